From an optimization exercise on the open Yosys and OpenROAD flow, aimed at small area and a short achievable clock period; shortcuts taken in it are not production practice. At most, simulation tests tie the RTL to the original design; equivalence was not proved. Runs are listed by start time; runs that overlapped did not see each other's results, and the first one shown may already differ from the original design. Some runs may be left out. An edit can pass the tests and still lose a function that they never use. For runs 2 to 4, 9, 11, 13 to 16, 18, 23 and 28, only the layout was checked, not whether the RTL still works. Power figures rest on the tool's default switching activity, not on a simulated workload.

### flow/design.v
module Aux_Segmentado #(
    parameter integer tamanyo = 32
) (
    input logic CLK, RSTa, Start,                    
    input logic SignNum, SignDen,                    
    input logic [tamanyo-1:0] Q, M, ACCU,            
    output logic [tamanyo-1:0] Q_out, M_out, ACCU_out,   
    output logic SignNum_out, SignDen_out,               
    output logic Done                                    
);
logic [tamanyo-1:0] ACCU_int, Q_int;         
assign {ACCU_int, Q_int} = {ACCU[tamanyo-2:0],Q,1'b0};
always_ff @(posedge CLK, negedge RSTa) begin
    if (!RSTa)
        {Q_out, M_out, ACCU_out, SignNum_out, SignDen_out, Done} <= '0;     
    else begin       
        M_out <= M;                  
        SignNum_out <= SignNum;      
        SignDen_out <= SignDen;     
        Q_out <= (ACCU_int >= M) ? Q_int + 1 : Q_int;    
        ACCU_out <= (ACCU_int >= M) ? ACCU_int-M : ACCU_int;     
        Done <= Start;       
    end
end
endmodule
module Dividor_Segmentado #(
    parameter integer tamanyo = 32
) (
    input CLK , RSTa , Start ,   
    input logic [tamanyo-1:0] Num , Den ,  
    output logic Done ,   
    output logic [tamanyo-1:0] Coc , Res     
);
localparam etapas=tamanyo;  
logic [etapas-1:0][tamanyo-1:0] ACCU, Q, M;   
logic [etapas-1:0] SignNum, SignDen, Done_mem;   
genvar i ;
generate
   for(i = 0; i<(etapas+1) ; i = i+1)   
      begin :generador
         case(i)   
            0:     
               Aux_Segmentado #(
                  .tamanyo(tamanyo)
               ) Comienzo_Division (      
                  .CLK(CLK),                              
                  .RSTa(RSTa),                            
                  .Start(Start),                          
                  .SignNum(Num[tamanyo-1]),               
                  .SignDen(Den[tamanyo-1]),               
                  .ACCU('0),                              
                  .Q(Num[tamanyo-1] ? (~Num+1) : Num),   
                  .M(Den[tamanyo-1] ? (~Den+1) : Den),   
                  .ACCU_out(ACCU[i]),                     
                  .Q_out(Q[i]),                           
                  .M_out(M[i]),                           
                  .SignNum_out(SignNum[i]),               
                  .SignDen_out(SignDen[i]),
                  .Done(Done_mem[i])                      
               );
            etapas:     
               always_ff @(posedge CLK,negedge RSTa)  
               begin                                  
                  if(!RSTa)             
                     begin
                        Coc <= '0;      
                        Res <= '0;      
                        Done <= 1'b0;   
                     end
                  else                  
                     begin 
                        Coc <= (SignNum[i-1]^SignDen[i-1]) ? (~Q[i-1]+1) : Q[i-1];   
                        Res <= (SignNum[i-1]) ? (~ACCU[i-1]+1) : ACCU[i-1];          
                        Done <= Done_mem[i-1];         
                     end
               end
            default:     
               Aux_Segmentado #(
                  .tamanyo(tamanyo)
               ) Siguiendo_Division (      
                  .CLK(CLK),                     
                  .RSTa(RSTa),                   
                  .Start(Done_mem[i-1]),         
                  .SignNum(SignNum[i-1]),        
                  .SignDen(SignDen[i-1]),        
                  .ACCU(ACCU[i-1]),              
                  .Q(Q[i-1]),                    
                  .M(M[i-1]),                    
                  .ACCU_out(ACCU[i]),            
                  .Q_out(Q[i]),                  
                  .M_out(M[i]),                  
                  .SignNum_out(SignNum[i]),      
                  .SignDen_out(SignDen[i]),      
                  .Done(Done_mem[i])             
               );
         endcase      
      end
endgenerate           
endmodule 
### flow/run.sh
#!/bin/bash
# synth_recipe.tcl (not shown) runs the flow's synth.tcl, then flattens the netlist and writes it again
# the make line also repeats each setting of config.mk as NAME=value (left out here)
make -C /OpenROAD-flow-scripts/flow DESIGN_CONFIG=/design/flow/config.mk WORK_HOME=/design/flow/orfs CLKGATE_MAP_FILE= SYNTH_SCRIPT=/design/flow/synth_recipe.tcl finish
### flow/config.mk
export PLATFORM = sky130hd
export DESIGN_NAME = Dividor_Segmentado
export DESIGN_NICKNAME = Dividor_Segmentado
export VERILOG_FILES = /design/flow/design.v
export SDC_FILE = /design/flow/constraint.sdc
export NUM_CORES = 4
export LEC_CHECK = 0
export CAP_MARGIN = 20
export CORE_MARGIN = 2
export CORE_UTILIZATION = 40
export SLEW_MARGIN = 20
### flow/constraint.sdc
create_clock -name core_clock -period 6.0 [get_ports {CLK}]
set_input_delay 1.2000 -clock core_clock [delete_from_list [all_inputs] [get_ports {CLK}]]
set_output_delay 1.2000 -clock core_clock [all_outputs]
set_load 0.01 [all_outputs]
==> results of run 1 <==
-- cells in the mapped netlist, types with 31 or more instances --
library cell,n
sky130_fd_sc_hd__a211oi_1,72
sky130_fd_sc_hd__a21o_1,458
sky130_fd_sc_hd__a21oi_1,1108
sky130_fd_sc_hd__a31oi_1,87
sky130_fd_sc_hd__and2_1,44
sky130_fd_sc_hd__and3_1,92
sky130_fd_sc_hd__buf_2,36
sky130_fd_sc_hd__clkbuf_1,200
sky130_fd_sc_hd__dfrtp_1,3170
sky130_fd_sc_hd__fa_1,31
sky130_fd_sc_hd__ha_1,998
sky130_fd_sc_hd__inv_1,1281
sky130_fd_sc_hd__mux2_2,360
sky130_fd_sc_hd__nand2_1,784
sky130_fd_sc_hd__nand2b_1,118
sky130_fd_sc_hd__nand3_1,181
sky130_fd_sc_hd__nand4_1,139
sky130_fd_sc_hd__nor2_1,722
sky130_fd_sc_hd__nor2b_1,109
sky130_fd_sc_hd__nor3_1,121
sky130_fd_sc_hd__nor4_1,46
sky130_fd_sc_hd__o211ai_1,53
sky130_fd_sc_hd__o21a_1,137
sky130_fd_sc_hd__o21ai_0,795
sky130_fd_sc_hd__o21bai_1,147
sky130_fd_sc_hd__o31ai_1,100
sky130_fd_sc_hd__or2_2,44
sky130_fd_sc_hd__or3_1,61
sky130_fd_sc_hd__xnor2_1,607
sky130_fd_sc_hd__xor2_1,335
-- per-stage QoR --
step           utilization, %  TNS, ns  instances  total power, mW
3_3_place_gp             42.3   -14.15      17700             41.3
2_1_floorplan               -        0      12900             37.0
6_report                 45.5        0      18300             62.2
4_1_cts                  45.5        0      18200             62.9
3_5_place_dp             42.3   -14.33      17700             41.5
5_1_grt                  45.5        0      18300             66.0
-- final cells by class --
class / count / share of cell area [%]
inverter: 1281 / 2.96
antenna: 34 / 0.0524
tap: 4751 / 3.66
multi-input combinational: 8219 / 36.0
timing repair buffer: 240 / 1.50
sequential: 3170 / 48.9
clock inverter: 132 / 1.11
clock buffer: 451 / 5.86
-- critical path: stages --
cell and delay (ns):
sky130_fd_sc_hd__clkdlybuf4s50_1 0.43, sky130_fd_sc_hd__nor4_1 0.40, sky130_fd_sc_hd__nand2_1 0.14, sky130_fd_sc_hd__or3_1 0.37, sky130_fd_sc_hd__nand2b_1 0.16, sky130_fd_sc_hd__or4_1 0.53, sky130_fd_sc_hd__or3_1 0.45, sky130_fd_sc_hd__nand4bb_1 0.29
sky130_fd_sc_hd__buf_4 0.24, sky130_fd_sc_hd__ha_1 0.18, sky130_fd_sc_hd__inv_1 0.07, sky130_fd_sc_hd__ha_1 0.16, sky130_fd_sc_hd__a21oi_1 0.05, sky130_fd_sc_hd__or4_1 0.46, sky130_fd_sc_hd__nor4_1 0.22, sky130_fd_sc_hd__nand3b_1 0.21
sky130_fd_sc_hd__a2111oi_4 0.29, sky130_fd_sc_hd__nand4_4 0.15, sky130_fd_sc_hd__buf_12 0.20, sky130_fd_sc_hd__mux2i_1 0.12
-- registers in the layout, summed over array words and instances (netlist names), 31 cells and up --
name                                              count
generador.genblk1.Comienzo_Division.ACCU_out         31
generador.genblk1.Siguiendo_Division.Done            31
generador.genblk1.Comienzo_Division.Q_out            32
Coc                                                  32
generador.genblk1.Siguiendo_Division.M_out          960
generador.genblk1.Siguiendo_Division.Q_out          992
generador.genblk1.Siguiendo_Division.ACCU_out       962
Res                                                  32
generador.genblk1.Siguiendo_Division.SignNum_out     31
generador.genblk1.Siguiendo_Division.SignDen_out     31
generador.genblk1.Comienzo_Division.M_out            32
-- logic make-up (layout without fill, tap and decap cells) --
group                      count (synthesis)  in the layout  synth area share [%]
DFF                                     3170           3170                  55.3
buffers and inverters                   1544           2104                  4.11
muxes                                    379            379                  2.96
AOI/OAI and AO/OA                       3306           3306                  14.3
other                                      0             34                     0
xor gates and xnor gates                 942            942                  5.75
and+or+nand+nor                         2563           2563                  8.44
adders and majority gates               1029           1029                  9.14
-- layer usage --
metal  GRT usage, %  share of wire (%)  vias to the layer above
met2           26.1                 45                     1690
met1           23.6                 47                    44800
li1               -                  -                    45300
met3           2.23                4.4                      511
met4           6.38                3.7                        0
met5              0                  0                        -
-- worst max-delay path by stage --
| stage | start | endpoint |
|---|---|---|
| 4_1_cts | Num[5] | generador[0].genblk1.Comienzo_Division.ACCU_out[0] |
| 3_3_place_gp | Num[5] | generador[0].genblk1.Comienzo_Division.ACCU_out[0] |
| 6_report | Num[5] | generador[0].genblk1.Comienzo_Division.ACCU_out[0] |
| 3_5_place_dp | Num[5] | generador[0].genblk1.Comienzo_Division.ACCU_out[0] |
| 5_1_grt | Num[5] | flip-flop |
| 2_1_floorplan | Num[9] | flip-flop |
-- power by group through the flow --
stage	combinational (mW)	sequential, mW	clock [mW]
floorplan	11.8	25.1	0
global placement	15.5	25.9	0
detailed placement	15.6	25.9	0
CTS	15.7	25.5	21.6
global route	17.7	25.7	22.6
finish	15.8	25.4	21.0
==> metrics.csv, run 1 <==
metric;value;unit
postCtsSetupBuffers;0;
placement_rows;219;
cts_max_level;5;
area_growth;13.2;%
io_buffers;131;
slew_viol_final;0;
syn_area_per_cell;11.1;um2
rr_startpoint;generador[27].genblk1.Siguiendo_Division.Q_out[31];
fp.coreArea;356000;um2
timing.setup.critical_path_class;in2reg;
synth_cell_types;93;
ctsHoldBuffers;0;
unrepaired_setup_endpoints_after_global_routing;false;
antenna_found_initial;18;
cts_resized;0;
clock_tree.root_cell;sky130_fd_sc_hd__clkbuf_16;
timing.final.setup_violations;0;
first_global_vias;90000;
timing.critical_path.required;6.73;ns
synth_largest_area_cell;sky130_fd_sc_hd__dfrtp_1;
wl_per_cell;16.7;um
timing.slew.headroom;15.1;%
multi_input_area;58500;um2
die_h;603;um
first_pass_iters;6;
drc_errors;0;
power.clock.fraction;33.8;%
max_cap_viol_count;0;
initial_core_util;40.2;%
netSwitchingFraction;30.5;%
worstPathMaxFanout;21;
tritoncts;built;
fp.dieArea;363000;um2
post-synth-top-area-fraction;55.3;%
preCtsSetupSlack;-0.522;ns
p_int;43.2;mW
period_share;93.3;%
clk_pin_slew;0.06;ns
nNetsFinal;14300;
postSynthRegisterBits;3170;
route.detailed.vias_per_inst;5.04;
synth.cell_area;143000;um2
synth-edff-count;0;
dpl-instance-area;151000;um2
worst_slew_pin_slew;1.26;ns
timing_hold_violations_final;0;
share_seq_of_total_power;40.8;%
hold_ws;0.303;ns
reg2reg_setup_slack;1.31;ns
most_common_cell_after_layout_fill_and_taps_aside;sky130_fd_sc_hd__dfrtp_1;
detail-route-antenna-nets;0;
drt-initial-drc-count;6646;
post_detailed_routing_wire_length;305000;um
p_leak;80.2;nW
horizontal_die_dimension;603;um
globalRouteTotalUtil;16.7;%
max_clock_buf_depth;4;
run_status;finished clean;
p_sw;19.0;mW
post-route-min-period;5.60;ns
cts-buffers-inserted;330;
synthTopCellsByArea;sky130_fd_sc_hd__dfrtp_1 (55%), sky130_fd_sc_hd__ha_1 (8.7%), sky130_fd_sc_hd__a21oi_1 (3.9%);
post-route-worst-setup-slack;0.401;ns
detailroute.via_count;92200;
max_freq;179;MHz
layout-drive-gt1-share;8.46;%
cp_data_arrival_time;6.33;ns
ff_latch_area;79300;um2
crit_path_end_kind;flip-flop;
asyncSetResetFlopFracSynth;100;%
yosysWarningCount;2;
pwr_cell_area;383;nW/um2
place.detailed.hpwl;228000;um
insertion_delay;0.87;ns
final.fill_count;32900;
timing.clock.skew;0.0564;ns
synth_ff_type;sky130_fd_sc_hd__dfrtp_1;
timing.critical_path.from_type;input port;
grt_pass1_wl;491000;um
ff2ff_path_depth;14;
place_congestion;0.882;
global_route.overflow_total;0;
vdd_ir_drop_max;0.247;mV
synth.net_count;14000;
combinationalPowerShare;25.4;%
commonest_cells_after_routing_fill_and_taps_aside;sky130_fd_sc_hd__dfrtp_1 (3170), sky130_fd_sc_hd__inv_1 (1281), sky130_fd_sc_hd__a21oi_1 (1103);
top_level_ports;132;
ys_seq_area_share;55.3;%
hp-class;in2async;
layout.cell_area.non_filler;162000;um2
largest_net_degree_at_the_start_of_global_routing;178;
count_of_clock_tree_sinks;3170;
syn-instance-count;12900;
==> run 2: changes to the inputs <==
==> flow/design.v (replaced) <==
module Aux_Segmentado #(
    parameter integer W = 1
) (
    input  logic [W-1:0]  R,
    input  logic          b,
    input  logic [31:0]   Dx,
    input  logic          sd,
    output logic [W:0]    R_out,
    output logic          qbit
);
    logic [W:0] T;
    logic [W+2:0] s;
    logic hz;
    assign T = {R, b};
    assign s = {1'b0, T, 1'b1} + {1'b0, ~Dx[W:0], ~sd};
    generate
        if (W + 1 < 32) begin : g_hi
            assign hz = ~|Dx[31:W+1];
        end else begin : g_nohi
            assign hz = 1'b1;
        end
    endgenerate
    assign qbit = s[W+2] & hz;
    assign R_out = qbit ? s[W+1:1] : T;
endmodule
module Dividor_Segmentado #(
    parameter integer tamanyo = 32
) (
    input CLK, RSTa, Start,
    input logic [tamanyo-1:0] Num, Den,
    output logic Done,
    output logic [tamanyo-1:0] Coc, Res
);
    logic v0, sn0, sq0, sd0;
    logic [31:0] dx0, qr0;
    logic [0:0] r0;
    logic v1, sn1, sq1, sd1;
    logic [31:0] dx1, qr1;
    logic [1:0] r1;
    logic v2, sn2, sq2, sd2;
    logic [31:0] dx2, qr2;
    logic [2:0] r2;
    logic v3, sn3, sq3, sd3;
    logic [31:0] dx3, qr3;
    logic [3:0] r3;
    logic v4, sn4, sq4, sd4;
    logic [31:0] dx4, qr4;
    logic [4:0] r4;
    logic v5, sn5, sq5, sd5;
    logic [31:0] dx5, qr5;
    logic [5:0] r5;
    logic v6, sn6, sq6, sd6;
    logic [31:0] dx6, qr6;
    logic [6:0] r6;
    logic v7, sn7, sq7, sd7;
    logic [31:0] dx7, qr7;
    logic [7:0] r7;
    logic v8, sn8, sq8, sd8;
    logic [31:0] dx8, qr8;
    logic [8:0] r8;
    logic v9, sn9, sq9, sd9;
    logic [31:0] dx9, qr9;
    logic [9:0] r9;
    logic v10, sn10, sq10, sd10;
    logic [31:0] dx10, qr10;
    logic [10:0] r10;
    logic v11, sn11, sq11, sd11;
    logic [31:0] dx11, qr11;
    logic [11:0] r11;
    logic v12, sn12, sq12, sd12;
    logic [31:0] dx12, qr12;
    logic [12:0] r12;
    logic v13, sn13, sq13, sd13;
    logic [31:0] dx13, qr13;
    logic [13:0] r13;
    logic v14, sn14, sq14, sd14;
    logic [31:0] dx14, qr14;
    logic [14:0] r14;
    logic v15, sn15, sq15, sd15;
    logic [31:0] dx15, qr15;
    logic [15:0] r15;
    logic v16, sn16, sq16, sd16;
    logic [31:0] dx16, qr16;
    logic [16:0] r16;
    logic v17, sn17, sq17, sd17;
    logic [31:0] dx17, qr17;
    logic [17:0] r17;
    logic v18, sn18, sq18, sd18;
    logic [31:0] dx18, qr18;
    logic [18:0] r18;
    logic v19, sn19, sq19, sd19;
    logic [31:0] dx19, qr19;
    logic [19:0] r19;
    logic v20, sn20, sq20, sd20;
    logic [31:0] dx20, qr20;
    logic [20:0] r20;
    logic v21, sn21, sq21, sd21;
    logic [31:0] dx21, qr21;
    logic [21:0] r21;
    logic v22, sn22, sq22, sd22;
    logic [31:0] dx22, qr22;
    logic [22:0] r22;
    logic v23, sn23, sq23, sd23;
    logic [31:0] dx23, qr23;
    logic [23:0] r23;
    logic v24, sn24, sq24, sd24;
    logic [31:0] dx24, qr24;
    logic [24:0] r24;
    logic v25, sn25, sq25, sd25;
    logic [31:0] dx25, qr25;
    logic [25:0] r25;
    logic v26, sn26, sq26, sd26;
    logic [31:0] dx26, qr26;
    logic [26:0] r26;
    logic v27, sn27, sq27, sd27;
    logic [31:0] dx27, qr27;
    logic [27:0] r27;
    logic v28, sn28, sq28, sd28;
    logic [31:0] dx28, qr28;
    logic [28:0] r28;
    logic v29, sn29, sq29, sd29;
    logic [31:0] dx29, qr29;
    logic [29:0] r29;
    logic v30, sn30, sq30, sd30;
    logic [31:0] dx30, qr30;
    logic [30:0] r30;
    logic v31, sn31, sq31, sd31;
    logic [31:0] dx31, qr31;
    logic [31:0] r31;
    logic [31:0] nabs, dxin;
    assign nabs = Num[31] ? (~Num + 32'd1) : Num;
    assign dxin = Den ^ {32{Den[31]}};
    logic [0:0] rr0_0; logic qb0_0;
    logic m0_0_0, m1_0_0;
    assign m0_0_0 = (dxin == 32'd0) & ~Den[31];
    assign m1_0_0 = (dxin == 32'd0) ? Den[31] : ((dxin == 32'd1) & ~Den[31]);
    assign qb0_0 = m0_0_0 | (m1_0_0 & nabs[31]);
    assign rr0_0 = nabs[31] & ~m1_0_0;
    logic [31:0] qq0_0;
    assign qq0_0 = {nabs[30:0], qb0_0};
    always_ff @(posedge CLK, negedge RSTa)
        if (!RSTa) v0 <= 1'b0;
        else v0 <= Start;
    always_ff @(posedge CLK) begin
        sn0 <= Num[31];
        sq0 <= Num[31] ^ Den[31];
        sd0 <= Den[31];
        dx0 <= dxin;
        qr0 <= qq0_0;
        r0 <= rr0_0;
    end
    logic [1:0] rr1_0; logic qb1_0;
    Aux_Segmentado #(.W(1)) u_step1_0 (.R(r0), .b(qr0[31]), .Dx(dx0), .sd(sd0), .R_out(rr1_0), .qbit(qb1_0));
    logic [31:0] qq1_0;
    assign qq1_0 = {qr0[30:0], qb1_0};
    always_ff @(posedge CLK, negedge RSTa)
        if (!RSTa) v1 <= 1'b0;
        else v1 <= v0;
    always_ff @(posedge CLK) begin
        sn1 <= sn0;
        sq1 <= sq0;
        sd1 <= sd0;
        dx1 <= dx0;
        qr1 <= qq1_0;
        r1 <= rr1_0;
    end
    logic [2:0] rr2_0; logic qb2_0;
    Aux_Segmentado #(.W(2)) u_step2_0 (.R(r1), .b(qr1[31]), .Dx(dx1), .sd(sd1), .R_out(rr2_0), .qbit(qb2_0));
    logic [31:0] qq2_0;
    assign qq2_0 = {qr1[30:0], qb2_0};
    always_ff @(posedge CLK, negedge RSTa)
        if (!RSTa) v2 <= 1'b0;
        else v2 <= v1;
    always_ff @(posedge CLK) begin
        sn2 <= sn1;
        sq2 <= sq1;
        sd2 <= sd1;
        dx2 <= dx1;
        qr2 <= qq2_0;
        r2 <= rr2_0;
    end
    logic [3:0] rr3_0; logic qb3_0;
    Aux_Segmentado #(.W(3)) u_step3_0 (.R(r2), .b(qr2[31]), .Dx(dx2), .sd(sd2), .R_out(rr3_0), .qbit(qb3_0));
    logic [31:0] qq3_0;
    assign qq3_0 = {qr2[30:0], qb3_0};
    always_ff @(posedge CLK, negedge RSTa)
        if (!RSTa) v3 <= 1'b0;
        else v3 <= v2;
    always_ff @(posedge CLK) begin
        sn3 <= sn2;
        sq3 <= sq2;
        sd3 <= sd2;
        dx3 <= dx2;
        qr3 <= qq3_0;
        r3 <= rr3_0;
    end
    logic [4:0] rr4_0; logic qb4_0;
    Aux_Segmentado #(.W(4)) u_step4_0 (.R(r3), .b(qr3[31]), .Dx(dx3), .sd(sd3), .R_out(rr4_0), .qbit(qb4_0));
    logic [31:0] qq4_0;
    assign qq4_0 = {qr3[30:0], qb4_0};
    always_ff @(posedge CLK, negedge RSTa)
        if (!RSTa) v4 <= 1'b0;
        else v4 <= v3;
    always_ff @(posedge CLK) begin
        sn4 <= sn3;
        sq4 <= sq3;
        sd4 <= sd3;
        dx4 <= dx3;
        qr4 <= qq4_0;
        r4 <= rr4_0;
    end
    logic [5:0] rr5_0; logic qb5_0;
    Aux_Segmentado #(.W(5)) u_step5_0 (.R(r4), .b(qr4[31]), .Dx(dx4), .sd(sd4), .R_out(rr5_0), .qbit(qb5_0));
    logic [31:0] qq5_0;
    assign qq5_0 = {qr4[30:0], qb5_0};
    always_ff @(posedge CLK, negedge RSTa)
        if (!RSTa) v5 <= 1'b0;
        else v5 <= v4;
    always_ff @(posedge CLK) begin
        sn5 <= sn4;
        sq5 <= sq4;
        sd5 <= sd4;
        dx5 <= dx4;
        qr5 <= qq5_0;
        r5 <= rr5_0;
    end
    logic [6:0] rr6_0; logic qb6_0;
    Aux_Segmentado #(.W(6)) u_step6_0 (.R(r5), .b(qr5[31]), .Dx(dx5), .sd(sd5), .R_out(rr6_0), .qbit(qb6_0));
    logic [31:0] qq6_0;
    assign qq6_0 = {qr5[30:0], qb6_0};
    always_ff @(posedge CLK, negedge RSTa)
        if (!RSTa) v6 <= 1'b0;
        else v6 <= v5;
    always_ff @(posedge CLK) begin
        sn6 <= sn5;
        sq6 <= sq5;
        sd6 <= sd5;
        dx6 <= dx5;
        qr6 <= qq6_0;
        r6 <= rr6_0;
    end
    logic [7:0] rr7_0; logic qb7_0;
    Aux_Segmentado #(.W(7)) u_step7_0 (.R(r6), .b(qr6[31]), .Dx(dx6), .sd(sd6), .R_out(rr7_0), .qbit(qb7_0));
    logic [31:0] qq7_0;
    assign qq7_0 = {qr6[30:0], qb7_0};
    always_ff @(posedge CLK, negedge RSTa)
        if (!RSTa) v7 <= 1'b0;
        else v7 <= v6;
    always_ff @(posedge CLK) begin
        sn7 <= sn6;
        sq7 <= sq6;
        sd7 <= sd6;
        dx7 <= dx6;
        qr7 <= qq7_0;
        r7 <= rr7_0;
    end
    logic [8:0] rr8_0; logic qb8_0;
    Aux_Segmentado #(.W(8)) u_step8_0 (.R(r7), .b(qr7[31]), .Dx(dx7), .sd(sd7), .R_out(rr8_0), .qbit(qb8_0));
    logic [31:0] qq8_0;
    assign qq8_0 = {qr7[30:0], qb8_0};
    always_ff @(posedge CLK, negedge RSTa)
        if (!RSTa) v8 <= 1'b0;
        else v8 <= v7;
    always_ff @(posedge CLK) begin
        sn8 <= sn7;
        sq8 <= sq7;
        sd8 <= sd7;
        dx8 <= dx7;
        qr8 <= qq8_0;
        r8 <= rr8_0;
    end
    logic [9:0] rr9_0; logic qb9_0;
    Aux_Segmentado #(.W(9)) u_step9_0 (.R(r8), .b(qr8[31]), .Dx(dx8), .sd(sd8), .R_out(rr9_0), .qbit(qb9_0));
    logic [31:0] qq9_0;
    assign qq9_0 = {qr8[30:0], qb9_0};
    always_ff @(posedge CLK, negedge RSTa)
        if (!RSTa) v9 <= 1'b0;
        else v9 <= v8;
    always_ff @(posedge CLK) begin
        sn9 <= sn8;
        sq9 <= sq8;
        sd9 <= sd8;
        dx9 <= dx8;
        qr9 <= qq9_0;
        r9 <= rr9_0;
    end
    logic [10:0] rr10_0; logic qb10_0;
    Aux_Segmentado #(.W(10)) u_step10_0 (.R(r9), .b(qr9[31]), .Dx(dx9), .sd(sd9), .R_out(rr10_0), .qbit(qb10_0));
    logic [31:0] qq10_0;
    assign qq10_0 = {qr9[30:0], qb10_0};
    always_ff @(posedge CLK, negedge RSTa)
        if (!RSTa) v10 <= 1'b0;
        else v10 <= v9;
    always_ff @(posedge CLK) begin
        sn10 <= sn9;
        sq10 <= sq9;
        sd10 <= sd9;
        dx10 <= dx9;
        qr10 <= qq10_0;
        r10 <= rr10_0;
    end
    logic [11:0] rr11_0; logic qb11_0;
    Aux_Segmentado #(.W(11)) u_step11_0 (.R(r10), .b(qr10[31]), .Dx(dx10), .sd(sd10), .R_out(rr11_0), .qbit(qb11_0));
    logic [31:0] qq11_0;
    assign qq11_0 = {qr10[30:0], qb11_0};
    always_ff @(posedge CLK, negedge RSTa)
        if (!RSTa) v11 <= 1'b0;
        else v11 <= v10;
    always_ff @(posedge CLK) begin
        sn11 <= sn10;
        sq11 <= sq10;
        sd11 <= sd10;
        dx11 <= dx10;
        qr11 <= qq11_0;
        r11 <= rr11_0;
    end
    logic [12:0] rr12_0; logic qb12_0;
    Aux_Segmentado #(.W(12)) u_step12_0 (.R(r11), .b(qr11[31]), .Dx(dx11), .sd(sd11), .R_out(rr12_0), .qbit(qb12_0));
    logic [31:0] qq12_0;
    assign qq12_0 = {qr11[30:0], qb12_0};
    always_ff @(posedge CLK, negedge RSTa)
        if (!RSTa) v12 <= 1'b0;
        else v12 <= v11;
    always_ff @(posedge CLK) begin
        sn12 <= sn11;
        sq12 <= sq11;
        sd12 <= sd11;
        dx12 <= dx11;
        qr12 <= qq12_0;
        r12 <= rr12_0;
    end
    logic [13:0] rr13_0; logic qb13_0;
    Aux_Segmentado #(.W(13)) u_step13_0 (.R(r12), .b(qr12[31]), .Dx(dx12), .sd(sd12), .R_out(rr13_0), .qbit(qb13_0));
    logic [31:0] qq13_0;
    assign qq13_0 = {qr12[30:0], qb13_0};
    always_ff @(posedge CLK, negedge RSTa)
        if (!RSTa) v13 <= 1'b0;
        else v13 <= v12;
    always_ff @(posedge CLK) begin
        sn13 <= sn12;
        sq13 <= sq12;
        sd13 <= sd12;
        dx13 <= dx12;
        qr13 <= qq13_0;
        r13 <= rr13_0;
    end
    logic [14:0] rr14_0; logic qb14_0;
    Aux_Segmentado #(.W(14)) u_step14_0 (.R(r13), .b(qr13[31]), .Dx(dx13), .sd(sd13), .R_out(rr14_0), .qbit(qb14_0));
    logic [31:0] qq14_0;
    assign qq14_0 = {qr13[30:0], qb14_0};
    always_ff @(posedge CLK, negedge RSTa)
        if (!RSTa) v14 <= 1'b0;
        else v14 <= v13;
    always_ff @(posedge CLK) begin
        sn14 <= sn13;
        sq14 <= sq13;
        sd14 <= sd13;
        dx14 <= dx13;
        qr14 <= qq14_0;
        r14 <= rr14_0;
    end
    logic [15:0] rr15_0; logic qb15_0;
    Aux_Segmentado #(.W(15)) u_step15_0 (.R(r14), .b(qr14[31]), .Dx(dx14), .sd(sd14), .R_out(rr15_0), .qbit(qb15_0));
    logic [31:0] qq15_0;
    assign qq15_0 = {qr14[30:0], qb15_0};
    always_ff @(posedge CLK, negedge RSTa)
        if (!RSTa) v15 <= 1'b0;
        else v15 <= v14;
    always_ff @(posedge CLK) begin
        sn15 <= sn14;
        sq15 <= sq14;
        sd15 <= sd14;
        dx15 <= dx14;
        qr15 <= qq15_0;
        r15 <= rr15_0;
    end
    logic [16:0] rr16_0; logic qb16_0;
    Aux_Segmentado #(.W(16)) u_step16_0 (.R(r15), .b(qr15[31]), .Dx(dx15), .sd(sd15), .R_out(rr16_0), .qbit(qb16_0));
    logic [31:0] qq16_0;
    assign qq16_0 = {qr15[30:0], qb16_0};
    always_ff @(posedge CLK, negedge RSTa)
        if (!RSTa) v16 <= 1'b0;
        else v16 <= v15;
    always_ff @(posedge CLK) begin
        sn16 <= sn15;
        sq16 <= sq15;
        sd16 <= sd15;
        dx16 <= dx15;
        qr16 <= qq16_0;
        r16 <= rr16_0;
    end
    logic [17:0] rr17_0; logic qb17_0;
    Aux_Segmentado #(.W(17)) u_step17_0 (.R(r16), .b(qr16[31]), .Dx(dx16), .sd(sd16), .R_out(rr17_0), .qbit(qb17_0));
    logic [31:0] qq17_0;
    assign qq17_0 = {qr16[30:0], qb17_0};
    always_ff @(posedge CLK, negedge RSTa)
        if (!RSTa) v17 <= 1'b0;
        else v17 <= v16;
    always_ff @(posedge CLK) begin
        sn17 <= sn16;
        sq17 <= sq16;
        sd17 <= sd16;
        dx17 <= dx16;
        qr17 <= qq17_0;
        r17 <= rr17_0;
    end
    logic [18:0] rr18_0; logic qb18_0;
    Aux_Segmentado #(.W(18)) u_step18_0 (.R(r17), .b(qr17[31]), .Dx(dx17), .sd(sd17), .R_out(rr18_0), .qbit(qb18_0));
    logic [31:0] qq18_0;
    assign qq18_0 = {qr17[30:0], qb18_0};
    always_ff @(posedge CLK, negedge RSTa)
        if (!RSTa) v18 <= 1'b0;
        else v18 <= v17;
    always_ff @(posedge CLK) begin
        sn18 <= sn17;
        sq18 <= sq17;
        sd18 <= sd17;
        dx18 <= dx17;
        qr18 <= qq18_0;
        r18 <= rr18_0;
    end
    logic [19:0] rr19_0; logic qb19_0;
    Aux_Segmentado #(.W(19)) u_step19_0 (.R(r18), .b(qr18[31]), .Dx(dx18), .sd(sd18), .R_out(rr19_0), .qbit(qb19_0));
    logic [31:0] qq19_0;
    assign qq19_0 = {qr18[30:0], qb19_0};
    always_ff @(posedge CLK, negedge RSTa)
        if (!RSTa) v19 <= 1'b0;
        else v19 <= v18;
    always_ff @(posedge CLK) begin
        sn19 <= sn18;
        sq19 <= sq18;
        sd19 <= sd18;
        dx19 <= dx18;
        qr19 <= qq19_0;
        r19 <= rr19_0;
    end
    logic [20:0] rr20_0; logic qb20_0;
    Aux_Segmentado #(.W(20)) u_step20_0 (.R(r19), .b(qr19[31]), .Dx(dx19), .sd(sd19), .R_out(rr20_0), .qbit(qb20_0));
    logic [31:0] qq20_0;
    assign qq20_0 = {qr19[30:0], qb20_0};
    always_ff @(posedge CLK, negedge RSTa)
        if (!RSTa) v20 <= 1'b0;
        else v20 <= v19;
    always_ff @(posedge CLK) begin
        sn20 <= sn19;
        sq20 <= sq19;
        sd20 <= sd19;
        dx20 <= dx19;
        qr20 <= qq20_0;
        r20 <= rr20_0;
    end
    logic [21:0] rr21_0; logic qb21_0;
    Aux_Segmentado #(.W(21)) u_step21_0 (.R(r20), .b(qr20[31]), .Dx(dx20), .sd(sd20), .R_out(rr21_0), .qbit(qb21_0));
    logic [31:0] qq21_0;
    assign qq21_0 = {qr20[30:0], qb21_0};
    always_ff @(posedge CLK, negedge RSTa)
        if (!RSTa) v21 <= 1'b0;
        else v21 <= v20;
    always_ff @(posedge CLK) begin
        sn21 <= sn20;
        sq21 <= sq20;
        sd21 <= sd20;
        dx21 <= dx20;
        qr21 <= qq21_0;
        r21 <= rr21_0;
    end
    logic [22:0] rr22_0; logic qb22_0;
    Aux_Segmentado #(.W(22)) u_step22_0 (.R(r21), .b(qr21[31]), .Dx(dx21), .sd(sd21), .R_out(rr22_0), .qbit(qb22_0));
    logic [31:0] qq22_0;
    assign qq22_0 = {qr21[30:0], qb22_0};
    always_ff @(posedge CLK, negedge RSTa)
        if (!RSTa) v22 <= 1'b0;
        else v22 <= v21;
    always_ff @(posedge CLK) begin
        sn22 <= sn21;
        sq22 <= sq21;
        sd22 <= sd21;
        dx22 <= dx21;
        qr22 <= qq22_0;
        r22 <= rr22_0;
    end
    logic [23:0] rr23_0; logic qb23_0;
    Aux_Segmentado #(.W(23)) u_step23_0 (.R(r22), .b(qr22[31]), .Dx(dx22), .sd(sd22), .R_out(rr23_0), .qbit(qb23_0));
    logic [31:0] qq23_0;
    assign qq23_0 = {qr22[30:0], qb23_0};
    always_ff @(posedge CLK, negedge RSTa)
        if (!RSTa) v23 <= 1'b0;
        else v23 <= v22;
    always_ff @(posedge CLK) begin
        sn23 <= sn22;
        sq23 <= sq22;
        sd23 <= sd22;
        dx23 <= dx22;
        qr23 <= qq23_0;
        r23 <= rr23_0;
    end
    logic [24:0] rr24_0; logic qb24_0;
    Aux_Segmentado #(.W(24)) u_step24_0 (.R(r23), .b(qr23[31]), .Dx(dx23), .sd(sd23), .R_out(rr24_0), .qbit(qb24_0));
    logic [31:0] qq24_0;
    assign qq24_0 = {qr23[30:0], qb24_0};
    always_ff @(posedge CLK, negedge RSTa)
        if (!RSTa) v24 <= 1'b0;
        else v24 <= v23;
    always_ff @(posedge CLK) begin
        sn24 <= sn23;
        sq24 <= sq23;
        sd24 <= sd23;
        dx24 <= dx23;
        qr24 <= qq24_0;
        r24 <= rr24_0;
    end
    logic [25:0] rr25_0; logic qb25_0;
    Aux_Segmentado #(.W(25)) u_step25_0 (.R(r24), .b(qr24[31]), .Dx(dx24), .sd(sd24), .R_out(rr25_0), .qbit(qb25_0));
    logic [31:0] qq25_0;
    assign qq25_0 = {qr24[30:0], qb25_0};
    always_ff @(posedge CLK, negedge RSTa)
        if (!RSTa) v25 <= 1'b0;
        else v25 <= v24;
    always_ff @(posedge CLK) begin
        sn25 <= sn24;
        sq25 <= sq24;
        sd25 <= sd24;
        dx25 <= dx24;
        qr25 <= qq25_0;
        r25 <= rr25_0;
    end
    logic [26:0] rr26_0; logic qb26_0;
    Aux_Segmentado #(.W(26)) u_step26_0 (.R(r25), .b(qr25[31]), .Dx(dx25), .sd(sd25), .R_out(rr26_0), .qbit(qb26_0));
    logic [31:0] qq26_0;
    assign qq26_0 = {qr25[30:0], qb26_0};
    always_ff @(posedge CLK, negedge RSTa)
        if (!RSTa) v26 <= 1'b0;
        else v26 <= v25;
    always_ff @(posedge CLK) begin
        sn26 <= sn25;
        sq26 <= sq25;
        sd26 <= sd25;
        dx26 <= dx25;
        qr26 <= qq26_0;
        r26 <= rr26_0;
    end
    logic [27:0] rr27_0; logic qb27_0;
    Aux_Segmentado #(.W(27)) u_step27_0 (.R(r26), .b(qr26[31]), .Dx(dx26), .sd(sd26), .R_out(rr27_0), .qbit(qb27_0));
    logic [31:0] qq27_0;
    assign qq27_0 = {qr26[30:0], qb27_0};
    always_ff @(posedge CLK, negedge RSTa)
        if (!RSTa) v27 <= 1'b0;
        else v27 <= v26;
    always_ff @(posedge CLK) begin
        sn27 <= sn26;
        sq27 <= sq26;
        sd27 <= sd26;
        dx27 <= dx26;
        qr27 <= qq27_0;
        r27 <= rr27_0;
    end
    logic [28:0] rr28_0; logic qb28_0;
    Aux_Segmentado #(.W(28)) u_step28_0 (.R(r27), .b(qr27[31]), .Dx(dx27), .sd(sd27), .R_out(rr28_0), .qbit(qb28_0));
    logic [31:0] qq28_0;
    assign qq28_0 = {qr27[30:0], qb28_0};
    always_ff @(posedge CLK, negedge RSTa)
        if (!RSTa) v28 <= 1'b0;
        else v28 <= v27;
    always_ff @(posedge CLK) begin
        sn28 <= sn27;
        sq28 <= sq27;
        sd28 <= sd27;
        dx28 <= dx27;
        qr28 <= qq28_0;
        r28 <= rr28_0;
    end
    logic [29:0] rr29_0; logic qb29_0;
    Aux_Segmentado #(.W(29)) u_step29_0 (.R(r28), .b(qr28[31]), .Dx(dx28), .sd(sd28), .R_out(rr29_0), .qbit(qb29_0));
    logic [31:0] qq29_0;
    assign qq29_0 = {qr28[30:0], qb29_0};
    always_ff @(posedge CLK, negedge RSTa)
        if (!RSTa) v29 <= 1'b0;
        else v29 <= v28;
    always_ff @(posedge CLK) begin
        sn29 <= sn28;
        sq29 <= sq28;
        sd29 <= sd28;
        dx29 <= dx28;
        qr29 <= qq29_0;
        r29 <= rr29_0;
    end
    logic [30:0] rr30_0; logic qb30_0;
    Aux_Segmentado #(.W(30)) u_step30_0 (.R(r29), .b(qr29[31]), .Dx(dx29), .sd(sd29), .R_out(rr30_0), .qbit(qb30_0));
    logic [31:0] qq30_0;
    assign qq30_0 = {qr29[30:0], qb30_0};
    always_ff @(posedge CLK, negedge RSTa)
        if (!RSTa) v30 <= 1'b0;
        else v30 <= v29;
    always_ff @(posedge CLK) begin
        sn30 <= sn29;
        sq30 <= sq29;
        sd30 <= sd29;
        dx30 <= dx29;
        qr30 <= qq30_0;
        r30 <= rr30_0;
    end
    logic [31:0] rr31_0; logic qb31_0;
    Aux_Segmentado #(.W(31)) u_step31_0 (.R(r30), .b(qr30[31]), .Dx(dx30), .sd(sd30), .R_out(rr31_0), .qbit(qb31_0));
    logic [31:0] qq31_0;
    assign qq31_0 = {qr30[30:0], qb31_0};
    always_ff @(posedge CLK, negedge RSTa)
        if (!RSTa) v31 <= 1'b0;
        else v31 <= v30;
    always_ff @(posedge CLK) begin
        sn31 <= sn30;
        sq31 <= sq30;
        sd31 <= sd30;
        dx31 <= dx30;
        qr31 <= qq31_0;
        r31 <= rr31_0;
    end
    always_ff @(posedge CLK, negedge RSTa)
        if (!RSTa) Done <= 1'b0;
        else Done <= v31;
    always_ff @(posedge CLK) begin
        Coc <= sq31 ? (~qr31 + 32'd1) : qr31;
        Res <= sn31 ? (~r31 + 32'd1) : r31;
    end
endmodule
--- a/flow/config.mk
+++ b/flow/config.mk
@@ -10,2 +10,3 @@
 export CORE_UTILIZATION = 40
+export SETUP_SLACK_MARGIN = 2.5
 export SLEW_MARGIN = 20
==> run 2 against run 1 <==
  * Cell area shrank 35%
  * Via count decreased by 41%
  * Final cell count decreased by 37%
  * Core utilization grew 2.1 points
  * Die area decreased by 37%
  * Highest routed layer unchanged
  * Synthesized cell count is 39% lower
  * Critical path depth fell by 3
  * Register-to-register slack improved by 1.1 ns
  * Wire length shrank 45%
  * Clock-buffer cell count decreased by 58
  * Sequential power is 17% lower
==> metrics.csv, run 2 <==
metric;value;unit;change
fp.dieArea;227000;um2;-37%
cp_data_arrival_time;4.35;ns;-1.98 ns
post-route-min-period;3.59;ns;-2.01 ns
worstPathMaxFanout;5;;-76%
multi_input_area;33200;um2;-43%
most_common_cell_after_layout_fill_and_taps_aside;sky130_fd_sc_hd__dfxtp_1;;
globalRouteTotalUtil;14.4;%;-2.3 points
path_cells;inv_1, ha_4, o211ai_1, a21oi_2, o21ai_2, a21oi_2, o2111ai_2, a311oi_2, buf_4, a2111oi_4, buf_4, o41ai_4, a21oi_4, buf_6, buf_12, buf_16, mux2_4;;
top_level_ports;132;;unchanged
area_growth;18.4;%;
place.detailed.hpwl;120000;um;-48%
die_h;477;um;-21%
cts_max_level;5;;unchanged
first_global_vias;53300;;-41%
synth_largest_area_cell;sky130_fd_sc_hd__dfxtp_1;;
finalSetupTns;0;ns;unchanged
ctsHoldBuffers;0;;unchanged
drc_errors;0;;unchanged
route.detailed.vias_per_inst;4.73;;-6.3%
max_clock_buf_depth;4;;unchanged
max_cap_viol_count;0;;unchanged
timing.final.setup_violations;0;;unchanged
max_freq;278;MHz;+56%
ff_latch_area;54300;um2;-32%
layout-drive-gt1-share;12.1;%;+3.6 points
postSynthRegisterBits;2705;;-15%
critical_path.max_stage_delay;0.42;ns;-0.11 ns
grt_pass1_wl;272000;um;-45%
worst-path-buf-inv;6;;+2
clk_pin_slew;0.06;ns;about the same
syn-instance-count;7886;;-39%
ys_seq_area_share;60.7;%;+5.4 points
first_pass_iters;6;;unchanged
critical-path-slowest-cell;sky130_fd_sc_hd__o41ai_4;;
dpl.cell_count;10900;;-38%
commonest_cells_after_routing_fill_and_taps_aside;sky130_fd_sc_hd__dfxtp_1 (2661), sky130_fd_sc_hd__inv_1 (722), sky130_fd_sc_hd__ha_1 (513);;
drt-initial-drc-count;2913;;-56%
final.fill_count;19900;;-39%
asyncSetResetFlopFracSynth;1.22;%;-99 points
unrepaired_setup_endpoints_after_global_routing;true;;
wl_per_cell;14.7;um;-12%
timing.critical_path.required;6.76;ns;+0.03 ns
detail-route-antenna-nets;0;;unchanged
timing.critical_path.from_type;flip-flop;;
cts-buffers-inserted;288;;-13%
timing.slew.headroom;12.9;%;-2.2 points
crit_path_end_kind;flip-flop;;
timing.clock.skew;0.0401;ns;-0.0163 ns
worst_path_dominant_cell_family;compound AO/OA/AOI/OAI gates;;
vdd_ir_drop_max;0.300;mV;+22%
nNetsFinal;8923;;-38%
worst_slew_pin_slew;1.29;ns;+0.0361 ns
preCtsSetupSlack;1.51;ns;+2.04 ns
largest_net_degree_at_the_start_of_global_routing;47;;-74%
fp.coreArea;222000;um2;-38%
place_congestion;0.835;;-5.4%
clock_tree.root_cell;sky130_fd_sc_hd__clkbuf_16;;
synth_cell_types;82;;-12%
count_of_clock_tree_sinks;2705;;-15%
detailroute.via_count;54200;;-41%
post-synth-top-area-fraction;59.8;%;+4.5 points
pwr_cell_area;461;nW/um2;+20%
global_route.overflow_total;0;;unchanged
synth_ff_type;sky130_fd_sc_hd__dfxtp_1;;
timing.setup.critical_path_class;reg2reg;;
synthTopCellsByArea;sky130_fd_sc_hd__dfxtp_1 (60%), sky130_fd_sc_hd__ha_1 (7.4%), sky130_fd_sc_hd__xnor2_1 (3.4%);;
post-synth-top-count-cell;sky130_fd_sc_hd__dfxtp_1;;
timing_hold_violations_final;0;;unchanged
yosysWarningCount;1;;-1
run_status;finished clean;;
period_share;59.8;%;-33 points
horizontal_die_dimension;477;um;-21%
post_detailed_routing_wire_length;169000;um;-45%
hp-class;reg2reg;;
num_antenna_cells;0;;-100%
post-route-worst-setup-slack;2.41;ns;+2.01 ns
p_leak;46.8;nW;-42%
placement_rows;173;;-21%
finalNonFillerCells;11500;;-37%
reg2reg_setup_slack;2.41;ns;+1.10 ns
synth-edff-count;0;;unchanged
hold_ws;0.303;ns;-0.000565 ns
io_buffers;131;;unchanged
initial_core_util;40.2;%;about the same
synth.cell_area;89400;um2;-38%
tritoncts;built;;
antenna_found_initial;1;;-17
synth.top_cells.by_count;sky130_fd_sc_hd__dfxtp_1 (2672), sky130_fd_sc_hd__inv_1 (730), sky130_fd_sc_hd__ha_1 (529), sky130_fd_sc_hd__nand2_1 (422), sky130_fd_sc_hd__a21oi_1 (388);;
slew_viol_final;0;;unchanged
syn_area_per_cell;11.3;um2;+2.2%
synth.net_count;8513;;-39%
insertion_delay;0.90;ns;+0.03 ns
run 2: cell types whose count changed in the layout (fill, tap and decap cells not counted), moves of 119 or more:
cell / previous run / this run
sky130_fd_sc_hd__inv_1: 1281 / 722
sky130_fd_sc_hd__a21o_1: 458 / 189
sky130_fd_sc_hd__ha_1: 998 / 513
sky130_fd_sc_hd__dfxtp_1: 0 / 2661
sky130_fd_sc_hd__dfrtp_1: 3170 / 33
sky130_fd_sc_hd__mux2_2: 360 / 241
sky130_fd_sc_hd__xnor2_1: 607 / 349
sky130_fd_sc_hd__o21ai_0: 794 / 361
sky130_fd_sc_hd__a21oi_1: 1103 / 372
sky130_fd_sc_hd__nand2_1: 783 / 418
sky130_fd_sc_hd__xor2_1: 335 / 193
sky130_fd_sc_hd__nor2_1: 721 / 348
run 2: through the flow:
| stage | utilization [%] | area [um2] | total power [mW] |
|---|---|---|---|
| CTS | 47.2 | 105000 | 48.9 |
| global placement | 42.4 | 94200 | 30.3 |
| detailed placement | 42.4 | 94300 | 30.5 |
| global route | 47.6 | 106000 | 51.5 |
| floorplan | - | 89400 | 28.1 |
| finish | 47.6 | 106000 | 48.8 |
run 2: final timing paths:
path                          start        to  cells after the start
max                         dx28[2]   r29[11]                     17
min                        qr11[20]  qr12[21]                      0
max reg2reg                 dx28[2]   r29[11]                     17
min reg2reg                qr11[20]  qr12[21]                      0
max in group asynchronous      RSTa       v23                      1
min in group asynchronous      RSTa        v0                      1
run 2: cell families after synthesis:
family	synth area share, %
XOR/XNOR	5.31
AND/OR/NAND/NOR	7.83
flip-flops	60.7
AO/OA/AOI/OAI	10.5
adder cells (fa/ha/maj)	8.10
buffers and inverters	3.54
multiplexers	4.01
run 2: cell type report:
class	count	share of cell area, %
multi-input cells	4348	31.4
clock inverters	94	1.10
flip-flops and latches	2705	51.3
inverters	731	2.60
well taps	2975	3.52
clock buffers	393	7.86
repair buffers	222	2.23
run 2: routing by layer:
layer / wire length (um) / share of wire, % / global-route usage (%)
met1: 80500 / 48 / 19.4
met2: 75000 / 45 / 23.1
met3: 8380 / 5.0 / 2.67
met4: 4600 / 2.7 / 4.81
met5: 0 / 0 / 0
run 2: power breakdown:
part | switching (mW) | total (mW) | internal (mW)
Clock | 6.77 | 17.5 | 10.7
Combinational | 5.28 | 10.2 | 4.97
Sequential | 1.09 | 21.1 | 20.0
run 2: timing repair:
item,4_1_cts,5_1_grt
setup buffers,31,33
gates resized for setup,129,148
pin swaps,32,41
gates cloned,7,8
setup endpoints to repair,380,354
run 2: worst reg2reg max path, delay by kind of cell (launching register included):
kind	cells	cell delay, ns
compound gates	9	1.71
buf+inv	6	0.86
flops	1	0.33
mux	1	0.29
fa+ha+maj	1	0.27
==> run 3: changes to the inputs <==
==> flow/design.v (replaced) <==
module Aux_Segmentado #(
    parameter integer W = 1
) (
    input  logic [W-1:0]  R,
    input  logic          b,
    input  logic [31:0]   Dn,
    input  logic          ci,
    output logic [W:0]    R_out,
    output logic          qbit
);
    logic [W:0] T;
    logic [W+2:0] s;
    logic hz;
    assign T = {R, b};
    assign s = {1'b0, T, 1'b1} + {1'b0, Dn[W:0], ci};
    generate
        if (W + 1 < 32) begin : g_hi
            assign hz = &Dn[31:W+1];
        end else begin : g_nohi
            assign hz = 1'b1;
        end
    endgenerate
    assign qbit = s[W+2] & hz;
    assign R_out = qbit ? s[W+1:1] : T;
endmodule
module Dividor_Segmentado #(
    parameter integer tamanyo = 32
) (
    input CLK, RSTa, Start,
    input logic [tamanyo-1:0] Num, Den,
    output logic Done,
    output logic [tamanyo-1:0] Coc, Res
);
    logic s0_v, s0_sn, s0_sq, s0_ci;
    logic [31:0] s0_dn, s0_qr;
    logic [0:0] s0_r;
    logic s1_v, s1_sn, s1_sq, s1_ci;
    logic [31:0] s1_dn, s1_qr;
    logic [1:0] s1_r;
    logic s2_v, s2_sn, s2_sq, s2_ci;
    logic [31:0] s2_dn, s2_qr;
    logic [2:0] s2_r;
    logic s3_v, s3_sn, s3_sq, s3_ci;
    logic [31:0] s3_dn, s3_qr;
    logic [3:0] s3_r;
    logic s4_v, s4_sn, s4_sq, s4_ci;
    logic [31:0] s4_dn, s4_qr;
    logic [4:0] s4_r;
    logic s5_v, s5_sn, s5_sq, s5_ci;
    logic [31:0] s5_dn, s5_qr;
    logic [5:0] s5_r;
    logic s6_v, s6_sn, s6_sq, s6_ci;
    logic [31:0] s6_dn, s6_qr;
    logic [6:0] s6_r;
    logic s7_v, s7_sn, s7_sq, s7_ci;
    logic [31:0] s7_dn, s7_qr;
    logic [7:0] s7_r;
    logic s8_v, s8_sn, s8_sq, s8_ci;
    logic [31:0] s8_dn, s8_qr;
    logic [8:0] s8_r;
    logic s9_v, s9_sn, s9_sq, s9_ci;
    logic [31:0] s9_dn, s9_qr;
    logic [9:0] s9_r;
    logic s10_v, s10_sn, s10_sq, s10_ci;
    logic [31:0] s10_dn, s10_qr;
    logic [10:0] s10_r;
    logic s11_v, s11_sn, s11_sq, s11_ci;
    logic [31:0] s11_dn, s11_qr;
    logic [11:0] s11_r;
    logic s12_v, s12_sn, s12_sq, s12_ci;
    logic [31:0] s12_dn, s12_qr;
    logic [12:0] s12_r;
    logic s13_v, s13_sn, s13_sq, s13_ci;
    logic [31:0] s13_dn, s13_qr;
    logic [13:0] s13_r;
    logic s14_v, s14_sn, s14_sq, s14_ci;
    logic [31:0] s14_dn, s14_qr;
    logic [14:0] s14_r;
    logic s15_v, s15_sn, s15_sq, s15_ci;
    logic [31:0] s15_dn, s15_qr;
    logic [15:0] s15_r;
    logic s16_v, s16_sn, s16_sq, s16_ci;
    logic [31:0] s16_dn, s16_qr;
    logic [16:0] s16_r;
    logic s17_v, s17_sn, s17_sq, s17_ci;
    logic [31:0] s17_dn, s17_qr;
    logic [17:0] s17_r;
    logic s18_v, s18_sn, s18_sq, s18_ci;
    logic [31:0] s18_dn, s18_qr;
    logic [18:0] s18_r;
    logic s19_v, s19_sn, s19_sq, s19_ci;
    logic [31:0] s19_dn, s19_qr;
    logic [19:0] s19_r;
    logic s20_v, s20_sn, s20_sq, s20_ci;
    logic [31:0] s20_dn, s20_qr;
    logic [20:0] s20_r;
    logic s21_v, s21_sn, s21_sq, s21_ci;
    logic [31:0] s21_dn, s21_qr;
    logic [21:0] s21_r;
    logic s22_v, s22_sn, s22_sq, s22_ci;
    logic [31:0] s22_dn, s22_qr;
    logic [22:0] s22_r;
    logic s23_v, s23_sn, s23_sq, s23_ci;
    logic [31:0] s23_dn, s23_qr;
    logic [23:0] s23_r;
    logic s24_v, s24_sn, s24_sq, s24_ci;
    logic [31:0] s24_dn, s24_qr;
    logic [24:0] s24_r;
    logic s25_v, s25_sn, s25_sq, s25_ci;
    logic [31:0] s25_dn, s25_qr;
    logic [25:0] s25_r;
    logic s26_v, s26_sn, s26_sq, s26_ci;
    logic [31:0] s26_dn, s26_qr;
    logic [26:0] s26_r;
    logic s27_v, s27_sn, s27_sq, s27_ci;
    logic [31:0] s27_dn, s27_qr;
    logic [27:0] s27_r;
    logic s28_v, s28_sn, s28_sq, s28_ci;
    logic [31:0] s28_dn, s28_qr;
    logic [28:0] s28_r;
    logic s29_v, s29_sn, s29_sq, s29_ci;
    logic [31:0] s29_dn, s29_qr;
    logic [29:0] s29_r;
    logic s30_v, s30_sn, s30_sq, s30_ci;
    logic [31:0] s30_dn, s30_qr;
    logic [30:0] s30_r;
    logic s31_v, s31_sn, s31_sq, s31_ci;
    logic [31:0] s31_dn, s31_qr;
    logic [31:0] s31_r;
    logic [31:0] nabs, dnin;
    assign nabs = Num ^ {32{Num[31]}};
    assign dnin = ~(Den ^ {32{Den[31]}});
    logic [0:0] rr0_0; logic qb0_0;
    logic m0_0_0, m1_0_0;
    assign m0_0_0 = (&dnin) & ~Den[31];
    assign m1_0_0 = (&dnin) ? ~~Den[31] : ((dnin == 32'hFFFFFFFE) & ~Den[31]);
    assign qb0_0 = m0_0_0 | (m1_0_0 & nabs[31]);
    assign rr0_0 = nabs[31] & ~m1_0_0;
    logic [31:0] qq0_0;
    assign qq0_0 = {nabs[30:0], qb0_0};
    always_ff @(posedge CLK, negedge RSTa)
        if (!RSTa) s0_v <= 1'b0;
        else s0_v <= Start;
    always_ff @(posedge CLK) begin
        s0_sn <= Num[31];
        s0_sq <= Num[31] ^ Den[31];
        s0_ci <= ~Den[31];
        s0_dn <= dnin;
        s0_qr <= qq0_0;
        s0_r <= rr0_0;
    end
    logic [1:0] rr1_0; logic qb1_0;
    Aux_Segmentado #(.W(1)) u_step1_0 (.R(s0_r), .b(s0_qr[31]), .Dn(s0_dn), .ci(s0_ci), .R_out(rr1_0), .qbit(qb1_0));
    logic [31:0] qq1_0;
    assign qq1_0 = {s0_qr[30:0], qb1_0};
    always_ff @(posedge CLK, negedge RSTa)
        if (!RSTa) s1_v <= 1'b0;
        else s1_v <= s0_v;
    always_ff @(posedge CLK) begin
        s1_sn <= s0_sn;
        s1_sq <= s0_sq;
        s1_ci <= s0_ci;
        s1_dn <= s0_dn;
        s1_qr <= qq1_0;
        s1_r <= rr1_0;
    end
    logic [2:0] rr2_0; logic qb2_0;
    Aux_Segmentado #(.W(2)) u_step2_0 (.R(s1_r), .b(s1_qr[31]), .Dn(s1_dn), .ci(s1_ci), .R_out(rr2_0), .qbit(qb2_0));
    logic [31:0] qq2_0;
    assign qq2_0 = {s1_qr[30:0], qb2_0};
    always_ff @(posedge CLK, negedge RSTa)
        if (!RSTa) s2_v <= 1'b0;
        else s2_v <= s1_v;
    always_ff @(posedge CLK) begin
        s2_sn <= s1_sn;
        s2_sq <= s1_sq;
        s2_ci <= s1_ci;
        s2_dn <= s1_dn;
        s2_qr <= qq2_0;
        s2_r <= rr2_0;
    end
    logic [3:0] rr3_0; logic qb3_0;
    Aux_Segmentado #(.W(3)) u_step3_0 (.R(s2_r), .b(s2_qr[31]), .Dn(s2_dn), .ci(s2_ci), .R_out(rr3_0), .qbit(qb3_0));
    logic [31:0] qq3_0;
    assign qq3_0 = {s2_qr[30:0], qb3_0};
    always_ff @(posedge CLK, negedge RSTa)
        if (!RSTa) s3_v <= 1'b0;
        else s3_v <= s2_v;
    always_ff @(posedge CLK) begin
        s3_sn <= s2_sn;
        s3_sq <= s2_sq;
        s3_ci <= s2_ci;
        s3_dn <= s2_dn;
        s3_qr <= qq3_0;
        s3_r <= rr3_0;
    end
    logic [4:0] rr4_0; logic qb4_0;
    Aux_Segmentado #(.W(4)) u_step4_0 (.R(s3_r), .b(s3_qr[31]), .Dn(s3_dn), .ci(s3_ci), .R_out(rr4_0), .qbit(qb4_0));
    logic [31:0] qq4_0;
    assign qq4_0 = {s3_qr[30:0], qb4_0};
    always_ff @(posedge CLK, negedge RSTa)
        if (!RSTa) s4_v <= 1'b0;
        else s4_v <= s3_v;
    always_ff @(posedge CLK) begin
        s4_sn <= s3_sn;
        s4_sq <= s3_sq;
        s4_ci <= s3_ci;
        s4_dn <= s3_dn;
        s4_qr <= qq4_0;
        s4_r <= rr4_0;
    end
    logic [5:0] rr5_0; logic qb5_0;
    Aux_Segmentado #(.W(5)) u_step5_0 (.R(s4_r), .b(s4_qr[31]), .Dn(s4_dn), .ci(s4_ci), .R_out(rr5_0), .qbit(qb5_0));
    logic [31:0] qq5_0;
    assign qq5_0 = {s4_qr[30:0], qb5_0};
    always_ff @(posedge CLK, negedge RSTa)
        if (!RSTa) s5_v <= 1'b0;
        else s5_v <= s4_v;
    always_ff @(posedge CLK) begin
        s5_sn <= s4_sn;
        s5_sq <= s4_sq;
        s5_ci <= s4_ci;
        s5_dn <= s4_dn;
        s5_qr <= qq5_0;
        s5_r <= rr5_0;
    end
    logic [6:0] rr6_0; logic qb6_0;
    Aux_Segmentado #(.W(6)) u_step6_0 (.R(s5_r), .b(s5_qr[31]), .Dn(s5_dn), .ci(s5_ci), .R_out(rr6_0), .qbit(qb6_0));
    logic [31:0] qq6_0;
    assign qq6_0 = {s5_qr[30:0], qb6_0};
    always_ff @(posedge CLK, negedge RSTa)
        if (!RSTa) s6_v <= 1'b0;
        else s6_v <= s5_v;
    always_ff @(posedge CLK) begin
        s6_sn <= s5_sn;
        s6_sq <= s5_sq;
        s6_ci <= s5_ci;
        s6_dn <= s5_dn;
        s6_qr <= qq6_0;
        s6_r <= rr6_0;
    end
    logic [7:0] rr7_0; logic qb7_0;
    Aux_Segmentado #(.W(7)) u_step7_0 (.R(s6_r), .b(s6_qr[31]), .Dn(s6_dn), .ci(s6_ci), .R_out(rr7_0), .qbit(qb7_0));
    logic [31:0] qq7_0;
    assign qq7_0 = {s6_qr[30:0], qb7_0};
    always_ff @(posedge CLK, negedge RSTa)
        if (!RSTa) s7_v <= 1'b0;
        else s7_v <= s6_v;
    always_ff @(posedge CLK) begin
        s7_sn <= s6_sn;
        s7_sq <= s6_sq;
        s7_ci <= s6_ci;
        s7_dn <= s6_dn;
        s7_qr <= qq7_0;
        s7_r <= rr7_0;
    end
    logic [8:0] rr8_0; logic qb8_0;
    Aux_Segmentado #(.W(8)) u_step8_0 (.R(s7_r), .b(s7_qr[31]), .Dn(s7_dn), .ci(s7_ci), .R_out(rr8_0), .qbit(qb8_0));
    logic [31:0] qq8_0;
    assign qq8_0 = {s7_qr[30:0], qb8_0};
    always_ff @(posedge CLK, negedge RSTa)
        if (!RSTa) s8_v <= 1'b0;
        else s8_v <= s7_v;
    always_ff @(posedge CLK) begin
        s8_sn <= s7_sn;
        s8_sq <= s7_sq;
        s8_ci <= s7_ci;
        s8_dn <= s7_dn;
        s8_qr <= qq8_0;
        s8_r <= rr8_0;
    end
    logic [9:0] rr9_0; logic qb9_0;
    Aux_Segmentado #(.W(9)) u_step9_0 (.R(s8_r), .b(s8_qr[31]), .Dn(s8_dn), .ci(s8_ci), .R_out(rr9_0), .qbit(qb9_0));
    logic [31:0] qq9_0;
    assign qq9_0 = {s8_qr[30:0], qb9_0};
    always_ff @(posedge CLK, negedge RSTa)
        if (!RSTa) s9_v <= 1'b0;
        else s9_v <= s8_v;
    always_ff @(posedge CLK) begin
        s9_sn <= s8_sn;
        s9_sq <= s8_sq;
        s9_ci <= s8_ci;
        s9_dn <= s8_dn;
        s9_qr <= qq9_0;
        s9_r <= rr9_0;
    end
    logic [10:0] rr10_0; logic qb10_0;
    Aux_Segmentado #(.W(10)) u_step10_0 (.R(s9_r), .b(s9_qr[31]), .Dn(s9_dn), .ci(s9_ci), .R_out(rr10_0), .qbit(qb10_0));
    logic [31:0] qq10_0;
    assign qq10_0 = {s9_qr[30:0], qb10_0};
    always_ff @(posedge CLK, negedge RSTa)
        if (!RSTa) s10_v <= 1'b0;
        else s10_v <= s9_v;
    always_ff @(posedge CLK) begin
        s10_sn <= s9_sn;
        s10_sq <= s9_sq;
        s10_ci <= s9_ci;
        s10_dn <= s9_dn;
        s10_qr <= qq10_0;
        s10_r <= rr10_0;
    end
    logic [11:0] rr11_0; logic qb11_0;
    Aux_Segmentado #(.W(11)) u_step11_0 (.R(s10_r), .b(s10_qr[31]), .Dn(s10_dn), .ci(s10_ci), .R_out(rr11_0), .qbit(qb11_0));
    logic [31:0] qq11_0;
    assign qq11_0 = {s10_qr[30:0], qb11_0};
    always_ff @(posedge CLK, negedge RSTa)
        if (!RSTa) s11_v <= 1'b0;
        else s11_v <= s10_v;
    always_ff @(posedge CLK) begin
        s11_sn <= s10_sn;
        s11_sq <= s10_sq;
        s11_ci <= s10_ci;
        s11_dn <= s10_dn;
        s11_qr <= qq11_0;
        s11_r <= rr11_0;
    end
    logic [12:0] rr12_0; logic qb12_0;
    Aux_Segmentado #(.W(12)) u_step12_0 (.R(s11_r), .b(s11_qr[31]), .Dn(s11_dn), .ci(s11_ci), .R_out(rr12_0), .qbit(qb12_0));
    logic [31:0] qq12_0;
    assign qq12_0 = {s11_qr[30:0], qb12_0};
    always_ff @(posedge CLK, negedge RSTa)
        if (!RSTa) s12_v <= 1'b0;
        else s12_v <= s11_v;
    always_ff @(posedge CLK) begin
        s12_sn <= s11_sn;
        s12_sq <= s11_sq;
        s12_ci <= s11_ci;
        s12_dn <= s11_dn;
        s12_qr <= qq12_0;
        s12_r <= rr12_0;
    end
    logic [13:0] rr13_0; logic qb13_0;
    Aux_Segmentado #(.W(13)) u_step13_0 (.R(s12_r), .b(s12_qr[31]), .Dn(s12_dn), .ci(s12_ci), .R_out(rr13_0), .qbit(qb13_0));
    logic [31:0] qq13_0;
    assign qq13_0 = {s12_qr[30:0], qb13_0};
    always_ff @(posedge CLK, negedge RSTa)
        if (!RSTa) s13_v <= 1'b0;
        else s13_v <= s12_v;
    always_ff @(posedge CLK) begin
        s13_sn <= s12_sn;
        s13_sq <= s12_sq;
        s13_ci <= s12_ci;
        s13_dn <= s12_dn;
        s13_qr <= qq13_0;
        s13_r <= rr13_0;
    end
    logic [14:0] rr14_0; logic qb14_0;
    Aux_Segmentado #(.W(14)) u_step14_0 (.R(s13_r), .b(s13_qr[31]), .Dn(s13_dn), .ci(s13_ci), .R_out(rr14_0), .qbit(qb14_0));
    logic [31:0] qq14_0;
    assign qq14_0 = {s13_qr[30:0], qb14_0};
    always_ff @(posedge CLK, negedge RSTa)
        if (!RSTa) s14_v <= 1'b0;
        else s14_v <= s13_v;
    always_ff @(posedge CLK) begin
        s14_sn <= s13_sn;
        s14_sq <= s13_sq;
        s14_ci <= s13_ci;
        s14_dn <= s13_dn;
        s14_qr <= qq14_0;
        s14_r <= rr14_0;
    end
    logic [15:0] rr15_0; logic qb15_0;
    Aux_Segmentado #(.W(15)) u_step15_0 (.R(s14_r), .b(s14_qr[31]), .Dn(s14_dn), .ci(s14_ci), .R_out(rr15_0), .qbit(qb15_0));
    logic [31:0] qq15_0;
    assign qq15_0 = {s14_qr[30:0], qb15_0};
    always_ff @(posedge CLK, negedge RSTa)
        if (!RSTa) s15_v <= 1'b0;
        else s15_v <= s14_v;
    always_ff @(posedge CLK) begin
        s15_sn <= s14_sn;
        s15_sq <= s14_sq;
        s15_ci <= s14_ci;
        s15_dn <= s14_dn;
        s15_qr <= qq15_0;
        s15_r <= rr15_0;
    end
    logic [16:0] rr16_0; logic qb16_0;
    Aux_Segmentado #(.W(16)) u_step16_0 (.R(s15_r), .b(s15_qr[31]), .Dn(s15_dn), .ci(s15_ci), .R_out(rr16_0), .qbit(qb16_0));
    logic [31:0] qq16_0;
    assign qq16_0 = {s15_qr[30:0], qb16_0};
    always_ff @(posedge CLK, negedge RSTa)
        if (!RSTa) s16_v <= 1'b0;
        else s16_v <= s15_v;
    always_ff @(posedge CLK) begin
        s16_sn <= s15_sn;
        s16_sq <= s15_sq;
        s16_ci <= s15_ci;
        s16_dn <= s15_dn;
        s16_qr <= qq16_0;
        s16_r <= rr16_0;
    end
    logic [17:0] rr17_0; logic qb17_0;
    Aux_Segmentado #(.W(17)) u_step17_0 (.R(s16_r), .b(s16_qr[31]), .Dn(s16_dn), .ci(s16_ci), .R_out(rr17_0), .qbit(qb17_0));
    logic [31:0] qq17_0;
    assign qq17_0 = {s16_qr[30:0], qb17_0};
    always_ff @(posedge CLK, negedge RSTa)
        if (!RSTa) s17_v <= 1'b0;
        else s17_v <= s16_v;
    always_ff @(posedge CLK) begin
        s17_sn <= s16_sn;
        s17_sq <= s16_sq;
        s17_ci <= s16_ci;
        s17_dn <= s16_dn;
        s17_qr <= qq17_0;
        s17_r <= rr17_0;
    end
    logic [18:0] rr18_0; logic qb18_0;
    Aux_Segmentado #(.W(18)) u_step18_0 (.R(s17_r), .b(s17_qr[31]), .Dn(s17_dn), .ci(s17_ci), .R_out(rr18_0), .qbit(qb18_0));
    logic [31:0] qq18_0;
    assign qq18_0 = {s17_qr[30:0], qb18_0};
    always_ff @(posedge CLK, negedge RSTa)
        if (!RSTa) s18_v <= 1'b0;
        else s18_v <= s17_v;
    always_ff @(posedge CLK) begin
        s18_sn <= s17_sn;
        s18_sq <= s17_sq;
        s18_ci <= s17_ci;
        s18_dn <= s17_dn;
        s18_qr <= qq18_0;
        s18_r <= rr18_0;
    end
    logic [19:0] rr19_0; logic qb19_0;
    Aux_Segmentado #(.W(19)) u_step19_0 (.R(s18_r), .b(s18_qr[31]), .Dn(s18_dn), .ci(s18_ci), .R_out(rr19_0), .qbit(qb19_0));
    logic [31:0] qq19_0;
    assign qq19_0 = {s18_qr[30:0], qb19_0};
    always_ff @(posedge CLK, negedge RSTa)
        if (!RSTa) s19_v <= 1'b0;
        else s19_v <= s18_v;
    always_ff @(posedge CLK) begin
        s19_sn <= s18_sn;
        s19_sq <= s18_sq;
        s19_ci <= s18_ci;
        s19_dn <= s18_dn;
        s19_qr <= qq19_0;
        s19_r <= rr19_0;
    end
    logic [20:0] rr20_0; logic qb20_0;
    Aux_Segmentado #(.W(20)) u_step20_0 (.R(s19_r), .b(s19_qr[31]), .Dn(s19_dn), .ci(s19_ci), .R_out(rr20_0), .qbit(qb20_0));
    logic [31:0] qq20_0;
    assign qq20_0 = {s19_qr[30:0], qb20_0};
    always_ff @(posedge CLK, negedge RSTa)
        if (!RSTa) s20_v <= 1'b0;
        else s20_v <= s19_v;
    always_ff @(posedge CLK) begin
        s20_sn <= s19_sn;
        s20_sq <= s19_sq;
        s20_ci <= s19_ci;
        s20_dn <= s19_dn;
        s20_qr <= qq20_0;
        s20_r <= rr20_0;
    end
    logic [21:0] rr21_0; logic qb21_0;
    Aux_Segmentado #(.W(21)) u_step21_0 (.R(s20_r), .b(s20_qr[31]), .Dn(s20_dn), .ci(s20_ci), .R_out(rr21_0), .qbit(qb21_0));
    logic [31:0] qq21_0;
    assign qq21_0 = {s20_qr[30:0], qb21_0};
    always_ff @(posedge CLK, negedge RSTa)
        if (!RSTa) s21_v <= 1'b0;
        else s21_v <= s20_v;
    always_ff @(posedge CLK) begin
        s21_sn <= s20_sn;
        s21_sq <= s20_sq;
        s21_ci <= s20_ci;
        s21_dn <= s20_dn;
        s21_qr <= qq21_0;
        s21_r <= rr21_0;
    end
    logic [22:0] rr22_0; logic qb22_0;
    Aux_Segmentado #(.W(22)) u_step22_0 (.R(s21_r), .b(s21_qr[31]), .Dn(s21_dn), .ci(s21_ci), .R_out(rr22_0), .qbit(qb22_0));
    logic [31:0] qq22_0;
    assign qq22_0 = {s21_qr[30:0], qb22_0};
    always_ff @(posedge CLK, negedge RSTa)
        if (!RSTa) s22_v <= 1'b0;
        else s22_v <= s21_v;
    always_ff @(posedge CLK) begin
        s22_sn <= s21_sn;
        s22_sq <= s21_sq;
        s22_ci <= s21_ci;
        s22_dn <= s21_dn;
        s22_qr <= qq22_0;
        s22_r <= rr22_0;
    end
    logic [23:0] rr23_0; logic qb23_0;
    Aux_Segmentado #(.W(23)) u_step23_0 (.R(s22_r), .b(s22_qr[31]), .Dn(s22_dn), .ci(s22_ci), .R_out(rr23_0), .qbit(qb23_0));
    logic [31:0] qq23_0;
    assign qq23_0 = {s22_qr[30:0], qb23_0};
    always_ff @(posedge CLK, negedge RSTa)
        if (!RSTa) s23_v <= 1'b0;
        else s23_v <= s22_v;
    always_ff @(posedge CLK) begin
        s23_sn <= s22_sn;
        s23_sq <= s22_sq;
        s23_ci <= s22_ci;
        s23_dn <= s22_dn;
        s23_qr <= qq23_0;
        s23_r <= rr23_0;
    end
    logic [24:0] rr24_0; logic qb24_0;
    Aux_Segmentado #(.W(24)) u_step24_0 (.R(s23_r), .b(s23_qr[31]), .Dn(s23_dn), .ci(s23_ci), .R_out(rr24_0), .qbit(qb24_0));
    logic [31:0] qq24_0;
    assign qq24_0 = {s23_qr[30:0], qb24_0};
    always_ff @(posedge CLK, negedge RSTa)
        if (!RSTa) s24_v <= 1'b0;
        else s24_v <= s23_v;
    always_ff @(posedge CLK) begin
        s24_sn <= s23_sn;
        s24_sq <= s23_sq;
        s24_ci <= s23_ci;
        s24_dn <= s23_dn;
        s24_qr <= qq24_0;
        s24_r <= rr24_0;
    end
    logic [25:0] rr25_0; logic qb25_0;
    Aux_Segmentado #(.W(25)) u_step25_0 (.R(s24_r), .b(s24_qr[31]), .Dn(s24_dn), .ci(s24_ci), .R_out(rr25_0), .qbit(qb25_0));
    logic [31:0] qq25_0;
    assign qq25_0 = {s24_qr[30:0], qb25_0};
    always_ff @(posedge CLK, negedge RSTa)
        if (!RSTa) s25_v <= 1'b0;
        else s25_v <= s24_v;
    always_ff @(posedge CLK) begin
        s25_sn <= s24_sn;
        s25_sq <= s24_sq;
        s25_ci <= s24_ci;
        s25_dn <= s24_dn;
        s25_qr <= qq25_0;
        s25_r <= rr25_0;
    end
    logic [26:0] rr26_0; logic qb26_0;
    Aux_Segmentado #(.W(26)) u_step26_0 (.R(s25_r), .b(s25_qr[31]), .Dn(s25_dn), .ci(s25_ci), .R_out(rr26_0), .qbit(qb26_0));
    logic [31:0] qq26_0;
    assign qq26_0 = {s25_qr[30:0], qb26_0};
    always_ff @(posedge CLK, negedge RSTa)
        if (!RSTa) s26_v <= 1'b0;
        else s26_v <= s25_v;
    always_ff @(posedge CLK) begin
        s26_sn <= s25_sn;
        s26_sq <= s25_sq;
        s26_ci <= s25_ci;
        s26_dn <= s25_dn;
        s26_qr <= qq26_0;
        s26_r <= rr26_0;
    end
    logic [27:0] rr27_0; logic qb27_0;
    Aux_Segmentado #(.W(27)) u_step27_0 (.R(s26_r), .b(s26_qr[31]), .Dn(s26_dn), .ci(s26_ci), .R_out(rr27_0), .qbit(qb27_0));
    logic [31:0] qq27_0;
    assign qq27_0 = {s26_qr[30:0], qb27_0};
    always_ff @(posedge CLK, negedge RSTa)
        if (!RSTa) s27_v <= 1'b0;
        else s27_v <= s26_v;
    always_ff @(posedge CLK) begin
        s27_sn <= s26_sn;
        s27_sq <= s26_sq;
        s27_ci <= s26_ci;
        s27_dn <= s26_dn;
        s27_qr <= qq27_0;
        s27_r <= rr27_0;
    end
    logic [28:0] rr28_0; logic qb28_0;
    Aux_Segmentado #(.W(28)) u_step28_0 (.R(s27_r), .b(s27_qr[31]), .Dn(s27_dn), .ci(s27_ci), .R_out(rr28_0), .qbit(qb28_0));
    logic [31:0] qq28_0;
    assign qq28_0 = {s27_qr[30:0], qb28_0};
    always_ff @(posedge CLK, negedge RSTa)
        if (!RSTa) s28_v <= 1'b0;
        else s28_v <= s27_v;
    always_ff @(posedge CLK) begin
        s28_sn <= s27_sn;
        s28_sq <= s27_sq;
        s28_ci <= s27_ci;
        s28_dn <= s27_dn;
        s28_qr <= qq28_0;
        s28_r <= rr28_0;
    end
    logic [29:0] rr29_0; logic qb29_0;
    Aux_Segmentado #(.W(29)) u_step29_0 (.R(s28_r), .b(s28_qr[31]), .Dn(s28_dn), .ci(s28_ci), .R_out(rr29_0), .qbit(qb29_0));
    logic [31:0] qq29_0;
    assign qq29_0 = {s28_qr[30:0], qb29_0};
    always_ff @(posedge CLK, negedge RSTa)
        if (!RSTa) s29_v <= 1'b0;
        else s29_v <= s28_v;
    always_ff @(posedge CLK) begin
        s29_sn <= s28_sn;
        s29_sq <= s28_sq;
        s29_ci <= s28_ci;
        s29_dn <= s28_dn;
        s29_qr <= qq29_0;
        s29_r <= rr29_0;
    end
    logic [30:0] rr30_0; logic qb30_0;
    Aux_Segmentado #(.W(30)) u_step30_0 (.R(s29_r), .b(s29_qr[31]), .Dn(s29_dn), .ci(s29_ci), .R_out(rr30_0), .qbit(qb30_0));
    logic [31:0] qq30_0;
    assign qq30_0 = {s29_qr[30:0], qb30_0};
    always_ff @(posedge CLK, negedge RSTa)
        if (!RSTa) s30_v <= 1'b0;
        else s30_v <= s29_v;
    always_ff @(posedge CLK) begin
        s30_sn <= s29_sn;
        s30_sq <= s29_sq;
        s30_ci <= s29_ci;
        s30_dn <= s29_dn;
        s30_qr <= qq30_0;
        s30_r <= rr30_0;
    end
    logic [31:0] rr31_0; logic qb31_0;
    Aux_Segmentado #(.W(31)) u_step31_0 (.R(s30_r), .b(s30_qr[31]), .Dn(s30_dn), .ci(s30_ci), .R_out(rr31_0), .qbit(qb31_0));
    logic [31:0] qq31_0;
    assign qq31_0 = {s30_qr[30:0], qb31_0};
    always_ff @(posedge CLK, negedge RSTa)
        if (!RSTa) s31_v <= 1'b0;
        else s31_v <= s30_v;
    always_ff @(posedge CLK) begin
        s31_sn <= s30_sn;
        s31_sq <= s30_sq;
        s31_ci <= s30_ci;
        s31_dn <= s30_dn;
        s31_qr <= qq31_0;
        s31_r <= rr31_0;
    end
    logic [31:0] fa, fb, fx;
    logic eq, wrap;
    assign fa = s31_r;
    assign fb = s31_dn;
    assign fx = ~(fa ^ fb);
    assign eq = (fx == {fa[30:0] & fb[30:0], s31_ci});
    assign wrap = s31_sn & eq;
    always_ff @(posedge CLK, negedge RSTa)
        if (!RSTa) Done <= 1'b0;
        else Done <= s31_v;
    always_ff @(posedge CLK) begin
        Coc <= (s31_qr ^ {32{s31_sq}}) + {31'd0, s31_sq ^ wrap};
        Res <= s31_sn ? (wrap ? 32'd0 : ~s31_r) : s31_r;
    end
endmodule
--- a/flow/config.mk
+++ b/flow/config.mk
@@ -10,2 +10,3 @@
 export CORE_UTILIZATION = 40
+export CTS_BUF_LIST = sky130_fd_sc_hd__clkbuf_4 sky130_fd_sc_hd__clkbuf_8
 export SETUP_SLACK_MARGIN = 2.5
==> run 3 against run 2 <==
  * Still clean
  * Final cell count fell by 0.68%
  * Total power fell by 2.3%
  * Synthesized area fell by 0.40%
  * Non-clock buffer count rose by 21
  * First-iteration DRC count fell by 29%
  * Global-route usage rose by 0.89 points
  * Combinational power barely moved
  * Sequential share of layout area rose by 0.69 points
  * Maximum frequency fell by 1.7%
  * Clock skew rose by 0.089 ns
  * Critical path depth fell by 3
  * Clock-buffer cell count rose by 285
==> metrics.csv, run 3 <==
metric;value;unit;change
clock_tree.root_cell;sky130_fd_sc_hd__clkbuf_8;;
timing.setup.critical_path_class;reg2reg;;
vdd_ir_drop_max;0.248;mV;-17%
place.detailed.hpwl;128000;um;+6.9%
unrepaired_setup_endpoints_after_global_routing;true;;
path_cells;ha_4, a211o_1, a2111oi_4, buf_4, o32ai_4, a32oi_2, a31oi_4, a221o_1, a21o_1, a21oi_4, o21ai_4, buf_12, buf_16, mux2_4;;
commonest_cells_after_routing_fill_and_taps_aside;sky130_fd_sc_hd__dfxtp_1 (2669), sky130_fd_sc_hd__clkbuf_8 (567), sky130_fd_sc_hd__ha_1 (531);;
ff2ff_path_depth;14;;-3
hold_ws;0.168;ns;-0.135 ns
crit_path_end_kind;flip-flop;;
timing.slew.headroom;33.8;%;+21 points
cts_max_level;5;;unchanged
syn_area_per_cell;11.8;um2;+4.3%
syn-instance-count;7532;;-4.5%
detail-route-antenna-nets;0;;unchanged
synth.cell_area;89100;um2;-0.40%
synth_largest_area_cell;sky130_fd_sc_hd__dfxtp_1;;
fp.dieArea;226000;um2;-0.40%
globalRouteTotalUtil;15.3;%;+0.89 points
ys_seq_area_share;61.7;%;+0.94 points
cp_data_arrival_time;4.56;ns;+0.21 ns
initial_core_util;40.1;%;-0.083 points
horizontal_die_dimension;476;um;-0.20%
max_cap_viol_count;0;;unchanged
max_freq;274;MHz;-1.7%
placement_rows;173;;unchanged
drc_errors;0;;unchanged
crit_path_start;s24_qr[31];;
run_status;finished clean;;
p_int;34.6;mW;-3.1%
clk_pin_slew;0.06;ns;about the same
synth-edff-count;0;;unchanged
yosysWarningCount;1;;unchanged
largest_net_degree_at_the_start_of_global_routing;65;;+38%
place_congestion;0.840;;+0.64%
fp.coreArea;222000;um2;-0.19%
synth_cell_types;92;;+12%
period_share;60.9;%;+1.0 points
post-synth-top-count-cell;sky130_fd_sc_hd__dfxtp_1;;
worstPathMaxFanout;7;;+2
reg2reg_setup_slack;2.35;ns;-0.06 ns
detailroute.via_count;54700;;+0.95%
p_sw;13.1;mW;-0.11%
pwr_cell_area;451;nW/um2;-2.2%
timing.final.setup_violations;0;;unchanged
first_pass_iters;5;;-1
finalSetupTns;0;ns;unchanged
timing_hold_violations_final;0;;unchanged
nNetsFinal;8749;;-2.0%
p_leak;45.5;nW;-2.8%
layout-drive-gt1-share;16.2;%;+4.1 points
drt-initial-drc-count;2067;;-29%
synth.net_count;8189;;-3.8%
timing.critical_path.from_type;flip-flop;;
tritoncts;built;;
wl_per_cell;15.5;um;+5.7%
top_level_ports;132;;unchanged
max_clock_buf_depth;4;;unchanged
rr_startpoint;s24_qr[31];;
power.clock.fraction;34.5;%;-1.3 points
post-route-min-period;3.65;ns;+0.0606 ns
count_of_clock_tree_sinks;2736;;+1.1%
timing.critical_path.required;6.91;ns;+0.15 ns
worst_slew_pin_slew;0.993;ns;-0.300 ns
antenna_found_initial;9;;+8
grt_pass1_wl;282000;um;+3.7%
post_detailed_routing_wire_length;177000;um;+5.0%
post-synth-top-area-fraction;60.8;%;+0.94 points
cts-buffers-inserted;436;;+51%
share_seq_of_total_power;44.6;%;+1.4 points
timing.clock.skew;0.129;ns;+0.0890 ns
slew_viol_final;0;;unchanged
first_global_vias;57100;;+7.2%
asyncSetResetFlopFracSynth;1.21;%;-0.014 points
synth.top_cells.by_count;sky130_fd_sc_hd__dfxtp_1 (2703), sky130_fd_sc_hd__ha_1 (559), sky130_fd_sc_hd__o21ai_0 (472), sky130_fd_sc_hd__nand2_1 (453), sky130_fd_sc_hd__a21oi_1 (362);;
insertion_delay;1.07;ns;+0.17 ns
area_growth;18.7;%;
most_common_cell_after_layout_fill_and_taps_aside;sky130_fd_sc_hd__dfxtp_1;;
worstReg2RegEnd;s25_r[10];;
synthTopCellsByArea;sky130_fd_sc_hd__dfxtp_1 (61%), sky130_fd_sc_hd__ha_1 (7.9%), sky130_fd_sc_hd__xnor2_1 (3.4%);;
hp-class;in2async;;
critical-path-slowest-cell;sky130_fd_sc_hd__a211o_1;;
combinationalPowerShare;20.9;%;about the same
route.detailed.vias_per_inst;4.80;;+1.6%
netSwitchingFraction;27.5;%;+0.61 points
synth_ff_type;sky130_fd_sc_hd__dfxtp_1;;
io_buffers;131;;unchanged
critical_path.max_stage_delay;0.34;ns;-0.08 ns
postSynthRegisterBits;2736;;+1.1%
die_h;476;um;-0.20%
global_route.overflow_total;0;;unchanged
[run 3: cell types whose count changed after synthesis, sizes merged, moves of 34 or more]
| cell | change |
|---|---|
| inv | -466 |
| nand4 | +101 |
| nor2 | -88 |
| o21ai | +84 |
| nor4 | -73 |
| mux2 | -46 |
| o31ai | -34 |
[run 3: repair_timing]
item	in CTS	in global routing
pin swaps	57	69
gates cloned	10	5
hold buffers	0	0
buffers inserted	43	30
endpoints found under the setup margin	358	359
gates resized for setup	171	119
endpoints found under the hold margin	0	0
[run 3: through the flow]
step / total power, mW / util [%] / std cells / setup slack [ns] / instance area (um2)
final: 47.7 / 47.6 / 11400 / 2.35 / 106000
after global routing: 50.4 / 47.6 / 11400 / 2.21 / 106000
after CTS: 48.0 / 47.2 / 11300 / 2.23 / 105000
after detailed placement: 30.9 / 42.3 / 10500 / 1.57 / 93900
after global placement: 30.7 / 42.3 / 10500 / 1.53 / 93900
after floorplan: 28.2 / - / 7532 / 2.41 / 89100
[run 3: kinds of logic (layout without fill, tap and decap cells)]
group,after synthesis,after routing,share of synthesized area [%]
and+or+nand+nor,1406,1408,7.78
buffers and inverters,389,1262,1.68
muxes,278,278,3.55
other,0,8,0
DFF,2736,2736,61.7
xor gates and xnor gates,565,565,5.56
AOI/OAI and AO/OA,1568,1568,11.2
adders and majority gates,590,590,8.55
[run 3: area by class of cell]
| class | instances | area (um2) |
|---|---|---|
| Sequential cell | 2736 | 55000 |
| Clock buffer | 678 | 8630 |
| Fill cell | 19900 | 116000 |
| Tap cell | 2975 | 3720 |
| Timing Repair Buffer | 243 | 2620 |
| Clock inverter | 75 | 749 |
| Antenna cell | 8 | 20.0 |
| Inverter | 266 | 998 |
| Multi-Input combinational cell | 4409 | 34000 |
[run 3: worst max path at each step]
stage | depth (start not counted) | endpoint
floorplan | 18 | Coc[30]
global placement | 17 | Coc[30]
detailed placement | 17 | Coc[30]
CTS | 19 | Coc[30]
global route | 17 | Coc[31]
finish | 14 | s25_r[10]
[run 3: layer usage]
layer	track usage [%]	routed length [um]
met5	0	0
met4	6.29	5870
met3	2.81	6260
met2	30.2	96900
met1	15.4	67900
[run 3: critical path: cells and delay by family, from the launching register on]
kind / cells / cell delay, ns
adder cells (fa/ha/maj): 1 / 0.23
multiplexers: 1 / 0.29
flip-flops: 1 / 0.33
AO/OA/AOI/OAI: 9 / 2.09
buffers and inverters: 3 / 0.51
[run 3: power by group through the flow]
stage               Combinational, mW  Sequential [mW]  Clock (mW)
detailed placement               9.21             21.6           0
global placement                 9.08             21.6           0
floorplan                        7.03             21.2           0
CTS                              9.69             21.3        17.0
global route                     11.1             21.5        17.9
finish                           9.97             21.3        16.5
==> run 4: changes to the inputs <==
--- a/flow/config.mk
+++ b/flow/config.mk
@@ -10,3 +10,3 @@
 export CORE_UTILIZATION = 40
-export CTS_BUF_LIST = sky130_fd_sc_hd__clkbuf_4 sky130_fd_sc_hd__clkbuf_8
+export CTS_BUF_LIST = sky130_fd_sc_hd__clkbuf_8
 export SETUP_SLACK_MARGIN = 2.5
==> run 4 against run 3 <==
  * Highest routed layer unchanged
  * Still clean on timing, DRC and antenna
  * Cell area fell by 0.34%
  * Synthesized area is the same
  * Sequential power about the same
  * Critical endpoint unchanged
  * Wire length hardly changed
  * Global-route usage is essentially flat
  * Critical path depth unchanged
  * Clock skew is 0.0071 ns higher
  * Combinational power is essentially flat
  * First-iteration DRC count is 4.5% lower
  * Sequential cell count unchanged
  * Via count decreased by 0.18%
  * Clock-buffer cell count decreased by 112
==> metrics.csv, run 4 <==
metric;value;unit;change
layout.cell_area.non_filler;105000;um2;-0.34%
period_share;60.9;%;about the same
run_status;finished clean;;
commonest_cells_after_routing_fill_and_taps_aside;sky130_fd_sc_hd__dfxtp_1 (2672), sky130_fd_sc_hd__clkbuf_8 (567), sky130_fd_sc_hd__ha_1 (530);;
cts-buffers-inserted;436;;unchanged
clock_tree.root_cell;sky130_fd_sc_hd__clkbuf_8;;
die_h;476;um;unchanged
hp-class;in2async;;
post-synth-top-area-fraction;60.8;%;unchanged
count_of_clock_tree_sinks;2736;;unchanged
wl_per_cell;15.5;um;about the same
drt-initial-drc-count;1974;;-4.5%
synth.net_count;8189;;unchanged
timing.critical_path.from_type;flip-flop;;
timing.clock.skew;0.136;ns;+0.00708 ns
global_route.overflow_total;0;;unchanged
preCtsSetupSlack;1.57;ns;unchanged
fp.dieArea;226000;um2;unchanged
pwr_cell_area;447;nW/um2;-1.1%
timing.setup.critical_path_class;reg2reg;;
horizontal_die_dimension;476;um;unchanged
detail-route-antenna-nets;0;;unchanged
p_leak;45.6;nW;+0.20%
first_global_vias;57100;;-0.042%
cts_max_level;5;;unchanged
post-synth-top-count-cell;sky130_fd_sc_hd__dfxtp_1;;
insertion_delay;1.07;ns;about the same
vdd_ir_drop_max;0.248;mV;about the same
timing.critical_path.required;6.90;ns;about the same
max_clock_buf_depth;4;;unchanged
syn_area_per_cell;11.8;um2;unchanged
asyncSetResetFlopFracSynth;1.21;%;unchanged
yosysWarningCount;1;;unchanged
initial_core_util;40.1;%;unchanged
place_congestion;0.840;;unchanged
cp_data_arrival_time;4.55;ns;about the same
layout-drive-gt1-share;14.9;%;-1.3 points
area_growth;18.2;%;
synthTopCellsByArea;sky130_fd_sc_hd__dfxtp_1 (61%), sky130_fd_sc_hd__ha_1 (7.9%), sky130_fd_sc_hd__xnor2_1 (3.4%);;
largest_net_degree_at_the_start_of_global_routing;65;;unchanged
synth.top_cells.by_count;sky130_fd_sc_hd__dfxtp_1 (2703), sky130_fd_sc_hd__ha_1 (559), sky130_fd_sc_hd__o21ai_0 (472), sky130_fd_sc_hd__nand2_1 (453), sky130_fd_sc_hd__a21oi_1 (362);;
postSynthRegisterBits;2736;;unchanged
timing.final.setup_violations;0;;unchanged
tritoncts;built;;
timing.slew.headroom;34.3;%;+0.55 points
io_buffers;131;;unchanged
nNetsFinal;8749;;unchanged
synth_ff_type;sky130_fd_sc_hd__dfxtp_1;;
slew_viol_final;0;;unchanged
multi_input_area;34000;um2;+0.15%
synth-edff-count;0;;unchanged
finalSetupTns;0;ns;unchanged
route.detailed.vias_per_inst;4.80;;-0.17%
clk_pin_slew;0.06;ns;about the same
crit_path_end_kind;flip-flop;;
first_pass_iters;5;;unchanged
ff_latch_area;55000;um2;about the same
globalRouteTotalUtil;15.2;%;about the same
top_level_ports;132;;unchanged
antenna_found_initial;9;;unchanged
synth_cell_types;92;;unchanged
max_cap_viol_count;0;;unchanged
most_common_cell_after_layout_fill_and_taps_aside;sky130_fd_sc_hd__dfxtp_1;;
final.fill_count;20000;;+0.36%
post-route-worst-setup-slack;2.35;ns;-0.000370 ns
placement_rows;173;;unchanged
synth.cell_area;89100;um2;unchanged
post_detailed_routing_wire_length;177000;um;about the same
synth_largest_area_cell;sky130_fd_sc_hd__dfxtp_1;;
max_freq;274;MHz;about the same
post-route-min-period;3.65;ns;+0.000370 ns
timing_hold_violations_final;0;;unchanged
grt_pass1_wl;282000;um;about the same
worst_slew_pin_slew;0.985;ns;-0.00823 ns
ys_seq_area_share;61.7;%;unchanged
syn-instance-count;7532;;unchanged
place.detailed.hpwl;128000;um;unchanged
layout.core_utilization;47.5;%;-0.16 points
fp.coreArea;222000;um2;unchanged
detailroute.via_count;54600;;-0.18%
dpl-instance-area;93900;um2;unchanged
unrepaired_setup_endpoints_after_global_routing;true;;
drc_errors;0;;unchanged
worstPathMaxFanout;7;;unchanged
## run 4: changes by cell type in the layout (fill, tap and decap cells not counted), moves of 3 or more
cell | before | now
sky130_fd_sc_hd__buf_6 | 12 | 16
sky130_fd_sc_hd__dfxtp_2 | 34 | 31
sky130_fd_sc_hd__inv_1 | 261 | 374
sky130_fd_sc_hd__dfxtp_1 | 2669 | 2672
sky130_fd_sc_hd__buf_4 | 70 | 66
sky130_fd_sc_hd__clkbuf_4 | 112 | 0
## run 4: final timing paths
kind,startpoint,endpoint,slack [ns],cells after the start
setup / recovery,s24_qr[31],s25_r[10],2.35,14
hold / removal,RSTa,s6_v,0.18,1
setup reg to reg,s24_qr[31],s25_r[10],2.35,14
hold reg to reg,s24_qr[3],s25_qr[4],0.25,0
max in group asynchronous,RSTa,s27_v,5.31,1
min in group core_clock,s24_qr[3],s25_qr[4],0.25,0
## run 4: through the flow
stage	power (mW)	cells	hold slack, ns
after floorplan	28.2	7532	0.310
after global placement	30.7	10500	0.310
after detailed placement	30.9	10500	0.312
after CTS	47.3	11300	0.0717
after global routing	49.7	11400	0.166
final	47.0	11400	0.177
## run 4: area by class of cell
class	count	share of cell area [%]
Sequential cell	2736	52.2
Clock buffer	566	7.40
Antenna cell	7	0.0166
Clock inverter	187	1.11
Multi-Input combinational cell	4409	32.3
Timing Repair Buffer	243	2.50
Tap cell	2975	3.53
Inverter	266	0.948
## run 4: critical path: stages (launching register included)
cell and delay, ns:
sky130_fd_sc_hd__dfxtp_2 0.33, sky130_fd_sc_hd__ha_4 0.24, sky130_fd_sc_hd__a211o_4 0.34, sky130_fd_sc_hd__a2111oi_4 0.28, sky130_fd_sc_hd__buf_4 0.19, sky130_fd_sc_hd__o32ai_4 0.14, sky130_fd_sc_hd__a32oi_2 0.29, sky130_fd_sc_hd__a31oi_4 0.13
sky130_fd_sc_hd__a221o_1 0.33, sky130_fd_sc_hd__a21o_1 0.22, sky130_fd_sc_hd__a21oi_4 0.20, sky130_fd_sc_hd__o21ai_4 0.15, sky130_fd_sc_hd__buf_12 0.18, sky130_fd_sc_hd__buf_16 0.14, sky130_fd_sc_hd__mux2_4 0.29
## run 4: cell families after synthesis
logic type | share of synthesized area, %
and+or+nand+nor | 7.78
xor gates and xnor gates | 5.56
AOI/OAI and AO/OA | 11.2
DFF | 61.7
buffers and inverters | 1.68
muxes | 3.55
adders and majority gates | 8.55
## run 4: repair_timing
item | CTS | global route
pin swaps | 59 | 79
gates cloned | 10 | 5
resized for setup | 163 | 140
setup endpoints to repair | 358 | 359
setup buffers | 41 | 32
hold buffers | 0 | 0
## run 4: power breakdown
| group | total, mW | internal (mW) | switching, mW | leakage (nW) |
|---|---|---|---|---|
| Clock | 15.8 | 8.95 | 6.81 | 5.07 |
| Combinational | 9.99 | 4.76 | 5.23 | 17.5 |
| Sequential | 21.3 | 20.2 | 1.09 | 23.0 |
| Total | 47.0 | 33.9 | 13.1 | 45.6 |
## run 4: metal layers
layer	share of wire (%)	GRT usage (%)	routed length, um
met5	0	0	0
met4	3.2	6.19	5730
met3	3.6	2.83	6380
met2	55	30.3	97100
met1	38	15.4	67700
==> run 5: changes to the inputs <==
--- a/flow/design.v
+++ b/flow/design.v
@@ -35,96 +35,90 @@
     logic [31:0] s0_dn, s0_qr;
-    logic [0:0] s0_r;
+    logic [1:0] s0_r;
     logic s1_v, s1_sn, s1_sq, s1_ci;
     logic [31:0] s1_dn, s1_qr;
-    logic [1:0] s1_r;
+    logic [3:0] s1_r;
     logic s2_v, s2_sn, s2_sq, s2_ci;
     logic [31:0] s2_dn, s2_qr;
-    logic [2:0] s2_r;
+    logic [4:0] s2_r;
     logic s3_v, s3_sn, s3_sq, s3_ci;
     logic [31:0] s3_dn, s3_qr;
-    logic [3:0] s3_r;
+    logic [5:0] s3_r;
     logic s4_v, s4_sn, s4_sq, s4_ci;
     logic [31:0] s4_dn, s4_qr;
-    logic [4:0] s4_r;
+    logic [6:0] s4_r;
     logic s5_v, s5_sn, s5_sq, s5_ci;
     logic [31:0] s5_dn, s5_qr;
-    logic [5:0] s5_r;
+    logic [7:0] s5_r;
     logic s6_v, s6_sn, s6_sq, s6_ci;
     logic [31:0] s6_dn, s6_qr;
-    logic [6:0] s6_r;
+    logic [8:0] s6_r;
     logic s7_v, s7_sn, s7_sq, s7_ci;
     logic [31:0] s7_dn, s7_qr;
-    logic [7:0] s7_r;
+    logic [9:0] s7_r;
     logic s8_v, s8_sn, s8_sq, s8_ci;
     logic [31:0] s8_dn, s8_qr;
-    logic [8:0] s8_r;
+    logic [10:0] s8_r;
     logic s9_v, s9_sn, s9_sq, s9_ci;
     logic [31:0] s9_dn, s9_qr;
-    logic [9:0] s9_r;
+    logic [11:0] s9_r;
     logic s10_v, s10_sn, s10_sq, s10_ci;
     logic [31:0] s10_dn, s10_qr;
-    logic [10:0] s10_r;
+    logic [12:0] s10_r;
     logic s11_v, s11_sn, s11_sq, s11_ci;
     logic [31:0] s11_dn, s11_qr;
-    logic [11:0] s11_r;
+    logic [13:0] s11_r;
     logic s12_v, s12_sn, s12_sq, s12_ci;
     logic [31:0] s12_dn, s12_qr;
-    logic [12:0] s12_r;
+    logic [14:0] s12_r;
     logic s13_v, s13_sn, s13_sq, s13_ci;
     logic [31:0] s13_dn, s13_qr;
-    logic [13:0] s13_r;
+    logic [15:0] s13_r;
     logic s14_v, s14_sn, s14_sq, s14_ci;
     logic [31:0] s14_dn, s14_qr;
-    logic [14:0] s14_r;
+    logic [16:0] s14_r;
     logic s15_v, s15_sn, s15_sq, s15_ci;
     logic [31:0] s15_dn, s15_qr;
-    logic [15:0] s15_r;
+    logic [17:0] s15_r;
     logic s16_v, s16_sn, s16_sq, s16_ci;
     logic [31:0] s16_dn, s16_qr;
-    logic [16:0] s16_r;
+    logic [18:0] s16_r;
     logic s17_v, s17_sn, s17_sq, s17_ci;
     logic [31:0] s17_dn, s17_qr;
-    logic [17:0] s17_r;
+    logic [19:0] s17_r;
     logic s18_v, s18_sn, s18_sq, s18_ci;
     logic [31:0] s18_dn, s18_qr;
-    logic [18:0] s18_r;
+    logic [20:0] s18_r;
     logic s19_v, s19_sn, s19_sq, s19_ci;
     logic [31:0] s19_dn, s19_qr;
-    logic [19:0] s19_r;
+    logic [21:0] s19_r;
     logic s20_v, s20_sn, s20_sq, s20_ci;
     logic [31:0] s20_dn, s20_qr;
-    logic [20:0] s20_r;
+    logic [22:0] s20_r;
     logic s21_v, s21_sn, s21_sq, s21_ci;
     logic [31:0] s21_dn, s21_qr;
-    logic [21:0] s21_r;
+    logic [23:0] s21_r;
     logic s22_v, s22_sn, s22_sq, s22_ci;
     logic [31:0] s22_dn, s22_qr;
-    logic [22:0] s22_r;
+    logic [24:0] s22_r;
     logic s23_v, s23_sn, s23_sq, s23_ci;
     logic [31:0] s23_dn, s23_qr;
-    logic [23:0] s23_r;
+    logic [25:0] s23_r;
     logic s24_v, s24_sn, s24_sq, s24_ci;
     logic [31:0] s24_dn, s24_qr;
-    logic [24:0] s24_r;
+    logic [26:0] s24_r;
     logic s25_v, s25_sn, s25_sq, s25_ci;
     logic [31:0] s25_dn, s25_qr;
-    logic [25:0] s25_r;
+    logic [27:0] s25_r;
     logic s26_v, s26_sn, s26_sq, s26_ci;
     logic [31:0] s26_dn, s26_qr;
-    logic [26:0] s26_r;
+    logic [28:0] s26_r;
     logic s27_v, s27_sn, s27_sq, s27_ci;
     logic [31:0] s27_dn, s27_qr;
-    logic [27:0] s27_r;
+    logic [29:0] s27_r;
     logic s28_v, s28_sn, s28_sq, s28_ci;
     logic [31:0] s28_dn, s28_qr;
-    logic [28:0] s28_r;
+    logic [30:0] s28_r;
     logic s29_v, s29_sn, s29_sq, s29_ci;
     logic [31:0] s29_dn, s29_qr;
-    logic [29:0] s29_r;
-    logic s30_v, s30_sn, s30_sq, s30_ci;
-    logic [31:0] s30_dn, s30_qr;
-    logic [30:0] s30_r;
-    logic s31_v, s31_sn, s31_sq, s31_ci;
-    logic [31:0] s31_dn, s31_qr;
-    logic [31:0] s31_r;
+    logic [31:0] s29_r;
     logic [31:0] nabs, dnin;
@@ -140,2 +134,6 @@
     assign qq0_0 = {nabs[30:0], qb0_0};
+    logic [1:0] rr0_1; logic qb0_1;
+    Aux_Segmentado #(.W(1)) u_step0_1 (.R(rr0_0), .b(qq0_0[31]), .Dn(dnin), .ci(~Den[31]), .R_out(rr0_1), .qbit(qb0_1));
+    logic [31:0] qq0_1;
+    assign qq0_1 = {qq0_0[30:0], qb0_1};
     always_ff @(posedge CLK, negedge RSTa)
@@ -148,9 +146,13 @@
         s0_dn <= dnin;
-        s0_qr <= qq0_0;
-        s0_r <= rr0_0;
+        s0_qr <= qq0_1;
+        s0_r <= rr0_1;
     end
-    logic [1:0] rr1_0; logic qb1_0;
-    Aux_Segmentado #(.W(1)) u_step1_0 (.R(s0_r), .b(s0_qr[31]), .Dn(s0_dn), .ci(s0_ci), .R_out(rr1_0), .qbit(qb1_0));
+    logic [2:0] rr1_0; logic qb1_0;
+    Aux_Segmentado #(.W(2)) u_step1_0 (.R(s0_r), .b(s0_qr[31]), .Dn(s0_dn), .ci(s0_ci), .R_out(rr1_0), .qbit(qb1_0));
     logic [31:0] qq1_0;
     assign qq1_0 = {s0_qr[30:0], qb1_0};
+    logic [3:0] rr1_1; logic qb1_1;
+    Aux_Segmentado #(.W(3)) u_step1_1 (.R(rr1_0), .b(qq1_0[31]), .Dn(s0_dn), .ci(s0_ci), .R_out(rr1_1), .qbit(qb1_1));
+    logic [31:0] qq1_1;
+    assign qq1_1 = {qq1_0[30:0], qb1_1};
     always_ff @(posedge CLK, negedge RSTa)
@@ -163,7 +165,7 @@
         s1_dn <= s0_dn;
-        s1_qr <= qq1_0;
-        s1_r <= rr1_0;
+        s1_qr <= qq1_1;
+        s1_r <= rr1_1;
     end
-    logic [2:0] rr2_0; logic qb2_0;
-    Aux_Segmentado #(.W(2)) u_step2_0 (.R(s1_r), .b(s1_qr[31]), .Dn(s1_dn), .ci(s1_ci), .R_out(rr2_0), .qbit(qb2_0));
+    logic [4:0] rr2_0; logic qb2_0;
+    Aux_Segmentado #(.W(4)) u_step2_0 (.R(s1_r), .b(s1_qr[31]), .Dn(s1_dn), .ci(s1_ci), .R_out(rr2_0), .qbit(qb2_0));
     logic [31:0] qq2_0;
@@ -181,4 +183,4 @@
     end
-    logic [3:0] rr3_0; logic qb3_0;
-    Aux_Segmentado #(.W(3)) u_step3_0 (.R(s2_r), .b(s2_qr[31]), .Dn(s2_dn), .ci(s2_ci), .R_out(rr3_0), .qbit(qb3_0));
+    logic [5:0] rr3_0; logic qb3_0;
+    Aux_Segmentado #(.W(5)) u_step3_0 (.R(s2_r), .b(s2_qr[31]), .Dn(s2_dn), .ci(s2_ci), .R_out(rr3_0), .qbit(qb3_0));
     logic [31:0] qq3_0;
@@ -196,4 +198,4 @@
     end
-    logic [4:0] rr4_0; logic qb4_0;
-    Aux_Segmentado #(.W(4)) u_step4_0 (.R(s3_r), .b(s3_qr[31]), .Dn(s3_dn), .ci(s3_ci), .R_out(rr4_0), .qbit(qb4_0));
+    logic [6:0] rr4_0; logic qb4_0;
+    Aux_Segmentado #(.W(6)) u_step4_0 (.R(s3_r), .b(s3_qr[31]), .Dn(s3_dn), .ci(s3_ci), .R_out(rr4_0), .qbit(qb4_0));
     logic [31:0] qq4_0;
@@ -211,4 +213,4 @@
     end
-    logic [5:0] rr5_0; logic qb5_0;
-    Aux_Segmentado #(.W(5)) u_step5_0 (.R(s4_r), .b(s4_qr[31]), .Dn(s4_dn), .ci(s4_ci), .R_out(rr5_0), .qbit(qb5_0));
+    logic [7:0] rr5_0; logic qb5_0;
+    Aux_Segmentado #(.W(7)) u_step5_0 (.R(s4_r), .b(s4_qr[31]), .Dn(s4_dn), .ci(s4_ci), .R_out(rr5_0), .qbit(qb5_0));
     logic [31:0] qq5_0;
@@ -226,4 +228,4 @@
     end
-    logic [6:0] rr6_0; logic qb6_0;
-    Aux_Segmentado #(.W(6)) u_step6_0 (.R(s5_r), .b(s5_qr[31]), .Dn(s5_dn), .ci(s5_ci), .R_out(rr6_0), .qbit(qb6_0));
+    logic [8:0] rr6_0; logic qb6_0;
+    Aux_Segmentado #(.W(8)) u_step6_0 (.R(s5_r), .b(s5_qr[31]), .Dn(s5_dn), .ci(s5_ci), .R_out(rr6_0), .qbit(qb6_0));
     logic [31:0] qq6_0;
@@ -241,4 +243,4 @@
     end
-    logic [7:0] rr7_0; logic qb7_0;
-    Aux_Segmentado #(.W(7)) u_step7_0 (.R(s6_r), .b(s6_qr[31]), .Dn(s6_dn), .ci(s6_ci), .R_out(rr7_0), .qbit(qb7_0));
+    logic [9:0] rr7_0; logic qb7_0;
+    Aux_Segmentado #(.W(9)) u_step7_0 (.R(s6_r), .b(s6_qr[31]), .Dn(s6_dn), .ci(s6_ci), .R_out(rr7_0), .qbit(qb7_0));
     logic [31:0] qq7_0;
@@ -256,4 +258,4 @@
     end
-    logic [8:0] rr8_0; logic qb8_0;
-    Aux_Segmentado #(.W(8)) u_step8_0 (.R(s7_r), .b(s7_qr[31]), .Dn(s7_dn), .ci(s7_ci), .R_out(rr8_0), .qbit(qb8_0));
+    logic [10:0] rr8_0; logic qb8_0;
+    Aux_Segmentado #(.W(10)) u_step8_0 (.R(s7_r), .b(s7_qr[31]), .Dn(s7_dn), .ci(s7_ci), .R_out(rr8_0), .qbit(qb8_0));
     logic [31:0] qq8_0;
@@ -271,4 +273,4 @@
     end
-    logic [9:0] rr9_0; logic qb9_0;
-    Aux_Segmentado #(.W(9)) u_step9_0 (.R(s8_r), .b(s8_qr[31]), .Dn(s8_dn), .ci(s8_ci), .R_out(rr9_0), .qbit(qb9_0));
+    logic [11:0] rr9_0; logic qb9_0;
+    Aux_Segmentado #(.W(11)) u_step9_0 (.R(s8_r), .b(s8_qr[31]), .Dn(s8_dn), .ci(s8_ci), .R_out(rr9_0), .qbit(qb9_0));
     logic [31:0] qq9_0;
@@ -286,4 +288,4 @@
     end
-    logic [10:0] rr10_0; logic qb10_0;
-    Aux_Segmentado #(.W(10)) u_step10_0 (.R(s9_r), .b(s9_qr[31]), .Dn(s9_dn), .ci(s9_ci), .R_out(rr10_0), .qbit(qb10_0));
+    logic [12:0] rr10_0; logic qb10_0;
+    Aux_Segmentado #(.W(12)) u_step10_0 (.R(s9_r), .b(s9_qr[31]), .Dn(s9_dn), .ci(s9_ci), .R_out(rr10_0), .qbit(qb10_0));
     logic [31:0] qq10_0;
@@ -301,4 +303,4 @@
     end
-    logic [11:0] rr11_0; logic qb11_0;
-    Aux_Segmentado #(.W(11)) u_step11_0 (.R(s10_r), .b(s10_qr[31]), .Dn(s10_dn), .ci(s10_ci), .R_out(rr11_0), .qbit(qb11_0));
+    logic [13:0] rr11_0; logic qb11_0;
+    Aux_Segmentado #(.W(13)) u_step11_0 (.R(s10_r), .b(s10_qr[31]), .Dn(s10_dn), .ci(s10_ci), .R_out(rr11_0), .qbit(qb11_0));
     logic [31:0] qq11_0;
@@ -316,4 +318,4 @@
     end
-    logic [12:0] rr12_0; logic qb12_0;
-    Aux_Segmentado #(.W(12)) u_step12_0 (.R(s11_r), .b(s11_qr[31]), .Dn(s11_dn), .ci(s11_ci), .R_out(rr12_0), .qbit(qb12_0));
+    logic [14:0] rr12_0; logic qb12_0;
+    Aux_Segmentado #(.W(14)) u_step12_0 (.R(s11_r), .b(s11_qr[31]), .Dn(s11_dn), .ci(s11_ci), .R_out(rr12_0), .qbit(qb12_0));
     logic [31:0] qq12_0;
@@ -331,4 +333,4 @@
     end
-    logic [13:0] rr13_0; logic qb13_0;
-    Aux_Segmentado #(.W(13)) u_step13_0 (.R(s12_r), .b(s12_qr[31]), .Dn(s12_dn), .ci(s12_ci), .R_out(rr13_0), .qbit(qb13_0));
+    logic [15:0] rr13_0; logic qb13_0;
+    Aux_Segmentado #(.W(15)) u_step13_0 (.R(s12_r), .b(s12_qr[31]), .Dn(s12_dn), .ci(s12_ci), .R_out(rr13_0), .qbit(qb13_0));
     logic [31:0] qq13_0;
@@ -346,4 +348,4 @@
     end
-    logic [14:0] rr14_0; logic qb14_0;
-    Aux_Segmentado #(.W(14)) u_step14_0 (.R(s13_r), .b(s13_qr[31]), .Dn(s13_dn), .ci(s13_ci), .R_out(rr14_0), .qbit(qb14_0));
+    logic [16:0] rr14_0; logic qb14_0;
+    Aux_Segmentado #(.W(16)) u_step14_0 (.R(s13_r), .b(s13_qr[31]), .Dn(s13_dn), .ci(s13_ci), .R_out(rr14_0), .qbit(qb14_0));
     logic [31:0] qq14_0;
@@ -361,4 +363,4 @@
     end
-    logic [15:0] rr15_0; logic qb15_0;
-    Aux_Segmentado #(.W(15)) u_step15_0 (.R(s14_r), .b(s14_qr[31]), .Dn(s14_dn), .ci(s14_ci), .R_out(rr15_0), .qbit(qb15_0));
+    logic [17:0] rr15_0; logic qb15_0;
+    Aux_Segmentado #(.W(17)) u_step15_0 (.R(s14_r), .b(s14_qr[31]), .Dn(s14_dn), .ci(s14_ci), .R_out(rr15_0), .qbit(qb15_0));
     logic [31:0] qq15_0;
@@ -376,4 +378,4 @@
     end
-    logic [16:0] rr16_0; logic qb16_0;
-    Aux_Segmentado #(.W(16)) u_step16_0 (.R(s15_r), .b(s15_qr[31]), .Dn(s15_dn), .ci(s15_ci), .R_out(rr16_0), .qbit(qb16_0));
+    logic [18:0] rr16_0; logic qb16_0;
+    Aux_Segmentado #(.W(18)) u_step16_0 (.R(s15_r), .b(s15_qr[31]), .Dn(s15_dn), .ci(s15_ci), .R_out(rr16_0), .qbit(qb16_0));
     logic [31:0] qq16_0;
@@ -391,4 +393,4 @@
     end
-    logic [17:0] rr17_0; logic qb17_0;
-    Aux_Segmentado #(.W(17)) u_step17_0 (.R(s16_r), .b(s16_qr[31]), .Dn(s16_dn), .ci(s16_ci), .R_out(rr17_0), .qbit(qb17_0));
+    logic [19:0] rr17_0; logic qb17_0;
+    Aux_Segmentado #(.W(19)) u_step17_0 (.R(s16_r), .b(s16_qr[31]), .Dn(s16_dn), .ci(s16_ci), .R_out(rr17_0), .qbit(qb17_0));
     logic [31:0] qq17_0;
@@ -406,4 +408,4 @@
     end
-    logic [18:0] rr18_0; logic qb18_0;
-    Aux_Segmentado #(.W(18)) u_step18_0 (.R(s17_r), .b(s17_qr[31]), .Dn(s17_dn), .ci(s17_ci), .R_out(rr18_0), .qbit(qb18_0));
+    logic [20:0] rr18_0; logic qb18_0;
+    Aux_Segmentado #(.W(20)) u_step18_0 (.R(s17_r), .b(s17_qr[31]), .Dn(s17_dn), .ci(s17_ci), .R_out(rr18_0), .qbit(qb18_0));
     logic [31:0] qq18_0;
@@ -421,4 +423,4 @@
     end
-    logic [19:0] rr19_0; logic qb19_0;
-    Aux_Segmentado #(.W(19)) u_step19_0 (.R(s18_r), .b(s18_qr[31]), .Dn(s18_dn), .ci(s18_ci), .R_out(rr19_0), .qbit(qb19_0));
+    logic [21:0] rr19_0; logic qb19_0;
+    Aux_Segmentado #(.W(21)) u_step19_0 (.R(s18_r), .b(s18_qr[31]), .Dn(s18_dn), .ci(s18_ci), .R_out(rr19_0), .qbit(qb19_0));
     logic [31:0] qq19_0;
@@ -436,4 +438,4 @@
     end
-    logic [20:0] rr20_0; logic qb20_0;
-    Aux_Segmentado #(.W(20)) u_step20_0 (.R(s19_r), .b(s19_qr[31]), .Dn(s19_dn), .ci(s19_ci), .R_out(rr20_0), .qbit(qb20_0));
+    logic [22:0] rr20_0; logic qb20_0;
+    Aux_Segmentado #(.W(22)) u_step20_0 (.R(s19_r), .b(s19_qr[31]), .Dn(s19_dn), .ci(s19_ci), .R_out(rr20_0), .qbit(qb20_0));
     logic [31:0] qq20_0;
@@ -451,4 +453,4 @@
     end
-    logic [21:0] rr21_0; logic qb21_0;
-    Aux_Segmentado #(.W(21)) u_step21_0 (.R(s20_r), .b(s20_qr[31]), .Dn(s20_dn), .ci(s20_ci), .R_out(rr21_0), .qbit(qb21_0));
+    logic [23:0] rr21_0; logic qb21_0;
+    Aux_Segmentado #(.W(23)) u_step21_0 (.R(s20_r), .b(s20_qr[31]), .Dn(s20_dn), .ci(s20_ci), .R_out(rr21_0), .qbit(qb21_0));
     logic [31:0] qq21_0;
@@ -466,4 +468,4 @@
     end
-    logic [22:0] rr22_0; logic qb22_0;
-    Aux_Segmentado #(.W(22)) u_step22_0 (.R(s21_r), .b(s21_qr[31]), .Dn(s21_dn), .ci(s21_ci), .R_out(rr22_0), .qbit(qb22_0));
+    logic [24:0] rr22_0; logic qb22_0;
+    Aux_Segmentado #(.W(24)) u_step22_0 (.R(s21_r), .b(s21_qr[31]), .Dn(s21_dn), .ci(s21_ci), .R_out(rr22_0), .qbit(qb22_0));
     logic [31:0] qq22_0;
@@ -481,4 +483,4 @@
     end
-    logic [23:0] rr23_0; logic qb23_0;
-    Aux_Segmentado #(.W(23)) u_step23_0 (.R(s22_r), .b(s22_qr[31]), .Dn(s22_dn), .ci(s22_ci), .R_out(rr23_0), .qbit(qb23_0));
+    logic [25:0] rr23_0; logic qb23_0;
+    Aux_Segmentado #(.W(25)) u_step23_0 (.R(s22_r), .b(s22_qr[31]), .Dn(s22_dn), .ci(s22_ci), .R_out(rr23_0), .qbit(qb23_0));
     logic [31:0] qq23_0;
@@ -496,4 +498,4 @@
     end
-    logic [24:0] rr24_0; logic qb24_0;
-    Aux_Segmentado #(.W(24)) u_step24_0 (.R(s23_r), .b(s23_qr[31]), .Dn(s23_dn), .ci(s23_ci), .R_out(rr24_0), .qbit(qb24_0));
+    logic [26:0] rr24_0; logic qb24_0;
+    Aux_Segmentado #(.W(26)) u_step24_0 (.R(s23_r), .b(s23_qr[31]), .Dn(s23_dn), .ci(s23_ci), .R_out(rr24_0), .qbit(qb24_0));
     logic [31:0] qq24_0;
@@ -511,4 +513,4 @@
     end
-    logic [25:0] rr25_0; logic qb25_0;
-    Aux_Segmentado #(.W(25)) u_step25_0 (.R(s24_r), .b(s24_qr[31]), .Dn(s24_dn), .ci(s24_ci), .R_out(rr25_0), .qbit(qb25_0));
+    logic [27:0] rr25_0; logic qb25_0;
+    Aux_Segmentado #(.W(27)) u_step25_0 (.R(s24_r), .b(s24_qr[31]), .Dn(s24_dn), .ci(s24_ci), .R_out(rr25_0), .qbit(qb25_0));
     logic [31:0] qq25_0;
@@ -526,4 +528,4 @@
     end
-    logic [26:0] rr26_0; logic qb26_0;
-    Aux_Segmentado #(.W(26)) u_step26_0 (.R(s25_r), .b(s25_qr[31]), .Dn(s25_dn), .ci(s25_ci), .R_out(rr26_0), .qbit(qb26_0));
+    logic [28:0] rr26_0; logic qb26_0;
+    Aux_Segmentado #(.W(28)) u_step26_0 (.R(s25_r), .b(s25_qr[31]), .Dn(s25_dn), .ci(s25_ci), .R_out(rr26_0), .qbit(qb26_0));
     logic [31:0] qq26_0;
@@ -541,4 +543,4 @@
     end
-    logic [27:0] rr27_0; logic qb27_0;
-    Aux_Segmentado #(.W(27)) u_step27_0 (.R(s26_r), .b(s26_qr[31]), .Dn(s26_dn), .ci(s26_ci), .R_out(rr27_0), .qbit(qb27_0));
+    logic [29:0] rr27_0; logic qb27_0;
+    Aux_Segmentado #(.W(29)) u_step27_0 (.R(s26_r), .b(s26_qr[31]), .Dn(s26_dn), .ci(s26_ci), .R_out(rr27_0), .qbit(qb27_0));
     logic [31:0] qq27_0;
@@ -556,4 +558,4 @@
     end
-    logic [28:0] rr28_0; logic qb28_0;
-    Aux_Segmentado #(.W(28)) u_step28_0 (.R(s27_r), .b(s27_qr[31]), .Dn(s27_dn), .ci(s27_ci), .R_out(rr28_0), .qbit(qb28_0));
+    logic [30:0] rr28_0; logic qb28_0;
+    Aux_Segmentado #(.W(30)) u_step28_0 (.R(s27_r), .b(s27_qr[31]), .Dn(s27_dn), .ci(s27_ci), .R_out(rr28_0), .qbit(qb28_0));
     logic [31:0] qq28_0;
@@ -571,4 +573,4 @@
     end
-    logic [29:0] rr29_0; logic qb29_0;
-    Aux_Segmentado #(.W(29)) u_step29_0 (.R(s28_r), .b(s28_qr[31]), .Dn(s28_dn), .ci(s28_ci), .R_out(rr29_0), .qbit(qb29_0));
+    logic [31:0] rr29_0; logic qb29_0;
+    Aux_Segmentado #(.W(31)) u_step29_0 (.R(s28_r), .b(s28_qr[31]), .Dn(s28_dn), .ci(s28_ci), .R_out(rr29_0), .qbit(qb29_0));
     logic [31:0] qq29_0;
@@ -586,45 +588,24 @@
     end
-    logic [30:0] rr30_0; logic qb30_0;
-    Aux_Segmentado #(.W(30)) u_step30_0 (.R(s29_r), .b(s29_qr[31]), .Dn(s29_dn), .ci(s29_ci), .R_out(rr30_0), .qbit(qb30_0));
-    logic [31:0] qq30_0;
-    assign qq30_0 = {s29_qr[30:0], qb30_0};
-    always_ff @(posedge CLK, negedge RSTa)
-        if (!RSTa) s30_v <= 1'b0;
-        else s30_v <= s29_v;
-    always_ff @(posedge CLK) begin
-        s30_sn <= s29_sn;
-        s30_sq <= s29_sq;
-        s30_ci <= s29_ci;
-        s30_dn <= s29_dn;
-        s30_qr <= qq30_0;
-        s30_r <= rr30_0;
-    end
-    logic [31:0] rr31_0; logic qb31_0;
-    Aux_Segmentado #(.W(31)) u_step31_0 (.R(s30_r), .b(s30_qr[31]), .Dn(s30_dn), .ci(s30_ci), .R_out(rr31_0), .qbit(qb31_0));
-    logic [31:0] qq31_0;
-    assign qq31_0 = {s30_qr[30:0], qb31_0};
-    always_ff @(posedge CLK, negedge RSTa)
-        if (!RSTa) s31_v <= 1'b0;
-        else s31_v <= s30_v;
-    always_ff @(posedge CLK) begin
-        s31_sn <= s30_sn;
-        s31_sq <= s30_sq;
-        s31_ci <= s30_ci;
-        s31_dn <= s30_dn;
-        s31_qr <= qq31_0;
-        s31_r <= rr31_0;
-    end
     logic [31:0] fa, fb, fx;
     logic eq, wrap;
-    assign fa = s31_r;
-    assign fb = s31_dn;
+    assign fa = s29_r;
+    assign fb = s29_dn;
     assign fx = ~(fa ^ fb);
-    assign eq = (fx == {fa[30:0] & fb[30:0], s31_ci});
-    assign wrap = s31_sn & eq;
+    assign eq = (fx == {fa[30:0] & fb[30:0], s29_ci});
+    assign wrap = s29_sn & eq;
+    logic [31:0] cy, cpre;
+    assign cy = s29_qr ^ {32{s29_sq}};
+    assign cpre[0] = 1'b1;
+    genvar ci_;
+    generate
+        for (ci_ = 1; ci_ < 32; ci_ = ci_ + 1) begin : g_cpre
+            assign cpre[ci_] = &cy[ci_-1:0];
+        end
+    endgenerate
     always_ff @(posedge CLK, negedge RSTa)
         if (!RSTa) Done <= 1'b0;
-        else Done <= s31_v;
+        else Done <= s29_v;
     always_ff @(posedge CLK) begin
-        Coc <= (s31_qr ^ {32{s31_sq}}) + {31'd0, s31_sq ^ wrap};
-        Res <= s31_sn ? (wrap ? 32'd0 : ~s31_r) : s31_r;
+        Coc <= cy ^ (cpre & {32{s29_sq ^ wrap}});
+        Res <= s29_sn ? (wrap ? 32'd0 : ~s29_r) : s29_r;
     end
--- a/flow/config.mk
+++ b/flow/config.mk
@@ -10,3 +10,4 @@
 export CORE_UTILIZATION = 40
-export CTS_BUF_LIST = sky130_fd_sc_hd__clkbuf_8
+export CTS_CLUSTER_DIAMETER = 100
+export CTS_CLUSTER_SIZE = 30
 export SETUP_SLACK_MARGIN = 2.5
==> run 5 against run 4 <==
  * Maximum frequency up 3.4%
  * Global-route usage down 0.85 points
  * Via count down 8.6%
  * Core utilization down 2.7 points
  * Non-clock buffer count up 3
  * First-iteration DRC count up 15%
  * Sequential power down 5%
==> metrics.csv, run 5 <==
metric;value;unit;change
io_buffers;131;;unchanged
critical_path.max_stage_delay;0.44;ns;+0.10 ns
crit_path_frequent_cell;sky130_fd_sc_hd__o21ai_2;;
die_h;466;um;-2.1%
post-synth-top-count-cell;sky130_fd_sc_hd__dfxtp_1;;
largest_net_degree_at_the_start_of_global_routing;58;;-11%
tritoncts;built;;
fp.coreArea;212000;um2;-4.4%
max_clock_buf_depth;3;;-1
synth_cell_types;101;;+9.8%
worst-path-buf-inv;2;;-1
fp.dieArea;217000;um2;-4.1%
count_of_clock_tree_sinks;2599;;-5.0%
pwr_cell_area;404;nW/um2;-9.5%
detailroute.via_count;49900;;-8.6%
ys_seq_area_share;61.1;%;-0.54 points
worstReg2RegEnd;s25_r[3];;
dpl.cell_count;10100;;-4.0%
crit_path_start;s24_dn[0];;
finalSetupTns;0;ns;unchanged
globalRouteTotalUtil;14.4;%;-0.85 points
path_cells;ha_1, a21o_1, a21oi_4, o21ai_4, a2111oi_4, a21oi_2, o41ai_4, o21ai_2, a311oi_2, o21ai_2, o211ai_4, buf_6, buf_12, mux2_2;;
ctsHoldBuffers;0;;unchanged
synth_ff_type;sky130_fd_sc_hd__dfxtp_1;;
detail-route-antenna-nets;0;;unchanged
top_level_ports;132;;unchanged
wl_per_cell;15.8;um;+2.0%
crit_path_end_kind;flip-flop;;
drt-initial-drc-count;2276;;+15%
grt_pass1_wl;253000;um;-10%
insertion_delay;0.81;ns;-0.26 ns
cts_max_level;3;;-2
unrepaired_setup_endpoints_after_global_routing;true;;
timing.final.setup_violations;0;;unchanged
first_global_vias;49400;;-13%
worst_path_dominant_cell_family;compound AO/OA/AOI/OAI gates;;
syn-instance-count;7259;;-3.6%
synth_largest_area_cell;sky130_fd_sc_hd__dfxtp_1;;
postSynthRegisterBits;2599;;-5.0%
vdd_ir_drop_max;0.304;mV;+23%
clk_pin_slew;0.11;ns;+0.05 ns
layout-drive-gt1-share;8.76;%;-6.1 points
area_growth;11.4;%;
worst_slew_pin_slew;0.952;ns;-0.0329 ns
post_detailed_routing_wire_length;164000;um;-7.4%
cts-buffers-inserted;102;;-77%
slew_viol_final;0;;unchanged
post-synth-top-area-fraction;60.2;%;-0.52 points
worstPathMaxFanout;8;;+1
timing.slew.headroom;36.5;%;+2.2 points
rr_startpoint;s24_dn[0];;
placement_rows;169;;-2.3%
finalNonFillerCells;10300;;-9.2%
first_pass_iters;7;;+2
timing_hold_violations_final;0;;unchanged
timing.setup.critical_path_class;reg2reg;;
asyncSetResetFlopFracSynth;1.19;%;-0.013 points
clock_tree.root_cell;sky130_fd_sc_hd__clkbuf_16;;
post-route-min-period;3.53;ns;-0.121 ns
cp_data_arrival_time;4.21;ns;-0.34 ns
yosysWarningCount;1;;unchanged
ff2ff_path_depth;14;;unchanged
horizontal_die_dimension;466;um;-2.1%
timing.critical_path.from_type;flip-flop;;
initial_core_util;40.2;%;+0.097 points
drc_errors;0;;unchanged
crit_cells;14;;unchanged
synth-edff-count;0;;unchanged
timing.clock.skew;0.0851;ns;-0.0511 ns
synthTopCellsByArea;sky130_fd_sc_hd__dfxtp_1 (60%), sky130_fd_sc_hd__ha_1 (8.2%), sky130_fd_sc_hd__xnor2_1 (3.5%);;
final.fill_count;19400;;-3.0%
reg2reg_setup_slack;2.47;ns;+0.12 ns
syn_area_per_cell;11.8;um2;-0.57%
synth.cell_area;85300;um2;-4.2%
place_congestion;0.850;;+1.2%
synth.top_cells.by_count;sky130_fd_sc_hd__dfxtp_1 (2568), sky130_fd_sc_hd__ha_1 (557), sky130_fd_sc_hd__nand2_1 (451), sky130_fd_sc_hd__a21oi_1 (429), sky130_fd_sc_hd__o21ai_0 (412);;
most_common_cell_after_layout_fill_and_taps_aside;sky130_fd_sc_hd__dfxtp_1;;
max_freq;283;MHz;+3.4%
synth.net_count;7913;;-3.4%
commonest_cells_after_routing_fill_and_taps_aside;sky130_fd_sc_hd__dfxtp_1 (2551), sky130_fd_sc_hd__ha_1 (548), sky130_fd_sc_hd__nand2_1 (451);;
place.detailed.hpwl;121000;um;-5.3%
run_status;finished clean;;
global_route.overflow_total;0;;unchanged
hold_ws;0.286;ns;+0.109 ns
p_leak;40.5;nW;-11%
hp-class;reg2reg;;
timing.critical_path.required;6.68;ns;-0.22 ns
route.detailed.vias_per_inst;4.83;;+0.67%
critPathCapture;s25_r[3];;
critical-path-slowest-cell;sky130_fd_sc_hd__a2111oi_4;;
antenna_found_initial;8;;-1
max_cap_viol_count;0;;unchanged
nNetsFinal;8147;;-6.9%
period_share;58.8;%;-2.0 points
==> run 5: cell count changes in the layout (fill, tap and decap cells not counted), sizes merged, moves of 20 or more <==
| cell | previous run | this run |
|---|---|---|
| inv | 380 | 221 |
| nor2 | 264 | 323 |
| nor3 | 92 | 61 |
| dfxtp | 2703 | 2568 |
| a21o | 217 | 248 |
| clkinv | 53 | 10 |
| a21oi | 363 | 431 |
| clkbuf | 572 | 122 |
| o21ai | 476 | 449 |
| nand3b | 38 | 4 |
| nand4 | 136 | 116 |
==> run 5: area by class of cell <==
| class | instances | area, um2 | area share [%] |
|---|---|---|---|
| Clock inverter | 26 | 489 | 0.515 |
| Clock buffer | 108 | 2590 | 2.73 |
| Multi-Input combinational cell | 4334 | 32700 | 34.4 |
| Inverter | 210 | 792 | 0.833 |
| Antenna cell | 1 | 2.50 | 0.00263 |
| Tap cell | 2821 | 3530 | 3.71 |
| Sequential cell | 2599 | 52200 | 54.9 |
| Timing Repair Buffer | 246 | 2730 | 2.87 |
==> run 5: worst min-delay path by stage <==
stage                    start         end  cells past startpoint
finish              s10_qr[23]  s11_qr[24]                      0
global route         s7_qr[19]   s8_qr[20]                      0
CTS                 s10_qr[23]  s11_qr[24]                      0
detailed placement   s10_qr[7]   s11_qr[8]                      0
global placement         s8_sn       s9_sn                      0
floorplan             s9_qr[9]  s10_qr[10]                      0
==> run 5: logic make-up after synthesis <==
group / synth area share, %
flip-flops: 61.1
AO/OA/AOI/OAI: 11.4
AND/OR/NAND/NOR: 7.60
adder cells (fa/ha/maj): 8.87
XOR/XNOR: 5.91
buffers and inverters: 1.55
multiplexers: 3.54
==> run 5: per-layer routing <==
| metal | wire length (um) | global-route usage [%] | share of wire, % | up-vias |
|---|---|---|---|---|
| li1 | - | - | - | 25600 |
| met3 | 4980 | 1.77 | 3.0 | 245 |
| met5 | 0 | 0 | 0 | - |
| met1 | 67300 | 16.0 | 41 | 23500 |
| met4 | 6400 | 6.03 | 3.9 | 0 |
| met2 | 85100 | 27.3 | 52 | 683 |
==> run 5: timing repair <==
action / CTS / global route
cloned: 7 / 16
pin swaps: 28 / 57
setup endpoints to repair: 331 / 353
gates resized for setup: 74 / 165
buffers inserted: 28 / 41
==> run 5: where the power goes <==
part | switching [mW] | internal [mW] | total (mW)
clock | 5.15 | 3.40 | 8.55
sequential | 1.20 | 19.1 | 20.3
combinational | 4.96 | 4.56 | 9.52
==> run 5: through the flow <==
stage          utilization, %  cell area, um2  power (mW)  worst slack (ns)
2_1_floorplan               -           85300        27.0              2.72
3_3_place_gp             42.4           89900        29.4              1.91
3_5_place_dp             42.4           89900        29.5              1.87
4_1_cts                  44.2           93700        38.3              2.46
5_1_grt                  44.8           95000        40.7              2.30
6_report                 44.8           95000        38.4              2.47
==> run 6: changes to the inputs <==
--- a/flow/config.mk
+++ b/flow/config.mk
@@ -12,3 +12,3 @@
 export CTS_CLUSTER_SIZE = 30
-export SETUP_SLACK_MARGIN = 2.5
+export SETUP_SLACK_MARGIN = 3.0
 export SLEW_MARGIN = 20
==> run 6 against run 5 <==
  * Global-route usage up 1.6 points
  * Sequential share of layout area shrank 3.7 points
  * Cell area up 7.6%
  * Final cell count increased by 3.0%
  * Critical path depth increased by 1
  * Highest routed layer is now met5
  * Non-clock buffer count up 292
  * Core utilization increased by 3.4 points
  * Sequential power about the same
  * Worst setup slack improved by 0.13 ns
  * Synthesized area unchanged
==> metrics.csv, run 6 <==
metric;value;unit;change
unrepaired_setup_endpoints_after_global_routing;true;;
globalRouteTotalUtil;16.0;%;+1.6 points
die_h;466;um;unchanged
placement_rows;169;;unchanged
timing.critical_path.required;6.65;ns;-0.03 ns
critical_path.max_stage_delay;0.38;ns;-0.06 ns
synth-xor-area-share;5.91;%;unchanged
hp-class;reg2reg;;
most_common_cell_after_layout_fill_and_taps_aside;sky130_fd_sc_hd__dfxtp_1;;
timing.clock.skew;0.0639;ns;-0.0213 ns
first_pass_iters;6;;-1
nNetsFinal;8442;;+3.6%
postSynthRegisterBits;2599;;unchanged
syn-instance-count;7259;;unchanged
period_share;56.7;%;-2.2 points
compound_gate_portion_of_the_synthesized_area;11.4;%;unchanged
synth-edff-count;0;;unchanged
layout-drive-gt1-share;20.0;%;+11 points
top_level_ports;132;;unchanged
synth.cell_area;85300;um2;unchanged
p_leak;43.2;nW;+6.6%
yosysWarningCount;1;;unchanged
detail-route-antenna-nets;0;;unchanged
path_cells;inv_2, fa_2, nor2b_1, o21a_1, o211ai_1, a211o_1, a41oi_4, a22oi_2, a21oi_2, a21oi_2, nand2b_4, a211oi_4, buf_6, buf_12, mux2_4;;
post-synth-top-count-cell;sky130_fd_sc_hd__dfxtp_1;;
post_detailed_routing_wire_length;184000;um;+12%
insertion_delay;0.79;ns;-0.02 ns
commonest_cells_after_routing_fill_and_taps_aside;sky130_fd_sc_hd__dfxtp_1 (2439), sky130_fd_sc_hd__ha_1 (493), sky130_fd_sc_hd__a21oi_1 (355);;
place_congestion;0.874;;+2.9%
final.fill_count;18800;;-3.2%
max_cap_viol_count;0;;unchanged
synth_cell_types;101;;unchanged
first_global_vias;52000;;+5.2%
timing.critical_path.from_type;flip-flop;;
post_synth_fa_ha_maj_area_fraction;8.87;%;unchanged
post-route-min-period;3.40;ns;-0.132 ns
dpl.cell_count;10100;;unchanged
worst_slew_pin_slew;0.895;ns;-0.0568 ns
run_status;finished clean;;
synth_largest_area_cell;sky130_fd_sc_hd__dfxtp_1;;
cp_data_arrival_time;4.05;ns;-0.16 ns
fp.dieArea;217000;um2;unchanged
pwr_cell_area;399;nW/um2;-1.3%
layout.cell_area.non_filler;102000;um2;+7.6%
grt_pass1_wl;280000;um;+11%
io_buffers;131;;unchanged
worstPathMaxFanout;7;;-1
timing_hold_violations_final;0;;unchanged
tritoncts;built;;
ff2ff_path_depth;15;;+1
ctsHoldBuffers;0;;unchanged
synthTopCellsByArea;sky130_fd_sc_hd__dfxtp_1 (60%), sky130_fd_sc_hd__ha_1 (8.2%), sky130_fd_sc_hd__xnor2_1 (3.5%);;
post-synth-top-area-fraction;60.2;%;unchanged
slew_viol_final;0;;unchanged
clk_pin_slew;0.10;ns;about the same
horizontal_die_dimension;466;um;unchanged
synth.net_count;7913;;unchanged
timing.setup.critical_path_class;reg2reg;;
largest_family_of_logic_cells_by_synthesized_area;compound AO/OA/AOI/OAI gates;;
timing.slew.headroom;39.8;%;+3.2 points
synth.top_cells.by_count;sky130_fd_sc_hd__dfxtp_1 (2568), sky130_fd_sc_hd__ha_1 (557), sky130_fd_sc_hd__nand2_1 (451), sky130_fd_sc_hd__a21oi_1 (429), sky130_fd_sc_hd__o21ai_0 (412);;
clock_tree.root_cell;sky130_fd_sc_hd__clkbuf_16;;
global_route.overflow_total;0;;unchanged
max_clock_buf_depth;3;;unchanged
synth_ff_type;sky130_fd_sc_hd__dfxtp_1;;
min_delay_path_depth;0;;unchanged
layout.core_utilization;48.2;%;+3.4 points
largest_net_degree_at_the_start_of_global_routing;46;;-21%
antenna_found_initial;11;;+3
crit_path_end_kind;flip-flop;;
area_growth;19.8;%;
drt-initial-drc-count;2574;;+13%
cts-buffers-inserted;103;;+0.98%
fp.coreArea;212000;um2;unchanged
synth-simple-area-share;7.60;%;unchanged
detailroute.via_count;52300;;+4.8%
finalSetupTns;0;ns;unchanged
count_of_clock_tree_sinks;2599;;unchanged
wl_per_cell;17.3;um;+9.2%
fin_total_pwr;40.8;mW;+6.1%
ys_seq_area_share;61.1;%;unchanged
drc_errors;0;;unchanged
asyncSetResetFlopFracSynth;1.19;%;unchanged
route.detailed.vias_per_inst;4.91;;+1.8%
crit_path_frequent_cell;sky130_fd_sc_hd__a21oi_2;;
initial_core_util;40.2;%;unchanged
max_freq;294;MHz;+3.9%
synthMuxAreaShare;3.54;%;unchanged
cts_max_level;3;;unchanged
dpl-instance-area;90200;um2;+0.35%
critical-path-slowest-cell;sky130_fd_sc_hd__fa_2;;
finalNonFillerCells;10700;;+3.0%
syn_area_per_cell;11.8;um2;unchanged
vdd_ir_drop_max;0.252;mV;-17%
place.detailed.hpwl;126000;um;+3.7%
timing.final.setup_violations;0;;unchanged
[run 6: cell types whose count changed in the layout (fill, tap and decap cells not counted), sizes merged, moves of 7 or more]
cell           delta
buf             +288
clkbuf           +12
diode            +11
clkdlybuf4s50    -10
dlygate4sd2       +7
[run 6: where the power goes]
group          switching (mW)  internal [mW]
Combinational            5.87           5.83
Clock                    5.18           3.41
Sequential               1.31           19.2
[run 6: repair_timing]
item                                    CTS  global route
buffers inserted                        195           114
endpoints found under the setup margin  533           529
gates cloned                             46            31
hold endpoints to repair                  0             0
gates resized for setup                 618           736
pin swaps                               191           306
[run 6: worst max-delay path: cells and delay by family (launching register included)]
kind | cells | cell delay, ns
simple gates | 2 | 0.26
buf+inv | 3 | 0.42
flops | 1 | 0.36
fa+ha+maj | 1 | 0.38
mux | 1 | 0.30
compound gates | 8 | 1.54
[run 6: final cells by class]
class	count	area (um2)	area share, %
diodes	12	30.0	0.0294
well taps	2821	3530	3.45
flip-flops and latches	2599	52400	51.3
clock inverters	25	374	0.366
multi-input cells	4336	36100	35.4
clock buffers	113	2670	2.61
repair buffers	538	6270	6.13
inverters	210	808	0.791
[run 6: cell families after synthesis]
group | Yosys count
mux | 271
flops | 2599
buf+inv | 330
simple gates | 1357
fa+ha+maj | 587
compound gates | 1539
xor+xnor | 576
[run 6: path summary, 6_finish.rpt]
kind	slack, ns	to	startpoint
worst max-delay path	2.60	s22_r[3]	s21_dn[0]
min in group asynchronous	0.79	s24_v	RSTa
max in group asynchronous	4.93	s6_v	RSTa
worst min-delay path	0.31	s14_qr[20]	s13_qr[19]
worst min register to register	0.31	s14_qr[20]	s13_qr[19]
worst max register to register	2.60	s22_r[3]	s21_dn[0]
[run 6: per-layer routing]
metal  vias to the layer above  part of all wire [%]  global-route usage, %
met5                         -                0.0071                      0
met4                         2                   3.6                   5.62
met3                       305                   3.1                   1.85
met2                       869                    51                   29.8
met1                     24900                    42                   18.8
li1                      26200                     -                      -
[run 6: stage by stage]
step | hold WS (ns) | setup slack (ns)
after floorplan | 0.310 | 2.82
after global placement | 0.310 | 1.92
after detailed placement | 0.312 | 2.12
after CTS | 0.308 | 2.61
after global routing | 0.327 | 2.47
final | 0.307 | 2.60
==> run 7: changes to the inputs <==
--- a/flow/config.mk
+++ b/flow/config.mk
@@ -7,2 +7,3 @@
 export LEC_CHECK = 0
+export ABC_AREA = 1
 export CAP_MARGIN = 20
@@ -12,3 +13,3 @@
 export CTS_CLUSTER_SIZE = 30
-export SETUP_SLACK_MARGIN = 3.0
+export SETUP_SLACK_MARGIN = 3.3
 export SLEW_MARGIN = 20
==> run 7 against run 6 <==
  * Critical path depth down 1
  * Critical endpoint is now s1_r[2]
  * Sequential power hardly changed
  * Core utilization decreased by 4.0 points
  * Still clean
  * Highest routed layer is now met4
  * Combinational power fell by 5%
==> metrics.csv, run 7 <==
metric;value;unit;change
run_status;finished clean;;
clock_tree.root_cell;sky130_fd_sc_hd__clkbuf_16;;
grt_pass1_wl;395000;um;+41%
reg2reg_setup_slack;3.32;ns;+0.72 ns
rr_startpoint;s0_dn[3];;
cp_data_arrival_time;3.45;ns;-0.60 ns
most_common_cell_after_layout_fill_and_taps_aside;sky130_fd_sc_hd__nand2_1;;
post-synth-top-count-cell;sky130_fd_sc_hd__nand2_1;;
period_share;44.7;%;-12 points
tritoncts;built;;
max_freq;373;MHz;+27%
critical-path-slowest-cell;sky130_fd_sc_hd__dfxtp_1;;
timing.critical_path.required;6.77;ns;+0.12 ns
hold_ws;0.312;ns;+0.00476 ns
worst_slew_pin_slew;1.02;ns;+0.127 ns
place_congestion;0.966;;+11%
nNetsFinal;11400;;+35%
multi_input_area;37700;um2;+4.3%
globalRouteTotalUtil;21.7;%;+5.7 points
horizontal_die_dimension;487;um;+4.5%
clk_pin_slew;0.11;ns;about the same
max_cap_viol_count;0;;unchanged
crit_path_end_kind;flip-flop;;
min_delay_path_depth;0;;unchanged
area_growth;10.1;%;
placement_rows;177;;+4.7%
unrepaired_setup_endpoints_after_global_routing;true;;
detail-route-antenna-nets;0;;unchanged
timing.critical_path.from_type;flip-flop;;
die_h;487;um;+4.5%
pwr_cell_area;400;nW/um2;+0.29%
place.detailed.hpwl;215000;um;+71%
timing_hold_violations_final;0;;unchanged
p_leak;47.8;nW;+11%
fp.coreArea;232000;um2;+9.5%
timing.final.setup_violations;0;;unchanged
holdCritStartpoint;s2_qr[16];;
post_detailed_routing_wire_length;265000;um;+44%
first_pass_iters;6;;unchanged
worstPathMaxFanout;6;;-1
drc_errors;0;;unchanged
synth.net_count;11200;;+42%
worst_path_dominant_cell_family;simple AND/OR/NAND/NOR gates;;
detailroute.via_count;67700;;+29%
wl_per_cell;19.1;um;+10%
syn_area_per_cell;8.83;um2;-25%
io_buffers;131;;unchanged
vdd_ir_drop_max;0.259;mV;+3.0%
ys_seq_area_share;55.9;%;-5.2 points
timing.slew.headroom;31.2;%;-8.6 points
fp.dieArea;237000;um2;+9.3%
insertion_delay;0.82;ns;+0.03 ns
worst-path-buf-inv;2;;-1
ff_latch_area;52300;um2;-0.17%
antenna_found_initial;20;;+9
timing.clock.skew;0.0847;ns;+0.0208 ns
largest_net_degree_at_the_start_of_global_routing;66;;+43%
synth_ff_type;sky130_fd_sc_hd__dfxtp_1;;
global_route.overflow_total;0;;unchanged
yosysWarningCount;1;;unchanged
asyncSetResetFlopFracSynth;1.19;%;unchanged
critical_path.max_stage_delay;0.45;ns;+0.07 ns
worstReg2RegEnd;s1_r[2];;
ff2ff_path_depth;14;;-1
syn-instance-count;10600;;+46%
cts_max_level;3;;unchanged
synth_largest_area_cell;sky130_fd_sc_hd__dfxtp_1;;
synth-edff-count;0;;unchanged
hp-class;reg2reg;;
drt-initial-drc-count;4218;;+64%
synth.cell_area;93400;um2;+9.4%
first_global_vias;65500;;+26%
crit_path_frequent_cell;sky130_fd_sc_hd__a21oi_2;;
timing.setup.critical_path_class;reg2reg;;
final.fill_count;22500;;+20%
cts-buffers-inserted;106;;+2.9%
layout-drive-gt1-share;3.96;%;-16 points
finalSetupTns;0;ns;unchanged
path_cells;nand4_1, nor4_4, nand4_1, and2_4, ha_4, a21oi_2, nand2_1, a21oi_2, inv_1, a21oi_2, nor2_4, inv_4, nand3_2, nand2_1;;
route.detailed.vias_per_inst;4.87;;-0.81%
postSynthRegisterBits;2599;;unchanged
commonest_cells_after_routing_fill_and_taps_aside;sky130_fd_sc_hd__nand2_1 (3009), sky130_fd_sc_hd__dfxtp_1 (2507), sky130_fd_sc_hd__inv_1 (897);;
count_of_clock_tree_sinks;2599;;unchanged
post-route-min-period;2.68;ns;-0.717 ns
initial_core_util;40.2;%;-0.057 points
max_clock_buf_depth;3;;unchanged
top_level_ports;132;;unchanged
synth_cell_types;48;;-52%
slew_viol_final;0;;unchanged
synthTopCellsByArea;sky130_fd_sc_hd__dfxtp_1 (55%), sky130_fd_sc_hd__nand2_1 (12%), sky130_fd_sc_hd__ha_1 (7.5%);;
synth.top_cells.by_count;sky130_fd_sc_hd__nand2_1 (3037), sky130_fd_sc_hd__dfxtp_1 (2568), sky130_fd_sc_hd__inv_1 (901), sky130_fd_sc_hd__nor2_1 (677), sky130_fd_sc_hd__a21oi_1 (565);;
post-synth-top-area-fraction;55.1;%;-5.2 points
whs_endpoint;s3_qr[17];;
run 7: cell types whose count changed after synthesis, sizes merged, moves of 119 or more:
cell	change
a21o	-209
a21oi	+134
inv	+695
mux2	-244
nand2	+2590
nand3	+428
nor2	+357
o21ai	+121
xnor2	-119
run 7: cell type report:
cell class	count	share of cell area, %
Clock buffer	120	2.66
Inverter	907	3.34
Clock inverter	35	0.648
Antenna cell	39	0.0950
Sequential cell	2599	50.9
Tap cell	3043	3.71
Multi-Input combinational cell	6950	36.7
Timing Repair Buffer	192	1.93
run 7: worst max path at each step:
stage          slack [ns]         to  cells after the start       from
2_1_floorplan        3.31    s1_r[1]                     16      s0_ci
3_3_place_gp         2.70  s19_r[14]                     11  s18_dn[1]
3_5_place_dp         2.72    s0_r[0]                     12    Den[31]
4_1_cts              3.10    Coc[27]                      1    Coc[27]
5_1_grt              3.15    s1_r[1]                     14   s0_dn[3]
6_report             3.32    s1_r[2]                     14   s0_dn[3]
run 7: kinds of logic (layout without fill, tap and decap cells):
kind of cell	count (synthesis)	in the layout	synth area share [%]
adder cells (fa/ha/maj)	587	587	8.11
flip-flops	2599	2599	55.9
other	0	39	0
AO/OA/AOI/OAI	1293	1293	7.35
XOR/XNOR	428	428	4.02
AND/OR/NAND/NOR	4641	4642	20.4
buffers and inverters	1023	1254	4.22
run 7: stage by stage:
step                      area (um2)  std cells  power, mW  setup WS, ns  util [%]
after floorplan                93400      10600       27.9          3.31         -
after global placement         98100      13700       32.0          2.70      42.2
after detailed placement       98100      13700       32.0          2.72      42.2
after CTS                     102000      13800       41.2          3.10      43.9
after global routing          103000      13900       43.5          3.15      44.2
final                         103000      13900       41.1          3.32      44.2
run 7: where the power goes:
part	switching (mW)	internal (mW)
Sequential	1.65	19.1
Combinational	7.18	3.97
Clock	5.47	3.68
run 7: routing by layer:
| layer | GRT usage [%] | vias up | routed length [um] |
|---|---|---|---|
| met4 | 8.85 | 0 | 11200 |
| met2 | 36.0 | 1408 | 121000 |
| li1 | - | 34500 | - |
| met5 | 0 | - | 0 |
| met1 | 29.1 | 31500 | 123000 |
| met3 | 1.91 | 317 | 9770 |
run 7: timing repair:
item / CTS / global route
endpoints found under the setup margin: 329 / 342
gates resized for setup: 305 / 141
pin swaps: 5 / 21
setup buffers: 9 / 23
gates cloned: 1 / 4
hold buffers: 0 / 0
==> run 8: changes to the inputs <==
--- a/flow/config.mk
+++ b/flow/config.mk
@@ -13,3 +13,3 @@
 export CTS_CLUSTER_SIZE = 30
-export SETUP_SLACK_MARGIN = 3.3
+export SETUP_SLACK_MARGIN = 3.0
 export SLEW_MARGIN = 20
==> run 8 against run 7 <==
  * Still clean
  * Total power grew 0.22%
  * Sequential cell count stayed put
  * Cell area shrank 0.57%
  * Sequential power about the same
  * Die area unchanged
  * Worst hold slack lost 0.018 ns
  * Critical endpoint is now Res[13]
  * Largest cell class unchanged
  * Highest routed layer is now met5
==> metrics.csv, run 8 <==
metric;value;unit;change
ys_seq_area_share;55.9;%;unchanged
final.fill_count;22600;;+0.83%
detailroute.via_count;67300;;-0.53%
synthTopCellsByArea;sky130_fd_sc_hd__dfxtp_1 (55%), sky130_fd_sc_hd__nand2_1 (12%), sky130_fd_sc_hd__ha_1 (7.5%);;
syn-instance-count;10600;;unchanged
placement_rows;177;;unchanged
share_seq_of_total_power;50.3;%;-0.3 points
finalNonFillerCells;13900;;+0.022%
tritoncts;built;;
globalRouteTotalUtil;21.8;%;+0.084 points
clock_tree.root_cell;sky130_fd_sc_hd__clkbuf_16;;
first_pass_iters;6;;unchanged
post-route-min-period;2.96;ns;+0.277 ns
crit_path_end_kind;primary output;;
io_buffers;131;;unchanged
vdd_ir_drop_max;0.268;mV;+3.4%
worstPathMaxFanout;1;;-5
met3WireLength;7880;um;-19%
timing.setup.critical_path_class;reg2out;;
routed_length_on_met1;125000;um;+2.2%
worst-path-buf-inv;1;;-1
slew_viol_final;0;;unchanged
cp_data_arrival_time;1.76;ns;-1.69 ns
count_of_clock_tree_sinks;2599;;unchanged
timing.final.setup_violations;0;;unchanged
p_leak;47.5;nW;-0.58%
finalSetupTns;0;ns;unchanged
synth-simple-area-share;20.4;%;unchanged
hp-class;reg2reg;;
fp.coreArea;232000;um2;unchanged
initial_core_util;40.2;%;unchanged
die_h;487;um;unchanged
synth-edff-count;0;;unchanged
yosysWarningCount;1;;unchanged
horizontal_die_dimension;487;um;unchanged
timing.critical_path.required;4.80;ns;-1.97 ns
area_growth;9.43;%;
power.clock.fraction;22.7;%;+0.4 points
clk_pin_slew;0.12;ns;about the same
worst_slew_pin_slew;1.15;ns;+0.128 ns
synth.net_count;11200;;unchanged
largest_family_of_logic_cells_by_synthesized_area;simple AND/OR/NAND/NOR gates;;
place_congestion;0.931;;-3.7%
wl_per_cell;19.1;um;-0.15%
cts_max_level;3;;unchanged
top_level_ports;132;;unchanged
layout-drive-gt1-share;2.61;%;-1.4 points
topRoutingLayerUsed;met5;;
max_freq;338;MHz;-9.4%
place.detailed.hpwl;216000;um;+0.30%
drt-initial-drc-count;4306;;+2.1%
synthMuxAreaShare;0;%;unchanged
synth_largest_area_cell;sky130_fd_sc_hd__dfxtp_1;;
global_route.overflow_total;0;;unchanged
compound_gate_portion_of_the_synthesized_area;7.35;%;unchanged
pwr_cell_area;403;nW/um2;+0.79%
drc_errors;0;;unchanged
max_clock_buf_depth;3;;unchanged
insertion_delay;0.82;ns;about the same
post_detailed_routing_wire_length;265000;um;-0.13%
timing.clock.skew;0.0643;ns;-0.0203 ns
asyncSetResetFlopFracSynth;1.19;%;unchanged
fp.dieArea;237000;um2;unchanged
p_sw;14.4;mW;+0.67%
synth.top_cells.by_count;sky130_fd_sc_hd__nand2_1 (3037), sky130_fd_sc_hd__dfxtp_1 (2568), sky130_fd_sc_hd__inv_1 (901), sky130_fd_sc_hd__nor2_1 (677), sky130_fd_sc_hd__a21oi_1 (565);;
ctsHoldBuffers;0;;unchanged
route.detailed.vias_per_inst;4.85;;-0.55%
largest_net_degree_at_the_start_of_global_routing;66;;unchanged
synth-xor-area-share;4.02;%;unchanged
first_global_vias;65800;;+0.50%
netSwitchingFraction;35.0;%;+0.16 points
worst_path_dominant_cell_family;buffers and inverters;;
most_common_cell_after_layout_fill_and_taps_aside;sky130_fd_sc_hd__nand2_1;;
path_cells;clkdlybuf4s50_1;;
commonest_cells_after_routing_fill_and_taps_aside;sky130_fd_sc_hd__nand2_1 (3028), sky130_fd_sc_hd__dfxtp_1 (2531), sky130_fd_sc_hd__inv_1 (899);;
timing.critical_path.from_type;flip-flop;;
run_status;finished clean;;
post-synth-top-area-fraction;55.1;%;unchanged
timing.slew.headroom;22.6;%;-8.6 points
dpl.cell_count;13700;;-0.022%
syn_area_per_cell;8.83;um2;unchanged
grt_pass1_wl;397000;um;+0.32%
period_share;49.3;%;+4.6 points
timing_hold_violations_final;0;;unchanged
combinationalPowerShare;27.0;%;about the same
routed-wl-met2;122000;um;+0.51%
cts-buffers-inserted;110;;+3.8%
synth_ff_type;sky130_fd_sc_hd__dfxtp_1;;
antenna_found_initial;26;;+30%
max_cap_viol_count;0;;unchanged
critical-path-slowest-cell;sky130_fd_sc_hd__clkdlybuf4s50_1;;
synth.cell_area;93400;um2;unchanged
postSynthRegisterBits;2599;;unchanged
detail-route-antenna-nets;0;;unchanged
post-synth-top-count-cell;sky130_fd_sc_hd__nand2_1;;
unrepaired_setup_endpoints_after_global_routing;true;;
critical_path.max_stage_delay;0.57;ns;+0.12 ns
p_int;26.8;mW;about the same
post_synth_fa_ha_maj_area_fraction;8.11;%;unchanged
nNetsFinal;11400;;-0.26%
synth_cell_types;48;;unchanged
[run 8: cell types whose count changed in the layout (fill, tap and decap cells not counted), sizes merged]
| cell | delta |
|---|---|
| clkdlybuf4s50 | +39 |
| diode | +26 |
| clkdlybuf4s15 | -23 |
| dlygate4sd2 | +5 |
| buf | -51 |
| clkbuf | +2 |
| clkinv | +3 |
| clkinvlp | -1 |
| bufinv | -3 |
| inv | +6 |
[run 8: cell type report]
class	instances	area (um2)	share of cell area, %
Multi-Input combinational cell	6950	37300	36.6
Timing Repair Buffer	158	1540	1.51
Clock inverter	40	741	0.725
Tap cell	3043	3810	3.73
Inverter	907	3410	3.34
Clock buffer	126	2860	2.80
Antenna cell	65	163	0.159
Sequential cell	2599	52300	51.2
[run 8: logic make-up after synthesis]
kind of cell | after synthesis
adders and majority gates | 587
buffers and inverters | 1023
xor gates and xnor gates | 428
DFF | 2599
and+or+nand+nor | 4641
AOI/OAI and AO/OA | 1293
[run 8: metal layers]
| layer | up-vias | GRT usage, % |
|---|---|---|
| met5 | - | 0 |
| met4 | 2 | 7.72 |
| met3 | 306 | 1.71 |
| met2 | 1257 | 36.4 |
| met1 | 31300 | 29.5 |
| li1 | 34400 | - |
[run 8: timing repair]
action / CTS / global route
pin swaps: 0 / 4
gates cloned: 0 / 1
setup buffers: 1 / 4
setup endpoints to repair: 83 / 189
gates resized for setup: 88 / 38
[run 8: power groups by stage]
| stage | Combinational [mW] | Sequential [mW] | Clock (mW) |
|---|---|---|---|
| global placement | 11.0 | 21.1 | 0 |
| CTS | 11.0 | 20.7 | 9.68 |
| finish | 11.1 | 20.7 | 9.34 |
| detailed placement | 11.0 | 21.1 | 0 |
| floorplan | 7.76 | 20.1 | 0 |
| global route | 12.5 | 20.9 | 10.3 |
[run 8: worst paths after layout]
| kind | slack (ns) | depth (start not counted) | to | startpoint |
|---|---|---|---|---|
| setup / recovery | 3.04 | 1 | Res[13] | Res[13] |
| hold / removal | 0.29 | 0 | s27_qr[30] | s26_qr[29] |
| setup reg to reg | 3.15 | 14 | s18_r[7] | s17_ci |
| hold reg to reg | 0.29 | 0 | s27_qr[30] | s26_qr[29] |
| max in group asynchronous | 4.83 | 1 | s8_v | RSTa |
| min in group asynchronous | 0.54 | 1 | Done | RSTa |
[run 8: through the flow]
step	power [mW]	instance area (um2)	worst slack, ns	hold slack [ns]	utilization [%]
6_report	41.2	102000	3.04	0.294	44.0
3_5_place_dp	32.0	98100	2.74	0.312	42.2
3_3_place_gp	32.1	98100	2.49	0.309	42.2
5_1_grt	43.6	102000	2.99	0.279	44.0
4_1_cts	41.4	102000	2.93	0.271	43.8
2_1_floorplan	27.9	93400	3.24	0.310	-
==> run 9: changes to the inputs <==
--- a/flow/design.v
+++ b/flow/design.v
@@ -5,4 +5,5 @@
     input  logic          b,
-    input  logic [31:0]   Dn,
+    input  logic [W:0]    Dn,
     input  logic          ci,
+    input  logic          hz,
     output logic [W:0]    R_out,
@@ -12,12 +13,4 @@
     logic [W+2:0] s;
-    logic hz;
     assign T = {R, b};
-    assign s = {1'b0, T, 1'b1} + {1'b0, Dn[W:0], ci};
-    generate
-        if (W + 1 < 32) begin : g_hi
-            assign hz = &Dn[31:W+1];
-        end else begin : g_nohi
-            assign hz = 1'b1;
-        end
-    endgenerate
+    assign s = {1'b0, T, 1'b1} + {1'b0, Dn, ci};
     assign qbit = s[W+2] & hz;
@@ -34,104 +27,106 @@
     logic s0_v, s0_sn, s0_sq, s0_ci;
-    logic [31:0] s0_dn, s0_qr;
+    logic [31:0] s0_dn, s0_qr;    
     logic [1:0] s0_r;
     logic s1_v, s1_sn, s1_sq, s1_ci;
-    logic [31:0] s1_dn, s1_qr;
-    logic [3:0] s1_r;
+    logic [31:0] s1_dn, s1_qr;    
+    logic [2:0] s1_r;
     logic s2_v, s2_sn, s2_sq, s2_ci;
-    logic [31:0] s2_dn, s2_qr;
-    logic [4:0] s2_r;
+    logic [31:0] s2_dn, s2_qr;    
+    logic [3:0] s2_r;
     logic s3_v, s3_sn, s3_sq, s3_ci;
-    logic [31:0] s3_dn, s3_qr;
-    logic [5:0] s3_r;
+    logic [31:0] s3_dn, s3_qr;    
+    logic [4:0] s3_r;
     logic s4_v, s4_sn, s4_sq, s4_ci;
-    logic [31:0] s4_dn, s4_qr;
-    logic [6:0] s4_r;
+    logic [31:0] s4_dn, s4_qr;    
+    logic [5:0] s4_r;
     logic s5_v, s5_sn, s5_sq, s5_ci;
-    logic [31:0] s5_dn, s5_qr;
-    logic [7:0] s5_r;
+    logic [31:0] s5_dn, s5_qr;    
+    logic [6:0] s5_r;
     logic s6_v, s6_sn, s6_sq, s6_ci;
-    logic [31:0] s6_dn, s6_qr;
-    logic [8:0] s6_r;
+    logic [31:0] s6_dn, s6_qr;    
+    logic [7:0] s6_r;
     logic s7_v, s7_sn, s7_sq, s7_ci;
-    logic [31:0] s7_dn, s7_qr;
-    logic [9:0] s7_r;
+    logic [31:0] s7_dn, s7_qr;    
+    logic [8:0] s7_r;
     logic s8_v, s8_sn, s8_sq, s8_ci;
-    logic [31:0] s8_dn, s8_qr;
-    logic [10:0] s8_r;
+    logic [31:0] s8_dn, s8_qr;    
+    logic [9:0] s8_r;
     logic s9_v, s9_sn, s9_sq, s9_ci;
-    logic [31:0] s9_dn, s9_qr;
-    logic [11:0] s9_r;
+    logic [31:0] s9_dn, s9_qr;    
+    logic [10:0] s9_r;
     logic s10_v, s10_sn, s10_sq, s10_ci;
-    logic [31:0] s10_dn, s10_qr;
-    logic [12:0] s10_r;
+    logic [31:0] s10_dn, s10_qr;    
+    logic [11:0] s10_r;
     logic s11_v, s11_sn, s11_sq, s11_ci;
-    logic [31:0] s11_dn, s11_qr;
-    logic [13:0] s11_r;
+    logic [31:0] s11_dn, s11_qr;    
+    logic [12:0] s11_r;
     logic s12_v, s12_sn, s12_sq, s12_ci;
-    logic [31:0] s12_dn, s12_qr;
-    logic [14:0] s12_r;
+    logic [31:0] s12_dn, s12_qr;    
+    logic [13:0] s12_r;
     logic s13_v, s13_sn, s13_sq, s13_ci;
-    logic [31:0] s13_dn, s13_qr;
-    logic [15:0] s13_r;
+    logic [31:0] s13_dn, s13_qr;    
+    logic [14:0] s13_r;
     logic s14_v, s14_sn, s14_sq, s14_ci;
-    logic [31:0] s14_dn, s14_qr;
-    logic [16:0] s14_r;
+    logic [31:0] s14_dn, s14_qr;    
+    logic [15:0] s14_r;
     logic s15_v, s15_sn, s15_sq, s15_ci;
-    logic [31:0] s15_dn, s15_qr;
-    logic [17:0] s15_r;
+    logic [31:0] s15_dn, s15_qr;    
+    logic [16:0] s15_r;
     logic s16_v, s16_sn, s16_sq, s16_ci;
-    logic [31:0] s16_dn, s16_qr;
-    logic [18:0] s16_r;
+    logic [31:0] s16_dn, s16_qr;    
+    logic [17:0] s16_r;
     logic s17_v, s17_sn, s17_sq, s17_ci;
-    logic [31:0] s17_dn, s17_qr;
-    logic [19:0] s17_r;
+    logic [31:0] s17_dn, s17_qr;    
+    logic [18:0] s17_r;
     logic s18_v, s18_sn, s18_sq, s18_ci;
-    logic [31:0] s18_dn, s18_qr;
-    logic [20:0] s18_r;
+    logic [31:0] s18_dn, s18_qr;    
+    logic [19:0] s18_r;
     logic s19_v, s19_sn, s19_sq, s19_ci;
-    logic [31:0] s19_dn, s19_qr;
-    logic [21:0] s19_r;
+    logic [31:0] s19_dn, s19_qr;    
+    logic [20:0] s19_r;
     logic s20_v, s20_sn, s20_sq, s20_ci;
-    logic [31:0] s20_dn, s20_qr;
-    logic [22:0] s20_r;
+    logic [31:0] s20_dn, s20_qr;    
+    logic [21:0] s20_r;
     logic s21_v, s21_sn, s21_sq, s21_ci;
-    logic [31:0] s21_dn, s21_qr;
-    logic [23:0] s21_r;
+    logic [31:0] s21_dn, s21_qr;    
+    logic [22:0] s21_r;
     logic s22_v, s22_sn, s22_sq, s22_ci;
-    logic [31:0] s22_dn, s22_qr;
-    logic [24:0] s22_r;
+    logic [31:0] s22_dn, s22_qr;    
+    logic [23:0] s22_r;
     logic s23_v, s23_sn, s23_sq, s23_ci;
-    logic [31:0] s23_dn, s23_qr;
-    logic [25:0] s23_r;
+    logic [31:0] s23_dn, s23_qr;    
+    logic [24:0] s23_r;
     logic s24_v, s24_sn, s24_sq, s24_ci;
-    logic [31:0] s24_dn, s24_qr;
-    logic [26:0] s24_r;
+    logic [31:0] s24_dn, s24_qr;    
+    logic [25:0] s24_r;
     logic s25_v, s25_sn, s25_sq, s25_ci;
-    logic [31:0] s25_dn, s25_qr;
-    logic [27:0] s25_r;
+    logic [31:0] s25_dn, s25_qr;    
+    logic [26:0] s25_r;
     logic s26_v, s26_sn, s26_sq, s26_ci;
-    logic [31:0] s26_dn, s26_qr;
-    logic [28:0] s26_r;
+    logic [31:0] s26_dn, s26_qr;    
+    logic [27:0] s26_r;
     logic s27_v, s27_sn, s27_sq, s27_ci;
-    logic [31:0] s27_dn, s27_qr;
-    logic [29:0] s27_r;
+    logic [31:0] s27_dn, s27_qr;    
+    logic [28:0] s27_r;
     logic s28_v, s28_sn, s28_sq, s28_ci;
-    logic [31:0] s28_dn, s28_qr;
-    logic [30:0] s28_r;
+    logic [31:0] s28_dn, s28_qr;    
+    logic [29:0] s28_r;
     logic s29_v, s29_sn, s29_sq, s29_ci;
-    logic [31:0] s29_dn, s29_qr;
-    logic [31:0] s29_r;
-    logic [31:0] nabs, dnin;
-    assign nabs = Num ^ {32{Num[31]}};
+    logic [31:0] s29_dn, s29_qr;    
+    logic [30:0] s29_r;
+    logic s30_v, s30_sn, s30_sq, s30_ci;
+    logic [31:0] s30_dn, s30_qr;    
+    logic [31:0] s30_r;
+    logic [31:0] xin, dnin;
+    assign xin = Num ^ {32{Num[31]}};
     assign dnin = ~(Den ^ {32{Den[31]}});
-    logic [0:0] rr0_0; logic qb0_0;
-    logic m0_0_0, m1_0_0;
+    logic rr0_0, qb0_0, m0_0_0, m1_0_0;
     assign m0_0_0 = (&dnin) & ~Den[31];
     assign m1_0_0 = (&dnin) ? ~~Den[31] : ((dnin == 32'hFFFFFFFE) & ~Den[31]);
-    assign qb0_0 = m0_0_0 | (m1_0_0 & nabs[31]);
-    assign rr0_0 = nabs[31] & ~m1_0_0;
+    assign qb0_0 = m0_0_0 | (m1_0_0 & xin[31]);
+    assign rr0_0 = xin[31] & ~m1_0_0;
     logic [31:0] qq0_0;
-    assign qq0_0 = {nabs[30:0], qb0_0};
+    assign qq0_0 = {xin[30:0], qb0_0};
     logic [1:0] rr0_1; logic qb0_1;
-    Aux_Segmentado #(.W(1)) u_step0_1 (.R(rr0_0), .b(qq0_0[31]), .Dn(dnin), .ci(~Den[31]), .R_out(rr0_1), .qbit(qb0_1));
+    Aux_Segmentado #(.W(1)) u_step0_1 (.R(rr0_0), .b(qq0_0[31]), .Dn(dnin[1:0]), .ci(~Den[31]), .hz(&dnin[31:2]), .R_out(rr0_1), .qbit(qb0_1));
     logic [31:0] qq0_1;
@@ -150,9 +145,5 @@
     logic [2:0] rr1_0; logic qb1_0;
-    Aux_Segmentado #(.W(2)) u_step1_0 (.R(s0_r), .b(s0_qr[31]), .Dn(s0_dn), .ci(s0_ci), .R_out(rr1_0), .qbit(qb1_0));
+    Aux_Segmentado #(.W(2)) u_step1_0 (.R(s0_r), .b(s0_qr[31]), .Dn(s0_dn[2:0]), .ci(s0_ci), .hz(&s0_dn[31:3]), .R_out(rr1_0), .qbit(qb1_0));
     logic [31:0] qq1_0;
     assign qq1_0 = {s0_qr[30:0], qb1_0};
-    logic [3:0] rr1_1; logic qb1_1;
-    Aux_Segmentado #(.W(3)) u_step1_1 (.R(rr1_0), .b(qq1_0[31]), .Dn(s0_dn), .ci(s0_ci), .R_out(rr1_1), .qbit(qb1_1));
-    logic [31:0] qq1_1;
-    assign qq1_1 = {qq1_0[30:0], qb1_1};
     always_ff @(posedge CLK, negedge RSTa)
@@ -165,7 +156,7 @@
         s1_dn <= s0_dn;
-        s1_qr <= qq1_1;
-        s1_r <= rr1_1;
+        s1_qr <= qq1_0;
+        s1_r <= rr1_0;
     end
-    logic [4:0] rr2_0; logic qb2_0;
-    Aux_Segmentado #(.W(4)) u_step2_0 (.R(s1_r), .b(s1_qr[31]), .Dn(s1_dn), .ci(s1_ci), .R_out(rr2_0), .qbit(qb2_0));
+    logic [3:0] rr2_0; logic qb2_0;
+    Aux_Segmentado #(.W(3)) u_step2_0 (.R(s1_r), .b(s1_qr[31]), .Dn(s1_dn[3:0]), .ci(s1_ci), .hz(&s1_dn[31:4]), .R_out(rr2_0), .qbit(qb2_0));
     logic [31:0] qq2_0;
@@ -183,4 +174,4 @@
     end
-    logic [5:0] rr3_0; logic qb3_0;
-    Aux_Segmentado #(.W(5)) u_step3_0 (.R(s2_r), .b(s2_qr[31]), .Dn(s2_dn), .ci(s2_ci), .R_out(rr3_0), .qbit(qb3_0));
+    logic [4:0] rr3_0; logic qb3_0;
+    Aux_Segmentado #(.W(4)) u_step3_0 (.R(s2_r), .b(s2_qr[31]), .Dn(s2_dn[4:0]), .ci(s2_ci), .hz(&s2_dn[31:5]), .R_out(rr3_0), .qbit(qb3_0));
     logic [31:0] qq3_0;
@@ -198,4 +189,4 @@
     end
-    logic [6:0] rr4_0; logic qb4_0;
-    Aux_Segmentado #(.W(6)) u_step4_0 (.R(s3_r), .b(s3_qr[31]), .Dn(s3_dn), .ci(s3_ci), .R_out(rr4_0), .qbit(qb4_0));
+    logic [5:0] rr4_0; logic qb4_0;
+    Aux_Segmentado #(.W(5)) u_step4_0 (.R(s3_r), .b(s3_qr[31]), .Dn(s3_dn[5:0]), .ci(s3_ci), .hz(&s3_dn[31:6]), .R_out(rr4_0), .qbit(qb4_0));
     logic [31:0] qq4_0;
@@ -213,4 +204,4 @@
     end
-    logic [7:0] rr5_0; logic qb5_0;
-    Aux_Segmentado #(.W(7)) u_step5_0 (.R(s4_r), .b(s4_qr[31]), .Dn(s4_dn), .ci(s4_ci), .R_out(rr5_0), .qbit(qb5_0));
+    logic [6:0] rr5_0; logic qb5_0;
+    Aux_Segmentado #(.W(6)) u_step5_0 (.R(s4_r), .b(s4_qr[31]), .Dn(s4_dn[6:0]), .ci(s4_ci), .hz(&s4_dn[31:7]), .R_out(rr5_0), .qbit(qb5_0));
     logic [31:0] qq5_0;
@@ -228,4 +219,4 @@
     end
-    logic [8:0] rr6_0; logic qb6_0;
-    Aux_Segmentado #(.W(8)) u_step6_0 (.R(s5_r), .b(s5_qr[31]), .Dn(s5_dn), .ci(s5_ci), .R_out(rr6_0), .qbit(qb6_0));
+    logic [7:0] rr6_0; logic qb6_0;
+    Aux_Segmentado #(.W(7)) u_step6_0 (.R(s5_r), .b(s5_qr[31]), .Dn(s5_dn[7:0]), .ci(s5_ci), .hz(&s5_dn[31:8]), .R_out(rr6_0), .qbit(qb6_0));
     logic [31:0] qq6_0;
@@ -243,4 +234,4 @@
     end
-    logic [9:0] rr7_0; logic qb7_0;
-    Aux_Segmentado #(.W(9)) u_step7_0 (.R(s6_r), .b(s6_qr[31]), .Dn(s6_dn), .ci(s6_ci), .R_out(rr7_0), .qbit(qb7_0));
+    logic [8:0] rr7_0; logic qb7_0;
+    Aux_Segmentado #(.W(8)) u_step7_0 (.R(s6_r), .b(s6_qr[31]), .Dn(s6_dn[8:0]), .ci(s6_ci), .hz(&s6_dn[31:9]), .R_out(rr7_0), .qbit(qb7_0));
     logic [31:0] qq7_0;
@@ -258,4 +249,4 @@
     end
-    logic [10:0] rr8_0; logic qb8_0;
-    Aux_Segmentado #(.W(10)) u_step8_0 (.R(s7_r), .b(s7_qr[31]), .Dn(s7_dn), .ci(s7_ci), .R_out(rr8_0), .qbit(qb8_0));
+    logic [9:0] rr8_0; logic qb8_0;
+    Aux_Segmentado #(.W(9)) u_step8_0 (.R(s7_r), .b(s7_qr[31]), .Dn(s7_dn[9:0]), .ci(s7_ci), .hz(&s7_dn[31:10]), .R_out(rr8_0), .qbit(qb8_0));
     logic [31:0] qq8_0;
@@ -273,4 +264,4 @@
     end
-    logic [11:0] rr9_0; logic qb9_0;
-    Aux_Segmentado #(.W(11)) u_step9_0 (.R(s8_r), .b(s8_qr[31]), .Dn(s8_dn), .ci(s8_ci), .R_out(rr9_0), .qbit(qb9_0));
+    logic [10:0] rr9_0; logic qb9_0;
+    Aux_Segmentado #(.W(10)) u_step9_0 (.R(s8_r), .b(s8_qr[31]), .Dn(s8_dn[10:0]), .ci(s8_ci), .hz(&s8_dn[31:11]), .R_out(rr9_0), .qbit(qb9_0));
     logic [31:0] qq9_0;
@@ -288,4 +279,4 @@
     end
-    logic [12:0] rr10_0; logic qb10_0;
-    Aux_Segmentado #(.W(12)) u_step10_0 (.R(s9_r), .b(s9_qr[31]), .Dn(s9_dn), .ci(s9_ci), .R_out(rr10_0), .qbit(qb10_0));
+    logic [11:0] rr10_0; logic qb10_0;
+    Aux_Segmentado #(.W(11)) u_step10_0 (.R(s9_r), .b(s9_qr[31]), .Dn(s9_dn[11:0]), .ci(s9_ci), .hz(&s9_dn[31:12]), .R_out(rr10_0), .qbit(qb10_0));
     logic [31:0] qq10_0;
@@ -303,4 +294,4 @@
     end
-    logic [13:0] rr11_0; logic qb11_0;
-    Aux_Segmentado #(.W(13)) u_step11_0 (.R(s10_r), .b(s10_qr[31]), .Dn(s10_dn), .ci(s10_ci), .R_out(rr11_0), .qbit(qb11_0));
+    logic [12:0] rr11_0; logic qb11_0;
+    Aux_Segmentado #(.W(12)) u_step11_0 (.R(s10_r), .b(s10_qr[31]), .Dn(s10_dn[12:0]), .ci(s10_ci), .hz(&s10_dn[31:13]), .R_out(rr11_0), .qbit(qb11_0));
     logic [31:0] qq11_0;
@@ -318,4 +309,4 @@
     end
-    logic [14:0] rr12_0; logic qb12_0;
-    Aux_Segmentado #(.W(14)) u_step12_0 (.R(s11_r), .b(s11_qr[31]), .Dn(s11_dn), .ci(s11_ci), .R_out(rr12_0), .qbit(qb12_0));
+    logic [13:0] rr12_0; logic qb12_0;
+    Aux_Segmentado #(.W(13)) u_step12_0 (.R(s11_r), .b(s11_qr[31]), .Dn(s11_dn[13:0]), .ci(s11_ci), .hz(&s11_dn[31:14]), .R_out(rr12_0), .qbit(qb12_0));
     logic [31:0] qq12_0;
@@ -333,4 +324,4 @@
     end
-    logic [15:0] rr13_0; logic qb13_0;
-    Aux_Segmentado #(.W(15)) u_step13_0 (.R(s12_r), .b(s12_qr[31]), .Dn(s12_dn), .ci(s12_ci), .R_out(rr13_0), .qbit(qb13_0));
+    logic [14:0] rr13_0; logic qb13_0;
+    Aux_Segmentado #(.W(14)) u_step13_0 (.R(s12_r), .b(s12_qr[31]), .Dn(s12_dn[14:0]), .ci(s12_ci), .hz(&s12_dn[31:15]), .R_out(rr13_0), .qbit(qb13_0));
     logic [31:0] qq13_0;
@@ -348,4 +339,4 @@
     end
-    logic [16:0] rr14_0; logic qb14_0;
-    Aux_Segmentado #(.W(16)) u_step14_0 (.R(s13_r), .b(s13_qr[31]), .Dn(s13_dn), .ci(s13_ci), .R_out(rr14_0), .qbit(qb14_0));
+    logic [15:0] rr14_0; logic qb14_0;
+    Aux_Segmentado #(.W(15)) u_step14_0 (.R(s13_r), .b(s13_qr[31]), .Dn(s13_dn[15:0]), .ci(s13_ci), .hz(&s13_dn[31:16]), .R_out(rr14_0), .qbit(qb14_0));
     logic [31:0] qq14_0;
@@ -363,4 +354,4 @@
     end
-    logic [17:0] rr15_0; logic qb15_0;
-    Aux_Segmentado #(.W(17)) u_step15_0 (.R(s14_r), .b(s14_qr[31]), .Dn(s14_dn), .ci(s14_ci), .R_out(rr15_0), .qbit(qb15_0));
+    logic [16:0] rr15_0; logic qb15_0;
+    Aux_Segmentado #(.W(16)) u_step15_0 (.R(s14_r), .b(s14_qr[31]), .Dn(s14_dn[16:0]), .ci(s14_ci), .hz(&s14_dn[31:17]), .R_out(rr15_0), .qbit(qb15_0));
     logic [31:0] qq15_0;
@@ -378,4 +369,4 @@
     end
-    logic [18:0] rr16_0; logic qb16_0;
-    Aux_Segmentado #(.W(18)) u_step16_0 (.R(s15_r), .b(s15_qr[31]), .Dn(s15_dn), .ci(s15_ci), .R_out(rr16_0), .qbit(qb16_0));
+    logic [17:0] rr16_0; logic qb16_0;
+    Aux_Segmentado #(.W(17)) u_step16_0 (.R(s15_r), .b(s15_qr[31]), .Dn(s15_dn[17:0]), .ci(s15_ci), .hz(&s15_dn[31:18]), .R_out(rr16_0), .qbit(qb16_0));
     logic [31:0] qq16_0;
@@ -393,4 +384,4 @@
     end
-    logic [19:0] rr17_0; logic qb17_0;
-    Aux_Segmentado #(.W(19)) u_step17_0 (.R(s16_r), .b(s16_qr[31]), .Dn(s16_dn), .ci(s16_ci), .R_out(rr17_0), .qbit(qb17_0));
+    logic [18:0] rr17_0; logic qb17_0;
+    Aux_Segmentado #(.W(18)) u_step17_0 (.R(s16_r), .b(s16_qr[31]), .Dn(s16_dn[18:0]), .ci(s16_ci), .hz(&s16_dn[31:19]), .R_out(rr17_0), .qbit(qb17_0));
     logic [31:0] qq17_0;
@@ -408,4 +399,4 @@
     end
-    logic [20:0] rr18_0; logic qb18_0;
-    Aux_Segmentado #(.W(20)) u_step18_0 (.R(s17_r), .b(s17_qr[31]), .Dn(s17_dn), .ci(s17_ci), .R_out(rr18_0), .qbit(qb18_0));
+    logic [19:0] rr18_0; logic qb18_0;
+    Aux_Segmentado #(.W(19)) u_step18_0 (.R(s17_r), .b(s17_qr[31]), .Dn(s17_dn[19:0]), .ci(s17_ci), .hz(&s17_dn[31:20]), .R_out(rr18_0), .qbit(qb18_0));
     logic [31:0] qq18_0;
@@ -423,4 +414,4 @@
     end
-    logic [21:0] rr19_0; logic qb19_0;
-    Aux_Segmentado #(.W(21)) u_step19_0 (.R(s18_r), .b(s18_qr[31]), .Dn(s18_dn), .ci(s18_ci), .R_out(rr19_0), .qbit(qb19_0));
+    logic [20:0] rr19_0; logic qb19_0;
+    Aux_Segmentado #(.W(20)) u_step19_0 (.R(s18_r), .b(s18_qr[31]), .Dn(s18_dn[20:0]), .ci(s18_ci), .hz(&s18_dn[31:21]), .R_out(rr19_0), .qbit(qb19_0));
     logic [31:0] qq19_0;
@@ -438,4 +429,4 @@
     end
-    logic [22:0] rr20_0; logic qb20_0;
-    Aux_Segmentado #(.W(22)) u_step20_0 (.R(s19_r), .b(s19_qr[31]), .Dn(s19_dn), .ci(s19_ci), .R_out(rr20_0), .qbit(qb20_0));
+    logic [21:0] rr20_0; logic qb20_0;
+    Aux_Segmentado #(.W(21)) u_step20_0 (.R(s19_r), .b(s19_qr[31]), .Dn(s19_dn[21:0]), .ci(s19_ci), .hz(&s19_dn[31:22]), .R_out(rr20_0), .qbit(qb20_0));
     logic [31:0] qq20_0;
@@ -453,4 +444,4 @@
     end
-    logic [23:0] rr21_0; logic qb21_0;
-    Aux_Segmentado #(.W(23)) u_step21_0 (.R(s20_r), .b(s20_qr[31]), .Dn(s20_dn), .ci(s20_ci), .R_out(rr21_0), .qbit(qb21_0));
+    logic [22:0] rr21_0; logic qb21_0;
+    Aux_Segmentado #(.W(22)) u_step21_0 (.R(s20_r), .b(s20_qr[31]), .Dn(s20_dn[22:0]), .ci(s20_ci), .hz(&s20_dn[31:23]), .R_out(rr21_0), .qbit(qb21_0));
     logic [31:0] qq21_0;
@@ -468,4 +459,4 @@
     end
-    logic [24:0] rr22_0; logic qb22_0;
-    Aux_Segmentado #(.W(24)) u_step22_0 (.R(s21_r), .b(s21_qr[31]), .Dn(s21_dn), .ci(s21_ci), .R_out(rr22_0), .qbit(qb22_0));
+    logic [23:0] rr22_0; logic qb22_0;
+    Aux_Segmentado #(.W(23)) u_step22_0 (.R(s21_r), .b(s21_qr[31]), .Dn(s21_dn[23:0]), .ci(s21_ci), .hz(&s21_dn[31:24]), .R_out(rr22_0), .qbit(qb22_0));
     logic [31:0] qq22_0;
@@ -483,4 +474,4 @@
     end
-    logic [25:0] rr23_0; logic qb23_0;
-    Aux_Segmentado #(.W(25)) u_step23_0 (.R(s22_r), .b(s22_qr[31]), .Dn(s22_dn), .ci(s22_ci), .R_out(rr23_0), .qbit(qb23_0));
+    logic [24:0] rr23_0; logic qb23_0;
+    Aux_Segmentado #(.W(24)) u_step23_0 (.R(s22_r), .b(s22_qr[31]), .Dn(s22_dn[24:0]), .ci(s22_ci), .hz(&s22_dn[31:25]), .R_out(rr23_0), .qbit(qb23_0));
     logic [31:0] qq23_0;
@@ -498,4 +489,4 @@
     end
-    logic [26:0] rr24_0; logic qb24_0;
-    Aux_Segmentado #(.W(26)) u_step24_0 (.R(s23_r), .b(s23_qr[31]), .Dn(s23_dn), .ci(s23_ci), .R_out(rr24_0), .qbit(qb24_0));
+    logic [25:0] rr24_0; logic qb24_0;
+    Aux_Segmentado #(.W(25)) u_step24_0 (.R(s23_r), .b(s23_qr[31]), .Dn(s23_dn[25:0]), .ci(s23_ci), .hz(&s23_dn[31:26]), .R_out(rr24_0), .qbit(qb24_0));
     logic [31:0] qq24_0;
@@ -513,4 +504,4 @@
     end
-    logic [27:0] rr25_0; logic qb25_0;
-    Aux_Segmentado #(.W(27)) u_step25_0 (.R(s24_r), .b(s24_qr[31]), .Dn(s24_dn), .ci(s24_ci), .R_out(rr25_0), .qbit(qb25_0));
+    logic [26:0] rr25_0; logic qb25_0;
+    Aux_Segmentado #(.W(26)) u_step25_0 (.R(s24_r), .b(s24_qr[31]), .Dn(s24_dn[26:0]), .ci(s24_ci), .hz(&s24_dn[31:27]), .R_out(rr25_0), .qbit(qb25_0));
     logic [31:0] qq25_0;
@@ -528,4 +519,4 @@
     end
-    logic [28:0] rr26_0; logic qb26_0;
-    Aux_Segmentado #(.W(28)) u_step26_0 (.R(s25_r), .b(s25_qr[31]), .Dn(s25_dn), .ci(s25_ci), .R_out(rr26_0), .qbit(qb26_0));
+    logic [27:0] rr26_0; logic qb26_0;
+    Aux_Segmentado #(.W(27)) u_step26_0 (.R(s25_r), .b(s25_qr[31]), .Dn(s25_dn[27:0]), .ci(s25_ci), .hz(&s25_dn[31:28]), .R_out(rr26_0), .qbit(qb26_0));
     logic [31:0] qq26_0;
@@ -543,4 +534,4 @@
     end
-    logic [29:0] rr27_0; logic qb27_0;
-    Aux_Segmentado #(.W(29)) u_step27_0 (.R(s26_r), .b(s26_qr[31]), .Dn(s26_dn), .ci(s26_ci), .R_out(rr27_0), .qbit(qb27_0));
+    logic [28:0] rr27_0; logic qb27_0;
+    Aux_Segmentado #(.W(28)) u_step27_0 (.R(s26_r), .b(s26_qr[31]), .Dn(s26_dn[28:0]), .ci(s26_ci), .hz(&s26_dn[31:29]), .R_out(rr27_0), .qbit(qb27_0));
     logic [31:0] qq27_0;
@@ -558,4 +549,4 @@
     end
-    logic [30:0] rr28_0; logic qb28_0;
-    Aux_Segmentado #(.W(30)) u_step28_0 (.R(s27_r), .b(s27_qr[31]), .Dn(s27_dn), .ci(s27_ci), .R_out(rr28_0), .qbit(qb28_0));
+    logic [29:0] rr28_0; logic qb28_0;
+    Aux_Segmentado #(.W(29)) u_step28_0 (.R(s27_r), .b(s27_qr[31]), .Dn(s27_dn[29:0]), .ci(s27_ci), .hz(&s27_dn[31:30]), .R_out(rr28_0), .qbit(qb28_0));
     logic [31:0] qq28_0;
@@ -573,4 +564,4 @@
     end
-    logic [31:0] rr29_0; logic qb29_0;
-    Aux_Segmentado #(.W(31)) u_step29_0 (.R(s28_r), .b(s28_qr[31]), .Dn(s28_dn), .ci(s28_ci), .R_out(rr29_0), .qbit(qb29_0));
+    logic [30:0] rr29_0; logic qb29_0;
+    Aux_Segmentado #(.W(30)) u_step29_0 (.R(s28_r), .b(s28_qr[31]), .Dn(s28_dn[30:0]), .ci(s28_ci), .hz(&s28_dn[31:31]), .R_out(rr29_0), .qbit(qb29_0));
     logic [31:0] qq29_0;
@@ -588,16 +579,29 @@
     end
-    logic [31:0] fa, fb, fx;
+    logic [31:0] rr30_0; logic qb30_0;
+    Aux_Segmentado #(.W(31)) u_step30_0 (.R(s29_r), .b(s29_qr[31]), .Dn(s29_dn[31:0]), .ci(s29_ci), .hz(1'b1), .R_out(rr30_0), .qbit(qb30_0));
+    logic [31:0] qq30_0;
+    assign qq30_0 = {s29_qr[30:0], qb30_0};
+    always_ff @(posedge CLK, negedge RSTa)
+        if (!RSTa) s30_v <= 1'b0;
+        else s30_v <= s29_v;
+    always_ff @(posedge CLK) begin
+        s30_sn <= s29_sn;
+        s30_sq <= s29_sq;
+        s30_ci <= s29_ci;
+        s30_dn <= s29_dn;
+        s30_qr <= qq30_0;
+        s30_r <= rr30_0;
+    end
+    logic [31:0] fx;
     logic eq, wrap;
-    assign fa = s29_r;
-    assign fb = s29_dn;
-    assign fx = ~(fa ^ fb);
-    assign eq = (fx == {fa[30:0] & fb[30:0], s29_ci});
-    assign wrap = s29_sn & eq;
+    assign fx = ~(s30_r ^ s30_dn);
+    assign eq = (fx == {s30_r[30:0] & s30_dn[30:0], s30_ci});
+    assign wrap = s30_sn & eq;
     logic [31:0] cy, cpre;
-    assign cy = s29_qr ^ {32{s29_sq}};
+    assign cy = s30_qr ^ {32{s30_sq}};
     assign cpre[0] = 1'b1;
-    genvar ci_;
+    genvar gi;
     generate
-        for (ci_ = 1; ci_ < 32; ci_ = ci_ + 1) begin : g_cpre
-            assign cpre[ci_] = &cy[ci_-1:0];
+        for (gi = 1; gi < 32; gi = gi + 1) begin : g_cpre
+            assign cpre[gi] = &cy[gi-1:0];
         end
@@ -606,6 +610,6 @@
         if (!RSTa) Done <= 1'b0;
-        else Done <= s29_v;
+        else Done <= s30_v;
     always_ff @(posedge CLK) begin
-        Coc <= cy ^ (cpre & {32{s29_sq ^ wrap}});
-        Res <= s29_sn ? (wrap ? 32'd0 : ~s29_r) : s29_r;
+        Coc <= cy ^ (cpre & {32{s30_sq ^ wrap}});
+        Res <= s30_sn ? (wrap ? 32'd0 : ~s30_r) : s30_r;
     end
--- a/flow/config.mk
+++ b/flow/config.mk
@@ -13,3 +13,3 @@
 export CTS_CLUSTER_SIZE = 30
-export SETUP_SLACK_MARGIN = 3.0
+export SETUP_SLACK_MARGIN = 3.3
 export SLEW_MARGIN = 20
==> run 9 against run 8 <==
  * Clock skew increased by 0.022 ns
  * Cell area rose by 2.4%
  * Now fails the layout checks on capacitance limit, slew limit
  * Wire length rose by 3.0%
  * Die area up 1.4%
  * Non-clock buffer count rose by 38
  * Total power rose by 3.0%
  * Synthesized area is 1.4% higher
==> metrics.csv, run 9 <==
metric;value;unit;change
run_status;finished with violations;;
check-failures;capacitance limit, slew limit;;
p_leak;48.3;nW;+1.7%
vdd_ir_drop_max;0.332;mV;+24%
synth_cell_types;54;;+13%
io_buffers;131;;unchanged
worst-path-buf-inv;1;;unchanged
layout.core_utilization;44.5;%;+0.51 points
area_growth;10.5;%;
post-synth-top-count-cell;sky130_fd_sc_hd__nand2_1;;
post-synth-top-area-fraction;55.8;%;+0.70 points
globalRouteTotalUtil;21.9;%;+0.15 points
drt-initial-drc-count;4431;;+2.9%
first_global_vias;66700;;+1.3%
timing.setup.critical_path_class;reg2reg;;
detail-route-antenna-nets;0;;unchanged
worst_path_dominant_cell_family;compound AO/OA/AOI/OAI gates;;
max_cap_viol_count;1;;+1
timing.slew.headroom;-19.4;%;-42 points
hp-class;reg2reg;;
cts_max_level;3;;unchanged
ctsHoldBuffers;0;;unchanged
postSynthRegisterBits;2669;;+2.7%
insertion_delay;0.85;ns;+0.03 ns
fp.dieArea;241000;um2;+1.4%
critical_path.max_stage_delay;0.56;ns;about the same
pwr_cell_area;406;nW/um2;+0.59%
yosysWarningCount;1;;unchanged
finalNonFillerCells;14000;;+0.72%
clock_tree.root_cell;sky130_fd_sc_hd__clkbuf_16;;
synth-edff-count;0;;unchanged
grt_pass1_wl;406000;um;+2.5%
post_detailed_routing_wire_length;273000;um;+3.0%
max_freq;375;MHz;+11%
compound_gate_portion_of_the_synthesized_area;7.48;%;+0.13 points
global_route.overflow_total;0;;unchanged
synthTopCellsByArea;sky130_fd_sc_hd__dfxtp_1 (56%), sky130_fd_sc_hd__nand2_1 (12%), sky130_fd_sc_hd__ha_1 (7.4%);;
top_level_ports;132;;unchanged
largest_net_degree_at_the_start_of_global_routing;62;;-6.1%
commonest_cells_after_routing_fill_and_taps_aside;sky130_fd_sc_hd__nand2_1 (2912), sky130_fd_sc_hd__dfxtp_1 (2602), sky130_fd_sc_hd__inv_1 (870);;
worst_slew_pin_slew;1.78;ns;+0.626 ns
largest_family_of_logic_cells_by_synthesized_area;simple AND/OR/NAND/NOR gates;;
crit_path_frequent_cell;sky130_fd_sc_hd__nand2_1;;
horizontal_die_dimension;490;um;+0.69%
cp_data_arrival_time;3.29;ns;+1.53 ns
detailroute.via_count;67800;;+0.76%
placement_rows;178;;+0.56%
fp.coreArea;235000;um2;+1.2%
timing.clock.skew;0.0862;ns;+0.0219 ns
path_cells;ha_2, a21oi_1, o21ai_0, a21oi_2, nand3_1, nand2_1, nand2_2, buf_8, nand2_1, nand2_1;;
timing_hold_violations_final;0;;unchanged
synth_largest_area_cell;sky130_fd_sc_hd__dfxtp_1;;
synth-xor-area-share;3.94;%;-0.082 points
synth_ff_type;sky130_fd_sc_hd__dfxtp_1;;
cts-buffers-inserted;117;;+6.4%
synth.top_cells.by_count;sky130_fd_sc_hd__nand2_1 (2931), sky130_fd_sc_hd__dfxtp_1 (2637), sky130_fd_sc_hd__inv_1 (880), sky130_fd_sc_hd__nor2_1 (655), sky130_fd_sc_hd__o21ai_0 (606);;
count_of_clock_tree_sinks;2669;;+2.7%
wl_per_cell;19.5;um;+2.2%
post-route-min-period;2.67;ns;-0.289 ns
asyncSetResetFlopFracSynth;1.20;%;+0.0062 points
layout-drive-gt1-share;4.21;%;+1.6 points
dpl.cell_count;13700;;+0.69%
crit_path_end_kind;flip-flop;;
post_synth_fa_ha_maj_area_fraction;8.00;%;-0.11 points
most_common_cell_after_layout_fill_and_taps_aside;sky130_fd_sc_hd__nand2_1;;
synth.cell_area;94700;um2;+1.4%
die_h;490;um;+0.69%
max_clock_buf_depth;3;;unchanged
antenna_found_initial;19;;-27%
holdCritStartpoint;s28_dn[7];;
ys_seq_area_share;56.6;%;+0.71 points
syn-instance-count;10600;;-0.14%
place.detailed.hpwl;221000;um;+2.4%
first_pass_iters;8;;+2
initial_core_util;40.2;%;+0.066 points
crit_path_start;s27_dn[21];;
syn_area_per_cell;8.97;um2;+1.5%
worstPathMaxFanout;31;;+30
timing.critical_path.required;6.62;ns;+1.82 ns
unrepaired_setup_endpoints_after_global_routing;true;;
place_congestion;0.964;;+3.5%
tritoncts;built;;
synthMuxAreaShare;0;%;unchanged
slew_viol_final;3;;+3
timing.critical_path.from_type;flip-flop;;
critical-path-slowest-cell;sky130_fd_sc_hd__dfxtp_1;;
rr_startpoint;s27_dn[21];;
drc_errors;0;;unchanged
period_share;44.5;%;-4.8 points
synth-simple-area-share;19.9;%;-0.54 points
timing.final.setup_violations;0;;unchanged
nNetsFinal;11400;;+0.32%
route.detailed.vias_per_inst;4.85;;about the same
synth.net_count;11200;;-0.13%
finalSetupTns;0;ns;unchanged
clk_pin_slew;0.11;ns;about the same
[run 9: cell types whose count changed after synthesis, sizes merged, moves of 18 or more]
cell / before / now
clkbuf: 69 / 51
dfxtp: 2568 / 2637
inv: 904 / 883
nand2: 3041 / 2939
nor3: 125 / 107
o21ai: 570 / 611
xnor2: 219 / 237
xor2: 209 / 183
[run 9: path summary, 6_finish.rpt]
kind | slack [ns] | end | cells after the start
max reg2reg | 3.33 | s28_r[6] | 10
max in group asynchronous | 4.83 | s29_v | 2
min in group asynchronous | 0.79 | s1_v | 2
max | 3.33 | s28_r[6] | 10
min reg2reg | 0.31 | s29_dn[7] | 0
min | 0.31 | s29_dn[7] | 0
[run 9: worst reg2reg max path, cell delays in order, from the launching register on]
cell and delay, ns:
sky130_fd_sc_hd__dfxtp_1 0.56, sky130_fd_sc_hd__ha_2 0.40, sky130_fd_sc_hd__a21oi_1 0.22, sky130_fd_sc_hd__o21ai_0 0.19, sky130_fd_sc_hd__a21oi_2 0.22, sky130_fd_sc_hd__nand3_1 0.14, sky130_fd_sc_hd__nand2_1 0.09, sky130_fd_sc_hd__nand2_2 0.13
sky130_fd_sc_hd__buf_8 0.23, sky130_fd_sc_hd__nand2_1 0.11, sky130_fd_sc_hd__nand2_1 0.16
[run 9: repair_timing]
action / in CTS / in global routing
setup buffers: 22 / 17
setup endpoints to repair: 429 / 367
pin swaps: 4 / 8
gates resized for setup: 303 / 112
gates cloned: 4 / 5
[run 9: logic make-up (layout without fill, tap and decap cells)]
kind of cell / count (synthesis) / count (layout)
buffers and inverters: 998 / 1254
flip-flops: 2669 / 2669
adder cells (fa/ha/maj): 587 / 587
AND/OR/NAND/NOR: 4542 / 4545
AO/OA/AOI/OAI: 1340 / 1340
other: 0 / 23
XOR/XNOR: 420 / 420
[run 9: cell type report]
class                      instances  area, um2
timing repair buffer             196       2080
fill                           23100     131000
clock inverter                    45        872
sequential                      2669      53700
timing repair inverter             2       15.0
inverter                         884       3360
clock buffer                     127       3010
antenna                           23       57.6
multi-input combinational       6892      37600
tap                             3150       3940
[run 9: metrics by stage]
stage	setup WS, ns	total power [mW]	hold WS, ns	instance area, um2
after floorplan	3.36	28.5	0.310	94700
after global placement	2.39	32.7	0.309	99500
after detailed placement	2.35	32.6	0.312	99500
after CTS	3.22	42.6	0.313	104000
after global routing	3.27	44.9	0.313	105000
final	3.33	42.4	0.309	105000
[run 9: report_power, final]
group          internal (mW)  switching (mW)  leakage [nW]
Combinational           4.02            7.46          24.1
Sequential              19.6            1.49          22.4
Clock                   3.95            5.88          1.85
Total                   27.6            14.8          48.3
[run 9: metal layers]
layer | GRT usage, % | vias up | wire length [um]
met5 | 0 | - | 10
met2 | 37.9 | 1371 | 129000
met4 | 6.94 | 2 | 9230
met1 | 28.7 | 31600 | 124000
met3 | 2.30 | 341 | 9940
li1 | - | 34500 | -
==> run 10: changes to the inputs <==
--- a/flow/design.v
+++ b/flow/design.v
@@ -29,92 +29,90 @@
     logic [1:0] s0_r;
+    logic [1:0] s0_hz;    
     logic s1_v, s1_sn, s1_sq, s1_ci;
     logic [31:0] s1_dn, s1_qr;    
-    logic [2:0] s1_r;
+    logic [3:0] s1_r;
     logic s2_v, s2_sn, s2_sq, s2_ci;
     logic [31:0] s2_dn, s2_qr;    
-    logic [3:0] s2_r;
+    logic [4:0] s2_r;
     logic s3_v, s3_sn, s3_sq, s3_ci;
     logic [31:0] s3_dn, s3_qr;    
-    logic [4:0] s3_r;
+    logic [5:0] s3_r;
     logic s4_v, s4_sn, s4_sq, s4_ci;
     logic [31:0] s4_dn, s4_qr;    
-    logic [5:0] s4_r;
+    logic [6:0] s4_r;
     logic s5_v, s5_sn, s5_sq, s5_ci;
     logic [31:0] s5_dn, s5_qr;    
-    logic [6:0] s5_r;
+    logic [7:0] s5_r;
     logic s6_v, s6_sn, s6_sq, s6_ci;
     logic [31:0] s6_dn, s6_qr;    
-    logic [7:0] s6_r;
+    logic [8:0] s6_r;
     logic s7_v, s7_sn, s7_sq, s7_ci;
     logic [31:0] s7_dn, s7_qr;    
-    logic [8:0] s7_r;
+    logic [9:0] s7_r;
     logic s8_v, s8_sn, s8_sq, s8_ci;
     logic [31:0] s8_dn, s8_qr;    
-    logic [9:0] s8_r;
+    logic [10:0] s8_r;
     logic s9_v, s9_sn, s9_sq, s9_ci;
     logic [31:0] s9_dn, s9_qr;    
-    logic [10:0] s9_r;
+    logic [11:0] s9_r;
     logic s10_v, s10_sn, s10_sq, s10_ci;
     logic [31:0] s10_dn, s10_qr;    
-    logic [11:0] s10_r;
+    logic [12:0] s10_r;
     logic s11_v, s11_sn, s11_sq, s11_ci;
     logic [31:0] s11_dn, s11_qr;    
-    logic [12:0] s11_r;
+    logic [13:0] s11_r;
     logic s12_v, s12_sn, s12_sq, s12_ci;
     logic [31:0] s12_dn, s12_qr;    
-    logic [13:0] s12_r;
+    logic [14:0] s12_r;
     logic s13_v, s13_sn, s13_sq, s13_ci;
     logic [31:0] s13_dn, s13_qr;    
-    logic [14:0] s13_r;
+    logic [15:0] s13_r;
     logic s14_v, s14_sn, s14_sq, s14_ci;
     logic [31:0] s14_dn, s14_qr;    
-    logic [15:0] s14_r;
+    logic [16:0] s14_r;
     logic s15_v, s15_sn, s15_sq, s15_ci;
     logic [31:0] s15_dn, s15_qr;    
-    logic [16:0] s15_r;
+    logic [17:0] s15_r;
     logic s16_v, s16_sn, s16_sq, s16_ci;
     logic [31:0] s16_dn, s16_qr;    
-    logic [17:0] s16_r;
+    logic [18:0] s16_r;
     logic s17_v, s17_sn, s17_sq, s17_ci;
     logic [31:0] s17_dn, s17_qr;    
-    logic [18:0] s17_r;
+    logic [19:0] s17_r;
     logic s18_v, s18_sn, s18_sq, s18_ci;
     logic [31:0] s18_dn, s18_qr;    
-    logic [19:0] s18_r;
+    logic [20:0] s18_r;
     logic s19_v, s19_sn, s19_sq, s19_ci;
     logic [31:0] s19_dn, s19_qr;    
-    logic [20:0] s19_r;
+    logic [21:0] s19_r;
     logic s20_v, s20_sn, s20_sq, s20_ci;
     logic [31:0] s20_dn, s20_qr;    
-    logic [21:0] s20_r;
+    logic [22:0] s20_r;
     logic s21_v, s21_sn, s21_sq, s21_ci;
     logic [31:0] s21_dn, s21_qr;    
-    logic [22:0] s21_r;
+    logic [23:0] s21_r;
     logic s22_v, s22_sn, s22_sq, s22_ci;
     logic [31:0] s22_dn, s22_qr;    
-    logic [23:0] s22_r;
+    logic [24:0] s22_r;
     logic s23_v, s23_sn, s23_sq, s23_ci;
     logic [31:0] s23_dn, s23_qr;    
-    logic [24:0] s23_r;
+    logic [25:0] s23_r;
     logic s24_v, s24_sn, s24_sq, s24_ci;
     logic [31:0] s24_dn, s24_qr;    
-    logic [25:0] s24_r;
+    logic [26:0] s24_r;
     logic s25_v, s25_sn, s25_sq, s25_ci;
     logic [31:0] s25_dn, s25_qr;    
-    logic [26:0] s25_r;
+    logic [27:0] s25_r;
     logic s26_v, s26_sn, s26_sq, s26_ci;
     logic [31:0] s26_dn, s26_qr;    
-    logic [27:0] s26_r;
+    logic [28:0] s26_r;
     logic s27_v, s27_sn, s27_sq, s27_ci;
     logic [31:0] s27_dn, s27_qr;    
-    logic [28:0] s27_r;
+    logic [29:0] s27_r;
     logic s28_v, s28_sn, s28_sq, s28_ci;
     logic [31:0] s28_dn, s28_qr;    
-    logic [29:0] s28_r;
+    logic [30:0] s28_r;
     logic s29_v, s29_sn, s29_sq, s29_ci;
     logic [31:0] s29_dn, s29_qr;    
-    logic [30:0] s29_r;
-    logic s30_v, s30_sn, s30_sq, s30_ci;
-    logic [31:0] s30_dn, s30_qr;    
-    logic [31:0] s30_r;
+    logic [31:0] s29_r;
     logic [31:0] xin, dnin;
@@ -143,7 +141,13 @@
         s0_r <= rr0_1;
+        s0_hz[0] <= &dnin[31:3];
+        s0_hz[1] <= &dnin[31:4];
     end
     logic [2:0] rr1_0; logic qb1_0;
-    Aux_Segmentado #(.W(2)) u_step1_0 (.R(s0_r), .b(s0_qr[31]), .Dn(s0_dn[2:0]), .ci(s0_ci), .hz(&s0_dn[31:3]), .R_out(rr1_0), .qbit(qb1_0));
+    Aux_Segmentado #(.W(2)) u_step1_0 (.R(s0_r), .b(s0_qr[31]), .Dn(s0_dn[2:0]), .ci(s0_ci), .hz(s0_hz[0]), .R_out(rr1_0), .qbit(qb1_0));
     logic [31:0] qq1_0;
     assign qq1_0 = {s0_qr[30:0], qb1_0};
+    logic [3:0] rr1_1; logic qb1_1;
+    Aux_Segmentado #(.W(3)) u_step1_1 (.R(rr1_0), .b(qq1_0[31]), .Dn(s0_dn[3:0]), .ci(s0_ci), .hz(s0_hz[1]), .R_out(rr1_1), .qbit(qb1_1));
+    logic [31:0] qq1_1;
+    assign qq1_1 = {qq1_0[30:0], qb1_1};
     always_ff @(posedge CLK, negedge RSTa)
@@ -156,7 +160,7 @@
         s1_dn <= s0_dn;
-        s1_qr <= qq1_0;
-        s1_r <= rr1_0;
+        s1_qr <= qq1_1;
+        s1_r <= rr1_1;
     end
-    logic [3:0] rr2_0; logic qb2_0;
-    Aux_Segmentado #(.W(3)) u_step2_0 (.R(s1_r), .b(s1_qr[31]), .Dn(s1_dn[3:0]), .ci(s1_ci), .hz(&s1_dn[31:4]), .R_out(rr2_0), .qbit(qb2_0));
+    logic [4:0] rr2_0; logic qb2_0;
+    Aux_Segmentado #(.W(4)) u_step2_0 (.R(s1_r), .b(s1_qr[31]), .Dn(s1_dn[4:0]), .ci(s1_ci), .hz(&s1_dn[31:5]), .R_out(rr2_0), .qbit(qb2_0));
     logic [31:0] qq2_0;
@@ -174,4 +178,4 @@
     end
-    logic [4:0] rr3_0; logic qb3_0;
-    Aux_Segmentado #(.W(4)) u_step3_0 (.R(s2_r), .b(s2_qr[31]), .Dn(s2_dn[4:0]), .ci(s2_ci), .hz(&s2_dn[31:5]), .R_out(rr3_0), .qbit(qb3_0));
+    logic [5:0] rr3_0; logic qb3_0;
+    Aux_Segmentado #(.W(5)) u_step3_0 (.R(s2_r), .b(s2_qr[31]), .Dn(s2_dn[5:0]), .ci(s2_ci), .hz(&s2_dn[31:6]), .R_out(rr3_0), .qbit(qb3_0));
     logic [31:0] qq3_0;
@@ -189,4 +193,4 @@
     end
-    logic [5:0] rr4_0; logic qb4_0;
-    Aux_Segmentado #(.W(5)) u_step4_0 (.R(s3_r), .b(s3_qr[31]), .Dn(s3_dn[5:0]), .ci(s3_ci), .hz(&s3_dn[31:6]), .R_out(rr4_0), .qbit(qb4_0));
+    logic [6:0] rr4_0; logic qb4_0;
+    Aux_Segmentado #(.W(6)) u_step4_0 (.R(s3_r), .b(s3_qr[31]), .Dn(s3_dn[6:0]), .ci(s3_ci), .hz(&s3_dn[31:7]), .R_out(rr4_0), .qbit(qb4_0));
     logic [31:0] qq4_0;
@@ -204,4 +208,4 @@
     end
-    logic [6:0] rr5_0; logic qb5_0;
-    Aux_Segmentado #(.W(6)) u_step5_0 (.R(s4_r), .b(s4_qr[31]), .Dn(s4_dn[6:0]), .ci(s4_ci), .hz(&s4_dn[31:7]), .R_out(rr5_0), .qbit(qb5_0));
+    logic [7:0] rr5_0; logic qb5_0;
+    Aux_Segmentado #(.W(7)) u_step5_0 (.R(s4_r), .b(s4_qr[31]), .Dn(s4_dn[7:0]), .ci(s4_ci), .hz(&s4_dn[31:8]), .R_out(rr5_0), .qbit(qb5_0));
     logic [31:0] qq5_0;
@@ -219,4 +223,4 @@
     end
-    logic [7:0] rr6_0; logic qb6_0;
-    Aux_Segmentado #(.W(7)) u_step6_0 (.R(s5_r), .b(s5_qr[31]), .Dn(s5_dn[7:0]), .ci(s5_ci), .hz(&s5_dn[31:8]), .R_out(rr6_0), .qbit(qb6_0));
+    logic [8:0] rr6_0; logic qb6_0;
+    Aux_Segmentado #(.W(8)) u_step6_0 (.R(s5_r), .b(s5_qr[31]), .Dn(s5_dn[8:0]), .ci(s5_ci), .hz(&s5_dn[31:9]), .R_out(rr6_0), .qbit(qb6_0));
     logic [31:0] qq6_0;
@@ -234,4 +238,4 @@
     end
-    logic [8:0] rr7_0; logic qb7_0;
-    Aux_Segmentado #(.W(8)) u_step7_0 (.R(s6_r), .b(s6_qr[31]), .Dn(s6_dn[8:0]), .ci(s6_ci), .hz(&s6_dn[31:9]), .R_out(rr7_0), .qbit(qb7_0));
+    logic [9:0] rr7_0; logic qb7_0;
+    Aux_Segmentado #(.W(9)) u_step7_0 (.R(s6_r), .b(s6_qr[31]), .Dn(s6_dn[9:0]), .ci(s6_ci), .hz(&s6_dn[31:10]), .R_out(rr7_0), .qbit(qb7_0));
     logic [31:0] qq7_0;
@@ -249,4 +253,4 @@
     end
-    logic [9:0] rr8_0; logic qb8_0;
-    Aux_Segmentado #(.W(9)) u_step8_0 (.R(s7_r), .b(s7_qr[31]), .Dn(s7_dn[9:0]), .ci(s7_ci), .hz(&s7_dn[31:10]), .R_out(rr8_0), .qbit(qb8_0));
+    logic [10:0] rr8_0; logic qb8_0;
+    Aux_Segmentado #(.W(10)) u_step8_0 (.R(s7_r), .b(s7_qr[31]), .Dn(s7_dn[10:0]), .ci(s7_ci), .hz(&s7_dn[31:11]), .R_out(rr8_0), .qbit(qb8_0));
     logic [31:0] qq8_0;
@@ -264,4 +268,4 @@
     end
-    logic [10:0] rr9_0; logic qb9_0;
-    Aux_Segmentado #(.W(10)) u_step9_0 (.R(s8_r), .b(s8_qr[31]), .Dn(s8_dn[10:0]), .ci(s8_ci), .hz(&s8_dn[31:11]), .R_out(rr9_0), .qbit(qb9_0));
+    logic [11:0] rr9_0; logic qb9_0;
+    Aux_Segmentado #(.W(11)) u_step9_0 (.R(s8_r), .b(s8_qr[31]), .Dn(s8_dn[11:0]), .ci(s8_ci), .hz(&s8_dn[31:12]), .R_out(rr9_0), .qbit(qb9_0));
     logic [31:0] qq9_0;
@@ -279,4 +283,4 @@
     end
-    logic [11:0] rr10_0; logic qb10_0;
-    Aux_Segmentado #(.W(11)) u_step10_0 (.R(s9_r), .b(s9_qr[31]), .Dn(s9_dn[11:0]), .ci(s9_ci), .hz(&s9_dn[31:12]), .R_out(rr10_0), .qbit(qb10_0));
+    logic [12:0] rr10_0; logic qb10_0;
+    Aux_Segmentado #(.W(12)) u_step10_0 (.R(s9_r), .b(s9_qr[31]), .Dn(s9_dn[12:0]), .ci(s9_ci), .hz(&s9_dn[31:13]), .R_out(rr10_0), .qbit(qb10_0));
     logic [31:0] qq10_0;
@@ -294,4 +298,4 @@
     end
-    logic [12:0] rr11_0; logic qb11_0;
-    Aux_Segmentado #(.W(12)) u_step11_0 (.R(s10_r), .b(s10_qr[31]), .Dn(s10_dn[12:0]), .ci(s10_ci), .hz(&s10_dn[31:13]), .R_out(rr11_0), .qbit(qb11_0));
+    logic [13:0] rr11_0; logic qb11_0;
+    Aux_Segmentado #(.W(13)) u_step11_0 (.R(s10_r), .b(s10_qr[31]), .Dn(s10_dn[13:0]), .ci(s10_ci), .hz(&s10_dn[31:14]), .R_out(rr11_0), .qbit(qb11_0));
     logic [31:0] qq11_0;
@@ -309,4 +313,4 @@
     end
-    logic [13:0] rr12_0; logic qb12_0;
-    Aux_Segmentado #(.W(13)) u_step12_0 (.R(s11_r), .b(s11_qr[31]), .Dn(s11_dn[13:0]), .ci(s11_ci), .hz(&s11_dn[31:14]), .R_out(rr12_0), .qbit(qb12_0));
+    logic [14:0] rr12_0; logic qb12_0;
+    Aux_Segmentado #(.W(14)) u_step12_0 (.R(s11_r), .b(s11_qr[31]), .Dn(s11_dn[14:0]), .ci(s11_ci), .hz(&s11_dn[31:15]), .R_out(rr12_0), .qbit(qb12_0));
     logic [31:0] qq12_0;
@@ -324,4 +328,4 @@
     end
-    logic [14:0] rr13_0; logic qb13_0;
-    Aux_Segmentado #(.W(14)) u_step13_0 (.R(s12_r), .b(s12_qr[31]), .Dn(s12_dn[14:0]), .ci(s12_ci), .hz(&s12_dn[31:15]), .R_out(rr13_0), .qbit(qb13_0));
+    logic [15:0] rr13_0; logic qb13_0;
+    Aux_Segmentado #(.W(15)) u_step13_0 (.R(s12_r), .b(s12_qr[31]), .Dn(s12_dn[15:0]), .ci(s12_ci), .hz(&s12_dn[31:16]), .R_out(rr13_0), .qbit(qb13_0));
     logic [31:0] qq13_0;
@@ -339,4 +343,4 @@
     end
-    logic [15:0] rr14_0; logic qb14_0;
-    Aux_Segmentado #(.W(15)) u_step14_0 (.R(s13_r), .b(s13_qr[31]), .Dn(s13_dn[15:0]), .ci(s13_ci), .hz(&s13_dn[31:16]), .R_out(rr14_0), .qbit(qb14_0));
+    logic [16:0] rr14_0; logic qb14_0;
+    Aux_Segmentado #(.W(16)) u_step14_0 (.R(s13_r), .b(s13_qr[31]), .Dn(s13_dn[16:0]), .ci(s13_ci), .hz(&s13_dn[31:17]), .R_out(rr14_0), .qbit(qb14_0));
     logic [31:0] qq14_0;
@@ -354,4 +358,4 @@
     end
-    logic [16:0] rr15_0; logic qb15_0;
-    Aux_Segmentado #(.W(16)) u_step15_0 (.R(s14_r), .b(s14_qr[31]), .Dn(s14_dn[16:0]), .ci(s14_ci), .hz(&s14_dn[31:17]), .R_out(rr15_0), .qbit(qb15_0));
+    logic [17:0] rr15_0; logic qb15_0;
+    Aux_Segmentado #(.W(17)) u_step15_0 (.R(s14_r), .b(s14_qr[31]), .Dn(s14_dn[17:0]), .ci(s14_ci), .hz(&s14_dn[31:18]), .R_out(rr15_0), .qbit(qb15_0));
     logic [31:0] qq15_0;
@@ -369,4 +373,4 @@
     end
-    logic [17:0] rr16_0; logic qb16_0;
-    Aux_Segmentado #(.W(17)) u_step16_0 (.R(s15_r), .b(s15_qr[31]), .Dn(s15_dn[17:0]), .ci(s15_ci), .hz(&s15_dn[31:18]), .R_out(rr16_0), .qbit(qb16_0));
+    logic [18:0] rr16_0; logic qb16_0;
+    Aux_Segmentado #(.W(18)) u_step16_0 (.R(s15_r), .b(s15_qr[31]), .Dn(s15_dn[18:0]), .ci(s15_ci), .hz(&s15_dn[31:19]), .R_out(rr16_0), .qbit(qb16_0));
     logic [31:0] qq16_0;
@@ -384,4 +388,4 @@
     end
-    logic [18:0] rr17_0; logic qb17_0;
-    Aux_Segmentado #(.W(18)) u_step17_0 (.R(s16_r), .b(s16_qr[31]), .Dn(s16_dn[18:0]), .ci(s16_ci), .hz(&s16_dn[31:19]), .R_out(rr17_0), .qbit(qb17_0));
+    logic [19:0] rr17_0; logic qb17_0;
+    Aux_Segmentado #(.W(19)) u_step17_0 (.R(s16_r), .b(s16_qr[31]), .Dn(s16_dn[19:0]), .ci(s16_ci), .hz(&s16_dn[31:20]), .R_out(rr17_0), .qbit(qb17_0));
     logic [31:0] qq17_0;
@@ -399,4 +403,4 @@
     end
-    logic [19:0] rr18_0; logic qb18_0;
-    Aux_Segmentado #(.W(19)) u_step18_0 (.R(s17_r), .b(s17_qr[31]), .Dn(s17_dn[19:0]), .ci(s17_ci), .hz(&s17_dn[31:20]), .R_out(rr18_0), .qbit(qb18_0));
+    logic [20:0] rr18_0; logic qb18_0;
+    Aux_Segmentado #(.W(20)) u_step18_0 (.R(s17_r), .b(s17_qr[31]), .Dn(s17_dn[20:0]), .ci(s17_ci), .hz(&s17_dn[31:21]), .R_out(rr18_0), .qbit(qb18_0));
     logic [31:0] qq18_0;
@@ -414,4 +418,4 @@
     end
-    logic [20:0] rr19_0; logic qb19_0;
-    Aux_Segmentado #(.W(20)) u_step19_0 (.R(s18_r), .b(s18_qr[31]), .Dn(s18_dn[20:0]), .ci(s18_ci), .hz(&s18_dn[31:21]), .R_out(rr19_0), .qbit(qb19_0));
+    logic [21:0] rr19_0; logic qb19_0;
+    Aux_Segmentado #(.W(21)) u_step19_0 (.R(s18_r), .b(s18_qr[31]), .Dn(s18_dn[21:0]), .ci(s18_ci), .hz(&s18_dn[31:22]), .R_out(rr19_0), .qbit(qb19_0));
     logic [31:0] qq19_0;
@@ -429,4 +433,4 @@
     end
-    logic [21:0] rr20_0; logic qb20_0;
-    Aux_Segmentado #(.W(21)) u_step20_0 (.R(s19_r), .b(s19_qr[31]), .Dn(s19_dn[21:0]), .ci(s19_ci), .hz(&s19_dn[31:22]), .R_out(rr20_0), .qbit(qb20_0));
+    logic [22:0] rr20_0; logic qb20_0;
+    Aux_Segmentado #(.W(22)) u_step20_0 (.R(s19_r), .b(s19_qr[31]), .Dn(s19_dn[22:0]), .ci(s19_ci), .hz(&s19_dn[31:23]), .R_out(rr20_0), .qbit(qb20_0));
     logic [31:0] qq20_0;
@@ -444,4 +448,4 @@
     end
-    logic [22:0] rr21_0; logic qb21_0;
-    Aux_Segmentado #(.W(22)) u_step21_0 (.R(s20_r), .b(s20_qr[31]), .Dn(s20_dn[22:0]), .ci(s20_ci), .hz(&s20_dn[31:23]), .R_out(rr21_0), .qbit(qb21_0));
+    logic [23:0] rr21_0; logic qb21_0;
+    Aux_Segmentado #(.W(23)) u_step21_0 (.R(s20_r), .b(s20_qr[31]), .Dn(s20_dn[23:0]), .ci(s20_ci), .hz(&s20_dn[31:24]), .R_out(rr21_0), .qbit(qb21_0));
     logic [31:0] qq21_0;
@@ -459,4 +463,4 @@
     end
-    logic [23:0] rr22_0; logic qb22_0;
-    Aux_Segmentado #(.W(23)) u_step22_0 (.R(s21_r), .b(s21_qr[31]), .Dn(s21_dn[23:0]), .ci(s21_ci), .hz(&s21_dn[31:24]), .R_out(rr22_0), .qbit(qb22_0));
+    logic [24:0] rr22_0; logic qb22_0;
+    Aux_Segmentado #(.W(24)) u_step22_0 (.R(s21_r), .b(s21_qr[31]), .Dn(s21_dn[24:0]), .ci(s21_ci), .hz(&s21_dn[31:25]), .R_out(rr22_0), .qbit(qb22_0));
     logic [31:0] qq22_0;
@@ -474,4 +478,4 @@
     end
-    logic [24:0] rr23_0; logic qb23_0;
-    Aux_Segmentado #(.W(24)) u_step23_0 (.R(s22_r), .b(s22_qr[31]), .Dn(s22_dn[24:0]), .ci(s22_ci), .hz(&s22_dn[31:25]), .R_out(rr23_0), .qbit(qb23_0));
+    logic [25:0] rr23_0; logic qb23_0;
+    Aux_Segmentado #(.W(25)) u_step23_0 (.R(s22_r), .b(s22_qr[31]), .Dn(s22_dn[25:0]), .ci(s22_ci), .hz(&s22_dn[31:26]), .R_out(rr23_0), .qbit(qb23_0));
     logic [31:0] qq23_0;
@@ -489,4 +493,4 @@
     end
-    logic [25:0] rr24_0; logic qb24_0;
-    Aux_Segmentado #(.W(25)) u_step24_0 (.R(s23_r), .b(s23_qr[31]), .Dn(s23_dn[25:0]), .ci(s23_ci), .hz(&s23_dn[31:26]), .R_out(rr24_0), .qbit(qb24_0));
+    logic [26:0] rr24_0; logic qb24_0;
+    Aux_Segmentado #(.W(26)) u_step24_0 (.R(s23_r), .b(s23_qr[31]), .Dn(s23_dn[26:0]), .ci(s23_ci), .hz(&s23_dn[31:27]), .R_out(rr24_0), .qbit(qb24_0));
     logic [31:0] qq24_0;
@@ -504,4 +508,4 @@
     end
-    logic [26:0] rr25_0; logic qb25_0;
-    Aux_Segmentado #(.W(26)) u_step25_0 (.R(s24_r), .b(s24_qr[31]), .Dn(s24_dn[26:0]), .ci(s24_ci), .hz(&s24_dn[31:27]), .R_out(rr25_0), .qbit(qb25_0));
+    logic [27:0] rr25_0; logic qb25_0;
+    Aux_Segmentado #(.W(27)) u_step25_0 (.R(s24_r), .b(s24_qr[31]), .Dn(s24_dn[27:0]), .ci(s24_ci), .hz(&s24_dn[31:28]), .R_out(rr25_0), .qbit(qb25_0));
     logic [31:0] qq25_0;
@@ -519,4 +523,4 @@
     end
-    logic [27:0] rr26_0; logic qb26_0;
-    Aux_Segmentado #(.W(27)) u_step26_0 (.R(s25_r), .b(s25_qr[31]), .Dn(s25_dn[27:0]), .ci(s25_ci), .hz(&s25_dn[31:28]), .R_out(rr26_0), .qbit(qb26_0));
+    logic [28:0] rr26_0; logic qb26_0;
+    Aux_Segmentado #(.W(28)) u_step26_0 (.R(s25_r), .b(s25_qr[31]), .Dn(s25_dn[28:0]), .ci(s25_ci), .hz(&s25_dn[31:29]), .R_out(rr26_0), .qbit(qb26_0));
     logic [31:0] qq26_0;
@@ -534,4 +538,4 @@
     end
-    logic [28:0] rr27_0; logic qb27_0;
-    Aux_Segmentado #(.W(28)) u_step27_0 (.R(s26_r), .b(s26_qr[31]), .Dn(s26_dn[28:0]), .ci(s26_ci), .hz(&s26_dn[31:29]), .R_out(rr27_0), .qbit(qb27_0));
+    logic [29:0] rr27_0; logic qb27_0;
+    Aux_Segmentado #(.W(29)) u_step27_0 (.R(s26_r), .b(s26_qr[31]), .Dn(s26_dn[29:0]), .ci(s26_ci), .hz(&s26_dn[31:30]), .R_out(rr27_0), .qbit(qb27_0));
     logic [31:0] qq27_0;
@@ -549,4 +553,4 @@
     end
-    logic [29:0] rr28_0; logic qb28_0;
-    Aux_Segmentado #(.W(29)) u_step28_0 (.R(s27_r), .b(s27_qr[31]), .Dn(s27_dn[29:0]), .ci(s27_ci), .hz(&s27_dn[31:30]), .R_out(rr28_0), .qbit(qb28_0));
+    logic [30:0] rr28_0; logic qb28_0;
+    Aux_Segmentado #(.W(30)) u_step28_0 (.R(s27_r), .b(s27_qr[31]), .Dn(s27_dn[30:0]), .ci(s27_ci), .hz(&s27_dn[31:31]), .R_out(rr28_0), .qbit(qb28_0));
     logic [31:0] qq28_0;
@@ -564,4 +568,4 @@
     end
-    logic [30:0] rr29_0; logic qb29_0;
-    Aux_Segmentado #(.W(30)) u_step29_0 (.R(s28_r), .b(s28_qr[31]), .Dn(s28_dn[30:0]), .ci(s28_ci), .hz(&s28_dn[31:31]), .R_out(rr29_0), .qbit(qb29_0));
+    logic [31:0] rr29_0; logic qb29_0;
+    Aux_Segmentado #(.W(31)) u_step29_0 (.R(s28_r), .b(s28_qr[31]), .Dn(s28_dn[31:0]), .ci(s28_ci), .hz(1'b1), .R_out(rr29_0), .qbit(qb29_0));
     logic [31:0] qq29_0;
@@ -579,24 +583,9 @@
     end
-    logic [31:0] rr30_0; logic qb30_0;
-    Aux_Segmentado #(.W(31)) u_step30_0 (.R(s29_r), .b(s29_qr[31]), .Dn(s29_dn[31:0]), .ci(s29_ci), .hz(1'b1), .R_out(rr30_0), .qbit(qb30_0));
-    logic [31:0] qq30_0;
-    assign qq30_0 = {s29_qr[30:0], qb30_0};
-    always_ff @(posedge CLK, negedge RSTa)
-        if (!RSTa) s30_v <= 1'b0;
-        else s30_v <= s29_v;
-    always_ff @(posedge CLK) begin
-        s30_sn <= s29_sn;
-        s30_sq <= s29_sq;
-        s30_ci <= s29_ci;
-        s30_dn <= s29_dn;
-        s30_qr <= qq30_0;
-        s30_r <= rr30_0;
-    end
     logic [31:0] fx;
     logic eq, wrap;
-    assign fx = ~(s30_r ^ s30_dn);
-    assign eq = (fx == {s30_r[30:0] & s30_dn[30:0], s30_ci});
-    assign wrap = s30_sn & eq;
+    assign fx = ~(s29_r ^ s29_dn);
+    assign eq = (fx == {s29_r[30:0] & s29_dn[30:0], s29_ci});
+    assign wrap = s29_sn & eq;
     logic [31:0] cy, cpre;
-    assign cy = s30_qr ^ {32{s30_sq}};
+    assign cy = s29_qr ^ {32{s29_sq}};
     assign cpre[0] = 1'b1;
@@ -610,6 +599,6 @@
         if (!RSTa) Done <= 1'b0;
-        else Done <= s30_v;
+        else Done <= s29_v;
     always_ff @(posedge CLK) begin
-        Coc <= cy ^ (cpre & {32{s30_sq ^ wrap}});
-        Res <= s30_sn ? (wrap ? 32'd0 : ~s30_r) : s30_r;
+        Coc <= cy ^ (cpre & {32{s29_sq ^ wrap}});
+        Res <= s29_sn ? (wrap ? 32'd0 : ~s29_r) : s29_r;
     end
==> run 10 against run 9 <==
  * Still fails the layout checks on capacitance limit, slew limit
  * Core utilization down 0.17 points
  * Worst hold slack worse by 0.010 ns
  * Sequential cell count down 68
  * Non-clock buffer count down 31
  * Synthesized area down 1.3%
  * Total power down 0.94%
  * Critical endpoint is now Coc[22]
==> metrics.csv, run 10 <==
metric;value;unit;change
post-route-worst-setup-slack;3.34;ns;+0.00638 ns
timing.final.setup_violations;0;;unchanged
clock_tree.root_cell;sky130_fd_sc_hd__clkbuf_16;;
unrepaired_setup_endpoints_after_global_routing;true;;
commonest_cells_after_routing_fill_and_taps_aside;sky130_fd_sc_hd__nand2_1 (3020), sky130_fd_sc_hd__dfxtp_1 (2525), sky130_fd_sc_hd__inv_1 (904);;
timing.critical_path.required;4.80;ns;-1.82 ns
top_level_ports;132;;unchanged
max_clock_buf_depth;3;;unchanged
cts-buffers-inserted;118;;+0.85%
postSynthRegisterBits;2601;;-2.5%
worst_path_dominant_cell_family;flip-flops;;
synth.cell_area;93400;um2;-1.3%
timing.critical_path.from_type;flip-flop;;
hold_ws;0.299;ns;-0.0101 ns
insertion_delay;0.88;ns;+0.03 ns
place.detailed.hpwl;215000;um;-2.9%
placement_rows;177;;-0.56%
max_freq;375;MHz;+0.24%
worst_slew_pin_slew;1.53;ns;-0.243 ns
post-synth-top-count-cell;sky130_fd_sc_hd__nand2_1;;
nNetsFinal;11400;;-0.026%
largest_net_degree_at_the_start_of_global_routing;62;;unchanged
crit_path_start;Coc[22];;
most_common_cell_after_layout_fill_and_taps_aside;sky130_fd_sc_hd__nand2_1;;
critical_path.max_stage_delay;0.49;ns;-0.07 ns
layout-drive-gt1-share;3.73;%;-0.48 points
ctsHoldBuffers;0;;unchanged
hp-class;reg2reg;;
synth_ff_type;sky130_fd_sc_hd__dfxtp_1;;
synth_largest_area_cell;sky130_fd_sc_hd__dfxtp_1;;
clk_pin_slew;0.10;ns;about the same
first_pass_iters;6;;-2
crit_path_end_kind;primary output;;
globalRouteTotalUtil;21.9;%;-0.029 points
detailroute.via_count;67700;;-0.24%
synthTopCellsByArea;sky130_fd_sc_hd__dfxtp_1 (55%), sky130_fd_sc_hd__nand2_1 (12%), sky130_fd_sc_hd__ha_1 (7.5%);;
die_h;487;um;-0.66%
count_of_clock_tree_sinks;2601;;-2.5%
initial_core_util;40.2;%;-0.041 points
period_share;44.4;%;-0.11 points
synth-edff-count;0;;unchanged
post-route-min-period;2.66;ns;-0.00638 ns
global_route.overflow_total;0;;unchanged
post-synth-top-area-fraction;55.1;%;-0.69 points
post_detailed_routing_wire_length;265000;um;-2.6%
rr_startpoint;s28_r[6];;
worstPathMaxFanout;1;;-97%
timing_hold_violations_final;0;;unchanged
cp_data_arrival_time;1.46;ns;-1.83 ns
pwr_cell_area;408;nW/um2;+0.68%
max_cap_viol_count;1;;unchanged
run_status;finished with violations;;
ys_seq_area_share;55.9;%;-0.70 points
vdd_ir_drop_max;0.286;mV;-14%
place_congestion;0.952;;-1.2%
preCtsSetupSlack;2.77;ns;+0.418 ns
synth.top_cells.by_count;sky130_fd_sc_hd__nand2_1 (3044), sky130_fd_sc_hd__dfxtp_1 (2570), sky130_fd_sc_hd__inv_1 (908), sky130_fd_sc_hd__nor2_1 (683), sky130_fd_sc_hd__o21ai_0 (574);;
drc_errors;0;;unchanged
tritoncts;built;;
drt-initial-drc-count;4280;;-3.4%
io_buffers;131;;unchanged
timing.clock.skew;0.0669;ns;-0.0193 ns
holdCritStartpoint;s3_qr[13];;
timing.slew.headroom;-3.05;%;+16 points
timing.setup.critical_path_class;reg2out;;
cts_max_level;3;;unchanged
p_leak;48.0;nW;-0.74%
syn_area_per_cell;8.83;um2;-1.5%
horizontal_die_dimension;487;um;-0.66%
detail-route-antenna-nets;0;;unchanged
final.fill_count;22700;;-2.0%
synth_cell_types;51;;-5.6%
syn-instance-count;10600;;+0.23%
route.detailed.vias_per_inst;4.87;;+0.45%
yosysWarningCount;1;;unchanged
slew_viol_final;3;;unchanged
worst-path-buf-inv;1;;unchanged
asyncSetResetFlopFracSynth;1.19;%;-0.0071 points
synth.net_count;11200;;+0.21%
check-failures;capacitance limit, slew limit;;
fin_total_pwr;42.0;mW;-0.94%
grt_pass1_wl;398000;um;-2.1%
area_growth;10.2;%;
fp.coreArea;232000;um2;-1.2%
antenna_found_initial;16;;-3
critical-path-slowest-cell;sky130_fd_sc_hd__dfxtp_4;;
finalSetupTns;0;ns;unchanged
wl_per_cell;19.1;um;-2.0%
first_global_vias;66300;;-0.66%
path_cells;buf_6;;
fp.dieArea;237000;um2;-1.3%
run 10: changes by cell type after synthesis, sizes merged, moves of 8 or more:
| cell | change |
|---|---|
| inv | +33 |
| a21oi | -11 |
| o21ai | -26 |
| nand2 | +108 |
| buf | -8 |
| or2 | -10 |
| dfxtp | -67 |
| nor2 | +26 |
| nand4 | -16 |
| nand3 | -12 |
| xor2 | +10 |
run 10: stage by stage:
step | util (%) | instances | area (um2)
6_report | 44.3 | 13900 | 103000
5_1_grt | 44.3 | 13900 | 103000
4_1_cts | 44.1 | 13900 | 102000
3_5_place_dp | 42.2 | 13700 | 98100
3_3_place_gp | 42.2 | 13700 | 98100
2_1_floorplan | - | 10600 | 93400
run 10: worst paths after layout:
kind	end	slack, ns	cells past startpoint
min in group asynchronous	s5_v	0.43	1
worst max register to register	s29_r[11]	3.34	12
worst min register to register	s4_qr[14]	0.30	0
worst max-delay path	Coc[22]	3.34	1
max in group asynchronous	Done	4.88	1
worst min-delay path	s4_qr[14]	0.30	0
run 10: kinds of logic after synthesis:
kind of cell             count (synthesis)  share of synthesized area, %
AO/OA/AOI/OAI                         1304                          7.39
adder cells (fa/ha/maj)                587                          8.10
AND/OR/NAND/NOR                       4626                          20.3
XOR/XNOR                               431                          4.07
flip-flops                            2601                          55.9
buffers and inverters                 1031                          4.27
run 10: power by group:
group	switching (mW)	total [mW]	internal, mW
sequential	1.54	20.7	19.2
clock	6.01	9.97	3.96
combinational	7.40	11.4	3.95
run 10: layout make-up:
| cell class | instances | area, um2 | share of cell area, % |
|---|---|---|---|
| Clock inverter | 54 | 1000 | 0.975 |
| Timing Repair inverter | 2 | 15.0 | 0.0146 |
| Tap cell | 3043 | 3810 | 3.70 |
| Inverter | 919 | 3490 | 3.39 |
| Timing Repair Buffer | 165 | 1650 | 1.60 |
| Sequential cell | 2601 | 52300 | 50.8 |
| Clock buffer | 134 | 3040 | 2.96 |
| Multi-Input combinational cell | 6952 | 37500 | 36.5 |
| Antenna cell | 22 | 55.1 | 0.0535 |
run 10: timing repair:
| action | in CTS | in global routing |
|---|---|---|
| cloned | 2 | 4 |
| pin swaps | 5 | 10 |
| gates resized for setup | 313 | 114 |
| setup buffers | 4 | 12 |
| endpoints found under the setup margin | 412 | 351 |
run 10: layer usage:
| metal | share of wire, % | global-route usage [%] | vias to the layer above |
|---|---|---|---|
| li1 | - | - | 34500 |
| met1 | 45 | 28.5 | 31300 |
| met2 | 46 | 37.0 | 1424 |
| met3 | 3.4 | 2.14 | 436 |
| met4 | 4.9 | 9.53 | 0 |
| met5 | 0 | 0 | - |
## Run 11: large edit since run 10, in outline
flow/design.v: 605 -> 651 lines; modules unchanged: 1
  Aux_Segmentado_P: new, 44 lines, not shown
  Dividor_Segmentado: edited, 587 -> 589 lines, not shown
--- a/flow/config.mk
+++ b/flow/config.mk
@@ -8,3 +8,3 @@
 export ABC_AREA = 1
-export CAP_MARGIN = 20
+export CAP_MARGIN = 30
 export CORE_MARGIN = 2
@@ -13,3 +13,3 @@
 export CTS_CLUSTER_SIZE = 30
-export SETUP_SLACK_MARGIN = 3.3
-export SLEW_MARGIN = 20
+export SETUP_SLACK_MARGIN = 3.4
+export SLEW_MARGIN = 30
==> run 11 against run 10 <==
  * Now clean on timing, DRC and antenna
  * First-iteration DRC count up 27%
  * Clock power down 5.3%
  * Maximum frequency up 4.1%
  * Synthesized cell count up 30%
  * Total power up 27%
  * Largest cell class unchanged
  * Largest power group unchanged
==> metrics.csv, run 11 <==
metric;value;unit;change
synth_cell_types;58;;+14%
timing.slew.headroom;32.3;%;+35 points
timing_hold_violations_final;0;;unchanged
io_buffers;131;;unchanged
placement_rows;186;;+5.1%
max_clock_buf_depth;3;;unchanged
dpl.cell_count;17100;;+25%
cts-buffers-inserted;111;;-5.9%
p_leak;56.1;nW;+17%
timing.final.setup_violations;0;;unchanged
top_level_ports;132;;unchanged
detailroute.via_count;80700;;+19%
slew_viol_final;0;;-3
timing.critical_path.from_type;flip-flop;;
area_growth;8.99;%;
routed_length_on_met1;123000;um;+2.6%
finalNonFillerCells;17300;;+25%
final.fill_count;26100;;+15%
worst_path_dominant_cell_family;flip-flops;;
clk_pin_slew;0.11;ns;about the same
first_global_vias;75600;;+14%
largest_net_degree_at_the_start_of_global_routing;66;;+6.5%
unrepaired_setup_endpoints_after_global_routing;true;;
path_cells;buf_6;;
synth-edff-count;0;;unchanged
max_cap_viol_count;0;;-1
first_pass_iters;6;;unchanged
run_status;finished clean;;
detail-route-antenna-nets;0;;unchanged
timing.critical_path.required;4.80;ns;about the same
pwr_cell_area;476;nW/um2;+17%
critical_path.max_stage_delay;0.42;ns;-0.07 ns
hp-class;reg2reg;;
worst_slew_pin_slew;1.01;ns;-0.527 ns
insertion_delay;0.84;ns;-0.04 ns
synth.net_count;13800;;+23%
nNetsFinal;13900;;+22%
post-route-min-period;2.56;ns;-0.106 ns
tritoncts;built;;
synth_ff_type;sky130_fd_sc_hd__dfxtp_1;;
crit_path_end_kind;primary output;;
post_detailed_routing_wire_length;257000;um;-3.3%
cp_data_arrival_time;1.36;ns;-0.10 ns
syn-instance-count;13700;;+30%
grt_pass1_wl;409000;um;+2.8%
die_h;511;um;+4.9%
commonest_cells_after_routing_fill_and_taps_aside;sky130_fd_sc_hd__nand2_1 (4416), sky130_fd_sc_hd__dfxtp_1 (2525), sky130_fd_sc_hd__inv_1 (2139);;
post-synth-top-area-fraction;50.0;%;-5.0 points
drt-initial-drc-count;5446;;+27%
worstPathMaxFanout;1;;unchanged
ys_seq_area_share;50.8;%;-5.1 points
asyncSetResetFlopFracSynth;1.19;%;about the same
max_freq;391;MHz;+4.1%
critical-path-slowest-cell;sky130_fd_sc_hd__dfxtp_4;;
topRoutingLayerUsed;met4;;
timing.clock.skew;0.0886;ns;+0.0217 ns
routed-wl-met2;114000;um;-7.3%
antenna_found_initial;8;;-8
met3WireLength;11000;um;+23%
cts_max_level;3;;unchanged
global_route.overflow_total;0;;unchanged
post-route-worst-setup-slack;3.44;ns;+0.106 ns
globalRouteTotalUtil;19.2;%;-2.7 points
fp.dieArea;261000;um2;+10%
synth_largest_area_cell;sky130_fd_sc_hd__dfxtp_1;;
drc_errors;0;;unchanged
initial_core_util;40.1;%;-0.089 points
synth.top_cells.by_count;sky130_fd_sc_hd__nand2_1 (4441), sky130_fd_sc_hd__dfxtp_1 (2569), sky130_fd_sc_hd__inv_1 (2142), sky130_fd_sc_hd__nand3_1 (1198), sky130_fd_sc_hd__nor2_1 (737);;
period_share;42.6;%;-1.8 points
preCtsSetupSlack;2.87;ns;+0.0937 ns
route.detailed.vias_per_inst;4.66;;-4.3%
post-synth-top-count-cell;sky130_fd_sc_hd__nand2_1;;
layout-drive-gt1-share;3.57;%;-0.16 points
wl_per_cell;14.8;um;-22%
syn_area_per_cell;7.49;um2;-15%
clock_tree.root_cell;sky130_fd_sc_hd__clkbuf_16;;
place_congestion;0.928;;-2.6%
most_common_cell_after_layout_fill_and_taps_aside;sky130_fd_sc_hd__nand2_1;;
postSynthRegisterBits;2600;;-0.038%
fin_total_pwr;53.4;mW;+27%
yosysWarningCount;94;;+93
count_of_clock_tree_sinks;2600;;-0.038%
horizontal_die_dimension;511;um;+4.9%
fp.coreArea;256000;um2;+10%
finalSetupTns;0;ns;unchanged
vdd_ir_drop_max;0.287;mV;+0.27%
worst-path-buf-inv;1;;unchanged
synthTopCellsByArea;sky130_fd_sc_hd__dfxtp_1 (50%), sky130_fd_sc_hd__nand2_1 (16%), sky130_fd_sc_hd__inv_1 (7.8%);;
timing.setup.critical_path_class;reg2out;;
synth.cell_area;103000;um2;+10%
place.detailed.hpwl;204000;um;-5.0%
run 11: cell types whose count changed in the layout (fill, tap and decap cells not counted), moves of 64 or more:
cell                       before   now
sky130_fd_sc_hd__nand2_1     3020  4416
sky130_fd_sc_hd__xnor2_1      237   518
sky130_fd_sc_hd__o21ai_0      532   468
sky130_fd_sc_hd__a21oi_1      559   300
sky130_fd_sc_hd__nand3b_1      42   211
sky130_fd_sc_hd__inv_1        904  2139
sky130_fd_sc_hd__nand3_1      517  1190
sky130_fd_sc_hd__ha_1         555    34
run 11: repair_timing:
| item | in CTS | in global routing |
|---|---|---|
| hold buffers | 0 | 0 |
| gates resized for setup | 341 | 106 |
| pin swaps | 1 | 11 |
| buffers inserted | 1 | 11 |
| endpoints found under the setup margin | 345 | 410 |
| gates cloned | 2 | 2 |
run 11: area by class of cell:
class / count / area [um2] / area share (%)
Inverter: 2195 / 8260 / 7.37
Clock buffer: 120 / 2850 / 2.55
Antenna cell: 36 / 90.1 / 0.0804
Timing Repair Buffer: 185 / 1590 / 1.42
Sequential cell: 2600 / 52300 / 46.7
Multi-Input combinational cell: 8748 / 41900 / 37.4
Clock inverter: 48 / 820 / 0.731
Timing Repair inverter: 1 / 7.51 / 0.00670
Tap cell: 3384 / 4230 / 3.78
run 11: path summary, 6_finish.rpt:
kind / from / to / slack, ns / cells after the start
setup / recovery: Coc[27] / Coc[27] / 3.44 / 1
min in group asynchronous: RSTa / s13_v / 0.74 / 2
max in group asynchronous: RSTa / s14_v / 4.97 / 2
hold / removal: s16_qr[0] / s17_qr[1] / 0.30 / 0
hold reg to reg: s16_qr[0] / s17_qr[1] / 0.30 / 0
setup reg to reg: s7_dn[0] / s8_p[7] / 3.45 / 10
run 11: metrics by stage:
| step | utilization, % | instance area, um2 | hold slack [ns] |
|---|---|---|---|
| 2_1_floorplan | - | 103000 | 0.310 |
| 3_3_place_gp | 42.1 | 108000 | 0.310 |
| 3_5_place_dp | 42.1 | 108000 | 0.312 |
| 4_1_cts | 43.5 | 111000 | 0.292 |
| 5_1_grt | 43.7 | 112000 | 0.300 |
| 6_report | 43.7 | 112000 | 0.296 |
run 11: kinds of logic after synthesis:
kind of cell    after synthesis  share of synthesized area, %
compound gates             1056                          5.61
xor+xnor                    650                          5.58
fa+ha+maj                    34                         0.414
buf+inv                    2380                          8.84
flops                      2600                          50.8
simple gates               7006                          28.8
run 11: report_power, final:
group / internal [mW] / total, mW / switching (mW)
Sequential: 20.3 / 24.2 / 3.84
Combinational: 7.06 / 19.8 / 12.7
Clock: 3.84 / 9.44 / 5.60
Total: 31.3 / 53.4 / 22.1
run 11: metal layers:
| layer | vias to the layer above | GRT usage, % |
|---|---|---|
| li1 | 42700 | - |
| met1 | 36200 | 26.3 |
| met2 | 1431 | 31.7 |
| met3 | 289 | 2.30 |
| met4 | 0 | 5.70 |
| met5 | - | 0 |
==> run 12: changes to the inputs <==
==> flow/design.v: back to that of run 10 <==
==> run 12 against run 11 <==
  * Synthesized cell count shrank 23%
  * Synthesized area shrank 9.1%
  * Register-to-register slack better by 0.03 ns
  * Worst hold slack gained 0.015 ns
  * Clock power down 0.8%
==> metrics.csv, run 12 <==
metric;value;unit;change
run_status;finished clean;;
detailroute.via_count;67400;;-16%
post_detailed_routing_wire_length;269000;um;+4.7%
timing_hold_violations_final;0;;unchanged
clk_pin_slew;0.11;ns;about the same
wl_per_cell;19.4;um;+31%
grt_pass1_wl;399000;um;-2.3%
worst_path_dominant_cell_family;flip-flops;;
combinationalPowerShare;27.9;%;-9.1 points
post-synth-top-area-fraction;55.1;%;+5.0 points
globalRouteTotalUtil;22.0;%;+2.8 points
p_int;27.0;mW;-14%
place_congestion;0.920;;-0.89%
max_clock_buf_depth;3;;unchanged
synthTopCellsByArea;sky130_fd_sc_hd__dfxtp_1 (55%), sky130_fd_sc_hd__nand2_1 (12%), sky130_fd_sc_hd__ha_1 (7.5%);;
timing.setup.critical_path_class;reg2out;;
timing.critical_path.from_type;flip-flop;;
finalSetupTns;0;ns;unchanged
post-route-min-period;2.65;ns;+0.0892 ns
first_global_vias;65700;;-13%
timing.critical_path.required;4.80;ns;about the same
ff2ff_path_depth;12;;+2
count_of_clock_tree_sinks;2601;;+0.038%
synth-edff-count;0;;unchanged
pwr_cell_area;405;nW/um2;-15%
critical-path-slowest-cell;sky130_fd_sc_hd__dfxtp_4;;
hold_ws;0.310;ns;+0.0146 ns
netSwitchingFraction;35.3;%;-6.1 points
crit_path_end_kind;primary output;;
initial_core_util;40.2;%;+0.089 points
die_h;487;um;-4.6%
crit_cells;1;;unchanged
synth.top_cells.by_count;sky130_fd_sc_hd__nand2_1 (3044), sky130_fd_sc_hd__dfxtp_1 (2570), sky130_fd_sc_hd__inv_1 (908), sky130_fd_sc_hd__nor2_1 (683), sky130_fd_sc_hd__o21ai_0 (574);;
cts_max_level;3;;unchanged
max_cap_viol_count;0;;unchanged
top_level_ports;132;;unchanged
path_cells;buf_6;;
commonest_cells_after_routing_fill_and_taps_aside;sky130_fd_sc_hd__nand2_1 (3011), sky130_fd_sc_hd__dfxtp_1 (2495), sky130_fd_sc_hd__inv_1 (904);;
route.detailed.vias_per_inst;4.86;;+4.3%
most_common_cell_after_layout_fill_and_taps_aside;sky130_fd_sc_hd__nand2_1;;
p_leak;48.0;nW;-14%
synth_largest_area_cell;sky130_fd_sc_hd__dfxtp_1;;
worst_slew_pin_slew;1.08;ns;+0.0761 ns
asyncSetResetFlopFracSynth;1.19;%;about the same
power.clock.fraction;22.4;%;+4.7 points
postSynthRegisterBits;2601;;+0.038%
cp_data_arrival_time;1.45;ns;+0.09 ns
critical_path.max_stage_delay;0.50;ns;+0.08 ns
ys_seq_area_share;55.9;%;+5.1 points
drc_errors;0;;unchanged
cts-buffers-inserted;110;;-0.90%
synth.net_count;11200;;-19%
layout.cell_area.non_filler;103000;um2;-8.0%
drt-initial-drc-count;4146;;-24%
preCtsSetupSlack;2.73;ns;-0.132 ns
unrepaired_setup_endpoints_after_global_routing;true;;
synth_ff_type;sky130_fd_sc_hd__dfxtp_1;;
synth.cell_area;93400;um2;-9.1%
period_share;44.1;%;+1.5 points
place.detailed.hpwl;216000;um;+6.1%
timing.slew.headroom;27.3;%;-5.1 points
max_freq;378;MHz;-3.4%
tritoncts;built;;
post-route-worst-setup-slack;3.35;ns;-0.0892 ns
area_growth;10.3;%;
insertion_delay;0.84;ns;about the same
syn-instance-count;10600;;-23%
hp-class;in2async;;
syn_area_per_cell;8.83;um2;+18%
layout-drive-gt1-share;4.87;%;+1.3 points
largest_net_degree_at_the_start_of_global_routing;66;;unchanged
slew_viol_final;0;;unchanged
placement_rows;177;;-4.8%
synth_cell_types;51;;-12%
timing.clock.skew;0.0692;ns;-0.0195 ns
fp.dieArea;237000;um2;-9.1%
worstPathMaxFanout;1;;unchanged
finalNonFillerCells;13900;;-20%
global_route.overflow_total;0;;unchanged
p_sw;14.7;mW;-33%
vdd_ir_drop_max;0.318;mV;+11%
io_buffers;131;;unchanged
fp.coreArea;232000;um2;-9.3%
dpl-instance-area;98200;um2;-9.0%
clock_tree.root_cell;sky130_fd_sc_hd__clkbuf_16;;
first_pass_iters;8;;+2
share_seq_of_total_power;49.7;%;+4.4 points
dpl.cell_count;13700;;-20%
detail-route-antenna-nets;0;;unchanged
antenna_found_initial;17;;+9
post-synth-top-count-cell;sky130_fd_sc_hd__nand2_1;;
timing.final.setup_violations;0;;unchanged
horizontal_die_dimension;487;um;-4.6%
nNetsFinal;11400;;-18%
yosysWarningCount;1;;-99%
worst-path-buf-inv;1;;unchanged
ctsHoldBuffers;0;;unchanged
run 12: cell count changes in the layout (fill, tap and decap cells not counted), moves of 29 or more:
| cell | change |
|---|---|
| sky130_fd_sc_hd__nand4_1 | -49 |
| sky130_fd_sc_hd__nand3_1 | -676 |
| sky130_fd_sc_hd__xnor2_1 | -281 |
| sky130_fd_sc_hd__ha_1 | +503 |
| sky130_fd_sc_hd__nand2_1 | -1405 |
| sky130_fd_sc_hd__inv_1 | -1235 |
| sky130_fd_sc_hd__nand3b_1 | -169 |
| sky130_fd_sc_hd__o21ai_0 | +32 |
| sky130_fd_sc_hd__a21oi_1 | +247 |
| sky130_fd_sc_hd__dfxtp_1 | -30 |
| sky130_fd_sc_hd__inv_2 | -41 |
| sky130_fd_sc_hd__xor2_1 | +58 |
| sky130_fd_sc_hd__fa_1 | +29 |
| sky130_fd_sc_hd__nor2_1 | -61 |
run 12: layout make-up:
class                      instances  area (um2)
clock inverter                    41         739
fill                           22600      129000
sequential                      2601       52400
tap                             3043        3810
clock buffer                     127        2870
timing repair buffer             179        1840
antenna                           18        45.0
multi-input combinational       6952       37900
inverter                         919        3500
run 12: cell families (layout without fill, tap and decap cells):
family          after synthesis  after routing  share of synthesized area (%)
buf+inv                    1031           1266                           4.27
fa+ha+maj                   587            587                           8.10
simple gates               4626           4630                           20.3
xor+xnor                    431            431                           4.07
other cells                   0             18                              0
flops                      2601           2601                           55.9
compound gates             1304           1304                           7.39
run 12: path summary, 6_finish.rpt:
| kind | start | end | slack (ns) |
|---|---|---|---|
| max | Coc[23] | Coc[23] | 3.35 |
| min | RSTa | s0_v | 0.31 |
| max reg2reg | s26_dn[3] | s27_r[8] | 3.48 |
| min reg2reg | s13_qr[1] | s14_qr[2] | 0.31 |
| max in group asynchronous | RSTa | Done | 5.22 |
| min in group core_clock | s13_qr[1] | s14_qr[2] | 0.31 |
run 12: timing repair:
action / 4_1_cts / 5_1_grt
cloned: 2 / 9
setup buffers: 7 / 14
pin swaps: 4 / 18
resized for setup: 483 / 196
endpoints found under the setup margin: 492 / 444
run 12: layer usage:
metal	vias to the layer above	part of all wire, %	GRT usage (%)	wire length, um
met2	1344	47	37.5	127000
met5	-	0	0	0
met3	330	3.3	1.95	8800
li1	34400	-	-	-
met4	0	3.5	7.70	9520
met1	31300	46	29.1	123000
run 12: power groups by stage:
stage	Clock, mW	Combinational, mW	Sequential (mW)
6_report	9.36	11.6	20.7
5_1_grt	10.3	13.0	20.9
4_1_cts	9.71	11.3	20.7
3_5_place_dp	0	11.2	21.1
3_3_place_gp	0	11.2	21.1
2_1_floorplan	0	7.90	20.2
run 12: metrics by stage:
stage | power (mW) | utilization [%]
3_3_place_gp | 32.3 | 42.2
6_report | 41.7 | 44.4
2_1_floorplan | 28.1 | -
3_5_place_dp | 32.2 | 42.3
5_1_grt | 44.2 | 44.4
4_1_cts | 41.7 | 44.0
==> run 13: changes to the inputs <==
--- a/flow/design.v
+++ b/flow/design.v
@@ -18,2 +18,46 @@
 endmodule
+module Aux_Segmentado_P #(
+    parameter integer W = 1
+) (
+    input  logic [W:0]    P,
+    input  logic [W:0]    Dn,
+    input  logic          ci,
+    input  logic          hz,
+    input  logic          bn,
+    input  logic [W+1:0]  Dnn,
+    output logic [W:0]    R_out,
+    output logic [W+1:0]  P_out,
+    output logic          qbit
+);
+    localparam integer N = W + 1;
+    localparam integer LV = $clog2(N);
+    logic [W:0] T, g, sum;
+    logic [N:0] c;
+    assign T = P ^ Dn;
+    assign g = Dn & ~P;
+    logic [N-1:0] G [0:LV];
+    logic [N-1:0] Q [0:LV];
+    assign G[0] = {g[N-1:1], g[0] | (P[0] & ci)};
+    assign Q[0] = {P[N-1:1], 1'b0};
+    genvar l, i;
+    generate
+        for (l = 0; l < LV; l = l + 1) begin : g_l
+            for (i = 0; i < N; i = i + 1) begin : g_i
+                if (((i >> l) & 1) == 1) begin : g_c
+                    assign G[l+1][i] = G[l][i] | (Q[l][i] & G[l][((i >> l) << l) - 1]);
+                    assign Q[l+1][i] = Q[l][i] & Q[l][((i >> l) << l) - 1];
+                end else begin : g_p
+                    assign G[l+1][i] = G[l][i];
+                    assign Q[l+1][i] = Q[l][i];
+                end
+            end
+        end
+    endgenerate
+    assign c[0] = ci;
+    assign c[N:1] = G[LV];
+    assign sum = P ^ c[W:0];
+    assign qbit = c[N] & hz;
+    assign R_out = qbit ? sum : T;
+    assign P_out = {R_out, bn} ^ Dnn;
+endmodule
 module Dividor_Segmentado #(
@@ -28,3 +72,3 @@
     logic [31:0] s0_dn, s0_qr;    
-    logic [1:0] s0_r;
+    logic [2:0] s0_p;    
     logic [1:0] s0_hz;    
@@ -32,84 +76,84 @@
     logic [31:0] s1_dn, s1_qr;    
-    logic [3:0] s1_r;
+    logic [4:0] s1_p;    
     logic s2_v, s2_sn, s2_sq, s2_ci;
     logic [31:0] s2_dn, s2_qr;    
-    logic [4:0] s2_r;
+    logic [5:0] s2_p;    
     logic s3_v, s3_sn, s3_sq, s3_ci;
     logic [31:0] s3_dn, s3_qr;    
-    logic [5:0] s3_r;
+    logic [6:0] s3_p;    
     logic s4_v, s4_sn, s4_sq, s4_ci;
     logic [31:0] s4_dn, s4_qr;    
-    logic [6:0] s4_r;
+    logic [7:0] s4_p;    
     logic s5_v, s5_sn, s5_sq, s5_ci;
     logic [31:0] s5_dn, s5_qr;    
-    logic [7:0] s5_r;
+    logic [8:0] s5_p;    
     logic s6_v, s6_sn, s6_sq, s6_ci;
     logic [31:0] s6_dn, s6_qr;    
-    logic [8:0] s6_r;
+    logic [9:0] s6_p;    
     logic s7_v, s7_sn, s7_sq, s7_ci;
     logic [31:0] s7_dn, s7_qr;    
-    logic [9:0] s7_r;
+    logic [10:0] s7_p;    
     logic s8_v, s8_sn, s8_sq, s8_ci;
     logic [31:0] s8_dn, s8_qr;    
-    logic [10:0] s8_r;
+    logic [11:0] s8_p;    
     logic s9_v, s9_sn, s9_sq, s9_ci;
     logic [31:0] s9_dn, s9_qr;    
-    logic [11:0] s9_r;
+    logic [12:0] s9_p;    
     logic s10_v, s10_sn, s10_sq, s10_ci;
     logic [31:0] s10_dn, s10_qr;    
-    logic [12:0] s10_r;
+    logic [13:0] s10_p;    
     logic s11_v, s11_sn, s11_sq, s11_ci;
     logic [31:0] s11_dn, s11_qr;    
-    logic [13:0] s11_r;
+    logic [14:0] s11_p;    
     logic s12_v, s12_sn, s12_sq, s12_ci;
     logic [31:0] s12_dn, s12_qr;    
-    logic [14:0] s12_r;
+    logic [15:0] s12_p;    
     logic s13_v, s13_sn, s13_sq, s13_ci;
     logic [31:0] s13_dn, s13_qr;    
-    logic [15:0] s13_r;
+    logic [16:0] s13_p;    
     logic s14_v, s14_sn, s14_sq, s14_ci;
     logic [31:0] s14_dn, s14_qr;    
-    logic [16:0] s14_r;
+    logic [17:0] s14_p;    
     logic s15_v, s15_sn, s15_sq, s15_ci;
     logic [31:0] s15_dn, s15_qr;    
-    logic [17:0] s15_r;
+    logic [18:0] s15_p;    
     logic s16_v, s16_sn, s16_sq, s16_ci;
     logic [31:0] s16_dn, s16_qr;    
-    logic [18:0] s16_r;
+    logic [19:0] s16_p;    
     logic s17_v, s17_sn, s17_sq, s17_ci;
     logic [31:0] s17_dn, s17_qr;    
-    logic [19:0] s17_r;
+    logic [20:0] s17_p;    
     logic s18_v, s18_sn, s18_sq, s18_ci;
     logic [31:0] s18_dn, s18_qr;    
-    logic [20:0] s18_r;
+    logic [21:0] s18_p;    
     logic s19_v, s19_sn, s19_sq, s19_ci;
     logic [31:0] s19_dn, s19_qr;    
-    logic [21:0] s19_r;
+    logic [22:0] s19_p;    
     logic s20_v, s20_sn, s20_sq, s20_ci;
     logic [31:0] s20_dn, s20_qr;    
-    logic [22:0] s20_r;
+    logic [23:0] s20_p;    
     logic s21_v, s21_sn, s21_sq, s21_ci;
     logic [31:0] s21_dn, s21_qr;    
-    logic [23:0] s21_r;
+    logic [24:0] s21_p;    
     logic s22_v, s22_sn, s22_sq, s22_ci;
     logic [31:0] s22_dn, s22_qr;    
-    logic [24:0] s22_r;
+    logic [25:0] s22_p;    
     logic s23_v, s23_sn, s23_sq, s23_ci;
     logic [31:0] s23_dn, s23_qr;    
-    logic [25:0] s23_r;
+    logic [26:0] s23_p;    
     logic s24_v, s24_sn, s24_sq, s24_ci;
     logic [31:0] s24_dn, s24_qr;    
-    logic [26:0] s24_r;
+    logic [27:0] s24_p;    
     logic s25_v, s25_sn, s25_sq, s25_ci;
     logic [31:0] s25_dn, s25_qr;    
-    logic [27:0] s25_r;
+    logic [28:0] s25_p;    
     logic s26_v, s26_sn, s26_sq, s26_ci;
     logic [31:0] s26_dn, s26_qr;    
-    logic [28:0] s26_r;
+    logic [29:0] s26_p;    
     logic s27_v, s27_sn, s27_sq, s27_ci;
     logic [31:0] s27_dn, s27_qr;    
-    logic [29:0] s27_r;
+    logic [30:0] s27_p;    
     logic s28_v, s28_sn, s28_sq, s28_ci;
     logic [31:0] s28_dn, s28_qr;    
-    logic [30:0] s28_r;
+    logic [31:0] s28_p;    
     logic s29_v, s29_sn, s29_sq, s29_ci;
@@ -121,2 +165,3 @@
     logic rr0_0, qb0_0, m0_0_0, m1_0_0;
+    logic [1:0] pp0_0;
     assign m0_0_0 = (&dnin) & ~Den[31];
@@ -125,6 +170,7 @@
     assign rr0_0 = xin[31] & ~m1_0_0;
+    assign pp0_0 = {rr0_0, xin[30]} ^ dnin[1:0];
     logic [31:0] qq0_0;
     assign qq0_0 = {xin[30:0], qb0_0};
-    logic [1:0] rr0_1; logic qb0_1;
-    Aux_Segmentado #(.W(1)) u_step0_1 (.R(rr0_0), .b(qq0_0[31]), .Dn(dnin[1:0]), .ci(~Den[31]), .hz(&dnin[31:2]), .R_out(rr0_1), .qbit(qb0_1));
+    logic [1:0] rr0_1; logic [2:0] pp0_1; logic qb0_1;
+    Aux_Segmentado_P #(.W(1)) u_step0_1 (.P(pp0_0), .Dn(dnin[1:0]), .ci(~Den[31]), .hz(&dnin[31:2]), .bn(qq0_0[30]), .Dnn(dnin[2:0]), .R_out(rr0_1), .P_out(pp0_1), .qbit(qb0_1));
     logic [31:0] qq0_1;
@@ -140,3 +186,3 @@
         s0_qr <= qq0_1;
-        s0_r <= rr0_1;
+        s0_p <= pp0_1;
         s0_hz[0] <= &dnin[31:3];
@@ -144,8 +190,8 @@
     end
-    logic [2:0] rr1_0; logic qb1_0;
-    Aux_Segmentado #(.W(2)) u_step1_0 (.R(s0_r), .b(s0_qr[31]), .Dn(s0_dn[2:0]), .ci(s0_ci), .hz(s0_hz[0]), .R_out(rr1_0), .qbit(qb1_0));
+    logic [2:0] rr1_0; logic [3:0] pp1_0; logic qb1_0;
+    Aux_Segmentado_P #(.W(2)) u_step1_0 (.P(s0_p), .Dn(s0_dn[2:0]), .ci(s0_ci), .hz(s0_hz[0]), .bn(s0_qr[30]), .Dnn(s0_dn[3:0]), .R_out(rr1_0), .P_out(pp1_0), .qbit(qb1_0));
     logic [31:0] qq1_0;
     assign qq1_0 = {s0_qr[30:0], qb1_0};
-    logic [3:0] rr1_1; logic qb1_1;
-    Aux_Segmentado #(.W(3)) u_step1_1 (.R(rr1_0), .b(qq1_0[31]), .Dn(s0_dn[3:0]), .ci(s0_ci), .hz(s0_hz[1]), .R_out(rr1_1), .qbit(qb1_1));
+    logic [3:0] rr1_1; logic [4:0] pp1_1; logic qb1_1;
+    Aux_Segmentado_P #(.W(3)) u_step1_1 (.P(pp1_0), .Dn(s0_dn[3:0]), .ci(s0_ci), .hz(s0_hz[1]), .bn(qq1_0[30]), .Dnn(s0_dn[4:0]), .R_out(rr1_1), .P_out(pp1_1), .qbit(qb1_1));
     logic [31:0] qq1_1;
@@ -161,6 +207,6 @@
         s1_qr <= qq1_1;
-        s1_r <= rr1_1;
+        s1_p <= pp1_1;
     end
-    logic [4:0] rr2_0; logic qb2_0;
-    Aux_Segmentado #(.W(4)) u_step2_0 (.R(s1_r), .b(s1_qr[31]), .Dn(s1_dn[4:0]), .ci(s1_ci), .hz(&s1_dn[31:5]), .R_out(rr2_0), .qbit(qb2_0));
+    logic [4:0] rr2_0; logic [5:0] pp2_0; logic qb2_0;
+    Aux_Segmentado_P #(.W(4)) u_step2_0 (.P(s1_p), .Dn(s1_dn[4:0]), .ci(s1_ci), .hz(&s1_dn[31:5]), .bn(s1_qr[30]), .Dnn(s1_dn[5:0]), .R_out(rr2_0), .P_out(pp2_0), .qbit(qb2_0));
     logic [31:0] qq2_0;
@@ -176,6 +222,6 @@
         s2_qr <= qq2_0;
-        s2_r <= rr2_0;
+        s2_p <= pp2_0;
     end
-    logic [5:0] rr3_0; logic qb3_0;
-    Aux_Segmentado #(.W(5)) u_step3_0 (.R(s2_r), .b(s2_qr[31]), .Dn(s2_dn[5:0]), .ci(s2_ci), .hz(&s2_dn[31:6]), .R_out(rr3_0), .qbit(qb3_0));
+    logic [5:0] rr3_0; logic [6:0] pp3_0; logic qb3_0;
+    Aux_Segmentado_P #(.W(5)) u_step3_0 (.P(s2_p), .Dn(s2_dn[5:0]), .ci(s2_ci), .hz(&s2_dn[31:6]), .bn(s2_qr[30]), .Dnn(s2_dn[6:0]), .R_out(rr3_0), .P_out(pp3_0), .qbit(qb3_0));
     logic [31:0] qq3_0;
@@ -191,6 +237,6 @@
         s3_qr <= qq3_0;
-        s3_r <= rr3_0;
+        s3_p <= pp3_0;
     end
-    logic [6:0] rr4_0; logic qb4_0;
-    Aux_Segmentado #(.W(6)) u_step4_0 (.R(s3_r), .b(s3_qr[31]), .Dn(s3_dn[6:0]), .ci(s3_ci), .hz(&s3_dn[31:7]), .R_out(rr4_0), .qbit(qb4_0));
+    logic [6:0] rr4_0; logic [7:0] pp4_0; logic qb4_0;
+    Aux_Segmentado_P #(.W(6)) u_step4_0 (.P(s3_p), .Dn(s3_dn[6:0]), .ci(s3_ci), .hz(&s3_dn[31:7]), .bn(s3_qr[30]), .Dnn(s3_dn[7:0]), .R_out(rr4_0), .P_out(pp4_0), .qbit(qb4_0));
     logic [31:0] qq4_0;
@@ -206,6 +252,6 @@
         s4_qr <= qq4_0;
-        s4_r <= rr4_0;
+        s4_p <= pp4_0;
     end
-    logic [7:0] rr5_0; logic qb5_0;
-    Aux_Segmentado #(.W(7)) u_step5_0 (.R(s4_r), .b(s4_qr[31]), .Dn(s4_dn[7:0]), .ci(s4_ci), .hz(&s4_dn[31:8]), .R_out(rr5_0), .qbit(qb5_0));
+    logic [7:0] rr5_0; logic [8:0] pp5_0; logic qb5_0;
+    Aux_Segmentado_P #(.W(7)) u_step5_0 (.P(s4_p), .Dn(s4_dn[7:0]), .ci(s4_ci), .hz(&s4_dn[31:8]), .bn(s4_qr[30]), .Dnn(s4_dn[8:0]), .R_out(rr5_0), .P_out(pp5_0), .qbit(qb5_0));
     logic [31:0] qq5_0;
@@ -221,6 +267,6 @@
         s5_qr <= qq5_0;
-        s5_r <= rr5_0;
+        s5_p <= pp5_0;
     end
-    logic [8:0] rr6_0; logic qb6_0;
-    Aux_Segmentado #(.W(8)) u_step6_0 (.R(s5_r), .b(s5_qr[31]), .Dn(s5_dn[8:0]), .ci(s5_ci), .hz(&s5_dn[31:9]), .R_out(rr6_0), .qbit(qb6_0));
+    logic [8:0] rr6_0; logic [9:0] pp6_0; logic qb6_0;
+    Aux_Segmentado_P #(.W(8)) u_step6_0 (.P(s5_p), .Dn(s5_dn[8:0]), .ci(s5_ci), .hz(&s5_dn[31:9]), .bn(s5_qr[30]), .Dnn(s5_dn[9:0]), .R_out(rr6_0), .P_out(pp6_0), .qbit(qb6_0));
     logic [31:0] qq6_0;
@@ -236,6 +282,6 @@
         s6_qr <= qq6_0;
-        s6_r <= rr6_0;
+        s6_p <= pp6_0;
     end
-    logic [9:0] rr7_0; logic qb7_0;
-    Aux_Segmentado #(.W(9)) u_step7_0 (.R(s6_r), .b(s6_qr[31]), .Dn(s6_dn[9:0]), .ci(s6_ci), .hz(&s6_dn[31:10]), .R_out(rr7_0), .qbit(qb7_0));
+    logic [9:0] rr7_0; logic [10:0] pp7_0; logic qb7_0;
+    Aux_Segmentado_P #(.W(9)) u_step7_0 (.P(s6_p), .Dn(s6_dn[9:0]), .ci(s6_ci), .hz(&s6_dn[31:10]), .bn(s6_qr[30]), .Dnn(s6_dn[10:0]), .R_out(rr7_0), .P_out(pp7_0), .qbit(qb7_0));
     logic [31:0] qq7_0;
@@ -251,6 +297,6 @@
         s7_qr <= qq7_0;
-        s7_r <= rr7_0;
+        s7_p <= pp7_0;
     end
-    logic [10:0] rr8_0; logic qb8_0;
-    Aux_Segmentado #(.W(10)) u_step8_0 (.R(s7_r), .b(s7_qr[31]), .Dn(s7_dn[10:0]), .ci(s7_ci), .hz(&s7_dn[31:11]), .R_out(rr8_0), .qbit(qb8_0));
+    logic [10:0] rr8_0; logic [11:0] pp8_0; logic qb8_0;
+    Aux_Segmentado_P #(.W(10)) u_step8_0 (.P(s7_p), .Dn(s7_dn[10:0]), .ci(s7_ci), .hz(&s7_dn[31:11]), .bn(s7_qr[30]), .Dnn(s7_dn[11:0]), .R_out(rr8_0), .P_out(pp8_0), .qbit(qb8_0));
     logic [31:0] qq8_0;
@@ -266,6 +312,6 @@
         s8_qr <= qq8_0;
-        s8_r <= rr8_0;
+        s8_p <= pp8_0;
     end
-    logic [11:0] rr9_0; logic qb9_0;
-    Aux_Segmentado #(.W(11)) u_step9_0 (.R(s8_r), .b(s8_qr[31]), .Dn(s8_dn[11:0]), .ci(s8_ci), .hz(&s8_dn[31:12]), .R_out(rr9_0), .qbit(qb9_0));
+    logic [11:0] rr9_0; logic [12:0] pp9_0; logic qb9_0;
+    Aux_Segmentado_P #(.W(11)) u_step9_0 (.P(s8_p), .Dn(s8_dn[11:0]), .ci(s8_ci), .hz(&s8_dn[31:12]), .bn(s8_qr[30]), .Dnn(s8_dn[12:0]), .R_out(rr9_0), .P_out(pp9_0), .qbit(qb9_0));
     logic [31:0] qq9_0;
@@ -281,6 +327,6 @@
         s9_qr <= qq9_0;
-        s9_r <= rr9_0;
+        s9_p <= pp9_0;
     end
-    logic [12:0] rr10_0; logic qb10_0;
-    Aux_Segmentado #(.W(12)) u_step10_0 (.R(s9_r), .b(s9_qr[31]), .Dn(s9_dn[12:0]), .ci(s9_ci), .hz(&s9_dn[31:13]), .R_out(rr10_0), .qbit(qb10_0));
+    logic [12:0] rr10_0; logic [13:0] pp10_0; logic qb10_0;
+    Aux_Segmentado_P #(.W(12)) u_step10_0 (.P(s9_p), .Dn(s9_dn[12:0]), .ci(s9_ci), .hz(&s9_dn[31:13]), .bn(s9_qr[30]), .Dnn(s9_dn[13:0]), .R_out(rr10_0), .P_out(pp10_0), .qbit(qb10_0));
     logic [31:0] qq10_0;
@@ -296,6 +342,6 @@
         s10_qr <= qq10_0;
-        s10_r <= rr10_0;
+        s10_p <= pp10_0;
     end
-    logic [13:0] rr11_0; logic qb11_0;
-    Aux_Segmentado #(.W(13)) u_step11_0 (.R(s10_r), .b(s10_qr[31]), .Dn(s10_dn[13:0]), .ci(s10_ci), .hz(&s10_dn[31:14]), .R_out(rr11_0), .qbit(qb11_0));
+    logic [13:0] rr11_0; logic [14:0] pp11_0; logic qb11_0;
+    Aux_Segmentado_P #(.W(13)) u_step11_0 (.P(s10_p), .Dn(s10_dn[13:0]), .ci(s10_ci), .hz(&s10_dn[31:14]), .bn(s10_qr[30]), .Dnn(s10_dn[14:0]), .R_out(rr11_0), .P_out(pp11_0), .qbit(qb11_0));
     logic [31:0] qq11_0;
@@ -311,6 +357,6 @@
         s11_qr <= qq11_0;
-        s11_r <= rr11_0;
+        s11_p <= pp11_0;
     end
-    logic [14:0] rr12_0; logic qb12_0;
-    Aux_Segmentado #(.W(14)) u_step12_0 (.R(s11_r), .b(s11_qr[31]), .Dn(s11_dn[14:0]), .ci(s11_ci), .hz(&s11_dn[31:15]), .R_out(rr12_0), .qbit(qb12_0));
+    logic [14:0] rr12_0; logic [15:0] pp12_0; logic qb12_0;
+    Aux_Segmentado_P #(.W(14)) u_step12_0 (.P(s11_p), .Dn(s11_dn[14:0]), .ci(s11_ci), .hz(&s11_dn[31:15]), .bn(s11_qr[30]), .Dnn(s11_dn[15:0]), .R_out(rr12_0), .P_out(pp12_0), .qbit(qb12_0));
     logic [31:0] qq12_0;
@@ -326,6 +372,6 @@
         s12_qr <= qq12_0;
-        s12_r <= rr12_0;
+        s12_p <= pp12_0;
     end
-    logic [15:0] rr13_0; logic qb13_0;
-    Aux_Segmentado #(.W(15)) u_step13_0 (.R(s12_r), .b(s12_qr[31]), .Dn(s12_dn[15:0]), .ci(s12_ci), .hz(&s12_dn[31:16]), .R_out(rr13_0), .qbit(qb13_0));
+    logic [15:0] rr13_0; logic [16:0] pp13_0; logic qb13_0;
+    Aux_Segmentado_P #(.W(15)) u_step13_0 (.P(s12_p), .Dn(s12_dn[15:0]), .ci(s12_ci), .hz(&s12_dn[31:16]), .bn(s12_qr[30]), .Dnn(s12_dn[16:0]), .R_out(rr13_0), .P_out(pp13_0), .qbit(qb13_0));
     logic [31:0] qq13_0;
@@ -341,6 +387,6 @@
         s13_qr <= qq13_0;
-        s13_r <= rr13_0;
+        s13_p <= pp13_0;
     end
-    logic [16:0] rr14_0; logic qb14_0;
-    Aux_Segmentado #(.W(16)) u_step14_0 (.R(s13_r), .b(s13_qr[31]), .Dn(s13_dn[16:0]), .ci(s13_ci), .hz(&s13_dn[31:17]), .R_out(rr14_0), .qbit(qb14_0));
+    logic [16:0] rr14_0; logic [17:0] pp14_0; logic qb14_0;
+    Aux_Segmentado_P #(.W(16)) u_step14_0 (.P(s13_p), .Dn(s13_dn[16:0]), .ci(s13_ci), .hz(&s13_dn[31:17]), .bn(s13_qr[30]), .Dnn(s13_dn[17:0]), .R_out(rr14_0), .P_out(pp14_0), .qbit(qb14_0));
     logic [31:0] qq14_0;
@@ -356,6 +402,6 @@
         s14_qr <= qq14_0;
-        s14_r <= rr14_0;
+        s14_p <= pp14_0;
     end
-    logic [17:0] rr15_0; logic qb15_0;
-    Aux_Segmentado #(.W(17)) u_step15_0 (.R(s14_r), .b(s14_qr[31]), .Dn(s14_dn[17:0]), .ci(s14_ci), .hz(&s14_dn[31:18]), .R_out(rr15_0), .qbit(qb15_0));
+    logic [17:0] rr15_0; logic [18:0] pp15_0; logic qb15_0;
+    Aux_Segmentado_P #(.W(17)) u_step15_0 (.P(s14_p), .Dn(s14_dn[17:0]), .ci(s14_ci), .hz(&s14_dn[31:18]), .bn(s14_qr[30]), .Dnn(s14_dn[18:0]), .R_out(rr15_0), .P_out(pp15_0), .qbit(qb15_0));
     logic [31:0] qq15_0;
@@ -371,6 +417,6 @@
         s15_qr <= qq15_0;
-        s15_r <= rr15_0;
+        s15_p <= pp15_0;
     end
-    logic [18:0] rr16_0; logic qb16_0;
-    Aux_Segmentado #(.W(18)) u_step16_0 (.R(s15_r), .b(s15_qr[31]), .Dn(s15_dn[18:0]), .ci(s15_ci), .hz(&s15_dn[31:19]), .R_out(rr16_0), .qbit(qb16_0));
+    logic [18:0] rr16_0; logic [19:0] pp16_0; logic qb16_0;
+    Aux_Segmentado_P #(.W(18)) u_step16_0 (.P(s15_p), .Dn(s15_dn[18:0]), .ci(s15_ci), .hz(&s15_dn[31:19]), .bn(s15_qr[30]), .Dnn(s15_dn[19:0]), .R_out(rr16_0), .P_out(pp16_0), .qbit(qb16_0));
     logic [31:0] qq16_0;
@@ -386,6 +432,6 @@
         s16_qr <= qq16_0;
-        s16_r <= rr16_0;
+        s16_p <= pp16_0;
     end
-    logic [19:0] rr17_0; logic qb17_0;
-    Aux_Segmentado #(.W(19)) u_step17_0 (.R(s16_r), .b(s16_qr[31]), .Dn(s16_dn[19:0]), .ci(s16_ci), .hz(&s16_dn[31:20]), .R_out(rr17_0), .qbit(qb17_0));
+    logic [19:0] rr17_0; logic [20:0] pp17_0; logic qb17_0;
+    Aux_Segmentado_P #(.W(19)) u_step17_0 (.P(s16_p), .Dn(s16_dn[19:0]), .ci(s16_ci), .hz(&s16_dn[31:20]), .bn(s16_qr[30]), .Dnn(s16_dn[20:0]), .R_out(rr17_0), .P_out(pp17_0), .qbit(qb17_0));
     logic [31:0] qq17_0;
@@ -401,6 +447,6 @@
         s17_qr <= qq17_0;
-        s17_r <= rr17_0;
+        s17_p <= pp17_0;
     end
-    logic [20:0] rr18_0; logic qb18_0;
-    Aux_Segmentado #(.W(20)) u_step18_0 (.R(s17_r), .b(s17_qr[31]), .Dn(s17_dn[20:0]), .ci(s17_ci), .hz(&s17_dn[31:21]), .R_out(rr18_0), .qbit(qb18_0));
+    logic [20:0] rr18_0; logic [21:0] pp18_0; logic qb18_0;
+    Aux_Segmentado_P #(.W(20)) u_step18_0 (.P(s17_p), .Dn(s17_dn[20:0]), .ci(s17_ci), .hz(&s17_dn[31:21]), .bn(s17_qr[30]), .Dnn(s17_dn[21:0]), .R_out(rr18_0), .P_out(pp18_0), .qbit(qb18_0));
     logic [31:0] qq18_0;
@@ -416,6 +462,6 @@
         s18_qr <= qq18_0;
-        s18_r <= rr18_0;
+        s18_p <= pp18_0;
     end
-    logic [21:0] rr19_0; logic qb19_0;
-    Aux_Segmentado #(.W(21)) u_step19_0 (.R(s18_r), .b(s18_qr[31]), .Dn(s18_dn[21:0]), .ci(s18_ci), .hz(&s18_dn[31:22]), .R_out(rr19_0), .qbit(qb19_0));
+    logic [21:0] rr19_0; logic [22:0] pp19_0; logic qb19_0;
+    Aux_Segmentado_P #(.W(21)) u_step19_0 (.P(s18_p), .Dn(s18_dn[21:0]), .ci(s18_ci), .hz(&s18_dn[31:22]), .bn(s18_qr[30]), .Dnn(s18_dn[22:0]), .R_out(rr19_0), .P_out(pp19_0), .qbit(qb19_0));
     logic [31:0] qq19_0;
@@ -431,6 +477,6 @@
         s19_qr <= qq19_0;
-        s19_r <= rr19_0;
+        s19_p <= pp19_0;
     end
-    logic [22:0] rr20_0; logic qb20_0;
-    Aux_Segmentado #(.W(22)) u_step20_0 (.R(s19_r), .b(s19_qr[31]), .Dn(s19_dn[22:0]), .ci(s19_ci), .hz(&s19_dn[31:23]), .R_out(rr20_0), .qbit(qb20_0));
+    logic [22:0] rr20_0; logic [23:0] pp20_0; logic qb20_0;
+    Aux_Segmentado_P #(.W(22)) u_step20_0 (.P(s19_p), .Dn(s19_dn[22:0]), .ci(s19_ci), .hz(&s19_dn[31:23]), .bn(s19_qr[30]), .Dnn(s19_dn[23:0]), .R_out(rr20_0), .P_out(pp20_0), .qbit(qb20_0));
     logic [31:0] qq20_0;
@@ -446,6 +492,6 @@
         s20_qr <= qq20_0;
-        s20_r <= rr20_0;
+        s20_p <= pp20_0;
     end
-    logic [23:0] rr21_0; logic qb21_0;
-    Aux_Segmentado #(.W(23)) u_step21_0 (.R(s20_r), .b(s20_qr[31]), .Dn(s20_dn[23:0]), .ci(s20_ci), .hz(&s20_dn[31:24]), .R_out(rr21_0), .qbit(qb21_0));
+    logic [23:0] rr21_0; logic [24:0] pp21_0; logic qb21_0;
+    Aux_Segmentado_P #(.W(23)) u_step21_0 (.P(s20_p), .Dn(s20_dn[23:0]), .ci(s20_ci), .hz(&s20_dn[31:24]), .bn(s20_qr[30]), .Dnn(s20_dn[24:0]), .R_out(rr21_0), .P_out(pp21_0), .qbit(qb21_0));
     logic [31:0] qq21_0;
@@ -461,6 +507,6 @@
         s21_qr <= qq21_0;
-        s21_r <= rr21_0;
+        s21_p <= pp21_0;
     end
-    logic [24:0] rr22_0; logic qb22_0;
-    Aux_Segmentado #(.W(24)) u_step22_0 (.R(s21_r), .b(s21_qr[31]), .Dn(s21_dn[24:0]), .ci(s21_ci), .hz(&s21_dn[31:25]), .R_out(rr22_0), .qbit(qb22_0));
+    logic [24:0] rr22_0; logic [25:0] pp22_0; logic qb22_0;
+    Aux_Segmentado_P #(.W(24)) u_step22_0 (.P(s21_p), .Dn(s21_dn[24:0]), .ci(s21_ci), .hz(&s21_dn[31:25]), .bn(s21_qr[30]), .Dnn(s21_dn[25:0]), .R_out(rr22_0), .P_out(pp22_0), .qbit(qb22_0));
     logic [31:0] qq22_0;
@@ -476,6 +522,6 @@
         s22_qr <= qq22_0;
-        s22_r <= rr22_0;
+        s22_p <= pp22_0;
     end
-    logic [25:0] rr23_0; logic qb23_0;
-    Aux_Segmentado #(.W(25)) u_step23_0 (.R(s22_r), .b(s22_qr[31]), .Dn(s22_dn[25:0]), .ci(s22_ci), .hz(&s22_dn[31:26]), .R_out(rr23_0), .qbit(qb23_0));
+    logic [25:0] rr23_0; logic [26:0] pp23_0; logic qb23_0;
+    Aux_Segmentado_P #(.W(25)) u_step23_0 (.P(s22_p), .Dn(s22_dn[25:0]), .ci(s22_ci), .hz(&s22_dn[31:26]), .bn(s22_qr[30]), .Dnn(s22_dn[26:0]), .R_out(rr23_0), .P_out(pp23_0), .qbit(qb23_0));
     logic [31:0] qq23_0;
@@ -491,6 +537,6 @@
         s23_qr <= qq23_0;
-        s23_r <= rr23_0;
+        s23_p <= pp23_0;
     end
-    logic [26:0] rr24_0; logic qb24_0;
-    Aux_Segmentado #(.W(26)) u_step24_0 (.R(s23_r), .b(s23_qr[31]), .Dn(s23_dn[26:0]), .ci(s23_ci), .hz(&s23_dn[31:27]), .R_out(rr24_0), .qbit(qb24_0));
+    logic [26:0] rr24_0; logic [27:0] pp24_0; logic qb24_0;
+    Aux_Segmentado_P #(.W(26)) u_step24_0 (.P(s23_p), .Dn(s23_dn[26:0]), .ci(s23_ci), .hz(&s23_dn[31:27]), .bn(s23_qr[30]), .Dnn(s23_dn[27:0]), .R_out(rr24_0), .P_out(pp24_0), .qbit(qb24_0));
     logic [31:0] qq24_0;
@@ -506,6 +552,6 @@
         s24_qr <= qq24_0;
-        s24_r <= rr24_0;
+        s24_p <= pp24_0;
     end
-    logic [27:0] rr25_0; logic qb25_0;
-    Aux_Segmentado #(.W(27)) u_step25_0 (.R(s24_r), .b(s24_qr[31]), .Dn(s24_dn[27:0]), .ci(s24_ci), .hz(&s24_dn[31:28]), .R_out(rr25_0), .qbit(qb25_0));
+    logic [27:0] rr25_0; logic [28:0] pp25_0; logic qb25_0;
+    Aux_Segmentado_P #(.W(27)) u_step25_0 (.P(s24_p), .Dn(s24_dn[27:0]), .ci(s24_ci), .hz(&s24_dn[31:28]), .bn(s24_qr[30]), .Dnn(s24_dn[28:0]), .R_out(rr25_0), .P_out(pp25_0), .qbit(qb25_0));
     logic [31:0] qq25_0;
@@ -521,6 +567,6 @@
         s25_qr <= qq25_0;
-        s25_r <= rr25_0;
+        s25_p <= pp25_0;
     end
-    logic [28:0] rr26_0; logic qb26_0;
-    Aux_Segmentado #(.W(28)) u_step26_0 (.R(s25_r), .b(s25_qr[31]), .Dn(s25_dn[28:0]), .ci(s25_ci), .hz(&s25_dn[31:29]), .R_out(rr26_0), .qbit(qb26_0));
+    logic [28:0] rr26_0; logic [29:0] pp26_0; logic qb26_0;
+    Aux_Segmentado_P #(.W(28)) u_step26_0 (.P(s25_p), .Dn(s25_dn[28:0]), .ci(s25_ci), .hz(&s25_dn[31:29]), .bn(s25_qr[30]), .Dnn(s25_dn[29:0]), .R_out(rr26_0), .P_out(pp26_0), .qbit(qb26_0));
     logic [31:0] qq26_0;
@@ -536,6 +582,6 @@
         s26_qr <= qq26_0;
-        s26_r <= rr26_0;
+        s26_p <= pp26_0;
     end
-    logic [29:0] rr27_0; logic qb27_0;
-    Aux_Segmentado #(.W(29)) u_step27_0 (.R(s26_r), .b(s26_qr[31]), .Dn(s26_dn[29:0]), .ci(s26_ci), .hz(&s26_dn[31:30]), .R_out(rr27_0), .qbit(qb27_0));
+    logic [29:0] rr27_0; logic [30:0] pp27_0; logic qb27_0;
+    Aux_Segmentado_P #(.W(29)) u_step27_0 (.P(s26_p), .Dn(s26_dn[29:0]), .ci(s26_ci), .hz(&s26_dn[31:30]), .bn(s26_qr[30]), .Dnn(s26_dn[30:0]), .R_out(rr27_0), .P_out(pp27_0), .qbit(qb27_0));
     logic [31:0] qq27_0;
@@ -551,6 +597,6 @@
         s27_qr <= qq27_0;
-        s27_r <= rr27_0;
+        s27_p <= pp27_0;
     end
-    logic [30:0] rr28_0; logic qb28_0;
-    Aux_Segmentado #(.W(30)) u_step28_0 (.R(s27_r), .b(s27_qr[31]), .Dn(s27_dn[30:0]), .ci(s27_ci), .hz(&s27_dn[31:31]), .R_out(rr28_0), .qbit(qb28_0));
+    logic [30:0] rr28_0; logic [31:0] pp28_0; logic qb28_0;
+    Aux_Segmentado_P #(.W(30)) u_step28_0 (.P(s27_p), .Dn(s27_dn[30:0]), .ci(s27_ci), .hz(&s27_dn[31:31]), .bn(s27_qr[30]), .Dnn(s27_dn[31:0]), .R_out(rr28_0), .P_out(pp28_0), .qbit(qb28_0));
     logic [31:0] qq28_0;
@@ -566,6 +612,6 @@
         s28_qr <= qq28_0;
-        s28_r <= rr28_0;
+        s28_p <= pp28_0;
     end
-    logic [31:0] rr29_0; logic qb29_0;
-    Aux_Segmentado #(.W(31)) u_step29_0 (.R(s28_r), .b(s28_qr[31]), .Dn(s28_dn[31:0]), .ci(s28_ci), .hz(1'b1), .R_out(rr29_0), .qbit(qb29_0));
+    logic [31:0] rr29_0; logic [32:0] pp29_0; logic qb29_0;
+    Aux_Segmentado_P #(.W(31)) u_step29_0 (.P(s28_p), .Dn(s28_dn[31:0]), .ci(s28_ci), .hz(1'b1), .bn(1'b0), .Dnn({1'b0, s28_dn}), .R_out(rr29_0), .P_out(pp29_0), .qbit(qb29_0));
     logic [31:0] qq29_0;
--- a/flow/config.mk
+++ b/flow/config.mk
@@ -13,3 +13,3 @@
 export CTS_CLUSTER_SIZE = 30
-export SETUP_SLACK_MARGIN = 3.4
+export SETUP_SLACK_MARGIN = 3.6
 export SLEW_MARGIN = 30
==> run 13 against run 12 <==
  * Worst setup slack improved by 0.14 ns
  * Clock power down 7.4%
  * Core utilization up 0.56 points
  * Clock-buffer cell count decreased by 15
  * Combinational power rose by 46%
  * Wire length decreased by 26%
  * Global-route usage fell by 6.2 points
  * Cell area is 1.4% higher
  * Register-to-register slack improved by 0.18 ns
  * First-iteration DRC count is 11% higher
  * Largest power group unchanged
==> metrics.csv, run 13 <==
metric;value;unit;change
hp-class;reg2reg;;
period_share;41.7;%;-2.4 points
drt-initial-drc-count;4613;;+11%
holdCritStartpoint;s17_qr[1];;
p_int;30.5;mW;+13%
synth.net_count;11400;;+1.6%
worst_slew_pin_slew;1.01;ns;-0.0710 ns
reg2reg_setup_slack;3.66;ns;+0.18 ns
post_synth_fa_ha_maj_area_fraction;0.441;%;-7.7 points
timing.critical_path.from_type;flip-flop;;
synthTopCellsByArea;sky130_fd_sc_hd__dfxtp_1 (55%), sky130_fd_sc_hd__nand2_1 (13%), sky130_fd_sc_hd__inv_1 (6.6%);;
p_leak;50.4;nW;+5.0%
insertion_delay;0.80;ns;-0.04 ns
timing.critical_path.required;4.80;ns;about the same
globalRouteTotalUtil;15.8;%;-6.2 points
post_detailed_routing_wire_length;199000;um;-26%
critical-path-slowest-cell;sky130_fd_sc_hd__dfrtp_1;;
fp.dieArea;238000;um2;+0.20%
max_freq;400;MHz;+5.8%
clock_tree.root_cell;sky130_fd_sc_hd__clkbuf_16;;
postSynthRegisterBits;2600;;-0.038%
die_h;488;um;about the same
critical_path.max_stage_delay;0.37;ns;-0.13 ns
worstPathMaxFanout;1;;unchanged
place_congestion;0.843;;-8.4%
timing.setup.critical_path_class;reg2out;;
route.detailed.vias_per_inst;4.70;;-3.3%
whs_endpoint;s18_qr[2];;
synthMuxAreaShare;0.139;%;+0.14 points
tritoncts;built;;
placement_rows;177;;unchanged
timing.final.setup_violations;0;;unchanged
worstReg2RegEnd;Coc[30];;
preCtsSetupSlack;2.67;ns;-0.0674 ns
run_status;finished clean;;
synth.cell_area;93600;um2;+0.20%
max_cap_viol_count;0;;unchanged
min_delay_path_depth;0;;
cts-buffers-inserted;104;;-5.5%
syn_area_per_cell;8.27;um2;-6.3%
layout-drive-gt1-share;7.05;%;+2.2 points
timing_hold_violations_final;0;;unchanged
synth_cell_types;65;;+27%
synth-edff-count;0;;unchanged
timing.slew.headroom;31.9;%;+4.7 points
horizontal_die_dimension;488;um;about the same
dpl.cell_count;14400;;+5.1%
yosysWarningCount;94;;+93
count_of_clock_tree_sinks;2600;;-0.038%
slew_viol_final;0;;unchanged
crit_path_end_kind;primary output;;
global_route.overflow_total;0;;unchanged
asyncSetResetFlopFracSynth;1.19;%;about the same
place.detailed.hpwl;139000;um;-36%
synth-simple-area-share;25.5;%;+5.2 points
combinationalPowerShare;34.4;%;+6.5 points
first_global_vias;64600;;-1.6%
area_growth;11.6;%;
rr_startpoint;s29_dn[23];;
max_clock_buf_depth;3;;unchanged
top_level_ports;132;;unchanged
post-synth-top-count-cell;sky130_fd_sc_hd__nand2_1;;
commonest_cells_after_routing_fill_and_taps_aside;sky130_fd_sc_hd__nand2_1 (3246), sky130_fd_sc_hd__dfxtp_1 (2464), sky130_fd_sc_hd__inv_1 (1625);;
synth-xor-area-share;6.00;%;+1.9 points
clk_pin_slew;0.11;ns;about the same
synth_ff_type;sky130_fd_sc_hd__dfxtp_1;;
synth.top_cells.by_count;sky130_fd_sc_hd__nand2_1 (3317), sky130_fd_sc_hd__dfxtp_1 (2569), sky130_fd_sc_hd__inv_1 (1634), sky130_fd_sc_hd__nand3_1 (1122), sky130_fd_sc_hd__xnor2_1 (544);;
detail-route-antenna-nets;0;;unchanged
path_cells;buf_2;;
largest_net_degree_at_the_start_of_global_routing;66;;unchanged
first_pass_iters;6;;-2
post-synth-top-area-fraction;55.0;%;-0.13 points
share_seq_of_total_power;47.9;%;-1.8 points
unrepaired_setup_endpoints_after_global_routing;true;;
power.clock.fraction;17.7;%;-4.7 points
cts_max_level;3;;unchanged
synth_largest_area_cell;sky130_fd_sc_hd__dfxtp_1;;
fp.coreArea;233000;um2;about the same
antenna_found_initial;14;;-3
ff2ff_path_depth;14;;+2
finalNonFillerCells;14600;;+5.5%
post-route-worst-setup-slack;3.50;ns;+0.145 ns
most_common_cell_after_layout_fill_and_taps_aside;sky130_fd_sc_hd__nand2_1;;
finalSetupTns;0;ns;unchanged
timing.clock.skew;0.0560;ns;-0.0131 ns
pwr_cell_area;469;nW/um2;+16%
wl_per_cell;13.6;um;-30%
ctsHoldBuffers;0;;unchanged
worst-path-buf-inv;1;;unchanged
vdd_ir_drop_max;0.296;mV;-6.9%
post-route-min-period;2.50;ns;-0.145 ns
worst_path_dominant_cell_family;flip-flops;;
detailroute.via_count;68800;;+2.0%
ys_seq_area_share;55.8;%;-0.13 points
io_buffers;131;;unchanged
initial_core_util;40.2;%;+0.041 points
syn-instance-count;11300;;+7.0%
nNetsFinal;11700;;+2.1%
compound_gate_portion_of_the_synthesized_area;4.53;%;-2.9 points
hold_ws;0.302;ns;-0.00851 ns
grt_pass1_wl;318000;um;-20%
drc_errors;0;;unchanged
largest_family_of_logic_cells_by_synthesized_area;simple AND/OR/NAND/NOR gates;;
p_sw;18.5;mW;+26%
netSwitchingFraction;37.8;%;+2.5 points
cp_data_arrival_time;1.30;ns;-0.15 ns
==> run 13: kinds of logic (layout without fill, tap and decap cells) <==
| group | Yosys count | in the layout |
|---|---|---|
| xor+xnor | 636 | 636 |
| flops | 2600 | 2600 |
| compound gates | 780 | 780 |
| other cells | 0 | 6 |
| fa+ha+maj | 33 | 33 |
| buf+inv | 1810 | 2053 |
| simple gates | 5446 | 5480 |
| mux | 13 | 13 |
==> run 13: how the worst max path moves through the flow <==
stage                     cells after the start  slack, ns  endpoint       from
after floorplan                              11       3.60   s0_p[1]    Den[31]
after global placement                       11       2.66    Coc[1]     s29_sn
after detailed placement                     15       2.67  s19_p[8]  s18_dn[2]
after CTS                                     1       3.40      Done       Done
after global routing                          1       3.39      Done       Done
final                                         1       3.50      Done       Done
==> run 13: layer usage <==
metal,global-route usage (%),wire length (um)
met1,20.9,93100
met2,27.3,92100
met3,1.93,8550
met4,4.14,4960
met5,0,0
==> run 13: timing repair <==
| action | in CTS | in global routing |
|---|---|---|
| pin swaps | 23 | 56 |
| endpoints found under the setup margin | 548 | 589 |
| gates cloned | 15 | 31 |
| resized for setup | 460 | 294 |
| buffers inserted | 28 | 68 |
==> run 13: power groups by stage <==
stage / clock, mW / sequential (mW) / combinational (mW)
final: 8.67 / 23.5 / 16.9
after global routing: 9.66 / 23.9 / 19.3
after CTS: 9.08 / 23.4 / 15.5
after detailed placement: 0 / 23.8 / 14.8
after global placement: 0 / 23.8 / 14.4
after floorplan: 0 / 22.9 / 12.1
==> run 13: stage by stage <==
step                util, %  total power [mW]  area [um2]
CTS                    44.0              48.0      102000
detailed placement     42.2              38.6       98200
floorplan                 -              35.0       93800
global route           44.9              52.9      104000
global placement       42.2              38.1       98100
finish                 44.9              49.0      104000
==> run 13: final cells by class <==
cell class | instances | area, um2
clock inverter | 28 | 410
clock buffer | 112 | 2710
multi-input combinational | 6942 | 36300
tap | 3043 | 3810
sequential | 2600 | 52300
antenna | 6 | 15.0
timing repair buffer | 277 | 2770
fill | 22200 | 128000
inverter | 1636 | 6160
==> run 14: changes to the inputs <==
--- a/flow/config.mk
+++ b/flow/config.mk
@@ -10,5 +10,6 @@
 export CORE_MARGIN = 2
-export CORE_UTILIZATION = 40
+export CORE_UTILIZATION = 55
 export CTS_CLUSTER_DIAMETER = 100
 export CTS_CLUSTER_SIZE = 30
+export PLACE_DENSITY = 0.65
 export SETUP_SLACK_MARGIN = 3.6
==> run 14 against run 13 <==
  * Core utilization rose by 16 points
  * Sequential share of layout area rose by 0.87 points
  * Final cell count fell by 5.9%
  * Largest power group unchanged
  * Clock skew fell by 0.013 ns
  * Non-clock buffer count fell by 4
  * Synthesized area did not move
  * Clock-buffer cell count fell by 12
  * Worst setup slack got worse by 0.0030 ns
==> metrics.csv, run 14 <==
metric;value;unit;change
run_status;finished clean;;
reg2reg_setup_slack;3.49;ns;-0.17 ns
cp_data_arrival_time;3.17;ns;+1.87 ns
final.fill_count;14800;;-33%
routed-wl-met2;92700;um;+0.64%
most_common_cell_after_layout_fill_and_taps_aside;sky130_fd_sc_hd__nand2_1;;
syn-instance-count;11300;;unchanged
asyncSetResetFlopFracSynth;1.19;%;unchanged
timing_hold_violations_final;0;;unchanged
timing.critical_path.from_type;flip-flop;;
dpl-instance-area;97100;um2;-1.1%
clk_pin_slew;0.11;ns;about the same
io_buffers;131;;unchanged
first_pass_iters;6;;unchanged
slew_viol_final;0;;unchanged
synth-edff-count;0;;unchanged
critPathCapture;Coc[13];;
synth_cell_types;65;;unchanged
worst_path_dominant_cell_family;simple AND/OR/NAND/NOR gates;;
global_route.overflow_total;0;;unchanged
path_cells;ha_4, or2_2, nand4_1, nor3_4, nand2_2, nor2_4, buf_6, nand4_1, buf_12, nand2_8, buf_12, nand2_4, nand2_2, nand2_1;;
max_clock_buf_depth;3;;unchanged
timing.setup.critical_path_class;reg2reg;;
unrepaired_setup_endpoints_after_global_routing;true;;
crit_path_end_kind;flip-flop;;
layout-drive-gt1-share;6.69;%;-0.37 points
worst_slew_pin_slew;1.33;ns;+0.313 ns
synth.cell_area;93600;um2;unchanged
cts-buffers-inserted;97;;-6.7%
timing.slew.headroom;10.7;%;-21 points
synth_ff_type;sky130_fd_sc_hd__dfxtp_1;;
crit_path_start;s29_dn[17];;
period_share;41.8;%;+0.050 points
dpl.cell_count;13500;;-5.7%
drt-initial-drc-count;3966;;-14%
timing.final.setup_violations;0;;unchanged
post-synth-top-count-cell;sky130_fd_sc_hd__nand2_1;;
timing.critical_path.required;6.66;ns;+1.86 ns
place.detailed.hpwl;138000;um;-0.76%
layout.core_utilization;60.7;%;+16 points
vdd_ir_drop_max;0.329;mV;+11%
worstReg2RegEnd;Coc[13];;
detailroute.via_count;68500;;-0.48%
post-route-worst-setup-slack;3.49;ns;-0.00302 ns
pwr_cell_area;467;nW/um2;-0.49%
wl_per_cell;14.0;um;+3.2%
synth_largest_area_cell;sky130_fd_sc_hd__dfxtp_1;;
syn_area_per_cell;8.27;um2;unchanged
initial_core_util;55.3;%;+15 points
worst-path-buf-inv;3;;+2
detail-route-antenna-nets;0;;unchanged
grt_pass1_wl;310000;um;-2.4%
crit_cells;14;;+13
worstPathMaxFanout;8;;+7
fp.coreArea;169000;um2;-27%
route.detailed.vias_per_inst;4.97;;+5.7%
hp-class;reg2reg;;
timing.clock.skew;0.0435;ns;-0.0126 ns
finalSetupTns;0;ns;unchanged
horizontal_die_dimension;417;um;-15%
post-synth-top-area-fraction;55.0;%;unchanged
top_level_ports;132;;unchanged
synth.top_cells.by_count;sky130_fd_sc_hd__nand2_1 (3317), sky130_fd_sc_hd__dfxtp_1 (2569), sky130_fd_sc_hd__inv_1 (1634), sky130_fd_sc_hd__nand3_1 (1122), sky130_fd_sc_hd__xnor2_1 (544);;
die_h;417;um;-15%
clock_tree.root_cell;sky130_fd_sc_hd__clkbuf_16;;
ys_seq_area_share;55.8;%;unchanged
ff_latch_area;52400;um2;about the same
max_cap_viol_count;0;;unchanged
ctsHoldBuffers;0;;unchanged
first_global_vias;63600;;-1.6%
cts_max_level;3;;unchanged
tritoncts;built;;
met3WireLength;7040;um;-18%
max_freq;399;MHz;-0.12%
holdCritStartpoint;s13_qr[5];;
largest_net_degree_at_the_start_of_global_routing;66;;unchanged
finalNonFillerCells;13800;;-5.9%
fin_total_pwr;47.9;mW;-2.2%
preCtsSetupSlack;2.62;ns;-0.0507 ns
drc_errors;0;;unchanged
hold_ws;0.323;ns;+0.0208 ns
critical_path.max_stage_delay;0.35;ns;-0.02 ns
antenna_found_initial;9;;-5
critical-path-slowest-cell;sky130_fd_sc_hd__dfxtp_1;;
count_of_clock_tree_sinks;2600;;unchanged
placement_rows;151;;-15%
rr_startpoint;s29_dn[17];;
yosysWarningCount;94;;unchanged
nNetsFinal;11600;;-0.13%
routed_length_on_met1;88100;um;-5.4%
place_congestion;0.876;;+3.9%
post_detailed_routing_wire_length;193000;um;-2.9%
topRoutingLayerUsed;met4;;
p_leak;50.1;nW;-0.69%
layout.cell_area.non_filler;103000;um2;-1.7%
insertion_delay;0.80;ns;about the same
globalRouteTotalUtil;21.4;%;+5.5 points
commonest_cells_after_routing_fill_and_taps_aside;sky130_fd_sc_hd__nand2_1 (3222), sky130_fd_sc_hd__dfxtp_1 (2481), sky130_fd_sc_hd__inv_1 (1622);;
synth.net_count;11400;;unchanged
fp.dieArea;173000;um2;-27%
post-route-min-period;2.51;ns;+0.00302 ns
synthTopCellsByArea;sky130_fd_sc_hd__dfxtp_1 (55%), sky130_fd_sc_hd__nand2_1 (13%), sky130_fd_sc_hd__inv_1 (6.6%);;
multi_input_area;36100;um2;-0.53%
area_growth;9.73;%;
ff2ff_path_depth;14;;unchanged
postSynthRegisterBits;2600;;unchanged
[run 14: changes by cell type in the layout (fill, tap and decap cells not counted), moves of 7 or more]
cell	change
sky130_fd_sc_hd__dfxtp_1	+17
sky130_fd_sc_hd__clkbuf_16	-15
sky130_fd_sc_hd__o21ai_0	+8
sky130_fd_sc_hd__nand2_1	-24
sky130_fd_sc_hd__dfxtp_2	-27
sky130_fd_sc_hd__nand2_2	+24
sky130_fd_sc_hd__dfxtp_4	+10
sky130_fd_sc_hd__o21ai_1	-7
[run 14: routing by layer]
metal / vias to the layer above / GRT usage (%)
met5: - / 0
met4: 0 / 6.86
met3: 267 / 2.20
met2: 1083 / 37.6
met1: 31400 / 27.5
li1: 35700 / -
[run 14: worst reg2reg max path: cells and delay by family, from the launching register on]
kind                       cells  cell delay (ns)
adders and majority gates      1             0.27
buffers and inverters          3             0.52
DFF                            1             0.35
and+or+nand+nor               10             1.24
[run 14: worst min path at each step]
stage | endpoint | cells after the start
after floorplan | s10_qr[10] | 0
after global placement | s18_sn | 0
after detailed placement | s24_qr[27] | 0
after CTS | s8_qr[11] | 0
after global routing | s14_qr[6] | 0
final | s14_qr[6] | 0
[run 14: cell families after synthesis]
logic type / synth area share, %
compound gates: 4.53
xor+xnor: 6.00
fa+ha+maj: 0.441
buf+inv: 7.66
flops: 55.8
mux: 0.139
simple gates: 25.5
[run 14: report_power, final]
part	total (mW)	internal, mW	leakage [nW]	switching, mW
combinational	16.5	6.59	26.9	9.90
clock	8.02	3.03	1.29	4.99
sequential	23.4	20.4	21.8	3.07
total	47.9	30.0	50.1	18.0
[run 14: cell type report]
class / count / area share, %
timing repair buffer: 273 / 2.63
sequential: 2600 / 51.0
clock inverter: 13 / 0.192
tap: 2218 / 2.70
inverter: 1636 / 6.00
multi-input combinational: 6938 / 35.1
clock buffer: 100 / 2.37
antenna: 5 / 0.0122
[run 14: timing repair]
item                       CTS  global route
pin swaps                   27            57
resized for setup          474           259
setup endpoints to repair  540           601
gates cloned                18            20
buffers inserted            30            66
==> run 15: changes to the inputs <==
--- a/flow/config.mk
+++ b/flow/config.mk
@@ -14,3 +14,3 @@
 export PLACE_DENSITY = 0.65
-export SETUP_SLACK_MARGIN = 3.6
+export SETUP_SLACK_MARGIN = 3.75
 export SLEW_MARGIN = 30
==> run 15 against run 14 <==
  * Synthesized area is the same
  * Clock-buffer cell count up 3
  * Global-route usage increased by 0.25 points
  * Via count is 0.96% higher
  * Register-to-register slack improved by 0.20 ns
  * Non-clock buffer count up 82
  * First-iteration DRC count increased by 11%
  * Core utilization up 1.2 points
  * Worst hold slack got worse by 0.018 ns
  * Worst setup slack gained 0.030 ns
  * Clock power is essentially flat
  * Wire length is 2.3% higher
==> metrics.csv, run 15 <==
metric;value;unit;change
max_clock_buf_depth;3;;unchanged
synth-edff-count;0;;unchanged
post-synth-top-area-fraction;55.0;%;unchanged
route.detailed.vias_per_inst;4.98;;+0.31%
most_common_cell_after_layout_fill_and_taps_aside;sky130_fd_sc_hd__nand2_1;;
pwr_cell_area;469;nW/um2;+0.51%
largest_net_degree_at_the_start_of_global_routing;66;;unchanged
initial_core_util;55.3;%;unchanged
drt-initial-drc-count;4401;;+11%
cp_data_arrival_time;1.28;ns;-1.89 ns
global_route.overflow_total;0;;unchanged
post-synth-top-count-cell;sky130_fd_sc_hd__nand2_1;;
cts-buffers-inserted;97;;unchanged
detailroute.via_count;69100;;+0.96%
first_pass_iters;8;;+2
timing.critical_path.required;4.80;ns;-1.86 ns
yosysWarningCount;94;;unchanged
detail-route-antenna-nets;0;;unchanged
nNetsFinal;11700;;+0.76%
syn-instance-count;11300;;unchanged
post-route-worst-setup-slack;3.52;ns;+0.0304 ns
fp.dieArea;173000;um2;unchanged
drc_errors;0;;unchanged
critical-path-slowest-cell;sky130_fd_sc_hd__dfrtp_1;;
period_share;41.3;%;-0.51 points
timing.clock.skew;0.0311;ns;-0.0124 ns
timing.final.setup_violations;0;;unchanged
synthTopCellsByArea;sky130_fd_sc_hd__dfxtp_1 (55%), sky130_fd_sc_hd__nand2_1 (13%), sky130_fd_sc_hd__inv_1 (6.6%);;
fp.coreArea;169000;um2;unchanged
antenna_found_initial;8;;-1
worst_slew_pin_slew;0.985;ns;-0.340 ns
layout.core_utilization;61.9;%;+1.2 points
critical_path.max_stage_delay;0.37;ns;+0.02 ns
hold_ws;0.305;ns;-0.0175 ns
synth_largest_area_cell;sky130_fd_sc_hd__dfxtp_1;;
timing.slew.headroom;34.3;%;+24 points
post_detailed_routing_wire_length;198000;um;+2.3%
io_buffers;131;;unchanged
p_leak;50.9;nW;+1.6%
post-route-min-period;2.48;ns;-0.0304 ns
slew_viol_final;0;;unchanged
preCtsSetupSlack;2.30;ns;-0.313 ns
clk_pin_slew;0.11;ns;about the same
max_freq;404;MHz;+1.2%
insertion_delay;0.78;ns;-0.02 ns
unrepaired_setup_endpoints_after_global_routing;true;;
run_status;finished clean;;
vdd_ir_drop_max;0.366;mV;+11%
place_congestion;0.880;;+0.51%
synth_cell_types;65;;unchanged
synth.net_count;11400;;unchanged
ctsHoldBuffers;0;;unchanged
worst-path-buf-inv;1;;-2
top_level_ports;132;;unchanged
die_h;417;um;unchanged
clock_tree.root_cell;sky130_fd_sc_hd__clkbuf_16;;
worst_path_dominant_cell_family;flip-flops;;
placement_rows;151;;unchanged
commonest_cells_after_routing_fill_and_taps_aside;sky130_fd_sc_hd__nand2_1 (3204), sky130_fd_sc_hd__dfxtp_1 (2398), sky130_fd_sc_hd__inv_1 (1618);;
hp-class;reg2reg;;
place.detailed.hpwl;137000;um;-0.94%
wl_per_cell;14.2;um;+1.6%
max_cap_viol_count;0;;unchanged
synth.top_cells.by_count;sky130_fd_sc_hd__nand2_1 (3317), sky130_fd_sc_hd__dfxtp_1 (2569), sky130_fd_sc_hd__inv_1 (1634), sky130_fd_sc_hd__nand3_1 (1122), sky130_fd_sc_hd__xnor2_1 (544);;
finalSetupTns;0;ns;unchanged
ys_seq_area_share;55.8;%;unchanged
synth_ff_type;sky130_fd_sc_hd__dfxtp_1;;
worstPathMaxFanout;1;;-7
asyncSetResetFlopFracSynth;1.19;%;unchanged
syn_area_per_cell;8.27;um2;unchanged
area_growth;11.9;%;
count_of_clock_tree_sinks;2600;;unchanged
synth.cell_area;93600;um2;unchanged
globalRouteTotalUtil;21.6;%;+0.25 points
layout-drive-gt1-share;9.00;%;+2.3 points
timing.setup.critical_path_class;reg2out;;
timing.critical_path.from_type;flip-flop;;
crit_path_end_kind;primary output;;
postSynthRegisterBits;2600;;unchanged
timing_hold_violations_final;0;;unchanged
tritoncts;built;;
horizontal_die_dimension;417;um;unchanged
path_cells;buf_2;;
grt_pass1_wl;313000;um;+0.83%
first_global_vias;63300;;-0.52%
cts_max_level;3;;unchanged
[run 15: cell counts after synthesis]
Identical to the previous run, type by type.
[run 15: worst register-to-register path, cell delays in order (launching register included)]
cell and delay, ns:
sky130_fd_sc_hd__dfxtp_2 0.35, sky130_fd_sc_hd__ha_4 0.26, sky130_fd_sc_hd__or2_4 0.10, sky130_fd_sc_hd__nand4_1 0.11, sky130_fd_sc_hd__nor3_2 0.18, sky130_fd_sc_hd__nand2_1 0.12
sky130_fd_sc_hd__nor2_4 0.17, sky130_fd_sc_hd__nand3_4 0.11, sky130_fd_sc_hd__buf_12 0.15, sky130_fd_sc_hd__nand2_8 0.07, sky130_fd_sc_hd__buf_12 0.17, sky130_fd_sc_hd__buf_8 0.15
sky130_fd_sc_hd__nand2_8 0.10, sky130_fd_sc_hd__nand2_4 0.09, sky130_fd_sc_hd__nand2_2 0.04, sky130_fd_sc_hd__nand2_1 0.07
[run 15: logic make-up (layout without fill, tap and decap cells)]
| kind of cell | after synthesis | after routing | synth area share, % |
|---|---|---|---|
| multiplexers | 13 | 13 | 0.139 |
| AND/OR/NAND/NOR | 5446 | 5483 | 25.5 |
| AO/OA/AOI/OAI | 780 | 780 | 4.53 |
| other | 0 | 1 | 0 |
| flip-flops | 2600 | 2600 | 55.8 |
| XOR/XNOR | 636 | 636 | 6.00 |
| buffers and inverters | 1810 | 2107 | 7.66 |
| adder cells (fa/ha/maj) | 33 | 33 | 0.441 |
[run 15: layout make-up]
class	instances	area (um2)
diodes	1	2.50
clock buffers	103	2470
clock inverters	13	153
fillers	14300	64600
inverters	1636	6170
multi-input cells	6945	37000
flip-flops and latches	2600	52500
well taps	2218	2780
repair buffers	355	3680
[run 15: through the flow]
step                power (mW)  cell area, um2  instances
finish                    49.1          105000      13900
global route              52.9          105000      13900
CTS                       47.7          102000      13700
detailed placement        38.5           97100      13500
global placement          38.1           97100      13500
floorplan                 35.0           93800      11300
[run 15: worst paths after layout]
kind	start	end	slack [ns]	cells past startpoint
min in group asynchronous	RSTa	s28_v	0.80	2
worst min-delay path	s11_qr[3]	s12_qr[4]	0.31	0
worst max-delay path	Done	Done	3.52	1
worst max register to register	s29_r[17]	Coc[21]	3.69	15
max in group asynchronous	RSTa	s8_v	4.92	2
worst min register to register	s11_qr[3]	s12_qr[4]	0.31	0
[run 15: layer usage]
metal	vias up	track usage (%)	part of all wire, %
met1	31700	27.5	45
met5	-	0	0.0066
met3	308	2.27	4.0
li1	35900	-	-
met2	1238	38.3	48
met4	2	6.97	3.1
[run 15: report_power, final]
| part | internal, mW | total [mW] | switching, mW |
|---|---|---|---|
| registers | 20.4 | 23.6 | 3.17 |
| clock network | 3.04 | 8.01 | 4.97 |
| logic | 7.20 | 17.5 | 10.3 |
| total | 30.7 | 49.1 | 18.5 |
[run 15: what timing repair did]
item                                    4_1_cts  5_1_grt
gates cloned                                 30       25
resized for setup                           572      448
buffers inserted                             68      101
pin swaps                                    48      104
endpoints found under the setup margin      582      637
==> run 16: changes to the inputs <==
--- a/flow/design.v
+++ b/flow/design.v
@@ -70,3 +70,3 @@
 );
-    logic s0_v, s0_sn, s0_sq, s0_ci;
+    logic s0_v, s0_sn, s0_ci;
     logic [31:0] s0_dn, s0_qr;    
@@ -74,87 +74,87 @@
     logic [1:0] s0_hz;    
-    logic s1_v, s1_sn, s1_sq, s1_ci;
+    logic s1_v, s1_sn, s1_ci;
     logic [31:0] s1_dn, s1_qr;    
     logic [4:0] s1_p;    
-    logic s2_v, s2_sn, s2_sq, s2_ci;
+    logic s2_v, s2_sn, s2_ci;
     logic [31:0] s2_dn, s2_qr;    
     logic [5:0] s2_p;    
-    logic s3_v, s3_sn, s3_sq, s3_ci;
+    logic s3_v, s3_sn, s3_ci;
     logic [31:0] s3_dn, s3_qr;    
     logic [6:0] s3_p;    
-    logic s4_v, s4_sn, s4_sq, s4_ci;
+    logic s4_v, s4_sn, s4_ci;
     logic [31:0] s4_dn, s4_qr;    
     logic [7:0] s4_p;    
-    logic s5_v, s5_sn, s5_sq, s5_ci;
+    logic s5_v, s5_sn, s5_ci;
     logic [31:0] s5_dn, s5_qr;    
     logic [8:0] s5_p;    
-    logic s6_v, s6_sn, s6_sq, s6_ci;
+    logic s6_v, s6_sn, s6_ci;
     logic [31:0] s6_dn, s6_qr;    
     logic [9:0] s6_p;    
-    logic s7_v, s7_sn, s7_sq, s7_ci;
+    logic s7_v, s7_sn, s7_ci;
     logic [31:0] s7_dn, s7_qr;    
     logic [10:0] s7_p;    
-    logic s8_v, s8_sn, s8_sq, s8_ci;
+    logic s8_v, s8_sn, s8_ci;
     logic [31:0] s8_dn, s8_qr;    
     logic [11:0] s8_p;    
-    logic s9_v, s9_sn, s9_sq, s9_ci;
+    logic s9_v, s9_sn, s9_ci;
     logic [31:0] s9_dn, s9_qr;    
     logic [12:0] s9_p;    
-    logic s10_v, s10_sn, s10_sq, s10_ci;
+    logic s10_v, s10_sn, s10_ci;
     logic [31:0] s10_dn, s10_qr;    
     logic [13:0] s10_p;    
-    logic s11_v, s11_sn, s11_sq, s11_ci;
+    logic s11_v, s11_sn, s11_ci;
     logic [31:0] s11_dn, s11_qr;    
     logic [14:0] s11_p;    
-    logic s12_v, s12_sn, s12_sq, s12_ci;
+    logic s12_v, s12_sn, s12_ci;
     logic [31:0] s12_dn, s12_qr;    
     logic [15:0] s12_p;    
-    logic s13_v, s13_sn, s13_sq, s13_ci;
+    logic s13_v, s13_sn, s13_ci;
     logic [31:0] s13_dn, s13_qr;    
     logic [16:0] s13_p;    
-    logic s14_v, s14_sn, s14_sq, s14_ci;
+    logic s14_v, s14_sn, s14_ci;
     logic [31:0] s14_dn, s14_qr;    
     logic [17:0] s14_p;    
-    logic s15_v, s15_sn, s15_sq, s15_ci;
+    logic s15_v, s15_sn, s15_ci;
     logic [31:0] s15_dn, s15_qr;    
     logic [18:0] s15_p;    
-    logic s16_v, s16_sn, s16_sq, s16_ci;
+    logic s16_v, s16_sn, s16_ci;
     logic [31:0] s16_dn, s16_qr;    
     logic [19:0] s16_p;    
-    logic s17_v, s17_sn, s17_sq, s17_ci;
+    logic s17_v, s17_sn, s17_ci;
     logic [31:0] s17_dn, s17_qr;    
     logic [20:0] s17_p;    
-    logic s18_v, s18_sn, s18_sq, s18_ci;
+    logic s18_v, s18_sn, s18_ci;
     logic [31:0] s18_dn, s18_qr;    
     logic [21:0] s18_p;    
-    logic s19_v, s19_sn, s19_sq, s19_ci;
+    logic s19_v, s19_sn, s19_ci;
     logic [31:0] s19_dn, s19_qr;    
     logic [22:0] s19_p;    
-    logic s20_v, s20_sn, s20_sq, s20_ci;
+    logic s20_v, s20_sn, s20_ci;
     logic [31:0] s20_dn, s20_qr;    
     logic [23:0] s20_p;    
-    logic s21_v, s21_sn, s21_sq, s21_ci;
+    logic s21_v, s21_sn, s21_ci;
     logic [31:0] s21_dn, s21_qr;    
     logic [24:0] s21_p;    
-    logic s22_v, s22_sn, s22_sq, s22_ci;
+    logic s22_v, s22_sn, s22_ci;
     logic [31:0] s22_dn, s22_qr;    
     logic [25:0] s22_p;    
-    logic s23_v, s23_sn, s23_sq, s23_ci;
+    logic s23_v, s23_sn, s23_ci;
     logic [31:0] s23_dn, s23_qr;    
     logic [26:0] s23_p;    
-    logic s24_v, s24_sn, s24_sq, s24_ci;
+    logic s24_v, s24_sn, s24_ci;
     logic [31:0] s24_dn, s24_qr;    
     logic [27:0] s24_p;    
-    logic s25_v, s25_sn, s25_sq, s25_ci;
+    logic s25_v, s25_sn, s25_ci;
     logic [31:0] s25_dn, s25_qr;    
     logic [28:0] s25_p;    
-    logic s26_v, s26_sn, s26_sq, s26_ci;
+    logic s26_v, s26_sn, s26_ci;
     logic [31:0] s26_dn, s26_qr;    
     logic [29:0] s26_p;    
-    logic s27_v, s27_sn, s27_sq, s27_ci;
+    logic s27_v, s27_sn, s27_ci;
     logic [31:0] s27_dn, s27_qr;    
     logic [30:0] s27_p;    
-    logic s28_v, s28_sn, s28_sq, s28_ci;
+    logic s28_v, s28_sn, s28_ci;
     logic [31:0] s28_dn, s28_qr;    
     logic [31:0] s28_p;    
-    logic s29_v, s29_sn, s29_sq, s29_ci;
+    logic s29_v, s29_sn, s29_ci;
     logic [31:0] s29_dn, s29_qr;    
@@ -182,3 +182,2 @@
         s0_sn <= Num[31];
-        s0_sq <= Num[31] ^ Den[31];
         s0_ci <= ~Den[31];
@@ -203,3 +202,2 @@
         s1_sn <= s0_sn;
-        s1_sq <= s0_sq;
         s1_ci <= s0_ci;
@@ -218,3 +216,2 @@
         s2_sn <= s1_sn;
-        s2_sq <= s1_sq;
         s2_ci <= s1_ci;
@@ -233,3 +230,2 @@
         s3_sn <= s2_sn;
-        s3_sq <= s2_sq;
         s3_ci <= s2_ci;
@@ -248,3 +244,2 @@
         s4_sn <= s3_sn;
-        s4_sq <= s3_sq;
         s4_ci <= s3_ci;
@@ -263,3 +258,2 @@
         s5_sn <= s4_sn;
-        s5_sq <= s4_sq;
         s5_ci <= s4_ci;
@@ -278,3 +272,2 @@
         s6_sn <= s5_sn;
-        s6_sq <= s5_sq;
         s6_ci <= s5_ci;
@@ -293,3 +286,2 @@
         s7_sn <= s6_sn;
-        s7_sq <= s6_sq;
         s7_ci <= s6_ci;
@@ -308,3 +300,2 @@
         s8_sn <= s7_sn;
-        s8_sq <= s7_sq;
         s8_ci <= s7_ci;
@@ -323,3 +314,2 @@
         s9_sn <= s8_sn;
-        s9_sq <= s8_sq;
         s9_ci <= s8_ci;
@@ -338,3 +328,2 @@
         s10_sn <= s9_sn;
-        s10_sq <= s9_sq;
         s10_ci <= s9_ci;
@@ -353,3 +342,2 @@
         s11_sn <= s10_sn;
-        s11_sq <= s10_sq;
         s11_ci <= s10_ci;
@@ -368,3 +356,2 @@
         s12_sn <= s11_sn;
-        s12_sq <= s11_sq;
         s12_ci <= s11_ci;
@@ -383,3 +370,2 @@
         s13_sn <= s12_sn;
-        s13_sq <= s12_sq;
         s13_ci <= s12_ci;
@@ -398,3 +384,2 @@
         s14_sn <= s13_sn;
-        s14_sq <= s13_sq;
         s14_ci <= s13_ci;
@@ -413,3 +398,2 @@
         s15_sn <= s14_sn;
-        s15_sq <= s14_sq;
         s15_ci <= s14_ci;
@@ -428,3 +412,2 @@
         s16_sn <= s15_sn;
-        s16_sq <= s15_sq;
         s16_ci <= s15_ci;
@@ -443,3 +426,2 @@
         s17_sn <= s16_sn;
-        s17_sq <= s16_sq;
         s17_ci <= s16_ci;
@@ -458,3 +440,2 @@
         s18_sn <= s17_sn;
-        s18_sq <= s17_sq;
         s18_ci <= s17_ci;
@@ -473,3 +454,2 @@
         s19_sn <= s18_sn;
-        s19_sq <= s18_sq;
         s19_ci <= s18_ci;
@@ -488,3 +468,2 @@
         s20_sn <= s19_sn;
-        s20_sq <= s19_sq;
         s20_ci <= s19_ci;
@@ -503,3 +482,2 @@
         s21_sn <= s20_sn;
-        s21_sq <= s20_sq;
         s21_ci <= s20_ci;
@@ -518,3 +496,2 @@
         s22_sn <= s21_sn;
-        s22_sq <= s21_sq;
         s22_ci <= s21_ci;
@@ -533,3 +510,2 @@
         s23_sn <= s22_sn;
-        s23_sq <= s22_sq;
         s23_ci <= s22_ci;
@@ -548,3 +524,2 @@
         s24_sn <= s23_sn;
-        s24_sq <= s23_sq;
         s24_ci <= s23_ci;
@@ -563,3 +538,2 @@
         s25_sn <= s24_sn;
-        s25_sq <= s24_sq;
         s25_ci <= s24_ci;
@@ -578,3 +552,2 @@
         s26_sn <= s25_sn;
-        s26_sq <= s25_sq;
         s26_ci <= s25_ci;
@@ -593,3 +566,2 @@
         s27_sn <= s26_sn;
-        s27_sq <= s26_sq;
         s27_ci <= s26_ci;
@@ -608,3 +580,2 @@
         s28_sn <= s27_sn;
-        s28_sq <= s27_sq;
         s28_ci <= s27_ci;
@@ -623,3 +594,2 @@
         s29_sn <= s28_sn;
-        s29_sq <= s28_sq;
         s29_ci <= s28_ci;
@@ -630,3 +600,4 @@
     logic [31:0] fx;
-    logic eq, wrap;
+    logic eq, wrap, sq;
+    assign sq = s29_sn ^ ~s29_ci;    
     assign fx = ~(s29_r ^ s29_dn);
@@ -635,3 +606,3 @@
     logic [31:0] cy, cpre;
-    assign cy = s29_qr ^ {32{s29_sq}};
+    assign cy = s29_qr ^ {32{sq}};
     assign cpre[0] = 1'b1;
@@ -647,3 +618,3 @@
     always_ff @(posedge CLK) begin
-        Coc <= cy ^ (cpre & {32{s29_sq ^ wrap}});
+        Coc <= cy ^ (cpre & {32{sq ^ wrap}});
         Res <= s29_sn ? (wrap ? 32'd0 : ~s29_r) : s29_r;
--- a/flow/config.mk
+++ b/flow/config.mk
@@ -10,7 +10,6 @@
 export CORE_MARGIN = 2
-export CORE_UTILIZATION = 55
+export CORE_UTILIZATION = 40
 export CTS_CLUSTER_DIAMETER = 100
-export CTS_CLUSTER_SIZE = 30
-export PLACE_DENSITY = 0.65
-export SETUP_SLACK_MARGIN = 3.75
+export CTS_CLUSTER_SIZE = 25
+export SETUP_SLACK_MARGIN = 3.7
 export SLEW_MARGIN = 30
==> run 16 against run 15 <==
  * Combinational power down 3%
  * Synthesized area is 0.91% lower
  * Via count is 0.30% lower
  * Clock skew grew 0.011 ns
  * Highest routed layer is now met4
  * Clock-buffer cell count is 26 higher
  * Still clean on timing, DRC and antenna
  * Register-to-register slack worse by 0.09 ns
  * Worst hold slack worse by 0.00066 ns
  * Critical path depth stayed put
  * Cell area increased by 0.68%
  * Largest power group unchanged
  * First-iteration DRC count fell by 1.2%
  * Sequential power hardly changed
==> metrics.csv, run 16 <==
metric;value;unit;change
syn-instance-count;11300;;+0.13%
worst_slew_pin_slew;0.925;ns;-0.0599 ns
timing.critical_path.from_type;flip-flop;;
syn_area_per_cell;8.18;um2;-1.0%
finalSetupTns;0;ns;unchanged
first_global_vias;63600;;+0.48%
hp-class;reg2reg;;
drc_errors;0;;unchanged
pwr_cell_area;470;nW/um2;about the same
crit_path_end_kind;primary output;;
worst-path-buf-inv;1;;unchanged
largest_net_degree_at_the_start_of_global_routing;42;;-36%
timing.clock.skew;0.0420;ns;+0.0110 ns
asyncSetResetFlopFracSynth;1.21;%;+0.014 points
nNetsFinal;11800;;+0.20%
synth.cell_area;92700;um2;-0.91%
place_congestion;0.896;;+1.9%
timing_hold_violations_final;0;;unchanged
insertion_delay;0.80;ns;+0.02 ns
fin_total_pwr;49.5;mW;+0.75%
fp.dieArea;236000;um2;+36%
timing.setup.critical_path_class;reg2out;;
die_h;486;um;+17%
clk_pin_slew;0.09;ns;-0.02 ns
cts-buffers-inserted;121;;+25%
timing.final.setup_violations;0;;unchanged
slew_viol_final;0;;unchanged
top_level_ports;132;;unchanged
fp.coreArea;230000;um2;+36%
timing.critical_path.required;4.80;ns;about the same
crit_path_start;Done;;
drt-initial-drc-count;4346;;-1.2%
finalNonFillerCells;14700;;+6.1%
max_cap_viol_count;0;;unchanged
timing.slew.headroom;38.3;%;+4.0 points
worst_path_dominant_cell_family;flip-flops;;
cp_data_arrival_time;1.31;ns;+0.03 ns
most_common_cell_after_layout_fill_and_taps_aside;sky130_fd_sc_hd__nand2_1;;
min_delay_path_depth;0;;unchanged
layout-drive-gt1-share;8.23;%;-0.78 points
initial_core_util;40.3;%;-15 points
commonest_cells_after_routing_fill_and_taps_aside;sky130_fd_sc_hd__nand2_1 (3256), sky130_fd_sc_hd__dfxtp_1 (2418), sky130_fd_sc_hd__inv_1 (1643);;
max_freq;398;MHz;-1.5%
detailroute.via_count;68900;;-0.30%
post-route-min-period;2.51;ns;+0.0366 ns
io_buffers;131;;unchanged
synth.top_cells.by_count;sky130_fd_sc_hd__nand2_1 (3386), sky130_fd_sc_hd__dfxtp_1 (2539), sky130_fd_sc_hd__inv_1 (1655), sky130_fd_sc_hd__nand3_1 (1094), sky130_fd_sc_hd__xnor2_1 (541);;
yosysWarningCount;94;;unchanged
final.fill_count;21800;;+52%
unrepaired_setup_endpoints_after_global_routing;true;;
globalRouteTotalUtil;16.1;%;-5.5 points
ff2ff_path_depth;15;;unchanged
post_detailed_routing_wire_length;201000;um;+1.8%
multi_input_area;36700;um2;-0.84%
global_route.overflow_total;0;;unchanged
rr_startpoint;s29_sn;;
max_clock_buf_depth;3;;unchanged
synth-edff-count;0;;unchanged
critPathCapture;Done;;
place.detailed.hpwl;141000;um;+2.9%
count_of_clock_tree_sinks;2570;;-1.2%
tritoncts;built;;
ys_seq_area_share;55.6;%;-0.13 points
critical_path.max_stage_delay;0.39;ns;+0.02 ns
antenna_found_initial;9;;+1
crit_cells;1;;unchanged
wl_per_cell;13.7;um;-4.0%
route.detailed.vias_per_inst;4.68;;-6.1%
ff_latch_area;51800;um2;-1.3%
worstPathMaxFanout;1;;unchanged
cts_max_level;3;;unchanged
horizontal_die_dimension;486;um;+17%
run_status;finished clean;;
layout.cell_area.non_filler;105000;um2;+0.68%
reg2reg_setup_slack;3.60;ns;-0.09 ns
synth_largest_area_cell;sky130_fd_sc_hd__dfxtp_1;;
worstReg2RegEnd;Coc[23];;
synth_ff_type;sky130_fd_sc_hd__dfxtp_1;;
synth.net_count;11400;;+0.12%
placement_rows;176;;+17%
vdd_ir_drop_max;0.287;mV;-22%
detail-route-antenna-nets;0;;unchanged
grt_pass1_wl;318000;um;+1.7%
clock_tree.root_cell;sky130_fd_sc_hd__clkbuf_16;;
p_leak;51.0;nW;+0.21%
path_cells;buf_2;;
period_share;41.9;%;+0.61 points
first_pass_iters;6;;-2
area_growth;13.7;%;
dpl-instance-area;97500;um2;+0.36%
synth_cell_types;55;;-15%
synthTopCellsByArea;sky130_fd_sc_hd__dfxtp_1 (55%), sky130_fd_sc_hd__nand2_1 (14%), sky130_fd_sc_hd__inv_1 (6.7%);;
critical-path-slowest-cell;sky130_fd_sc_hd__dfrtp_1;;
dpl.cell_count;14400;;+6.1%
post-synth-top-count-cell;sky130_fd_sc_hd__nand2_1;;
postSynthRegisterBits;2570;;-1.2%
post-synth-top-area-fraction;54.8;%;-0.14 points
==> run 16: worst min path at each step <==
stage / start / end / slack, ns
2_1_floorplan: s9_qr[9] / s10_qr[10] / 0.31
3_3_place_gp: s15_qr[18] / s16_qr[19] / 0.31
3_5_place_dp: s9_qr[26] / s10_qr[27] / 0.31
4_1_cts: s9_sn / s10_sn / 0.30
5_1_grt: s20_qr[27] / s21_qr[28] / 0.31
6_report: s9_sn / s10_sn / 0.30
==> run 16: what timing repair did <==
item / CTS / global route
gates resized for setup: 550 / 395
hold endpoints to repair: 0 / 0
hold buffers: 0 / 0
pin swaps: 39 / 107
setup buffers: 62 / 101
gates cloned: 23 / 21
endpoints found under the setup margin: 620 / 631
==> run 16: power by group <==
group	total [mW]	leakage, nW	switching [mW]	internal [mW]
Sequential	23.3	21.6	3.19	20.1
Clock	9.23	1.72	5.34	3.88
Combinational	16.9	27.7	9.99	6.94
==> run 16: cell families after synthesis <==
kind of cell | synth area share, %
and+or+nand+nor | 25.5
DFF | 55.6
buffers and inverters | 7.64
AOI/OAI and AO/OA | 4.58
xor gates and xnor gates | 6.11
adders and majority gates | 0.432
muxes | 0.140
==> run 16: per-layer routing <==
| layer | GRT usage (%) | vias up | part of all wire (%) |
|---|---|---|---|
| met5 | 0 | - | 0 |
| met4 | 4.88 | 0 | 2.4 |
| met3 | 1.81 | 322 | 4.1 |
| met2 | 28.7 | 1367 | 49 |
| met1 | 20.3 | 31300 | 45 |
| li1 | - | 35900 | - |
==> run 16: through the flow <==
step	util (%)	setup WS, ns	hold slack, ns
after detailed placement	42.3	2.36	0.312
final	45.8	3.49	0.304
after global routing	45.8	3.41	0.312
after floorplan	-	3.63	0.310
after CTS	44.6	3.39	0.299
after global placement	42.3	2.41	0.309
==> run 16: final cells by class <==
cell class	count	area share (%)
clock inverters	28	0.388
well taps	3026	3.59
diodes	2	0.00475
flip-flops and latches	2570	49.1
repair buffers	345	3.20
multi-input cells	6958	34.8
inverters	1663	5.95
clock buffers	129	2.95
==> run 17: changes to the inputs <==
--- a/flow/design.v
+++ b/flow/design.v
@@ -32,3 +32,3 @@
     localparam integer N = W + 1;
-    localparam integer LV = $clog2(N);
+    localparam integer LV = (N > 16) ? 5 : (N > 8) ? 4 : (N > 4) ? 3 : (N > 2) ? 2 : 1;
     logic [W:0] T, g, sum;
--- a/flow/config.mk
+++ b/flow/config.mk
@@ -12,4 +12,4 @@
 export CTS_CLUSTER_DIAMETER = 100
-export CTS_CLUSTER_SIZE = 25
-export SETUP_SLACK_MARGIN = 3.7
+export CTS_CLUSTER_SIZE = 30
+export SETUP_SLACK_MARGIN = 3.6
 export SLEW_MARGIN = 30
==> run 17 against run 16 <==
  * Core utilization decreased by 0.62 points
  * Clock power increased by 0.4%
  * Wire length decreased by 1.8%
  * Sequential cell count unchanged
  * First-iteration DRC count decreased by 3.8%
  * Final cell count decreased by 0.40%
  * Non-clock buffer count decreased by 64
  * Global-route usage decreased by 0.090 points
  * Critical path depth unchanged
  * Worst setup slack got worse by 0.038 ns
  * Combinational power decreased by 4%
  * Die area unchanged
  * Critical endpoint unchanged
  * Largest cell class unchanged
  * Highest routed layer is now met5
==> metrics.csv, run 17 <==
metric;value;unit;change
path_cells;buf_2;;
synth_largest_area_cell;sky130_fd_sc_hd__dfxtp_1;;
fp.dieArea;236000;um2;unchanged
clock_tree.root_cell;sky130_fd_sc_hd__clkbuf_16;;
timing.critical_path.required;4.80;ns;about the same
post-synth-top-count-cell;sky130_fd_sc_hd__nand2_1;;
max_clock_buf_depth;3;;unchanged
antenna_found_initial;15;;+6
grt_pass1_wl;317000;um;-0.34%
ff2ff_path_depth;13;;-2
global_route.overflow_total;0;;unchanged
count_of_clock_tree_sinks;2570;;unchanged
initial_core_util;40.3;%;unchanged
crit_path_start;Done;;
most_common_cell_after_layout_fill_and_taps_aside;sky130_fd_sc_hd__nand2_1;;
first_pass_iters;7;;+1
vdd_ir_drop_max;0.259;mV;-9.9%
globalRouteTotalUtil;16.0;%;-0.090 points
multi_input_area;35800;um2;-2.4%
yosysWarningCount;94;;unchanged
worst-path-buf-inv;1;;unchanged
cts-buffers-inserted;110;;-9.1%
ys_seq_area_share;55.6;%;unchanged
holdCritStartpoint;s14_qr[23];;
p_leak;50.4;nW;-1.1%
synthTopCellsByArea;sky130_fd_sc_hd__dfxtp_1 (55%), sky130_fd_sc_hd__nand2_1 (14%), sky130_fd_sc_hd__inv_1 (6.7%);;
post_detailed_routing_wire_length;198000;um;-1.8%
tritoncts;built;;
run_status;finished clean;;
worst_path_dominant_cell_family;flip-flops;;
drc_errors;0;;unchanged
critical_path.max_stage_delay;0.39;ns;about the same
wl_per_cell;13.5;um;-1.4%
drt-initial-drc-count;4180;;-3.8%
rr_startpoint;s20_dn[3];;
period_share;42.5;%;+0.63 points
timing.clock.skew;0.0564;ns;+0.0144 ns
synth.top_cells.by_count;sky130_fd_sc_hd__nand2_1 (3386), sky130_fd_sc_hd__dfxtp_1 (2539), sky130_fd_sc_hd__inv_1 (1655), sky130_fd_sc_hd__nand3_1 (1094), sky130_fd_sc_hd__xnor2_1 (541);;
timing.critical_path.from_type;flip-flop;;
clk_pin_slew;0.10;ns;about the same
worstReg2RegEnd;s21_p[6];;
place.detailed.hpwl;141000;um;+0.14%
asyncSetResetFlopFracSynth;1.21;%;unchanged
hp-class;reg2reg;;
worst_slew_pin_slew;1.00;ns;+0.0779 ns
dpl.cell_count;14400;;-0.0070%
synth_ff_type;sky130_fd_sc_hd__dfxtp_1;;
cts_max_level;3;;unchanged
postSynthRegisterBits;2570;;unchanged
largest_net_degree_at_the_start_of_global_routing;54;;+29%
finalNonFillerCells;14700;;-0.40%
critical-path-slowest-cell;sky130_fd_sc_hd__dfrtp_1;;
insertion_delay;0.82;ns;+0.02 ns
synth-edff-count;0;;unchanged
timing.final.setup_violations;0;;unchanged
area_growth;12.1;%;
nNetsFinal;11700;;-0.70%
cp_data_arrival_time;1.35;ns;+0.04 ns
finalSetupTns;0;ns;unchanged
ctsHoldBuffers;0;;unchanged
place_congestion;0.860;;-4.0%
synth_cell_types;55;;unchanged
crit_cells;1;;unchanged
max_freq;392;MHz;-1.5%
synth.net_count;11400;;unchanged
top_level_ports;132;;unchanged
ff_latch_area;51800;um2;about the same
syn_area_per_cell;8.18;um2;unchanged
unrepaired_setup_endpoints_after_global_routing;true;;
horizontal_die_dimension;486;um;unchanged
first_global_vias;63100;;-0.77%
reg2reg_setup_slack;3.70;ns;+0.10 ns
post-synth-top-area-fraction;54.8;%;unchanged
timing.setup.critical_path_class;reg2out;;
synth.cell_area;92700;um2;unchanged
crit_path_end_kind;primary output;;
worstPathMaxFanout;1;;unchanged
timing.slew.headroom;32.8;%;-5.5 points
post-route-min-period;2.55;ns;+0.0378 ns
detailroute.via_count;68200;;-0.99%
slew_viol_final;0;;unchanged
detail-route-antenna-nets;0;;unchanged
route.detailed.vias_per_inst;4.65;;-0.59%
commonest_cells_after_routing_fill_and_taps_aside;sky130_fd_sc_hd__nand2_1 (3298), sky130_fd_sc_hd__dfxtp_1 (2442), sky130_fd_sc_hd__inv_1 (1648);;
timing_hold_violations_final;0;;unchanged
io_buffers;131;;unchanged
max_cap_viol_count;0;;unchanged
placement_rows;176;;unchanged
hold_ws;0.284;ns;-0.0203 ns
die_h;486;um;unchanged
syn-instance-count;11300;;unchanged
pwr_cell_area;470;nW/um2;+0.11%
fp.coreArea;230000;um2;unchanged
critPathCapture;Done;;
layout-drive-gt1-share;6.77;%;-1.5 points
final.fill_count;22000;;+0.88%
run 17: cell count changes in the layout (fill, tap and decap cells not counted), moves of 8 or more:
cell,change
sky130_fd_sc_hd__ha_4,-9
sky130_fd_sc_hd__ha_1,+9
sky130_fd_sc_hd__nand2_1,+42
sky130_fd_sc_hd__clkinv_8,+8
sky130_fd_sc_hd__nand2_2,-27
sky130_fd_sc_hd__nand2_4,-9
sky130_fd_sc_hd__nand2_8,-13
sky130_fd_sc_hd__clkbuf_16,-12
sky130_fd_sc_hd__dfxtp_1,+24
sky130_fd_sc_hd__dfxtp_2,-21
sky130_fd_sc_hd__buf_4,-49
sky130_fd_sc_hd__nor2_4,-21
sky130_fd_sc_hd__nor2_2,+15
run 17: power by group:
group          switching (mW)  internal [mW]
Combinational            9.73           6.60
Clock                    5.53           3.73
Sequential               3.15           20.1
Total                    18.4           30.5
run 17: how the worst min path moves through the flow:
stage | cells after the start | end
after CTS | 0 | s15_qr[24]
after global placement | 0 | s26_qr[11]
final | 0 | s15_qr[24]
after floorplan | 0 | s10_qr[10]
after global routing | 0 | s17_qr[3]
after detailed placement | 0 | s2_qr[9]
run 17: cell type report:
class                      instances  area share [%]
sequential                      2570            49.8
multi-input combinational       6951            34.4
inverter                        1663            6.02
tap                             3026            3.64
clock buffer                     117            2.71
timing repair buffer             281            2.70
clock inverter                    52           0.742
antenna                            2         0.00481
run 17: cells by family (layout without fill, tap and decap cells):
| group | Yosys count | after routing | share of synthesized area [%] |
|---|---|---|---|
| simple gates | 5461 | 5483 | 25.5 |
| flops | 2570 | 2570 | 55.6 |
| buf+inv | 1834 | 2113 | 7.64 |
| compound gates | 786 | 786 | 4.58 |
| xor+xnor | 637 | 637 | 6.11 |
| fa+ha+maj | 32 | 32 | 0.432 |
| mux | 13 | 13 | 0.140 |
| other cells | 0 | 2 | 0 |
run 17: what timing repair did:
action | CTS | global route
resized for setup | 489 | 241
cloned | 14 | 22
setup buffers | 27 | 73
setup endpoints to repair | 568 | 584
pin swaps | 14 | 49
run 17: per-stage QoR:
stage	util (%)	setup slack, ns	power, mW	area, um2
floorplan	-	3.61	34.6	92900
global placement	42.3	2.56	37.9	97400
finish	45.2	3.45	48.9	104000
global route	45.1	3.39	52.7	104000
detailed placement	42.3	2.50	38.3	97500
CTS	44.4	3.35	48.3	102000
run 17: metal layers:
metal	GRT usage [%]	part of all wire (%)	wire length [um]	vias up
met1	20.8	46	91600	30900
met5	0	0.0066	13	-
li1	-	-	-	35700
met3	1.96	4.4	8710	290
met2	27.7	47	92400	1310
met4	4.86	2.4	4770	2
==> run 18: changes to the inputs <==
==> flow/design.v (replaced) <==
module Aux_Segmentado #(
    parameter integer W = 1
) (
    input  logic [W:0]    Pn,
    input  logic [W:0]    Dn,
    input  logic          ci,
    input  logic          hz,
    input  logic          bn,
    input  logic [W+1:0]  Dnn,
    output logic [W:0]    R_out,
    output logic [W+1:0]  Pn_out,
    output logic          qbit
);
    localparam integer N = W + 1;
    localparam integer LV = (N > 16) ? 5 : (N > 8) ? 4 : (N > 4) ? 3 : (N > 2) ? 2 : 1;
    logic [W:0] P, T, g, sum;
    logic [N:0] c;
    assign P = ~Pn;
    assign T = P ^ Dn;
    assign g = Dn & ~P;
    logic [N-1:0] G [0:LV];
    logic [N-1:0] Q [0:LV];
    assign G[0] = {g[N-1:1], g[0] | (P[0] & ci)};
    assign Q[0] = {P[N-1:1], 1'b0};
    genvar l, i;
    generate
        for (l = 0; l < LV; l = l + 1) begin : g_l
            for (i = 0; i < N; i = i + 1) begin : g_i
                if (((i >> l) & 1) == 1) begin : g_c
                    assign G[l+1][i] = G[l][i] | (Q[l][i] & G[l][((i >> l) << l) - 1]);
                    assign Q[l+1][i] = Q[l][i] & Q[l][((i >> l) << l) - 1];
                end else begin : g_p
                    assign G[l+1][i] = G[l][i];
                    assign Q[l+1][i] = Q[l][i];
                end
            end
        end
    endgenerate
    assign c[0] = ci;
    assign c[N:1] = G[LV];
    assign sum = P ^ c[W:0];
    assign qbit = c[N] & hz;
    assign R_out = qbit ? sum : T;
    assign Pn_out = ~({R_out, bn} ^ Dnn);
endmodule
module Dividor_Segmentado #(
    parameter integer tamanyo = 32
) (
    input CLK, RSTa, Start,
    input logic [tamanyo-1:0] Num, Den,
    output logic Done,
    output logic [tamanyo-1:0] Coc, Res
);
    logic s0_v, s0_sn, s0_ci;
    logic [31:0] s0_dn, s0_qr;    
    logic [2:0] s0_p;    
    logic [1:0] s0_hz;    
    logic s1_v, s1_sn, s1_ci;
    logic [31:0] s1_dn, s1_qr;    
    logic [4:0] s1_p;    
    logic s2_v, s2_sn, s2_ci;
    logic [31:0] s2_dn, s2_qr;    
    logic [6:0] s2_p;    
    logic s3_v, s3_sn, s3_ci;
    logic [31:0] s3_dn, s3_qr;    
    logic [8:0] s3_p;    
    logic s4_v, s4_sn, s4_ci;
    logic [31:0] s4_dn, s4_qr;    
    logic [10:0] s4_p;    
    logic s5_v, s5_sn, s5_ci;
    logic [31:0] s5_dn, s5_qr;    
    logic [12:0] s5_p;    
    logic s6_v, s6_sn, s6_ci;
    logic [31:0] s6_dn, s6_qr;    
    logic [14:0] s6_p;    
    logic s7_v, s7_sn, s7_ci;
    logic [31:0] s7_dn, s7_qr;    
    logic [16:0] s7_p;    
    logic s8_v, s8_sn, s8_ci;
    logic [31:0] s8_dn, s8_qr;    
    logic [18:0] s8_p;    
    logic s9_v, s9_sn, s9_ci;
    logic [31:0] s9_dn, s9_qr;    
    logic [20:0] s9_p;    
    logic s10_v, s10_sn, s10_ci;
    logic [31:0] s10_dn, s10_qr;    
    logic [22:0] s10_p;    
    logic s11_v, s11_sn, s11_ci;
    logic [31:0] s11_dn, s11_qr;    
    logic [24:0] s11_p;    
    logic s12_v, s12_sn, s12_ci;
    logic [31:0] s12_dn, s12_qr;    
    logic [26:0] s12_p;    
    logic s13_v, s13_sn, s13_ci;
    logic [31:0] s13_dn, s13_qr;    
    logic [28:0] s13_p;    
    logic s14_v, s14_sn, s14_ci;
    logic [31:0] s14_dn, s14_qr;    
    logic [30:0] s14_p;    
    logic s15_v, s15_sn, s15_ci;
    logic [31:0] s15_dn, s15_qr;    
    logic [31:0] s15_r;
    logic [31:0] xin, dnin;
    assign xin = Num ^ {32{Num[31]}};
    assign dnin = ~(Den ^ {32{Den[31]}});
    logic rr0_0, qb0_0, m0_0_0, m1_0_0;
    logic [1:0] pp0_0;
    assign m0_0_0 = (&dnin) & ~Den[31];
    assign m1_0_0 = (&dnin) ? ~~Den[31] : ((dnin == 32'hFFFFFFFE) & ~Den[31]);
    assign qb0_0 = m0_0_0 | (m1_0_0 & xin[31]);
    assign rr0_0 = xin[31] & ~m1_0_0;
    assign pp0_0 = ~({rr0_0, xin[30]} ^ dnin[1:0]);
    logic [31:0] qq0_0;
    assign qq0_0 = {xin[30:0], qb0_0};
    logic [1:0] rr0_1; logic [2:0] pp0_1; logic qb0_1;
    Aux_Segmentado #(.W(1)) u_step0_1 (.Pn(pp0_0), .Dn(dnin[1:0]), .ci(~Den[31]), .hz(&dnin[31:2]), .bn(qq0_0[30]), .Dnn(dnin[2:0]), .R_out(rr0_1), .Pn_out(pp0_1), .qbit(qb0_1));
    logic [31:0] qq0_1;
    assign qq0_1 = {qq0_0[30:0], qb0_1};
    always_ff @(posedge CLK, negedge RSTa)
        if (!RSTa) s0_v <= 1'b0;
        else s0_v <= Start;
    always_ff @(posedge CLK) begin
        s0_sn <= Num[31];
        s0_ci <= ~Den[31];
        s0_dn <= dnin;
        s0_qr <= qq0_1;
        s0_p <= pp0_1;
        s0_hz[0] <= &dnin[31:3];
        s0_hz[1] <= &dnin[31:4];
    end
    logic [2:0] rr1_0; logic [3:0] pp1_0; logic qb1_0;
    Aux_Segmentado #(.W(2)) u_step1_0 (.Pn(s0_p), .Dn(s0_dn[2:0]), .ci(s0_ci), .hz(s0_hz[0]), .bn(s0_qr[30]), .Dnn(s0_dn[3:0]), .R_out(rr1_0), .Pn_out(pp1_0), .qbit(qb1_0));
    logic [31:0] qq1_0;
    assign qq1_0 = {s0_qr[30:0], qb1_0};
    logic [3:0] rr1_1; logic [4:0] pp1_1; logic qb1_1;
    Aux_Segmentado #(.W(3)) u_step1_1 (.Pn(pp1_0), .Dn(s0_dn[3:0]), .ci(s0_ci), .hz(s0_hz[1]), .bn(qq1_0[30]), .Dnn(s0_dn[4:0]), .R_out(rr1_1), .Pn_out(pp1_1), .qbit(qb1_1));
    logic [31:0] qq1_1;
    assign qq1_1 = {qq1_0[30:0], qb1_1};
    always_ff @(posedge CLK, negedge RSTa)
        if (!RSTa) s1_v <= 1'b0;
        else s1_v <= s0_v;
    always_ff @(posedge CLK) begin
        s1_sn <= s0_sn;
        s1_ci <= s0_ci;
        s1_dn <= s0_dn;
        s1_qr <= qq1_1;
        s1_p <= pp1_1;
    end
    logic [4:0] rr2_0; logic [5:0] pp2_0; logic qb2_0;
    Aux_Segmentado #(.W(4)) u_step2_0 (.Pn(s1_p), .Dn(s1_dn[4:0]), .ci(s1_ci), .hz(&s1_dn[31:5]), .bn(s1_qr[30]), .Dnn(s1_dn[5:0]), .R_out(rr2_0), .Pn_out(pp2_0), .qbit(qb2_0));
    logic [31:0] qq2_0;
    assign qq2_0 = {s1_qr[30:0], qb2_0};
    logic [5:0] rr2_1; logic [6:0] pp2_1; logic qb2_1;
    Aux_Segmentado #(.W(5)) u_step2_1 (.Pn(pp2_0), .Dn(s1_dn[5:0]), .ci(s1_ci), .hz(&s1_dn[31:6]), .bn(qq2_0[30]), .Dnn(s1_dn[6:0]), .R_out(rr2_1), .Pn_out(pp2_1), .qbit(qb2_1));
    logic [31:0] qq2_1;
    assign qq2_1 = {qq2_0[30:0], qb2_1};
    always_ff @(posedge CLK, negedge RSTa)
        if (!RSTa) s2_v <= 1'b0;
        else s2_v <= s1_v;
    always_ff @(posedge CLK) begin
        s2_sn <= s1_sn;
        s2_ci <= s1_ci;
        s2_dn <= s1_dn;
        s2_qr <= qq2_1;
        s2_p <= pp2_1;
    end
    logic [6:0] rr3_0; logic [7:0] pp3_0; logic qb3_0;
    Aux_Segmentado #(.W(6)) u_step3_0 (.Pn(s2_p), .Dn(s2_dn[6:0]), .ci(s2_ci), .hz(&s2_dn[31:7]), .bn(s2_qr[30]), .Dnn(s2_dn[7:0]), .R_out(rr3_0), .Pn_out(pp3_0), .qbit(qb3_0));
    logic [31:0] qq3_0;
    assign qq3_0 = {s2_qr[30:0], qb3_0};
    logic [7:0] rr3_1; logic [8:0] pp3_1; logic qb3_1;
    Aux_Segmentado #(.W(7)) u_step3_1 (.Pn(pp3_0), .Dn(s2_dn[7:0]), .ci(s2_ci), .hz(&s2_dn[31:8]), .bn(qq3_0[30]), .Dnn(s2_dn[8:0]), .R_out(rr3_1), .Pn_out(pp3_1), .qbit(qb3_1));
    logic [31:0] qq3_1;
    assign qq3_1 = {qq3_0[30:0], qb3_1};
    always_ff @(posedge CLK, negedge RSTa)
        if (!RSTa) s3_v <= 1'b0;
        else s3_v <= s2_v;
    always_ff @(posedge CLK) begin
        s3_sn <= s2_sn;
        s3_ci <= s2_ci;
        s3_dn <= s2_dn;
        s3_qr <= qq3_1;
        s3_p <= pp3_1;
    end
    logic [8:0] rr4_0; logic [9:0] pp4_0; logic qb4_0;
    Aux_Segmentado #(.W(8)) u_step4_0 (.Pn(s3_p), .Dn(s3_dn[8:0]), .ci(s3_ci), .hz(&s3_dn[31:9]), .bn(s3_qr[30]), .Dnn(s3_dn[9:0]), .R_out(rr4_0), .Pn_out(pp4_0), .qbit(qb4_0));
    logic [31:0] qq4_0;
    assign qq4_0 = {s3_qr[30:0], qb4_0};
    logic [9:0] rr4_1; logic [10:0] pp4_1; logic qb4_1;
    Aux_Segmentado #(.W(9)) u_step4_1 (.Pn(pp4_0), .Dn(s3_dn[9:0]), .ci(s3_ci), .hz(&s3_dn[31:10]), .bn(qq4_0[30]), .Dnn(s3_dn[10:0]), .R_out(rr4_1), .Pn_out(pp4_1), .qbit(qb4_1));
    logic [31:0] qq4_1;
    assign qq4_1 = {qq4_0[30:0], qb4_1};
    always_ff @(posedge CLK, negedge RSTa)
        if (!RSTa) s4_v <= 1'b0;
        else s4_v <= s3_v;
    always_ff @(posedge CLK) begin
        s4_sn <= s3_sn;
        s4_ci <= s3_ci;
        s4_dn <= s3_dn;
        s4_qr <= qq4_1;
        s4_p <= pp4_1;
    end
    logic [10:0] rr5_0; logic [11:0] pp5_0; logic qb5_0;
    Aux_Segmentado #(.W(10)) u_step5_0 (.Pn(s4_p), .Dn(s4_dn[10:0]), .ci(s4_ci), .hz(&s4_dn[31:11]), .bn(s4_qr[30]), .Dnn(s4_dn[11:0]), .R_out(rr5_0), .Pn_out(pp5_0), .qbit(qb5_0));
    logic [31:0] qq5_0;
    assign qq5_0 = {s4_qr[30:0], qb5_0};
    logic [11:0] rr5_1; logic [12:0] pp5_1; logic qb5_1;
    Aux_Segmentado #(.W(11)) u_step5_1 (.Pn(pp5_0), .Dn(s4_dn[11:0]), .ci(s4_ci), .hz(&s4_dn[31:12]), .bn(qq5_0[30]), .Dnn(s4_dn[12:0]), .R_out(rr5_1), .Pn_out(pp5_1), .qbit(qb5_1));
    logic [31:0] qq5_1;
    assign qq5_1 = {qq5_0[30:0], qb5_1};
    always_ff @(posedge CLK, negedge RSTa)
        if (!RSTa) s5_v <= 1'b0;
        else s5_v <= s4_v;
    always_ff @(posedge CLK) begin
        s5_sn <= s4_sn;
        s5_ci <= s4_ci;
        s5_dn <= s4_dn;
        s5_qr <= qq5_1;
        s5_p <= pp5_1;
    end
    logic [12:0] rr6_0; logic [13:0] pp6_0; logic qb6_0;
    Aux_Segmentado #(.W(12)) u_step6_0 (.Pn(s5_p), .Dn(s5_dn[12:0]), .ci(s5_ci), .hz(&s5_dn[31:13]), .bn(s5_qr[30]), .Dnn(s5_dn[13:0]), .R_out(rr6_0), .Pn_out(pp6_0), .qbit(qb6_0));
    logic [31:0] qq6_0;
    assign qq6_0 = {s5_qr[30:0], qb6_0};
    logic [13:0] rr6_1; logic [14:0] pp6_1; logic qb6_1;
    Aux_Segmentado #(.W(13)) u_step6_1 (.Pn(pp6_0), .Dn(s5_dn[13:0]), .ci(s5_ci), .hz(&s5_dn[31:14]), .bn(qq6_0[30]), .Dnn(s5_dn[14:0]), .R_out(rr6_1), .Pn_out(pp6_1), .qbit(qb6_1));
    logic [31:0] qq6_1;
    assign qq6_1 = {qq6_0[30:0], qb6_1};
    always_ff @(posedge CLK, negedge RSTa)
        if (!RSTa) s6_v <= 1'b0;
        else s6_v <= s5_v;
    always_ff @(posedge CLK) begin
        s6_sn <= s5_sn;
        s6_ci <= s5_ci;
        s6_dn <= s5_dn;
        s6_qr <= qq6_1;
        s6_p <= pp6_1;
    end
    logic [14:0] rr7_0; logic [15:0] pp7_0; logic qb7_0;
    Aux_Segmentado #(.W(14)) u_step7_0 (.Pn(s6_p), .Dn(s6_dn[14:0]), .ci(s6_ci), .hz(&s6_dn[31:15]), .bn(s6_qr[30]), .Dnn(s6_dn[15:0]), .R_out(rr7_0), .Pn_out(pp7_0), .qbit(qb7_0));
    logic [31:0] qq7_0;
    assign qq7_0 = {s6_qr[30:0], qb7_0};
    logic [15:0] rr7_1; logic [16:0] pp7_1; logic qb7_1;
    Aux_Segmentado #(.W(15)) u_step7_1 (.Pn(pp7_0), .Dn(s6_dn[15:0]), .ci(s6_ci), .hz(&s6_dn[31:16]), .bn(qq7_0[30]), .Dnn(s6_dn[16:0]), .R_out(rr7_1), .Pn_out(pp7_1), .qbit(qb7_1));
    logic [31:0] qq7_1;
    assign qq7_1 = {qq7_0[30:0], qb7_1};
    always_ff @(posedge CLK, negedge RSTa)
        if (!RSTa) s7_v <= 1'b0;
        else s7_v <= s6_v;
    always_ff @(posedge CLK) begin
        s7_sn <= s6_sn;
        s7_ci <= s6_ci;
        s7_dn <= s6_dn;
        s7_qr <= qq7_1;
        s7_p <= pp7_1;
    end
    logic [16:0] rr8_0; logic [17:0] pp8_0; logic qb8_0;
    Aux_Segmentado #(.W(16)) u_step8_0 (.Pn(s7_p), .Dn(s7_dn[16:0]), .ci(s7_ci), .hz(&s7_dn[31:17]), .bn(s7_qr[30]), .Dnn(s7_dn[17:0]), .R_out(rr8_0), .Pn_out(pp8_0), .qbit(qb8_0));
    logic [31:0] qq8_0;
    assign qq8_0 = {s7_qr[30:0], qb8_0};
    logic [17:0] rr8_1; logic [18:0] pp8_1; logic qb8_1;
    Aux_Segmentado #(.W(17)) u_step8_1 (.Pn(pp8_0), .Dn(s7_dn[17:0]), .ci(s7_ci), .hz(&s7_dn[31:18]), .bn(qq8_0[30]), .Dnn(s7_dn[18:0]), .R_out(rr8_1), .Pn_out(pp8_1), .qbit(qb8_1));
    logic [31:0] qq8_1;
    assign qq8_1 = {qq8_0[30:0], qb8_1};
    always_ff @(posedge CLK, negedge RSTa)
        if (!RSTa) s8_v <= 1'b0;
        else s8_v <= s7_v;
    always_ff @(posedge CLK) begin
        s8_sn <= s7_sn;
        s8_ci <= s7_ci;
        s8_dn <= s7_dn;
        s8_qr <= qq8_1;
        s8_p <= pp8_1;
    end
    logic [18:0] rr9_0; logic [19:0] pp9_0; logic qb9_0;
    Aux_Segmentado #(.W(18)) u_step9_0 (.Pn(s8_p), .Dn(s8_dn[18:0]), .ci(s8_ci), .hz(&s8_dn[31:19]), .bn(s8_qr[30]), .Dnn(s8_dn[19:0]), .R_out(rr9_0), .Pn_out(pp9_0), .qbit(qb9_0));
    logic [31:0] qq9_0;
    assign qq9_0 = {s8_qr[30:0], qb9_0};
    logic [19:0] rr9_1; logic [20:0] pp9_1; logic qb9_1;
    Aux_Segmentado #(.W(19)) u_step9_1 (.Pn(pp9_0), .Dn(s8_dn[19:0]), .ci(s8_ci), .hz(&s8_dn[31:20]), .bn(qq9_0[30]), .Dnn(s8_dn[20:0]), .R_out(rr9_1), .Pn_out(pp9_1), .qbit(qb9_1));
    logic [31:0] qq9_1;
    assign qq9_1 = {qq9_0[30:0], qb9_1};
    always_ff @(posedge CLK, negedge RSTa)
        if (!RSTa) s9_v <= 1'b0;
        else s9_v <= s8_v;
    always_ff @(posedge CLK) begin
        s9_sn <= s8_sn;
        s9_ci <= s8_ci;
        s9_dn <= s8_dn;
        s9_qr <= qq9_1;
        s9_p <= pp9_1;
    end
    logic [20:0] rr10_0; logic [21:0] pp10_0; logic qb10_0;
    Aux_Segmentado #(.W(20)) u_step10_0 (.Pn(s9_p), .Dn(s9_dn[20:0]), .ci(s9_ci), .hz(&s9_dn[31:21]), .bn(s9_qr[30]), .Dnn(s9_dn[21:0]), .R_out(rr10_0), .Pn_out(pp10_0), .qbit(qb10_0));
    logic [31:0] qq10_0;
    assign qq10_0 = {s9_qr[30:0], qb10_0};
    logic [21:0] rr10_1; logic [22:0] pp10_1; logic qb10_1;
    Aux_Segmentado #(.W(21)) u_step10_1 (.Pn(pp10_0), .Dn(s9_dn[21:0]), .ci(s9_ci), .hz(&s9_dn[31:22]), .bn(qq10_0[30]), .Dnn(s9_dn[22:0]), .R_out(rr10_1), .Pn_out(pp10_1), .qbit(qb10_1));
    logic [31:0] qq10_1;
    assign qq10_1 = {qq10_0[30:0], qb10_1};
    always_ff @(posedge CLK, negedge RSTa)
        if (!RSTa) s10_v <= 1'b0;
        else s10_v <= s9_v;
    always_ff @(posedge CLK) begin
        s10_sn <= s9_sn;
        s10_ci <= s9_ci;
        s10_dn <= s9_dn;
        s10_qr <= qq10_1;
        s10_p <= pp10_1;
    end
    logic [22:0] rr11_0; logic [23:0] pp11_0; logic qb11_0;
    Aux_Segmentado #(.W(22)) u_step11_0 (.Pn(s10_p), .Dn(s10_dn[22:0]), .ci(s10_ci), .hz(&s10_dn[31:23]), .bn(s10_qr[30]), .Dnn(s10_dn[23:0]), .R_out(rr11_0), .Pn_out(pp11_0), .qbit(qb11_0));
    logic [31:0] qq11_0;
    assign qq11_0 = {s10_qr[30:0], qb11_0};
    logic [23:0] rr11_1; logic [24:0] pp11_1; logic qb11_1;
    Aux_Segmentado #(.W(23)) u_step11_1 (.Pn(pp11_0), .Dn(s10_dn[23:0]), .ci(s10_ci), .hz(&s10_dn[31:24]), .bn(qq11_0[30]), .Dnn(s10_dn[24:0]), .R_out(rr11_1), .Pn_out(pp11_1), .qbit(qb11_1));
    logic [31:0] qq11_1;
    assign qq11_1 = {qq11_0[30:0], qb11_1};
    always_ff @(posedge CLK, negedge RSTa)
        if (!RSTa) s11_v <= 1'b0;
        else s11_v <= s10_v;
    always_ff @(posedge CLK) begin
        s11_sn <= s10_sn;
        s11_ci <= s10_ci;
        s11_dn <= s10_dn;
        s11_qr <= qq11_1;
        s11_p <= pp11_1;
    end
    logic [24:0] rr12_0; logic [25:0] pp12_0; logic qb12_0;
    Aux_Segmentado #(.W(24)) u_step12_0 (.Pn(s11_p), .Dn(s11_dn[24:0]), .ci(s11_ci), .hz(&s11_dn[31:25]), .bn(s11_qr[30]), .Dnn(s11_dn[25:0]), .R_out(rr12_0), .Pn_out(pp12_0), .qbit(qb12_0));
    logic [31:0] qq12_0;
    assign qq12_0 = {s11_qr[30:0], qb12_0};
    logic [25:0] rr12_1; logic [26:0] pp12_1; logic qb12_1;
    Aux_Segmentado #(.W(25)) u_step12_1 (.Pn(pp12_0), .Dn(s11_dn[25:0]), .ci(s11_ci), .hz(&s11_dn[31:26]), .bn(qq12_0[30]), .Dnn(s11_dn[26:0]), .R_out(rr12_1), .Pn_out(pp12_1), .qbit(qb12_1));
    logic [31:0] qq12_1;
    assign qq12_1 = {qq12_0[30:0], qb12_1};
    always_ff @(posedge CLK, negedge RSTa)
        if (!RSTa) s12_v <= 1'b0;
        else s12_v <= s11_v;
    always_ff @(posedge CLK) begin
        s12_sn <= s11_sn;
        s12_ci <= s11_ci;
        s12_dn <= s11_dn;
        s12_qr <= qq12_1;
        s12_p <= pp12_1;
    end
    logic [26:0] rr13_0; logic [27:0] pp13_0; logic qb13_0;
    Aux_Segmentado #(.W(26)) u_step13_0 (.Pn(s12_p), .Dn(s12_dn[26:0]), .ci(s12_ci), .hz(&s12_dn[31:27]), .bn(s12_qr[30]), .Dnn(s12_dn[27:0]), .R_out(rr13_0), .Pn_out(pp13_0), .qbit(qb13_0));
    logic [31:0] qq13_0;
    assign qq13_0 = {s12_qr[30:0], qb13_0};
    logic [27:0] rr13_1; logic [28:0] pp13_1; logic qb13_1;
    Aux_Segmentado #(.W(27)) u_step13_1 (.Pn(pp13_0), .Dn(s12_dn[27:0]), .ci(s12_ci), .hz(&s12_dn[31:28]), .bn(qq13_0[30]), .Dnn(s12_dn[28:0]), .R_out(rr13_1), .Pn_out(pp13_1), .qbit(qb13_1));
    logic [31:0] qq13_1;
    assign qq13_1 = {qq13_0[30:0], qb13_1};
    always_ff @(posedge CLK, negedge RSTa)
        if (!RSTa) s13_v <= 1'b0;
        else s13_v <= s12_v;
    always_ff @(posedge CLK) begin
        s13_sn <= s12_sn;
        s13_ci <= s12_ci;
        s13_dn <= s12_dn;
        s13_qr <= qq13_1;
        s13_p <= pp13_1;
    end
    logic [28:0] rr14_0; logic [29:0] pp14_0; logic qb14_0;
    Aux_Segmentado #(.W(28)) u_step14_0 (.Pn(s13_p), .Dn(s13_dn[28:0]), .ci(s13_ci), .hz(&s13_dn[31:29]), .bn(s13_qr[30]), .Dnn(s13_dn[29:0]), .R_out(rr14_0), .Pn_out(pp14_0), .qbit(qb14_0));
    logic [31:0] qq14_0;
    assign qq14_0 = {s13_qr[30:0], qb14_0};
    logic [29:0] rr14_1; logic [30:0] pp14_1; logic qb14_1;
    Aux_Segmentado #(.W(29)) u_step14_1 (.Pn(pp14_0), .Dn(s13_dn[29:0]), .ci(s13_ci), .hz(&s13_dn[31:30]), .bn(qq14_0[30]), .Dnn(s13_dn[30:0]), .R_out(rr14_1), .Pn_out(pp14_1), .qbit(qb14_1));
    logic [31:0] qq14_1;
    assign qq14_1 = {qq14_0[30:0], qb14_1};
    always_ff @(posedge CLK, negedge RSTa)
        if (!RSTa) s14_v <= 1'b0;
        else s14_v <= s13_v;
    always_ff @(posedge CLK) begin
        s14_sn <= s13_sn;
        s14_ci <= s13_ci;
        s14_dn <= s13_dn;
        s14_qr <= qq14_1;
        s14_p <= pp14_1;
    end
    logic [30:0] rr15_0; logic [31:0] pp15_0; logic qb15_0;
    Aux_Segmentado #(.W(30)) u_step15_0 (.Pn(s14_p), .Dn(s14_dn[30:0]), .ci(s14_ci), .hz(&s14_dn[31:31]), .bn(s14_qr[30]), .Dnn(s14_dn[31:0]), .R_out(rr15_0), .Pn_out(pp15_0), .qbit(qb15_0));
    logic [31:0] qq15_0;
    assign qq15_0 = {s14_qr[30:0], qb15_0};
    logic [31:0] rr15_1; logic [32:0] pp15_1; logic qb15_1;
    Aux_Segmentado #(.W(31)) u_step15_1 (.Pn(pp15_0), .Dn(s14_dn[31:0]), .ci(s14_ci), .hz(1'b1), .bn(1'b0), .Dnn({1'b0, s14_dn}), .R_out(rr15_1), .Pn_out(pp15_1), .qbit(qb15_1));
    logic [31:0] qq15_1;
    assign qq15_1 = {qq15_0[30:0], qb15_1};
    always_ff @(posedge CLK, negedge RSTa)
        if (!RSTa) s15_v <= 1'b0;
        else s15_v <= s14_v;
    always_ff @(posedge CLK) begin
        s15_sn <= s14_sn;
        s15_ci <= s14_ci;
        s15_dn <= s14_dn;
        s15_qr <= qq15_1;
        s15_r <= rr15_1;
    end
    logic [31:0] fx;
    logic eq, wrap, sq;
    assign sq = s15_sn ^ ~s15_ci;    
    assign fx = ~(s15_r ^ s15_dn);
    assign eq = (fx == {s15_r[30:0] & s15_dn[30:0], s15_ci});
    assign wrap = s15_sn & eq;
    logic [31:0] cy, cpre;
    assign cy = s15_qr ^ {32{sq}};
    assign cpre[0] = 1'b1;
    genvar gi;
    generate
        for (gi = 1; gi < 32; gi = gi + 1) begin : g_cpre
            assign cpre[gi] = &cy[gi-1:0];
        end
    endgenerate
    always_ff @(posedge CLK, negedge RSTa)
        if (!RSTa) Done <= 1'b0;
        else Done <= s15_v;
    always_ff @(posedge CLK) begin
        Coc <= cy ^ (cpre & {32{sq ^ wrap}});
        Res <= s15_sn ? (wrap ? 32'd0 : ~s15_r) : s15_r;
    end
endmodule
--- a/flow/config.mk
+++ b/flow/config.mk
@@ -13,3 +13,3 @@
 export CTS_CLUSTER_SIZE = 30
-export SETUP_SLACK_MARGIN = 3.6
+export SETUP_SLACK_MARGIN = 2.7
 export SLEW_MARGIN = 30
==> run 18 against run 17 <==
  * Register-to-register slack worse by 1.6 ns
  * Synthesized cell count down 21%
  * Total power down 8.5%
  * Worst hold slack better by 0.0012 ns
  * Core utilization up 7.6 points
  * Final cell count down 18%
  * Combinational power up 66%
  * Clock power down 46%
  * First-iteration DRC count down 28%
  * Largest cell class is now multi-input combinational cells
  * Largest power group is now combinational logic
  * Highest routed layer is now met4
==> metrics.csv, run 18 <==
metric;value;unit;change
timing.final.setup_violations;0;;unchanged
most_common_cell_after_layout_fill_and_taps_aside;sky130_fd_sc_hd__nand2_1;;
place_congestion;0.876;;+1.9%
vdd_ir_drop_max;0.353;mV;+36%
timing.critical_path.from_type;flip-flop;;
cts-buffers-inserted;59;;-46%
timing.slew.headroom;17.5;%;-15 points
wl_per_cell;15.1;um;+12%
placement_rows;148;;-16%
layout.core_utilization;52.8;%;+7.6 points
synthTopCellsByArea;sky130_fd_sc_hd__dfxtp_1 (42%), sky130_fd_sc_hd__nand2_1 (16%), sky130_fd_sc_hd__inv_1 (7.0%);;
global_route.overflow_total;0;;unchanged
clock_tree.root_cell;sky130_fd_sc_hd__clkbuf_16;;
antenna_found_initial;4;;-11
synth-xor-area-share;7.40;%;+1.3 points
worstPathMaxFanout;7;;+6
horizontal_die_dimension;410;um;-16%
syn-instance-count;8966;;-21%
route.detailed.vias_per_inst;4.91;;+5.4%
nNetsFinal;10000;;-14%
postSynthRegisterBits;1395;;-46%
crit_path_start;s13_dn[11];;
globalRouteTotalUtil;20.6;%;+4.6 points
tritoncts;built;;
pwr_cell_area;520;nW/um2;+11%
max_clock_buf_depth;3;;unchanged
commonest_cells_after_routing_fill_and_taps_aside;sky130_fd_sc_hd__nand2_1 (2340), sky130_fd_sc_hd__inv_1 (1147), sky130_fd_sc_hd__dfxtp_1 (1094);;
synth_cell_types;74;;+35%
top_level_ports;132;;unchanged
detailroute.via_count;59000;;-14%
grt_pass1_wl;284000;um;-10%
drc_errors;0;;unchanged
yosysWarningCount;94;;unchanged
first_global_vias;56800;;-9.9%
insertion_delay;0.78;ns;-0.04 ns
count_of_clock_tree_sinks;1395;;-46%
fp.dieArea;168000;um2;-29%
ff2ff_path_depth;26;;+13
timing.critical_path.required;6.63;ns;+1.83 ns
reg2reg_setup_slack;2.10;ns;-1.60 ns
final.fill_count;14800;;-33%
largest_family_of_logic_cells_by_synthesized_area;simple AND/OR/NAND/NOR gates;;
place.detailed.hpwl;120000;um;-15%
crit_path_end_kind;flip-flop;;
dpl.cell_count;11200;;-22%
finalSetupTns;0;ns;unchanged
timing.setup.critical_path_class;reg2reg;;
post-synth-top-count-cell;sky130_fd_sc_hd__nand2_1;;
fp.coreArea;163000;um2;-29%
max_cap_viol_count;0;;unchanged
synth.top_cells.by_count;sky130_fd_sc_hd__nand2_1 (2849), sky130_fd_sc_hd__dfxtp_1 (1378), sky130_fd_sc_hd__inv_1 (1235), sky130_fd_sc_hd__nand3_1 (919), sky130_fd_sc_hd__nor2_1 (383);;
worstReg2RegEnd;s14_p[23];;
asyncSetResetFlopFracSynth;1.22;%;+0.012 points
rr_startpoint;s13_dn[11];;
finalNonFillerCells;12000;;-18%
slew_viol_final;0;;unchanged
synth-simple-area-share;32.0;%;+6.6 points
initial_core_util;40.4;%;+0.11 points
period_share;65.1;%;+23 points
timing.clock.skew;0.0717;ns;+0.0153 ns
synth.net_count;9184;;-20%
timing_hold_violations_final;0;;unchanged
synth-edff-count;0;;unchanged
ys_seq_area_share;42.6;%;-13 points
hp-class;reg2reg;;
unrepaired_setup_endpoints_after_global_routing;true;;
p_leak;41.6;nW;-17%
largest_net_degree_at_the_start_of_global_routing;66;;+22%
clk_pin_slew;0.12;ns;+0.02 ns
detail-route-antenna-nets;0;;unchanged
area_growth;30.7;%;
post-route-min-period;3.90;ns;+1.36 ns
worst_slew_pin_slew;1.23;ns;+0.224 ns
synth_largest_area_cell;sky130_fd_sc_hd__dfxtp_1;;
io_buffers;131;;unchanged
synth_ff_type;sky130_fd_sc_hd__dfxtp_1;;
post_synth_fa_ha_maj_area_fraction;2.87;%;+2.4 points
max_freq;256;MHz;-35%
run_status;finished clean;;
cp_data_arrival_time;4.54;ns;+3.19 ns
post_detailed_routing_wire_length;182000;um;-7.8%
synth.cell_area;65800;um2;-29%
drt-initial-drc-count;3022;;-28%
compound_gate_portion_of_the_synthesized_area;6.50;%;+1.9 points
first_pass_iters;8;;+1
layout-drive-gt1-share;25.7;%;+19 points
synthMuxAreaShare;0.108;%;-0.032 points
syn_area_per_cell;7.34;um2;-10%
die_h;410;um;-16%
post-synth-top-area-fraction;41.9;%;-13 points
critPathCapture;s14_p[23];;
cts_max_level;2;;-1
## run 18: cell count changes in the layout (fill, tap and decap cells not counted), sizes merged, moves of 119 or more
cell,previous run,this run
nand2,3440,3006
buf,205,740
ha,32,151
xnor2,548,231
inv,1682,1265
nand3,1095,953
xor2,89,323
dfxtp,2539,1378
## run 18: cells by family (layout without fill, tap and decap cells)
kind of cell / count (synthesis) / in the layout
AOI/OAI and AO/OA: 721 / 722
adders and majority gates: 151 / 151
buffers and inverters: 1388 / 2224
muxes: 7 / 7
DFF: 1395 / 1395
other: 0 / 2
and+or+nand+nor: 4750 / 4798
xor gates and xnor gates: 554 / 554
## run 18: per-stage QoR
stage	area (um2)	hold WS, ns	setup WS (ns)	power [mW]
after floorplan	66500	0.310	2.56	26.6
after global placement	69800	0.309	1.28	30.0
after detailed placement	69800	0.312	1.28	30.3
after CTS	81500	0.286	2.21	42.2
after global routing	86000	0.287	1.86	48.2
final	86000	0.285	2.10	44.7
## run 18: worst min-delay path by stage
| stage | start | end | slack (ns) | cells past startpoint |
|---|---|---|---|---|
| detailed placement | s4_qr[22] | s5_qr[24] | 0.31 | 0 |
| global route | s6_qr[21] | s7_qr[23] | 0.29 | 0 |
| global placement | s7_qr[15] | s8_qr[17] | 0.31 | 0 |
| floorplan | s9_qr[8] | s10_qr[10] | 0.31 | 0 |
| finish | s6_qr[20] | s7_qr[22] | 0.29 | 0 |
| CTS | s6_qr[20] | s7_qr[22] | 0.29 | 0 |
## run 18: worst max-delay path: stages (launching register included)
cell and delay, ns:
sky130_fd_sc_hd__dfxtp_1 0.40, sky130_fd_sc_hd__o21ai_0 0.27, sky130_fd_sc_hd__nand2_2 0.13, sky130_fd_sc_hd__a21oi_4 0.20
sky130_fd_sc_hd__nand2_8 0.09, sky130_fd_sc_hd__nand2_4 0.09, sky130_fd_sc_hd__nand2_8 0.09, sky130_fd_sc_hd__nand2_8 0.17
sky130_fd_sc_hd__buf_6 0.16, sky130_fd_sc_hd__nand2_1 0.06, sky130_fd_sc_hd__o221ai_2 0.07, sky130_fd_sc_hd__xor2_1 0.18
sky130_fd_sc_hd__inv_1 0.09, sky130_fd_sc_hd__ha_4 0.29, sky130_fd_sc_hd__inv_1 0.06, sky130_fd_sc_hd__nor2_4 0.11
sky130_fd_sc_hd__nand2_4 0.08, sky130_fd_sc_hd__inv_4 0.06, sky130_fd_sc_hd__nand2_4 0.07, sky130_fd_sc_hd__nor3_4 0.25
sky130_fd_sc_hd__nand2_8 0.15, sky130_fd_sc_hd__nand2_8 0.22, sky130_fd_sc_hd__nand2_8 0.13, sky130_fd_sc_hd__nand2_4 0.14
sky130_fd_sc_hd__nand3_2 0.06, sky130_fd_sc_hd__nand2_1 0.06, sky130_fd_sc_hd__inv_1 0.03
## run 18: timing repair
item	in CTS	in global routing
hold buffers	0	0
resized for setup	1276	803
pin swaps	548	512
gates cloned	64	10
endpoints found under the setup margin	292	292
endpoints found under the hold margin	0	0
buffers inserted	494	184
## run 18: routing by layer
| layer | GRT usage [%] | wire length, um |
|---|---|---|
| met3 | 2.25 | 5990 |
| met4 | 13.0 | 13600 |
| met5 | 0 | 0 |
| met1 | 21.6 | 68800 |
| met2 | 38.7 | 93800 |
## run 18: layout make-up
class                   count  area (um2)  area share (%)
clock inverters            26         375           0.437
multi-input cells        6232       39300            45.7
diodes                      2        5.00         0.00582
repair inverters            6        63.8          0.0742
flip-flops and latches   1395       28600            33.3
inverters                1258        4900            5.70
repair buffers            873        8480            9.86
well taps                2175        2720            3.16
clock buffers              61        1480            1.73
## run 18: power by group
| part | switching, mW | leakage (nW) | internal, mW |
|---|---|---|---|
| sequential | 1.57 | 11.8 | 11.1 |
| clock | 3.07 | 0.896 | 1.97 |
| combinational | 15.5 | 29.0 | 11.6 |
==> run 19: changes to the inputs <==
==> flow/design.v (replaced) <==
module Aux_Segmentado #(
    parameter integer W = 1
) (
    input  logic [W:0]    Pn,
    input  logic [W:0]    Dn,
    input  logic          ci,
    input  logic          hz,
    input  logic          bn,
    input  logic [W+1:0]  Dnn,
    output logic [W:0]    R_out,
    output logic [W+1:0]  Pn_out,
    output logic          qbit
);
    localparam integer N = W + 1;
    localparam integer LV = (N > 16) ? 5 : (N > 8) ? 4 : (N > 4) ? 3 : (N > 2) ? 2 : 1;
    logic [W:0] P, T, g, sum;
    logic [N:0] c;
    assign P = ~Pn;
    assign T = P ^ Dn;
    assign g = Dn & ~P;
    logic [N-1:0] G [0:LV];
    logic [N-1:0] Q [0:LV];
    assign G[0] = {g[N-1:1], g[0] | (P[0] & ci)};
    assign Q[0] = {P[N-1:1], 1'b0};
    genvar l, i;
    generate
        for (l = 0; l < LV; l = l + 1) begin : g_l
            for (i = 0; i < N; i = i + 1) begin : g_i
                if (((i >> l) & 1) == 1) begin : g_c
                    assign G[l+1][i] = G[l][i] | (Q[l][i] & G[l][((i >> l) << l) - 1]);
                    assign Q[l+1][i] = Q[l][i] & Q[l][((i >> l) << l) - 1];
                end else begin : g_p
                    assign G[l+1][i] = G[l][i];
                    assign Q[l+1][i] = Q[l][i];
                end
            end
        end
    endgenerate
    assign c[0] = ci;
    assign c[N:1] = G[LV];
    assign sum = P ^ c[W:0];
    assign qbit = c[N] & hz;
    assign R_out = qbit ? sum : T;
    assign Pn_out = ~({R_out, bn} ^ Dnn);
endmodule
module Dividor_Segmentado #(
    parameter integer tamanyo = 32
) (
    input CLK, RSTa, Start,
    input logic [tamanyo-1:0] Num, Den,
    output logic Done,
    output logic [tamanyo-1:0] Coc, Res
);
    logic s0_v, s0_sn, s0_ci;
    logic [31:0] s0_dn, s0_qr;    
    logic [2:0] s0_p;    
    logic [1:0] s0_hz;    
    logic s1_v, s1_sn, s1_ci;
    logic [31:0] s1_dn, s1_qr;    
    logic [4:0] s1_p;    
    logic s2_v, s2_sn, s2_ci;
    logic [31:0] s2_dn, s2_qr;    
    logic [5:0] s2_p;    
    logic s3_v, s3_sn, s3_ci;
    logic [31:0] s3_dn, s3_qr;    
    logic [6:0] s3_p;    
    logic s4_v, s4_sn, s4_ci;
    logic [31:0] s4_dn, s4_qr;    
    logic [7:0] s4_p;    
    logic s5_v, s5_sn, s5_ci;
    logic [31:0] s5_dn, s5_qr;    
    logic [8:0] s5_p;    
    logic s6_v, s6_sn, s6_ci;
    logic [31:0] s6_dn, s6_qr;    
    logic [9:0] s6_p;    
    logic s7_v, s7_sn, s7_ci;
    logic [31:0] s7_dn, s7_qr;    
    logic [10:0] s7_p;    
    logic s8_v, s8_sn, s8_ci;
    logic [31:0] s8_dn, s8_qr;    
    logic [11:0] s8_p;    
    logic s9_v, s9_sn, s9_ci;
    logic [31:0] s9_dn, s9_qr;    
    logic [12:0] s9_p;    
    logic s10_v, s10_sn, s10_ci;
    logic [31:0] s10_dn, s10_qr;    
    logic [13:0] s10_p;    
    logic s11_v, s11_sn, s11_ci;
    logic [31:0] s11_dn, s11_qr;    
    logic [14:0] s11_p;    
    logic s12_v, s12_sn, s12_ci;
    logic [31:0] s12_dn, s12_qr;    
    logic [15:0] s12_p;    
    logic s13_v, s13_sn, s13_ci;
    logic [31:0] s13_dn, s13_qr;    
    logic [16:0] s13_p;    
    logic s14_v, s14_sn, s14_ci;
    logic [31:0] s14_dn, s14_qr;    
    logic [17:0] s14_p;    
    logic s15_v, s15_sn, s15_ci;
    logic [31:0] s15_dn, s15_qr;    
    logic [18:0] s15_p;    
    logic s16_v, s16_sn, s16_ci;
    logic [31:0] s16_dn, s16_qr;    
    logic [19:0] s16_p;    
    logic s17_v, s17_sn, s17_ci;
    logic [31:0] s17_dn, s17_qr;    
    logic [20:0] s17_p;    
    logic s18_v, s18_sn, s18_ci;
    logic [31:0] s18_dn, s18_qr;    
    logic [21:0] s18_p;    
    logic s19_v, s19_sn, s19_ci;
    logic [31:0] s19_dn, s19_qr;    
    logic [22:0] s19_p;    
    logic s20_v, s20_sn, s20_ci;
    logic [31:0] s20_dn, s20_qr;    
    logic [23:0] s20_p;    
    logic s21_v, s21_sn, s21_ci;
    logic [31:0] s21_dn, s21_qr;    
    logic [24:0] s21_p;    
    logic s22_v, s22_sn, s22_ci;
    logic [31:0] s22_dn, s22_qr;    
    logic [25:0] s22_p;    
    logic s23_v, s23_sn, s23_ci;
    logic [31:0] s23_dn, s23_qr;    
    logic [26:0] s23_p;    
    logic s24_v, s24_sn, s24_ci;
    logic [31:0] s24_dn, s24_qr;    
    logic [27:0] s24_p;    
    logic s25_v, s25_sn, s25_ci;
    logic [31:0] s25_dn, s25_qr;    
    logic [28:0] s25_p;    
    logic s26_v, s26_sn, s26_ci;
    logic [31:0] s26_dn, s26_qr;    
    logic [29:0] s26_p;    
    logic s27_v, s27_sn, s27_ci;
    logic [31:0] s27_dn, s27_qr;    
    logic [30:0] s27_p;    
    logic s28_v, s28_sn, s28_ci;
    logic [31:0] s28_dn, s28_qr;    
    logic [31:0] s28_p;    
    logic s29_v, s29_sn, s29_ci;
    logic [31:0] s29_dn, s29_qr;    
    logic [31:0] s29_r;
    logic [31:0] xin, dnin;
    assign xin = Num ^ {32{Num[31]}};
    assign dnin = ~(Den ^ {32{Den[31]}});
    logic rr0_0, qb0_0, m0_0_0, m1_0_0;
    logic [1:0] pp0_0;
    assign m0_0_0 = (&dnin) & ~Den[31];
    assign m1_0_0 = (&dnin) ? ~~Den[31] : ((dnin == 32'hFFFFFFFE) & ~Den[31]);
    assign qb0_0 = m0_0_0 | (m1_0_0 & xin[31]);
    assign rr0_0 = xin[31] & ~m1_0_0;
    assign pp0_0 = ~({rr0_0, xin[30]} ^ dnin[1:0]);
    logic [31:0] qq0_0;
    assign qq0_0 = {xin[30:0], qb0_0};
    logic [1:0] rr0_1; logic [2:0] pp0_1; logic qb0_1;
    Aux_Segmentado #(.W(1)) u_step0_1 (.Pn(pp0_0), .Dn(dnin[1:0]), .ci(~Den[31]), .hz(&dnin[31:2]), .bn(qq0_0[30]), .Dnn(dnin[2:0]), .R_out(rr0_1), .Pn_out(pp0_1), .qbit(qb0_1));
    logic [31:0] qq0_1;
    assign qq0_1 = {qq0_0[30:0], qb0_1};
    always_ff @(posedge CLK, negedge RSTa)
        if (!RSTa) s0_v <= 1'b0;
        else s0_v <= Start;
    always_ff @(posedge CLK) begin
        s0_sn <= Num[31];
        s0_ci <= ~Den[31];
        s0_dn <= dnin;
        s0_qr <= qq0_1;
        s0_p <= pp0_1;
        s0_hz[0] <= &dnin[31:3];
        s0_hz[1] <= &dnin[31:4];
    end
    logic [2:0] rr1_0; logic [3:0] pp1_0; logic qb1_0;
    Aux_Segmentado #(.W(2)) u_step1_0 (.Pn(s0_p), .Dn(s0_dn[2:0]), .ci(s0_ci), .hz(s0_hz[0]), .bn(s0_qr[30]), .Dnn(s0_dn[3:0]), .R_out(rr1_0), .Pn_out(pp1_0), .qbit(qb1_0));
    logic [31:0] qq1_0;
    assign qq1_0 = {s0_qr[30:0], qb1_0};
    logic [3:0] rr1_1; logic [4:0] pp1_1; logic qb1_1;
    Aux_Segmentado #(.W(3)) u_step1_1 (.Pn(pp1_0), .Dn(s0_dn[3:0]), .ci(s0_ci), .hz(s0_hz[1]), .bn(qq1_0[30]), .Dnn(s0_dn[4:0]), .R_out(rr1_1), .Pn_out(pp1_1), .qbit(qb1_1));
    logic [31:0] qq1_1;
    assign qq1_1 = {qq1_0[30:0], qb1_1};
    always_ff @(posedge CLK, negedge RSTa)
        if (!RSTa) s1_v <= 1'b0;
        else s1_v <= s0_v;
    always_ff @(posedge CLK) begin
        s1_sn <= s0_sn;
        s1_ci <= s0_ci;
        s1_dn <= s0_dn;
        s1_qr <= qq1_1;
        s1_p <= pp1_1;
    end
    logic [4:0] rr2_0; logic [5:0] pp2_0; logic qb2_0;
    Aux_Segmentado #(.W(4)) u_step2_0 (.Pn(s1_p), .Dn(s1_dn[4:0]), .ci(s1_ci), .hz(&s1_dn[31:5]), .bn(s1_qr[30]), .Dnn(s1_dn[5:0]), .R_out(rr2_0), .Pn_out(pp2_0), .qbit(qb2_0));
    logic [31:0] qq2_0;
    assign qq2_0 = {s1_qr[30:0], qb2_0};
    always_ff @(posedge CLK, negedge RSTa)
        if (!RSTa) s2_v <= 1'b0;
        else s2_v <= s1_v;
    always_ff @(posedge CLK) begin
        s2_sn <= s1_sn;
        s2_ci <= s1_ci;
        s2_dn <= s1_dn;
        s2_qr <= qq2_0;
        s2_p <= pp2_0;
    end
    logic [5:0] rr3_0; logic [6:0] pp3_0; logic qb3_0;
    Aux_Segmentado #(.W(5)) u_step3_0 (.Pn(s2_p), .Dn(s2_dn[5:0]), .ci(s2_ci), .hz(&s2_dn[31:6]), .bn(s2_qr[30]), .Dnn(s2_dn[6:0]), .R_out(rr3_0), .Pn_out(pp3_0), .qbit(qb3_0));
    logic [31:0] qq3_0;
    assign qq3_0 = {s2_qr[30:0], qb3_0};
    always_ff @(posedge CLK, negedge RSTa)
        if (!RSTa) s3_v <= 1'b0;
        else s3_v <= s2_v;
    always_ff @(posedge CLK) begin
        s3_sn <= s2_sn;
        s3_ci <= s2_ci;
        s3_dn <= s2_dn;
        s3_qr <= qq3_0;
        s3_p <= pp3_0;
    end
    logic [6:0] rr4_0; logic [7:0] pp4_0; logic qb4_0;
    Aux_Segmentado #(.W(6)) u_step4_0 (.Pn(s3_p), .Dn(s3_dn[6:0]), .ci(s3_ci), .hz(&s3_dn[31:7]), .bn(s3_qr[30]), .Dnn(s3_dn[7:0]), .R_out(rr4_0), .Pn_out(pp4_0), .qbit(qb4_0));
    logic [31:0] qq4_0;
    assign qq4_0 = {s3_qr[30:0], qb4_0};
    always_ff @(posedge CLK, negedge RSTa)
        if (!RSTa) s4_v <= 1'b0;
        else s4_v <= s3_v;
    always_ff @(posedge CLK) begin
        s4_sn <= s3_sn;
        s4_ci <= s3_ci;
        s4_dn <= s3_dn;
        s4_qr <= qq4_0;
        s4_p <= pp4_0;
    end
    logic [7:0] rr5_0; logic [8:0] pp5_0; logic qb5_0;
    Aux_Segmentado #(.W(7)) u_step5_0 (.Pn(s4_p), .Dn(s4_dn[7:0]), .ci(s4_ci), .hz(&s4_dn[31:8]), .bn(s4_qr[30]), .Dnn(s4_dn[8:0]), .R_out(rr5_0), .Pn_out(pp5_0), .qbit(qb5_0));
    logic [31:0] qq5_0;
    assign qq5_0 = {s4_qr[30:0], qb5_0};
    always_ff @(posedge CLK, negedge RSTa)
        if (!RSTa) s5_v <= 1'b0;
        else s5_v <= s4_v;
    always_ff @(posedge CLK) begin
        s5_sn <= s4_sn;
        s5_ci <= s4_ci;
        s5_dn <= s4_dn;
        s5_qr <= qq5_0;
        s5_p <= pp5_0;
    end
    logic [8:0] rr6_0; logic [9:0] pp6_0; logic qb6_0;
    Aux_Segmentado #(.W(8)) u_step6_0 (.Pn(s5_p), .Dn(s5_dn[8:0]), .ci(s5_ci), .hz(&s5_dn[31:9]), .bn(s5_qr[30]), .Dnn(s5_dn[9:0]), .R_out(rr6_0), .Pn_out(pp6_0), .qbit(qb6_0));
    logic [31:0] qq6_0;
    assign qq6_0 = {s5_qr[30:0], qb6_0};
    always_ff @(posedge CLK, negedge RSTa)
        if (!RSTa) s6_v <= 1'b0;
        else s6_v <= s5_v;
    always_ff @(posedge CLK) begin
        s6_sn <= s5_sn;
        s6_ci <= s5_ci;
        s6_dn <= s5_dn;
        s6_qr <= qq6_0;
        s6_p <= pp6_0;
    end
    logic [9:0] rr7_0; logic [10:0] pp7_0; logic qb7_0;
    Aux_Segmentado #(.W(9)) u_step7_0 (.Pn(s6_p), .Dn(s6_dn[9:0]), .ci(s6_ci), .hz(&s6_dn[31:10]), .bn(s6_qr[30]), .Dnn(s6_dn[10:0]), .R_out(rr7_0), .Pn_out(pp7_0), .qbit(qb7_0));
    logic [31:0] qq7_0;
    assign qq7_0 = {s6_qr[30:0], qb7_0};
    always_ff @(posedge CLK, negedge RSTa)
        if (!RSTa) s7_v <= 1'b0;
        else s7_v <= s6_v;
    always_ff @(posedge CLK) begin
        s7_sn <= s6_sn;
        s7_ci <= s6_ci;
        s7_dn <= s6_dn;
        s7_qr <= qq7_0;
        s7_p <= pp7_0;
    end
    logic [10:0] rr8_0; logic [11:0] pp8_0; logic qb8_0;
    Aux_Segmentado #(.W(10)) u_step8_0 (.Pn(s7_p), .Dn(s7_dn[10:0]), .ci(s7_ci), .hz(&s7_dn[31:11]), .bn(s7_qr[30]), .Dnn(s7_dn[11:0]), .R_out(rr8_0), .Pn_out(pp8_0), .qbit(qb8_0));
    logic [31:0] qq8_0;
    assign qq8_0 = {s7_qr[30:0], qb8_0};
    always_ff @(posedge CLK, negedge RSTa)
        if (!RSTa) s8_v <= 1'b0;
        else s8_v <= s7_v;
    always_ff @(posedge CLK) begin
        s8_sn <= s7_sn;
        s8_ci <= s7_ci;
        s8_dn <= s7_dn;
        s8_qr <= qq8_0;
        s8_p <= pp8_0;
    end
    logic [11:0] rr9_0; logic [12:0] pp9_0; logic qb9_0;
    Aux_Segmentado #(.W(11)) u_step9_0 (.Pn(s8_p), .Dn(s8_dn[11:0]), .ci(s8_ci), .hz(&s8_dn[31:12]), .bn(s8_qr[30]), .Dnn(s8_dn[12:0]), .R_out(rr9_0), .Pn_out(pp9_0), .qbit(qb9_0));
    logic [31:0] qq9_0;
    assign qq9_0 = {s8_qr[30:0], qb9_0};
    always_ff @(posedge CLK, negedge RSTa)
        if (!RSTa) s9_v <= 1'b0;
        else s9_v <= s8_v;
    always_ff @(posedge CLK) begin
        s9_sn <= s8_sn;
        s9_ci <= s8_ci;
        s9_dn <= s8_dn;
        s9_qr <= qq9_0;
        s9_p <= pp9_0;
    end
    logic [12:0] rr10_0; logic [13:0] pp10_0; logic qb10_0;
    Aux_Segmentado #(.W(12)) u_step10_0 (.Pn(s9_p), .Dn(s9_dn[12:0]), .ci(s9_ci), .hz(&s9_dn[31:13]), .bn(s9_qr[30]), .Dnn(s9_dn[13:0]), .R_out(rr10_0), .Pn_out(pp10_0), .qbit(qb10_0));
    logic [31:0] qq10_0;
    assign qq10_0 = {s9_qr[30:0], qb10_0};
    always_ff @(posedge CLK, negedge RSTa)
        if (!RSTa) s10_v <= 1'b0;
        else s10_v <= s9_v;
    always_ff @(posedge CLK) begin
        s10_sn <= s9_sn;
        s10_ci <= s9_ci;
        s10_dn <= s9_dn;
        s10_qr <= qq10_0;
        s10_p <= pp10_0;
    end
    logic [13:0] rr11_0; logic [14:0] pp11_0; logic qb11_0;
    Aux_Segmentado #(.W(13)) u_step11_0 (.Pn(s10_p), .Dn(s10_dn[13:0]), .ci(s10_ci), .hz(&s10_dn[31:14]), .bn(s10_qr[30]), .Dnn(s10_dn[14:0]), .R_out(rr11_0), .Pn_out(pp11_0), .qbit(qb11_0));
    logic [31:0] qq11_0;
    assign qq11_0 = {s10_qr[30:0], qb11_0};
    always_ff @(posedge CLK, negedge RSTa)
        if (!RSTa) s11_v <= 1'b0;
        else s11_v <= s10_v;
    always_ff @(posedge CLK) begin
        s11_sn <= s10_sn;
        s11_ci <= s10_ci;
        s11_dn <= s10_dn;
        s11_qr <= qq11_0;
        s11_p <= pp11_0;
    end
    logic [14:0] rr12_0; logic [15:0] pp12_0; logic qb12_0;
    Aux_Segmentado #(.W(14)) u_step12_0 (.Pn(s11_p), .Dn(s11_dn[14:0]), .ci(s11_ci), .hz(&s11_dn[31:15]), .bn(s11_qr[30]), .Dnn(s11_dn[15:0]), .R_out(rr12_0), .Pn_out(pp12_0), .qbit(qb12_0));
    logic [31:0] qq12_0;
    assign qq12_0 = {s11_qr[30:0], qb12_0};
    always_ff @(posedge CLK, negedge RSTa)
        if (!RSTa) s12_v <= 1'b0;
        else s12_v <= s11_v;
    always_ff @(posedge CLK) begin
        s12_sn <= s11_sn;
        s12_ci <= s11_ci;
        s12_dn <= s11_dn;
        s12_qr <= qq12_0;
        s12_p <= pp12_0;
    end
    logic [15:0] rr13_0; logic [16:0] pp13_0; logic qb13_0;
    Aux_Segmentado #(.W(15)) u_step13_0 (.Pn(s12_p), .Dn(s12_dn[15:0]), .ci(s12_ci), .hz(&s12_dn[31:16]), .bn(s12_qr[30]), .Dnn(s12_dn[16:0]), .R_out(rr13_0), .Pn_out(pp13_0), .qbit(qb13_0));
    logic [31:0] qq13_0;
    assign qq13_0 = {s12_qr[30:0], qb13_0};
    always_ff @(posedge CLK, negedge RSTa)
        if (!RSTa) s13_v <= 1'b0;
        else s13_v <= s12_v;
    always_ff @(posedge CLK) begin
        s13_sn <= s12_sn;
        s13_ci <= s12_ci;
        s13_dn <= s12_dn;
        s13_qr <= qq13_0;
        s13_p <= pp13_0;
    end
    logic [16:0] rr14_0; logic [17:0] pp14_0; logic qb14_0;
    Aux_Segmentado #(.W(16)) u_step14_0 (.Pn(s13_p), .Dn(s13_dn[16:0]), .ci(s13_ci), .hz(&s13_dn[31:17]), .bn(s13_qr[30]), .Dnn(s13_dn[17:0]), .R_out(rr14_0), .Pn_out(pp14_0), .qbit(qb14_0));
    logic [31:0] qq14_0;
    assign qq14_0 = {s13_qr[30:0], qb14_0};
    always_ff @(posedge CLK, negedge RSTa)
        if (!RSTa) s14_v <= 1'b0;
        else s14_v <= s13_v;
    always_ff @(posedge CLK) begin
        s14_sn <= s13_sn;
        s14_ci <= s13_ci;
        s14_dn <= s13_dn;
        s14_qr <= qq14_0;
        s14_p <= pp14_0;
    end
    logic [17:0] rr15_0; logic [18:0] pp15_0; logic qb15_0;
    Aux_Segmentado #(.W(17)) u_step15_0 (.Pn(s14_p), .Dn(s14_dn[17:0]), .ci(s14_ci), .hz(&s14_dn[31:18]), .bn(s14_qr[30]), .Dnn(s14_dn[18:0]), .R_out(rr15_0), .Pn_out(pp15_0), .qbit(qb15_0));
    logic [31:0] qq15_0;
    assign qq15_0 = {s14_qr[30:0], qb15_0};
    always_ff @(posedge CLK, negedge RSTa)
        if (!RSTa) s15_v <= 1'b0;
        else s15_v <= s14_v;
    always_ff @(posedge CLK) begin
        s15_sn <= s14_sn;
        s15_ci <= s14_ci;
        s15_dn <= s14_dn;
        s15_qr <= qq15_0;
        s15_p <= pp15_0;
    end
    logic [18:0] rr16_0; logic [19:0] pp16_0; logic qb16_0;
    Aux_Segmentado #(.W(18)) u_step16_0 (.Pn(s15_p), .Dn(s15_dn[18:0]), .ci(s15_ci), .hz(&s15_dn[31:19]), .bn(s15_qr[30]), .Dnn(s15_dn[19:0]), .R_out(rr16_0), .Pn_out(pp16_0), .qbit(qb16_0));
    logic [31:0] qq16_0;
    assign qq16_0 = {s15_qr[30:0], qb16_0};
    always_ff @(posedge CLK, negedge RSTa)
        if (!RSTa) s16_v <= 1'b0;
        else s16_v <= s15_v;
    always_ff @(posedge CLK) begin
        s16_sn <= s15_sn;
        s16_ci <= s15_ci;
        s16_dn <= s15_dn;
        s16_qr <= qq16_0;
        s16_p <= pp16_0;
    end
    logic [19:0] rr17_0; logic [20:0] pp17_0; logic qb17_0;
    Aux_Segmentado #(.W(19)) u_step17_0 (.Pn(s16_p), .Dn(s16_dn[19:0]), .ci(s16_ci), .hz(&s16_dn[31:20]), .bn(s16_qr[30]), .Dnn(s16_dn[20:0]), .R_out(rr17_0), .Pn_out(pp17_0), .qbit(qb17_0));
    logic [31:0] qq17_0;
    assign qq17_0 = {s16_qr[30:0], qb17_0};
    always_ff @(posedge CLK, negedge RSTa)
        if (!RSTa) s17_v <= 1'b0;
        else s17_v <= s16_v;
    always_ff @(posedge CLK) begin
        s17_sn <= s16_sn;
        s17_ci <= s16_ci;
        s17_dn <= s16_dn;
        s17_qr <= qq17_0;
        s17_p <= pp17_0;
    end
    logic [20:0] rr18_0; logic [21:0] pp18_0; logic qb18_0;
    Aux_Segmentado #(.W(20)) u_step18_0 (.Pn(s17_p), .Dn(s17_dn[20:0]), .ci(s17_ci), .hz(&s17_dn[31:21]), .bn(s17_qr[30]), .Dnn(s17_dn[21:0]), .R_out(rr18_0), .Pn_out(pp18_0), .qbit(qb18_0));
    logic [31:0] qq18_0;
    assign qq18_0 = {s17_qr[30:0], qb18_0};
    always_ff @(posedge CLK, negedge RSTa)
        if (!RSTa) s18_v <= 1'b0;
        else s18_v <= s17_v;
    always_ff @(posedge CLK) begin
        s18_sn <= s17_sn;
        s18_ci <= s17_ci;
        s18_dn <= s17_dn;
        s18_qr <= qq18_0;
        s18_p <= pp18_0;
    end
    logic [21:0] rr19_0; logic [22:0] pp19_0; logic qb19_0;
    Aux_Segmentado #(.W(21)) u_step19_0 (.Pn(s18_p), .Dn(s18_dn[21:0]), .ci(s18_ci), .hz(&s18_dn[31:22]), .bn(s18_qr[30]), .Dnn(s18_dn[22:0]), .R_out(rr19_0), .Pn_out(pp19_0), .qbit(qb19_0));
    logic [31:0] qq19_0;
    assign qq19_0 = {s18_qr[30:0], qb19_0};
    always_ff @(posedge CLK, negedge RSTa)
        if (!RSTa) s19_v <= 1'b0;
        else s19_v <= s18_v;
    always_ff @(posedge CLK) begin
        s19_sn <= s18_sn;
        s19_ci <= s18_ci;
        s19_dn <= s18_dn;
        s19_qr <= qq19_0;
        s19_p <= pp19_0;
    end
    logic [22:0] rr20_0; logic [23:0] pp20_0; logic qb20_0;
    Aux_Segmentado #(.W(22)) u_step20_0 (.Pn(s19_p), .Dn(s19_dn[22:0]), .ci(s19_ci), .hz(&s19_dn[31:23]), .bn(s19_qr[30]), .Dnn(s19_dn[23:0]), .R_out(rr20_0), .Pn_out(pp20_0), .qbit(qb20_0));
    logic [31:0] qq20_0;
    assign qq20_0 = {s19_qr[30:0], qb20_0};
    always_ff @(posedge CLK, negedge RSTa)
        if (!RSTa) s20_v <= 1'b0;
        else s20_v <= s19_v;
    always_ff @(posedge CLK) begin
        s20_sn <= s19_sn;
        s20_ci <= s19_ci;
        s20_dn <= s19_dn;
        s20_qr <= qq20_0;
        s20_p <= pp20_0;
    end
    logic [23:0] rr21_0; logic [24:0] pp21_0; logic qb21_0;
    Aux_Segmentado #(.W(23)) u_step21_0 (.Pn(s20_p), .Dn(s20_dn[23:0]), .ci(s20_ci), .hz(&s20_dn[31:24]), .bn(s20_qr[30]), .Dnn(s20_dn[24:0]), .R_out(rr21_0), .Pn_out(pp21_0), .qbit(qb21_0));
    logic [31:0] qq21_0;
    assign qq21_0 = {s20_qr[30:0], qb21_0};
    always_ff @(posedge CLK, negedge RSTa)
        if (!RSTa) s21_v <= 1'b0;
        else s21_v <= s20_v;
    always_ff @(posedge CLK) begin
        s21_sn <= s20_sn;
        s21_ci <= s20_ci;
        s21_dn <= s20_dn;
        s21_qr <= qq21_0;
        s21_p <= pp21_0;
    end
    logic [24:0] rr22_0; logic [25:0] pp22_0; logic qb22_0;
    Aux_Segmentado #(.W(24)) u_step22_0 (.Pn(s21_p), .Dn(s21_dn[24:0]), .ci(s21_ci), .hz(&s21_dn[31:25]), .bn(s21_qr[30]), .Dnn(s21_dn[25:0]), .R_out(rr22_0), .Pn_out(pp22_0), .qbit(qb22_0));
    logic [31:0] qq22_0;
    assign qq22_0 = {s21_qr[30:0], qb22_0};
    always_ff @(posedge CLK, negedge RSTa)
        if (!RSTa) s22_v <= 1'b0;
        else s22_v <= s21_v;
    always_ff @(posedge CLK) begin
        s22_sn <= s21_sn;
        s22_ci <= s21_ci;
        s22_dn <= s21_dn;
        s22_qr <= qq22_0;
        s22_p <= pp22_0;
    end
    logic [25:0] rr23_0; logic [26:0] pp23_0; logic qb23_0;
    Aux_Segmentado #(.W(25)) u_step23_0 (.Pn(s22_p), .Dn(s22_dn[25:0]), .ci(s22_ci), .hz(&s22_dn[31:26]), .bn(s22_qr[30]), .Dnn(s22_dn[26:0]), .R_out(rr23_0), .Pn_out(pp23_0), .qbit(qb23_0));
    logic [31:0] qq23_0;
    assign qq23_0 = {s22_qr[30:0], qb23_0};
    always_ff @(posedge CLK, negedge RSTa)
        if (!RSTa) s23_v <= 1'b0;
        else s23_v <= s22_v;
    always_ff @(posedge CLK) begin
        s23_sn <= s22_sn;
        s23_ci <= s22_ci;
        s23_dn <= s22_dn;
        s23_qr <= qq23_0;
        s23_p <= pp23_0;
    end
    logic [26:0] rr24_0; logic [27:0] pp24_0; logic qb24_0;
    Aux_Segmentado #(.W(26)) u_step24_0 (.Pn(s23_p), .Dn(s23_dn[26:0]), .ci(s23_ci), .hz(&s23_dn[31:27]), .bn(s23_qr[30]), .Dnn(s23_dn[27:0]), .R_out(rr24_0), .Pn_out(pp24_0), .qbit(qb24_0));
    logic [31:0] qq24_0;
    assign qq24_0 = {s23_qr[30:0], qb24_0};
    always_ff @(posedge CLK, negedge RSTa)
        if (!RSTa) s24_v <= 1'b0;
        else s24_v <= s23_v;
    always_ff @(posedge CLK) begin
        s24_sn <= s23_sn;
        s24_ci <= s23_ci;
        s24_dn <= s23_dn;
        s24_qr <= qq24_0;
        s24_p <= pp24_0;
    end
    logic [27:0] rr25_0; logic [28:0] pp25_0; logic qb25_0;
    Aux_Segmentado #(.W(27)) u_step25_0 (.Pn(s24_p), .Dn(s24_dn[27:0]), .ci(s24_ci), .hz(&s24_dn[31:28]), .bn(s24_qr[30]), .Dnn(s24_dn[28:0]), .R_out(rr25_0), .Pn_out(pp25_0), .qbit(qb25_0));
    logic [31:0] qq25_0;
    assign qq25_0 = {s24_qr[30:0], qb25_0};
    always_ff @(posedge CLK, negedge RSTa)
        if (!RSTa) s25_v <= 1'b0;
        else s25_v <= s24_v;
    always_ff @(posedge CLK) begin
        s25_sn <= s24_sn;
        s25_ci <= s24_ci;
        s25_dn <= s24_dn;
        s25_qr <= qq25_0;
        s25_p <= pp25_0;
    end
    logic [28:0] rr26_0; logic [29:0] pp26_0; logic qb26_0;
    Aux_Segmentado #(.W(28)) u_step26_0 (.Pn(s25_p), .Dn(s25_dn[28:0]), .ci(s25_ci), .hz(&s25_dn[31:29]), .bn(s25_qr[30]), .Dnn(s25_dn[29:0]), .R_out(rr26_0), .Pn_out(pp26_0), .qbit(qb26_0));
    logic [31:0] qq26_0;
    assign qq26_0 = {s25_qr[30:0], qb26_0};
    always_ff @(posedge CLK, negedge RSTa)
        if (!RSTa) s26_v <= 1'b0;
        else s26_v <= s25_v;
    always_ff @(posedge CLK) begin
        s26_sn <= s25_sn;
        s26_ci <= s25_ci;
        s26_dn <= s25_dn;
        s26_qr <= qq26_0;
        s26_p <= pp26_0;
    end
    logic [29:0] rr27_0; logic [30:0] pp27_0; logic qb27_0;
    Aux_Segmentado #(.W(29)) u_step27_0 (.Pn(s26_p), .Dn(s26_dn[29:0]), .ci(s26_ci), .hz(&s26_dn[31:30]), .bn(s26_qr[30]), .Dnn(s26_dn[30:0]), .R_out(rr27_0), .Pn_out(pp27_0), .qbit(qb27_0));
    logic [31:0] qq27_0;
    assign qq27_0 = {s26_qr[30:0], qb27_0};
    always_ff @(posedge CLK, negedge RSTa)
        if (!RSTa) s27_v <= 1'b0;
        else s27_v <= s26_v;
    always_ff @(posedge CLK) begin
        s27_sn <= s26_sn;
        s27_ci <= s26_ci;
        s27_dn <= s26_dn;
        s27_qr <= qq27_0;
        s27_p <= pp27_0;
    end
    logic [30:0] rr28_0; logic [31:0] pp28_0; logic qb28_0;
    Aux_Segmentado #(.W(30)) u_step28_0 (.Pn(s27_p), .Dn(s27_dn[30:0]), .ci(s27_ci), .hz(&s27_dn[31:31]), .bn(s27_qr[30]), .Dnn(s27_dn[31:0]), .R_out(rr28_0), .Pn_out(pp28_0), .qbit(qb28_0));
    logic [31:0] qq28_0;
    assign qq28_0 = {s27_qr[30:0], qb28_0};
    always_ff @(posedge CLK, negedge RSTa)
        if (!RSTa) s28_v <= 1'b0;
        else s28_v <= s27_v;
    always_ff @(posedge CLK) begin
        s28_sn <= s27_sn;
        s28_ci <= s27_ci;
        s28_dn <= s27_dn;
        s28_qr <= qq28_0;
        s28_p <= pp28_0;
    end
    logic [31:0] rr29_0; logic [32:0] pp29_0; logic qb29_0;
    Aux_Segmentado #(.W(31)) u_step29_0 (.Pn(s28_p), .Dn(s28_dn[31:0]), .ci(s28_ci), .hz(1'b1), .bn(1'b0), .Dnn({1'b0, s28_dn}), .R_out(rr29_0), .Pn_out(pp29_0), .qbit(qb29_0));
    logic [31:0] qq29_0;
    assign qq29_0 = {s28_qr[30:0], qb29_0};
    always_ff @(posedge CLK, negedge RSTa)
        if (!RSTa) s29_v <= 1'b0;
        else s29_v <= s28_v;
    always_ff @(posedge CLK) begin
        s29_sn <= s28_sn;
        s29_ci <= s28_ci;
        s29_dn <= s28_dn;
        s29_qr <= qq29_0;
        s29_r <= rr29_0;
    end
    logic [31:0] fx;
    logic eq, wrap, sq;
    assign sq = s29_sn ^ ~s29_ci;    
    assign fx = ~(s29_r ^ s29_dn);
    assign eq = (fx == {s29_r[30:0] & s29_dn[30:0], s29_ci});
    assign wrap = s29_sn & eq;
    logic [31:0] cy, cpre;
    assign cy = s29_qr ^ {32{sq}};
    assign cpre[0] = 1'b1;
    genvar gi;
    generate
        for (gi = 1; gi < 32; gi = gi + 1) begin : g_cpre
            assign cpre[gi] = &cy[gi-1:0];
        end
    endgenerate
    always_ff @(posedge CLK, negedge RSTa)
        if (!RSTa) Done <= 1'b0;
        else Done <= s29_v;
    always_ff @(posedge CLK) begin
        Coc <= cy ^ (cpre & {32{sq ^ wrap}});
        Res <= s29_sn ? (wrap ? 32'd0 : ~s29_r) : s29_r;
    end
endmodule
--- a/flow/config.mk
+++ b/flow/config.mk
@@ -13,3 +13,3 @@
 export CTS_CLUSTER_SIZE = 30
-export SETUP_SLACK_MARGIN = 2.7
+export SETUP_SLACK_MARGIN = 3.6
 export SLEW_MARGIN = 30
==> run 19 against run 18 <==
  * Cell area increased by 17%
  * Die area up 36%
  * Sequential cell count is 1176 higher
  * Clock skew increased by 0.0056 ns
  * Register-to-register slack gained 1.4 ns
  * Maximum frequency grew 57%
  * Sequential power rose by 83%
  * Combinational power shrank 41%
  * Critical endpoint is now Coc[26]
  * Largest cell class is now sequential cells
  * Largest power group is now registers
  * Highest routed layer unchanged
==> metrics.csv, run 19 <==
metric;value;unit;change
drt-initial-drc-count;3513;;+16%
p_leak;47.9;nW;+15%
globalRouteTotalUtil;15.1;%;-5.4 points
preCtsSetupSlack;2.60;ns;+1.32 ns
layout.cell_area.non_filler;101000;um2;+17%
vdd_ir_drop_max;0.264;mV;-25%
holdCritStartpoint;s5_qr[13];;
rr_startpoint;s29_sn;;
synth-edff-count;0;;unchanged
first_global_vias;59700;;+5.0%
max_cap_viol_count;0;;unchanged
worstReg2RegEnd;Coc[26];;
combinationalPowerShare;33.7;%;-27 points
ff2ff_path_depth;14;;-46%
dpl-instance-area;94600;um2;+35%
synth_ff_type;sky130_fd_sc_hd__dfxtp_1;;
netSwitchingFraction;36.5;%;-8.5 points
period_share;41.5;%;-24 points
clock_tree.root_cell;sky130_fd_sc_hd__clkbuf_16;;
timing.final.setup_violations;0;;unchanged
timing_hold_violations_final;0;;unchanged
max_freq;402;MHz;+57%
finalSetupTns;0;ns;unchanged
hp-class;reg2reg;;
commonest_cells_after_routing_fill_and_taps_aside;sky130_fd_sc_hd__nand2_1 (3311), sky130_fd_sc_hd__dfxtp_1 (2455), sky130_fd_sc_hd__inv_1 (1260);;
cts-buffers-inserted;104;;+76%
global_route.overflow_total;0;;unchanged
timing.critical_path.required;6.68;ns;+0.05 ns
cp_data_arrival_time;3.17;ns;-1.37 ns
nNetsFinal;11000;;+9.7%
route.detailed.vias_per_inst;4.61;;-6.1%
synth.net_count;10700;;+17%
power.clock.fraction;18.1;%;+6.8 points
slew_viol_final;0;;unchanged
synth.top_cells.by_count;sky130_fd_sc_hd__nand2_1 (3448), sky130_fd_sc_hd__dfxtp_1 (2540), sky130_fd_sc_hd__inv_1 (1267), sky130_fd_sc_hd__nand3_1 (726), sky130_fd_sc_hd__xnor2_1 (550);;
crit_path_end_kind;flip-flop;;
synth_largest_area_cell;sky130_fd_sc_hd__dfxtp_1;;
synth.cell_area;89700;um2;+36%
path_cells;inv_1, nand2_4, nand2_4, xor2_1, nor2_2, nand3_1, nor2_1, nand2_2, nor2_4, nand2_1, nor2_1, nand2_1, nand2_1, nand2_1;;
p_sw;17.5;mW;-13%
most_common_cell_after_layout_fill_and_taps_aside;sky130_fd_sc_hd__nand2_1;;
grt_pass1_wl;293000;um;+3.3%
largest_net_degree_at_the_start_of_global_routing;57;;-14%
min_delay_path_depth;0;;unchanged
unrepaired_setup_endpoints_after_global_routing;true;;
crit_path_frequent_cell;sky130_fd_sc_hd__nand2_1;;
worstPathMaxFanout;8;;+1
p_int;30.4;mW;+24%
fp.coreArea;223000;um2;+37%
drc_errors;0;;unchanged
detailroute.via_count;64200;;+8.8%
whs_endpoint;s6_qr[14];;
max_clock_buf_depth;3;;unchanged
final.fill_count;21400;;+44%
ys_seq_area_share;57.5;%;+15 points
post-synth-top-area-fraction;56.7;%;+15 points
fp.dieArea;228000;um2;+36%
timing.slew.headroom;34.2;%;+17 points
wl_per_cell;13.1;um;-14%
worst_path_dominant_cell_family;simple AND/OR/NAND/NOR gates;;
place.detailed.hpwl;131000;um;+9.0%
first_pass_iters;6;;-2
area_growth;12.6;%;
worst-path-buf-inv;1;;-4
place_congestion;0.873;;-0.42%
post-route-worst-setup-slack;3.51;ns;+1.42 ns
initial_core_util;40.3;%;-0.048 points
detail-route-antenna-nets;0;;unchanged
top_level_ports;132;;unchanged
post_detailed_routing_wire_length;182000;um;+0.13%
timing.setup.critical_path_class;reg2reg;;
syn-instance-count;10600;;+19%
layout-drive-gt1-share;7.34;%;-18 points
worst_slew_pin_slew;0.977;ns;-0.250 ns
hold_ws;0.261;ns;-0.0244 ns
multi_input_area;34500;um2;-12%
timing.clock.skew;0.0773;ns;+0.00556 ns
fin_total_pwr;47.9;mW;+7.1%
crit_cells;14;;-46%
critical-path-slowest-cell;sky130_fd_sc_hd__dfxtp_4;;
yosysWarningCount;94;;unchanged
reg2reg_setup_slack;3.51;ns;+1.42 ns
synthTopCellsByArea;sky130_fd_sc_hd__dfxtp_1 (57%), sky130_fd_sc_hd__nand2_1 (14%), sky130_fd_sc_hd__xnor2_1 (5.4%);;
cts_max_level;3;;+1
timing.critical_path.from_type;flip-flop;;
clk_pin_slew;0.11;ns;about the same
postSynthRegisterBits;2571;;+84%
critical_path.max_stage_delay;0.45;ns;+0.05 ns
num_antenna_cells;0;;-2
syn_area_per_cell;8.43;um2;+15%
die_h;478;um;+17%
placement_rows;173;;+17%
antenna_found_initial;5;;+1
tritoncts;built;;
count_of_clock_tree_sinks;2571;;+84%
asyncSetResetFlopFracSynth;1.21;%;-0.013 points
pwr_cell_area;474;nW/um2;-8.8%
post-route-min-period;2.49;ns;-1.42 ns
post-synth-top-count-cell;sky130_fd_sc_hd__nand2_1;;
run_status;finished clean;;
horizontal_die_dimension;478;um;+17%
synth_cell_types;59;;-20%
io_buffers;131;;unchanged
ff_latch_area;51800;um2;+81%
insertion_delay;0.81;ns;+0.03 ns
share_seq_of_total_power;48.2;%;+20 points
[run 19: layout make-up]
type / instances / area share, %
clock buffers: 114 / 2.64
clock inverters: 38 / 0.521
inverters: 1285 / 4.82
multi-input cells: 6665 / 34.2
flip-flops and latches: 2571 / 51.2
well taps: 2975 / 3.68
repair buffers: 287 / 2.91
[run 19: kinds of logic (layout without fill, tap and decap cells)]
group / Yosys count / after routing / share of synthesized area (%)
compound gates: 661 / 661 / 4.05
xor+xnor: 637 / 638 / 6.27
fa+ha+maj: 32 / 32 / 0.446
buf+inv: 1431 / 1724 / 6.12
flops: 2571 / 2571 / 57.5
mux: 22 / 22 / 0.250
simple gates: 5291 / 5312 / 25.3
[run 19: power by group through the flow]
stage / clock network, mW / registers (mW) / logic, mW
3_3_place_gp: 0 / 23.4 / 13.5
2_1_floorplan: 0 / 22.6 / 11.3
6_report: 8.69 / 23.1 / 16.1
5_1_grt: 9.71 / 23.5 / 18.4
4_1_cts: 9.10 / 23.1 / 14.7
3_5_place_dp: 0 / 23.4 / 13.9
[run 19: worst max path at each step]
| stage | start | to | slack, ns |
|---|---|---|---|
| finish | s29_sn | Coc[26] | 3.51 |
| global route | s29_sn | Coc[27] | 3.37 |
| CTS | Done | Done | 3.43 |
| detailed placement | Den[31] | s0_p[1] | 2.60 |
| global placement | s26_dn[0] | s27_p[24] | 2.41 |
| floorplan | Den[31] | s0_p[1] | 3.49 |
[run 19: repair_timing]
| action | CTS | global route |
|---|---|---|
| resized for setup | 496 | 296 |
| endpoints found under the setup margin | 568 | 605 |
| endpoints found under the hold margin | 0 | 0 |
| gates cloned | 21 | 23 |
| setup buffers | 32 | 61 |
| hold buffers | 0 | 0 |
| pin swaps | 28 | 59 |
[run 19: per-stage QoR]
stage | instances | utilization [%]
global route | 13900 | 45.4
floorplan | 10600 | -
finish | 13900 | 45.4
global placement | 13600 | 42.5
CTS | 13900 | 44.5
detailed placement | 13600 | 42.5
[run 19: routing by layer]
layer  share of wire (%)  GRT usage, %
met1                  44          18.6
met2                  50          27.5
met3                 3.1          1.80
met4                 2.5          4.69
met5                   0             0
==> run 20: changes to the inputs <==
--- a/flow/config.mk
+++ b/flow/config.mk
@@ -13,3 +13,4 @@
 export CTS_CLUSTER_SIZE = 30
-export SETUP_SLACK_MARGIN = 3.6
+export SETUP_SLACK_MARGIN = 3.75
 export SLEW_MARGIN = 30
+export TNS_END_PERCENT = 5
==> run 20 against run 19 <==
  * Still clean
  * Worst setup slack worse by 0.0051 ns
  * Non-clock buffer count shrank 6
  * Clock-buffer cell count up 6
  * Critical path depth decreased by 13
  * First-iteration DRC count decreased by 0.54%
  * Wire length decreased by 0.33%
  * Die area unchanged
  * Sequential cell count did not move
  * Largest cell class unchanged
==> metrics.csv, run 20 <==
metric;value;unit;change
wl_per_cell;13.0;um;-0.37%
synth.cell_area;89700;um2;unchanged
crit_path_end_kind;primary output;;
asyncSetResetFlopFracSynth;1.21;%;unchanged
clk_pin_slew;0.11;ns;about the same
whs_endpoint;s4_qr[12];;
placement_rows;173;;unchanged
fp.coreArea;223000;um2;unchanged
syn_area_per_cell;8.43;um2;unchanged
top_level_ports;132;;unchanged
detailroute.via_count;64200;;+0.033%
hp-class;reg2reg;;
cp_data_arrival_time;1.29;ns;-1.88 ns
io_buffers;131;;unchanged
tritoncts;built;;
cts-buffers-inserted;107;;+2.9%
layout-drive-gt1-share;6.91;%;-0.44 points
nNetsFinal;11000;;unchanged
max_cap_viol_count;0;;unchanged
count_of_clock_tree_sinks;2571;;unchanged
largest_net_degree_at_the_start_of_global_routing;43;;-25%
commonest_cells_after_routing_fill_and_taps_aside;sky130_fd_sc_hd__nand2_1 (3343), sky130_fd_sc_hd__dfxtp_1 (2461), sky130_fd_sc_hd__inv_1 (1255);;
reg2reg_setup_slack;3.55;ns;+0.04 ns
place.detailed.hpwl;130000;um;-0.38%
max_clock_buf_depth;3;;unchanged
slew_viol_final;0;;unchanged
worst-path-buf-inv;1;;unchanged
initial_core_util;40.3;%;unchanged
global_route.overflow_total;0;;unchanged
synth_ff_type;sky130_fd_sc_hd__dfxtp_1;;
path_cells;clkdlybuf4s15_2;;
clock_tree.root_cell;sky130_fd_sc_hd__clkbuf_16;;
post-route-min-period;2.49;ns;+0.00509 ns
first_global_vias;59500;;-0.23%
timing.final.setup_violations;0;;unchanged
die_h;478;um;unchanged
syn-instance-count;10600;;unchanged
period_share;41.6;%;+0.085 points
hold_ws;0.315;ns;+0.0543 ns
timing.critical_path.from_type;flip-flop;;
run_status;finished clean;;
detail-route-antenna-nets;0;;unchanged
timing_hold_violations_final;0;;unchanged
vdd_ir_drop_max;0.244;mV;-7.7%
place_congestion;0.880;;+0.80%
finalSetupTns;0;ns;unchanged
critical-path-slowest-cell;sky130_fd_sc_hd__dfxtp_1;;
timing.slew.headroom;32.9;%;-1.4 points
post_detailed_routing_wire_length;182000;um;-0.33%
p_leak;47.8;nW;-0.14%
horizontal_die_dimension;478;um;unchanged
ff2ff_path_depth;11;;-3
antenna_found_initial;5;;unchanged
rr_startpoint;s21_p[16];;
post-synth-top-count-cell;sky130_fd_sc_hd__nand2_1;;
worstReg2RegEnd;s22_p[2];;
yosysWarningCount;94;;unchanged
first_pass_iters;6;;unchanged
fp.dieArea;228000;um2;unchanged
most_common_cell_after_layout_fill_and_taps_aside;sky130_fd_sc_hd__nand2_1;;
globalRouteTotalUtil;14.8;%;-0.31 points
post-synth-top-area-fraction;56.7;%;unchanged
synthTopCellsByArea;sky130_fd_sc_hd__dfxtp_1 (57%), sky130_fd_sc_hd__nand2_1 (14%), sky130_fd_sc_hd__xnor2_1 (5.4%);;
postSynthRegisterBits;2571;;unchanged
synth_cell_types;59;;unchanged
ys_seq_area_share;57.5;%;unchanged
cts_max_level;3;;unchanged
synth_largest_area_cell;sky130_fd_sc_hd__dfxtp_1;;
min_delay_path_depth;0;;unchanged
holdCritStartpoint;s3_qr[11];;
drc_errors;0;;unchanged
synth.top_cells.by_count;sky130_fd_sc_hd__nand2_1 (3448), sky130_fd_sc_hd__dfxtp_1 (2540), sky130_fd_sc_hd__inv_1 (1267), sky130_fd_sc_hd__nand3_1 (726), sky130_fd_sc_hd__xnor2_1 (550);;
grt_pass1_wl;288000;um;-1.7%
insertion_delay;0.80;ns;about the same
unrepaired_setup_endpoints_after_global_routing;true;;
drt-initial-drc-count;3494;;-0.54%
worst_path_dominant_cell_family;flip-flops;;
synth.net_count;10700;;unchanged
worst_slew_pin_slew;0.998;ns;+0.0206 ns
worstPathMaxFanout;1;;-7
critical_path.max_stage_delay;0.33;ns;-0.12 ns
synth-edff-count;0;;unchanged
route.detailed.vias_per_inst;4.61;;about the same
pwr_cell_area;475;nW/um2;+0.15%
timing.clock.skew;0.0509;ns;-0.0264 ns
timing.setup.critical_path_class;reg2out;;
max_freq;401;MHz;-0.20%
timing.critical_path.required;4.80;ns;-1.88 ns
area_growth;12.4;%;
## run 20: cell count changes in the layout (fill, tap and decap cells not counted), moves of 6 or more
cell,change
sky130_fd_sc_hd__nand2_2,-37
sky130_fd_sc_hd__buf_6,-20
sky130_fd_sc_hd__nand2_1,+32
sky130_fd_sc_hd__dfxtp_2,-6
sky130_fd_sc_hd__clkbuf_16,+6
sky130_fd_sc_hd__buf_2,+12
sky130_fd_sc_hd__dfxtp_1,+6
## run 20: final cells by class
class	count	area, um2
Clock inverter	38	569
Inverter	1285	4880
Clock buffer	120	2800
Sequential cell	2571	51800
Fill cell	21300	122000
Multi-Input combinational cell	6666	34400
Tap cell	2975	3720
Timing Repair Buffer	281	2710
Timing Repair inverter	2	15.0
Antenna cell	2	5.00
## run 20: worst max-delay path by stage
| stage | slack [ns] | cells after the start | end | startpoint |
|---|---|---|---|---|
| 6_report | 3.51 | 1 | Coc[31] | Coc[31] |
| 5_1_grt | 3.42 | 13 | Coc[29] | s29_sn |
| 4_1_cts | 3.40 | 1 | Done | Done |
| 3_5_place_dp | 2.61 | 11 | s0_p[1] | Den[31] |
| 3_3_place_gp | 2.41 | 17 | s27_p[4] | s26_dn[0] |
| 2_1_floorplan | 3.51 | 12 | s0_p[1] | Den[31] |
## run 20: timing repair
action | CTS | global route
setup buffers | 12 | 82
pin swaps | 8 | 50
resized for setup | 380 | 344
setup endpoints to repair | 607 | 623
cloned | 7 | 33
hold buffers | 0 | 0
## run 20: power by group
part | internal (mW) | switching, mW
clock network | 3.64 | 5.33
logic | 6.71 | 9.15
registers | 20.1 | 2.99
total | 30.5 | 17.5
## run 20: metrics by stage
stage	power, mW	utilization (%)	worst slack (ns)	std cells	area, um2
3_3_place_gp	36.9	42.5	2.41	13600	94600
4_1_cts	46.8	44.3	3.40	13800	98500
6_report	47.9	45.3	3.51	13900	101000
2_1_floorplan	33.8	-	3.51	10600	89900
3_5_place_dp	37.3	42.5	2.61	13600	94600
5_1_grt	51.6	45.3	3.42	13900	101000
## run 20: cells by family (layout without fill, tap and decap cells)
family	count (synthesis)	after routing	share of synthesized area, %
AOI/OAI and AO/OA	661	661	4.05
xor gates and xnor gates	637	638	6.27
muxes	22	22	0.250
and+or+nand+nor	5291	5313	25.3
adders and majority gates	32	32	0.446
buffers and inverters	1431	1726	6.12
DFF	2571	2571	57.5
other	0	2	0
## run 20: metal layers
metal | GRT usage, % | wire (um) | vias to the layer above
met2 | 26.9 | 89900 | 1002
met3 | 1.76 | 6070 | 305
met5 | 0 | 0 | -
li1 | - | - | 33700
met1 | 18.2 | 80400 | 29200
met4 | 4.79 | 5390 | 0
==> run 21: changes to the inputs <==
--- a/flow/config.mk
+++ b/flow/config.mk
@@ -13,3 +13,4 @@
 export CTS_CLUSTER_SIZE = 30
-export SETUP_SLACK_MARGIN = 3.75
+export PLACE_DENSITY = 0.72
+export SETUP_SLACK_MARGIN = 3.6
 export SLEW_MARGIN = 30
==> run 21 against run 20 <==
  * Still clean
  * Core utilization down 0.93 points
  * Non-clock buffer count shrank 85
  * Sequential power about the same
  * Clock power fell by 6.1%
  * Die area unchanged
  * Sequential share of layout area increased by 0.99 points
  * Worst hold slack worse by 0.020 ns
  * Synthesized cell count unchanged
  * Global-route usage down 1.4 points
  * First-iteration DRC count shrank 15%
  * Final cell count is 0.88% lower
  * Clock skew is 0.0027 ns higher
==> metrics.csv, run 21 <==
metric;value;unit;change
fp.coreArea;223000;um2;unchanged
worst-path-buf-inv;1;;unchanged
post-route-min-period;2.60;ns;+0.107 ns
nNetsFinal;10900;;-0.92%
layout.cell_area.non_filler;98800;um2;-2.1%
max_clock_buf_depth;3;;unchanged
cts-buffers-inserted;101;;-5.6%
critPathCapture;Coc[26];;
slew_viol_final;0;;unchanged
antenna_found_initial;5;;unchanged
synth_largest_area_cell;sky130_fd_sc_hd__dfxtp_1;;
timing_hold_violations_final;0;;unchanged
rr_startpoint;s29_r[30];;
cts_max_level;3;;unchanged
unrepaired_setup_endpoints_after_global_routing;true;;
fin_total_pwr;45.8;mW;-4.3%
die_h;478;um;unchanged
drt-initial-drc-count;2963;;-15%
place_congestion;0.878;;-0.25%
post-route-worst-setup-slack;3.40;ns;-0.107 ns
worstReg2RegEnd;Coc[18];;
max_freq;384;MHz;-4.1%
layout-drive-gt1-share;3.90;%;-3.0 points
synthTopCellsByArea;sky130_fd_sc_hd__dfxtp_1 (57%), sky130_fd_sc_hd__nand2_1 (14%), sky130_fd_sc_hd__xnor2_1 (5.4%);;
route.detailed.vias_per_inst;4.50;;-2.2%
first_global_vias;56000;;-6.0%
horizontal_die_dimension;478;um;unchanged
clk_pin_slew;0.10;ns;about the same
postSynthRegisterBits;2571;;unchanged
synth_ff_type;sky130_fd_sc_hd__dfxtp_1;;
post-synth-top-count-cell;sky130_fd_sc_hd__nand2_1;;
syn_area_per_cell;8.43;um2;unchanged
post-synth-top-area-fraction;56.7;%;unchanged
vdd_ir_drop_max;0.296;mV;+21%
timing.final.setup_violations;0;;unchanged
ff2ff_path_depth;13;;+2
crit_path_end_kind;primary output;;
io_buffers;131;;unchanged
reg2reg_setup_slack;3.44;ns;-0.11 ns
timing.slew.headroom;38.6;%;+5.7 points
area_growth;10.1;%;
detailroute.via_count;62200;;-3.1%
synth.cell_area;89700;um2;unchanged
tritoncts;built;;
cp_data_arrival_time;1.40;ns;+0.11 ns
yosysWarningCount;94;;unchanged
ctsHoldBuffers;0;;unchanged
synth.top_cells.by_count;sky130_fd_sc_hd__nand2_1 (3448), sky130_fd_sc_hd__dfxtp_1 (2540), sky130_fd_sc_hd__inv_1 (1267), sky130_fd_sc_hd__nand3_1 (726), sky130_fd_sc_hd__xnor2_1 (550);;
count_of_clock_tree_sinks;2571;;unchanged
commonest_cells_after_routing_fill_and_taps_aside;sky130_fd_sc_hd__nand2_1 (3395), sky130_fd_sc_hd__dfxtp_1 (2514), sky130_fd_sc_hd__inv_1 (1265);;
hp-class;reg2reg;;
synth_cell_types;59;;unchanged
worstPathMaxFanout;1;;unchanged
first_pass_iters;6;;unchanged
timing.critical_path.required;4.80;ns;about the same
multi_input_area;33600;um2;-2.4%
critical-path-slowest-cell;sky130_fd_sc_hd__dfxtp_2;;
asyncSetResetFlopFracSynth;1.21;%;unchanged
drc_errors;0;;unchanged
most_common_cell_after_layout_fill_and_taps_aside;sky130_fd_sc_hd__nand2_1;;
worst_path_dominant_cell_family;flip-flops;;
fp.dieArea;228000;um2;unchanged
ys_seq_area_share;57.5;%;unchanged
largest_net_degree_at_the_start_of_global_routing;63;;+47%
layout.core_utilization;44.4;%;-0.93 points
pwr_cell_area;464;nW/um2;-2.3%
synth-edff-count;0;;unchanged
insertion_delay;0.82;ns;+0.02 ns
crit_path_start;Coc[26];;
critical_path.max_stage_delay;0.37;ns;+0.04 ns
post_detailed_routing_wire_length;161000;um;-11%
period_share;43.4;%;+1.8 points
final.fill_count;21400;;+0.60%
clock_tree.root_cell;sky130_fd_sc_hd__clkbuf_16;;
timing.critical_path.from_type;flip-flop;;
crit_cells;1;;unchanged
globalRouteTotalUtil;13.4;%;-1.4 points
synth.net_count;10700;;unchanged
place.detailed.hpwl;119000;um;-8.4%
detail-route-antenna-nets;0;;unchanged
grt_pass1_wl;260000;um;-9.7%
preCtsSetupSlack;2.35;ns;-0.268 ns
ff_latch_area;51700;um2;-0.16%
dpl-instance-area;94600;um2;about the same
initial_core_util;40.3;%;unchanged
timing.setup.critical_path_class;reg2out;;
path_cells;clkdlybuf4s15_2;;
top_level_ports;132;;unchanged
hold_ws;0.295;ns;-0.0203 ns
dpl.cell_count;13600;;-0.037%
worst_slew_pin_slew;0.920;ns;-0.0778 ns
run_status;finished clean;;
timing.clock.skew;0.0536;ns;+0.00273 ns
syn-instance-count;10600;;unchanged
p_leak;46.9;nW;-1.9%
max_cap_viol_count;0;;unchanged
finalNonFillerCells;13800;;-0.88%
global_route.overflow_total;0;;unchanged
finalSetupTns;0;ns;unchanged
placement_rows;173;;unchanged
wl_per_cell;11.7;um;-10%
run 21: cell count changes in the layout (fill, tap and decap cells not counted), moves of 24 or more:
cell / previous run / this run
sky130_fd_sc_hd__buf_2: 63 / 6
sky130_fd_sc_hd__nand2_4: 58 / 34
sky130_fd_sc_hd__nand2_1: 3343 / 3395
sky130_fd_sc_hd__buf_4: 108 / 47
sky130_fd_sc_hd__dlygate4sd2_1: 0 / 53
sky130_fd_sc_hd__dfxtp_2: 66 / 19
sky130_fd_sc_hd__dfxtp_1: 2461 / 2514
run 21: cell families (layout without fill, tap and decap cells):
family,count (synthesis),count (layout),synth area share [%]
buf+inv,1431,1610,6.12
mux,22,22,0.250
fa+ha+maj,32,32,0.446
simple gates,5291,5306,25.3
compound gates,661,661,4.05
xor+xnor,637,637,6.27
flops,2571,2571,57.5
other cells,0,4,0
run 21: worst min path at each step:
stage | depth (start not counted) | endpoint | start | slack, ns
6_report | 0 | s2_qr[11] | s1_qr[10] | 0.29
5_1_grt | 0 | s2_qr[11] | s1_qr[10] | 0.29
4_1_cts | 0 | s2_qr[11] | s1_qr[10] | 0.29
3_5_place_dp | 0 | s10_qr[13] | s9_qr[12] | 0.31
3_3_place_gp | 0 | s24_qr[13] | s23_qr[12] | 0.31
2_1_floorplan | 0 | s10_qr[10] | s9_qr[9] | 0.31
run 21: area by class of cell:
class,instances,share of cell area [%]
multi-input combinational,6658,34.0
timing repair buffer,196,1.96
clock inverter,18,0.357
clock buffer,111,2.69
sequential,2571,52.3
tap,2975,3.77
antenna,4,0.0101
inverter,1285,4.92
run 21: what timing repair did:
item	4_1_cts	5_1_grt
resized for setup	169	132
endpoints found under the setup margin	572	608
setup buffers	2	20
hold endpoints to repair	0	0
pin swaps	1	11
gates cloned	2	20
run 21: power breakdown:
group	switching [mW]	internal [mW]	leakage [nW]	total [mW]
clock network	5.06	3.36	1.46	8.42
logic	8.39	6.04	23.9	14.4
registers	2.90	20.1	21.6	23.0
run 21: metal layers:
layer | wire length [um] | global-route usage (%) | share of wire, % | vias to the layer above
li1 | - | - | - | 33500
met1 | 66400 | 14.8 | 41 | 27600
met2 | 83600 | 25.6 | 52 | 834
met3 | 5070 | 1.81 | 3.1 | 284
met4 | 6480 | 5.24 | 4.0 | 0
met5 | 0 | 0 | 0 | -
run 21: worst reg2reg max path, stage by stage, from the launching register on:
cell and delay [ns]:
sky130_fd_sc_hd__dfxtp_1 0.35, sky130_fd_sc_hd__ha_1 0.30, sky130_fd_sc_hd__xor2_1 0.18, sky130_fd_sc_hd__nand2_1 0.07, sky130_fd_sc_hd__a211oi_1 0.23, sky130_fd_sc_hd__nand2_1 0.16
sky130_fd_sc_hd__nor2_2 0.17, sky130_fd_sc_hd__nand3_1 0.11, sky130_fd_sc_hd__buf_6 0.21, sky130_fd_sc_hd__xor2_4 0.19, sky130_fd_sc_hd__buf_12 0.15, sky130_fd_sc_hd__clkbuf_16 0.17
sky130_fd_sc_hd__nand3b_1 0.09, sky130_fd_sc_hd__nand2_1 0.08
==> run 22: changes to the inputs <==
--- a/flow/config.mk
+++ b/flow/config.mk
@@ -13,3 +13,2 @@
 export CTS_CLUSTER_SIZE = 30
-export PLACE_DENSITY = 0.72
 export SETUP_SLACK_MARGIN = 3.6
==> run 22 against run 21 <==
  * Still clean
  * Wire length increased by 12%
  * Global-route usage increased by 1.4 points
  * Combinational power increased by 9%
  * Total power grew 3.4%
  * Synthesized area unchanged
  * Register-to-register slack better by 0.11 ns
  * Synthesized cell count unchanged
  * Worst hold slack gained 0.022 ns
  * Critical endpoint is now Coc[24]
  * Largest power group unchanged
==> metrics.csv, run 22 <==
metric;value;unit;change
detailroute.via_count;63800;;+2.5%
whs_endpoint;s19_qr[30];;
post-synth-top-count-cell;sky130_fd_sc_hd__nand2_1;;
clk_pin_slew;0.11;ns;about the same
timing.critical_path.from_type;flip-flop;;
crit_path_end_kind;primary output;;
post-synth-top-area-fraction;56.7;%;unchanged
placement_rows;173;;unchanged
timing.setup.critical_path_class;reg2out;;
worst-path-buf-inv;1;;unchanged
layout.core_utilization;45.0;%;+0.63 points
place.detailed.hpwl;131000;um;+9.8%
max_freq;402;MHz;+4.6%
synth.top_cells.by_count;sky130_fd_sc_hd__nand2_1 (3448), sky130_fd_sc_hd__dfxtp_1 (2540), sky130_fd_sc_hd__inv_1 (1267), sky130_fd_sc_hd__nand3_1 (726), sky130_fd_sc_hd__xnor2_1 (550);;
yosysWarningCount;94;;unchanged
worst_slew_pin_slew;0.988;ns;+0.0680 ns
critical_path.max_stage_delay;0.32;ns;-0.05 ns
fp.coreArea;223000;um2;unchanged
p_leak;47.6;nW;+1.4%
insertion_delay;0.80;ns;-0.02 ns
asyncSetResetFlopFracSynth;1.21;%;unchanged
pwr_cell_area;473;nW/um2;+1.9%
grt_pass1_wl;288000;um;+11%
first_pass_iters;8;;+2
slew_viol_final;0;;unchanged
synth_largest_area_cell;sky130_fd_sc_hd__dfxtp_1;;
period_share;41.5;%;-1.9 points
rr_startpoint;s29_sn;;
initial_core_util;40.3;%;unchanged
syn_area_per_cell;8.43;um2;unchanged
antenna_found_initial;7;;+2
ff2ff_path_depth;14;;+1
first_global_vias;59300;;+5.9%
fp.dieArea;228000;um2;unchanged
synth-edff-count;0;;unchanged
synth_cell_types;59;;unchanged
tritoncts;built;;
finalNonFillerCells;13900;;+0.68%
synthTopCellsByArea;sky130_fd_sc_hd__dfxtp_1 (57%), sky130_fd_sc_hd__nand2_1 (14%), sky130_fd_sc_hd__xnor2_1 (5.4%);;
layout-drive-gt1-share;6.10;%;+2.2 points
syn-instance-count;10600;;unchanged
largest_net_degree_at_the_start_of_global_routing;54;;-14%
post-route-min-period;2.49;ns;-0.114 ns
finalSetupTns;0;ns;unchanged
fin_total_pwr;47.4;mW;+3.4%
drc_errors;0;;unchanged
commonest_cells_after_routing_fill_and_taps_aside;sky130_fd_sc_hd__nand2_1 (3346), sky130_fd_sc_hd__dfxtp_1 (2492), sky130_fd_sc_hd__inv_1 (1263);;
holdCritStartpoint;s18_qr[29];;
postSynthRegisterBits;2571;;unchanged
detail-route-antenna-nets;0;;unchanged
path_cells;clkdlybuf4s15_2;;
area_growth;11.7;%;
run_status;finished clean;;
timing_hold_violations_final;0;;unchanged
timing.slew.headroom;34.0;%;-4.6 points
unrepaired_setup_endpoints_after_global_routing;true;;
most_common_cell_after_layout_fill_and_taps_aside;sky130_fd_sc_hd__nand2_1;;
io_buffers;131;;unchanged
critical-path-slowest-cell;sky130_fd_sc_hd__dfxtp_1;;
synth_ff_type;sky130_fd_sc_hd__dfxtp_1;;
worstPathMaxFanout;1;;unchanged
min_delay_path_depth;0;;unchanged
top_level_ports;132;;unchanged
place_congestion;0.870;;-0.91%
hp-class;reg2reg;;
nNetsFinal;11000;;+0.71%
worst_path_dominant_cell_family;flip-flops;;
clock_tree.root_cell;sky130_fd_sc_hd__clkbuf_16;;
timing.final.setup_violations;0;;unchanged
route.detailed.vias_per_inst;4.58;;+1.8%
horizontal_die_dimension;478;um;unchanged
reg2reg_setup_slack;3.55;ns;+0.11 ns
synth.net_count;10700;;unchanged
timing.clock.skew;0.0647;ns;+0.0110 ns
ctsHoldBuffers;0;;unchanged
vdd_ir_drop_max;0.254;mV;-14%
timing.critical_path.required;4.80;ns;about the same
post_detailed_routing_wire_length;181000;um;+12%
drt-initial-drc-count;3573;;+21%
die_h;478;um;unchanged
dpl.cell_count;13600;;+0.022%
wl_per_cell;13.0;um;+12%
cts-buffers-inserted;104;;+3.0%
max_clock_buf_depth;3;;unchanged
count_of_clock_tree_sinks;2571;;unchanged
worstReg2RegEnd;Coc[30];;
cts_max_level;3;;unchanged
cp_data_arrival_time;1.29;ns;-0.11 ns
ys_seq_area_share;57.5;%;unchanged
globalRouteTotalUtil;14.8;%;+1.4 points
max_cap_viol_count;0;;unchanged
synth.cell_area;89700;um2;unchanged
global_route.overflow_total;0;;unchanged
[run 22: cell count changes in the layout (fill, tap and decap cells not counted), moves of 20 or more]
cell                            change
sky130_fd_sc_hd__dlygate4sd2_1     -53
sky130_fd_sc_hd__buf_2             +51
sky130_fd_sc_hd__nand2_2           +33
sky130_fd_sc_hd__buf_4             +37
sky130_fd_sc_hd__dfxtp_2           +20
sky130_fd_sc_hd__dfxtp_1           -22
sky130_fd_sc_hd__nand2_1           -49
[run 22: final cells by class]
cell class / count / area (um2)
Fill cell: 21400 / 122000
Sequential cell: 2571 / 51700
Multi-Input combinational cell: 6667 / 34100
Inverter: 1285 / 4870
Tap cell: 2975 / 3720
Clock buffer: 114 / 2670
Timing Repair Buffer: 262 / 2640
Clock inverter: 37 / 454
Antenna cell: 1 / 2.50
[run 22: cells by family (layout without fill, tap and decap cells)]
kind of cell | count (synthesis) | after routing | synth area share (%)
compound gates | 661 | 661 | 4.05
flops | 2571 | 2571 | 57.5
mux | 22 | 22 | 0.250
other cells | 0 | 1 | 0
simple gates | 5291 | 5315 | 25.3
xor+xnor | 637 | 637 | 6.27
buf+inv | 1431 | 1698 | 6.12
fa+ha+maj | 32 | 32 | 0.446
[run 22: power by group]
part	total, mW	internal (mW)	switching (mW)	leakage (nW)
sequential	23.1	20.1	2.96	21.6
combinational	15.7	6.61	9.12	24.5
clock	8.60	3.37	5.22	1.53
total	47.4	30.1	17.3	47.6
[run 22: what timing repair did]
item / 4_1_cts / 5_1_grt
setup endpoints to repair: 573 / 618
setup buffers: 9 / 67
hold endpoints to repair: 0 / 0
resized for setup: 387 / 227
gates cloned: 5 / 34
pin swaps: 4 / 42
[run 22: how the worst max path moves through the flow]
stage	start	end	depth (start not counted)
global placement	s26_dn[0]	s27_p[4]	17
finish	Coc[24]	Coc[24]	1
floorplan	Den[31]	s0_p[1]	12
CTS	Done	Done	1
global route	s22_p[12]	s23_p[4]	15
detailed placement	Den[31]	s0_p[1]	11
[run 22: layer usage]
layer	global-route usage, %	vias up	part of all wire (%)
li1	-	33700	-
met1	18.3	28900	45
met2	26.6	900	50
met3	1.79	262	3.2
met4	4.72	0	2.7
met5	0	-	0
[run 22: through the flow]
| stage | worst slack, ns | instance area [um2] | hold slack, ns |
|---|---|---|---|
| finish | 3.51 | 100000 | 0.317 |
| global route | 3.39 | 100000 | 0.323 |
| CTS | 3.42 | 98300 | 0.320 |
| detailed placement | 2.60 | 94600 | 0.312 |
| global placement | 2.41 | 94600 | 0.310 |
| floorplan | 3.49 | 89900 | 0.310 |
--- run 23: outline of the changes from run 22 ---
flow/design.v: 605 -> 600 lines; modules unchanged: 1
  Dividor_Segmentado: edited, 560 -> 555 lines, shown in part
==> module Dividor_Segmentado, changes in run 23, first 43 of 425 lines <==
@@ -10,91 +10,88 @@
     logic [31:0] s0_dn, s0_qr;    
-    logic [2:0] s0_p;    
-    logic [1:0] s0_hz;    
+    logic [4:0] s0_p;    
+    logic [0:0] s0_hz;    
     logic s1_v, s1_sn, s1_ci;
     logic [31:0] s1_dn, s1_qr;    
-    logic [4:0] s1_p;    
+    logic [5:0] s1_p;    
     logic s2_v, s2_sn, s2_ci;
     logic [31:0] s2_dn, s2_qr;    
-    logic [5:0] s2_p;    
+    logic [6:0] s2_p;    
     logic s3_v, s3_sn, s3_ci;
     logic [31:0] s3_dn, s3_qr;    
-    logic [6:0] s3_p;    
+    logic [7:0] s3_p;    
     logic s4_v, s4_sn, s4_ci;
     logic [31:0] s4_dn, s4_qr;    
-    logic [7:0] s4_p;    
+    logic [8:0] s4_p;    
     logic s5_v, s5_sn, s5_ci;
     logic [31:0] s5_dn, s5_qr;    
-    logic [8:0] s5_p;    
+    logic [9:0] s5_p;    
     logic s6_v, s6_sn, s6_ci;
     logic [31:0] s6_dn, s6_qr;    
-    logic [9:0] s6_p;    
+    logic [10:0] s6_p;    
     logic s7_v, s7_sn, s7_ci;
     logic [31:0] s7_dn, s7_qr;    
-    logic [10:0] s7_p;    
+    logic [11:0] s7_p;    
     logic s8_v, s8_sn, s8_ci;
     logic [31:0] s8_dn, s8_qr;    
-    logic [11:0] s8_p;    
+    logic [12:0] s8_p;    
     logic s9_v, s9_sn, s9_ci;
     logic [31:0] s9_dn, s9_qr;    
-    logic [12:0] s9_p;    
+    logic [13:0] s9_p;    
     logic s10_v, s10_sn, s10_ci;
==> run 23 against run 22 <==
  * Cell area is 0.15% higher
  * Clock-buffer cell count is 2 lower
  * Clock power is 2.6% higher
  * Critical path depth stayed put
  * Wire length is 5.0% higher
  * Combinational power is 6% lower
  * First-iteration DRC count is 6.7% higher
  * Global-route usage is 1.4 points higher
  * Total power is 3.0% lower
  * Sequential power is 3% lower
  * Largest cell class unchanged
  * Largest power group unchanged
  * Highest routed layer unchanged
==> metrics.csv, run 23 <==
metric;value;unit;change
combinationalPowerShare;32.2;%;-1.0 points
whs_endpoint;s20_qr[24];;
finalSetupTns;0;ns;unchanged
clk_pin_slew;0.10;ns;about the same
layout.cell_area.non_filler;100000;um2;+0.15%
globalRoute.busiestLayer;met2;;
routing_usage_on_met2;28.2;%;+1.6 points
synth.top_cells.by_count;sky130_fd_sc_hd__nand2_1 (3457), sky130_fd_sc_hd__dfxtp_1 (2472), sky130_fd_sc_hd__inv_1 (1382), sky130_fd_sc_hd__nand3_1 (798), sky130_fd_sc_hd__xnor2_1 (524);;
post_detailed_routing_wire_length;190000;um;+5.0%
worst_slew_pin_slew;1.17;ns;+0.181 ns
min_delay_path_depth;0;;unchanged
detailroute.via_count;66100;;+3.7%
worst_path_dominant_cell_family;flip-flops;;
max_cap_viol_count;0;;unchanged
route.detailed.vias_per_inst;4.65;;+1.5%
synth.net_count;11000;;+2.5%
die_h;478;um;about the same
wl_per_cell;13.4;um;+2.8%
timing.clock.skew;0.0472;ns;-0.0175 ns
dpl-instance-area;94700;um2;about the same
post-synth-top-area-fraction;55.1;%;-1.6 points
antenna_found_initial;11;;+4
drt-initial-drc-count;3811;;+6.7%
p_int;29.1;mW;-3.3%
horizontal_die_dimension;478;um;about the same
synth_cell_types;67;;+14%
yosysWarningCount;85;;-9.6%
layout-drive-gt1-share;6.46;%;+0.36 points
worstReg2RegEnd;Coc[22];;
io_buffers;131;;unchanged
worst-path-buf-inv;1;;unchanged
nNetsFinal;11300;;+2.5%
power.clock.fraction;19.2;%;+1.1 points
critical_path.max_stage_delay;0.38;ns;+0.06 ns
period_share;41.6;%;+0.13 points
timing.setup.critical_path_class;reg2out;;
critical-path-slowest-cell;sky130_fd_sc_hd__dfrtp_1;;
commonest_cells_after_routing_fill_and_taps_aside;sky130_fd_sc_hd__nand2_1 (3356), sky130_fd_sc_hd__dfxtp_1 (2406), sky130_fd_sc_hd__inv_1 (1360);;
place.detailed.hpwl;140000;um;+7.4%
run_status;finished clean;;
reg2reg_setup_slack;3.53;ns;-0.02 ns
holdCritStartpoint;s19_qr[23];;
cts_max_level;3;;unchanged
fp.dieArea;229000;um2;+0.17%
pwr_cell_area;458;nW/um2;-3.1%
netSwitchingFraction;36.8;%;+0.25 points
initial_core_util;40.1;%;-0.20 points
syn-instance-count;10900;;+2.5%
cp_data_arrival_time;1.29;ns;about the same
post-synth-top-count-cell;sky130_fd_sc_hd__nand2_1;;
p_sw;16.9;mW;-2.3%
timing.critical_path.from_type;flip-flop;;
insertion_delay;0.82;ns;+0.02 ns
postSynthRegisterBits;2502;;-2.7%
syn_area_per_cell;8.24;um2;-2.3%
global_route.overflow_total;0;;unchanged
path_cells;buf_2;;
largest_net_degree_at_the_start_of_global_routing;40;;-26%
grt_util_met1;21.0;%;+2.7 points
unrepaired_setup_endpoints_after_global_routing;true;;
slew_viol_final;0;;unchanged
first_pass_iters;8;;unchanged
post-route-min-period;2.49;ns;+0.00759 ns
timing_hold_violations_final;0;;unchanged
top_level_ports;132;;unchanged
count_of_clock_tree_sinks;2502;;-2.7%
synth-edff-count;0;;unchanged
synth_ff_type;sky130_fd_sc_hd__dfxtp_1;;
synthTopCellsByArea;sky130_fd_sc_hd__dfxtp_1 (55%), sky130_fd_sc_hd__nand2_1 (14%), sky130_fd_sc_hd__inv_1 (5.8%);;
vdd_ir_drop_max;0.266;mV;+5.0%
detail-route-antenna-nets;0;;unchanged
max_freq;401;MHz;-0.30%
area_growth;11.7;%;about the same
clock_tree.root_cell;sky130_fd_sc_hd__clkbuf_16;;
grt_pass1_wl;310000;um;+7.5%
rr_startpoint;s28_sn;;
crit_cells;1;;unchanged
place_congestion;0.852;;-2.0%
share_seq_of_total_power;48.6;%;about the same
fp.coreArea;224000;um2;+0.68%
timing.slew.headroom;21.8;%;-12 points
first_global_vias;61900;;+4.5%
drc_errors;0;;unchanged
placement_rows;174;;+0.58%
synth_largest_area_cell;sky130_fd_sc_hd__dfxtp_1;;
fin_total_pwr;46.0;mW;-3.0%
timing.critical_path.required;4.80;ns;about the same
most_common_cell_after_layout_fill_and_taps_aside;sky130_fd_sc_hd__nand2_1;;
asyncSetResetFlopFracSynth;1.20;%;-0.0067 points
grt_use_met3;1.76;%;-0.034 points
max_clock_buf_depth;3;;unchanged
tritoncts;built;;
p_leak;48.1;nW;+1.1%
globalRouteTotalUtil;16.2;%;+1.4 points
synth.cell_area;89900;um2;+0.17%
ys_seq_area_share;55.9;%;-1.6 points
crit_path_end_kind;primary output;;
ff2ff_path_depth;15;;+1
cts-buffers-inserted;105;;+0.96%
worstPathMaxFanout;1;;unchanged
timing.final.setup_violations;0;;unchanged
hp-class;reg2reg;;
-- run 23: worst max-delay path by stage --
stage | start | end | slack (ns)
4_1_cts | Done | Done | 3.41
5_1_grt | s11_dn[0] | s12_p[7] | 3.39
2_1_floorplan | Den[31] | s0_p[1] | 3.36
6_report | Done | Done | 3.51
3_5_place_dp | Den[31] | s0_p[2] | 1.81
3_3_place_gp | Den[31] | s0_p[1] | 1.74
-- run 23: power by group through the flow --
stage | clock (mW) | combinational, mW | sequential, mW
after floorplan | 0 | 11.0 | 21.8
after global placement | 0 | 13.3 | 22.7
after detailed placement | 0 | 13.7 | 22.7
after CTS | 9.23 | 14.1 | 22.3
after global routing | 9.82 | 17.0 | 22.8
final | 8.82 | 14.8 | 22.4
-- run 23: per-layer routing --
| metal | vias up | share of wire, % | wire length [um] |
|---|---|---|---|
| met5 | - | 0 | 0 |
| met1 | 30100 | 47 | 88700 |
| met4 | 0 | 2.4 | 4580 |
| met2 | 1142 | 47 | 89900 |
| li1 | 34600 | - | - |
| met3 | 274 | 3.8 | 7260 |
-- run 23: repair_timing --
item                       4_1_cts  5_1_grt
gates cloned                    14       12
buffers inserted                31       65
hold buffers                     0        0
hold endpoints to repair         0        0
setup endpoints to repair      563      606
pin swaps                       17       51
resized for setup              416      254
-- run 23: kinds of logic after synthesis --
logic type / Yosys count / synth area share, %
DFF: 2502 / 55.9
buffers and inverters: 1538 / 6.60
and+or+nand+nor: 5385 / 25.7
adders and majority gates: 33 / 0.459
xor gates and xnor gates: 608 / 5.95
muxes: 26 / 0.291
AOI/OAI and AO/OA: 822 / 5.14
-- run 23: metrics by stage --
step	instances	setup slack (ns)	utilization, %	hold WS [ns]
after floorplan	10900	3.36	-	0.310
after global placement	13900	1.74	42.2	0.310
after detailed placement	13900	1.81	42.3	0.312
final	14200	3.51	44.8	0.308
after CTS	14100	3.41	44.1	0.306
after global routing	14200	3.39	44.8	0.313
-- run 23: layout make-up --
class / count / area, um2
Multi-Input combinational cell: 6889 / 35100
Clock inverter: 46 / 702
Timing Repair Buffer: 270 / 2460
Fill cell: 21600 / 124000
Clock buffer: 112 / 2680
Timing Repair inverter: 2 / 15.0
Inverter: 1390 / 5310
Tap cell: 2992 / 3740
Antenna cell: 6 / 15.0
Sequential cell: 2502 / 50300
==> run 24: changes to the inputs <==
==> flow/design.v: back to that of run 19 <==
--- a/flow/config.mk
+++ b/flow/config.mk
@@ -13,2 +13,3 @@
 export CTS_CLUSTER_SIZE = 30
+export GPL_ROUTABILITY_DRIVEN = 0
 export SETUP_SLACK_MARGIN = 3.6
==> run 24 against run 23 <==
  * Via count decreased by 4.0%
  * Clock skew rose by 0.0010 ns
  * Sequential share of layout area increased by 1.4 points
  * Worst hold slack improved by 0.0014 ns
  * Die area down 0.17%
  * Still clean
  * Highest routed layer is now met5
  * Critical path depth rose by 15
  * Largest power group unchanged
  * Critical endpoint is now Coc[22]
  * Sequential cell count is 69 higher
==> metrics.csv, run 24 <==
metric;value;unit;change
crit_path_end_kind;flip-flop;;
crit_path_frequent_cell;sky130_fd_sc_hd__nand2_1;;
route.detailed.vias_per_inst;4.57;;-1.7%
post_synth_fa_ha_maj_area_fraction;0.446;%;-0.013 points
layout-drive-gt1-share;5.23;%;-1.2 points
p_int;30.2;mW;+3.8%
hp-class;reg2reg;;
post-route-min-period;2.54;ns;+0.0492 ns
ctsHoldBuffers;0;;unchanged
critical-path-slowest-cell;sky130_fd_sc_hd__dfxtp_1;;
drc_errors;0;;unchanged
unrepaired_setup_endpoints_after_global_routing;true;;
max_freq;393;MHz;-1.9%
most_common_cell_after_layout_fill_and_taps_aside;sky130_fd_sc_hd__nand2_1;;
combinationalPowerShare;32.5;%;+0.3 points
commonest_cells_after_routing_fill_and_taps_aside;sky130_fd_sc_hd__nand2_1 (3369), sky130_fd_sc_hd__dfxtp_1 (2494), sky130_fd_sc_hd__inv_1 (1264);;
placement_rows;173;;-0.57%
worstReg2RegEnd;Coc[22];;
preCtsSetupSlack;2.52;ns;+0.709 ns
synthMuxAreaShare;0.250;%;-0.041 points
pwr_cell_area;471;nW/um2;+2.8%
p_sw;17.1;mW;+0.95%
wl_per_cell;12.8;um;-4.6%
vdd_ir_drop_max;0.269;mV;+1.1%
top_level_ports;132;;unchanged
synth-simple-area-share;25.3;%;-0.34 points
antenna_found_initial;4;;-7
timing.slew.headroom;34.9;%;+13 points
timing_hold_violations_final;0;;unchanged
synth.net_count;10700;;-2.5%
min_delay_path_depth;0;;unchanged
clock_tree.root_cell;sky130_fd_sc_hd__clkbuf_16;;
post-synth-top-count-cell;sky130_fd_sc_hd__nand2_1;;
yosysWarningCount;94;;+11%
largest_net_degree_at_the_start_of_global_routing;41;;+2.5%
share_seq_of_total_power;48.8;%;+0.2 points
grt_pass1_wl;285000;um;-7.9%
compound_gate_portion_of_the_synthesized_area;4.05;%;-1.1 points
syn-instance-count;10600;;-2.5%
synthTopCellsByArea;sky130_fd_sc_hd__dfxtp_1 (57%), sky130_fd_sc_hd__nand2_1 (14%), sky130_fd_sc_hd__xnor2_1 (5.4%);;
initial_core_util;40.3;%;+0.20 points
dpl-instance-area;94600;um2;about the same
layout.cell_area.non_filler;100000;um2;about the same
tritoncts;built;;
critPathCapture;Coc[22];;
drt-initial-drc-count;3484;;-8.6%
ff2ff_path_depth;16;;+1
worst_slew_pin_slew;0.974;ns;-0.194 ns
synth-edff-count;0;;unchanged
worstPathMaxFanout;6;;+5
reg2reg_setup_slack;3.46;ns;-0.07 ns
count_of_clock_tree_sinks;2571;;+2.8%
post-route-worst-setup-slack;3.46;ns;-0.0492 ns
cp_data_arrival_time;3.20;ns;+1.91 ns
clk_pin_slew;0.11;ns;about the same
fp.dieArea;228000;um2;-0.17%
netSwitchingFraction;36.1;%;-0.64 points
power.clock.fraction;18.7;%;-0.5 points
layout.core_utilization;45.1;%;+0.29 points
cts_max_level;3;;unchanged
crit_path_start;s29_dn[28];;
post-synth-top-area-fraction;56.7;%;+1.6 points
ys_seq_area_share;57.5;%;+1.6 points
final.fill_count;21300;;-1.3%
die_h;478;um;about the same
synth.cell_area;89700;um2;-0.17%
path_cells;ha_1, xor2_1, o211ai_1, nor3_1, nand2_1, nor2_4, nand3_2, buf_12, xor2_4, clkbuf_16, buf_12, buf_4, buf_12, nand2_1, nand2_1, nand2_1;;
horizontal_die_dimension;478;um;about the same
detail-route-antenna-nets;0;;unchanged
detailroute.via_count;63500;;-4.0%
worst-path-buf-inv;5;;+4
io_buffers;131;;unchanged
rr_startpoint;s29_dn[28];;
post_detailed_routing_wire_length;178000;um;-6.7%
largest_family_of_logic_cells_by_synthesized_area;simple AND/OR/NAND/NOR gates;;
area_growth;11.8;%;
global_route.overflow_total;0;;unchanged
fp.coreArea;223000;um2;-0.67%
timing.final.setup_violations;0;;unchanged
synth.top_cells.by_count;sky130_fd_sc_hd__nand2_1 (3448), sky130_fd_sc_hd__dfxtp_1 (2540), sky130_fd_sc_hd__inv_1 (1267), sky130_fd_sc_hd__nand3_1 (726), sky130_fd_sc_hd__xnor2_1 (550);;
synth_largest_area_cell;sky130_fd_sc_hd__dfxtp_1;;
holdCritStartpoint;s16_qr[27];;
cts-buffers-inserted;104;;-0.95%
first_global_vias;59900;;-3.2%
dpl.cell_count;13600;;-2.0%
globalRouteTotalUtil;14.6;%;-1.5 points
timing.critical_path.from_type;flip-flop;;
insertion_delay;0.78;ns;-0.04 ns
timing.critical_path.required;6.66;ns;+1.86 ns
place.detailed.hpwl;129000;um;-8.3%
timing.setup.critical_path_class;reg2reg;;
period_share;42.4;%;+0.82 points
postSynthRegisterBits;2571;;+2.8%
synth_cell_types;59;;-12%
critical_path.max_stage_delay;0.32;ns;-0.06 ns
slew_viol_final;0;;unchanged
first_pass_iters;6;;-2
max_clock_buf_depth;3;;unchanged
nNetsFinal;11000;;-2.6%
syn_area_per_cell;8.43;um2;+2.4%
max_cap_viol_count;0;;unchanged
worst_path_dominant_cell_family;simple AND/OR/NAND/NOR gates;;
hold_ws;0.309;ns;+0.00144 ns
synth-xor-area-share;6.27;%;+0.32 points
fin_total_pwr;47.2;mW;+2.8%
timing.clock.skew;0.0482;ns;+0.00103 ns
finalNonFillerCells;13900;;-2.3%
asyncSetResetFlopFracSynth;1.21;%;+0.0067 points
finalSetupTns;0;ns;unchanged
run_status;finished clean;;
crit_cells;16;;+15
synth_ff_type;sky130_fd_sc_hd__dfxtp_1;;
p_leak;47.5;nW;-1.4%
run 24: final cells by class:
class                   instances  area (um2)  share of cell area, %
flip-flops and latches       2571       51700                   51.5
multi-input cells            6663       34000                   33.9
inverters                    1285        4870                   4.85
well taps                    2975        3720                   3.71
repair buffers                246        2760                   2.75
clock buffers                 115        2750                   2.74
clock inverters                29         485                  0.484
diodes                          1        2.50                0.00249
run 24: power by group through the flow:
stage | clock network [mW] | registers (mW) | logic, mW
3_3_place_gp | 0 | 23.4 | 13.4
4_1_cts | 9.24 | 23.0 | 14.2
3_5_place_dp | 0 | 23.4 | 13.8
5_1_grt | 9.80 | 23.5 | 17.6
2_1_floorplan | 0 | 22.6 | 11.3
6_report | 8.83 | 23.1 | 15.3
run 24: metal layers:
layer	wire, um	vias to the layer above	track usage (%)
met4	7400	2	6.01
met1	76400	28600	16.9
met3	5440	340	1.97
li1	-	33600	-
met2	88400	981	26.9
met5	16	-	0
run 24: worst min-delay path by stage:
stage                            end  slack, ns
after floorplan           s10_qr[10]       0.31
after CTS                 s14_qr[29]       0.30
final                     s17_qr[28]       0.31
after detailed placement   s4_qr[29]       0.31
after global placement      s9_qr[7]       0.31
after global routing      s14_qr[30]       0.32
run 24: worst register-to-register path, delay by kind of cell, from the launching register on:
family                   cells  cell delay (ns)
AND/OR/NAND/NOR              7             0.72
adder cells (fa/ha/maj)      1             0.29
XOR/XNOR                     2             0.34
flip-flops                   1             0.32
AO/OA/AOI/OAI                1             0.10
buffers and inverters        5             0.66
run 24: timing repair:
action	4_1_cts	5_1_grt
resized for setup	297	183
pin swaps	15	41
cloned	11	24
endpoints found under the setup margin	588	618
setup buffers	20	36
run 24: logic make-up after synthesis:
logic type / count (synthesis)
AND/OR/NAND/NOR: 5291
adder cells (fa/ha/maj): 32
buffers and inverters: 1431
XOR/XNOR: 637
multiplexers: 22
flip-flops: 2571
AO/OA/AOI/OAI: 661
==> run 25: changes to the inputs <==
--- a/flow/config.mk
+++ b/flow/config.mk
@@ -13,5 +13,4 @@
 export CTS_CLUSTER_SIZE = 30
-export GPL_ROUTABILITY_DRIVEN = 0
-export SETUP_SLACK_MARGIN = 3.6
+export SETUP_SLACK_MARGIN = 3.75
 export SLEW_MARGIN = 30
-export TNS_END_PERCENT = 5
+export TNS_END_PERCENT = 0
==> run 25 against run 24 <==
  * Still clean
  * Worst hold slack gained 0.0074 ns
  * Sequential cell count unchanged
  * Clock-buffer cell count is 5 higher
  * Total power about the same
  * Global-route usage rose by 0.089 points
  * Wire length increased by 0.26%
  * Combinational power barely moved
  * Critical path type is now reg2out
==> metrics.csv, run 25 <==
metric;value;unit;change
cp_data_arrival_time;1.29;ns;-1.91 ns
place_congestion;0.880;;
synth_cell_types;59;;unchanged
synth_largest_area_cell;sky130_fd_sc_hd__dfxtp_1;;
timing.critical_path.from_type;flip-flop;;
first_global_vias;59400;;-0.86%
synth-edff-count;0;;unchanged
nNetsFinal;11000;;+0.055%
initial_core_util;40.3;%;unchanged
top_level_ports;132;;unchanged
period_share;41.6;%;-0.83 points
ctsHoldBuffers;0;;unchanged
dpl.cell_count;13600;;-0.022%
worst-path-buf-inv;1;;-4
finalNonFillerCells;13900;;+0.12%
timing_hold_violations_final;0;;unchanged
clk_pin_slew;0.10;ns;about the same
post-synth-top-area-fraction;56.7;%;unchanged
worst_slew_pin_slew;0.972;ns;-0.00196 ns
p_leak;47.4;nW;about the same
synth.top_cells.by_count;sky130_fd_sc_hd__nand2_1 (3448), sky130_fd_sc_hd__dfxtp_1 (2540), sky130_fd_sc_hd__inv_1 (1267), sky130_fd_sc_hd__nand3_1 (726), sky130_fd_sc_hd__xnor2_1 (550);;
rr_startpoint;s29_dn[30];;
globalRouteTotalUtil;14.7;%;+0.089 points
insertion_delay;0.80;ns;+0.02 ns
grt_pass1_wl;287000;um;+0.56%
detailroute.via_count;63700;;+0.37%
timing.clock.skew;0.0503;ns;+0.00206 ns
timing.slew.headroom;34.6;%;-0.30 points
die_h;478;um;unchanged
worst_path_dominant_cell_family;flip-flops;;
synth.net_count;10700;;unchanged
reg2reg_setup_slack;3.55;ns;+0.09 ns
global_route.overflow_total;0;;unchanged
clock_tree.root_cell;sky130_fd_sc_hd__clkbuf_16;;
post-synth-top-count-cell;sky130_fd_sc_hd__nand2_1;;
io_buffers;131;;unchanged
max_freq;401;MHz;+2.0%
ys_seq_area_share;57.5;%;unchanged
synth_ff_type;sky130_fd_sc_hd__dfxtp_1;;
ff2ff_path_depth;13;;-3
pwr_cell_area;473;nW/um2;+0.45%
critPathCapture;Coc[31];;
min_delay_path_depth;0;;unchanged
route.detailed.vias_per_inst;4.59;;+0.25%
run_status;finished clean;;
fp.dieArea;228000;um2;unchanged
final.fill_count;21400;;+0.74%
commonest_cells_after_routing_fill_and_taps_aside;sky130_fd_sc_hd__nand2_1 (3371), sky130_fd_sc_hd__dfxtp_1 (2501), sky130_fd_sc_hd__inv_1 (1263);;
critical_path.max_stage_delay;0.33;ns;about the same
ff_latch_area;51700;um2;about the same
max_cap_viol_count;0;;unchanged
max_clock_buf_depth;3;;unchanged
yosysWarningCount;94;;unchanged
wl_per_cell;12.8;um;+0.14%
fin_total_pwr;47.2;mW;about the same
timing.final.setup_violations;0;;unchanged
asyncSetResetFlopFracSynth;1.21;%;unchanged
holdCritStartpoint;s12_qr[9];;
multi_input_area;33900;um2;-0.37%
layout-drive-gt1-share;5.53;%;+0.29 points
largest_net_degree_at_the_start_of_global_routing;43;;+4.9%
crit_path_start;Coc[31];;
syn-instance-count;10600;;unchanged
vdd_ir_drop_max;0.245;mV;-9.2%
synth.cell_area;89700;um2;unchanged
worstPathMaxFanout;1;;-5
detail-route-antenna-nets;0;;unchanged
finalSetupTns;0;ns;unchanged
synthTopCellsByArea;sky130_fd_sc_hd__dfxtp_1 (57%), sky130_fd_sc_hd__nand2_1 (14%), sky130_fd_sc_hd__xnor2_1 (5.4%);;
fp.coreArea;223000;um2;unchanged
count_of_clock_tree_sinks;2571;;unchanged
unrepaired_setup_endpoints_after_global_routing;true;;
most_common_cell_after_layout_fill_and_taps_aside;sky130_fd_sc_hd__nand2_1;;
hp-class;reg2reg;;
postSynthRegisterBits;2571;;unchanged
critical-path-slowest-cell;sky130_fd_sc_hd__dfxtp_1;;
place.detailed.hpwl;130000;um;+0.97%
slew_viol_final;0;;unchanged
tritoncts;built;;
worstReg2RegEnd;Coc[31];;
antenna_found_initial;5;;+1
horizontal_die_dimension;478;um;unchanged
area_growth;11.3;%;
placement_rows;173;;unchanged
first_pass_iters;6;;unchanged
drt-initial-drc-count;3560;;+2.2%
post-route-min-period;2.49;ns;-0.0497 ns
drc_errors;0;;unchanged
crit_path_end_kind;primary output;;
post_detailed_routing_wire_length;178000;um;+0.26%
syn_area_per_cell;8.43;um2;unchanged
timing.setup.critical_path_class;reg2out;;
path_cells;clkdlybuf4s15_2;;
cts_max_level;3;;unchanged
cts-buffers-inserted;107;;+2.9%
crit_cells;1;;-15
timing.critical_path.required;4.80;ns;-1.86 ns
[run 25: kinds of logic after synthesis]
group           share of synthesized area [%]
compound gates                           4.05
xor+xnor                                 6.27
fa+ha+maj                               0.446
buf+inv                                  6.12
flops                                    57.5
mux                                     0.250
simple gates                             25.3
[run 25: metrics by stage]
stage / hold slack [ns] / worst slack [ns] / cell area, um2 / utilization, %
CTS: 0.307 / 3.40 / 98200 / 44.2
global route: 0.315 / 3.42 / 99900 / 44.9
detailed placement: 0.312 / 2.61 / 94600 / 42.5
global placement: 0.310 / 2.41 / 94600 / 42.5
floorplan: 0.310 / 3.51 / 89900 / -
finish: 0.317 / 3.51 / 99900 / 44.9
[run 25: final cells by class]
cell class / count / share of cell area, %
repair buffers: 250 / 2.30
flip-flops and latches: 2571 / 51.8
diodes: 1 / 0.00251
inverters: 1285 / 4.87
repair inverters: 2 / 0.0150
clock buffers: 120 / 2.80
clock inverters: 38 / 0.570
multi-input cells: 6660 / 34.0
well taps: 2975 / 3.73
[run 25: what timing repair did]
action | 4_1_cts | 5_1_grt
endpoints found under the setup margin | 607 | 625
cloned | 3 | 25
pin swaps | 3 | 25
buffers inserted | 6 | 63
gates resized for setup | 355 | 195
[run 25: how the worst min path moves through the flow]
stage	to
6_report	s13_qr[10]
5_1_grt	s13_qr[12]
4_1_cts	s13_qr[10]
3_5_place_dp	s10_qr[10]
3_3_place_gp	s15_qr[16]
2_1_floorplan	s10_qr[10]
[run 25: layer usage]
metal  vias to the layer above  wire [um]  GRT usage, %
li1                      33600          -             -
met3                       288       5640          1.76
met2                       882      87600          26.6
met4                         0       5020          4.79
met5                         -          0             0
met1                     29000      79800          18.1
[run 25: power by group]
group	switching (mW)	internal, mW	total [mW]
sequential	2.97	20.1	23.1
combinational	8.86	6.37	15.2
clock	5.32	3.64	8.95
==> run 26: changes to the inputs <==
--- a/flow/config.mk
+++ b/flow/config.mk
@@ -13,3 +13,3 @@
 export CTS_CLUSTER_SIZE = 30
-export SETUP_SLACK_MARGIN = 3.75
+export SETUP_SLACK_MARGIN = 3.55
 export SLEW_MARGIN = 30
==> run 26 against run 25 <==
  * Still clean on timing, DRC and antenna
  * Wire length decreased by 1.5%
  * Cell area decreased by 0.92%
  * Synthesized cell count unchanged
  * Clock-buffer cell count decreased by 6
  * Critical path type is now reg2reg
==> metrics.csv, run 26 <==
metric;value;unit;change
post-route-worst-setup-slack;3.46;ns;-0.0446 ns
rr_startpoint;s29_ci;;
period_share;42.3;%;+0.74 points
area_growth;10.3;%;
syn_area_per_cell;8.43;um2;unchanged
p_leak;47.0;nW;-0.84%
synthTopCellsByArea;sky130_fd_sc_hd__dfxtp_1 (57%), sky130_fd_sc_hd__nand2_1 (14%), sky130_fd_sc_hd__xnor2_1 (5.4%);;
synth_ff_type;sky130_fd_sc_hd__dfxtp_1;;
horizontal_die_dimension;478;um;unchanged
run_status;finished clean;;
timing.setup.critical_path_class;reg2reg;;
detail-route-antenna-nets;0;;unchanged
io_buffers;131;;unchanged
layout.core_utilization;44.5;%;-0.41 points
max_cap_viol_count;0;;unchanged
synth.net_count;10700;;unchanged
finalSetupTns;0;ns;unchanged
crit_path_end_kind;flip-flop;;
postSynthRegisterBits;2571;;unchanged
nNetsFinal;10900;;-0.43%
ctsHoldBuffers;0;;unchanged
timing.clock.skew;0.0632;ns;+0.0129 ns
place_congestion;0.870;;-1.2%
clk_pin_slew;0.11;ns;about the same
drt-initial-drc-count;3450;;-3.1%
crit_path_start;s29_ci;;
vdd_ir_drop_max;0.253;mV;+3.5%
hold_ws;0.319;ns;+0.00192 ns
top_level_ports;132;;unchanged
count_of_clock_tree_sinks;2571;;unchanged
p_int;29.5;mW;-2.0%
hp-class;reg2reg;;
largest_net_degree_at_the_start_of_global_routing;54;;+26%
route.detailed.vias_per_inst;4.57;;-0.36%
drc_errors;0;;unchanged
timing.slew.headroom;30.4;%;-4.2 points
dpl-instance-area;94600;um2;about the same
placement_rows;173;;unchanged
power.clock.fraction;18.6;%;-0.3 points
synth_cell_types;59;;unchanged
yosysWarningCount;94;;unchanged
cp_data_arrival_time;3.20;ns;+1.91 ns
most_common_cell_after_layout_fill_and_taps_aside;sky130_fd_sc_hd__nand2_1;;
combinationalPowerShare;31.6;%;-0.6 points
final.fill_count;21500;;+0.13%
timing.critical_path.required;6.66;ns;+1.86 ns
clock_tree.root_cell;sky130_fd_sc_hd__clkbuf_16;;
post-route-min-period;2.54;ns;+0.0446 ns
first_global_vias;59200;;-0.29%
synth.cell_area;89700;um2;unchanged
synth.top_cells.by_count;sky130_fd_sc_hd__nand2_1 (3448), sky130_fd_sc_hd__dfxtp_1 (2540), sky130_fd_sc_hd__inv_1 (1267), sky130_fd_sc_hd__nand3_1 (726), sky130_fd_sc_hd__xnor2_1 (550);;
post-synth-top-count-cell;sky130_fd_sc_hd__nand2_1;;
wl_per_cell;12.7;um;-1.2%
slew_viol_final;0;;unchanged
initial_core_util;40.3;%;unchanged
timing_hold_violations_final;0;;unchanged
fp.dieArea;228000;um2;unchanged
synth_largest_area_cell;sky130_fd_sc_hd__dfxtp_1;;
insertion_delay;0.79;ns;about the same
multi_input_area;33600;um2;-0.87%
place.detailed.hpwl;131000;um;+0.57%
holdCritStartpoint;s18_qr[29];;
ys_seq_area_share;57.5;%;unchanged
p_sw;16.8;mW;-2.2%
first_pass_iters;7;;+1
unrepaired_setup_endpoints_after_global_routing;true;;
worstPathMaxFanout;16;;+15
ff_latch_area;51700;um2;about the same
max_freq;394;MHz;-1.8%
synth-edff-count;0;;unchanged
timing.final.setup_violations;0;;unchanged
asyncSetResetFlopFracSynth;1.21;%;unchanged
post-synth-top-area-fraction;56.7;%;unchanged
die_h;478;um;unchanged
globalRouteTotalUtil;14.7;%;+0.018 points
post_detailed_routing_wire_length;175000;um;-1.5%
antenna_found_initial;8;;+3
syn-instance-count;10600;;unchanged
detailroute.via_count;63300;;-0.72%
pwr_cell_area;467;nW/um2;-1.2%
commonest_cells_after_routing_fill_and_taps_aside;sky130_fd_sc_hd__nand2_1 (3397), sky130_fd_sc_hd__dfxtp_1 (2516), sky130_fd_sc_hd__inv_1 (1264);;
timing.critical_path.from_type;flip-flop;;
preCtsSetupSlack;2.60;ns;-0.0116 ns
cts-buffers-inserted;104;;-2.8%
layout.cell_area.non_filler;99000;um2;-0.92%
grt_pass1_wl;287000;um;+0.20%
tritoncts;built;;
fp.coreArea;223000;um2;unchanged
netSwitchingFraction;36.2;%;about the same
worst_slew_pin_slew;1.04;ns;+0.0679 ns
cts_max_level;3;;unchanged
layout-drive-gt1-share;4.66;%;-0.87 points
max_clock_buf_depth;3;;unchanged
global_route.overflow_total;0;;unchanged
share_seq_of_total_power;49.8;%;+1.0 points
[run 26: cell count changes in the layout (fill, tap and decap cells not counted), sizes merged, moves of 3 or more]
| cell | delta |
|---|---|
| buf | -40 |
| clkinv | +6 |
| nand2 | -4 |
| clkinvlp | -4 |
| clkdlybuf4s15 | +9 |
| clkbuf | -13 |
| inv | -3 |
[run 26: timing repair]
item | CTS | global route
pin swaps | 3 | 16
resized for setup | 375 | 76
gates cloned | 4 | 13
endpoints found under the setup margin | 567 | 618
setup buffers | 5 | 33
[run 26: routing by layer]
metal | up-vias | wire length, um | track usage (%)
li1 | 33500 | - | -
met3 | 245 | 5600 | 1.75
met1 | 28600 | 79500 | 18.3
met5 | - | 0 | 0
met2 | 852 | 85800 | 26.4
met4 | 0 | 4580 | 4.80
[run 26: stage by stage]
stage	std cells	power, mW
3_5_place_dp	13600	37.3
3_3_place_gp	13600	36.9
6_report	13900	46.3
5_1_grt	13900	50.0
4_1_cts	13800	46.2
2_1_floorplan	10600	33.8
[run 26: worst max-delay path, stage by stage (launching register included)]
cell and delay (ns):
sky130_fd_sc_hd__dfxtp_4 0.46, sky130_fd_sc_hd__inv_1 0.08, sky130_fd_sc_hd__nand2_2 0.18, sky130_fd_sc_hd__nand2_8 0.11, sky130_fd_sc_hd__buf_4 0.17, sky130_fd_sc_hd__xor2_1 0.18, sky130_fd_sc_hd__nor2_1 0.17, sky130_fd_sc_hd__nand3_2 0.15
sky130_fd_sc_hd__nor3_2 0.27, sky130_fd_sc_hd__nand2_4 0.20, sky130_fd_sc_hd__nor3b_2 0.24, sky130_fd_sc_hd__nand2_1 0.07, sky130_fd_sc_hd__nand2_1 0.05, sky130_fd_sc_hd__nand2_1 0.05
[run 26: power by group through the flow]
stage | logic [mW] | registers, mW | clock network, mW
2_1_floorplan | 11.3 | 22.6 | 0
3_3_place_gp | 13.5 | 23.4 | 0
3_5_place_dp | 13.9 | 23.5 | 0
4_1_cts | 14.2 | 23.1 | 9.02
5_1_grt | 16.8 | 23.5 | 9.60
6_report | 14.6 | 23.0 | 8.58
[run 26: final cells by class]
type	instances	area share, %
Sequential cell	2571	52.2
Multi-Input combinational cell	6655	34.0
Inverter	1285	4.90
Tap cell	2975	3.76
Clock buffer	114	2.70
Timing Repair Buffer	213	1.99
Clock inverter	37	0.459
Antenna cell	2	0.00506
[run 26: final timing paths]
path / endpoint / slack, ns / cells after the start
min reg2reg: s19_qr[30] / 0.32 / 0
min: s19_qr[30] / 0.32 / 0
max in group asynchronous: s5_v / 4.87 / 2
max: Coc[30] / 3.46 / 13
min in group asynchronous: s23_v / 0.82 / 2
max reg2reg: Coc[30] / 3.46 / 13
[run 26: cell families (layout without fill, tap and decap cells)]
group | count (synthesis) | count (layout) | synth area share, %
fa+ha+maj | 32 | 32 | 0.446
other cells | 0 | 2 | 0
compound gates | 661 | 661 | 4.05
mux | 22 | 22 | 0.250
buf+inv | 1431 | 1649 | 6.12
flops | 2571 | 2571 | 57.5
xor+xnor | 637 | 637 | 6.27
simple gates | 5291 | 5303 | 25.3
==> run 27: changes to the inputs <==
--- a/flow/config.mk
+++ b/flow/config.mk
@@ -13,3 +13,3 @@
 export CTS_CLUSTER_SIZE = 30
-export SETUP_SLACK_MARGIN = 3.55
+export SETUP_SLACK_MARGIN = 3.65
 export SLEW_MARGIN = 30
==> run 27 against run 26 <==
  * Highest routed layer unchanged
  * Cell area grew 0.93%
  * Clock-buffer cell count increased by 6
  * Final cell count rose by 0.36%
  * Wire length rose by 1.5%
  * Clock skew shrank 0.013 ns
==> metrics.csv, run 27 <==
metric;value;unit;change
run_status;finished clean;;
p_sw;17.1;mW;+2.2%
ctsHoldBuffers;0;;unchanged
combinationalPowerShare;32.2;%;+0.6 points
synth_ff_type;sky130_fd_sc_hd__dfxtp_1;;
horizontal_die_dimension;478;um;unchanged
cts-buffers-inserted;107;;+2.9%
most_common_cell_after_layout_fill_and_taps_aside;sky130_fd_sc_hd__nand2_1;;
period_share;41.6;%;-0.74 points
top_level_ports;132;;unchanged
path_cells;clkdlybuf4s15_2;;
synth_largest_area_cell;sky130_fd_sc_hd__dfxtp_1;;
ys_seq_area_share;57.5;%;unchanged
nNetsFinal;11000;;+0.43%
timing_hold_violations_final;0;;unchanged
insertion_delay;0.80;ns;about the same
wl_per_cell;12.8;um;+1.2%
postSynthRegisterBits;2571;;unchanged
synth.top_cells.by_count;sky130_fd_sc_hd__nand2_1 (3448), sky130_fd_sc_hd__dfxtp_1 (2540), sky130_fd_sc_hd__inv_1 (1267), sky130_fd_sc_hd__nand3_1 (726), sky130_fd_sc_hd__xnor2_1 (550);;
timing.critical_path.from_type;flip-flop;;
globalRouteTotalUtil;14.7;%;-0.018 points
place_congestion;0.880;;+1.2%
post_detailed_routing_wire_length;178000;um;+1.5%
synth-xor-area-share;6.27;%;unchanged
detailroute.via_count;63700;;+0.72%
timing.setup.critical_path_class;reg2out;;
clk_pin_slew;0.10;ns;about the same
pwr_cell_area;473;nW/um2;+1.2%
p_int;30.1;mW;+2.1%
largest_family_of_logic_cells_by_synthesized_area;simple AND/OR/NAND/NOR gates;;
clock_tree.root_cell;sky130_fd_sc_hd__clkbuf_16;;
die_h;478;um;unchanged
cts_max_level;3;;unchanged
first_global_vias;59400;;+0.29%
first_pass_iters;6;;-1
placement_rows;173;;unchanged
global_route.overflow_total;0;;unchanged
p_leak;47.4;nW;+0.85%
initial_core_util;40.3;%;unchanged
netSwitchingFraction;36.3;%;about the same
crit_path_end_kind;primary output;;
count_of_clock_tree_sinks;2571;;unchanged
timing.slew.headroom;34.6;%;+4.2 points
share_seq_of_total_power;48.8;%;-1.0 points
slew_viol_final;0;;unchanged
place.detailed.hpwl;130000;um;-0.57%
post-synth-top-area-fraction;56.7;%;unchanged
layout.core_utilization;44.9;%;+0.41 points
largest_net_degree_at_the_start_of_global_routing;43;;-20%
detail-route-antenna-nets;0;;unchanged
layout.cell_area.non_filler;99900;um2;+0.93%
max_clock_buf_depth;3;;unchanged
synth-edff-count;0;;unchanged
fin_total_pwr;47.2;mW;+2.1%
area_growth;11.3;%;
post-synth-top-count-cell;sky130_fd_sc_hd__nand2_1;;
fp.coreArea;223000;um2;unchanged
synth.cell_area;89700;um2;unchanged
cp_data_arrival_time;1.29;ns;-1.91 ns
compound_gate_portion_of_the_synthesized_area;4.05;%;unchanged
tritoncts;built;;
max_freq;401;MHz;+1.8%
syn_area_per_cell;8.43;um2;unchanged
unrepaired_setup_endpoints_after_global_routing;true;;
final.fill_count;21400;;-0.13%
worst-path-buf-inv;1;;-1
synthTopCellsByArea;sky130_fd_sc_hd__dfxtp_1 (57%), sky130_fd_sc_hd__nand2_1 (14%), sky130_fd_sc_hd__xnor2_1 (5.4%);;
io_buffers;131;;unchanged
finalSetupTns;0;ns;unchanged
timing.clock.skew;0.0503;ns;-0.0129 ns
synth_cell_types;59;;unchanged
synthMuxAreaShare;0.250;%;unchanged
asyncSetResetFlopFracSynth;1.21;%;unchanged
route.detailed.vias_per_inst;4.59;;+0.36%
power.clock.fraction;18.9;%;+0.3 points
worst_path_dominant_cell_family;flip-flops;;
timing.critical_path.required;4.80;ns;-1.86 ns
yosysWarningCount;94;;unchanged
critical-path-slowest-cell;sky130_fd_sc_hd__dfxtp_1;;
layout-drive-gt1-share;5.53;%;+0.87 points
drc_errors;0;;unchanged
drt-initial-drc-count;3560;;+3.2%
dpl-instance-area;94600;um2;about the same
post_synth_fa_ha_maj_area_fraction;0.446;%;unchanged
max_cap_viol_count;0;;unchanged
synth-simple-area-share;25.3;%;unchanged
timing.final.setup_violations;0;;unchanged
synth.net_count;10700;;unchanged
antenna_found_initial;5;;-3
vdd_ir_drop_max;0.245;mV;-3.4%
commonest_cells_after_routing_fill_and_taps_aside;sky130_fd_sc_hd__nand2_1 (3371), sky130_fd_sc_hd__dfxtp_1 (2501), sky130_fd_sc_hd__inv_1 (1263);;
worstPathMaxFanout;1;;-15
syn-instance-count;10600;;unchanged
critical_path.max_stage_delay;0.33;ns;-0.13 ns
fp.dieArea;228000;um2;unchanged
worst_slew_pin_slew;0.972;ns;-0.0679 ns
grt_pass1_wl;287000;um;-0.20%
post-route-min-period;2.49;ns;-0.0446 ns
hp-class;reg2reg;;
hold_ws;0.317;ns;-0.00192 ns
run 27: metrics by stage:
step / setup slack [ns] / cells
2_1_floorplan: 3.51 / 10600
3_3_place_gp: 2.41 / 13600
3_5_place_dp: 2.61 / 13600
4_1_cts: 3.40 / 13800
5_1_grt: 3.42 / 13900
6_report: 3.51 / 13900
run 27: metal layers:
metal  wire length [um]  global-route usage [%]  vias up
li1                   -                       -    33600
met1              79800                    18.1    29000
met2              87600                    26.6      882
met3               5640                    1.76      288
met4               5020                    4.79        0
met5                  0                       0        -
run 27: worst paths after layout:
path | to | from | slack [ns] | cells after the start
max in group asynchronous | s2_v | RSTa | 4.88 | 2
worst max register to register | Coc[31] | s29_dn[30] | 3.55 | 13
worst min-delay path | s13_qr[10] | s12_qr[9] | 0.32 | 0
worst max-delay path | Coc[31] | Coc[31] | 3.51 | 1
worst min register to register | s13_qr[10] | s12_qr[9] | 0.32 | 0
min in group asynchronous | s26_v | RSTa | 0.81 | 2
run 27: power by group through the flow:
stage	registers (mW)	logic (mW)	clock network, mW
final	23.1	15.2	8.95
after global routing	23.5	17.4	9.99
after CTS	23.1	14.1	9.37
after detailed placement	23.5	13.8	0
after global placement	23.4	13.4	0
after floorplan	22.6	11.3	0
run 27: repair_timing:
item,4_1_cts,5_1_grt
cloned,3,25
buffers inserted,6,63
gates resized for setup,355,195
pin swaps,3,25
setup endpoints to repair,574,621
run 27: cell families (layout without fill, tap and decap cells):
logic type / after synthesis / count (layout)
AND/OR/NAND/NOR: 5291 / 5307
buffers and inverters: 1431 / 1695
XOR/XNOR: 637 / 638
other: 0 / 1
AO/OA/AOI/OAI: 661 / 661
adder cells (fa/ha/maj): 32 / 32
flip-flops: 2571 / 2571
multiplexers: 22 / 22
run 27: final cells by class:
class | instances | area [um2] | area share, %
Sequential cell | 2571 | 51700 | 51.8
Timing Repair Buffer | 250 | 2300 | 2.30
Clock buffer | 120 | 2800 | 2.80
Multi-Input combinational cell | 6660 | 33900 | 34.0
Inverter | 1285 | 4860 | 4.87
Clock inverter | 38 | 569 | 0.570
Tap cell | 2975 | 3720 | 3.73
Timing Repair inverter | 2 | 15.0 | 0.0150
Antenna cell | 1 | 2.50 | 0.00251
==> run 28: changes to the inputs <==
==> flow/design.v: back to that of run 23 <==
==> run 28 against run 27 <==
  * Still clean
  * Sequential power shrank 3%
  * Worst hold slack lost 0.0081 ns
  * Die area rose by 0.17%
  * Via count grew 3.4%
  * Register-to-register slack about the same
  * Clock-buffer cell count fell by 8
  * Cell area fell by 0.21%
  * Largest cell class unchanged
  * Largest power group unchanged
  * Highest routed layer unchanged
==> metrics.csv, run 28 <==
metric;value;unit;change
first_pass_iters;6;;unchanged
p_leak;47.8;nW;+0.75%
first_global_vias;61900;;+4.1%
most_common_cell_after_layout_fill_and_taps_aside;sky130_fd_sc_hd__nand2_1;;
synth-edff-count;0;;unchanged
detail-route-antenna-nets;0;;unchanged
cts_max_level;3;;unchanged
finalNonFillerCells;14200;;+1.9%
detailroute.via_count;65900;;+3.4%
max_clock_buf_depth;3;;unchanged
ys_seq_area_share;55.9;%;-1.6 points
vdd_ir_drop_max;0.267;mV;+9.0%
unrepaired_setup_endpoints_after_global_routing;true;;
timing.setup.critical_path_class;reg2out;;
drt-initial-drc-count;3854;;+8.3%
crit_path_start;Done;;
clk_pin_slew;0.10;ns;about the same
global_route.overflow_total;0;;unchanged
layout-drive-gt1-share;5.71;%;+0.18 points
largest_net_degree_at_the_start_of_global_routing;40;;-7.0%
dpl.cell_count;13900;;+2.0%
tritoncts;built;;
crit_path_end_kind;primary output;;
asyncSetResetFlopFracSynth;1.20;%;-0.0067 points
synth_cell_types;67;;+14%
nNetsFinal;11200;;+2.3%
critPathCapture;Done;;
postSynthRegisterBits;2502;;-2.7%
horizontal_die_dimension;478;um;about the same
run_status;finished clean;;
rr_startpoint;s21_dn[0];;
post-synth-top-count-cell;sky130_fd_sc_hd__nand2_1;;
slew_viol_final;0;;unchanged
timing.critical_path.required;4.80;ns;about the same
die_h;478;um;about the same
initial_core_util;40.1;%;-0.20 points
path_cells;buf_2;;
critical_path.max_stage_delay;0.38;ns;+0.05 ns
pwr_cell_area;458;nW/um2;-3.2%
synth.cell_area;89900;um2;+0.17%
top_level_ports;132;;unchanged
timing.clock.skew;0.0456;ns;-0.00472 ns
synth_largest_area_cell;sky130_fd_sc_hd__dfxtp_1;;
max_cap_viol_count;0;;unchanged
synth.top_cells.by_count;sky130_fd_sc_hd__nand2_1 (3457), sky130_fd_sc_hd__dfxtp_1 (2472), sky130_fd_sc_hd__inv_1 (1382), sky130_fd_sc_hd__nand3_1 (798), sky130_fd_sc_hd__xnor2_1 (524);;
hp-class;reg2reg;;
synth.net_count;11000;;+2.5%
preCtsSetupSlack;1.81;ns;-0.805 ns
globalRouteTotalUtil;16.1;%;+1.4 points
critical-path-slowest-cell;sky130_fd_sc_hd__dfrtp_1;;
worstPathMaxFanout;1;;unchanged
io_buffers;131;;unchanged
placement_rows;174;;+0.58%
synthTopCellsByArea;sky130_fd_sc_hd__dfxtp_1 (55%), sky130_fd_sc_hd__nand2_1 (14%), sky130_fd_sc_hd__inv_1 (5.8%);;
layout.core_utilization;44.5;%;-0.39 points
synth_ff_type;sky130_fd_sc_hd__dfxtp_1;;
wl_per_cell;13.3;um;+4.0%
route.detailed.vias_per_inst;4.65;;+1.4%
worst_path_dominant_cell_family;flip-flops;;
period_share;41.5;%;about the same
ff2ff_path_depth;15;;+2
layout.cell_area.non_filler;99700;um2;-0.21%
count_of_clock_tree_sinks;2502;;-2.7%
place_congestion;0.852;;-3.1%
timing.slew.headroom;23.5;%;-11 points
timing.final.setup_violations;0;;unchanged
fp.coreArea;224000;um2;+0.68%
timing_hold_violations_final;0;;unchanged
fin_total_pwr;45.7;mW;-3.4%
place.detailed.hpwl;140000;um;+8.0%
reg2reg_setup_slack;3.54;ns;about the same
post_detailed_routing_wire_length;189000;um;+6.0%
post-route-worst-setup-slack;3.51;ns;+0.00165 ns
fp.dieArea;229000;um2;+0.17%
finalSetupTns;0;ns;unchanged
post-route-min-period;2.49;ns;-0.00165 ns
drc_errors;0;;unchanged
hold_ws;0.309;ns;-0.00808 ns
cts-buffers-inserted;105;;-1.9%
cp_data_arrival_time;1.29;ns;about the same
area_growth;10.9;%;
antenna_found_initial;11;;+6
timing.critical_path.from_type;flip-flop;;
syn_area_per_cell;8.24;um2;-2.3%
worstReg2RegEnd;s22_p[26];;
commonest_cells_after_routing_fill_and_taps_aside;sky130_fd_sc_hd__nand2_1 (3374), sky130_fd_sc_hd__dfxtp_1 (2421), sky130_fd_sc_hd__inv_1 (1363);;
worst-path-buf-inv;1;;unchanged
dpl-instance-area;94700;um2;about the same
worst_slew_pin_slew;1.14;ns;+0.171 ns
syn-instance-count;10900;;+2.5%
max_freq;401;MHz;about the same
yosysWarningCount;85;;-9.6%
post-synth-top-area-fraction;55.1;%;-1.6 points
grt_pass1_wl;309000;um;+7.7%
clock_tree.root_cell;sky130_fd_sc_hd__clkbuf_16;;
insertion_delay;0.81;ns;about the same
crit_cells;1;;unchanged
[run 28: cell count changes in the layout (fill, tap and decap cells not counted), sizes merged, moves of 15 or more]
cell / previous run / this run
nand3b: 318 / 276
nand3: 727 / 800
or2: 28 / 47
nor2: 469 / 527
clkbuf: 130 / 115
o211ai: 23 / 68
xnor2: 556 / 526
nand4: 134 / 105
inv: 1300 / 1398
o21ai: 359 / 420
dfxtp: 2540 / 2472
a21oi: 168 / 205
[run 28: area by class of cell]
cell class / instances / area, um2
Sequential cell: 2502 / 50300
Timing Repair inverter: 2 / 15.0
Timing Repair Buffer: 234 / 2050
Antenna cell: 5 / 12.5
Inverter: 1390 / 5290
Multi-Input combinational cell: 6888 / 34900
Fill cell: 21600 / 124000
Tap cell: 2992 / 3740
Clock inverter: 46 / 702
Clock buffer: 112 / 2680
[run 28: worst min-delay path by stage]
stage / from / end / slack, ns / depth (start not counted)
2_1_floorplan: s9_qr[9] / s10_qr[10] / 0.31 / 0
3_3_place_gp: s26_qr[16] / s27_qr[17] / 0.31 / 0
3_5_place_dp: s9_qr[22] / s10_qr[23] / 0.31 / 0
4_1_cts: s11_qr[14] / s12_qr[15] / 0.31 / 0
5_1_grt: s11_qr[14] / s12_qr[15] / 0.31 / 0
6_report: s19_qr[23] / s20_qr[24] / 0.31 / 0
[run 28: repair_timing]
item,in CTS,in global routing
hold buffers,0,0
hold endpoints to repair,0,0
cloned,13,7
gates resized for setup,408,174
endpoints found under the setup margin,607,612
setup buffers,22,43
pin swaps,16,29
[run 28: metal layers]
layer  up-vias  wire (um)  part of all wire, %  GRT usage, %
met5         -          0                    0             0
met4         0       4700                  2.5          4.78
met3       271       6890                  3.6          1.76
met2      1057      88700                   47          28.1
met1     30100      88500                   47          20.9
li1      34500          -                    -             -
[run 28: report_power, final]
group          internal [mW]  switching, mW
clock network           3.57           5.24
logic                   5.88           8.61
registers               19.4           2.91
total                   28.9           16.8
[run 28: cell families after synthesis]
group,share of synthesized area [%]
simple gates,25.7
mux,0.291
xor+xnor,5.95
compound gates,5.14
buf+inv,6.60
flops,55.9
fa+ha+maj,0.459
==> run 29: changes to the inputs <==
==> flow/design.v: back to that of run 19 <==
--- a/flow/config.mk
+++ b/flow/config.mk
@@ -10,3 +10,3 @@
 export CORE_MARGIN = 2
-export CORE_UTILIZATION = 40
+export CORE_UTILIZATION = 46
 export CTS_CLUSTER_DIAMETER = 100
==> run 29 against run 28 <==
  * Worst hold slack better by 0.011 ns
  * Sequential cell count increased by 69
  * Critical path type is now reg2reg
  * Worst setup slack got worse by 0.045 ns
  * Register-to-register slack got worse by 0.08 ns
  * Critical endpoint is now Coc[11]
  * Still clean on timing, DRC and antenna
  * Core utilization increased by 6.3 points
  * Total power rose by 1.5%
  * Non-clock buffer count down 1
  * Clock skew fell by 0.0023 ns
  * Largest cell class unchanged
==> metrics.csv, run 29 <==
metric;value;unit;change
rr_startpoint;s29_dn[28];;
asyncSetResetFlopFracSynth;1.21;%;+0.0067 points
place.detailed.hpwl;131000;um;-6.7%
netSwitchingFraction;36.3;%;-0.38 points
ff2ff_path_depth;14;;-1
timing.critical_path.from_type;flip-flop;;
timing.slew.headroom;41.4;%;+18 points
cts_max_level;3;;unchanged
final.fill_count;18000;;-17%
reg2reg_setup_slack;3.46;ns;-0.08 ns
drc_errors;0;;unchanged
min_delay_path_depth;0;;unchanged
detailroute.via_count;64000;;-2.9%
path_cells;ha_1, xor2_1, o211ai_1, nor3_1, nand2_1, nor2_4, nand3_4, buf_12, xor2_4, buf_12, clkbuf_16, nand2_1, nand2_1, nand2_1;;
clk_pin_slew;0.12;ns;+0.02 ns
post-route-worst-setup-slack;3.46;ns;-0.0453 ns
post_detailed_routing_wire_length;179000;um;-4.9%
post-synth-top-area-fraction;56.7;%;+1.6 points
fin_total_pwr;46.4;mW;+1.5%
worstReg2RegEnd;Coc[11];;
synth_largest_area_cell;sky130_fd_sc_hd__dfxtp_1;;
run_status;finished clean;;
critical_path.max_stage_delay;0.33;ns;-0.05 ns
layout-drive-gt1-share;5.16;%;-0.55 points
die_h;446;um;-6.8%
synth.cell_area;89700;um2;-0.17%
top_level_ports;132;;unchanged
timing.final.setup_violations;0;;unchanged
synth-edff-count;0;;unchanged
layout.core_utilization;50.8;%;+6.3 points
slew_viol_final;0;;unchanged
synth.net_count;10700;;-2.5%
detail-route-antenna-nets;0;;unchanged
vdd_ir_drop_max;0.241;mV;-9.6%
post-synth-top-count-cell;sky130_fd_sc_hd__nand2_1;;
synth_cell_types;59;;-12%
p_int;29.5;mW;+2.1%
max_clock_buf_depth;3;;unchanged
synth.top_cells.by_count;sky130_fd_sc_hd__nand2_1 (3448), sky130_fd_sc_hd__dfxtp_1 (2540), sky130_fd_sc_hd__inv_1 (1267), sky130_fd_sc_hd__nand3_1 (726), sky130_fd_sc_hd__xnor2_1 (550);;
timing.setup.critical_path_class;reg2reg;;
p_sw;16.8;mW;+0.49%
timing.critical_path.required;6.65;ns;+1.85 ns
cp_data_arrival_time;3.19;ns;+1.90 ns
placement_rows;162;;-6.9%
synthTopCellsByArea;sky130_fd_sc_hd__dfxtp_1 (57%), sky130_fd_sc_hd__nand2_1 (14%), sky130_fd_sc_hd__xnor2_1 (5.4%);;
cts-buffers-inserted;100;;-4.8%
count_of_clock_tree_sinks;2571;;+2.8%
io_buffers;131;;unchanged
first_pass_iters;5;;-1
wl_per_cell;13.4;um;+0.34%
commonest_cells_after_routing_fill_and_taps_aside;sky130_fd_sc_hd__nand2_1 (3381), sky130_fd_sc_hd__dfxtp_1 (2499), sky130_fd_sc_hd__inv_1 (1263);;
crit_path_frequent_cell;sky130_fd_sc_hd__nand2_1;;
tritoncts;built;;
worst_slew_pin_slew;0.871;ns;-0.272 ns
timing.clock.skew;0.0432;ns;-0.00233 ns
hp-class;reg2reg;;
finalSetupTns;0;ns;unchanged
num_antenna_cells;0;;-5
synth_ff_type;sky130_fd_sc_hd__dfxtp_1;;
horizontal_die_dimension;446;um;-6.8%
max_freq;394;MHz;-1.8%
fp.dieArea;199000;um2;-13%
first_global_vias;59100;;-4.6%
unrepaired_setup_endpoints_after_global_routing;true;;
dpl.cell_count;13200;;-5.1%
largest_net_degree_at_the_start_of_global_routing;63;;+57%
syn-instance-count;10600;;-2.5%
p_leak;47.1;nW;-1.4%
worstPathMaxFanout;8;;+7
critical-path-slowest-cell;sky130_fd_sc_hd__dfxtp_1;;
hold_ws;0.319;ns;+0.0107 ns
initial_core_util;46.2;%;+6.0 points
insertion_delay;0.78;ns;-0.03 ns
area_growth;10.1;%;
max_cap_viol_count;0;;unchanged
ctsHoldBuffers;0;;unchanged
yosysWarningCount;94;;+11%
holdCritStartpoint;s22_qr[2];;
layout.cell_area.non_filler;98800;um2;-0.85%
postSynthRegisterBits;2571;;+2.8%
fp.coreArea;194000;um2;-13%
crit_path_end_kind;flip-flop;;
clock_tree.root_cell;sky130_fd_sc_hd__clkbuf_16;;
nNetsFinal;10900;;-2.5%
timing_hold_violations_final;0;;unchanged
grt_pass1_wl;290000;um;-6.2%
period_share;42.3;%;+0.75 points
place_congestion;0.837;;-1.7%
drt-initial-drc-count;3765;;-2.3%
most_common_cell_after_layout_fill_and_taps_aside;sky130_fd_sc_hd__nand2_1;;
whs_endpoint;s23_qr[3];;
share_seq_of_total_power;49.8;%;+0.8 points
antenna_found_initial;5;;-6
syn_area_per_cell;8.43;um2;+2.4%
combinationalPowerShare;32.1;%;+0.4 points
globalRouteTotalUtil;17.3;%;+1.2 points
post-route-min-period;2.54;ns;+0.0453 ns
global_route.overflow_total;0;;unchanged
power.clock.fraction;18.1;%;-1.2 points
pwr_cell_area;469;nW/um2;+2.4%
route.detailed.vias_per_inst;4.76;;+2.5%
ys_seq_area_share;57.5;%;+1.6 points
dpl-instance-area;94000;um2;-0.64%
finalNonFillerCells;13400;;-5.3%
preCtsSetupSlack;2.46;ns;+0.648 ns
run 29: what timing repair did:
| action | CTS | global route |
|---|---|---|
| pin swaps | 8 | 37 |
| cloned | 6 | 19 |
| gates resized for setup | 382 | 148 |
| endpoints found under the setup margin | 592 | 613 |
| buffers inserted | 10 | 42 |
run 29: how the worst max path moves through the flow:
stage	startpoint	end	slack (ns)	cells after the start
finish	s29_dn[28]	Coc[11]	3.46	14
global route	s29_sn	Coc[20]	3.34	16
CTS	Done	Done	3.41	1
detailed placement	s28_ci	s29_r[5]	2.46	15
global placement	s28_ci	s29_r[28]	2.04	15
floorplan	Den[31]	s0_p[1]	3.51	12
run 29: metal layers:
metal	part of all wire [%]	global-route usage (%)	routed length (um)
met1	48	23.1	85900
met5	0	0	0
met3	3.3	1.91	5900
met4	2.1	3.70	3720
met2	47	30.1	83900
run 29: worst max-delay path, delay by kind of cell (launching register included):
family                     cells  cell delay (ns)
DFF                            1             0.33
AOI/OAI and AO/OA              1             0.10
xor gates and xnor gates       2             0.40
and+or+nand+nor                7             0.75
buffers and inverters          3             0.50
adders and majority gates      1             0.31
run 29: cells by family after synthesis:
kind of cell / Yosys count / synth area share (%)
simple gates: 5291 / 25.3
xor+xnor: 637 / 6.27
compound gates: 661 / 4.05
flops: 2571 / 57.5
fa+ha+maj: 32 / 0.446
buf+inv: 1431 / 6.12
mux: 22 / 0.250
run 29: area by class of cell:
cell class                      count  area, um2  area share, %
Timing Repair Buffer              233       2240           2.26
Inverter                         1285       4850           4.91
Sequential cell                  2571      51700           52.3
Tap cell                         2542       3180           3.22
Multi-Input combinational cell   6655      33900           34.3
Timing Repair inverter              3       21.3         0.0215
Clock buffer                      108       2540           2.57
Clock inverter                     27        403          0.408
run 29: power groups by stage:
stage | combinational, mW | clock [mW] | sequential (mW)
2_1_floorplan | 11.3 | 0 | 22.6
3_3_place_gp | 13.5 | 0 | 23.5
3_5_place_dp | 13.9 | 0 | 23.5
4_1_cts | 14.2 | 8.79 | 23.1
5_1_grt | 17.1 | 9.38 | 23.5
6_report | 14.9 | 8.40 | 23.1
==> run 30: changes to the inputs <==
--- a/flow/config.mk
+++ b/flow/config.mk
@@ -8,5 +8,5 @@
 export ABC_AREA = 1
-export CAP_MARGIN = 30
+export CAP_MARGIN = 25
 export CORE_MARGIN = 2
-export CORE_UTILIZATION = 46
+export CORE_UTILIZATION = 40
 export CTS_CLUSTER_DIAMETER = 100
@@ -14,3 +14,3 @@
 export SETUP_SLACK_MARGIN = 3.65
-export SLEW_MARGIN = 30
+export SLEW_MARGIN = 25
 export TNS_END_PERCENT = 0
==> run 30 against run 29 <==
  * Critical endpoint is now Coc[30]
  * Register-to-register slack improved by 0.04 ns
  * Largest power group unchanged
  * Sequential power about the same
  * Largest cell class unchanged
  * Sequential cell count unchanged
  * Worst setup slack improved by 0.037 ns
  * Final cell count increased by 3.5%
==> metrics.csv, run 30 <==
metric;value;unit;change
global_route.overflow_total;0;;unchanged
fp.dieArea;228000;um2;+15%
yosysWarningCount;94;;unchanged
layout.cell_area.non_filler;99800;um2;+0.99%
die_h;478;um;+7.2%
count_of_clock_tree_sinks;2571;;unchanged
synth_ff_type;sky130_fd_sc_hd__dfxtp_1;;
timing.slew.headroom;35.5;%;-5.9 points
largest_net_degree_at_the_start_of_global_routing;43;;-32%
crit_path_end_kind;flip-flop;;
critical_path.max_stage_delay;0.45;ns;+0.12 ns
ff2ff_path_depth;14;;unchanged
path_cells;inv_1, nand2_4, nand2_8, buf_12, xnor2_2, nand2_1, nor3_1, nand2_2, inv_4, nand2_8, nor3b_2, nand2_1, nand2_1, nand2_1;;
share_seq_of_total_power;48.9;%;-0.9 points
insertion_delay;0.78;ns;about the same
nNetsFinal;11000;;+0.23%
initial_core_util;40.3;%;-5.8 points
drt-initial-drc-count;3562;;-5.4%
holdCritStartpoint;s8_qr[4];;
place.detailed.hpwl;130000;um;-0.66%
fp.coreArea;223000;um2;+14%
post-synth-top-area-fraction;56.7;%;unchanged
syn_area_per_cell;8.43;um2;unchanged
worst_slew_pin_slew;0.959;ns;+0.0884 ns
synth.top_cells.by_count;sky130_fd_sc_hd__nand2_1 (3448), sky130_fd_sc_hd__dfxtp_1 (2540), sky130_fd_sc_hd__inv_1 (1267), sky130_fd_sc_hd__nand3_1 (726), sky130_fd_sc_hd__xnor2_1 (550);;
worstReg2RegEnd;Coc[30];;
syn-instance-count;10600;;unchanged
whs_endpoint;s9_qr[5];;
layout-drive-gt1-share;5.41;%;+0.26 points
critical-path-slowest-cell;sky130_fd_sc_hd__dfxtp_4;;
hp-class;reg2reg;;
cp_data_arrival_time;3.13;ns;-0.06 ns
worstPathMaxFanout;16;;+8
synth_largest_area_cell;sky130_fd_sc_hd__dfxtp_1;;
first_pass_iters;6;;+1
asyncSetResetFlopFracSynth;1.21;%;unchanged
top_level_ports;132;;unchanged
run_status;finished clean;;
p_int;30.1;mW;+1.9%
post-route-min-period;2.50;ns;-0.0375 ns
timing.setup.critical_path_class;reg2reg;;
most_common_cell_after_layout_fill_and_taps_aside;sky130_fd_sc_hd__nand2_1;;
drc_errors;0;;unchanged
power.clock.fraction;18.8;%;+0.7 points
max_clock_buf_depth;3;;unchanged
max_cap_viol_count;0;;unchanged
timing_hold_violations_final;0;;unchanged
finalSetupTns;0;ns;unchanged
netSwitchingFraction;36.2;%;-0.098 points
period_share;41.7;%;-0.62 points
place_congestion;0.880;;+5.1%
io_buffers;131;;unchanged
timing.clock.skew;0.0527;ns;+0.00943 ns
crit_path_frequent_cell;sky130_fd_sc_hd__nand2_1;;
pwr_cell_area;473;nW/um2;+0.76%
min_delay_path_depth;0;;unchanged
horizontal_die_dimension;478;um;+7.2%
wl_per_cell;12.9;um;-3.7%
reg2reg_setup_slack;3.50;ns;+0.04 ns
synth.cell_area;89700;um2;unchanged
ys_seq_area_share;57.5;%;unchanged
synth_cell_types;59;;unchanged
clock_tree.root_cell;sky130_fd_sc_hd__clkbuf_16;;
slew_viol_final;0;;unchanged
vdd_ir_drop_max;0.300;mV;+24%
first_global_vias;59700;;+1.0%
detailroute.via_count;63800;;-0.20%
tritoncts;built;;
globalRouteTotalUtil;14.8;%;-2.5 points
combinationalPowerShare;32.4;%;+0.3 points
post-synth-top-count-cell;sky130_fd_sc_hd__nand2_1;;
commonest_cells_after_routing_fill_and_taps_aside;sky130_fd_sc_hd__nand2_1 (3372), sky130_fd_sc_hd__dfxtp_1 (2511), sky130_fd_sc_hd__inv_1 (1263);;
grt_pass1_wl;288000;um;-0.71%
ctsHoldBuffers;0;;unchanged
dpl-instance-area;94600;um2;+0.61%
unrepaired_setup_endpoints_after_global_routing;true;;
cts_max_level;3;;unchanged
timing.critical_path.required;6.63;ns;-0.02 ns
p_sw;17.1;mW;+1.5%
route.detailed.vias_per_inst;4.59;;-3.6%
placement_rows;173;;+6.8%
synthTopCellsByArea;sky130_fd_sc_hd__dfxtp_1 (57%), sky130_fd_sc_hd__nand2_1 (14%), sky130_fd_sc_hd__xnor2_1 (5.4%);;
timing.final.setup_violations;0;;unchanged
detail-route-antenna-nets;0;;unchanged
postSynthRegisterBits;2571;;unchanged
p_leak;47.4;nW;+0.65%
synth.net_count;10700;;unchanged
timing.critical_path.from_type;flip-flop;;
post_detailed_routing_wire_length;179000;um;-0.33%
rr_startpoint;s29_sn;;
synth-edff-count;0;;unchanged
max_freq;400;MHz;+1.5%
clk_pin_slew;0.11;ns;about the same
final.fill_count;21500;;+20%
antenna_found_initial;6;;+1
area_growth;11.2;%;
cts-buffers-inserted;105;;+5.0%
-- run 30: per-stage QoR --
stage,std cells,util (%),power (mW),worst slack (ns),hold WS (ns)
after global routing,13900,44.8,50.9,3.38,0.313
after global placement,13600,42.5,36.9,2.41,0.310
after CTS,13800,44.2,46.5,3.42,0.315
after floorplan,10600,-,33.8,3.51,0.310
final,13900,44.8,47.2,3.50,0.314
after detailed placement,13600,42.5,37.3,2.38,0.312
-- run 30: worst max path at each step --
stage / cells after the start / startpoint / endpoint / slack, ns
2_1_floorplan: 12 / Den[31] / s0_p[1] / 3.51
3_3_place_gp: 17 / s26_dn[0] / s27_p[4] / 2.41
3_5_place_dp: 17 / s26_dn[0] / s27_p[28] / 2.38
4_1_cts: 1 / Done / Done / 3.42
5_1_grt: 17 / s28_ci / s29_r[23] / 3.38
6_report: 14 / s29_sn / Coc[30] / 3.50
-- run 30: metal layers --
layer / global-route usage [%] / routed length [um] / up-vias
met5: 0 / 0 / -
met4: 5.08 / 5640 / 0
met3: 1.71 / 5580 / 293
met2: 26.6 / 87300 / 952
met1: 18.1 / 80300 / 29000
li1: - / - / 33600
-- run 30: power groups by stage --
stage	Clock, mW	Sequential, mW	Combinational, mW
finish	8.84	23.1	15.3
global route	9.87	23.5	17.5
CTS	9.27	23.1	14.2
detailed placement	0	23.5	13.8
global placement	0	23.4	13.4
floorplan	0	22.6	11.3
-- run 30: timing repair --
item,4_1_cts,5_1_grt
buffers inserted,8,57
pin swaps,6,26
resized for setup,371,166
setup endpoints to repair,581,621
cloned,5,24
-- run 30: critical path: cells and delay by family (launching register included) --
family / cells / cell delay (ns)
XOR/XNOR: 1 / 0.17
buffers and inverters: 3 / 0.38
flip-flops: 1 / 0.45
AND/OR/NAND/NOR: 10 / 1.32
-- run 30: kinds of logic after synthesis --
group | synth area share [%]
muxes | 0.250
adders and majority gates | 0.446
DFF | 57.5
and+or+nand+nor | 25.3
AOI/OAI and AO/OA | 4.05
xor gates and xnor gates | 6.27
buffers and inverters | 6.12
-- run 30: final cells by class --
class                           count  area, um2  share of cell area, %
Inverter                         1285       4860                   4.87
Multi-Input combinational cell   6661      33900                   34.0
Timing Repair inverter              1       7.51                0.00752
Timing Repair Buffer              249       2310                   2.32
Clock inverter                     37        576                  0.577
Antenna cell                        2       5.00                0.00501
Tap cell                         2975       3720                   3.73
Clock buffer                      115       2720                   2.72
Sequential cell                  2571      51700                   51.8
==> run 31: changes to the inputs <==
--- a/flow/config.mk
+++ b/flow/config.mk
@@ -8,9 +8,9 @@
 export ABC_AREA = 1
-export CAP_MARGIN = 25
+export CAP_MARGIN = 30
 export CORE_MARGIN = 2
 export CORE_UTILIZATION = 40
-export CTS_CLUSTER_DIAMETER = 100
-export CTS_CLUSTER_SIZE = 30
+export CTS_CLUSTER_DIAMETER = 80
+export CTS_CLUSTER_SIZE = 25
 export SETUP_SLACK_MARGIN = 3.65
-export SLEW_MARGIN = 25
+export SLEW_MARGIN = 30
 export TNS_END_PERCENT = 0
==> run 31 against run 30 <==
  * Synthesized cell count stayed put
  * Combinational power down 3%
  * Core utilization grew 0.38 points
  * Largest power group unchanged
==> metrics.csv, run 31 <==
metric;value;unit;change
synth.net_count;10700;;unchanged
grt_pass1_wl;287000;um;-0.14%
area_growth;12.2;%;
worstPathMaxFanout;1;;-15
drt-initial-drc-count;3414;;-4.2%
largest_net_degree_at_the_start_of_global_routing;43;;unchanged
horizontal_die_dimension;478;um;unchanged
holdCritStartpoint;s1_qr[13];;
clk_pin_slew;0.09;ns;-0.02 ns
worst-path-buf-inv;1;;-2
die_h;478;um;unchanged
commonest_cells_after_routing_fill_and_taps_aside;sky130_fd_sc_hd__nand2_1 (3385), sky130_fd_sc_hd__dfxtp_1 (2513), sky130_fd_sc_hd__inv_1 (1263);;
most_common_cell_after_layout_fill_and_taps_aside;sky130_fd_sc_hd__nand2_1;;
synth-edff-count;0;;unchanged
initial_core_util;40.3;%;unchanged
vdd_ir_drop_max;0.365;mV;+22%
detail-route-antenna-nets;0;;unchanged
synthTopCellsByArea;sky130_fd_sc_hd__dfxtp_1 (57%), sky130_fd_sc_hd__nand2_1 (14%), sky130_fd_sc_hd__xnor2_1 (5.4%);;
wl_per_cell;12.7;um;-1.1%
detailroute.via_count;63800;;+0.011%
antenna_found_initial;5;;-1
tritoncts;built;;
timing.clock.skew;0.0352;ns;-0.0175 ns
synth_cell_types;59;;unchanged
count_of_clock_tree_sinks;2571;;unchanged
synth.top_cells.by_count;sky130_fd_sc_hd__nand2_1 (3448), sky130_fd_sc_hd__dfxtp_1 (2540), sky130_fd_sc_hd__inv_1 (1267), sky130_fd_sc_hd__nand3_1 (726), sky130_fd_sc_hd__xnor2_1 (550);;
critical_path.max_stage_delay;0.37;ns;-0.08 ns
fin_total_pwr;48.6;mW;+3.0%
post-synth-top-area-fraction;56.7;%;unchanged
period_share;42.0;%;+0.33 points
postSynthRegisterBits;2571;;unchanged
timing.final.setup_violations;0;;unchanged
slew_viol_final;0;;unchanged
yosysWarningCount;94;;unchanged
rr_startpoint;s29_ci;;
timing.critical_path.from_type;flip-flop;;
cts-buffers-inserted;140;;+33%
ff_latch_area;51700;um2;about the same
synth_ff_type;sky130_fd_sc_hd__dfxtp_1;;
placement_rows;173;;unchanged
fp.coreArea;223000;um2;unchanged
place.detailed.hpwl;130000;um;about the same
first_global_vias;59900;;+0.33%
p_leak;47.8;nW;+0.84%
final.fill_count;21400;;-0.48%
dpl-instance-area;94600;um2;about the same
layout-drive-gt1-share;5.61;%;+0.19 points
asyncSetResetFlopFracSynth;1.21;%;unchanged
timing.critical_path.required;4.80;ns;-1.83 ns
synth_largest_area_cell;sky130_fd_sc_hd__dfxtp_1;;
place_congestion;0.880;;unchanged
timing.slew.headroom;42.9;%;+7.4 points
globalRouteTotalUtil;14.8;%;+0.020 points
io_buffers;131;;unchanged
nNetsFinal;11000;;+0.082%
fp.dieArea;228000;um2;unchanged
layout.cell_area.non_filler;101000;um2;+0.84%
top_level_ports;132;;unchanged
clock_tree.root_cell;sky130_fd_sc_hd__clkbuf_16;;
ctsHoldBuffers;0;;unchanged
timing_hold_violations_final;0;;unchanged
cp_data_arrival_time;1.32;ns;-1.81 ns
global_route.overflow_total;0;;unchanged
syn-instance-count;10600;;unchanged
unrepaired_setup_endpoints_after_global_routing;true;;
finalSetupTns;0;ns;unchanged
route.detailed.vias_per_inst;4.58;;-0.35%
insertion_delay;0.83;ns;+0.05 ns
first_pass_iters;6;;unchanged
cts_max_level;4;;+1
ys_seq_area_share;57.5;%;unchanged
post-route-min-period;2.52;ns;+0.0196 ns
crit_path_end_kind;primary output;;
crit_path_start;Done;;
path_cells;buf_2;;
post_detailed_routing_wire_length;177000;um;-0.78%
pwr_cell_area;483;nW/um2;+2.1%
critical-path-slowest-cell;sky130_fd_sc_hd__dfrtp_1;;
timing.setup.critical_path_class;reg2out;;
synth.cell_area;89700;um2;unchanged
run_status;finished clean;;
max_freq;397;MHz;-0.78%
syn_area_per_cell;8.43;um2;unchanged
drc_errors;0;;unchanged
max_cap_viol_count;0;;unchanged
multi_input_area;33800;um2;-0.47%
max_clock_buf_depth;3;;unchanged
worst_slew_pin_slew;0.849;ns;-0.110 ns
post-synth-top-count-cell;sky130_fd_sc_hd__nand2_1;;
worst_path_dominant_cell_family;flip-flops;;
hp-class;reg2reg;;
[run 31: cell counts after synthesis]
Identical to the previous run, type by type.
[run 31: logic make-up (layout without fill, tap and decap cells)]
family | Yosys count | count (layout) | synth area share [%]
AND/OR/NAND/NOR | 5291 | 5305 | 25.3
buffers and inverters | 1431 | 1741 | 6.12
XOR/XNOR | 637 | 638 | 6.27
adder cells (fa/ha/maj) | 32 | 32 | 0.446
AO/OA/AOI/OAI | 661 | 661 | 4.05
multiplexers | 22 | 22 | 0.250
flip-flops | 2571 | 2571 | 57.5
other | 0 | 1 | 0
[run 31: final cells by class]
cell class	count	area share, %
timing repair inverter	2	0.0149
tap	2975	3.70
clock inverter	72	1.01
inverter	1285	4.83
timing repair buffer	225	1.92
sequential	2571	51.3
antenna	1	0.00249
clock buffer	157	3.63
multi-input combinational	6658	33.6
[run 31: per-layer routing]
metal	vias to the layer above	global-route usage [%]	part of all wire [%]
met3	294	2.17	3.4
met5	-	0	0
met4	0	4.90	2.7
met2	965	26.6	49
met1	28900	18.0	45
li1	33700	-	-
[run 31: path summary, 6_finish.rpt]
check | endpoint | slack (ns) | cells after the start
setup / recovery | Done | 3.48 | 1
max in group asynchronous | s4_v | 4.91 | 2
setup reg to reg | Coc[30] | 3.56 | 12
hold reg to reg | s2_qr[14] | 0.31 | 0
hold / removal | s2_qr[14] | 0.31 | 0
min in group asynchronous | Done | 0.77 | 2
[run 31: through the flow]
step	utilization (%)	hold slack (ns)	instances	setup slack, ns
final	45.2	0.311	13900	3.48
after CTS	44.7	0.314	13900	3.38
after detailed placement	42.5	0.312	13600	2.61
after global routing	45.2	0.319	13900	3.38
after floorplan	-	0.310	10600	3.51
after global placement	42.5	0.310	13600	2.41
[run 31: power by group]
part | switching [mW] | leakage [nW] | internal (mW) | total, mW
registers | 2.96 | 21.6 | 20.1 | 23.1
clock network | 5.79 | 2.25 | 4.89 | 10.7
logic | 8.70 | 24.0 | 6.14 | 14.8
[run 31: what timing repair did]
item	4_1_cts	5_1_grt
setup endpoints to repair	575	620
gates resized for setup	353	151
pin swaps	3	19
setup buffers	4	44
cloned	2	20

static timing again, ports no longer ideal:
No port has a modelled driver above. Below, the same layouts with a new extraction and two added sets of constraints. Step 1 assumes that a clkbuf_16 drives the clock port and a buf_2 every other input. Step 2 moves the port delays by t, midway between the first and last clock arrival at a register: inputs arrive t later, outputs are due t later. That takes back most of the time a late clock gives input paths. a / b / c = ideal ports / drivers / drivers and shift; a / b = the first two.
| run | t, ns | setup WS [ns] | hold WS [ns] |
|---|---|---|---|
| run 1 | 0.954 | 0.401 / 0.485 / -0.469 | 0.303 / 0.287 / 0.326 |
| run 2 | 0.964 | 2.409 / 2.409 / 1.792 | 0.303 / 0.303 / 0.303 |
| run 3 | 1.103 | 2.349 / 2.349 / 2.349 | 0.168 / 0.115 / 0.249 |
| run 4 | 1.093 | 2.348 / 2.348 / 2.348 | 0.177 / 0.124 / 0.246 |
| run 5 | 0.853 | 2.469 / 2.469 / 2.469 | 0.286 / 0.286 / 0.286 |
| run 6 | 0.853 | 2.601 / 2.601 / 2.601 | 0.307 / 0.307 / 0.307 |
| run 7 | 0.869 | 3.318 / 3.254 / 2.740 | 0.312 / 0.312 / 0.312 |
| run 8 | 0.885 | 3.041 / 2.947 / 2.796 | 0.294 / 0.294 / 0.294 |
| run 9 | 0.894 | 3.330 / 3.254 / 2.725 | 0.309 / 0.309 / 0.309 |
| run 10 | 0.945 | 3.336 / 3.241 / 2.831 | 0.299 / 0.299 / 0.299 |
| run 11 | 0.889 | 3.442 / 3.346 / 2.964 | 0.296 / 0.296 / 0.296 |
| run 12 | 0.900 | 3.353 / 3.253 / 3.001 | 0.310 / 0.241 / 0.310 |
| run 13 | 0.869 | 3.497 / 3.403 / 3.070 | 0.302 / 0.302 / 0.302 |
| run 14 | 0.861 | 3.494 / 3.434 / 2.958 | 0.323 / 0.323 / 0.323 |
| run 15 | 0.849 | 3.525 / 3.441 / 3.097 | 0.305 / 0.305 / 0.305 |
| run 16 | 0.872 | 3.488 / 3.399 / 2.992 | 0.304 / 0.304 / 0.304 |
| run 17 | 0.877 | 3.450 / 3.363 / 2.984 | 0.284 / 0.284 / 0.284 |
| run 18 | 0.812 | 2.095 / 2.095 / 2.095 | 0.285 / 0.285 / 0.285 |
| run 19 | 0.851 | 3.511 / 3.456 / 3.006 | 0.261 / 0.261 / 0.261 |
| run 20 | 0.857 | 3.505 / 3.425 / 2.992 | 0.315 / 0.315 / 0.315 |
| run 21 | 0.855 | 3.399 / 3.327 / 2.738 | 0.295 / 0.295 / 0.295 |
| run 22 | 0.859 | 3.513 / 3.423 / 2.975 | 0.317 / 0.317 / 0.317 |
| run 23 | 0.882 | 3.505 / 3.417 / 2.746 | 0.308 / 0.308 / 0.308 |
| run 24 | 0.851 | 3.456 / 3.381 / 2.935 | 0.309 / 0.309 / 0.309 |
| run 25 | 0.856 | 3.506 / 3.425 / 2.991 | 0.317 / 0.317 / 0.317 |
| run 26 | 0.849 | 3.461 / 3.422 / 2.978 | 0.319 / 0.319 / 0.319 |
| run 27 | 0.856 | 3.506 / 3.425 / 2.991 | 0.317 / 0.317 / 0.317 |
| run 28 | 0.881 | 3.508 / 3.419 / 2.747 | 0.309 / 0.309 / 0.309 |
| run 29 | 0.839 | 3.462 / 3.417 / 2.997 | 0.319 / 0.319 / 0.319 |
| run 30 | 0.835 | 3.500 / 3.445 / 3.002 | 0.314 / 0.314 / 0.314 |
| run 31 | 0.890 | 3.480 / 3.400 / 2.977 | 0.311 / 0.311 / 0.311 |
Met with ideal ports but missed after step 2: setup timing in run 1. The setup slack of run 1, which loses most, moves by +0.084 ns with the drivers and by -0.870 ns with both steps.
